From an optimization exercise on the open Yosys and OpenROAD flow, aimed at small area, a short achievable clock period and few clock cycles per item; shortcuts taken in it are not production practice.
In this exercise RTL edits were held to simulation tests only and were not proved equivalent to the original.
The runs stand in the order in which they began. Some may have run side by side, so a run need not build on the results above it, and the first need not be the original design.
Not every run is shown, and edits may drop behaviour that the tests do not exercise.

<file path="design/flow/design.v">
`timescale 1ns / 1ps
module serial_multiplier (
    input  logic        clk,
    input  logic        rst,
    input  logic        start,
    input  logic [2:0]  funct3,         
    input  logic [31:0] A,
    input  logic [31:0] B,
    output logic [63:0] result_64,      
    output logic [31:0] result,         
    output logic        ready,
    output logic        stall
);
    localparam int D  = 4;              
    localparam int NB = 2 * D;          
    localparam int N  = 16 / D;         
    localparam int CW = (N > 4) ? 3 : (N > 2) ? 2 : 1;
    localparam int SW = 32 + NB;        
    logic          busy;
    logic [CW-1:0] cnt;
    logic [32:0]   a;                   
    logic [31:0]   h;                   
    logic [31:0]   l;                   
    logic          bprev;               
    logic          d16;                 
    logic          hi_sel;              
    wire last = (cnt == CW'(N - 1));
    wire a_sgn = (funct3 != 3'b011);
    wire b_sgn = funct3[2] | ~funct3[1];
    logic [SW-1:0] sum;
    always_comb begin
        logic [SW-1:0] acc;
        logic [2:0]    t;
        logic          one, two, neg;
        logic [34:0]   pp;
        acc = {{NB{h[31]}}, h};
        for (int i = 0; i < D; i++) begin
            t   = {l[2*i+1], l[2*i], (i == 0) ? bprev : l[2*i-1]};
            one = t[1] ^ t[0];
            two = (t[2] & ~t[1] & ~t[0]) | (~t[2] & t[1] & t[0]);
            neg = t[2];
            pp  = ({35{one}} & {{2{a[32]}}, a}) | ({35{two}} & {a[32], a, 1'b0});
            pp  = pp ^ {35{neg}};
            acc = acc + ({{(SW-35){pp[34]}}, pp} << (2 * i)) + (SW'(neg) << (2 * i));
        end
        if (d16 && last)
            acc = acc + ({{(SW-33){a[32]}}, a} << NB);
        sum = acc;
    end
    always_ff @(posedge clk or posedge rst) begin
        if (rst) begin
            busy  <= 1'b0;
            ready <= 1'b0;
        end else begin
            busy  <= busy ? !last : start;
            ready <= busy & last;
        end
    end
    always_ff @(posedge clk) begin
        if (busy) begin
            cnt   <= cnt + 1'b1;
            h     <= sum[SW-1:NB];
            l     <= {sum[NB-1:0], l[31:NB]};
            bprev <= l[NB-1];
        end else begin
            cnt    <= '0;
            h      <= '0;
            l      <= B;
            bprev  <= 1'b0;
            a      <= {a_sgn & A[31], A};
            d16    <= ~b_sgn & B[31];
            hi_sel <= ~funct3[2] & (funct3[1] | funct3[0]);
        end
    end
    assign stall     = busy;
    assign result_64 = {h, l};
    assign result    = hi_sel ? h : l;
endmodule
</file>
<file path="design/flow/config.mk">
export PLATFORM = sky130hd
export DESIGN_NAME = serial_multiplier
export DESIGN_NICKNAME = serial_multiplier
export VERILOG_FILES = /design/flow/design.v
export SDC_FILE = /design/flow/constraint.sdc
export NUM_CORES = 4
export LEC_CHECK = 0
export CAP_MARGIN = 20
export CORE_MARGIN = 2
export CORE_UTILIZATION = 40
export SETUP_SLACK_MARGIN = 0.2
export SLEW_MARGIN = 20
</file>
<file path="design/flow/constraint.sdc">
create_clock -name core_clock -period 5.5 [get_ports {clk}]
set_input_delay 1.1000 -clock core_clock [delete_from_list [all_inputs] [get_ports {clk}]]
set_output_delay 1.1000 -clock core_clock [all_outputs]
set_load 0.01 [all_outputs]
</file>
<file path="design/flow/run.sh">
#!/bin/bash
# synth_recipe.tcl (not shown) runs the flow's synth.tcl, then flattens the netlist and writes it again
# the make line also repeats each setting of config.mk as NAME=value (left out here)
make -C /OpenROAD-flow-scripts/flow DESIGN_CONFIG=/design/flow/config.mk WORK_HOME=/design/flow/orfs CLKGATE_MAP_FILE= SYNTH_SCRIPT=/design/flow/synth_recipe.tcl finish
</file>
==> qor.yml, run 1 <==
routing:
  post_drt_wl_per_cell_um: 20.8
  vias: 17600
  first_iter_violations: 1616
  wl_um: 63800
  route.detailed.drc: 0
  first_pass_iters: 6
  final_antenna_net_count: 0
  post_drt_via_cell_ratio: 5.76
synth:
  yosysMostFrequentCell: "a21oi_1"
  synth-seq-area-share_pct: 15.4
  ys.flop_type: "dfxtp_1"
  ys_seq_elements: 104
  synth_edf_count: 35
  syn_area_per_cell_um2: 7.75
  synth_area_um2: 15800
  netlist_instances: 2040
  async_flop_share_pct: 1.92
  yosys_warnings: 1
  yosysTopAreaCellShare_pct: 13.5
  ys_top_cells_by_count: "a21oi_1 (244), inv_1 (185), clkbuf_1 (174)"
  synth_area_leaders: "fa_1 (14%), ha_1 (8.9%), dfxtp_1 (8.5%), a21oi_1 (7.7%), edfxtp_1 (6.6%)"
  netlist-cell-type-count: 71
  yosysTopAreaCell: "fa_1"
floorplanning:
  core_region_area_um2: 38800
  die-area_um2: 41100
  die_h_um: 203
  start_util_pct: 40.7
  rows: 72
  die_w_um: 203
  io_pins: 168
global_route:
  grt_pass1_vias: 16800
  grt_pass1_wl_um: 95700
  antenna_found_initial: 0
  grt_remaining_overflow: 0
  grt_max_degree: 68
  grt.total_usage_pct: 29.7
sta:
  tightest_slew_ps: 1100
  drv_slew: 0
  hold_viol_final: 0
  timing.final.crit_share_pct: 128
  finClkSkew_ps: 10.2
  fmax_ghz: 0.142
  setup_viol: 27
  period_minus_slack_ps: 7030
  rsz0062_at_grt: "true"
  relSlewSlack_pct: 26.5
  fin_ws_ps: -1530
clock_network:
  cts_buffer_depth: 2
  cts-root-buf: "clkbuf_16"
  htreeDepth: 3
  cts_sinks: 104
  clock_latency_ps: 380
  cts_tree: "yes"
  ctsHoldBuffers: 0
  cts_inserted_buffers: 9
  cts.clk_slew.worst_paths_ps: 80
critical_path:
  slowest_stage: "fa_1"
  ff2ff_setup_slack_ps: -1530
  timing.rr.end: "h[30]$_SDFF_PN0_"
  worstPathArrival_ps: 7300
  crit_path_max_incr_delay_ps: 550
  worstSetupPathType: "reg -> reg"
  path_buf_inv: 5
  crit_fanout: 12
  endpoint: "h[30]$_SDFF_PN0_"
  crit_family: "compound AO/OA/AOI/OAI gates"
  crit_path_start_kind: "register"
  worst_path_most_repeated_cell: "fa_1"
  r2r_start: "l[1]$_DFF_P_"
  cp.required_ps: 5770
  crit_start: "l[1]$_DFF_P_"
  reg2reg_depth: 30
  cp-end-kind: "register"
  cp.depth: 30
status:
  status: "complete, but fails checks"
  failed_checks: "negative setup slack"
hold_path:
  min_path_cells: 1
  min-delay-path-class: "reg -> reg"
  worstHoldStart: "cnt[0]$_SDFF_PN0_"
job:
  drv_cap: 0
place:
  dp_hpwl_um: 49000
  pre_cts_slack_ps: -1560
  place.gp.congestion: 0.966
  io_buffers: 167
layout:
  fillerInstances: 3235
  nNetsFinal: 2825
  drive_gt1_share_pct: 33.6
  area_growth_pct: 52.4
-- placed cells by master, fill, tap and decap left out, types with 20 or more instances in the layout --
cell	synthesis	final
a21o_1	27	27
mux2_2	65	65
maj3_1	61	59
nor2_1	163	148
a221oi_4	0	20
nand2_1	153	149
buf_4	0	442
xor2_1	25	20
a21oi_2	0	32
nor2b_1	60	56
ha_1	112	88
a221oi_2	1	29
o21ai_0	50	34
clkdlybuf4s50_1	0	167
o22ai_1	106	99
buf_6	0	26
buf_12	0	45
dfxtp_1	67	58
inv_1	185	180
fa_1	107	99
edfxtp_1	35	35
a21oi_1	244	209
o31ai_1	51	47
xnor2_1	41	29
-- worst reg2reg max path: cells and delay by family, from the launching register on --
family	cells	cell delay, ps
simple gates	5	650
flops	1	450
buf+inv	5	800
fa+ha+maj	5	2190
xor+xnor	1	70
compound gates	14	2770
-- routing by layer --
layer | share of wire (%) | global-route usage [%] | wire length, µm | vias to the layer above
met5 | 0 | 0 | 0 | -
met4 | 1.7 | 5.37 | 1080 | 0
met3 | 8.5 | 5.54 | 5430 | 60
met2 | 44 | 44.9 | 28100 | 794
met1 | 46 | 44.2 | 29200 | 8543
li1 | - | - | - | 8222
-- metrics by stage --
step	util (%)	std cells	cell area, µm²	hold slack (ps)	TNS (ps)
6_report	62.0	3060	24100	426	-29600
5_1_grt	62.0	3059	24100	460	-33850
4_1_cts	59.0	3030	22900	429	-22130
3_5_place_dp	56.4	2988	21900	418	-27700
3_3_place_gp	56.4	2988	21900	409	-26660
2_1_floorplan	-	2040	16500	399	-11410
-- logic make-up after synthesis --
family	count (synthesis)	synth area share (%)
AOI/OAI and AO/OA	648	26.5
xor gates and xnor gates	66	3.66
adders and majority gates	280	26.3
buffers and inverters	390	9.26
DFF	104	15.4
muxes	70	4.95
and+or+nand+nor	482	13.9
-- registers in the layout, indices dropped and copies added (netlist names) --
register and count:
cnt 2, l 32, hi_sel 1, h 32, bprev 1, busy 1
a 33, d16 1, ready 1
-- worst min-delay path by stage --
stage | endpoint | slack [ps]
after floorplan | cnt[0]$_SDFF_PN0_ | 400
after global placement | cnt[0]$_SDFF_PN0_ | 410
after detailed placement | cnt[0]$_SDFF_PN0_ | 420
after CTS | cnt[0]$_SDFF_PN0_ | 430
after global routing | cnt[0]$_SDFF_PN0_ | 460
final | cnt[0]$_SDFF_PN0_ | 430
-- area by class of cell --
class	instances	area [µm²]	share of cell area, %
multi-input combinational	1546	13600	56.3
timing repair buffer	690	6430	26.7
clock buffer	9	225	0.935
tap	518	648	2.69
clock inverter	7	70.1	0.291
inverter	185	694	2.88
antenna	1	2.50	0.0104
sequential	104	2470	10.3
-- what timing repair did --
action / 4_1_cts / 5_1_grt
buffers inserted: 25 / 22
endpoints found under the setup margin: 29 / 29
gates resized for setup: 92 / 156
gates cloned: 1 / 7
hold endpoints to repair: 0 / 0
pin swaps: 43 / 62
Testbench counts, summed over its fixed seeds: cycles 16,008, items 3,200.
Power of run 1 is not shown: default switching activity piles up to over one toggle a cycle in this logic, so the estimate is an artifact.
==> run 2, diff against run 1 <==
==> design/flow/design.v (replaced) <==
`timescale 1ns / 1ps
module serial_multiplier (
    input  logic        clk,
    input  logic        rst,
    input  logic        start,
    input  logic [2:0]  funct3,         
    input  logic [31:0] A,
    input  logic [31:0] B,
    output logic [63:0] result_64,      
    output logic [31:0] result,         
    output logic        ready,
    output logic        stall
);
    localparam logic [31:0] KUP = 32'ha9a9a9ac;
    logic        busy;
    logic [2:0]  cnt;
    logic        first;                 
    logic        fin;                   
    logic        xg;                    
    logic [32:0] a;                     
    logic [33:0] hs, hc;                
    logic [7:0]  lo_s, lo_c;            
    logic        cin;                   
    logic [31:0] l;                     
    logic [3:0]  one, two, neg;         
    logic        d16;                   
    logic        hi_sel;                
    wire a_sgn = (funct3 != 3'b011);
    wire b_sgn = funct3[2] | ~funct3[1];
    function automatic logic [11:0] booth(input logic [8:0] t);
        logic [3:0] o, w, n;
        for (int i = 0; i < 4; i++) begin
            o[i] = t[2*i+1] ^ t[2*i];
            w[i] = (t[2*i+2] & ~t[2*i+1] & ~t[2*i]) | (~t[2*i+2] & t[2*i+1] & t[2*i]);
            n[i] = t[2*i+2] & ~(t[2*i+1] & t[2*i]);
        end
        booth = {n, w, o};
    endfunction
    function automatic logic [34:0] pprow(input logic o, input logic w, input logic n,
                                          input logic [32:0] m);
        logic [34:0] p;
        p = (({35{o}} & {{2{m[32]}}, m}) | ({35{w}} & {m[32], m, 1'b0})) ^ {35{n}};
        pprow = {~p[34], p[33:0]};
    endfunction
    wire [34:0] u0 = pprow(one[0], two[0], neg[0], a);
    wire [34:0] u1 = pprow(one[1], two[1], neg[1], a);
    wire [34:0] u2 = pprow(one[2], two[2], neg[2], a);
    wire [34:0] u3 = pprow(one[3], two[3], neg[3], a);
    wire [32:0] xr = a & {33{xg}};
    wire [32:0] ux = {~xr[32], xr[31:0]};
    wire [33:0] hs_in = hs & {34{~first}};
    wire [33:0] hc_in = hc & {34{~first}};
    logic [41:0] cs_s, cs_c;
    wire fs0, fc0, fs1, fc1, fs2, fc2, fs3, fc3, fs4, fc4, fs5, fc5, fs6, fc6, fs7, fc7, fs8, fc8, fs9, fc9, fs10, fc10, fs11, fc11, fs12, fc12, fs13, fc13, fs14, fc14, fs15, fc15, fs16, fc16, fs17, fc17, fs18, fc18, fs19, fc19, fs20, fc20, fs21, fc21, fs22, fc22, fs23, fc23, fs24, fc24, fs25, fc25, fs26, fc26, fs27, fc27, fs28, fc28, fs29, fc29, fs30, fc30, fs31, fc31, fs32, fc32, fs33, fc33, fs34, fc34, fs35, fc35, fs36, fc36, fs37, fc37, fs38, fc38, fs39, fc39, fs40, fc40, fs41, fc41, fs42, fc42, fs43, fc43, fs44, fc44, fs45, fc45, fs46, fc46, fs47, fc47, fs48, fc48, fs49, fc49, fs50, fc50, fs51, fc51, fs52, fc52, fs53, fc53, fs54, fc54, fs55, fc55, fs56, fc56, fs57, fc57, fs58, fc58, fs59, fc59, fs60, fc60, fs61, fc61, fs62, fc62, fs63, fc63, fs64, fc64, fs65, fc65, fs66, fc66, fs67, fc67, fs68, fc68, fs69, fc69, fs70, fc70, fs71, fc71, fs72, fc72, fs73, fc73, fs74, fc74, fs75, fc75, fs76, fc76, fs77, fc77, fs78, fc78, fs79, fc79, fs80, fc80, fs81, fc81, fs82, fc82, fs83, fc83, fs84, fc84, fs85, fc85, fs86, fc86, fs87, fc87, fs88, fc88, fs89, fc89, fs90, fc90, fs91, fc91, fs92, fc92, fs93, fc93, fs94, fc94, fs95, fc95, fs96, fc96, fs97, fc97, fs98, fc98, fs99, fc99, fs100, fc100, fs101, fc101, fs102, fc102, fs103, fc103, fs104, fc104, fs105, fc105, fs106, fc106, fs107, fc107, fs108, fc108, fs109, fc109, fs110, fc110, fs111, fc111, fs112, fc112, fs113, fc113, fs114, fc114, fs115, fc115, fs116, fc116, fs117, fc117, fs118, fc118, fs119, fc119, fs120, fc120, fs121, fc121, fs122, fc122, fs123, fc123, fs124, fc124, fs125, fc125, fs126, fc126, fs127, fc127, fs128, fc128, fs129, fc129, fs130, fc130, fs131, fc131, fs132, fc132, fs133, fc133, fs134, fc134, fs135, fc135, fs136, fc136, fs137, fc137, fs138, fc138, fs139, fc139, fs140, fc140, fs141, fc141, fs142, fc142, fs143, fc143, fs144, fc144, fs145, fc145, fs146, fc146, fs147, fc147, fs148, fc148, fs149, fc149, fs150, fc150, fs151, fc151, fs152, fc152, fs153, fc153, fs154, fc154, fs155, fc155, fs156, fc156, fs157, fc157, fs158, fc158, fs159, fc159, fs160, fc160, fs161, fc161, fs162, fc162, fs163, fc163, fs164, fc164, fs165, fc165;
    assign fs0 = hs_in[0] ^ hc_in[0] ^ neg[0];
    assign fc0 = (hs_in[0] & hc_in[0]) | (hs_in[0] & neg[0]) | (hc_in[0] & neg[0]);
    assign fs1 = hs_in[1] ^ hc_in[1] ^ u0[1];
    assign fc1 = (hs_in[1] & hc_in[1]) | (hs_in[1] & u0[1]) | (hc_in[1] & u0[1]);
    assign fs2 = hs_in[2] ^ hc_in[2] ^ neg[1];
    assign fc2 = (hs_in[2] & hc_in[2]) | (hs_in[2] & neg[1]) | (hc_in[2] & neg[1]);
    assign fs3 = u0[2] ^ u1[0] ^ fs2;
    assign fc3 = (u0[2] & u1[0]) | (u0[2] & fs2) | (u1[0] & fs2);
    assign fs4 = hs_in[3] ^ hc_in[3] ^ u0[3];
    assign fc4 = (hs_in[3] & hc_in[3]) | (hs_in[3] & u0[3]) | (hc_in[3] & u0[3]);
    assign fs5 = u1[1] ^ fc2 ^ fs4;
    assign fc5 = (u1[1] & fc2) | (u1[1] & fs4) | (fc2 & fs4);
    assign fs6 = hs_in[4] ^ hc_in[4] ^ neg[2];
    assign fc6 = (hs_in[4] & hc_in[4]) | (hs_in[4] & neg[2]) | (hc_in[4] & neg[2]);
    assign fs7 = u0[4] ^ u1[2] ^ u2[0];
    assign fc7 = (u0[4] & u1[2]) | (u0[4] & u2[0]) | (u1[2] & u2[0]);
    assign fs8 = fs6 ^ fc4 ^ fs7;
    assign fc8 = (fs6 & fc4) | (fs6 & fs7) | (fc4 & fs7);
    assign fs9 = hs_in[5] ^ hc_in[5] ^ u0[5];
    assign fc9 = (hs_in[5] & hc_in[5]) | (hs_in[5] & u0[5]) | (hc_in[5] & u0[5]);
    assign fs10 = u1[3] ^ u2[1] ^ fc6;
    assign fc10 = (u1[3] & u2[1]) | (u1[3] & fc6) | (u2[1] & fc6);
    assign fs11 = fc7 ^ fs9 ^ fs10;
    assign fc11 = (fc7 & fs9) | (fc7 & fs10) | (fs9 & fs10);
    assign fs12 = hs_in[6] ^ hc_in[6] ^ neg[3];
    assign fc12 = (hs_in[6] & hc_in[6]) | (hs_in[6] & neg[3]) | (hc_in[6] & neg[3]);
    assign fs13 = u0[6] ^ u1[4] ^ u2[2];
    assign fc13 = (u0[6] & u1[4]) | (u0[6] & u2[2]) | (u1[4] & u2[2]);
    assign fs14 = u3[0] ^ fs12 ^ fc9;
    assign fc14 = (u3[0] & fs12) | (u3[0] & fc9) | (fs12 & fc9);
    assign fs15 = fc10 ^ fs13 ^ fs14;
    assign fc15 = (fc10 & fs13) | (fc10 & fs14) | (fs13 & fs14);
    assign fs16 = hs_in[7] ^ hc_in[7] ^ u0[7];
    assign fc16 = (hs_in[7] & hc_in[7]) | (hs_in[7] & u0[7]) | (hc_in[7] & u0[7]);
    assign fs17 = u1[5] ^ u2[3] ^ u3[1];
    assign fc17 = (u1[5] & u2[3]) | (u1[5] & u3[1]) | (u2[3] & u3[1]);
    assign fs18 = fc12 ^ fc13 ^ fs16;
    assign fc18 = (fc12 & fc13) | (fc12 & fs16) | (fc13 & fs16);
    assign fs19 = fs17 ^ fc14 ^ fs18;
    assign fc19 = (fs17 & fc14) | (fs17 & fs18) | (fc14 & fs18);
    assign fs20 = hs_in[8] ^ hc_in[8] ^ ux[0];
    assign fc20 = (hs_in[8] & hc_in[8]) | (hs_in[8] & ux[0]) | (hc_in[8] & ux[0]);
    assign fs21 = u0[8] ^ u1[6] ^ u2[4];
    assign fc21 = (u0[8] & u1[6]) | (u0[8] & u2[4]) | (u1[6] & u2[4]);
    assign fs22 = u3[2] ^ fs20 ^ fc16;
    assign fc22 = (u3[2] & fs20) | (u3[2] & fc16) | (fs20 & fc16);
    assign fs23 = fc17 ^ fs21 ^ fs22;
    assign fc23 = (fc17 & fs21) | (fc17 & fs22) | (fs21 & fs22);
    assign fs24 = fc18 ^ fc19 ^ fs23;
    assign fc24 = (fc18 & fc19) | (fc18 & fs23) | (fc19 & fs23);
    assign fs25 = hs_in[9] ^ hc_in[9] ^ ux[1];
    assign fc25 = (hs_in[9] & hc_in[9]) | (hs_in[9] & ux[1]) | (hc_in[9] & ux[1]);
    assign fs26 = u0[9] ^ u1[7] ^ u2[5];
    assign fc26 = (u0[9] & u1[7]) | (u0[9] & u2[5]) | (u1[7] & u2[5]);
    assign fs27 = u3[3] ^ fc20 ^ fs25;
    assign fc27 = (u3[3] & fc20) | (u3[3] & fs25) | (fc20 & fs25);
    assign fs28 = fc21 ^ fs26 ^ fs27;
    assign fc28 = (fc21 & fs26) | (fc21 & fs27) | (fs26 & fs27);
    assign fs29 = fc22 ^ fs28 ^ fc23;
    assign fc29 = (fc22 & fs28) | (fc22 & fc23) | (fs28 & fc23);
    assign fs30 = hs_in[10] ^ hc_in[10] ^ ux[2];
    assign fc30 = (hs_in[10] & hc_in[10]) | (hs_in[10] & ux[2]) | (hc_in[10] & ux[2]);
    assign fs31 = u0[10] ^ u1[8] ^ u2[6];
    assign fc31 = (u0[10] & u1[8]) | (u0[10] & u2[6]) | (u1[8] & u2[6]);
    assign fs32 = u3[4] ^ fc25 ^ fs30;
    assign fc32 = (u3[4] & fc25) | (u3[4] & fs30) | (fc25 & fs30);
    assign fs33 = fc26 ^ fs31 ^ fc27;
    assign fc33 = (fc26 & fs31) | (fc26 & fc27) | (fs31 & fc27);
    assign fs34 = fs32 ^ fc28 ^ fs33;
    assign fc34 = (fs32 & fc28) | (fs32 & fs33) | (fc28 & fs33);
    assign fs35 = hs_in[11] ^ hc_in[11] ^ ux[3];
    assign fc35 = (hs_in[11] & hc_in[11]) | (hs_in[11] & ux[3]) | (hc_in[11] & ux[3]);
    assign fs36 = u0[11] ^ u1[9] ^ u2[7];
    assign fc36 = (u0[11] & u1[9]) | (u0[11] & u2[7]) | (u1[9] & u2[7]);
    assign fs37 = u3[5] ^ fc30 ^ fs35;
    assign fc37 = (u3[5] & fc30) | (u3[5] & fs35) | (fc30 & fs35);
    assign fs38 = fc31 ^ fs36 ^ fc32;
    assign fc38 = (fc31 & fs36) | (fc31 & fc32) | (fs36 & fc32);
    assign fs39 = fs37 ^ fc33 ^ fs38;
    assign fc39 = (fs37 & fc33) | (fs37 & fs38) | (fc33 & fs38);
    assign fs40 = hs_in[12] ^ hc_in[12] ^ ux[4];
    assign fc40 = (hs_in[12] & hc_in[12]) | (hs_in[12] & ux[4]) | (hc_in[12] & ux[4]);
    assign fs41 = u0[12] ^ u1[10] ^ u2[8];
    assign fc41 = (u0[12] & u1[10]) | (u0[12] & u2[8]) | (u1[10] & u2[8]);
    assign fs42 = u3[6] ^ fc35 ^ fs40;
    assign fc42 = (u3[6] & fc35) | (u3[6] & fs40) | (fc35 & fs40);
    assign fs43 = fc36 ^ fs41 ^ fc37;
    assign fc43 = (fc36 & fs41) | (fc36 & fc37) | (fs41 & fc37);
    assign fs44 = fs42 ^ fc38 ^ fs43;
    assign fc44 = (fs42 & fc38) | (fs42 & fs43) | (fc38 & fs43);
    assign fs45 = hs_in[13] ^ hc_in[13] ^ ux[5];
    assign fc45 = (hs_in[13] & hc_in[13]) | (hs_in[13] & ux[5]) | (hc_in[13] & ux[5]);
    assign fs46 = u0[13] ^ u1[11] ^ u2[9];
    assign fc46 = (u0[13] & u1[11]) | (u0[13] & u2[9]) | (u1[11] & u2[9]);
    assign fs47 = u3[7] ^ fc40 ^ fs45;
    assign fc47 = (u3[7] & fc40) | (u3[7] & fs45) | (fc40 & fs45);
    assign fs48 = fc41 ^ fs46 ^ fc42;
    assign fc48 = (fc41 & fs46) | (fc41 & fc42) | (fs46 & fc42);
    assign fs49 = fs47 ^ fc43 ^ fs48;
    assign fc49 = (fs47 & fc43) | (fs47 & fs48) | (fc43 & fs48);
    assign fs50 = hs_in[14] ^ hc_in[14] ^ ux[6];
    assign fc50 = (hs_in[14] & hc_in[14]) | (hs_in[14] & ux[6]) | (hc_in[14] & ux[6]);
    assign fs51 = u0[14] ^ u1[12] ^ u2[10];
    assign fc51 = (u0[14] & u1[12]) | (u0[14] & u2[10]) | (u1[12] & u2[10]);
    assign fs52 = u3[8] ^ fc45 ^ fs50;
    assign fc52 = (u3[8] & fc45) | (u3[8] & fs50) | (fc45 & fs50);
    assign fs53 = fc46 ^ fs51 ^ fc47;
    assign fc53 = (fc46 & fs51) | (fc46 & fc47) | (fs51 & fc47);
    assign fs54 = fs52 ^ fc48 ^ fs53;
    assign fc54 = (fs52 & fc48) | (fs52 & fs53) | (fc48 & fs53);
    assign fs55 = hs_in[15] ^ hc_in[15] ^ ux[7];
    assign fc55 = (hs_in[15] & hc_in[15]) | (hs_in[15] & ux[7]) | (hc_in[15] & ux[7]);
    assign fs56 = u0[15] ^ u1[13] ^ u2[11];
    assign fc56 = (u0[15] & u1[13]) | (u0[15] & u2[11]) | (u1[13] & u2[11]);
    assign fs57 = u3[9] ^ fc50 ^ fs55;
    assign fc57 = (u3[9] & fc50) | (u3[9] & fs55) | (fc50 & fs55);
    assign fs58 = fc51 ^ fs56 ^ fc52;
    assign fc58 = (fc51 & fs56) | (fc51 & fc52) | (fs56 & fc52);
    assign fs59 = fs57 ^ fc53 ^ fs58;
    assign fc59 = (fs57 & fc53) | (fs57 & fs58) | (fc53 & fs58);
    assign fs60 = hs_in[16] ^ hc_in[16] ^ ux[8];
    assign fc60 = (hs_in[16] & hc_in[16]) | (hs_in[16] & ux[8]) | (hc_in[16] & ux[8]);
    assign fs61 = u0[16] ^ u1[14] ^ u2[12];
    assign fc61 = (u0[16] & u1[14]) | (u0[16] & u2[12]) | (u1[14] & u2[12]);
    assign fs62 = u3[10] ^ fc55 ^ fs60;
    assign fc62 = (u3[10] & fc55) | (u3[10] & fs60) | (fc55 & fs60);
    assign fs63 = fc56 ^ fs61 ^ fc57;
    assign fc63 = (fc56 & fs61) | (fc56 & fc57) | (fs61 & fc57);
    assign fs64 = fs62 ^ fc58 ^ fs63;
    assign fc64 = (fs62 & fc58) | (fs62 & fs63) | (fc58 & fs63);
    assign fs65 = hs_in[17] ^ hc_in[17] ^ ux[9];
    assign fc65 = (hs_in[17] & hc_in[17]) | (hs_in[17] & ux[9]) | (hc_in[17] & ux[9]);
    assign fs66 = u0[17] ^ u1[15] ^ u2[13];
    assign fc66 = (u0[17] & u1[15]) | (u0[17] & u2[13]) | (u1[15] & u2[13]);
    assign fs67 = u3[11] ^ fc60 ^ fs65;
    assign fc67 = (u3[11] & fc60) | (u3[11] & fs65) | (fc60 & fs65);
    assign fs68 = fc61 ^ fs66 ^ fc62;
    assign fc68 = (fc61 & fs66) | (fc61 & fc62) | (fs66 & fc62);
    assign fs69 = fs67 ^ fc63 ^ fs68;
    assign fc69 = (fs67 & fc63) | (fs67 & fs68) | (fc63 & fs68);
    assign fs70 = hs_in[18] ^ hc_in[18] ^ ux[10];
    assign fc70 = (hs_in[18] & hc_in[18]) | (hs_in[18] & ux[10]) | (hc_in[18] & ux[10]);
    assign fs71 = u0[18] ^ u1[16] ^ u2[14];
    assign fc71 = (u0[18] & u1[16]) | (u0[18] & u2[14]) | (u1[16] & u2[14]);
    assign fs72 = u3[12] ^ fc65 ^ fs70;
    assign fc72 = (u3[12] & fc65) | (u3[12] & fs70) | (fc65 & fs70);
    assign fs73 = fc66 ^ fs71 ^ fc67;
    assign fc73 = (fc66 & fs71) | (fc66 & fc67) | (fs71 & fc67);
    assign fs74 = fs72 ^ fc68 ^ fs73;
    assign fc74 = (fs72 & fc68) | (fs72 & fs73) | (fc68 & fs73);
    assign fs75 = hs_in[19] ^ hc_in[19] ^ ux[11];
    assign fc75 = (hs_in[19] & hc_in[19]) | (hs_in[19] & ux[11]) | (hc_in[19] & ux[11]);
    assign fs76 = u0[19] ^ u1[17] ^ u2[15];
    assign fc76 = (u0[19] & u1[17]) | (u0[19] & u2[15]) | (u1[17] & u2[15]);
    assign fs77 = u3[13] ^ fc70 ^ fs75;
    assign fc77 = (u3[13] & fc70) | (u3[13] & fs75) | (fc70 & fs75);
    assign fs78 = fc71 ^ fs76 ^ fc72;
    assign fc78 = (fc71 & fs76) | (fc71 & fc72) | (fs76 & fc72);
    assign fs79 = fs77 ^ fc73 ^ fs78;
    assign fc79 = (fs77 & fc73) | (fs77 & fs78) | (fc73 & fs78);
    assign fs80 = hs_in[20] ^ hc_in[20] ^ ux[12];
    assign fc80 = (hs_in[20] & hc_in[20]) | (hs_in[20] & ux[12]) | (hc_in[20] & ux[12]);
    assign fs81 = u0[20] ^ u1[18] ^ u2[16];
    assign fc81 = (u0[20] & u1[18]) | (u0[20] & u2[16]) | (u1[18] & u2[16]);
    assign fs82 = u3[14] ^ fc75 ^ fs80;
    assign fc82 = (u3[14] & fc75) | (u3[14] & fs80) | (fc75 & fs80);
    assign fs83 = fc76 ^ fs81 ^ fc77;
    assign fc83 = (fc76 & fs81) | (fc76 & fc77) | (fs81 & fc77);
    assign fs84 = fs82 ^ fc78 ^ fs83;
    assign fc84 = (fs82 & fc78) | (fs82 & fs83) | (fc78 & fs83);
    assign fs85 = hs_in[21] ^ hc_in[21] ^ ux[13];
    assign fc85 = (hs_in[21] & hc_in[21]) | (hs_in[21] & ux[13]) | (hc_in[21] & ux[13]);
    assign fs86 = u0[21] ^ u1[19] ^ u2[17];
    assign fc86 = (u0[21] & u1[19]) | (u0[21] & u2[17]) | (u1[19] & u2[17]);
    assign fs87 = u3[15] ^ fc80 ^ fs85;
    assign fc87 = (u3[15] & fc80) | (u3[15] & fs85) | (fc80 & fs85);
    assign fs88 = fc81 ^ fs86 ^ fc82;
    assign fc88 = (fc81 & fs86) | (fc81 & fc82) | (fs86 & fc82);
    assign fs89 = fs87 ^ fc83 ^ fs88;
    assign fc89 = (fs87 & fc83) | (fs87 & fs88) | (fc83 & fs88);
    assign fs90 = hs_in[22] ^ hc_in[22] ^ ux[14];
    assign fc90 = (hs_in[22] & hc_in[22]) | (hs_in[22] & ux[14]) | (hc_in[22] & ux[14]);
    assign fs91 = u0[22] ^ u1[20] ^ u2[18];
    assign fc91 = (u0[22] & u1[20]) | (u0[22] & u2[18]) | (u1[20] & u2[18]);
    assign fs92 = u3[16] ^ fc85 ^ fs90;
    assign fc92 = (u3[16] & fc85) | (u3[16] & fs90) | (fc85 & fs90);
    assign fs93 = fc86 ^ fs91 ^ fc87;
    assign fc93 = (fc86 & fs91) | (fc86 & fc87) | (fs91 & fc87);
    assign fs94 = fs92 ^ fc88 ^ fs93;
    assign fc94 = (fs92 & fc88) | (fs92 & fs93) | (fc88 & fs93);
    assign fs95 = hs_in[23] ^ hc_in[23] ^ ux[15];
    assign fc95 = (hs_in[23] & hc_in[23]) | (hs_in[23] & ux[15]) | (hc_in[23] & ux[15]);
    assign fs96 = u0[23] ^ u1[21] ^ u2[19];
    assign fc96 = (u0[23] & u1[21]) | (u0[23] & u2[19]) | (u1[21] & u2[19]);
    assign fs97 = u3[17] ^ fc90 ^ fs95;
    assign fc97 = (u3[17] & fc90) | (u3[17] & fs95) | (fc90 & fs95);
    assign fs98 = fc91 ^ fs96 ^ fc92;
    assign fc98 = (fc91 & fs96) | (fc91 & fc92) | (fs96 & fc92);
    assign fs99 = fs97 ^ fc93 ^ fs98;
    assign fc99 = (fs97 & fc93) | (fs97 & fs98) | (fc93 & fs98);
    assign fs100 = hs_in[24] ^ hc_in[24] ^ ux[16];
    assign fc100 = (hs_in[24] & hc_in[24]) | (hs_in[24] & ux[16]) | (hc_in[24] & ux[16]);
    assign fs101 = u0[24] ^ u1[22] ^ u2[20];
    assign fc101 = (u0[24] & u1[22]) | (u0[24] & u2[20]) | (u1[22] & u2[20]);
    assign fs102 = u3[18] ^ fc95 ^ fs100;
    assign fc102 = (u3[18] & fc95) | (u3[18] & fs100) | (fc95 & fs100);
    assign fs103 = fc96 ^ fs101 ^ fc97;
    assign fc103 = (fc96 & fs101) | (fc96 & fc97) | (fs101 & fc97);
    assign fs104 = fs102 ^ fc98 ^ fs103;
    assign fc104 = (fs102 & fc98) | (fs102 & fs103) | (fc98 & fs103);
    assign fs105 = hs_in[25] ^ hc_in[25] ^ ux[17];
    assign fc105 = (hs_in[25] & hc_in[25]) | (hs_in[25] & ux[17]) | (hc_in[25] & ux[17]);
    assign fs106 = u0[25] ^ u1[23] ^ u2[21];
    assign fc106 = (u0[25] & u1[23]) | (u0[25] & u2[21]) | (u1[23] & u2[21]);
    assign fs107 = u3[19] ^ fc100 ^ fs105;
    assign fc107 = (u3[19] & fc100) | (u3[19] & fs105) | (fc100 & fs105);
    assign fs108 = fc101 ^ fs106 ^ fc102;
    assign fc108 = (fc101 & fs106) | (fc101 & fc102) | (fs106 & fc102);
    assign fs109 = fs107 ^ fc103 ^ fs108;
    assign fc109 = (fs107 & fc103) | (fs107 & fs108) | (fc103 & fs108);
    assign fs110 = hs_in[26] ^ hc_in[26] ^ ux[18];
    assign fc110 = (hs_in[26] & hc_in[26]) | (hs_in[26] & ux[18]) | (hc_in[26] & ux[18]);
    assign fs111 = u0[26] ^ u1[24] ^ u2[22];
    assign fc111 = (u0[26] & u1[24]) | (u0[26] & u2[22]) | (u1[24] & u2[22]);
    assign fs112 = u3[20] ^ fc105 ^ fs110;
    assign fc112 = (u3[20] & fc105) | (u3[20] & fs110) | (fc105 & fs110);
    assign fs113 = fc106 ^ fs111 ^ fc107;
    assign fc113 = (fc106 & fs111) | (fc106 & fc107) | (fs111 & fc107);
    assign fs114 = fs112 ^ fc108 ^ fs113;
    assign fc114 = (fs112 & fc108) | (fs112 & fs113) | (fc108 & fs113);
    assign fs115 = hs_in[27] ^ hc_in[27] ^ ux[19];
    assign fc115 = (hs_in[27] & hc_in[27]) | (hs_in[27] & ux[19]) | (hc_in[27] & ux[19]);
    assign fs116 = u0[27] ^ u1[25] ^ u2[23];
    assign fc116 = (u0[27] & u1[25]) | (u0[27] & u2[23]) | (u1[25] & u2[23]);
    assign fs117 = u3[21] ^ fc110 ^ fs115;
    assign fc117 = (u3[21] & fc110) | (u3[21] & fs115) | (fc110 & fs115);
    assign fs118 = fc111 ^ fs116 ^ fc112;
    assign fc118 = (fc111 & fs116) | (fc111 & fc112) | (fs116 & fc112);
    assign fs119 = fs117 ^ fc113 ^ fs118;
    assign fc119 = (fs117 & fc113) | (fs117 & fs118) | (fc113 & fs118);
    assign fs120 = hs_in[28] ^ hc_in[28] ^ ux[20];
    assign fc120 = (hs_in[28] & hc_in[28]) | (hs_in[28] & ux[20]) | (hc_in[28] & ux[20]);
    assign fs121 = u0[28] ^ u1[26] ^ u2[24];
    assign fc121 = (u0[28] & u1[26]) | (u0[28] & u2[24]) | (u1[26] & u2[24]);
    assign fs122 = u3[22] ^ fc115 ^ fs120;
    assign fc122 = (u3[22] & fc115) | (u3[22] & fs120) | (fc115 & fs120);
    assign fs123 = fc116 ^ fs121 ^ fc117;
    assign fc123 = (fc116 & fs121) | (fc116 & fc117) | (fs121 & fc117);
    assign fs124 = fs122 ^ fc118 ^ fs123;
    assign fc124 = (fs122 & fc118) | (fs122 & fs123) | (fc118 & fs123);
    assign fs125 = hs_in[29] ^ hc_in[29] ^ ux[21];
    assign fc125 = (hs_in[29] & hc_in[29]) | (hs_in[29] & ux[21]) | (hc_in[29] & ux[21]);
    assign fs126 = u0[29] ^ u1[27] ^ u2[25];
    assign fc126 = (u0[29] & u1[27]) | (u0[29] & u2[25]) | (u1[27] & u2[25]);
    assign fs127 = u3[23] ^ fc120 ^ fs125;
    assign fc127 = (u3[23] & fc120) | (u3[23] & fs125) | (fc120 & fs125);
    assign fs128 = fc121 ^ fs126 ^ fc122;
    assign fc128 = (fc121 & fs126) | (fc121 & fc122) | (fs126 & fc122);
    assign fs129 = fs127 ^ fc123 ^ fs128;
    assign fc129 = (fs127 & fc123) | (fs127 & fs128) | (fc123 & fs128);
    assign fs130 = hs_in[30] ^ hc_in[30] ^ ux[22];
    assign fc130 = (hs_in[30] & hc_in[30]) | (hs_in[30] & ux[22]) | (hc_in[30] & ux[22]);
    assign fs131 = u0[30] ^ u1[28] ^ u2[26];
    assign fc131 = (u0[30] & u1[28]) | (u0[30] & u2[26]) | (u1[28] & u2[26]);
    assign fs132 = u3[24] ^ fc125 ^ fs130;
    assign fc132 = (u3[24] & fc125) | (u3[24] & fs130) | (fc125 & fs130);
    assign fs133 = fc126 ^ fs131 ^ fc127;
    assign fc133 = (fc126 & fs131) | (fc126 & fc127) | (fs131 & fc127);
    assign fs134 = fs132 ^ fc128 ^ fs133;
    assign fc134 = (fs132 & fc128) | (fs132 & fs133) | (fc128 & fs133);
    assign fs135 = hs_in[31] ^ hc_in[31] ^ ux[23];
    assign fc135 = (hs_in[31] & hc_in[31]) | (hs_in[31] & ux[23]) | (hc_in[31] & ux[23]);
    assign fs136 = u0[31] ^ u1[29] ^ u2[27];
    assign fc136 = (u0[31] & u1[29]) | (u0[31] & u2[27]) | (u1[29] & u2[27]);
    assign fs137 = u3[25] ^ fc130 ^ fs135;
    assign fc137 = (u3[25] & fc130) | (u3[25] & fs135) | (fc130 & fs135);
    assign fs138 = fc131 ^ fs136 ^ fc132;
    assign fc138 = (fc131 & fs136) | (fc131 & fc132) | (fs136 & fc132);
    assign fs139 = fs137 ^ fc133 ^ fs138;
    assign fc139 = (fs137 & fc133) | (fs137 & fs138) | (fc133 & fs138);
    assign fs140 = hs_in[32] ^ hc_in[32] ^ ux[24];
    assign fc140 = (hs_in[32] & hc_in[32]) | (hs_in[32] & ux[24]) | (hc_in[32] & ux[24]);
    assign fs141 = u0[32] ^ u1[30] ^ u2[28];
    assign fc141 = (u0[32] & u1[30]) | (u0[32] & u2[28]) | (u1[30] & u2[28]);
    assign fs142 = u3[26] ^ fc135 ^ fs140;
    assign fc142 = (u3[26] & fc135) | (u3[26] & fs140) | (fc135 & fs140);
    assign fs143 = fc136 ^ fs141 ^ fc137;
    assign fc143 = (fc136 & fs141) | (fc136 & fc137) | (fs141 & fc137);
    assign fs144 = fs142 ^ fc138 ^ fs143;
    assign fc144 = (fs142 & fc138) | (fs142 & fs143) | (fc138 & fs143);
    assign fs145 = hs_in[33] ^ hc_in[33] ^ ux[25];
    assign fc145 = (hs_in[33] & hc_in[33]) | (hs_in[33] & ux[25]) | (hc_in[33] & ux[25]);
    assign fs146 = u0[33] ^ u1[31] ^ u2[29];
    assign fc146 = (u0[33] & u1[31]) | (u0[33] & u2[29]) | (u1[31] & u2[29]);
    assign fs147 = u3[27] ^ fc140 ^ fs145;
    assign fc147 = (u3[27] & fc140) | (u3[27] & fs145) | (fc140 & fs145);
    assign fs148 = fc141 ^ fs146 ^ fc142;
    assign fc148 = (fc141 & fs146) | (fc141 & fc142) | (fs146 & fc142);
    assign fs149 = fs147 ^ fc143 ^ fs148;
    assign fc149 = (fs147 & fc143) | (fs147 & fs148) | (fc143 & fs148);
    assign fs150 = ux[26] ^ u0[34] ^ u1[32];
    assign fc150 = (ux[26] & u0[34]) | (ux[26] & u1[32]) | (u0[34] & u1[32]);
    assign fs151 = u2[30] ^ u3[28] ^ fc145;
    assign fc151 = (u2[30] & u3[28]) | (u2[30] & fc145) | (u3[28] & fc145);
    assign fs152 = fc146 ^ fs150 ^ fs151;
    assign fc152 = (fc146 & fs150) | (fc146 & fs151) | (fs150 & fs151);
    assign fs153 = fc147 ^ fc148 ^ fs152;
    assign fc153 = (fc147 & fc148) | (fc147 & fs152) | (fc148 & fs152);
    assign fs154 = ux[27] ^ u1[33] ^ u2[31];
    assign fc154 = (ux[27] & u1[33]) | (ux[27] & u2[31]) | (u1[33] & u2[31]);
    assign fs155 = u3[29] ^ fc150 ^ fc151;
    assign fc155 = (u3[29] & fc150) | (u3[29] & fc151) | (fc150 & fc151);
    assign fs156 = fs154 ^ fs155 ^ fc152;
    assign fc156 = (fs154 & fs155) | (fs154 & fc152) | (fs155 & fc152);
    assign fs157 = ux[28] ^ u1[34] ^ u2[32];
    assign fc157 = (ux[28] & u1[34]) | (ux[28] & u2[32]) | (u1[34] & u2[32]);
    assign fs158 = u3[30] ^ fc154 ^ fs157;
    assign fc158 = (u3[30] & fc154) | (u3[30] & fs157) | (fc154 & fs157);
    assign fs159 = fc155 ^ fs158 ^ fc156;
    assign fc159 = (fc155 & fs158) | (fc155 & fc156) | (fs158 & fc156);
    assign fs160 = ux[29] ^ u2[33] ^ u3[31];
    assign fc160 = (ux[29] & u2[33]) | (ux[29] & u3[31]) | (u2[33] & u3[31]);
    assign fs161 = fc157 ^ fs160 ^ fc158;
    assign fc161 = (fc157 & fs160) | (fc157 & fc158) | (fs160 & fc158);
    assign fs162 = ux[30] ^ u2[34] ^ u3[32];
    assign fc162 = (ux[30] & u2[34]) | (ux[30] & u3[32]) | (u2[34] & u3[32]);
    assign fs163 = fc160 ^ fs162 ^ fc161;
    assign fc163 = (fc160 & fs162) | (fc160 & fc161) | (fs162 & fc161);
    assign fs164 = ux[31] ^ u3[33] ^ fc162;
    assign fc164 = (ux[31] & u3[33]) | (ux[31] & fc162) | (u3[33] & fc162);
    assign fs165 = ux[32] ^ u3[34] ^ fc164;
    assign fc165 = (ux[32] & u3[34]) | (ux[32] & fc164) | (u3[34] & fc164);
    assign cs_s[0] = u0[0];
    assign cs_c[0] = fs0;
    assign cs_s[1] = fc0;
    assign cs_c[1] = fs1;
    assign cs_s[2] = fc1;
    assign cs_c[2] = fs3;
    assign cs_s[3] = fc3;
    assign cs_c[3] = fs5;
    assign cs_s[4] = fc5;
    assign cs_c[4] = fs8;
    assign cs_s[5] = fc8;
    assign cs_c[5] = fs11;
    assign cs_s[6] = fc11;
    assign cs_c[6] = fs15;
    assign cs_s[7] = fc15;
    assign cs_c[7] = fs19;
    assign cs_s[8] = fs24;
    assign cs_c[8] = 1'b0;
    assign cs_s[9] = fc24;
    assign cs_c[9] = fs29;
    assign cs_s[10] = fc29;
    assign cs_c[10] = fs34;
    assign cs_s[11] = fc34;
    assign cs_c[11] = fs39;
    assign cs_s[12] = fc39;
    assign cs_c[12] = fs44;
    assign cs_s[13] = fc44;
    assign cs_c[13] = fs49;
    assign cs_s[14] = fc49;
    assign cs_c[14] = fs54;
    assign cs_s[15] = fc54;
    assign cs_c[15] = fs59;
    assign cs_s[16] = fc59;
    assign cs_c[16] = fs64;
    assign cs_s[17] = fc64;
    assign cs_c[17] = fs69;
    assign cs_s[18] = fc69;
    assign cs_c[18] = fs74;
    assign cs_s[19] = fc74;
    assign cs_c[19] = fs79;
    assign cs_s[20] = fc79;
    assign cs_c[20] = fs84;
    assign cs_s[21] = fc84;
    assign cs_c[21] = fs89;
    assign cs_s[22] = fc89;
    assign cs_c[22] = fs94;
    assign cs_s[23] = fc94;
    assign cs_c[23] = fs99;
    assign cs_s[24] = fc99;
    assign cs_c[24] = fs104;
    assign cs_s[25] = fc104;
    assign cs_c[25] = fs109;
    assign cs_s[26] = fc109;
    assign cs_c[26] = fs114;
    assign cs_s[27] = fc114;
    assign cs_c[27] = fs119;
    assign cs_s[28] = fc119;
    assign cs_c[28] = fs124;
    assign cs_s[29] = fc124;
    assign cs_c[29] = fs129;
    assign cs_s[30] = fc129;
    assign cs_c[30] = fs134;
    assign cs_s[31] = fc134;
    assign cs_c[31] = fs139;
    assign cs_s[32] = fc139;
    assign cs_c[32] = fs144;
    assign cs_s[33] = fc144;
    assign cs_c[33] = fs149;
    assign cs_s[34] = fc149;
    assign cs_c[34] = fs153;
    assign cs_s[35] = fc153;
    assign cs_c[35] = fs156;
    assign cs_s[36] = fs159;
    assign cs_c[36] = 1'b0;
    assign cs_s[37] = fc159;
    assign cs_c[37] = fs161;
    assign cs_s[38] = fs163;
    assign cs_c[38] = 1'b0;
    assign cs_s[39] = fc163;
    assign cs_c[39] = fs164;
    assign cs_s[40] = fs165;
    assign cs_c[40] = 1'b0;
    assign cs_s[41] = fc165;
    assign cs_c[41] = 1'b0;
    wire [9:0] lo_w = {1'b0, lo_s, 1'b1} + {1'b0, lo_c, cin};
    wire [8:0] lo_sum = lo_w[9:1];
    wire [31:0] fs = hs[31:0] ^ hc[31:0] ^ KUP;
    wire [31:0] fc = (hs[31:0] & hc[31:0]) | (hs[31:0] & KUP) | (hc[31:0] & KUP);
    wire [32:0] upw = {fs, 1'b1} + {fc[30:0], 1'b0, lo_sum[8]};
    wire [31:0] up = upw[32:1];
    always_ff @(posedge clk or posedge rst) begin
        if (rst) begin
            busy  <= 1'b0;
            ready <= 1'b0;
        end else begin
            busy  <= busy ? !fin : start;
            ready <= busy & fin;
        end
    end
    always_ff @(posedge clk) begin
        first <= ~busy;
        fin   <= busy & (cnt == 3'd3);
        xg    <= busy & (cnt == 3'd2) & d16;
        cnt   <= busy ? cnt + 3'd1 : 3'd0;
        hs    <= cs_s[41:8];
        hc    <= cs_c[41:8];
        lo_s  <= cs_s[7:0];
        lo_c  <= cs_c[7:0];
        cin   <= ~first & lo_sum[8];
        if (fin)
            a <= {1'b0, up};
        else if (!busy)
            a <= {a_sgn & A[31], A};
        if (busy) begin
            l <= {lo_sum[7:0], l[31:8]};
            {neg, two, one} <= booth(l[15:7]);
        end else begin
            l <= B;
            {neg, two, one} <= booth({B[7:0], 1'b0});
            d16    <= ~b_sgn & B[31];
            hi_sel <= ~funct3[2] & (funct3[1] | funct3[0]);
        end
    end
    assign stall     = busy;
    assign result_64 = {a[31:0], l};
    assign result    = hi_sel ? a[31:0] : l;
endmodule
--- a/design/flow/config.mk
+++ b/design/flow/config.mk
@@ -8,5 +8,5 @@
 export CAP_MARGIN = 20
 export CORE_MARGIN = 2
 export CORE_UTILIZATION = 40
-export SETUP_SLACK_MARGIN = 0.2
+export SETUP_SLACK_MARGIN = 2.0
 export SLEW_MARGIN = 20
==> run 2 against run 1 <==
Against the previous run: the run now finishes clean; first-iteration DRC count shrank 44%; sequential cell count increased by 63; global-route usage is 5.3 points lower; synthesized cell count fell by 24%; final cell count is 31% lower.
==> qor.yml, run 2 <==
synth:
  ys.flop_type: "dfxtp_1"
  yosysMostFrequentCell: "inv_1"
  async_flop_share_pct: 1.20  # -0.73 points
  synth_area_um2: 15000  # -4.9%
  synthAdderAreaFrac_pct: 28.2  # +2.0 points
  yosys_warnings: 1  # unchanged
  muxShareOfSynthArea_pct: 5.53  # +0.59 points
  synthXorXnorAreaFrac_pct: 9.32  # +5.7 points
  synth-seq-area-share_pct: 24.6  # +9.1 points
  netlist_instances: 1559  # -24%
  synthSimpleGateAreaFrac_pct: 9.32  # -4.6 points
  synth_area_leaders: "fa_1 (22%), dfxtp_1 (17%), edfxtp_1 (6.8%), ha_1 (6.7%), a22oi_1 (6.5%)"
  ys_seq_elements: 167  # +61%
  syn_area_per_cell_um2: 9.64  # +24%
  synth_top_family_by_area: "adder cells"
  synth_compound_area_share_pct: 13.5  # -13 points
  ys_top_cells_by_count: "inv_1 (193), fa_1 (162), dfxtp_1 (131)"
  yosysTopAreaCellShare_pct: 21.6  # +8.0 points
  yosysTopAreaCell: "fa_1"
  synth_edf_count: 34  # -2.9%
  netlist-cell-type-count: 71  # unchanged
clock_network:
  cts_sinks: 167  # +61%
  cts_inserted_buffers: 17  # +8
  htreeDepth: 4  # +1
  cts_buffer_depth: 2  # unchanged
  ctsHoldBuffers: 0  # unchanged
  cts_tree: "yes"
  cts-root-buf: "clkbuf_16"
  cts.clk_slew.worst_paths_ps: 70  # about the same
  clock_latency_ps: 460  # +80 ps
sta:
  tightest_slew_ps: 992  # -111 ps
  finalSetupTns_ps: 0  # +29600 ps
  relSlewSlack_pct: 33.6  # +7.1 points
  rsz0062_at_grt: "false"
  hold_viol_final: 0  # unchanged
  timing.final.crit_share_pct: 61.1  # -67 points
  fmax_ghz: 0.297  # +110%
  setup_viol: 0  # -100%
  drv_slew: 0  # unchanged
  finClkSkew_ps: 13.9  # +3.70 ps
  period_minus_slack_ps: 3360  # -3670 ps
global_route:
  grt_pass1_wl_um: 71400  # -25%
  antenna_found_initial: 1  # +1
  grt_remaining_overflow: 0  # unchanged
  grt_pass1_vias: 11900  # -29%
  grt.total_usage_pct: 24.4  # -5.3 points
  grt_max_degree: 40  # -41%
floorplanning:
  die-area_um2: 39200  # -4.8%
  rows: 71  # -1.4%
  start_util_pct: 40.3  # -0.43 points
  io_pins: 168  # unchanged
  die_h_um: 198  # -2.4%
  core_region_area_um2: 37300  # -3.9%
  die_w_um: 198  # -2.4%
critical_path:
  worstPathArrival_ps: 3570  # -3730 ps
  worstSetupPathType: "reg -> reg"
  crit_path_start_kind: "register"
  crit_fanout: 4  # -8
  cp.required_ps: 5710  # -60 ps
  cp-end-kind: "register"
routing:
  route.detailed.drc: 0  # unchanged
  final_antenna_net_count: 0  # unchanged
  first_pass_iters: 5  # -1
  post_drt_via_cell_ratio: 5.43  # -5.7%
  post_drt_wl_per_cell_um: 22.0  # +5.3%
  wl_um: 46400  # -27%
  vias: 11500  # -35%
  first_iter_violations: 901  # -44%
layout:
  antenna_cells: 0  # -1
  area_growth_pct: 16.9
  final_common_cell: "inv_1"
  nNetsFinal: 1938  # -31%
  largest_reg_flops: 34  # +3.0%
  regMostFlops: "hs"
  drive_gt1_share_pct: 10.1  # -24 points
  final_cell_mix: "inv_1 (192), clkdlybuf4s50_1 (167), fa_1 (162)"
place:
  io_buffers: 167  # unchanged
  place.gp.congestion: 0.874  # -9.5%
  dp_hpwl_um: 34200  # -30%
hold_path:
  min-delay-path-class: "reg -> reg"
status:
  status: "finished clean"
job:
  drv_cap: 0  # unchanged
run 2: cell families after synthesis:
family | count (synthesis)
AO/OA/AOI/OAI | 291
flip-flops | 167
buffers and inverters | 344
AND/OR/NAND/NOR | 281
adder cells (fa/ha/maj) | 242
multiplexers | 74
XOR/XNOR | 160
run 2: what timing repair did:
item | 4_1_cts | 5_1_grt
resized for setup | 20 | 5
setup endpoints to repair | 18 | 14
pin swaps | 7 | 7
buffers inserted | 5 | 8
run 2: worst paths after layout:
kind,to,slack (ps),cells after the start,startpoint
max in group asynchronous,busy$_DFF_PP0_,4580,2,rst
hold reg to reg,xg$_DFF_P_,430,1,cnt[2]$_SDFF_PN0_
hold / removal,xg$_DFF_P_,430,1,cnt[2]$_SDFF_PN0_
setup / recovery,a[27]$_DFFE_PP_,2140,15,lo_s[0]$_DFF_P_
min in group asynchronous,busy$_DFF_PP0_,790,2,rst
setup reg to reg,a[27]$_DFFE_PP_,2140,15,lo_s[0]$_DFF_P_
run 2: worst max-delay path: stages, from the launching register on:
cell,delay (ps)
dfxtp_1,310
ha_1,280
a21o_1,170
and4_1,210
or2_4,270
a31oi_4,180
inv_2,60
ha_4,170
a311oi_4,240
o21bai_4,150
a211oi_2,210
buf_4,170
o221ai_4,170
a21boi_2,180
xnor2_1,70
mux2_2,250
run 2: per-stage QoR:
stage | utilization, % | instance area [µm²] | std cells | setup slack, ps | hold WS, ps
3_5_place_dp | 44.9 | 16700 | 2068 | 1390 | 413
6_report | 47.1 | 17600 | 2113 | 2140 | 425
3_3_place_gp | 44.9 | 16700 | 2068 | 1520 | 409
2_1_floorplan | - | 15000 | 1559 | 2130 | 395
5_1_grt | 47.1 | 17600 | 2113 | 2010 | 435
4_1_cts | 46.8 | 17500 | 2105 | 2010 | 424
run 2: layout make-up:
| cell class | instances | area (µm²) |
|---|---|---|
| timing repair buffer | 197 | 1920 |
| inverter | 195 | 732 |
| clock inverter | 9 | 76.3 |
| tap | 474 | 593 |
| sequential | 167 | 3720 |
| fill | 3513 | 19700 |
| clock buffer | 23 | 520 |
| multi-input combinational | 1048 | 10000 |
run 2: metal layers:
| layer | global-route usage [%] | part of all wire [%] | wire, µm | up-vias |
|---|---|---|---|---|
| met4 | 8.74 | 2.7 | 1260 | 0 |
| met1 | 32.2 | 43 | 19800 | 5759 |
| met5 | 0 | 0 | 0 | - |
| met2 | 40.1 | 48 | 22300 | 401 |
| li1 | - | - | - | 5258 |
| met3 | 4.31 | 6.5 | 3000 | 53 |
Testbench counts for the RTL of run 2, summed over its fixed seeds: cycles 19,208, items 3,200.
Power of run 2 is left out for the same reason.
==> run 3, diff against run 2 <==
==> design/flow/design.v (replaced) <==
`timescale 1ns / 1ps
module serial_multiplier (
    input  logic        clk,
    input  logic        rst,
    input  logic        start,
    input  logic [2:0]  funct3,         
    input  logic [31:0] A,
    input  logic [31:0] B,
    output logic [63:0] result_64,      
    output logic [31:0] result,         
    output logic        ready,
    output logic        stall
);
    localparam logic [31:0] KUP = 32'h9999999c;
    logic        busy;
    logic [3:0]  cnt;
    logic        first;                 
    logic        fin;                   
    logic        xg;                    
    logic [32:0] a;                     
    logic [33:0] hs, hc;                
    logic [3:0]  lo_s, lo_c;            
    logic        cin;                   
    logic [31:0] l;                     
    logic [1:0]  one, two, neg;         
    logic        d16;                   
    logic        hi_sel;                
    wire a_sgn = (funct3 != 3'b011);
    wire b_sgn = funct3[2] | ~funct3[1];
    function automatic logic [5:0] booth(input logic [4:0] t);
        logic [1:0] o, w, n;
        for (int i = 0; i < 2; i++) begin
            o[i] = t[2*i+1] ^ t[2*i];
            w[i] = (t[2*i+2] & ~t[2*i+1] & ~t[2*i]) | (~t[2*i+2] & t[2*i+1] & t[2*i]);
            n[i] = t[2*i+2] & ~(t[2*i+1] & t[2*i]);
        end
        booth = {n, w, o};
    endfunction
    function automatic logic [34:0] pprow(input logic o, input logic w, input logic n,
                                          input logic [32:0] m);
        logic [34:0] p;
        p = (({35{o}} & {{2{m[32]}}, m}) | ({35{w}} & {m[32], m, 1'b0})) ^ {35{n}};
        pprow = {~p[34], p[33:0]};
    endfunction
    wire [34:0] u0 = pprow(one[0], two[0], neg[0], a);
    wire [34:0] u1 = pprow(one[1], two[1], neg[1], a);
    wire [32:0] xr = a & {33{xg}};
    wire [32:0] ux = {~xr[32], xr[31:0]};
    wire [33:0] hs_in = hs & {34{~first}};
    wire [33:0] hc_in = hc & {34{~first}};
    logic [37:0] cs_s, cs_c;
    wire fs0, fc0, fs1, fc1, fs2, fc2, fs3, fc3, fs4, fc4, fs5, fc5, fs6, fc6, fs7, fc7, fs8, fc8, fs9, fc9, fs10, fc10, fs11, fc11, fs12, fc12, fs13, fc13, fs14, fc14, fs15, fc15, fs16, fc16, fs17, fc17, fs18, fc18, fs19, fc19, fs20, fc20, fs21, fc21, fs22, fc22, fs23, fc23, fs24, fc24, fs25, fc25, fs26, fc26, fs27, fc27, fs28, fc28, fs29, fc29, fs30, fc30, fs31, fc31, fs32, fc32, fs33, fc33, fs34, fc34, fs35, fc35, fs36, fc36, fs37, fc37, fs38, fc38, fs39, fc39, fs40, fc40, fs41, fc41, fs42, fc42, fs43, fc43, fs44, fc44, fs45, fc45, fs46, fc46, fs47, fc47, fs48, fc48, fs49, fc49, fs50, fc50, fs51, fc51, fs52, fc52, fs53, fc53, fs54, fc54, fs55, fc55, fs56, fc56, fs57, fc57, fs58, fc58, fs59, fc59, fs60, fc60, fs61, fc61, fs62, fc62, fs63, fc63, fs64, fc64, fs65, fc65, fs66, fc66, fs67, fc67, fs68, fc68, fs69, fc69, fs70, fc70, fs71, fc71, fs72, fc72, fs73, fc73, fs74, fc74, fs75, fc75, fs76, fc76, fs77, fc77, fs78, fc78, fs79, fc79, fs80, fc80, fs81, fc81, fs82, fc82, fs83, fc83, fs84, fc84, fs85, fc85, fs86, fc86, fs87, fc87, fs88, fc88, fs89, fc89, fs90, fc90, fs91, fc91, fs92, fc92, fs93, fc93, fs94, fc94, fs95, fc95, fs96, fc96, fs97, fc97, fs98, fc98, fs99, fc99;
    assign fs0 = hs_in[0] ^ hc_in[0] ^ neg[0];
    assign fc0 = (hs_in[0] & hc_in[0]) | (hs_in[0] & neg[0]) | (hc_in[0] & neg[0]);
    assign fs1 = hs_in[1] ^ hc_in[1] ^ u0[1];
    assign fc1 = (hs_in[1] & hc_in[1]) | (hs_in[1] & u0[1]) | (hc_in[1] & u0[1]);
    assign fs2 = hs_in[2] ^ hc_in[2] ^ neg[1];
    assign fc2 = (hs_in[2] & hc_in[2]) | (hs_in[2] & neg[1]) | (hc_in[2] & neg[1]);
    assign fs3 = u0[2] ^ u1[0] ^ fs2;
    assign fc3 = (u0[2] & u1[0]) | (u0[2] & fs2) | (u1[0] & fs2);
    assign fs4 = hs_in[3] ^ hc_in[3] ^ u0[3];
    assign fc4 = (hs_in[3] & hc_in[3]) | (hs_in[3] & u0[3]) | (hc_in[3] & u0[3]);
    assign fs5 = u1[1] ^ fc2 ^ fs4;
    assign fc5 = (u1[1] & fc2) | (u1[1] & fs4) | (fc2 & fs4);
    assign fs6 = hs_in[4] ^ hc_in[4] ^ ux[0];
    assign fc6 = (hs_in[4] & hc_in[4]) | (hs_in[4] & ux[0]) | (hc_in[4] & ux[0]);
    assign fs7 = u0[4] ^ u1[2] ^ fs6;
    assign fc7 = (u0[4] & u1[2]) | (u0[4] & fs6) | (u1[2] & fs6);
    assign fs8 = fc4 ^ fs7 ^ fc5;
    assign fc8 = (fc4 & fs7) | (fc4 & fc5) | (fs7 & fc5);
    assign fs9 = hs_in[5] ^ hc_in[5] ^ ux[1];
    assign fc9 = (hs_in[5] & hc_in[5]) | (hs_in[5] & ux[1]) | (hc_in[5] & ux[1]);
    assign fs10 = u0[5] ^ u1[3] ^ fc6;
    assign fc10 = (u0[5] & u1[3]) | (u0[5] & fc6) | (u1[3] & fc6);
    assign fs11 = fs9 ^ fs10 ^ fc7;
    assign fc11 = (fs9 & fs10) | (fs9 & fc7) | (fs10 & fc7);
    assign fs12 = hs_in[6] ^ hc_in[6] ^ ux[2];
    assign fc12 = (hs_in[6] & hc_in[6]) | (hs_in[6] & ux[2]) | (hc_in[6] & ux[2]);
    assign fs13 = u0[6] ^ u1[4] ^ fc9;
    assign fc13 = (u0[6] & u1[4]) | (u0[6] & fc9) | (u1[4] & fc9);
    assign fs14 = fs12 ^ fc10 ^ fs13;
    assign fc14 = (fs12 & fc10) | (fs12 & fs13) | (fc10 & fs13);
    assign fs15 = hs_in[7] ^ hc_in[7] ^ ux[3];
    assign fc15 = (hs_in[7] & hc_in[7]) | (hs_in[7] & ux[3]) | (hc_in[7] & ux[3]);
    assign fs16 = u0[7] ^ u1[5] ^ fc12;
    assign fc16 = (u0[7] & u1[5]) | (u0[7] & fc12) | (u1[5] & fc12);
    assign fs17 = fs15 ^ fc13 ^ fs16;
    assign fc17 = (fs15 & fc13) | (fs15 & fs16) | (fc13 & fs16);
    assign fs18 = hs_in[8] ^ hc_in[8] ^ ux[4];
    assign fc18 = (hs_in[8] & hc_in[8]) | (hs_in[8] & ux[4]) | (hc_in[8] & ux[4]);
    assign fs19 = u0[8] ^ u1[6] ^ fc15;
    assign fc19 = (u0[8] & u1[6]) | (u0[8] & fc15) | (u1[6] & fc15);
    assign fs20 = fs18 ^ fc16 ^ fs19;
    assign fc20 = (fs18 & fc16) | (fs18 & fs19) | (fc16 & fs19);
    assign fs21 = hs_in[9] ^ hc_in[9] ^ ux[5];
    assign fc21 = (hs_in[9] & hc_in[9]) | (hs_in[9] & ux[5]) | (hc_in[9] & ux[5]);
    assign fs22 = u0[9] ^ u1[7] ^ fc18;
    assign fc22 = (u0[9] & u1[7]) | (u0[9] & fc18) | (u1[7] & fc18);
    assign fs23 = fs21 ^ fc19 ^ fs22;
    assign fc23 = (fs21 & fc19) | (fs21 & fs22) | (fc19 & fs22);
    assign fs24 = hs_in[10] ^ hc_in[10] ^ ux[6];
    assign fc24 = (hs_in[10] & hc_in[10]) | (hs_in[10] & ux[6]) | (hc_in[10] & ux[6]);
    assign fs25 = u0[10] ^ u1[8] ^ fc21;
    assign fc25 = (u0[10] & u1[8]) | (u0[10] & fc21) | (u1[8] & fc21);
    assign fs26 = fs24 ^ fc22 ^ fs25;
    assign fc26 = (fs24 & fc22) | (fs24 & fs25) | (fc22 & fs25);
    assign fs27 = hs_in[11] ^ hc_in[11] ^ ux[7];
    assign fc27 = (hs_in[11] & hc_in[11]) | (hs_in[11] & ux[7]) | (hc_in[11] & ux[7]);
    assign fs28 = u0[11] ^ u1[9] ^ fc24;
    assign fc28 = (u0[11] & u1[9]) | (u0[11] & fc24) | (u1[9] & fc24);
    assign fs29 = fs27 ^ fc25 ^ fs28;
    assign fc29 = (fs27 & fc25) | (fs27 & fs28) | (fc25 & fs28);
    assign fs30 = hs_in[12] ^ hc_in[12] ^ ux[8];
    assign fc30 = (hs_in[12] & hc_in[12]) | (hs_in[12] & ux[8]) | (hc_in[12] & ux[8]);
    assign fs31 = u0[12] ^ u1[10] ^ fc27;
    assign fc31 = (u0[12] & u1[10]) | (u0[12] & fc27) | (u1[10] & fc27);
    assign fs32 = fs30 ^ fc28 ^ fs31;
    assign fc32 = (fs30 & fc28) | (fs30 & fs31) | (fc28 & fs31);
    assign fs33 = hs_in[13] ^ hc_in[13] ^ ux[9];
    assign fc33 = (hs_in[13] & hc_in[13]) | (hs_in[13] & ux[9]) | (hc_in[13] & ux[9]);
    assign fs34 = u0[13] ^ u1[11] ^ fc30;
    assign fc34 = (u0[13] & u1[11]) | (u0[13] & fc30) | (u1[11] & fc30);
    assign fs35 = fs33 ^ fc31 ^ fs34;
    assign fc35 = (fs33 & fc31) | (fs33 & fs34) | (fc31 & fs34);
    assign fs36 = hs_in[14] ^ hc_in[14] ^ ux[10];
    assign fc36 = (hs_in[14] & hc_in[14]) | (hs_in[14] & ux[10]) | (hc_in[14] & ux[10]);
    assign fs37 = u0[14] ^ u1[12] ^ fc33;
    assign fc37 = (u0[14] & u1[12]) | (u0[14] & fc33) | (u1[12] & fc33);
    assign fs38 = fs36 ^ fc34 ^ fs37;
    assign fc38 = (fs36 & fc34) | (fs36 & fs37) | (fc34 & fs37);
    assign fs39 = hs_in[15] ^ hc_in[15] ^ ux[11];
    assign fc39 = (hs_in[15] & hc_in[15]) | (hs_in[15] & ux[11]) | (hc_in[15] & ux[11]);
    assign fs40 = u0[15] ^ u1[13] ^ fc36;
    assign fc40 = (u0[15] & u1[13]) | (u0[15] & fc36) | (u1[13] & fc36);
    assign fs41 = fs39 ^ fc37 ^ fs40;
    assign fc41 = (fs39 & fc37) | (fs39 & fs40) | (fc37 & fs40);
    assign fs42 = hs_in[16] ^ hc_in[16] ^ ux[12];
    assign fc42 = (hs_in[16] & hc_in[16]) | (hs_in[16] & ux[12]) | (hc_in[16] & ux[12]);
    assign fs43 = u0[16] ^ u1[14] ^ fc39;
    assign fc43 = (u0[16] & u1[14]) | (u0[16] & fc39) | (u1[14] & fc39);
    assign fs44 = fs42 ^ fc40 ^ fs43;
    assign fc44 = (fs42 & fc40) | (fs42 & fs43) | (fc40 & fs43);
    assign fs45 = hs_in[17] ^ hc_in[17] ^ ux[13];
    assign fc45 = (hs_in[17] & hc_in[17]) | (hs_in[17] & ux[13]) | (hc_in[17] & ux[13]);
    assign fs46 = u0[17] ^ u1[15] ^ fc42;
    assign fc46 = (u0[17] & u1[15]) | (u0[17] & fc42) | (u1[15] & fc42);
    assign fs47 = fs45 ^ fc43 ^ fs46;
    assign fc47 = (fs45 & fc43) | (fs45 & fs46) | (fc43 & fs46);
    assign fs48 = hs_in[18] ^ hc_in[18] ^ ux[14];
    assign fc48 = (hs_in[18] & hc_in[18]) | (hs_in[18] & ux[14]) | (hc_in[18] & ux[14]);
    assign fs49 = u0[18] ^ u1[16] ^ fc45;
    assign fc49 = (u0[18] & u1[16]) | (u0[18] & fc45) | (u1[16] & fc45);
    assign fs50 = fs48 ^ fc46 ^ fs49;
    assign fc50 = (fs48 & fc46) | (fs48 & fs49) | (fc46 & fs49);
    assign fs51 = hs_in[19] ^ hc_in[19] ^ ux[15];
    assign fc51 = (hs_in[19] & hc_in[19]) | (hs_in[19] & ux[15]) | (hc_in[19] & ux[15]);
    assign fs52 = u0[19] ^ u1[17] ^ fc48;
    assign fc52 = (u0[19] & u1[17]) | (u0[19] & fc48) | (u1[17] & fc48);
    assign fs53 = fs51 ^ fc49 ^ fs52;
    assign fc53 = (fs51 & fc49) | (fs51 & fs52) | (fc49 & fs52);
    assign fs54 = hs_in[20] ^ hc_in[20] ^ ux[16];
    assign fc54 = (hs_in[20] & hc_in[20]) | (hs_in[20] & ux[16]) | (hc_in[20] & ux[16]);
    assign fs55 = u0[20] ^ u1[18] ^ fc51;
    assign fc55 = (u0[20] & u1[18]) | (u0[20] & fc51) | (u1[18] & fc51);
    assign fs56 = fs54 ^ fc52 ^ fs55;
    assign fc56 = (fs54 & fc52) | (fs54 & fs55) | (fc52 & fs55);
    assign fs57 = hs_in[21] ^ hc_in[21] ^ ux[17];
    assign fc57 = (hs_in[21] & hc_in[21]) | (hs_in[21] & ux[17]) | (hc_in[21] & ux[17]);
    assign fs58 = u0[21] ^ u1[19] ^ fc54;
    assign fc58 = (u0[21] & u1[19]) | (u0[21] & fc54) | (u1[19] & fc54);
    assign fs59 = fs57 ^ fc55 ^ fs58;
    assign fc59 = (fs57 & fc55) | (fs57 & fs58) | (fc55 & fs58);
    assign fs60 = hs_in[22] ^ hc_in[22] ^ ux[18];
    assign fc60 = (hs_in[22] & hc_in[22]) | (hs_in[22] & ux[18]) | (hc_in[22] & ux[18]);
    assign fs61 = u0[22] ^ u1[20] ^ fc57;
    assign fc61 = (u0[22] & u1[20]) | (u0[22] & fc57) | (u1[20] & fc57);
    assign fs62 = fs60 ^ fc58 ^ fs61;
    assign fc62 = (fs60 & fc58) | (fs60 & fs61) | (fc58 & fs61);
    assign fs63 = hs_in[23] ^ hc_in[23] ^ ux[19];
    assign fc63 = (hs_in[23] & hc_in[23]) | (hs_in[23] & ux[19]) | (hc_in[23] & ux[19]);
    assign fs64 = u0[23] ^ u1[21] ^ fc60;
    assign fc64 = (u0[23] & u1[21]) | (u0[23] & fc60) | (u1[21] & fc60);
    assign fs65 = fs63 ^ fc61 ^ fs64;
    assign fc65 = (fs63 & fc61) | (fs63 & fs64) | (fc61 & fs64);
    assign fs66 = hs_in[24] ^ hc_in[24] ^ ux[20];
    assign fc66 = (hs_in[24] & hc_in[24]) | (hs_in[24] & ux[20]) | (hc_in[24] & ux[20]);
    assign fs67 = u0[24] ^ u1[22] ^ fc63;
    assign fc67 = (u0[24] & u1[22]) | (u0[24] & fc63) | (u1[22] & fc63);
    assign fs68 = fs66 ^ fc64 ^ fs67;
    assign fc68 = (fs66 & fc64) | (fs66 & fs67) | (fc64 & fs67);
    assign fs69 = hs_in[25] ^ hc_in[25] ^ ux[21];
    assign fc69 = (hs_in[25] & hc_in[25]) | (hs_in[25] & ux[21]) | (hc_in[25] & ux[21]);
    assign fs70 = u0[25] ^ u1[23] ^ fc66;
    assign fc70 = (u0[25] & u1[23]) | (u0[25] & fc66) | (u1[23] & fc66);
    assign fs71 = fs69 ^ fc67 ^ fs70;
    assign fc71 = (fs69 & fc67) | (fs69 & fs70) | (fc67 & fs70);
    assign fs72 = hs_in[26] ^ hc_in[26] ^ ux[22];
    assign fc72 = (hs_in[26] & hc_in[26]) | (hs_in[26] & ux[22]) | (hc_in[26] & ux[22]);
    assign fs73 = u0[26] ^ u1[24] ^ fc69;
    assign fc73 = (u0[26] & u1[24]) | (u0[26] & fc69) | (u1[24] & fc69);
    assign fs74 = fs72 ^ fc70 ^ fs73;
    assign fc74 = (fs72 & fc70) | (fs72 & fs73) | (fc70 & fs73);
    assign fs75 = hs_in[27] ^ hc_in[27] ^ ux[23];
    assign fc75 = (hs_in[27] & hc_in[27]) | (hs_in[27] & ux[23]) | (hc_in[27] & ux[23]);
    assign fs76 = u0[27] ^ u1[25] ^ fc72;
    assign fc76 = (u0[27] & u1[25]) | (u0[27] & fc72) | (u1[25] & fc72);
    assign fs77 = fs75 ^ fc73 ^ fs76;
    assign fc77 = (fs75 & fc73) | (fs75 & fs76) | (fc73 & fs76);
    assign fs78 = hs_in[28] ^ hc_in[28] ^ ux[24];
    assign fc78 = (hs_in[28] & hc_in[28]) | (hs_in[28] & ux[24]) | (hc_in[28] & ux[24]);
    assign fs79 = u0[28] ^ u1[26] ^ fc75;
    assign fc79 = (u0[28] & u1[26]) | (u0[28] & fc75) | (u1[26] & fc75);
    assign fs80 = fs78 ^ fc76 ^ fs79;
    assign fc80 = (fs78 & fc76) | (fs78 & fs79) | (fc76 & fs79);
    assign fs81 = hs_in[29] ^ hc_in[29] ^ ux[25];
    assign fc81 = (hs_in[29] & hc_in[29]) | (hs_in[29] & ux[25]) | (hc_in[29] & ux[25]);
    assign fs82 = u0[29] ^ u1[27] ^ fc78;
    assign fc82 = (u0[29] & u1[27]) | (u0[29] & fc78) | (u1[27] & fc78);
    assign fs83 = fs81 ^ fc79 ^ fs82;
    assign fc83 = (fs81 & fc79) | (fs81 & fs82) | (fc79 & fs82);
    assign fs84 = hs_in[30] ^ hc_in[30] ^ ux[26];
    assign fc84 = (hs_in[30] & hc_in[30]) | (hs_in[30] & ux[26]) | (hc_in[30] & ux[26]);
    assign fs85 = u0[30] ^ u1[28] ^ fc81;
    assign fc85 = (u0[30] & u1[28]) | (u0[30] & fc81) | (u1[28] & fc81);
    assign fs86 = fs84 ^ fc82 ^ fs85;
    assign fc86 = (fs84 & fc82) | (fs84 & fs85) | (fc82 & fs85);
    assign fs87 = hs_in[31] ^ hc_in[31] ^ ux[27];
    assign fc87 = (hs_in[31] & hc_in[31]) | (hs_in[31] & ux[27]) | (hc_in[31] & ux[27]);
    assign fs88 = u0[31] ^ u1[29] ^ fc84;
    assign fc88 = (u0[31] & u1[29]) | (u0[31] & fc84) | (u1[29] & fc84);
    assign fs89 = fs87 ^ fc85 ^ fs88;
    assign fc89 = (fs87 & fc85) | (fs87 & fs88) | (fc85 & fs88);
    assign fs90 = hs_in[32] ^ hc_in[32] ^ ux[28];
    assign fc90 = (hs_in[32] & hc_in[32]) | (hs_in[32] & ux[28]) | (hc_in[32] & ux[28]);
    assign fs91 = u0[32] ^ u1[30] ^ fc87;
    assign fc91 = (u0[32] & u1[30]) | (u0[32] & fc87) | (u1[30] & fc87);
    assign fs92 = fs90 ^ fc88 ^ fs91;
    assign fc92 = (fs90 & fc88) | (fs90 & fs91) | (fc88 & fs91);
    assign fs93 = hs_in[33] ^ hc_in[33] ^ ux[29];
    assign fc93 = (hs_in[33] & hc_in[33]) | (hs_in[33] & ux[29]) | (hc_in[33] & ux[29]);
    assign fs94 = u0[33] ^ u1[31] ^ fc90;
    assign fc94 = (u0[33] & u1[31]) | (u0[33] & fc90) | (u1[31] & fc90);
    assign fs95 = fs93 ^ fc91 ^ fs94;
    assign fc95 = (fs93 & fc91) | (fs93 & fs94) | (fc91 & fs94);
    assign fs96 = ux[30] ^ u0[34] ^ u1[32];
    assign fc96 = (ux[30] & u0[34]) | (ux[30] & u1[32]) | (u0[34] & u1[32]);
    assign fs97 = fc93 ^ fc94 ^ fs96;
    assign fc97 = (fc93 & fc94) | (fc93 & fs96) | (fc94 & fs96);
    assign fs98 = ux[31] ^ u1[33] ^ fc96;
    assign fc98 = (ux[31] & u1[33]) | (ux[31] & fc96) | (u1[33] & fc96);
    assign fs99 = ux[32] ^ u1[34] ^ fc98;
    assign fc99 = (ux[32] & u1[34]) | (ux[32] & fc98) | (u1[34] & fc98);
    assign cs_s[0] = u0[0];
    assign cs_c[0] = fs0;
    assign cs_s[1] = fc0;
    assign cs_c[1] = fs1;
    assign cs_s[2] = fc1;
    assign cs_c[2] = fs3;
    assign cs_s[3] = fc3;
    assign cs_c[3] = fs5;
    assign cs_s[4] = fs8;
    assign cs_c[4] = 1'b0;
    assign cs_s[5] = fc8;
    assign cs_c[5] = fs11;
    assign cs_s[6] = fc11;
    assign cs_c[6] = fs14;
    assign cs_s[7] = fc14;
    assign cs_c[7] = fs17;
    assign cs_s[8] = fc17;
    assign cs_c[8] = fs20;
    assign cs_s[9] = fc20;
    assign cs_c[9] = fs23;
    assign cs_s[10] = fc23;
    assign cs_c[10] = fs26;
    assign cs_s[11] = fc26;
    assign cs_c[11] = fs29;
    assign cs_s[12] = fc29;
    assign cs_c[12] = fs32;
    assign cs_s[13] = fc32;
    assign cs_c[13] = fs35;
    assign cs_s[14] = fc35;
    assign cs_c[14] = fs38;
    assign cs_s[15] = fc38;
    assign cs_c[15] = fs41;
    assign cs_s[16] = fc41;
    assign cs_c[16] = fs44;
    assign cs_s[17] = fc44;
    assign cs_c[17] = fs47;
    assign cs_s[18] = fc47;
    assign cs_c[18] = fs50;
    assign cs_s[19] = fc50;
    assign cs_c[19] = fs53;
    assign cs_s[20] = fc53;
    assign cs_c[20] = fs56;
    assign cs_s[21] = fc56;
    assign cs_c[21] = fs59;
    assign cs_s[22] = fc59;
    assign cs_c[22] = fs62;
    assign cs_s[23] = fc62;
    assign cs_c[23] = fs65;
    assign cs_s[24] = fc65;
    assign cs_c[24] = fs68;
    assign cs_s[25] = fc68;
    assign cs_c[25] = fs71;
    assign cs_s[26] = fc71;
    assign cs_c[26] = fs74;
    assign cs_s[27] = fc74;
    assign cs_c[27] = fs77;
    assign cs_s[28] = fc77;
    assign cs_c[28] = fs80;
    assign cs_s[29] = fc80;
    assign cs_c[29] = fs83;
    assign cs_s[30] = fc83;
    assign cs_c[30] = fs86;
    assign cs_s[31] = fc86;
    assign cs_c[31] = fs89;
    assign cs_s[32] = fc89;
    assign cs_c[32] = fs92;
    assign cs_s[33] = fc92;
    assign cs_c[33] = fs95;
    assign cs_s[34] = fc95;
    assign cs_c[34] = fs97;
    assign cs_s[35] = fc97;
    assign cs_c[35] = fs98;
    assign cs_s[36] = fs99;
    assign cs_c[36] = 1'b0;
    assign cs_s[37] = fc99;
    assign cs_c[37] = 1'b0;
    wire [5:0] lo_w = {1'b0, lo_s, 1'b1} + {1'b0, lo_c, cin};
    wire [4:0] lo_sum = lo_w[5:1];
    wire [31:0] fs = hs[31:0] ^ hc[31:0] ^ KUP;
    wire [31:0] fc = (hs[31:0] & hc[31:0]) | (hs[31:0] & KUP) | (hc[31:0] & KUP);
    wire [32:0] upw = {fs, 1'b1} + {fc[30:0], 1'b0, lo_sum[4]};
    wire [31:0] up = upw[32:1];
    always_ff @(posedge clk or posedge rst) begin
        if (rst) begin
            busy  <= 1'b0;
            ready <= 1'b0;
        end else begin
            busy  <= busy ? !fin : start;
            ready <= busy & fin;
        end
    end
    always_ff @(posedge clk) begin
        first <= ~busy;
        fin   <= busy & (cnt == 4'd7);
        xg    <= busy & (cnt == 4'd6) & d16;
        cnt   <= busy ? cnt + 4'd1 : 4'd0;
        hs    <= cs_s[37:4];
        hc    <= cs_c[37:4];
        lo_s  <= cs_s[3:0];
        lo_c  <= cs_c[3:0];
        cin   <= ~first & lo_sum[4];
        if (fin)
            a <= {1'b0, up};
        else if (!busy)
            a <= {a_sgn & A[31], A};
        if (busy) begin
            l <= {lo_sum[3:0], l[31:4]};
            {neg, two, one} <= booth(l[7:3]);
        end else begin
            l <= B;
            {neg, two, one} <= booth({B[3:0], 1'b0});
            d16    <= ~b_sgn & B[31];
            hi_sel <= ~funct3[2] & (funct3[1] | funct3[0]);
        end
    end
    assign stall     = busy;
    assign result_64 = {a[31:0], l};
    assign result    = hi_sel ? a[31:0] : l;
endmodule
--- a/design/flow/config.mk
+++ b/design/flow/config.mk
@@ -8,5 +8,5 @@
 export CAP_MARGIN = 20
 export CORE_MARGIN = 2
 export CORE_UTILIZATION = 40
-export SETUP_SLACK_MARGIN = 2.0
+export SETUP_SLACK_MARGIN = 2.3
 export SLEW_MARGIN = 20
==> run 3 against run 2 <==
Against the previous run: still clean; synthesized area fell by 23%; cell area fell by 19%; count of clock-buffer cells in the layout fell by 5; worst setup slack improved by 260 ps; die area fell by 23%; core utilization rose by 2.7 points; critical endpoint is now result[25].
==> qor.yml, run 3 <==
routing:
  wl_um: 32200  # -31%
  post_drt_via_cell_ratio: 5.11  # -5.9%
  first_iter_violations: 539  # -40%
  post_drt_wl_per_cell_um: 19.1  # -13%
  vias: 8585  # -25%
  final_antenna_net_count: 0  # unchanged
  first_pass_iters: 7  # +2
  route.detailed.drc: 0  # unchanged
clock_network:
  cts_sinks: 156  # -6.6%
  htreeDepth: 4  # unchanged
  cts_inserted_buffers: 17  # unchanged
  cts_buffer_depth: 2  # unchanged
  clock_latency_ps: 430  # -30 ps
  cts.clk_slew.worst_paths_ps: 70  # about the same
  cts_tree: "yes"
  cts-root-buf: "clkbuf_16"
sta:
  drv_slew: 0  # unchanged
  period_minus_slack_ps: 3100  # -263 ps
  relSlewSlack_pct: 40.2  # +6.6 points
  timing.final.crit_share_pct: 56.4  # -4.8 points
  finClkSkew_ps: 11.8  # -2.07 ps
  rsz0062_at_grt: "false"
  setup_viol: 0  # unchanged
  tightest_slew_ps: 897  # -95.2 ps
  hold_viol_final: 0  # unchanged
  finalSetupTns_ps: 0  # unchanged
  fmax_ghz: 0.323  # +8.5%
place:
  dp_hpwl_um: 23300  # -32%
  io_buffers: 167  # unchanged
  placed_area_um2: 13300  # -20%
  place.gp.congestion: 0.822  # -6.0%
floorplanning:
  io_pins: 168  # unchanged
  start_util_pct: 40.4  # +0.14 points
  core_region_area_um2: 28500  # -23%
  die_h_um: 174  # -12%
  die-area_um2: 30200  # -23%
  die_w_um: 174  # -12%
  rows: 62  # -13%
critical_path:
  crit_path_max_incr_delay_ps: 490  # +180 ps
  crit_path_start_kind: "register"
  slowest_stage: "clkdlybuf4s50_1"
  worstSetupPathType: "reg -> out"
  worst_path_most_repeated_cell: "buf_4"
  worstPathArrival_ps: 2000  # -1570 ps
  ff2ff_setup_slack_ps: 2400  # +260 ps
  crit_fanout: 12  # +8
  path_cells: "buf_4, buf_4, mux2_2, clkdlybuf4s50_1"
  cp.required_ps: 4400  # -1310 ps
  cp-end-kind: "output pin"
global_route:
  grt_pass1_wl_um: 50200  # -30%
  grt_remaining_overflow: 0  # unchanged
  grt_max_degree: 43  # +7.5%
  grt_pass1_vias: 9009  # -25%
  grt.total_usage_pct: 21.5  # -2.9 points
  antenna_found_initial: 0  # -1
hold_path:
  min-delay-path-class: "reg -> reg"
layout:
  antenna_cells: 0  # unchanged
  final_common_cell: "inv_1"
  largest_reg_flops: 34  # unchanged
  finish.instance_area_um2: 14200  # -19%
  area_growth_pct: 23.3
  nNetsFinal: 1524  # -21%
  drive_gt1_share_pct: 12.7  # +2.7 points
  fillerInstances: 2710  # -23%
  final_cell_mix: "inv_1 (172), clkdlybuf4s50_1 (167), dfxtp_1 (114)"
  regMostFlops: "hs"
synth:
  ys_seq_elements: 156  # -6.6%
  synth_area_um2: 11500  # -23%
  yosys_warnings: 1  # unchanged
  ys_top_cells_by_count: "inv_1 (172), dfxtp_1 (120), fa_1 (98)"
  netlist_instances: 1159  # -26%
  ys.flop_type: "dfxtp_1"
  synth_area_leaders: "dfxtp_1 (21%), fa_1 (17%), edfxtp_1 (8.8%), ha_1 (7.8%), mux2_2 (7.6%)"
  yosysMostFrequentCell: "inv_1"
  async_flop_share_pct: 1.28  # +0.084 points
  syn_area_per_cell_um2: 9.96  # +3.3%
  netlist-cell-type-count: 59  # -17%
  yosysTopAreaCellShare_pct: 20.8  # -0.76 points
  synth_edf_count: 34  # unchanged
  yosysTopAreaCell: "dfxtp_1"
  synth-seq-area-share_pct: 30.1  # +5.5 points
status:
  status: "finished clean"
job:
  drv_cap: 0  # unchanged
run 3: critical path, delay by kind of cell, from the launching register on:
| family | cells | cell delay, ps |
|---|---|---|
| flip-flops | 1 | 320 |
| multiplexers | 1 | 360 |
| buffers and inverters | 3 | 890 |
run 3: final timing paths:
path                                   endpoint  cells past startpoint               from
worst max-delay path                 result[25]                      4   hi_sel$_DFFE_PN_
worst min-delay path                 xg$_DFF_P_                      1  cnt[3]$_SDFF_PN0_
worst max register to register  a[20]$_DFFE_PP_                     14      hs[7]$_DFF_P_
worst min register to register       xg$_DFF_P_                      1  cnt[3]$_SDFF_PN0_
max in group asynchronous        busy$_DFF_PP0_                      2                rst
min in group asynchronous       ready$_DFF_PP0_                      2                rst
run 3: final cells by class:
class	instances	area (µm²)	area share [%]
sequential	156	3480	24.5
multi-input combinational	747	7170	50.4
clock buffer	18	450	3.16
clock inverter	14	151	1.06
tap	384	480	3.38
timing repair buffer	190	1860	13.0
inverter	172	646	4.54
run 3: per-layer routing:
layer  vias up  global-route usage [%]  wire (µm)
met1      4251                    29.0      14400
met2       270                    35.4      15300
met3        22                    4.69       1980
met4         0                    4.87        430
li1       4042                       -          -
met5         -                       0          0
run 3: what timing repair did:
item | in CTS | in global routing
pin swaps | 3 | 17
gates resized for setup | 6 | 31
buffers inserted | 5 | 8
hold buffers | 0 | 0
setup endpoints to repair | 44 | 16
gates cloned | 0 | 1
run 3: cells by family (layout without fill, tap and decap cells):
family,count (synthesis),after routing,share of synthesized area [%]
adder cells (fa/ha/maj),170,170,24.8
XOR/XNOR,100,100,7.59
AO/OA/AOI/OAI,181,182,10.9
multiplexers,78,78,7.61
buffers and inverters,257,394,9.42
flip-flops,156,156,30.1
AND/OR/NAND/NOR,217,217,9.53
run 3: through the flow:
stage	util [%]	setup slack, ps	cells	hold slack [ps]
6_report	49.9	2400	1681	457
5_1_grt	49.9	2290	1681	469
4_1_cts	49.0	2300	1672	454
3_5_place_dp	46.7	1870	1635	434
3_3_place_gp	46.7	1930	1635	431
2_1_floorplan	-	2470	1159	415
Testbench counts for the RTL of run 3, summed over its fixed seeds: cycles 32,008, items 3,200.
Power of run 3 is left out for the same reason.
==> run 4, diff against run 3 <==
==> design/flow/design.v (replaced) <==
`timescale 1ns / 1ps
module serial_multiplier (
    input  logic        clk,
    input  logic        rst,
    input  logic        start,
    input  logic [2:0]  funct3,         
    input  logic [31:0] A,
    input  logic [31:0] B,
    output logic [63:0] result_64,      
    output logic [31:0] result,         
    output logic        ready,
    output logic        stall
);
    localparam logic [31:0] KUP = 32'ha9a9a9ac;
    logic        busy;
    logic [32:0] a;                     
    logic [3:0]  one, two, neg;         
    logic        d16;                   
    logic        hi_sel;                
    logic [33:0] hs, hc;                
    logic [7:0] lo_s, lo_c;            
    logic [2:0]  cnt;
    logic        first;                 
    logic        xg;                    
    logic        cin;                   
    logic [31:0] l;                     
    wire a_sgn = (funct3 != 3'b011);
    wire b_sgn = funct3[2] | ~funct3[1];
    function automatic logic [11:0] booth(input logic [8:0] t);
        logic [3:0] o, w, n;
        for (int i = 0; i < 4; i++) begin
            o[i] = t[2*i+1] ^ t[2*i];
            w[i] = (t[2*i+2] & ~t[2*i+1] & ~t[2*i]) | (~t[2*i+2] & t[2*i+1] & t[2*i]);
            n[i] = t[2*i+2] & ~(t[2*i+1] & t[2*i]);
        end
        booth = {n, w, o};
    endfunction
    function automatic logic [34:0] pprow(input logic o, input logic w, input logic n,
                                          input logic [32:0] m);
        logic [34:0] p;
        p = (({35{o}} & {{2{m[32]}}, m}) | ({35{w}} & {m[32], m, 1'b0})) ^ {35{n}};
        pprow = {~p[34], p[33:0]};
    endfunction
    wire [34:0] u0 = pprow(one[0], two[0], neg[0], a);
    wire [34:0] u1 = pprow(one[1], two[1], neg[1], a);
    wire [34:0] u2 = pprow(one[2], two[2], neg[2], a);
    wire [34:0] u3 = pprow(one[3], two[3], neg[3], a);
    wire [32:0] xr = a & {33{xg}};
    wire [32:0] ux = {~xr[32], xr[31:0]};
    wire [33:0] hs_in = hs & {34{~first}};
    wire [33:0] hc_in = hc & {34{~first}};
    logic [41:0] cs_s, cs_c;
    wire fs0, fc0, fs1, fc1, fs2, fc2, fs3, fc3, fs4, fc4, fs5, fc5, fs6, fc6, fs7, fc7, fs8, fc8, fs9, fc9, fs10, fc10, fs11, fc11, fs12, fc12, fs13, fc13, fs14, fc14, fs15, fc15, fs16, fc16, fs17, fc17, fs18, fc18, fs19, fc19, fs20, fc20, fs21, fc21, fs22, fc22, fs23, fc23, fs24, fc24, fs25, fc25, fs26, fc26, fs27, fc27, fs28, fc28, fs29, fc29, fs30, fc30, fs31, fc31, fs32, fc32, fs33, fc33, fs34, fc34, fs35, fc35, fs36, fc36, fs37, fc37, fs38, fc38, fs39, fc39, fs40, fc40, fs41, fc41, fs42, fc42, fs43, fc43, fs44, fc44, fs45, fc45, fs46, fc46, fs47, fc47, fs48, fc48, fs49, fc49, fs50, fc50, fs51, fc51, fs52, fc52, fs53, fc53, fs54, fc54, fs55, fc55, fs56, fc56, fs57, fc57, fs58, fc58, fs59, fc59, fs60, fc60, fs61, fc61, fs62, fc62, fs63, fc63, fs64, fc64, fs65, fc65, fs66, fc66, fs67, fc67, fs68, fc68, fs69, fc69, fs70, fc70, fs71, fc71, fs72, fc72, fs73, fc73, fs74, fc74, fs75, fc75, fs76, fc76, fs77, fc77, fs78, fc78, fs79, fc79, fs80, fc80, fs81, fc81, fs82, fc82, fs83, fc83, fs84, fc84, fs85, fc85, fs86, fc86, fs87, fc87, fs88, fc88, fs89, fc89, fs90, fc90, fs91, fc91, fs92, fc92, fs93, fc93, fs94, fc94, fs95, fc95, fs96, fc96, fs97, fc97, fs98, fc98, fs99, fc99, fs100, fc100, fs101, fc101, fs102, fc102, fs103, fc103, fs104, fc104, fs105, fc105, fs106, fc106, fs107, fc107, fs108, fc108, fs109, fc109, fs110, fc110, fs111, fc111, fs112, fc112, fs113, fc113, fs114, fc114, fs115, fc115, fs116, fc116, fs117, fc117, fs118, fc118, fs119, fc119, fs120, fc120, fs121, fc121, fs122, fc122, fs123, fc123, fs124, fc124, fs125, fc125, fs126, fc126, fs127, fc127, fs128, fc128, fs129, fc129, fs130, fc130, fs131, fc131, fs132, fc132, fs133, fc133, fs134, fc134, fs135, fc135, fs136, fc136, fs137, fc137, fs138, fc138, fs139, fc139, fs140, fc140, fs141, fc141, fs142, fc142, fs143, fc143, fs144, fc144, fs145, fc145, fs146, fc146, fs147, fc147, fs148, fc148, fs149, fc149, fs150, fc150, fs151, fc151, fs152, fc152, fs153, fc153, fs154, fc154, fs155, fc155, fs156, fc156, fs157, fc157, fs158, fc158, fs159, fc159, fs160, fc160, fs161, fc161, fs162, fc162;
    wire has0, hac0, has1, hac1, has2, hac2;
    assign fs0 = hs_in[0] ^ hc_in[0] ^ neg[0];
    assign fc0 = (hs_in[0] & hc_in[0]) | (hs_in[0] & neg[0]) | (hc_in[0] & neg[0]);
    assign fs1 = hs_in[1] ^ hc_in[1] ^ u0[1];
    assign fc1 = (hs_in[1] & hc_in[1]) | (hs_in[1] & u0[1]) | (hc_in[1] & u0[1]);
    assign fs2 = hs_in[2] ^ hc_in[2] ^ neg[1];
    assign fc2 = (hs_in[2] & hc_in[2]) | (hs_in[2] & neg[1]) | (hc_in[2] & neg[1]);
    assign fs3 = u0[2] ^ u1[0] ^ fs2;
    assign fc3 = (u0[2] & u1[0]) | (u0[2] & fs2) | (u1[0] & fs2);
    assign fs4 = hs_in[3] ^ hc_in[3] ^ u0[3];
    assign fc4 = (hs_in[3] & hc_in[3]) | (hs_in[3] & u0[3]) | (hc_in[3] & u0[3]);
    assign fs5 = u1[1] ^ fc2 ^ fs4;
    assign fc5 = (u1[1] & fc2) | (u1[1] & fs4) | (fc2 & fs4);
    assign fs6 = hs_in[4] ^ hc_in[4] ^ neg[2];
    assign fc6 = (hs_in[4] & hc_in[4]) | (hs_in[4] & neg[2]) | (hc_in[4] & neg[2]);
    assign fs7 = u0[4] ^ u1[2] ^ u2[0];
    assign fc7 = (u0[4] & u1[2]) | (u0[4] & u2[0]) | (u1[2] & u2[0]);
    assign fs8 = fs6 ^ fc4 ^ fs7;
    assign fc8 = (fs6 & fc4) | (fs6 & fs7) | (fc4 & fs7);
    assign fs9 = hs_in[5] ^ hc_in[5] ^ u0[5];
    assign fc9 = (hs_in[5] & hc_in[5]) | (hs_in[5] & u0[5]) | (hc_in[5] & u0[5]);
    assign fs10 = u1[3] ^ u2[1] ^ fc6;
    assign fc10 = (u1[3] & u2[1]) | (u1[3] & fc6) | (u2[1] & fc6);
    assign fs11 = fc7 ^ fs9 ^ fs10;
    assign fc11 = (fc7 & fs9) | (fc7 & fs10) | (fs9 & fs10);
    assign fs12 = hs_in[6] ^ hc_in[6] ^ neg[3];
    assign fc12 = (hs_in[6] & hc_in[6]) | (hs_in[6] & neg[3]) | (hc_in[6] & neg[3]);
    assign fs13 = u0[6] ^ u1[4] ^ u2[2];
    assign fc13 = (u0[6] & u1[4]) | (u0[6] & u2[2]) | (u1[4] & u2[2]);
    assign fs14 = u3[0] ^ fs12 ^ fc9;
    assign fc14 = (u3[0] & fs12) | (u3[0] & fc9) | (fs12 & fc9);
    assign fs15 = fc10 ^ fs13 ^ fs14;
    assign fc15 = (fc10 & fs13) | (fc10 & fs14) | (fs13 & fs14);
    assign fs16 = hs_in[7] ^ hc_in[7] ^ u0[7];
    assign fc16 = (hs_in[7] & hc_in[7]) | (hs_in[7] & u0[7]) | (hc_in[7] & u0[7]);
    assign fs17 = u1[5] ^ u2[3] ^ u3[1];
    assign fc17 = (u1[5] & u2[3]) | (u1[5] & u3[1]) | (u2[3] & u3[1]);
    assign fs18 = fc12 ^ fc13 ^ fs16;
    assign fc18 = (fc12 & fc13) | (fc12 & fs16) | (fc13 & fs16);
    assign fs19 = fs17 ^ fc14 ^ fs18;
    assign fc19 = (fs17 & fc14) | (fs17 & fs18) | (fc14 & fs18);
    assign fs20 = hs_in[8] ^ hc_in[8] ^ ux[0];
    assign fc20 = (hs_in[8] & hc_in[8]) | (hs_in[8] & ux[0]) | (hc_in[8] & ux[0]);
    assign fs21 = u0[8] ^ u1[6] ^ u2[4];
    assign fc21 = (u0[8] & u1[6]) | (u0[8] & u2[4]) | (u1[6] & u2[4]);
    assign fs22 = u3[2] ^ fs20 ^ fc16;
    assign fc22 = (u3[2] & fs20) | (u3[2] & fc16) | (fs20 & fc16);
    assign fs23 = fc17 ^ fs21 ^ fs22;
    assign fc23 = (fc17 & fs21) | (fc17 & fs22) | (fs21 & fs22);
    assign fs24 = fc18 ^ fc19 ^ fs23;
    assign fc24 = (fc18 & fc19) | (fc18 & fs23) | (fc19 & fs23);
    assign fs25 = hs_in[9] ^ hc_in[9] ^ ux[1];
    assign fc25 = (hs_in[9] & hc_in[9]) | (hs_in[9] & ux[1]) | (hc_in[9] & ux[1]);
    assign fs26 = u0[9] ^ u1[7] ^ u2[5];
    assign fc26 = (u0[9] & u1[7]) | (u0[9] & u2[5]) | (u1[7] & u2[5]);
    assign fs27 = u3[3] ^ fc20 ^ fs25;
    assign fc27 = (u3[3] & fc20) | (u3[3] & fs25) | (fc20 & fs25);
    assign fs28 = fc21 ^ fs26 ^ fs27;
    assign fc28 = (fc21 & fs26) | (fc21 & fs27) | (fs26 & fs27);
    assign fs29 = fc22 ^ fs28 ^ fc23;
    assign fc29 = (fc22 & fs28) | (fc22 & fc23) | (fs28 & fc23);
    assign fs30 = hs_in[10] ^ hc_in[10] ^ ux[2];
    assign fc30 = (hs_in[10] & hc_in[10]) | (hs_in[10] & ux[2]) | (hc_in[10] & ux[2]);
    assign fs31 = u0[10] ^ u1[8] ^ u2[6];
    assign fc31 = (u0[10] & u1[8]) | (u0[10] & u2[6]) | (u1[8] & u2[6]);
    assign fs32 = u3[4] ^ fc25 ^ fs30;
    assign fc32 = (u3[4] & fc25) | (u3[4] & fs30) | (fc25 & fs30);
    assign fs33 = fc26 ^ fs31 ^ fc27;
    assign fc33 = (fc26 & fs31) | (fc26 & fc27) | (fs31 & fc27);
    assign fs34 = fs32 ^ fc28 ^ fs33;
    assign fc34 = (fs32 & fc28) | (fs32 & fs33) | (fc28 & fs33);
    assign fs35 = hs_in[11] ^ hc_in[11] ^ ux[3];
    assign fc35 = (hs_in[11] & hc_in[11]) | (hs_in[11] & ux[3]) | (hc_in[11] & ux[3]);
    assign fs36 = u0[11] ^ u1[9] ^ u2[7];
    assign fc36 = (u0[11] & u1[9]) | (u0[11] & u2[7]) | (u1[9] & u2[7]);
    assign fs37 = u3[5] ^ fc30 ^ fs35;
    assign fc37 = (u3[5] & fc30) | (u3[5] & fs35) | (fc30 & fs35);
    assign fs38 = fc31 ^ fs36 ^ fc32;
    assign fc38 = (fc31 & fs36) | (fc31 & fc32) | (fs36 & fc32);
    assign fs39 = fs37 ^ fc33 ^ fs38;
    assign fc39 = (fs37 & fc33) | (fs37 & fs38) | (fc33 & fs38);
    assign fs40 = hs_in[12] ^ hc_in[12] ^ ux[4];
    assign fc40 = (hs_in[12] & hc_in[12]) | (hs_in[12] & ux[4]) | (hc_in[12] & ux[4]);
    assign fs41 = u0[12] ^ u1[10] ^ u2[8];
    assign fc41 = (u0[12] & u1[10]) | (u0[12] & u2[8]) | (u1[10] & u2[8]);
    assign fs42 = u3[6] ^ fc35 ^ fs40;
    assign fc42 = (u3[6] & fc35) | (u3[6] & fs40) | (fc35 & fs40);
    assign fs43 = fc36 ^ fs41 ^ fc37;
    assign fc43 = (fc36 & fs41) | (fc36 & fc37) | (fs41 & fc37);
    assign fs44 = fs42 ^ fc38 ^ fs43;
    assign fc44 = (fs42 & fc38) | (fs42 & fs43) | (fc38 & fs43);
    assign fs45 = hs_in[13] ^ hc_in[13] ^ ux[5];
    assign fc45 = (hs_in[13] & hc_in[13]) | (hs_in[13] & ux[5]) | (hc_in[13] & ux[5]);
    assign fs46 = u0[13] ^ u1[11] ^ u2[9];
    assign fc46 = (u0[13] & u1[11]) | (u0[13] & u2[9]) | (u1[11] & u2[9]);
    assign fs47 = u3[7] ^ fc40 ^ fs45;
    assign fc47 = (u3[7] & fc40) | (u3[7] & fs45) | (fc40 & fs45);
    assign fs48 = fc41 ^ fs46 ^ fc42;
    assign fc48 = (fc41 & fs46) | (fc41 & fc42) | (fs46 & fc42);
    assign fs49 = fs47 ^ fc43 ^ fs48;
    assign fc49 = (fs47 & fc43) | (fs47 & fs48) | (fc43 & fs48);
    assign fs50 = hs_in[14] ^ hc_in[14] ^ ux[6];
    assign fc50 = (hs_in[14] & hc_in[14]) | (hs_in[14] & ux[6]) | (hc_in[14] & ux[6]);
    assign fs51 = u0[14] ^ u1[12] ^ u2[10];
    assign fc51 = (u0[14] & u1[12]) | (u0[14] & u2[10]) | (u1[12] & u2[10]);
    assign fs52 = u3[8] ^ fc45 ^ fs50;
    assign fc52 = (u3[8] & fc45) | (u3[8] & fs50) | (fc45 & fs50);
    assign fs53 = fc46 ^ fs51 ^ fc47;
    assign fc53 = (fc46 & fs51) | (fc46 & fc47) | (fs51 & fc47);
    assign fs54 = fs52 ^ fc48 ^ fs53;
    assign fc54 = (fs52 & fc48) | (fs52 & fs53) | (fc48 & fs53);
    assign fs55 = hs_in[15] ^ hc_in[15] ^ ux[7];
    assign fc55 = (hs_in[15] & hc_in[15]) | (hs_in[15] & ux[7]) | (hc_in[15] & ux[7]);
    assign fs56 = u0[15] ^ u1[13] ^ u2[11];
    assign fc56 = (u0[15] & u1[13]) | (u0[15] & u2[11]) | (u1[13] & u2[11]);
    assign fs57 = u3[9] ^ fc50 ^ fs55;
    assign fc57 = (u3[9] & fc50) | (u3[9] & fs55) | (fc50 & fs55);
    assign fs58 = fc51 ^ fs56 ^ fc52;
    assign fc58 = (fc51 & fs56) | (fc51 & fc52) | (fs56 & fc52);
    assign fs59 = fs57 ^ fc53 ^ fs58;
    assign fc59 = (fs57 & fc53) | (fs57 & fs58) | (fc53 & fs58);
    assign fs60 = hs_in[16] ^ hc_in[16] ^ ux[8];
    assign fc60 = (hs_in[16] & hc_in[16]) | (hs_in[16] & ux[8]) | (hc_in[16] & ux[8]);
    assign fs61 = u0[16] ^ u1[14] ^ u2[12];
    assign fc61 = (u0[16] & u1[14]) | (u0[16] & u2[12]) | (u1[14] & u2[12]);
    assign fs62 = u3[10] ^ fc55 ^ fs60;
    assign fc62 = (u3[10] & fc55) | (u3[10] & fs60) | (fc55 & fs60);
    assign fs63 = fc56 ^ fs61 ^ fc57;
    assign fc63 = (fc56 & fs61) | (fc56 & fc57) | (fs61 & fc57);
    assign fs64 = fs62 ^ fc58 ^ fs63;
    assign fc64 = (fs62 & fc58) | (fs62 & fs63) | (fc58 & fs63);
    assign fs65 = hs_in[17] ^ hc_in[17] ^ ux[9];
    assign fc65 = (hs_in[17] & hc_in[17]) | (hs_in[17] & ux[9]) | (hc_in[17] & ux[9]);
    assign fs66 = u0[17] ^ u1[15] ^ u2[13];
    assign fc66 = (u0[17] & u1[15]) | (u0[17] & u2[13]) | (u1[15] & u2[13]);
    assign fs67 = u3[11] ^ fc60 ^ fs65;
    assign fc67 = (u3[11] & fc60) | (u3[11] & fs65) | (fc60 & fs65);
    assign fs68 = fc61 ^ fs66 ^ fc62;
    assign fc68 = (fc61 & fs66) | (fc61 & fc62) | (fs66 & fc62);
    assign fs69 = fs67 ^ fc63 ^ fs68;
    assign fc69 = (fs67 & fc63) | (fs67 & fs68) | (fc63 & fs68);
    assign fs70 = hs_in[18] ^ hc_in[18] ^ ux[10];
    assign fc70 = (hs_in[18] & hc_in[18]) | (hs_in[18] & ux[10]) | (hc_in[18] & ux[10]);
    assign fs71 = u0[18] ^ u1[16] ^ u2[14];
    assign fc71 = (u0[18] & u1[16]) | (u0[18] & u2[14]) | (u1[16] & u2[14]);
    assign fs72 = u3[12] ^ fc65 ^ fs70;
    assign fc72 = (u3[12] & fc65) | (u3[12] & fs70) | (fc65 & fs70);
    assign fs73 = fc66 ^ fs71 ^ fc67;
    assign fc73 = (fc66 & fs71) | (fc66 & fc67) | (fs71 & fc67);
    assign fs74 = fs72 ^ fc68 ^ fs73;
    assign fc74 = (fs72 & fc68) | (fs72 & fs73) | (fc68 & fs73);
    assign fs75 = hs_in[19] ^ hc_in[19] ^ ux[11];
    assign fc75 = (hs_in[19] & hc_in[19]) | (hs_in[19] & ux[11]) | (hc_in[19] & ux[11]);
    assign fs76 = u0[19] ^ u1[17] ^ u2[15];
    assign fc76 = (u0[19] & u1[17]) | (u0[19] & u2[15]) | (u1[17] & u2[15]);
    assign fs77 = u3[13] ^ fc70 ^ fs75;
    assign fc77 = (u3[13] & fc70) | (u3[13] & fs75) | (fc70 & fs75);
    assign fs78 = fc71 ^ fs76 ^ fc72;
    assign fc78 = (fc71 & fs76) | (fc71 & fc72) | (fs76 & fc72);
    assign fs79 = fs77 ^ fc73 ^ fs78;
    assign fc79 = (fs77 & fc73) | (fs77 & fs78) | (fc73 & fs78);
    assign fs80 = hs_in[20] ^ hc_in[20] ^ ux[12];
    assign fc80 = (hs_in[20] & hc_in[20]) | (hs_in[20] & ux[12]) | (hc_in[20] & ux[12]);
    assign fs81 = u0[20] ^ u1[18] ^ u2[16];
    assign fc81 = (u0[20] & u1[18]) | (u0[20] & u2[16]) | (u1[18] & u2[16]);
    assign fs82 = u3[14] ^ fc75 ^ fs80;
    assign fc82 = (u3[14] & fc75) | (u3[14] & fs80) | (fc75 & fs80);
    assign fs83 = fc76 ^ fs81 ^ fc77;
    assign fc83 = (fc76 & fs81) | (fc76 & fc77) | (fs81 & fc77);
    assign fs84 = fs82 ^ fc78 ^ fs83;
    assign fc84 = (fs82 & fc78) | (fs82 & fs83) | (fc78 & fs83);
    assign fs85 = hs_in[21] ^ hc_in[21] ^ ux[13];
    assign fc85 = (hs_in[21] & hc_in[21]) | (hs_in[21] & ux[13]) | (hc_in[21] & ux[13]);
    assign fs86 = u0[21] ^ u1[19] ^ u2[17];
    assign fc86 = (u0[21] & u1[19]) | (u0[21] & u2[17]) | (u1[19] & u2[17]);
    assign fs87 = u3[15] ^ fc80 ^ fs85;
    assign fc87 = (u3[15] & fc80) | (u3[15] & fs85) | (fc80 & fs85);
    assign fs88 = fc81 ^ fs86 ^ fc82;
    assign fc88 = (fc81 & fs86) | (fc81 & fc82) | (fs86 & fc82);
    assign fs89 = fs87 ^ fc83 ^ fs88;
    assign fc89 = (fs87 & fc83) | (fs87 & fs88) | (fc83 & fs88);
    assign fs90 = hs_in[22] ^ hc_in[22] ^ ux[14];
    assign fc90 = (hs_in[22] & hc_in[22]) | (hs_in[22] & ux[14]) | (hc_in[22] & ux[14]);
    assign fs91 = u0[22] ^ u1[20] ^ u2[18];
    assign fc91 = (u0[22] & u1[20]) | (u0[22] & u2[18]) | (u1[20] & u2[18]);
    assign fs92 = u3[16] ^ fc85 ^ fs90;
    assign fc92 = (u3[16] & fc85) | (u3[16] & fs90) | (fc85 & fs90);
    assign fs93 = fc86 ^ fs91 ^ fc87;
    assign fc93 = (fc86 & fs91) | (fc86 & fc87) | (fs91 & fc87);
    assign fs94 = fs92 ^ fc88 ^ fs93;
    assign fc94 = (fs92 & fc88) | (fs92 & fs93) | (fc88 & fs93);
    assign fs95 = hs_in[23] ^ hc_in[23] ^ ux[15];
    assign fc95 = (hs_in[23] & hc_in[23]) | (hs_in[23] & ux[15]) | (hc_in[23] & ux[15]);
    assign fs96 = u0[23] ^ u1[21] ^ u2[19];
    assign fc96 = (u0[23] & u1[21]) | (u0[23] & u2[19]) | (u1[21] & u2[19]);
    assign fs97 = u3[17] ^ fc90 ^ fs95;
    assign fc97 = (u3[17] & fc90) | (u3[17] & fs95) | (fc90 & fs95);
    assign fs98 = fc91 ^ fs96 ^ fc92;
    assign fc98 = (fc91 & fs96) | (fc91 & fc92) | (fs96 & fc92);
    assign fs99 = fs97 ^ fc93 ^ fs98;
    assign fc99 = (fs97 & fc93) | (fs97 & fs98) | (fc93 & fs98);
    assign fs100 = hs_in[24] ^ hc_in[24] ^ ux[16];
    assign fc100 = (hs_in[24] & hc_in[24]) | (hs_in[24] & ux[16]) | (hc_in[24] & ux[16]);
    assign fs101 = u0[24] ^ u1[22] ^ u2[20];
    assign fc101 = (u0[24] & u1[22]) | (u0[24] & u2[20]) | (u1[22] & u2[20]);
    assign fs102 = u3[18] ^ fc95 ^ fs100;
    assign fc102 = (u3[18] & fc95) | (u3[18] & fs100) | (fc95 & fs100);
    assign fs103 = fc96 ^ fs101 ^ fc97;
    assign fc103 = (fc96 & fs101) | (fc96 & fc97) | (fs101 & fc97);
    assign fs104 = fs102 ^ fc98 ^ fs103;
    assign fc104 = (fs102 & fc98) | (fs102 & fs103) | (fc98 & fs103);
    assign fs105 = hs_in[25] ^ hc_in[25] ^ ux[17];
    assign fc105 = (hs_in[25] & hc_in[25]) | (hs_in[25] & ux[17]) | (hc_in[25] & ux[17]);
    assign fs106 = u0[25] ^ u1[23] ^ u2[21];
    assign fc106 = (u0[25] & u1[23]) | (u0[25] & u2[21]) | (u1[23] & u2[21]);
    assign fs107 = u3[19] ^ fc100 ^ fs105;
    assign fc107 = (u3[19] & fc100) | (u3[19] & fs105) | (fc100 & fs105);
    assign fs108 = fc101 ^ fs106 ^ fc102;
    assign fc108 = (fc101 & fs106) | (fc101 & fc102) | (fs106 & fc102);
    assign fs109 = fs107 ^ fc103 ^ fs108;
    assign fc109 = (fs107 & fc103) | (fs107 & fs108) | (fc103 & fs108);
    assign fs110 = hs_in[26] ^ hc_in[26] ^ ux[18];
    assign fc110 = (hs_in[26] & hc_in[26]) | (hs_in[26] & ux[18]) | (hc_in[26] & ux[18]);
    assign fs111 = u0[26] ^ u1[24] ^ u2[22];
    assign fc111 = (u0[26] & u1[24]) | (u0[26] & u2[22]) | (u1[24] & u2[22]);
    assign fs112 = u3[20] ^ fc105 ^ fs110;
    assign fc112 = (u3[20] & fc105) | (u3[20] & fs110) | (fc105 & fs110);
    assign fs113 = fc106 ^ fs111 ^ fc107;
    assign fc113 = (fc106 & fs111) | (fc106 & fc107) | (fs111 & fc107);
    assign fs114 = fs112 ^ fc108 ^ fs113;
    assign fc114 = (fs112 & fc108) | (fs112 & fs113) | (fc108 & fs113);
    assign fs115 = hs_in[27] ^ hc_in[27] ^ ux[19];
    assign fc115 = (hs_in[27] & hc_in[27]) | (hs_in[27] & ux[19]) | (hc_in[27] & ux[19]);
    assign fs116 = u0[27] ^ u1[25] ^ u2[23];
    assign fc116 = (u0[27] & u1[25]) | (u0[27] & u2[23]) | (u1[25] & u2[23]);
    assign fs117 = u3[21] ^ fc110 ^ fs115;
    assign fc117 = (u3[21] & fc110) | (u3[21] & fs115) | (fc110 & fs115);
    assign fs118 = fc111 ^ fs116 ^ fc112;
    assign fc118 = (fc111 & fs116) | (fc111 & fc112) | (fs116 & fc112);
    assign fs119 = fs117 ^ fc113 ^ fs118;
    assign fc119 = (fs117 & fc113) | (fs117 & fs118) | (fc113 & fs118);
    assign fs120 = hs_in[28] ^ hc_in[28] ^ ux[20];
    assign fc120 = (hs_in[28] & hc_in[28]) | (hs_in[28] & ux[20]) | (hc_in[28] & ux[20]);
    assign fs121 = u0[28] ^ u1[26] ^ u2[24];
    assign fc121 = (u0[28] & u1[26]) | (u0[28] & u2[24]) | (u1[26] & u2[24]);
    assign fs122 = u3[22] ^ fc115 ^ fs120;
    assign fc122 = (u3[22] & fc115) | (u3[22] & fs120) | (fc115 & fs120);
    assign fs123 = fc116 ^ fs121 ^ fc117;
    assign fc123 = (fc116 & fs121) | (fc116 & fc117) | (fs121 & fc117);
    assign fs124 = fs122 ^ fc118 ^ fs123;
    assign fc124 = (fs122 & fc118) | (fs122 & fs123) | (fc118 & fs123);
    assign fs125 = hs_in[29] ^ hc_in[29] ^ ux[21];
    assign fc125 = (hs_in[29] & hc_in[29]) | (hs_in[29] & ux[21]) | (hc_in[29] & ux[21]);
    assign fs126 = u0[29] ^ u1[27] ^ u2[25];
    assign fc126 = (u0[29] & u1[27]) | (u0[29] & u2[25]) | (u1[27] & u2[25]);
    assign fs127 = u3[23] ^ fc120 ^ fs125;
    assign fc127 = (u3[23] & fc120) | (u3[23] & fs125) | (fc120 & fs125);
    assign fs128 = fc121 ^ fs126 ^ fc122;
    assign fc128 = (fc121 & fs126) | (fc121 & fc122) | (fs126 & fc122);
    assign fs129 = fs127 ^ fc123 ^ fs128;
    assign fc129 = (fs127 & fc123) | (fs127 & fs128) | (fc123 & fs128);
    assign fs130 = hs_in[30] ^ hc_in[30] ^ ux[22];
    assign fc130 = (hs_in[30] & hc_in[30]) | (hs_in[30] & ux[22]) | (hc_in[30] & ux[22]);
    assign fs131 = u0[30] ^ u1[28] ^ u2[26];
    assign fc131 = (u0[30] & u1[28]) | (u0[30] & u2[26]) | (u1[28] & u2[26]);
    assign fs132 = u3[24] ^ fc125 ^ fs130;
    assign fc132 = (u3[24] & fc125) | (u3[24] & fs130) | (fc125 & fs130);
    assign fs133 = fc126 ^ fs131 ^ fc127;
    assign fc133 = (fc126 & fs131) | (fc126 & fc127) | (fs131 & fc127);
    assign fs134 = fs132 ^ fc128 ^ fs133;
    assign fc134 = (fs132 & fc128) | (fs132 & fs133) | (fc128 & fs133);
    assign fs135 = hs_in[31] ^ hc_in[31] ^ ux[23];
    assign fc135 = (hs_in[31] & hc_in[31]) | (hs_in[31] & ux[23]) | (hc_in[31] & ux[23]);
    assign fs136 = u0[31] ^ u1[29] ^ u2[27];
    assign fc136 = (u0[31] & u1[29]) | (u0[31] & u2[27]) | (u1[29] & u2[27]);
    assign fs137 = u3[25] ^ fc130 ^ fs135;
    assign fc137 = (u3[25] & fc130) | (u3[25] & fs135) | (fc130 & fs135);
    assign fs138 = fc131 ^ fs136 ^ fc132;
    assign fc138 = (fc131 & fs136) | (fc131 & fc132) | (fs136 & fc132);
    assign fs139 = fs137 ^ fc133 ^ fs138;
    assign fc139 = (fs137 & fc133) | (fs137 & fs138) | (fc133 & fs138);
    assign fs140 = hs_in[32] ^ hc_in[32] ^ ux[24];
    assign fc140 = (hs_in[32] & hc_in[32]) | (hs_in[32] & ux[24]) | (hc_in[32] & ux[24]);
    assign fs141 = u0[32] ^ u1[30] ^ u2[28];
    assign fc141 = (u0[32] & u1[30]) | (u0[32] & u2[28]) | (u1[30] & u2[28]);
    assign fs142 = u3[26] ^ fc135 ^ fs140;
    assign fc142 = (u3[26] & fc135) | (u3[26] & fs140) | (fc135 & fs140);
    assign fs143 = fc136 ^ fs141 ^ fc137;
    assign fc143 = (fc136 & fs141) | (fc136 & fc137) | (fs141 & fc137);
    assign fs144 = fs142 ^ fc138 ^ fs143;
    assign fc144 = (fs142 & fc138) | (fs142 & fs143) | (fc138 & fs143);
    assign fs145 = hs_in[33] ^ hc_in[33] ^ ux[25];
    assign fc145 = (hs_in[33] & hc_in[33]) | (hs_in[33] & ux[25]) | (hc_in[33] & ux[25]);
    assign fs146 = u0[33] ^ u1[31] ^ u2[29];
    assign fc146 = (u0[33] & u1[31]) | (u0[33] & u2[29]) | (u1[31] & u2[29]);
    assign fs147 = u3[27] ^ fc140 ^ fs145;
    assign fc147 = (u3[27] & fc140) | (u3[27] & fs145) | (fc140 & fs145);
    assign fs148 = fc141 ^ fs146 ^ fc142;
    assign fc148 = (fc141 & fs146) | (fc141 & fc142) | (fs146 & fc142);
    assign fs149 = fs147 ^ fc143 ^ fs148;
    assign fc149 = (fs147 & fc143) | (fs147 & fs148) | (fc143 & fs148);
    assign fs150 = ux[26] ^ u0[34] ^ u1[32];
    assign fc150 = (ux[26] & u0[34]) | (ux[26] & u1[32]) | (u0[34] & u1[32]);
    assign fs151 = u2[30] ^ u3[28] ^ fc145;
    assign fc151 = (u2[30] & u3[28]) | (u2[30] & fc145) | (u3[28] & fc145);
    assign fs152 = fc146 ^ fs150 ^ fs151;
    assign fc152 = (fc146 & fs150) | (fc146 & fs151) | (fs150 & fs151);
    assign fs153 = fc147 ^ fc148 ^ fs152;
    assign fc153 = (fc147 & fc148) | (fc147 & fs152) | (fc148 & fs152);
    assign fs154 = ux[27] ^ u1[33] ^ u2[31];
    assign fc154 = (ux[27] & u1[33]) | (ux[27] & u2[31]) | (u1[33] & u2[31]);
    assign fs155 = u3[29] ^ fc150 ^ fc151;
    assign fc155 = (u3[29] & fc150) | (u3[29] & fc151) | (fc150 & fc151);
    assign fs156 = fs154 ^ fs155 ^ fc152;
    assign fc156 = (fs154 & fs155) | (fs154 & fc152) | (fs155 & fc152);
    assign fs157 = ux[28] ^ u1[34] ^ u2[32];
    assign fc157 = (ux[28] & u1[34]) | (ux[28] & u2[32]) | (u1[34] & u2[32]);
    assign fs158 = u3[30] ^ fc154 ^ fs157;
    assign fc158 = (u3[30] & fc154) | (u3[30] & fs157) | (fc154 & fs157);
    assign has0 = fc155 ^ fs158;
    assign hac0 = fc155 & fs158;
    assign fs159 = ux[29] ^ u2[33] ^ u3[31];
    assign fc159 = (ux[29] & u2[33]) | (ux[29] & u3[31]) | (u2[33] & u3[31]);
    assign fs160 = fc157 ^ fs159 ^ fc158;
    assign fc160 = (fc157 & fs159) | (fc157 & fc158) | (fs159 & fc158);
    assign fs161 = ux[30] ^ u2[34] ^ u3[32];
    assign fc161 = (ux[30] & u2[34]) | (ux[30] & u3[32]) | (u2[34] & u3[32]);
    assign has1 = fc159 ^ fs161;
    assign hac1 = fc159 & fs161;
    assign fs162 = ux[31] ^ u3[33] ^ fc161;
    assign fc162 = (ux[31] & u3[33]) | (ux[31] & fc161) | (u3[33] & fc161);
    assign has2 = ux[32] ^ u3[34];
    assign hac2 = ux[32] & u3[34];
    assign cs_s[0] = u0[0];
    assign cs_c[0] = fs0;
    assign cs_s[1] = fc0;
    assign cs_c[1] = fs1;
    assign cs_s[2] = fc1;
    assign cs_c[2] = fs3;
    assign cs_s[3] = fc3;
    assign cs_c[3] = fs5;
    assign cs_s[4] = fc5;
    assign cs_c[4] = fs8;
    assign cs_s[5] = fc8;
    assign cs_c[5] = fs11;
    assign cs_s[6] = fc11;
    assign cs_c[6] = fs15;
    assign cs_s[7] = fc15;
    assign cs_c[7] = fs19;
    assign cs_s[8] = fs24;
    assign cs_c[8] = 1'b0;
    assign cs_s[9] = fc24;
    assign cs_c[9] = fs29;
    assign cs_s[10] = fc29;
    assign cs_c[10] = fs34;
    assign cs_s[11] = fc34;
    assign cs_c[11] = fs39;
    assign cs_s[12] = fc39;
    assign cs_c[12] = fs44;
    assign cs_s[13] = fc44;
    assign cs_c[13] = fs49;
    assign cs_s[14] = fc49;
    assign cs_c[14] = fs54;
    assign cs_s[15] = fc54;
    assign cs_c[15] = fs59;
    assign cs_s[16] = fc59;
    assign cs_c[16] = fs64;
    assign cs_s[17] = fc64;
    assign cs_c[17] = fs69;
    assign cs_s[18] = fc69;
    assign cs_c[18] = fs74;
    assign cs_s[19] = fc74;
    assign cs_c[19] = fs79;
    assign cs_s[20] = fc79;
    assign cs_c[20] = fs84;
    assign cs_s[21] = fc84;
    assign cs_c[21] = fs89;
    assign cs_s[22] = fc89;
    assign cs_c[22] = fs94;
    assign cs_s[23] = fc94;
    assign cs_c[23] = fs99;
    assign cs_s[24] = fc99;
    assign cs_c[24] = fs104;
    assign cs_s[25] = fc104;
    assign cs_c[25] = fs109;
    assign cs_s[26] = fc109;
    assign cs_c[26] = fs114;
    assign cs_s[27] = fc114;
    assign cs_c[27] = fs119;
    assign cs_s[28] = fc119;
    assign cs_c[28] = fs124;
    assign cs_s[29] = fc124;
    assign cs_c[29] = fs129;
    assign cs_s[30] = fc129;
    assign cs_c[30] = fs134;
    assign cs_s[31] = fc134;
    assign cs_c[31] = fs139;
    assign cs_s[32] = fc139;
    assign cs_c[32] = fs144;
    assign cs_s[33] = fc144;
    assign cs_c[33] = fs149;
    assign cs_s[34] = fc149;
    assign cs_c[34] = fs153;
    assign cs_s[35] = fc153;
    assign cs_c[35] = fs156;
    assign cs_s[36] = fc156;
    assign cs_c[36] = has0;
    assign cs_s[37] = hac0;
    assign cs_c[37] = fs160;
    assign cs_s[38] = fc160;
    assign cs_c[38] = has1;
    assign cs_s[39] = hac1;
    assign cs_c[39] = fs162;
    assign cs_s[40] = fc162;
    assign cs_c[40] = has2;
    assign cs_s[41] = hac2;
    assign cs_c[41] = 1'b0;
    wire [9:0] lo_w = {1'b0, lo_s, 1'b1} + {1'b0, lo_c, cin};
    wire [8:0] lo_sum = lo_w[9:1];
    wire [31:0] fs = hs[31:0] ^ hc[31:0] ^ KUP;
    wire [31:0] fc = (hs[31:0] & hc[31:0]) | (hs[31:0] & KUP) | (hc[31:0] & KUP);
    wire [40:0] pw = {fs, lo_s, 1'b1} + {fc[30:0], 1'b0, lo_c, cin};
    assign result_64 = {pw[40:1], l[31:8]};
    assign result    = hi_sel ? result_64[63:32] : result_64[31:0];
    assign stall     = busy;
    always_ff @(posedge clk or posedge rst) begin
        if (rst) begin
            busy  <= 1'b0;
            ready <= 1'b0;
        end else begin
            busy  <= busy ? (cnt != 3'd3) : start;
            ready <= busy & (cnt == 3'd3);
        end
    end
    always_ff @(posedge clk) begin
        first <= ~busy;
        xg    <= busy & (cnt == 3'd2) & d16;
        cnt   <= busy ? cnt + 3'd1 : 3'd0;
        hs    <= cs_s[41:8];
        hc    <= cs_c[41:8];
        lo_s  <= cs_s[7:0];
        lo_c  <= cs_c[7:0];
        cin   <= ~first & lo_sum[8];
        if (busy) begin
            l <= {lo_sum[7:0], l[31:8]};
            {neg, two, one} <= booth(l[15:7]);
        end else begin
            l <= B;
            {neg, two, one} <= booth({B[7:0], 1'b0});
            a      <= {a_sgn & A[31], A};
            d16    <= ~b_sgn & B[31];
            hi_sel <= ~funct3[2] & (funct3[1] | funct3[0]);
        end
    end
endmodule
--- a/design/flow/config.mk
+++ b/design/flow/config.mk
@@ -8,5 +8,5 @@
 export CAP_MARGIN = 20
 export CORE_MARGIN = 2
 export CORE_UTILIZATION = 40
-export SETUP_SLACK_MARGIN = 2.3
+export SETUP_SLACK_MARGIN = 2.0
 export SLEW_MARGIN = 20
==> run 4 against run 3 <==
Against the previous run: register-to-register slack lost 320 ps; count of clock-buffer cells in the layout decreased by 1; non-clock buffer count rose by 111; core utilization grew 3.5 points; first-iteration DRC count increased by 100%; via count is 38% higher; sequential cell count rose by 6; hold slack lost 45 ps; clock skew rose by 0.94 ps; final cell count up 29%; synthesized area increased by 27%; critical endpoint is now result[22].
==> qor.yml, run 4 <==
floorplanning:
  die_w_um: 196  # +12%
  io_pins: 168  # unchanged
  rows: 70  # +13%
  start_util_pct: 40.4  # -0.070 points
  core_region_area_um2: 36300  # +27%
  die_h_um: 196  # +12%
  die-area_um2: 38200  # +26%
clock_network:
  cts.clk_slew.worst_paths_ps: 70  # about the same
  cts_tree: "yes"
  cts_buffer_depth: 2  # unchanged
  clock_latency_ps: 470  # +40 ps
  cts_inserted_buffers: 17  # unchanged
  cts_sinks: 162  # +3.8%
  htreeDepth: 4  # unchanged
  cts-root-buf: "clkbuf_16"
  ctsHoldBuffers: 0  # unchanged
critical_path:
  path_buf_inv: 5  # +2
  path_cells: "inv_2, ha_4, inv_4, ha_4, and3_4, and4_4, nand2_2, a41oi_4, buf_6, a31oi_4, xnor2_2, buf_4, mux2_4, buf_6"
  crit_family: "simple AND/OR/NAND/NOR gates"
  cp.required_ps: 4400  # about the same
  cp-end-kind: "output pin"
  crit_path_start_kind: "register"
  worstSetupPathType: "reg -> out"
  crit_path_max_incr_delay_ps: 410  # -80 ps
  crit_fanout: 4  # -8
  worstPathArrival_ps: 3350  # +1350 ps
  slowest_stage: "a41oi_4"
synth:
  async_flop_share_pct: 1.23  # -0.047 points
  netlist-cell-type-count: 63  # +6.8%
  yosysMostFrequentCell: "inv_1"
  yosysTopAreaCellShare_pct: 22.1  # +1.3 points
  synth_area_um2: 14700  # +27%
  ys.flop_type: "dfxtp_1"
  ys_seq_elements: 162  # +3.8%
  synth-seq-area-share_pct: 24.6  # -5.5 points
  yosysTopAreaCell: "fa_1"
  syn_area_per_cell_um2: 9.73  # -2.3%
  netlist_instances: 1508  # +30%
  ys_top_cells_by_count: "inv_1 (180), fa_1 (162), a22oi_1 (128)"
  synth_area_leaders: "fa_1 (22%), dfxtp_1 (17%), edfxtp_1 (7.2%), ha_1 (7.0%), a22oi_1 (6.6%)"
  yosys_warnings: 1  # unchanged
  synth_edf_count: 35  # +2.9%
layout:
  drive_gt1_share_pct: 29.5  # +17 points
  regMostFlops: "hs"
  final_cell_mix: "inv_1 (165), fa_1 (161), a22oi_1 (128)"
  largest_reg_flops: 34  # unchanged
  final_common_cell: "inv_1"
  antenna_cells: 0  # unchanged
  nNetsFinal: 2001  # +31%
  area_growth_pct: 32.2
routing:
  first_iter_violations: 1092  # +100%
  vias: 11800  # +38%
  post_drt_wl_per_cell_um: 22.2  # +16%
  wl_um: 48200  # +50%
  post_drt_via_cell_ratio: 5.45  # +6.7%
  first_pass_iters: 5  # -2
  route.detailed.drc: 0  # unchanged
  final_antenna_net_count: 0  # unchanged
sta:
  hold_viol_final: 0  # unchanged
  tightest_slew_ps: 952  # +54.8 ps
  fmax_ghz: 0.225  # -30%
  rsz0062_at_grt: "true"
  setup_viol: 0  # unchanged
  finClkSkew_ps: 12.7  # +0.936 ps
  fin_ws_ps: 1050  # -1350 ps
  timing.final.crit_share_pct: 81.0  # +25 points
  period_minus_slack_ps: 4450  # +1350 ps
  finalSetupTns_ps: 0  # unchanged
  drv_slew: 0  # unchanged
  relSlewSlack_pct: 36.1  # -4.1 points
global_route:
  grt_max_degree: 47  # +9.3%
  antenna_found_initial: 2  # +2
  grt_pass1_wl_um: 72800  # +45%
  grt_remaining_overflow: 0  # unchanged
  grt_pass1_vias: 12300  # +36%
  grt.total_usage_pct: 24.9  # +3.5 points
place:
  place.gp.congestion: 0.871  # +6.0%
  io_buffers: 167  # unchanged
  pre_cts_slack_ps: 891  # -978 ps
  dp_hpwl_um: 35000  # +50%
job:
  drv_cap: 0  # unchanged
hold_path:
  min-delay-path-class: "reg -> reg"
status:
  status: "finished clean"
run 4: cell count changes in the layout (fill, tap and decap cells not counted), sizes merged, moves of 34 or more:
cell / delta
a22oi: +61
fa: +64
xor2: +34
buf: +177
xnor2: +38
clkdlybuf4s50: -69
run 4: metal layers:
layer	vias to the layer above	track usage (%)	part of all wire (%)
met1	5886	33.2	43
li1	5310	-	-
met5	-	0	0.021
met2	501	42.0	47
met3	113	3.44	5.8
met4	2	7.86	3.4
run 4: final cells by class:
type	instances	area [µm²]
Inverter	181	687
Clock buffer	17	425
Multi-Input combinational cell	1024	11200
Clock inverter	15	159
Fill cell	3148	17000
Sequential cell	162	3650
Timing Repair Buffer	301	2730
Tap cell	468	586
run 4: worst paths after layout:
check | start | endpoint | depth (start not counted) | slack (ps)
worst max-delay path | hs[2]$_DFF_P_ | result[22] | 14 | 1050
worst min-delay path | cnt[2]$_SDFF_PN0_ | xg$_DFF_P_ | 1 | 410
worst max register to register | one[2]$_DFF_P_ | hc[24]$_DFF_P_ | 7 | 2080
worst min register to register | cnt[2]$_SDFF_PN0_ | xg$_DFF_P_ | 1 | 410
max in group asynchronous | rst | busy$_DFF_PP0_ | 2 | 4580
min in group asynchronous | rst | ready$_DFF_PP0_ | 2 | 800
run 4: what timing repair did:
action	4_1_cts	5_1_grt
gates resized for setup	477	150
setup endpoints to repair	102	74
buffers inserted	80	38
cloned	0	0
pin swaps	84	79
run 4: per-stage QoR:
stage	area, µm²	cells	util [%]	hold WS, ps
2_1_floorplan	14800	1508	-	395
3_3_place_gp	16500	2018	45.4	404
3_5_place_dp	16500	2018	45.4	412
4_1_cts	18600	2130	51.1	423
5_1_grt	19400	2168	53.4	435
6_report	19400	2168	53.4	412
run 4: kinds of logic (layout without fill, tap and decap cells):
logic type | after synthesis | after routing | share of synthesized area, %
compound gates | 290 | 290 | 14.4
buf+inv | 322 | 514 | 8.93
flops | 162 | 162 | 24.6
mux | 48 | 48 | 3.68
simple gates | 270 | 270 | 9.06
xor+xnor | 172 | 172 | 10.3
fa+ha+maj | 244 | 244 | 29.1
Testbench counts for the RTL of run 4, summed over its fixed seeds: cycles 16,008, items 3,200.
Power of run 4 is left out for the same reason.
## Run 5: large edit since run 4, in outline
design/flow/design.v: 508 -> 792 lines; modules unchanged: 0
  serial_multiplier: edited, 507 -> 791 lines, shown in part
==> module serial_multiplier, changes in run 5, first 42 of 1100 lines <==
@@ -10,14 +10,14 @@
     output logic        ready,
     output logic        stall
 );
-    localparam logic [31:0] KUP = 32'ha9a9a9ac;
+    localparam logic [31:0] KUP = 32'haaa9aaac;
     logic        busy;
     logic [32:0] a;                     
-    logic [3:0]  one, two, neg;         
+    logic [7:0]  one, two, neg;         
     logic        d16;                   
     logic        hi_sel;                
     logic [33:0] hs, hc;                
-    logic [7:0] lo_s, lo_c;            
+    logic [15:0] lo_s, lo_c;            
     logic [2:0]  cnt;
     logic        first;                 
     logic        xg;                    
@@ -25,9 +25,9 @@
     logic [31:0] l;                     
     wire a_sgn = (funct3 != 3'b011);
     wire b_sgn = funct3[2] | ~funct3[1];
-    function automatic logic [11:0] booth(input logic [8:0] t);
-        logic [3:0] o, w, n;
-        for (int i = 0; i < 4; i++) begin
+    function automatic logic [23:0] booth(input logic [16:0] t);
+        logic [7:0] o, w, n;
+        for (int i = 0; i < 8; i++) begin
             o[i] = t[2*i+1] ^ t[2*i];
             w[i] = (t[2*i+2] & ~t[2*i+1] & ~t[2*i]) | (~t[2*i+2] & t[2*i+1] & t[2*i]);
             n[i] = t[2*i+2] & ~(t[2*i+1] & t[2*i]);
@@ -44,13 +44,17 @@
     wire [34:0] u1 = pprow(one[1], two[1], neg[1], a);
     wire [34:0] u2 = pprow(one[2], two[2], neg[2], a);
     wire [34:0] u3 = pprow(one[3], two[3], neg[3], a);
+    wire [34:0] u4 = pprow(one[4], two[4], neg[4], a);
+    wire [34:0] u5 = pprow(one[5], two[5], neg[5], a);
+    wire [34:0] u6 = pprow(one[6], two[6], neg[6], a);
+    wire [34:0] u7 = pprow(one[7], two[7], neg[7], a);
     wire [32:0] xr = a & {33{xg}};
     wire [32:0] ux = {~xr[32], xr[31:0]};
     wire [33:0] hs_in = hs & {34{~first}};
--- a/design/flow/config.mk
+++ b/design/flow/config.mk
@@ -8,5 +8,5 @@
 export CAP_MARGIN = 20
 export CORE_MARGIN = 2
 export CORE_UTILIZATION = 40
-export SETUP_SLACK_MARGIN = 2.0
+export SETUP_SLACK_MARGIN = 1.6
 export SLEW_MARGIN = 20
==> run 5 against run 4 <==
Against the previous run: cell area increased by 44%; register-to-register slack lost 430 ps; final cell count increased by 52%; die area grew 47%.
==> qor.yml, run 5 <==
hold_path:
  min-delay-path-class: "reg -> reg"
global_route:
  antenna_found_initial: 2  # unchanged
  grt_pass1_vias: 19200  # +57%
  grt.total_usage_pct: 28.0  # +3.0 points
  grt_pass1_wl_um: 117000  # +61%
  grt_remaining_overflow: 0  # unchanged
  grt_max_degree: 56  # +19%
sta:
  hold_viol_final: 0  # unchanged
  rsz0062_at_grt: "true"
  period_minus_slack_ps: 4660  # +207 ps
  relSlewSlack_pct: 48.0  # +12 points
  timing.final.crit_share_pct: 84.7  # +3.8 points
  tightest_slew_ps: 781  # -171 ps
  drv_slew: 0  # unchanged
  fmax_ghz: 0.215  # -4.5%
  finalSetupTns_ps: 0  # unchanged
  setup_viol: 0  # unchanged
  finClkSkew_ps: 15.9  # +3.22 ps
place:
  io_buffers: 167  # unchanged
  place.gp.congestion: 0.924  # +6.1%
  placed_area_um2: 23900  # +45%
  dp_hpwl_um: 57400  # +64%
  post-place-cells: 3053  # +51%
floorplanning:
  start_util_pct: 40.4  # +0.072 points
  die_h_um: 237  # +21%
  rows: 85  # +21%
  die-area_um2: 56300  # +47%
  io_pins: 168  # unchanged
  die_w_um: 237  # +21%
  core_region_area_um2: 53800  # +48%
routing:
  post_drt_via_cell_ratio: 5.62  # +3.1%
  post_drt_wl_per_cell_um: 24.3  # +9.6%
  first_iter_violations: 1825  # +67%
  final_antenna_net_count: 0  # unchanged
  first_pass_iters: 6  # +1
  route.detailed.drc: 0  # unchanged
  vias: 18500  # +56%
  wl_um: 80000  # +66%
critical_path:
  worstPathArrival_ps: 3560  # +210 ps
  cp-end-kind: "output pin"
  crit_path_start_kind: "register"
  cp.required_ps: 4400  # about the same
  worstSetupPathType: "reg -> out"
  crit_fanout: 5  # +1
clock_network:
  cts.clk_slew.worst_paths_ps: 80  # about the same
  cts_inserted_buffers: 17  # unchanged
  cts_sinks: 182  # +12%
  clock_latency_ps: 510  # +40 ps
  htreeDepth: 4  # unchanged
  cts_tree: "yes"
  cts-root-buf: "clkbuf_16"
  ctsHoldBuffers: 0  # unchanged
  cts_buffer_depth: 2  # unchanged
layout:
  largest_reg_flops: 34  # unchanged
  nNetsFinal: 3036  # +52%
  drive_gt1_share_pct: 24.9  # -4.6 points
  finalNonFillerCells: 3287  # +52%
  final_common_cell: "inv_1"
  final_cell_mix: "inv_1 (380), fa_1 (285), a22oi_1 (257)"
  area_growth_pct: 28.4
  regMostFlops: "hs"
  finish.instance_area_um2: 27900  # +44%
synth:
  yosysMostFrequentCell: "inv_1"
  yosys_warnings: 1  # unchanged
  yosysTopAreaCellShare_pct: 26.3  # +4.2 points
  ys_seq_elements: 182  # +12%
  yosysTopAreaCell: "fa_1"
  synth-seq-area-share_pct: 18.4  # -6.2 points
  async_flop_share_pct: 1.10  # -0.14 points
  ys_top_cells_by_count: "inv_1 (395), fa_1 (286), a22oi_1 (257)"
  synth_area_leaders: "fa_1 (26%), dfxtp_1 (13%), a22oi_1 (8.9%), xor2_1 (7.1%), inv_1 (6.8%)"
  ys.flop_type: "dfxtp_1"
  synth_area_um2: 21800  # +48%
  synth_edf_count: 35  # unchanged
  netlist_instances: 2347  # +56%
  netlist-cell-type-count: 77  # +22%
  syn_area_per_cell_um2: 9.27  # -4.7%
status:
  status: "finished clean"
job:
  drv_cap: 0  # unchanged
## run 5: cell types whose count changed in the layout (fill, tap and decap cells not counted), moves of 21 or more
cell / change
a21oi_1: +22
a22oi_1: +129
buf_12: +26
buf_4: +90
fa_1: +124
ha_1: +21
inv_1: +215
nand2b_1: -41
nor2_1: +25
nor2b_1: +30
xnor2_1: +74
xor2_1: +74
## run 5: metal layers
metal	global-route usage (%)	share of wire (%)	up-vias
li1	-	-	7990
met1	34.5	39	9335
met2	47.2	49	921
met3	4.58	7.2	226
met4	14.4	5.0	0
met5	0	0	-
## run 5: timing repair
action | 4_1_cts | 5_1_grt
gates cloned | 0 | 1
pin swaps | 98 | 64
setup buffers | 121 | 79
setup endpoints to repair | 110 | 101
resized for setup | 522 | 146
## run 5: final cells by class
| class | count | area (µm²) |
|---|---|---|
| flip-flops and latches | 182 | 4080 |
| clock inverters | 14 | 151 |
| fillers | 4809 | 25900 |
| diodes | 1 | 2.50 |
| well taps | 696 | 871 |
| repair buffers | 427 | 4050 |
| inverters | 398 | 1500 |
| clock buffers | 18 | 429 |
| multi-input cells | 1551 | 16900 |
## run 5: kinds of logic (layout without fill, tap and decap cells)
logic type	Yosys count	in the layout	synth area share [%]
buffers and inverters	614	857	11.0
AO/OA/AOI/OAI	474	474	15.6
adder cells (fa/ha/maj)	391	391	32.3
XOR/XNOR	326	326	13.1
AND/OR/NAND/NOR	309	309	6.90
flip-flops	182	182	18.4
multiplexers	51	51	2.63
other	0	1	0
## run 5: final timing paths
path	from	endpoint	slack, ps	cells after the start
worst max-delay path	hc[12]$_DFF_P_	result[30]	840	14
worst min-delay path	cnt[0]$_SDFF_PN0_	cnt[0]$_SDFF_PN0_	470	1
worst max register to register	one[4]$_DFF_P_	hc[19]$_DFF_P_	1650	9
worst min register to register	cnt[0]$_SDFF_PN0_	cnt[0]$_SDFF_PN0_	470	1
max in group asynchronous	rst	busy$_DFF_PP0_	4640	2
min in group asynchronous	rst	ready$_DFF_PP0_	740	2
## run 5: worst max-delay path, stage by stage, from the launching register on
cell,delay [ps]
dfxtp_2,350
ha_4,240
ha_4,260
buf_4,160
nand2_1,110
o21a_1,250
o21a_1,130
a31oi_1,250
a311oi_2,190
o21ai_2,280
nand4_1,200
buf_4,180
mux2i_1,110
a211o_1,220
buf_2,140
## run 5: per-stage QoR
stage	hold WS (ps)	util [%]	worst slack, ps
floorplan	418	-	1610
global route	506	51.9	754
global placement	431	44.4	877
detailed placement	452	44.4	869
finish	468	51.9	839
CTS	471	49.7	849
Testbench counts for the RTL of run 5, summed over its fixed seeds: cycles 9,608, items 3,200.
Power of run 5 is left out for the same reason.
==> run 6, diff against run 5 <==
==> design/flow/design.v (replaced) <==
`timescale 1ns / 1ps
module serial_multiplier (
    input  logic        clk,
    input  logic        rst,
    input  logic        start,
    input  logic [2:0]  funct3,         
    input  logic [31:0] A,
    input  logic [31:0] B,
    output logic [63:0] result_64,      
    output logic [31:0] result,         
    output logic        ready,
    output logic        stall
);
    logic        busy;
    logic [32:0] a;                     
    logic [7:0]  one, two, neg;         
    logic        d16;                   
    logic        hi_sel;                
    logic [33:0] hs, hc;                
    logic [15:0] lo_s, lo_c;            
    logic [2:0]  cnt;
    logic        first;                 
    logic        xg;                    
    logic        kg;                    
    logic        cin;                   
    logic [31:0] l;                     
    wire a_sgn = (funct3 != 3'b011);
    wire b_sgn = funct3[2] | ~funct3[1];
    function automatic logic [23:0] booth(input logic [16:0] t);
        logic [7:0] o, w, n;
        for (int i = 0; i < 8; i++) begin
            o[i] = t[2*i+1] ^ t[2*i];
            w[i] = (t[2*i+2] & ~t[2*i+1] & ~t[2*i]) | (~t[2*i+2] & t[2*i+1] & t[2*i]);
            n[i] = t[2*i+2] & ~(t[2*i+1] & t[2*i]);
        end
        booth = {n, w, o};
    endfunction
    function automatic logic [34:0] pprow(input logic o, input logic w, input logic n,
                                          input logic [32:0] m);
        logic [34:0] p;
        p = (({35{o}} & {{2{m[32]}}, m}) | ({35{w}} & {m[32], m, 1'b0})) ^ {35{n}};
        pprow = {~p[34], p[33:0]};
    endfunction
    wire [34:0] u0 = pprow(one[0], two[0], neg[0], a);
    wire [34:0] u1 = pprow(one[1], two[1], neg[1], a);
    wire [34:0] u2 = pprow(one[2], two[2], neg[2], a);
    wire [34:0] u3 = pprow(one[3], two[3], neg[3], a);
    wire [34:0] u4 = pprow(one[4], two[4], neg[4], a);
    wire [34:0] u5 = pprow(one[5], two[5], neg[5], a);
    wire [34:0] u6 = pprow(one[6], two[6], neg[6], a);
    wire [34:0] u7 = pprow(one[7], two[7], neg[7], a);
    wire [32:0] xr = a & {33{xg}};
    wire [32:0] ux = {~xr[32], xr[31:0]};
    wire [33:0] hs_in = hs & {34{~first}};
    wire [33:0] hc_in = hc & {34{~first}};
    logic [49:0] cs_s, cs_c;
    wire fs0, fc0, fs1, fc1, fs2, fc2, fs3, fc3, fs4, fc4, fs5, fc5, fs6, fc6, fs7, fc7, fs8, fc8, fs9, fc9, fs10, fc10, fs11, fc11, fs12, fc12, fs13, fc13, fs14, fc14, fs15, fc15, fs16, fc16, fs17, fc17, fs18, fc18, fs19, fc19, fs20, fc20, fs21, fc21, fs22, fc22, fs23, fc23, fs24, fc24, fs25, fc25, fs26, fc26, fs27, fc27, fs28, fc28, fs29, fc29, fs30, fc30, fs31, fc31, fs32, fc32, fs33, fc33, fs34, fc34, fs35, fc35, fs36, fc36, fs37, fc37, fs38, fc38, fs39, fc39, fs40, fc40, fs41, fc41, fs42, fc42, fs43, fc43, fs44, fc44, fs45, fc45, fs46, fc46, fs47, fc47, fs48, fc48, fs49, fc49, fs50, fc50, fs51, fc51, fs52, fc52, fs53, fc53, fs54, fc54, fs55, fc55, fs56, fc56, fs57, fc57, fs58, fc58, fs59, fc59, fs60, fc60, fs61, fc61, fs62, fc62, fs63, fc63, fs64, fc64, fs65, fc65, fs66, fc66, fs67, fc67, fs68, fc68, fs69, fc69, fs70, fc70, fs71, fc71, fs72, fc72, fs73, fc73, fs74, fc74, fs75, fc75, fs76, fc76, fs77, fc77, fs78, fc78, fs79, fc79, fs80, fc80, fs81, fc81, fs82, fc82, fs83, fc83, fs84, fc84, fs85, fc85, fs86, fc86, fs87, fc87, fs88, fc88, fs89, fc89, fs90, fc90, fs91, fc91, fs92, fc92, fs93, fc93, fs94, fc94, fs95, fc95, fs96, fc96, fs97, fc97, fs98, fc98, fs99, fc99, fs100, fc100, fs101, fc101, fs102, fc102, fs103, fc103, fs104, fc104, fs105, fc105, fs106, fc106, fs107, fc107, fs108, fc108, fs109, fc109, fs110, fc110, fs111, fc111, fs112, fc112, fs113, fc113, fs114, fc114, fs115, fc115, fs116, fc116, fs117, fc117, fs118, fc118, fs119, fc119, fs120, fc120, fs121, fc121, fs122, fc122, fs123, fc123, fs124, fc124, fs125, fc125, fs126, fc126, fs127, fc127, fs128, fc128, fs129, fc129, fs130, fc130, fs131, fc131, fs132, fc132, fs133, fc133, fs134, fc134, fs135, fc135, fs136, fc136, fs137, fc137, fs138, fc138, fs139, fc139, fs140, fc140, fs141, fc141, fs142, fc142, fs143, fc143, fs144, fc144, fs145, fc145, fs146, fc146, fs147, fc147, fs148, fc148, fs149, fc149, fs150, fc150, fs151, fc151, fs152, fc152, fs153, fc153, fs154, fc154, fs155, fc155, fs156, fc156, fs157, fc157, fs158, fc158, fs159, fc159, fs160, fc160, fs161, fc161, fs162, fc162, fs163, fc163, fs164, fc164, fs165, fc165, fs166, fc166, fs167, fc167, fs168, fc168, fs169, fc169, fs170, fc170, fs171, fc171, fs172, fc172, fs173, fc173, fs174, fc174, fs175, fc175, fs176, fc176, fs177, fc177, fs178, fc178, fs179, fc179, fs180, fc180, fs181, fc181, fs182, fc182, fs183, fc183, fs184, fc184, fs185, fc185, fs186, fc186, fs187, fc187, fs188, fc188, fs189, fc189, fs190, fc190, fs191, fc191, fs192, fc192, fs193, fc193, fs194, fc194, fs195, fc195, fs196, fc196, fs197, fc197, fs198, fc198, fs199, fc199, fs200, fc200, fs201, fc201, fs202, fc202, fs203, fc203, fs204, fc204, fs205, fc205, fs206, fc206, fs207, fc207, fs208, fc208, fs209, fc209, fs210, fc210, fs211, fc211, fs212, fc212, fs213, fc213, fs214, fc214, fs215, fc215, fs216, fc216, fs217, fc217, fs218, fc218, fs219, fc219, fs220, fc220, fs221, fc221, fs222, fc222, fs223, fc223, fs224, fc224, fs225, fc225, fs226, fc226, fs227, fc227, fs228, fc228, fs229, fc229, fs230, fc230, fs231, fc231, fs232, fc232, fs233, fc233, fs234, fc234, fs235, fc235, fs236, fc236, fs237, fc237, fs238, fc238, fs239, fc239, fs240, fc240, fs241, fc241, fs242, fc242, fs243, fc243, fs244, fc244, fs245, fc245, fs246, fc246, fs247, fc247, fs248, fc248, fs249, fc249, fs250, fc250, fs251, fc251, fs252, fc252, fs253, fc253, fs254, fc254, fs255, fc255, fs256, fc256, fs257, fc257, fs258, fc258, fs259, fc259, fs260, fc260, fs261, fc261, fs262, fc262, fs263, fc263, fs264, fc264, fs265, fc265, fs266, fc266, fs267, fc267, fs268, fc268, fs269, fc269, fs270, fc270, fs271, fc271, fs272, fc272, fs273, fc273, fs274, fc274, fs275, fc275, fs276, fc276, fs277, fc277, fs278, fc278, fs279, fc279, fs280, fc280, fs281, fc281, fs282, fc282, fs283, fc283, fs284, fc284, fs285, fc285, fs286, fc286, fs287, fc287, fs288, fc288, fs289, fc289, fs290, fc290, fs291, fc291, fs292, fc292, fs293, fc293, fs294, fc294, fs295, fc295, fs296, fc296, fs297, fc297, fs298, fc298, fs299, fc299, fs300, fc300, fs301, fc301, fs302, fc302, fs303, fc303, fs304, fc304, fs305, fc305, fs306, fc306, fs307, fc307, fs308, fc308;
    wire has0, hac0, has1, hac1, has2, hac2, has3, hac3, has4, hac4, has5, hac5, has6, hac6, has7, hac7, has8, hac8, has9, hac9, has10, hac10, has11, hac11, has12, hac12;
    serial_multiplier_fa fa0 (.a(hs_in[0]), .b(hc_in[0]), .c(neg[0]), .s(fs0), .co(fc0));
    serial_multiplier_fa fa1 (.a(hs_in[1]), .b(hc_in[1]), .c(u0[1]), .s(fs1), .co(fc1));
    serial_multiplier_fa fa2 (.a(hs_in[2]), .b(hc_in[2]), .c(neg[1]), .s(fs2), .co(fc2));
    serial_multiplier_fa fa3 (.a(u0[2]), .b(u1[0]), .c(fs2), .s(fs3), .co(fc3));
    serial_multiplier_fa fa4 (.a(hs_in[3]), .b(hc_in[3]), .c(u0[3]), .s(fs4), .co(fc4));
    serial_multiplier_fa fa5 (.a(u1[1]), .b(fc2), .c(fs4), .s(fs5), .co(fc5));
    serial_multiplier_fa fa6 (.a(hs_in[4]), .b(hc_in[4]), .c(neg[2]), .s(fs6), .co(fc6));
    serial_multiplier_fa fa7 (.a(u0[4]), .b(u1[2]), .c(u2[0]), .s(fs7), .co(fc7));
    serial_multiplier_fa fa8 (.a(fs6), .b(fc4), .c(fs7), .s(fs8), .co(fc8));
    serial_multiplier_fa fa9 (.a(hs_in[5]), .b(hc_in[5]), .c(u0[5]), .s(fs9), .co(fc9));
    serial_multiplier_fa fa10 (.a(u1[3]), .b(u2[1]), .c(fc6), .s(fs10), .co(fc10));
    serial_multiplier_fa fa11 (.a(fc7), .b(fs9), .c(fs10), .s(fs11), .co(fc11));
    serial_multiplier_fa fa12 (.a(hs_in[6]), .b(hc_in[6]), .c(neg[3]), .s(fs12), .co(fc12));
    serial_multiplier_fa fa13 (.a(u0[6]), .b(u1[4]), .c(u2[2]), .s(fs13), .co(fc13));
    serial_multiplier_fa fa14 (.a(u3[0]), .b(fs12), .c(fc9), .s(fs14), .co(fc14));
    serial_multiplier_fa fa15 (.a(fc10), .b(fs13), .c(fs14), .s(fs15), .co(fc15));
    serial_multiplier_fa fa16 (.a(hs_in[7]), .b(hc_in[7]), .c(u0[7]), .s(fs16), .co(fc16));
    serial_multiplier_fa fa17 (.a(u1[5]), .b(u2[3]), .c(u3[1]), .s(fs17), .co(fc17));
    serial_multiplier_fa fa18 (.a(fc12), .b(fc13), .c(fs16), .s(fs18), .co(fc18));
    serial_multiplier_fa fa19 (.a(fs17), .b(fc14), .c(fs18), .s(fs19), .co(fc19));
    serial_multiplier_fa fa20 (.a(hs_in[8]), .b(hc_in[8]), .c(neg[4]), .s(fs20), .co(fc20));
    serial_multiplier_fa fa21 (.a(u0[8]), .b(u1[6]), .c(u2[4]), .s(fs21), .co(fc21));
    serial_multiplier_fa fa22 (.a(u3[2]), .b(u4[0]), .c(fs20), .s(fs22), .co(fc22));
    serial_multiplier_fa fa23 (.a(fc16), .b(fc17), .c(fs21), .s(fs23), .co(fc23));
    serial_multiplier_fa fa24 (.a(fs22), .b(fc18), .c(fs23), .s(fs24), .co(fc24));
    serial_multiplier_fa fa25 (.a(hs_in[9]), .b(hc_in[9]), .c(u0[9]), .s(fs25), .co(fc25));
    serial_multiplier_fa fa26 (.a(u1[7]), .b(u2[5]), .c(u3[3]), .s(fs26), .co(fc26));
    serial_multiplier_fa fa27 (.a(u4[1]), .b(fc20), .c(fc21), .s(fs27), .co(fc27));
    serial_multiplier_fa fa28 (.a(fs25), .b(fs26), .c(fc22), .s(fs28), .co(fc28));
    serial_multiplier_fa fa29 (.a(fs27), .b(fc23), .c(fs28), .s(fs29), .co(fc29));
    serial_multiplier_fa fa30 (.a(hs_in[10]), .b(hc_in[10]), .c(neg[5]), .s(fs30), .co(fc30));
    serial_multiplier_fa fa31 (.a(u0[10]), .b(u1[8]), .c(u2[6]), .s(fs31), .co(fc31));
    serial_multiplier_fa fa32 (.a(u3[4]), .b(u4[2]), .c(u5[0]), .s(fs32), .co(fc32));
    serial_multiplier_fa fa33 (.a(fs30), .b(fc25), .c(fc26), .s(fs33), .co(fc33));
    serial_multiplier_fa fa34 (.a(fs31), .b(fs32), .c(fc27), .s(fs34), .co(fc34));
    serial_multiplier_fa fa35 (.a(fs33), .b(fc28), .c(fs34), .s(fs35), .co(fc35));
    serial_multiplier_fa fa36 (.a(hs_in[11]), .b(hc_in[11]), .c(u0[11]), .s(fs36), .co(fc36));
    serial_multiplier_fa fa37 (.a(u1[9]), .b(u2[7]), .c(u3[5]), .s(fs37), .co(fc37));
    serial_multiplier_fa fa38 (.a(u4[3]), .b(u5[1]), .c(fc30), .s(fs38), .co(fc38));
    serial_multiplier_fa fa39 (.a(fc31), .b(fc32), .c(fs36), .s(fs39), .co(fc39));
    serial_multiplier_fa fa40 (.a(fs37), .b(fs38), .c(fc33), .s(fs40), .co(fc40));
    serial_multiplier_fa fa41 (.a(fs39), .b(fc34), .c(fs40), .s(fs41), .co(fc41));
    serial_multiplier_fa fa42 (.a(hs_in[12]), .b(hc_in[12]), .c(neg[6]), .s(fs42), .co(fc42));
    serial_multiplier_fa fa43 (.a(u0[12]), .b(u1[10]), .c(u2[8]), .s(fs43), .co(fc43));
    serial_multiplier_fa fa44 (.a(u3[6]), .b(u4[4]), .c(u5[2]), .s(fs44), .co(fc44));
    serial_multiplier_fa fa45 (.a(u6[0]), .b(fs42), .c(fc36), .s(fs45), .co(fc45));
    serial_multiplier_fa fa46 (.a(fc37), .b(fc38), .c(fs43), .s(fs46), .co(fc46));
    serial_multiplier_fa fa47 (.a(fs44), .b(fs45), .c(fc39), .s(fs47), .co(fc47));
    serial_multiplier_fa fa48 (.a(fs46), .b(fc40), .c(fs47), .s(fs48), .co(fc48));
    serial_multiplier_fa fa49 (.a(hs_in[13]), .b(hc_in[13]), .c(u0[13]), .s(fs49), .co(fc49));
    serial_multiplier_fa fa50 (.a(u1[11]), .b(u2[9]), .c(u3[7]), .s(fs50), .co(fc50));
    serial_multiplier_fa fa51 (.a(u4[5]), .b(u5[3]), .c(u6[1]), .s(fs51), .co(fc51));
    serial_multiplier_fa fa52 (.a(fc42), .b(fc43), .c(fc44), .s(fs52), .co(fc52));
    serial_multiplier_fa fa53 (.a(fs49), .b(fs50), .c(fs51), .s(fs53), .co(fc53));
    serial_multiplier_fa fa54 (.a(fc45), .b(fs52), .c(fc46), .s(fs54), .co(fc54));
    serial_multiplier_fa fa55 (.a(fs53), .b(fc47), .c(fs54), .s(fs55), .co(fc55));
    serial_multiplier_fa fa56 (.a(hs_in[14]), .b(hc_in[14]), .c(neg[7]), .s(fs56), .co(fc56));
    serial_multiplier_fa fa57 (.a(u0[14]), .b(u1[12]), .c(u2[10]), .s(fs57), .co(fc57));
    serial_multiplier_fa fa58 (.a(u3[8]), .b(u4[6]), .c(u5[4]), .s(fs58), .co(fc58));
    serial_multiplier_fa fa59 (.a(u6[2]), .b(u7[0]), .c(fs56), .s(fs59), .co(fc59));
    serial_multiplier_fa fa60 (.a(fc49), .b(fc50), .c(fc51), .s(fs60), .co(fc60));
    serial_multiplier_fa fa61 (.a(fs57), .b(fs58), .c(fs59), .s(fs61), .co(fc61));
    serial_multiplier_fa fa62 (.a(fc52), .b(fs60), .c(fc53), .s(fs62), .co(fc62));
    serial_multiplier_fa fa63 (.a(fs61), .b(fc54), .c(fs62), .s(fs63), .co(fc63));
    serial_multiplier_fa fa64 (.a(hs_in[15]), .b(hc_in[15]), .c(u0[15]), .s(fs64), .co(fc64));
    serial_multiplier_fa fa65 (.a(u1[13]), .b(u2[11]), .c(u3[9]), .s(fs65), .co(fc65));
    serial_multiplier_fa fa66 (.a(u4[7]), .b(u5[5]), .c(u6[3]), .s(fs66), .co(fc66));
    serial_multiplier_fa fa67 (.a(u7[1]), .b(fc56), .c(fc57), .s(fs67), .co(fc67));
    serial_multiplier_fa fa68 (.a(fc58), .b(fs64), .c(fs65), .s(fs68), .co(fc68));
    serial_multiplier_fa fa69 (.a(fs66), .b(fc59), .c(fc60), .s(fs69), .co(fc69));
    serial_multiplier_fa fa70 (.a(fs67), .b(fc61), .c(fs68), .s(fs70), .co(fc70));
    serial_multiplier_fa fa71 (.a(fc62), .b(fs69), .c(fs70), .s(fs71), .co(fc71));
    serial_multiplier_fa fa72 (.a(hs_in[16]), .b(hc_in[16]), .c(ux[0]), .s(fs72), .co(fc72));
    serial_multiplier_fa fa73 (.a(u0[16]), .b(u1[14]), .c(u2[12]), .s(fs73), .co(fc73));
    serial_multiplier_fa fa74 (.a(u3[10]), .b(u4[8]), .c(u5[6]), .s(fs74), .co(fc74));
    serial_multiplier_fa fa75 (.a(u6[4]), .b(u7[2]), .c(fs72), .s(fs75), .co(fc75));
    serial_multiplier_fa fa76 (.a(fc64), .b(fc65), .c(fc66), .s(fs76), .co(fc76));
    serial_multiplier_fa fa77 (.a(fs73), .b(fs74), .c(fs75), .s(fs77), .co(fc77));
    serial_multiplier_fa fa78 (.a(fc67), .b(fs76), .c(fc68), .s(fs78), .co(fc78));
    serial_multiplier_fa fa79 (.a(fs77), .b(fc69), .c(fc70), .s(fs79), .co(fc79));
    serial_multiplier_fa fa80 (.a(fs78), .b(fc71), .c(fs79), .s(fs80), .co(fc80));
    serial_multiplier_fa fa81 (.a(hs_in[17]), .b(hc_in[17]), .c(ux[1]), .s(fs81), .co(fc81));
    serial_multiplier_fa fa82 (.a(u0[17]), .b(u1[15]), .c(u2[13]), .s(fs82), .co(fc82));
    serial_multiplier_fa fa83 (.a(u3[11]), .b(u4[9]), .c(u5[7]), .s(fs83), .co(fc83));
    serial_multiplier_fa fa84 (.a(u6[5]), .b(u7[3]), .c(fc72), .s(fs84), .co(fc84));
    serial_multiplier_fa fa85 (.a(fs81), .b(fc73), .c(fc74), .s(fs85), .co(fc85));
    serial_multiplier_fa fa86 (.a(fs82), .b(fs83), .c(fs84), .s(fs86), .co(fc86));
    serial_multiplier_fa fa87 (.a(fc75), .b(fc76), .c(fs85), .s(fs87), .co(fc87));
    serial_multiplier_fa fa88 (.a(fc77), .b(fs86), .c(fc78), .s(fs88), .co(fc88));
    serial_multiplier_fa fa89 (.a(fs87), .b(fc79), .c(fs88), .s(fs89), .co(fc89));
    serial_multiplier_fa fa90 (.a(hs_in[18]), .b(hc_in[18]), .c(ux[2]), .s(fs90), .co(fc90));
    serial_multiplier_fa fa91 (.a(kg), .b(u0[18]), .c(u1[16]), .s(fs91), .co(fc91));
    serial_multiplier_fa fa92 (.a(u2[14]), .b(u3[12]), .c(u4[10]), .s(fs92), .co(fc92));
    serial_multiplier_fa fa93 (.a(u5[8]), .b(u6[6]), .c(u7[4]), .s(fs93), .co(fc93));
    serial_multiplier_fa fa94 (.a(fc81), .b(fs90), .c(fc82), .s(fs94), .co(fc94));
    serial_multiplier_fa fa95 (.a(fc83), .b(fc84), .c(fs91), .s(fs95), .co(fc95));
    serial_multiplier_fa fa96 (.a(fs92), .b(fs93), .c(fc85), .s(fs96), .co(fc96));
    serial_multiplier_fa fa97 (.a(fs94), .b(fc86), .c(fs95), .s(fs97), .co(fc97));
    serial_multiplier_fa fa98 (.a(fc87), .b(fs96), .c(fs97), .s(fs98), .co(fc98));
    assign has0 = fc88 ^ fs98;
    assign hac0 = fc88 & fs98;
    serial_multiplier_fa fa99 (.a(hs_in[19]), .b(hc_in[19]), .c(ux[3]), .s(fs99), .co(fc99));
    serial_multiplier_fa fa100 (.a(kg), .b(u0[19]), .c(u1[17]), .s(fs100), .co(fc100));
    serial_multiplier_fa fa101 (.a(u2[15]), .b(u3[13]), .c(u4[11]), .s(fs101), .co(fc101));
    serial_multiplier_fa fa102 (.a(u5[9]), .b(u6[7]), .c(u7[5]), .s(fs102), .co(fc102));
    serial_multiplier_fa fa103 (.a(fc90), .b(fs99), .c(fc91), .s(fs103), .co(fc103));
    serial_multiplier_fa fa104 (.a(fc92), .b(fc93), .c(fs100), .s(fs104), .co(fc104));
    serial_multiplier_fa fa105 (.a(fs101), .b(fs102), .c(fc94), .s(fs105), .co(fc105));
    serial_multiplier_fa fa106 (.a(fs103), .b(fc95), .c(fs104), .s(fs106), .co(fc106));
    serial_multiplier_fa fa107 (.a(fc96), .b(fs105), .c(fc97), .s(fs107), .co(fc107));
    serial_multiplier_fa fa108 (.a(fs106), .b(fc98), .c(fs107), .s(fs108), .co(fc108));
    serial_multiplier_fa fa109 (.a(hs_in[20]), .b(hc_in[20]), .c(ux[4]), .s(fs109), .co(fc109));
    serial_multiplier_fa fa110 (.a(u0[20]), .b(u1[18]), .c(u2[16]), .s(fs110), .co(fc110));
    serial_multiplier_fa fa111 (.a(u3[14]), .b(u4[12]), .c(u5[10]), .s(fs111), .co(fc111));
    serial_multiplier_fa fa112 (.a(u6[8]), .b(u7[6]), .c(fc99), .s(fs112), .co(fc112));
    serial_multiplier_fa fa113 (.a(fs109), .b(fc100), .c(fc101), .s(fs113), .co(fc113));
    serial_multiplier_fa fa114 (.a(fc102), .b(fs110), .c(fs111), .s(fs114), .co(fc114));
    serial_multiplier_fa fa115 (.a(fs112), .b(fc103), .c(fs113), .s(fs115), .co(fc115));
    serial_multiplier_fa fa116 (.a(fc104), .b(fs114), .c(fc105), .s(fs116), .co(fc116));
    serial_multiplier_fa fa117 (.a(fc106), .b(fs115), .c(fs116), .s(fs117), .co(fc117));
    serial_multiplier_fa fa118 (.a(fc107), .b(fs117), .c(fc108), .s(fs118), .co(fc118));
    serial_multiplier_fa fa119 (.a(hs_in[21]), .b(hc_in[21]), .c(ux[5]), .s(fs119), .co(fc119));
    serial_multiplier_fa fa120 (.a(kg), .b(u0[21]), .c(u1[19]), .s(fs120), .co(fc120));
    serial_multiplier_fa fa121 (.a(u2[17]), .b(u3[15]), .c(u4[13]), .s(fs121), .co(fc121));
    serial_multiplier_fa fa122 (.a(u5[11]), .b(u6[9]), .c(u7[7]), .s(fs122), .co(fc122));
    serial_multiplier_fa fa123 (.a(fc109), .b(fs119), .c(fc110), .s(fs123), .co(fc123));
    serial_multiplier_fa fa124 (.a(fc111), .b(fc112), .c(fs120), .s(fs124), .co(fc124));
    serial_multiplier_fa fa125 (.a(fs121), .b(fs122), .c(fc113), .s(fs125), .co(fc125));
    serial_multiplier_fa fa126 (.a(fs123), .b(fc114), .c(fs124), .s(fs126), .co(fc126));
    serial_multiplier_fa fa127 (.a(fc115), .b(fs125), .c(fs126), .s(fs127), .co(fc127));
    serial_multiplier_fa fa128 (.a(fc116), .b(fs127), .c(fc117), .s(fs128), .co(fc128));
    serial_multiplier_fa fa129 (.a(hs_in[22]), .b(hc_in[22]), .c(ux[6]), .s(fs129), .co(fc129));
    serial_multiplier_fa fa130 (.a(u0[22]), .b(u1[20]), .c(u2[18]), .s(fs130), .co(fc130));
    serial_multiplier_fa fa131 (.a(u3[16]), .b(u4[14]), .c(u5[12]), .s(fs131), .co(fc131));
    serial_multiplier_fa fa132 (.a(u6[10]), .b(u7[8]), .c(fc119), .s(fs132), .co(fc132));
    serial_multiplier_fa fa133 (.a(fs129), .b(fc120), .c(fc121), .s(fs133), .co(fc133));
    serial_multiplier_fa fa134 (.a(fc122), .b(fs130), .c(fs131), .s(fs134), .co(fc134));
    serial_multiplier_fa fa135 (.a(fs132), .b(fc123), .c(fs133), .s(fs135), .co(fc135));
    serial_multiplier_fa fa136 (.a(fc124), .b(fs134), .c(fc125), .s(fs136), .co(fc136));
    serial_multiplier_fa fa137 (.a(fc126), .b(fs135), .c(fs136), .s(fs137), .co(fc137));
    assign has1 = fc127 ^ fs137;
    assign hac1 = fc127 & fs137;
    serial_multiplier_fa fa138 (.a(hs_in[23]), .b(hc_in[23]), .c(ux[7]), .s(fs138), .co(fc138));
    serial_multiplier_fa fa139 (.a(kg), .b(u0[23]), .c(u1[21]), .s(fs139), .co(fc139));
    serial_multiplier_fa fa140 (.a(u2[19]), .b(u3[17]), .c(u4[15]), .s(fs140), .co(fc140));
    serial_multiplier_fa fa141 (.a(u5[13]), .b(u6[11]), .c(u7[9]), .s(fs141), .co(fc141));
    serial_multiplier_fa fa142 (.a(fc129), .b(fs138), .c(fc130), .s(fs142), .co(fc142));
    serial_multiplier_fa fa143 (.a(fc131), .b(fc132), .c(fs139), .s(fs143), .co(fc143));
    serial_multiplier_fa fa144 (.a(fs140), .b(fs141), .c(fc133), .s(fs144), .co(fc144));
    serial_multiplier_fa fa145 (.a(fs142), .b(fc134), .c(fs143), .s(fs145), .co(fc145));
    serial_multiplier_fa fa146 (.a(fc135), .b(fs144), .c(fs145), .s(fs146), .co(fc146));
    serial_multiplier_fa fa147 (.a(fc136), .b(fs146), .c(fc137), .s(fs147), .co(fc147));
    serial_multiplier_fa fa148 (.a(hs_in[24]), .b(hc_in[24]), .c(ux[8]), .s(fs148), .co(fc148));
    serial_multiplier_fa fa149 (.a(u0[24]), .b(u1[22]), .c(u2[20]), .s(fs149), .co(fc149));
    serial_multiplier_fa fa150 (.a(u3[18]), .b(u4[16]), .c(u5[14]), .s(fs150), .co(fc150));
    serial_multiplier_fa fa151 (.a(u6[12]), .b(u7[10]), .c(fc138), .s(fs151), .co(fc151));
    serial_multiplier_fa fa152 (.a(fs148), .b(fc139), .c(fc140), .s(fs152), .co(fc152));
    serial_multiplier_fa fa153 (.a(fc141), .b(fs149), .c(fs150), .s(fs153), .co(fc153));
    serial_multiplier_fa fa154 (.a(fs151), .b(fc142), .c(fs152), .s(fs154), .co(fc154));
    serial_multiplier_fa fa155 (.a(fc143), .b(fs153), .c(fc144), .s(fs155), .co(fc155));
    serial_multiplier_fa fa156 (.a(fc145), .b(fs154), .c(fs155), .s(fs156), .co(fc156));
    assign has2 = fc146 ^ fs156;
    assign hac2 = fc146 & fs156;
    serial_multiplier_fa fa157 (.a(hs_in[25]), .b(hc_in[25]), .c(ux[9]), .s(fs157), .co(fc157));
    serial_multiplier_fa fa158 (.a(kg), .b(u0[25]), .c(u1[23]), .s(fs158), .co(fc158));
    serial_multiplier_fa fa159 (.a(u2[21]), .b(u3[19]), .c(u4[17]), .s(fs159), .co(fc159));
    serial_multiplier_fa fa160 (.a(u5[15]), .b(u6[13]), .c(u7[11]), .s(fs160), .co(fc160));
    serial_multiplier_fa fa161 (.a(fc148), .b(fs157), .c(fc149), .s(fs161), .co(fc161));
    serial_multiplier_fa fa162 (.a(fc150), .b(fc151), .c(fs158), .s(fs162), .co(fc162));
    serial_multiplier_fa fa163 (.a(fs159), .b(fs160), .c(fc152), .s(fs163), .co(fc163));
    serial_multiplier_fa fa164 (.a(fs161), .b(fc153), .c(fs162), .s(fs164), .co(fc164));
    serial_multiplier_fa fa165 (.a(fc154), .b(fs163), .c(fs164), .s(fs165), .co(fc165));
    serial_multiplier_fa fa166 (.a(fc155), .b(fs165), .c(fc156), .s(fs166), .co(fc166));
    serial_multiplier_fa fa167 (.a(hs_in[26]), .b(hc_in[26]), .c(ux[10]), .s(fs167), .co(fc167));
    serial_multiplier_fa fa168 (.a(u0[26]), .b(u1[24]), .c(u2[22]), .s(fs168), .co(fc168));
    serial_multiplier_fa fa169 (.a(u3[20]), .b(u4[18]), .c(u5[16]), .s(fs169), .co(fc169));
    serial_multiplier_fa fa170 (.a(u6[14]), .b(u7[12]), .c(fc157), .s(fs170), .co(fc170));
    serial_multiplier_fa fa171 (.a(fs167), .b(fc158), .c(fc159), .s(fs171), .co(fc171));
    serial_multiplier_fa fa172 (.a(fc160), .b(fs168), .c(fs169), .s(fs172), .co(fc172));
    serial_multiplier_fa fa173 (.a(fs170), .b(fc161), .c(fs171), .s(fs173), .co(fc173));
    serial_multiplier_fa fa174 (.a(fc162), .b(fs172), .c(fc163), .s(fs174), .co(fc174));
    serial_multiplier_fa fa175 (.a(fc164), .b(fs173), .c(fs174), .s(fs175), .co(fc175));
    assign has3 = fc165 ^ fs175;
    assign hac3 = fc165 & fs175;
    serial_multiplier_fa fa176 (.a(hs_in[27]), .b(hc_in[27]), .c(ux[11]), .s(fs176), .co(fc176));
    serial_multiplier_fa fa177 (.a(kg), .b(u0[27]), .c(u1[25]), .s(fs177), .co(fc177));
    serial_multiplier_fa fa178 (.a(u2[23]), .b(u3[21]), .c(u4[19]), .s(fs178), .co(fc178));
    serial_multiplier_fa fa179 (.a(u5[17]), .b(u6[15]), .c(u7[13]), .s(fs179), .co(fc179));
    serial_multiplier_fa fa180 (.a(fc167), .b(fs176), .c(fc168), .s(fs180), .co(fc180));
    serial_multiplier_fa fa181 (.a(fc169), .b(fc170), .c(fs177), .s(fs181), .co(fc181));
    serial_multiplier_fa fa182 (.a(fs178), .b(fs179), .c(fc171), .s(fs182), .co(fc182));
    serial_multiplier_fa fa183 (.a(fs180), .b(fc172), .c(fs181), .s(fs183), .co(fc183));
    serial_multiplier_fa fa184 (.a(fc173), .b(fs182), .c(fs183), .s(fs184), .co(fc184));
    serial_multiplier_fa fa185 (.a(fc174), .b(fs184), .c(fc175), .s(fs185), .co(fc185));
    serial_multiplier_fa fa186 (.a(hs_in[28]), .b(hc_in[28]), .c(ux[12]), .s(fs186), .co(fc186));
    serial_multiplier_fa fa187 (.a(u0[28]), .b(u1[26]), .c(u2[24]), .s(fs187), .co(fc187));
    serial_multiplier_fa fa188 (.a(u3[22]), .b(u4[20]), .c(u5[18]), .s(fs188), .co(fc188));
    serial_multiplier_fa fa189 (.a(u6[16]), .b(u7[14]), .c(fc176), .s(fs189), .co(fc189));
    serial_multiplier_fa fa190 (.a(fs186), .b(fc177), .c(fc178), .s(fs190), .co(fc190));
    serial_multiplier_fa fa191 (.a(fc179), .b(fs187), .c(fs188), .s(fs191), .co(fc191));
    serial_multiplier_fa fa192 (.a(fs189), .b(fc180), .c(fs190), .s(fs192), .co(fc192));
    serial_multiplier_fa fa193 (.a(fc181), .b(fs191), .c(fc182), .s(fs193), .co(fc193));
    serial_multiplier_fa fa194 (.a(fc183), .b(fs192), .c(fs193), .s(fs194), .co(fc194));
    assign has4 = fc184 ^ fs194;
    assign hac4 = fc184 & fs194;
    serial_multiplier_fa fa195 (.a(hs_in[29]), .b(hc_in[29]), .c(ux[13]), .s(fs195), .co(fc195));
    serial_multiplier_fa fa196 (.a(kg), .b(u0[29]), .c(u1[27]), .s(fs196), .co(fc196));
    serial_multiplier_fa fa197 (.a(u2[25]), .b(u3[23]), .c(u4[21]), .s(fs197), .co(fc197));
    serial_multiplier_fa fa198 (.a(u5[19]), .b(u6[17]), .c(u7[15]), .s(fs198), .co(fc198));
    serial_multiplier_fa fa199 (.a(fc186), .b(fs195), .c(fc187), .s(fs199), .co(fc199));
    serial_multiplier_fa fa200 (.a(fc188), .b(fc189), .c(fs196), .s(fs200), .co(fc200));
    serial_multiplier_fa fa201 (.a(fs197), .b(fs198), .c(fc190), .s(fs201), .co(fc201));
    serial_multiplier_fa fa202 (.a(fs199), .b(fc191), .c(fs200), .s(fs202), .co(fc202));
    serial_multiplier_fa fa203 (.a(fc192), .b(fs201), .c(fs202), .s(fs203), .co(fc203));
    serial_multiplier_fa fa204 (.a(fc193), .b(fs203), .c(fc194), .s(fs204), .co(fc204));
    serial_multiplier_fa fa205 (.a(hs_in[30]), .b(hc_in[30]), .c(ux[14]), .s(fs205), .co(fc205));
    serial_multiplier_fa fa206 (.a(u0[30]), .b(u1[28]), .c(u2[26]), .s(fs206), .co(fc206));
    serial_multiplier_fa fa207 (.a(u3[24]), .b(u4[22]), .c(u5[20]), .s(fs207), .co(fc207));
    serial_multiplier_fa fa208 (.a(u6[18]), .b(u7[16]), .c(fc195), .s(fs208), .co(fc208));
    serial_multiplier_fa fa209 (.a(fs205), .b(fc196), .c(fc197), .s(fs209), .co(fc209));
    serial_multiplier_fa fa210 (.a(fc198), .b(fs206), .c(fs207), .s(fs210), .co(fc210));
    serial_multiplier_fa fa211 (.a(fs208), .b(fc199), .c(fs209), .s(fs211), .co(fc211));
    serial_multiplier_fa fa212 (.a(fc200), .b(fs210), .c(fc201), .s(fs212), .co(fc212));
    serial_multiplier_fa fa213 (.a(fc202), .b(fs211), .c(fs212), .s(fs213), .co(fc213));
    assign has5 = fc203 ^ fs213;
    assign hac5 = fc203 & fs213;
    serial_multiplier_fa fa214 (.a(hs_in[31]), .b(hc_in[31]), .c(ux[15]), .s(fs214), .co(fc214));
    serial_multiplier_fa fa215 (.a(kg), .b(u0[31]), .c(u1[29]), .s(fs215), .co(fc215));
    serial_multiplier_fa fa216 (.a(u2[27]), .b(u3[25]), .c(u4[23]), .s(fs216), .co(fc216));
    serial_multiplier_fa fa217 (.a(u5[21]), .b(u6[19]), .c(u7[17]), .s(fs217), .co(fc217));
    serial_multiplier_fa fa218 (.a(fc205), .b(fs214), .c(fc206), .s(fs218), .co(fc218));
    serial_multiplier_fa fa219 (.a(fc207), .b(fc208), .c(fs215), .s(fs219), .co(fc219));
    serial_multiplier_fa fa220 (.a(fs216), .b(fs217), .c(fc209), .s(fs220), .co(fc220));
    serial_multiplier_fa fa221 (.a(fs218), .b(fc210), .c(fs219), .s(fs221), .co(fc221));
    serial_multiplier_fa fa222 (.a(fc211), .b(fs220), .c(fs221), .s(fs222), .co(fc222));
    serial_multiplier_fa fa223 (.a(fc212), .b(fs222), .c(fc213), .s(fs223), .co(fc223));
    serial_multiplier_fa fa224 (.a(hs_in[32]), .b(hc_in[32]), .c(ux[16]), .s(fs224), .co(fc224));
    serial_multiplier_fa fa225 (.a(kg), .b(u0[32]), .c(u1[30]), .s(fs225), .co(fc225));
    serial_multiplier_fa fa226 (.a(u2[28]), .b(u3[26]), .c(u4[24]), .s(fs226), .co(fc226));
    serial_multiplier_fa fa227 (.a(u5[22]), .b(u6[20]), .c(u7[18]), .s(fs227), .co(fc227));
    serial_multiplier_fa fa228 (.a(fc214), .b(fs224), .c(fc215), .s(fs228), .co(fc228));
    serial_multiplier_fa fa229 (.a(fc216), .b(fc217), .c(fs225), .s(fs229), .co(fc229));
    serial_multiplier_fa fa230 (.a(fs226), .b(fs227), .c(fc218), .s(fs230), .co(fc230));
    serial_multiplier_fa fa231 (.a(fs228), .b(fc219), .c(fs229), .s(fs231), .co(fc231));
    serial_multiplier_fa fa232 (.a(fc220), .b(fs230), .c(fc221), .s(fs232), .co(fc232));
    serial_multiplier_fa fa233 (.a(fs231), .b(fc222), .c(fs232), .s(fs233), .co(fc233));
    serial_multiplier_fa fa234 (.a(hs_in[33]), .b(hc_in[33]), .c(ux[17]), .s(fs234), .co(fc234));
    serial_multiplier_fa fa235 (.a(u0[33]), .b(u1[31]), .c(u2[29]), .s(fs235), .co(fc235));
    serial_multiplier_fa fa236 (.a(u3[27]), .b(u4[25]), .c(u5[23]), .s(fs236), .co(fc236));
    serial_multiplier_fa fa237 (.a(u6[21]), .b(u7[19]), .c(fc224), .s(fs237), .co(fc237));
    serial_multiplier_fa fa238 (.a(fs234), .b(fc225), .c(fc226), .s(fs238), .co(fc238));
    serial_multiplier_fa fa239 (.a(fc227), .b(fs235), .c(fs236), .s(fs239), .co(fc239));
    serial_multiplier_fa fa240 (.a(fs237), .b(fc228), .c(fs238), .s(fs240), .co(fc240));
    serial_multiplier_fa fa241 (.a(fc229), .b(fs239), .c(fc230), .s(fs241), .co(fc241));
    serial_multiplier_fa fa242 (.a(fc231), .b(fs240), .c(fs241), .s(fs242), .co(fc242));
    serial_multiplier_fa fa243 (.a(fc232), .b(fs242), .c(fc233), .s(fs243), .co(fc243));
    serial_multiplier_fa fa244 (.a(ux[18]), .b(u0[34]), .c(u1[32]), .s(fs244), .co(fc244));
    serial_multiplier_fa fa245 (.a(u2[30]), .b(u3[28]), .c(u4[26]), .s(fs245), .co(fc245));
    serial_multiplier_fa fa246 (.a(u5[24]), .b(u6[22]), .c(u7[20]), .s(fs246), .co(fc246));
    serial_multiplier_fa fa247 (.a(fc234), .b(fc235), .c(fc236), .s(fs247), .co(fc247));
    serial_multiplier_fa fa248 (.a(fc237), .b(fs244), .c(fs245), .s(fs248), .co(fc248));
    serial_multiplier_fa fa249 (.a(fs246), .b(fc238), .c(fs247), .s(fs249), .co(fc249));
    serial_multiplier_fa fa250 (.a(fc239), .b(fs248), .c(fc240), .s(fs250), .co(fc250));
    serial_multiplier_fa fa251 (.a(fs249), .b(fc241), .c(fs250), .s(fs251), .co(fc251));
    assign has6 = fc242 ^ fs251;
    assign hac6 = fc242 & fs251;
    serial_multiplier_fa fa252 (.a(ux[19]), .b(kg), .c(u1[33]), .s(fs252), .co(fc252));
    serial_multiplier_fa fa253 (.a(u2[31]), .b(u3[29]), .c(u4[27]), .s(fs253), .co(fc253));
    serial_multiplier_fa fa254 (.a(u5[25]), .b(u6[23]), .c(u7[21]), .s(fs254), .co(fc254));
    serial_multiplier_fa fa255 (.a(fc244), .b(fc245), .c(fc246), .s(fs255), .co(fc255));
    serial_multiplier_fa fa256 (.a(fs252), .b(fs253), .c(fs254), .s(fs256), .co(fc256));
    serial_multiplier_fa fa257 (.a(fc247), .b(fs255), .c(fc248), .s(fs257), .co(fc257));
    serial_multiplier_fa fa258 (.a(fs256), .b(fc249), .c(fs257), .s(fs258), .co(fc258));
    serial_multiplier_fa fa259 (.a(fc250), .b(fs258), .c(fc251), .s(fs259), .co(fc259));
    serial_multiplier_fa fa260 (.a(ux[20]), .b(u1[34]), .c(u2[32]), .s(fs260), .co(fc260));
    serial_multiplier_fa fa261 (.a(u3[30]), .b(u4[28]), .c(u5[26]), .s(fs261), .co(fc261));
    serial_multiplier_fa fa262 (.a(u6[24]), .b(u7[22]), .c(fc252), .s(fs262), .co(fc262));
    serial_multiplier_fa fa263 (.a(fc253), .b(fc254), .c(fs260), .s(fs263), .co(fc263));
    serial_multiplier_fa fa264 (.a(fs261), .b(fc255), .c(fs262), .s(fs264), .co(fc264));
    serial_multiplier_fa fa265 (.a(fc256), .b(fs263), .c(fc257), .s(fs265), .co(fc265));
    serial_multiplier_fa fa266 (.a(fs264), .b(fc258), .c(fs265), .s(fs266), .co(fc266));
    serial_multiplier_fa fa267 (.a(ux[21]), .b(kg), .c(u2[33]), .s(fs267), .co(fc267));
    serial_multiplier_fa fa268 (.a(u3[31]), .b(u4[29]), .c(u5[27]), .s(fs268), .co(fc268));
    serial_multiplier_fa fa269 (.a(u6[25]), .b(u7[23]), .c(fc260), .s(fs269), .co(fc269));
    serial_multiplier_fa fa270 (.a(fc261), .b(fs267), .c(fs268), .s(fs270), .co(fc270));
    serial_multiplier_fa fa271 (.a(fc262), .b(fs269), .c(fc263), .s(fs271), .co(fc271));
    serial_multiplier_fa fa272 (.a(fs270), .b(fc264), .c(fs271), .s(fs272), .co(fc272));
    assign has7 = fc265 ^ fs272;
    assign hac7 = fc265 & fs272;
    serial_multiplier_fa fa273 (.a(ux[22]), .b(u2[34]), .c(u3[32]), .s(fs273), .co(fc273));
    serial_multiplier_fa fa274 (.a(u4[30]), .b(u5[28]), .c(u6[26]), .s(fs274), .co(fc274));
    serial_multiplier_fa fa275 (.a(u7[24]), .b(fc267), .c(fc268), .s(fs275), .co(fc275));
    serial_multiplier_fa fa276 (.a(fs273), .b(fs274), .c(fc269), .s(fs276), .co(fc276));
    serial_multiplier_fa fa277 (.a(fs275), .b(fc270), .c(fc271), .s(fs277), .co(fc277));
    serial_multiplier_fa fa278 (.a(fs276), .b(fc272), .c(fs277), .s(fs278), .co(fc278));
    serial_multiplier_fa fa279 (.a(ux[23]), .b(kg), .c(u3[33]), .s(fs279), .co(fc279));
    serial_multiplier_fa fa280 (.a(u4[31]), .b(u5[29]), .c(u6[27]), .s(fs280), .co(fc280));
    serial_multiplier_fa fa281 (.a(u7[25]), .b(fc273), .c(fc274), .s(fs281), .co(fc281));
    serial_multiplier_fa fa282 (.a(fs279), .b(fs280), .c(fc275), .s(fs282), .co(fc282));
    serial_multiplier_fa fa283 (.a(fs281), .b(fc276), .c(fs282), .s(fs283), .co(fc283));
    assign has8 = fc277 ^ fs283;
    assign hac8 = fc277 & fs283;
    serial_multiplier_fa fa284 (.a(ux[24]), .b(u3[34]), .c(u4[32]), .s(fs284), .co(fc284));
    serial_multiplier_fa fa285 (.a(u5[30]), .b(u6[28]), .c(u7[26]), .s(fs285), .co(fc285));
    serial_multiplier_fa fa286 (.a(fc279), .b(fc280), .c(fs284), .s(fs286), .co(fc286));
    serial_multiplier_fa fa287 (.a(fs285), .b(fc281), .c(fs286), .s(fs287), .co(fc287));
    serial_multiplier_fa fa288 (.a(fc282), .b(fs287), .c(fc283), .s(fs288), .co(fc288));
    serial_multiplier_fa fa289 (.a(ux[25]), .b(kg), .c(u4[33]), .s(fs289), .co(fc289));
    serial_multiplier_fa fa290 (.a(u5[31]), .b(u6[29]), .c(u7[27]), .s(fs290), .co(fc290));
    serial_multiplier_fa fa291 (.a(fc284), .b(fc285), .c(fs289), .s(fs291), .co(fc291));
    serial_multiplier_fa fa292 (.a(fs290), .b(fc286), .c(fs291), .s(fs292), .co(fc292));
    assign has9 = fc287 ^ fs292;
    assign hac9 = fc287 & fs292;
    serial_multiplier_fa fa293 (.a(ux[26]), .b(u4[34]), .c(u5[32]), .s(fs293), .co(fc293));
    serial_multiplier_fa fa294 (.a(u6[30]), .b(u7[28]), .c(fc289), .s(fs294), .co(fc294));
    serial_multiplier_fa fa295 (.a(fc290), .b(fs293), .c(fs294), .s(fs295), .co(fc295));
    serial_multiplier_fa fa296 (.a(fc291), .b(fc292), .c(fs295), .s(fs296), .co(fc296));
    serial_multiplier_fa fa297 (.a(ux[27]), .b(kg), .c(u5[33]), .s(fs297), .co(fc297));
    serial_multiplier_fa fa298 (.a(u6[31]), .b(u7[29]), .c(fc293), .s(fs298), .co(fc298));
    serial_multiplier_fa fa299 (.a(fs297), .b(fc294), .c(fs298), .s(fs299), .co(fc299));
    assign has10 = fc295 ^ fs299;
    assign hac10 = fc295 & fs299;
    serial_multiplier_fa fa300 (.a(ux[28]), .b(u5[34]), .c(u6[32]), .s(fs300), .co(fc300));
    serial_multiplier_fa fa301 (.a(u7[30]), .b(fc297), .c(fs300), .s(fs301), .co(fc301));
    serial_multiplier_fa fa302 (.a(fc298), .b(fs301), .c(fc299), .s(fs302), .co(fc302));
    serial_multiplier_fa fa303 (.a(ux[29]), .b(kg), .c(u6[33]), .s(fs303), .co(fc303));
    serial_multiplier_fa fa304 (.a(u7[31]), .b(fc300), .c(fs303), .s(fs304), .co(fc304));
    assign has11 = fc301 ^ fs304;
    assign hac11 = fc301 & fs304;
    serial_multiplier_fa fa305 (.a(ux[30]), .b(u6[34]), .c(u7[32]), .s(fs305), .co(fc305));
    serial_multiplier_fa fa306 (.a(fc303), .b(fs305), .c(fc304), .s(fs306), .co(fc306));
    serial_multiplier_fa fa307 (.a(ux[31]), .b(kg), .c(u7[33]), .s(fs307), .co(fc307));
    assign has12 = fc305 ^ fs307;
    assign hac12 = fc305 & fs307;
    serial_multiplier_fa fa308 (.a(ux[32]), .b(u7[34]), .c(fc307), .s(fs308), .co(fc308));
    assign cs_s[0] = u0[0];
    assign cs_c[0] = fs0;
    assign cs_s[1] = fc0;
    assign cs_c[1] = fs1;
    assign cs_s[2] = fc1;
    assign cs_c[2] = fs3;
    assign cs_s[3] = fc3;
    assign cs_c[3] = fs5;
    assign cs_s[4] = fc5;
    assign cs_c[4] = fs8;
    assign cs_s[5] = fc8;
    assign cs_c[5] = fs11;
    assign cs_s[6] = fc11;
    assign cs_c[6] = fs15;
    assign cs_s[7] = fc15;
    assign cs_c[7] = fs19;
    assign cs_s[8] = fc19;
    assign cs_c[8] = fs24;
    assign cs_s[9] = fc24;
    assign cs_c[9] = fs29;
    assign cs_s[10] = fc29;
    assign cs_c[10] = fs35;
    assign cs_s[11] = fc35;
    assign cs_c[11] = fs41;
    assign cs_s[12] = fc41;
    assign cs_c[12] = fs48;
    assign cs_s[13] = fc48;
    assign cs_c[13] = fs55;
    assign cs_s[14] = fc55;
    assign cs_c[14] = fs63;
    assign cs_s[15] = fc63;
    assign cs_c[15] = fs71;
    assign cs_s[16] = fs80;
    assign cs_c[16] = 1'b0;
    assign cs_s[17] = fc80;
    assign cs_c[17] = fs89;
    assign cs_s[18] = fc89;
    assign cs_c[18] = has0;
    assign cs_s[19] = hac0;
    assign cs_c[19] = fs108;
    assign cs_s[20] = fs118;
    assign cs_c[20] = 1'b0;
    assign cs_s[21] = fc118;
    assign cs_c[21] = fs128;
    assign cs_s[22] = fc128;
    assign cs_c[22] = has1;
    assign cs_s[23] = hac1;
    assign cs_c[23] = fs147;
    assign cs_s[24] = fc147;
    assign cs_c[24] = has2;
    assign cs_s[25] = hac2;
    assign cs_c[25] = fs166;
    assign cs_s[26] = fc166;
    assign cs_c[26] = has3;
    assign cs_s[27] = hac3;
    assign cs_c[27] = fs185;
    assign cs_s[28] = fc185;
    assign cs_c[28] = has4;
    assign cs_s[29] = hac4;
    assign cs_c[29] = fs204;
    assign cs_s[30] = fc204;
    assign cs_c[30] = has5;
    assign cs_s[31] = hac5;
    assign cs_c[31] = fs223;
    assign cs_s[32] = fc223;
    assign cs_c[32] = fs233;
    assign cs_s[33] = fs243;
    assign cs_c[33] = 1'b0;
    assign cs_s[34] = fc243;
    assign cs_c[34] = has6;
    assign cs_s[35] = hac6;
    assign cs_c[35] = fs259;
    assign cs_s[36] = fc259;
    assign cs_c[36] = fs266;
    assign cs_s[37] = fc266;
    assign cs_c[37] = has7;
    assign cs_s[38] = hac7;
    assign cs_c[38] = fs278;
    assign cs_s[39] = fc278;
    assign cs_c[39] = has8;
    assign cs_s[40] = hac8;
    assign cs_c[40] = fs288;
    assign cs_s[41] = fc288;
    assign cs_c[41] = has9;
    assign cs_s[42] = hac9;
    assign cs_c[42] = fs296;
    assign cs_s[43] = fc296;
    assign cs_c[43] = has10;
    assign cs_s[44] = hac10;
    assign cs_c[44] = fs302;
    assign cs_s[45] = fc302;
    assign cs_c[45] = has11;
    assign cs_s[46] = hac11;
    assign cs_c[46] = fs306;
    assign cs_s[47] = fc306;
    assign cs_c[47] = has12;
    assign cs_s[48] = hac12;
    assign cs_c[48] = fs308;
    assign cs_s[49] = fc308;
    assign cs_c[49] = 1'b0;
    wire [17:0] lo_w = {1'b0, lo_s, 1'b1} + {1'b0, lo_c, cin};
    wire [16:0] lo_sum = lo_w[17:1];
    wire [48:0] pw = {hs[31:0], lo_s, 1'b1} + {hc[31:0], lo_c, cin};
    assign result_64 = {pw[48:1], l[31:16]};
    assign result    = hi_sel ? result_64[63:32] : result_64[31:0];
    assign stall     = busy;
    always_ff @(posedge clk or posedge rst) begin
        if (rst) begin
            busy  <= 1'b0;
            ready <= 1'b0;
        end else begin
            busy  <= busy ? (cnt != 3'd1) : start;
            ready <= busy & (cnt == 3'd1);
        end
    end
    always_ff @(posedge clk) begin
        first <= ~busy;
        xg    <= busy & (cnt == 3'd0) & d16;
        kg    <= busy & (cnt == 3'd0);
        cnt   <= busy ? cnt + 3'd1 : 3'd0;
        hs    <= cs_s[49:16];
        hc    <= cs_c[49:16];
        lo_s  <= cs_s[15:0];
        lo_c  <= cs_c[15:0];
        cin   <= ~first & lo_sum[16];
        if (busy) begin
            l <= {lo_sum[15:0], l[31:16]};
            {neg, two, one} <= booth(l[31:15]);
        end else begin
            l <= B;
            {neg, two, one} <= booth({B[15:0], 1'b0});
            a      <= {a_sgn & A[31], A};
            d16    <= ~b_sgn & B[31];
            hi_sel <= ~funct3[2] & (funct3[1] | funct3[0]);
        end
    end
endmodule
module serial_multiplier_fa (
    input  logic a,
    input  logic b,
    input  logic c,
    output logic s,
    output logic co
);
    assign s  = a ^ b ^ c;
    assign co = (a & b) | (a & c) | (b & c);
endmodule
--- a/design/flow/config.mk
+++ b/design/flow/config.mk
@@ -7,6 +7,8 @@
 export LEC_CHECK = 0
 export CAP_MARGIN = 20
 export CORE_MARGIN = 2
-export CORE_UTILIZATION = 40
-export SETUP_SLACK_MARGIN = 1.6
+export CORE_UTILIZATION = 65
+export SETUP_SLACK_MARGIN = 1.2
 export SLEW_MARGIN = 20
+export SYNTH_HIERARCHICAL = 1
+export SYNTH_MINIMUM_KEEP_SIZE = 0
==> run 6 against run 5 <==
Against the previous run: final cell count shrank 25%; via count shrank 7.6%; non-clock buffer count shrank 115; critical endpoint is now result[27].
==> qor.yml, run 6 <==
routing:
  wl_um: 70900  # -11%
  post_drt_via_cell_ratio: 6.93  # +23%
  first_pass_iters: 6  # unchanged
  first_iter_violations: 1923  # +5.4%
  post_drt_wl_per_cell_um: 28.8  # +18%
  final_antenna_net_count: 0  # unchanged
  route.detailed.drc: 0  # unchanged
  vias: 17100  # -7.6%
clock_network:
  cts_tree: "yes"
  cts_sinks: 181  # -0.55%
  clock_latency_ps: 470  # -40 ps
  htreeDepth: 4  # unchanged
  cts-root-buf: "clkbuf_16"
  cts_inserted_buffers: 17  # unchanged
  cts.clk_slew.worst_paths_ps: 80  # about the same
  cts_buffer_depth: 2  # unchanged
  ctsHoldBuffers: 0  # unchanged
floorplanning:
  start_util_pct: 66.2  # +26 points
  io_pins: 168  # unchanged
  core_region_area_um2: 30700  # -43%
  die-area_um2: 32800  # -42%
  rows: 64  # -25%
  die_h_um: 181  # -24%
  die_w_um: 181  # -24%
sta:
  rsz0062_at_grt: "true"
  period_minus_slack_ps: 4440  # -218 ps
  relSlewSlack_pct: 27.3  # -21 points
  setup_viol: 0  # unchanged
  fmax_ghz: 0.225  # +4.9%
  hold_viol_final: 0  # unchanged
  tightest_slew_ps: 1090  # +310 ps
  drv_slew: 0  # unchanged
  finalSetupTns_ps: 0  # unchanged
  timing.final.crit_share_pct: 80.8  # -4.0 points
  finClkSkew_ps: 17.9  # +2.00 ps
layout:
  final_common_cell: "fa_1"
  nNetsFinal: 2509  # -17%
  regMostFlops: "hs"
  final_cell_mix: "fa_1 (309), xnor2_1 (290), a22oi_1 (257)"
  largest_reg_flops: 34  # unchanged
  drive_gt1_share_pct: 19.5  # -5.4 points
  finish.instance_area_um2: 24200  # -13%
  area_growth_pct: 18.9
  utilization_pct: 78.7  # +27 points
  antenna_cells: 0  # -1
critical_path:
  crit_family: "compound AO/OA/AOI/OAI gates"
  worst_path_most_repeated_cell: "buf_4"
  path_cells: "inv_2, fa_2, nor2b_4, o2111ai_2, a211oi_2, buf_4, o311ai_4, and4bb_4, o21ai_4, mux2i_2, buf_4, a31o_2, buf_6"
  cp.depth: 13  # -1
  worstSetupPathType: "reg -> out"
  crit_fanout: 4  # -1
  timing.rr.end: "hc[19]$_DFF_P_"
  worstPathArrival_ps: 3340  # -220 ps
  reg2reg_depth: 9  # unchanged
  crit_start: "cin$_DFF_P_"
  r2r_start: "two[4]$_DFF_P_"
  slowest_stage: "fa_2"
  crit_path_start_kind: "register"
  path_buf_inv: 4  # +1
  crit_path_max_incr_delay_ps: 410  # +60 ps
  endpoint: "result[27]"
  ff2ff_setup_slack_ps: 1220  # -430 ps
  cp.required_ps: 4400  # about the same
  cp-end-kind: "output pin"
global_route:
  grt_max_degree: 55  # -1.8%
  grt_remaining_overflow: 0  # unchanged
  grt.total_usage_pct: 43.0  # +15 points
  antenna_found_initial: 1  # -1
  grt_pass1_vias: 17600  # -8.3%
  grt_pass1_wl_um: 105000  # -11%
synth:
  netlist_instances: 1934  # -18%
  synth_area_um2: 20400  # -6.4%
  async_flop_share_pct: 1.10  # +0.0061 points
  netlist-cell-type-count: 67  # -13%
  yosysMostFrequentCell: "fa_1"
  synth_area_leaders: "fa_1 (30%), dfxtp_1 (14%), xnor2_1 (13%), a22oi_1 (9.5%), edfxtp_1 (5.2%)"
  ys.flop_type: "dfxtp_1"
  synth_edf_count: 35  # unchanged
  syn_area_per_cell_um2: 10.5  # +14%
  yosys_warnings: 7  # +6
  yosysTopAreaCell: "fa_1"
  ys_top_cells_by_count: "fa_1 (310), xnor2_1 (298), a22oi_1 (257)"
  ys_seq_elements: 181  # -0.55%
  yosysTopAreaCellShare_pct: 30.5  # +4.2 points
  synth-seq-area-share_pct: 19.6  # +1.2 points
place:
  io_buffers: 167  # unchanged
  placed_area_um2: 22100  # -7.3%
  dp_hpwl_um: 50800  # -12%
  place.gp.congestion: 1.01  # +9.2%
hold_path:
  min_path_cells: 1  # unchanged
  min-delay-path-class: "reg -> reg"
job:
  drv_cap: 0  # unchanged
status:
  status: "finished clean"
-- run 6: changes by cell type after synthesis, sizes merged, moves of 15 or more --
cell	previous run	this run
xor2	177	20
a21oi	72	41
nor2	88	43
nand2	85	70
ha	103	75
nand2b	19	2
inv	396	28
fa	286	310
nor2b	36	72
xnor2	149	298
-- run 6: area by class of cell --
cell class,instances,area (µm²)
multi-input cells,1514,16300
fillers,2004,6540
flip-flops and latches,181,4020
repair buffers,312,2770
well taps,396,495
clock buffers,18,429
clock inverters,14,118
inverters,28,105
-- run 6: worst register-to-register path, cell delays in order, from the launching register on --
cell and delay, ps:
dfxtp_1 920, buf_4 300, a22oi_1 90, xnor2_1 200, fa_1 390, fa_1 470
fa_1 390, fa_1 470, fa_1 400, fa_1 510
-- run 6: through the flow --
| step | worst slack, ps | cells | hold slack (ps) |
|---|---|---|---|
| after floorplan | 1430 | 1937 | 418 |
| after global placement | 923 | 2345 | 428 |
| after detailed placement | 924 | 2345 | 426 |
| after CTS | 1090 | 2424 | 443 |
| after global routing | 939 | 2463 | 462 |
| final | 1060 | 2463 | 443 |
-- run 6: what timing repair did --
| item | in CTS | in global routing |
|---|---|---|
| hold endpoints to repair | 0 | 0 |
| endpoints found under the setup margin | 70 | 76 |
| pin swaps | 53 | 50 |
| setup buffers | 47 | 39 |
| gates resized for setup | 189 | 118 |
-- run 6: per-module statistics from Yosys (local to each module, per instance) --
module	flip-flops and latches	cells	area [µm²]	times used
serial_multiplier_fa	0	1	20.0	309
serial_multiplier	181	1625	14200	1
-- run 6: worst min path at each step --
stage / start / end / slack (ps)
after floorplan: cnt[0]$_SDFF_PN0_ / cnt[0]$_SDFF_PN0_ / 420
after global placement: d16$_DFFE_PN_ / xg$_DFF_P_ / 430
after detailed placement: d16$_DFFE_PN_ / xg$_DFF_P_ / 430
after CTS: d16$_DFFE_PN_ / xg$_DFF_P_ / 440
after global routing: d16$_DFFE_PN_ / xg$_DFF_P_ / 460
final: d16$_DFFE_PN_ / xg$_DFF_P_ / 440
-- run 6: cells by family (layout without fill, tap and decap cells) --
| kind of cell | Yosys count | after routing | share of synthesized area [%] |
|---|---|---|---|
| compound gates | 446 | 446 | 15.6 |
| fa+ha+maj | 385 | 385 | 35.1 |
| xor+xnor | 318 | 318 | 13.7 |
| simple gates | 309 | 309 | 8.42 |
| buf+inv | 242 | 372 | 4.77 |
| flops | 181 | 181 | 19.6 |
| mux | 52 | 52 | 2.84 |
| other cells | 1 | 4 | 0.0184 |
-- run 6: routing by layer --
metal	GRT usage, %	share of wire [%]
met1	51.9	34
met2	71.7	48
met3	9.11	11
met4	24.7	6.8
met5	0	0
Testbench counts for the RTL of run 6, summed over its fixed seeds: cycles 9,608, items 3,200.
Power of run 6 is left out for the same reason.
==> run 7, diff against run 6 <==
--- a/design/flow/config.mk
+++ b/design/flow/config.mk
@@ -7,7 +7,7 @@
 export LEC_CHECK = 0
 export CAP_MARGIN = 20
 export CORE_MARGIN = 2
-export CORE_UTILIZATION = 65
+export CORE_UTILIZATION = 40
 export SETUP_SLACK_MARGIN = 1.2
 export SLEW_MARGIN = 20
 export SYNTH_HIERARCHICAL = 1
==> run 7 against run 6 <==
Against the previous run: non-clock buffer count grew 1; global-route usage decreased by 15 points; clock skew about the same; sequential cell count unchanged; routed wire length increased by 5.2%; synthesized cell count did not move; critical path depth rose by 1; still clean; sequential share of layout area decreased by 0.27 points; register-to-register slack better by 20 ps; die area increased by 61%; fmax down 0.56%.
==> qor.yml, run 7 <==
layout:
  fillerInstances: 4535  # +130%
  final_cell_mix: "fa_1 (309), xnor2_1 (285), a22oi_1 (257)"
  drive_gt1_share_pct: 20.5  # +0.96 points
  final_common_cell: "fa_1"
  finalNonFillerCells: 2741  # +11%
  largest_reg_flops: 34  # unchanged
  finish.instance_area_um2: 24700  # +1.8%
  area_growth_pct: 21.1
  regMostFlops: "hs"
  nNetsFinal: 2510  # +0.040%
critical_path:
  r2r_start: "one[5]$_DFF_P_"
  cp.required_ps: 4400  # about the same
  worstPathArrival_ps: 3370  # +30 ps
  worstSetupPathType: "reg -> out"
  cp-end-kind: "output pin"
  timing.rr.end: "hs[17]$_DFF_P_"
  crit_fanout: 3  # -1
  crit_path_start_kind: "register"
  reg2reg_depth: 8  # -1
  ff2ff_setup_slack_ps: 1240  # +20 ps
floorplanning:
  die_w_um: 230  # +27%
  io_pins: 168  # unchanged
  die_h_um: 230  # +27%
  start_util_pct: 40.6  # -26 points
  rows: 82  # +28%
  core_region_area_um2: 50200  # +63%
  die-area_um2: 52700  # +61%
place:
  post-place-cells: 2617  # +12%
  place.gp.congestion: 0.893  # -11%
  dp_hpwl_um: 53800  # +5.8%
  pre_cts_slack_ps: 646  # -278 ps
  placed_area_um2: 22500  # +1.4%
  io_buffers: 167  # unchanged
synth:
  ys.flop_type: "dfxtp_1"
  ys_top_cells_by_count: "fa_1 (310), xnor2_1 (298), a22oi_1 (257)"
  syn_area_per_cell_um2: 10.5  # unchanged
  yosysMostFrequentCell: "fa_1"
  synth_edf_count: 35  # unchanged
  yosysTopAreaCell: "fa_1"
  yosys_warnings: 7  # unchanged
  synth-seq-area-share_pct: 19.6  # unchanged
  netlist-cell-type-count: 67  # unchanged
  yosysTopAreaCellShare_pct: 30.5  # unchanged
  netlist_instances: 1934  # unchanged
  ys_seq_elements: 181  # unchanged
  synth_area_leaders: "fa_1 (30%), dfxtp_1 (14%), xnor2_1 (13%), a22oi_1 (9.5%), edfxtp_1 (5.2%)"
  synth_area_um2: 20400  # unchanged
  async_flop_share_pct: 1.10  # unchanged
global_route:
  grt.total_usage_pct: 28.2  # -15 points
  grt_max_degree: 55  # unchanged
  grt_pass1_vias: 17500  # -1.0%
  grt_remaining_overflow: 0  # unchanged
  grt_pass1_wl_um: 110000  # +5.2%
  antenna_found_initial: 3  # +2
sta:
  fmax_ghz: 0.224  # -0.56%
  period_minus_slack_ps: 4470  # +25.1 ps
  fin_ws_ps: 1030  # -25.1 ps
  hold_viol_final: 0  # unchanged
  tightest_slew_ps: 1090  # +2.81 ps
  timing.final.crit_share_pct: 81.2  # +0.46 points
  drv_slew: 0  # unchanged
  relSlewSlack_pct: 27.1  # -0.19 points
  finClkSkew_ps: 17.8  # -0.121 ps
  rsz0062_at_grt: "true"
  setup_viol: 0  # unchanged
  finalSetupTns_ps: 0  # unchanged
hold_path:
  min_path_cells: 1  # unchanged
  min-delay-path-class: "reg -> reg"
  min_to: "cnt[0]$_SDFF_PN0_"
  worstHoldStart: "cnt[0]$_SDFF_PN0_"
routing:
  wl_um: 74600  # +5.2%
  vias: 16200  # -5.0%
  post_drt_wl_per_cell_um: 27.2  # -5.4%
  post_drt_via_cell_ratio: 5.91  # -15%
  route.detailed.drc: 0  # unchanged
  final_antenna_net_count: 0  # unchanged
  first_iter_violations: 1556  # -19%
  first_pass_iters: 6  # unchanged
clock_network:
  cts_sinks: 181  # unchanged
  cts_inserted_buffers: 17  # unchanged
  cts_buffer_depth: 2  # unchanged
  cts-root-buf: "clkbuf_16"
  ctsHoldBuffers: 0  # unchanged
  htreeDepth: 4  # unchanged
  clock_latency_ps: 500  # +30 ps
  cts.clk_slew.worst_paths_ps: 80  # about the same
  cts_tree: "yes"
status:
  status: "finished clean"
job:
  drv_cap: 0  # unchanged
-- run 7: changes by cell type in the layout (fill, tap and decap cells not counted), moves of 4 or more --
cell / delta
buf_2: +9
xor2_1: -4
dfxtp_2: -4
dlymetal6s2s_1: -4
clkdlybuf4s50_1: -8
nor2_1: +4
xnor2_2: +5
dlygate4sd2_1: +4
xnor2_1: -5
-- run 7: kinds of logic (layout without fill, tap and decap cells) --
kind of cell	Yosys count	in the layout	share of synthesized area, %
DFF	181	181	19.6
other	1	5	0.0184
and+or+nand+nor	309	309	8.42
adders and majority gates	385	385	35.1
AOI/OAI and AO/OA	446	446	15.6
xor gates and xnor gates	318	318	13.7
buffers and inverters	242	373	4.77
muxes	52	52	2.84
-- run 7: per-stage QoR --
step,utilization [%],hold WS (ps)
floorplan,-,418
global placement,44.8,434
detailed placement,44.8,444
CTS,48.1,460
global route,49.1,475
finish,49.1,454
-- run 7: how the worst max path moves through the flow --
stage	startpoint	to	slack, ps	cells past startpoint
after floorplan	first$_DFF_P_	hs[4]$_DFF_P_	1430	10
after global placement	lo_s[0]$_DFF_P_	result_64[63]	670	11
after detailed placement	lo_s[0]$_DFF_P_	result_64[63]	650	11
after CTS	lo_c[0]$_DFF_P_	result_64[63]	980	12
after global routing	lo_c[0]$_DFF_P_	result[27]	920	14
final	lo_s[0]$_DFF_P_	result[27]	1030	14
-- run 7: layout make-up --
cell class / count / area [µm²] / area share [%]
antenna: 1 / 2.50 / 0.0101
clock buffer: 19 / 433 / 1.76
clock inverter: 13 / 131 / 0.533
inverter: 28 / 105 / 0.426
multi-input combinational: 1514 / 16400 / 66.6
sequential: 181 / 4030 / 16.3
tap: 672 / 841 / 3.41
timing repair buffer: 313 / 2690 / 10.9
-- run 7: routing by layer --
metal	track usage (%)	wire length, µm	part of all wire, %
met5	0	0	0
met4	12.8	3450	4.6
met3	6.13	5430	7.3
met2	48.9	37500	50
met1	33.3	28200	38
-- run 7: what timing repair did --
item | CTS | global route
buffers inserted | 53 | 38
pin swaps | 59 | 39
gates resized for setup | 278 | 88
setup endpoints to repair | 72 | 64
-- run 7: critical path, stage by stage, from the launching register on --
cell,delay (ps)
dfxtp_2,340
inv_2,40
fa_2,410
nor2b_4,150
o2111ai_4,130
a211oi_2,250
buf_4,190
o311ai_4,150
and4bb_4,390
buf_6,120
o21ai_4,60
mux2i_1,130
buf_4,140
a31o_2,210
buf_2,130
-- run 7: Yosys stat by module, one instance, submodules excluded --
| module | cell area, µm² | times used | cells inside | flops+latches |
|---|---|---|---|---|
| serial_multiplier | 14200 | 1 | 1625 | 181 |
| serial_multiplier_fa | 20.0 | 309 | 1 | 0 |
Power of run 7 is left out for the same reason.
==> run 8, diff against run 7 <==
--- a/design/flow/design.v
+++ b/design/flow/design.v
@@ -23,7 +23,7 @@
     logic        xg;                    
     logic        kg;                    
     logic        cin;                   
-    logic [31:0] l;                     
+    logic [16:0] l;                     
     wire a_sgn = (funct3 != 3'b011);
     wire b_sgn = funct3[2] | ~funct3[1];
     function automatic logic [23:0] booth(input logic [16:0] t);
@@ -494,7 +494,7 @@
     wire [17:0] lo_w = {1'b0, lo_s, 1'b1} + {1'b0, lo_c, cin};
     wire [16:0] lo_sum = lo_w[17:1];
     wire [48:0] pw = {hs[31:0], lo_s, 1'b1} + {hc[31:0], lo_c, cin};
-    assign result_64 = {pw[48:1], l[31:16]};
+    assign result_64 = {pw[48:1], l[16:1]};
     assign result    = hi_sel ? result_64[63:32] : result_64[31:0];
     assign stall     = busy;
     always_ff @(posedge clk or posedge rst) begin
@@ -517,10 +517,10 @@
         lo_c  <= cs_c[15:0];
         cin   <= ~first & lo_sum[16];
         if (busy) begin
-            l <= {lo_sum[15:0], l[31:16]};
-            {neg, two, one} <= booth(l[31:15]);
+            l <= {lo_sum[15:0], l[16:16]};
+            {neg, two, one} <= booth(l[16:0]);
         end else begin
-            l <= B;
+            l <= B[31:15];
             {neg, two, one} <= booth({B[15:0], 1'b0});
             a      <= {a_sgn & A[31], A};
             d16    <= ~b_sgn & B[31];
--- a/design/flow/config.mk
+++ b/design/flow/config.mk
@@ -7,7 +7,7 @@
 export LEC_CHECK = 0
 export CAP_MARGIN = 20
 export CORE_MARGIN = 2
-export CORE_UTILIZATION = 40
+export CORE_UTILIZATION = 50
 export SETUP_SLACK_MARGIN = 1.2
 export SLEW_MARGIN = 20
 export SYNTH_HIERARCHICAL = 1
==> run 8 against run 7 <==
Against the previous run: cell area is 0.75% lower; final cell count down 5.4%; sequential cell count did not move; still clean on timing, DRC and antenna; synthesized area unchanged; fmax grew 1.5%; global-route usage up 7.1 points.
==> qor.yml, run 8 <==
status:
  status: "finished clean"
critical_path:
  crit_path_max_incr_delay_ps: 340  # -70 ps
  path_cells: "ha_1, a211o_1, a211oi_4, buf_4, o21a_1, o41a_1, o21a_4, o211ai_1, xor2_1, mux2_2, dlygate4sd2_1"
  crit_fanout: 3  # unchanged
  worstSetupPathType: "reg -> out"
  worstPathArrival_ps: 3300  # -70 ps
  crit_path_start_kind: "register"
  crit_start: "lo_s[0]$_DFF_P_"
  r2r_start: "neg[1]$_DFF_P_"
  cp.required_ps: 4400  # about the same
  slowest_stage: "dfxtp_2"
  cp-end-kind: "output pin"
clock_network:
  clock_latency_ps: 480  # -20 ps
  cts_tree: "yes"
  cts.clk_slew.worst_paths_ps: 80  # about the same
  cts_sinks: 181  # unchanged
  cts-root-buf: "clkbuf_16"
  cts_inserted_buffers: 17  # unchanged
  cts_buffer_depth: 2  # unchanged
  htreeDepth: 4  # unchanged
  ctsHoldBuffers: 0  # unchanged
sta:
  finClkSkew_ps: 19.9  # +2.04 ps
  finalSetupTns_ps: 0  # unchanged
  timing.final.crit_share_pct: 80.0  # -1.2 points
  fmax_ghz: 0.227  # +1.5%
  period_minus_slack_ps: 4400  # -68.2 ps
  setup_viol: 0  # unchanged
  relSlewSlack_pct: 29.5  # +2.4 points
  rsz0062_at_grt: "true"
  tightest_slew_ps: 1060  # -36.3 ps
  drv_slew: 0  # unchanged
  hold_viol_final: 0  # unchanged
layout:
  drive_gt1_share_pct: 19.5  # -0.92 points
  antenna_cells: 0  # -1
  fillerInstances: 3315  # -27%
  nNetsFinal: 2510  # unchanged
  final_cell_mix: "fa_1 (309), xnor2_1 (288), a22oi_1 (257)"
  area_growth_pct: 20.1
  regMostFlops: "hs"
  final_common_cell: "fa_1"
  largest_reg_flops: 34  # unchanged
routing:
  post_drt_wl_per_cell_um: 28.3  # +3.9%
  final_antenna_net_count: 0  # unchanged
  vias: 16200  # +0.031%
  route.detailed.drc: 0  # unchanged
  first_pass_iters: 6  # unchanged
  post_drt_via_cell_ratio: 6.25  # +5.7%
  wl_um: 73300  # -1.7%
  first_iter_violations: 1456  # -6.4%
floorplanning:
  start_util_pct: 50.9  # +10 points
  rows: 73  # -11%
  io_pins: 168  # unchanged
  die-area_um2: 42400  # -20%
  die_h_um: 206  # -10%
  core_region_area_um2: 40000  # -20%
  die_w_um: 206  # -10%
global_route:
  grt.total_usage_pct: 35.3  # +7.1 points
  grt_max_degree: 55  # unchanged
  grt_pass1_wl_um: 108000  # -2.0%
  grt_pass1_vias: 17000  # -2.5%
  grt_remaining_overflow: 0  # unchanged
  antenna_found_initial: 4  # +1
synth:
  synth_edf_count: 35  # unchanged
  ys_seq_elements: 181  # unchanged
  netlist_instances: 1934  # unchanged
  synth_area_leaders: "fa_1 (30%), dfxtp_1 (14%), xnor2_1 (13%), a22oi_1 (9.5%), edfxtp_1 (5.2%)"
  synth_area_um2: 20400  # unchanged
  netlist-cell-type-count: 67  # unchanged
  syn_area_per_cell_um2: 10.5  # unchanged
  yosysMostFrequentCell: "fa_1"
  synth-seq-area-share_pct: 19.6  # unchanged
  yosys_warnings: 7  # unchanged
  yosysTopAreaCellShare_pct: 30.5  # unchanged
  async_flop_share_pct: 1.10  # unchanged
  ys.flop_type: "dfxtp_1"
  ys_top_cells_by_count: "fa_1 (310), xnor2_1 (298), a22oi_1 (257)"
  yosysTopAreaCell: "fa_1"
job:
  drv_cap: 0  # unchanged
hold_path:
  min-delay-path-class: "reg -> reg"
  worstHoldStart: "cnt[0]$_SDFF_PN0_"
place:
  dp_hpwl_um: 52700  # -1.9%
  io_buffers: 167  # unchanged
  place.gp.congestion: 0.948  # +6.1%
==> run 8: cell types whose count changed in the layout (fill, tap and decap cells not counted), moves of 4 or more <==
cell and change:
a21oi_1 +4, buf_12 +5, buf_2 -4, buf_4 -5
dlygate4sd2_1 -5, dlymetal6s2s_1 +8
==> run 8: per-layer routing <==
layer  part of all wire [%]  vias to the layer above  track usage (%)
met3                    7.4                      201             5.51
li1                       -                     6882                -
met2                     49                      860             58.3
met5                      0                        -                0
met4                    5.1                        0             18.0
met1                     39                     8267             44.9
==> run 8: worst max-delay path, delay by kind of cell (launching register included) <==
family                     cells  cell delay [ps]
AOI/OAI and AO/OA              6             1290
muxes                          1              270
buffers and inverters          2              440
xor gates and xnor gates       1              190
adders and majority gates      1              300
DFF                            1              340
==> run 8: worst paths after layout <==
check | end | depth (start not counted) | slack [ps]
max in group asynchronous | busy$_DFF_PP0_ | 2 | 4580
min in group asynchronous | busy$_DFF_PP0_ | 2 | 800
max | result[26] | 11 | 1100
max reg2reg | hs[4]$_DFF_P_ | 8 | 1240
min reg2reg | cnt[0]$_SDFF_PN0_ | 1 | 460
min | cnt[0]$_SDFF_PN0_ | 1 | 460
==> run 8: final cells by class <==
type / instances / area [µm²] / area share [%]
Sequential cell: 181 / 4030 / 16.5
Multi-Input combinational cell: 1514 / 16300 / 66.6
Tap cell: 525 / 657 / 2.68
Clock buffer: 17 / 425 / 1.74
Timing Repair Buffer: 313 / 2800 / 11.4
Clock inverter: 15 / 165 / 0.675
Inverter: 28 / 105 / 0.429
==> run 8: cells by family (layout without fill, tap and decap cells) <==
group                    after synthesis  after routing  share of synthesized area, %
AO/OA/AOI/OAI                        446            446                          15.6
buffers and inverters                242            373                          4.77
multiplexers                          52             52                          2.84
flip-flops                           181            181                          19.6
AND/OR/NAND/NOR                      309            309                          8.42
other                                  1              4                        0.0184
XOR/XNOR                             318            318                          13.7
adder cells (fa/ha/maj)              385            385                          35.1
==> run 8: stage by stage <==
step                std cells  util, %  hold WS [ps]  setup WS [ps]  instance area, µm²
floorplan                1937        -           418           1430               20400
global placement         2468     55.6           432            745               22300
detailed placement       2468     55.6           454            729               22300
CTS                      2547     59.5           473           1000               23800
global route             2593     61.2           497           1000               24500
finish                   2593     61.2           464           1100               24500
==> run 8: modules after synthesis, one instance, submodules excluded <==
module                times used  area [µm²]  cells
serial_multiplier              1       14200   1625
serial_multiplier_fa         309        20.0      1
==> run 8: what timing repair did <==
item                       in CTS  in global routing
setup endpoints to repair      89                 68
gates cloned                    0                  0
pin swaps                      46                 41
resized for setup             202                118
buffers inserted               47                 46
Testbench counts for the RTL of run 8, summed over its fixed seeds: cycles 9,608, items 3,200.
Power of run 8 is left out for the same reason.
==> run 9, diff against run 8 <==
--- a/design/flow/design.v
+++ b/design/flow/design.v
@@ -493,7 +493,462 @@
     assign cs_c[49] = 1'b0;
     wire [17:0] lo_w = {1'b0, lo_s, 1'b1} + {1'b0, lo_c, cin};
     wire [16:0] lo_sum = lo_w[17:1];
-    wire [48:0] pw = {hs[31:0], lo_s, 1'b1} + {hc[31:0], lo_c, cin};
+    wire [47:0] ax = {hs[31:0], lo_s};
+    wire [47:0] ay = {hc[31:0], lo_c};
+    wire [47:0] pp0 = ax ^ ay;
+    wire [47:0] gg0 = ax & ay;
+    wire g1_1 = gg0[1] | (pp0[1] & (gg0[0] | (pp0[0] & cin)));
+    wire p1_1 = pp0[1] & pp0[0];
+    wire g1_2 = gg0[2] | (pp0[2] & gg0[1]);
+    wire p1_2 = pp0[2] & pp0[1];
+    wire g1_3 = gg0[3] | (pp0[3] & gg0[2]);
+    wire p1_3 = pp0[3] & pp0[2];
+    wire g1_4 = gg0[4] | (pp0[4] & gg0[3]);
+    wire p1_4 = pp0[4] & pp0[3];
+    wire g1_5 = gg0[5] | (pp0[5] & gg0[4]);
+    wire p1_5 = pp0[5] & pp0[4];
+    wire g1_6 = gg0[6] | (pp0[6] & gg0[5]);
+    wire p1_6 = pp0[6] & pp0[5];
+    wire g1_7 = gg0[7] | (pp0[7] & gg0[6]);
+    wire p1_7 = pp0[7] & pp0[6];
+    wire g1_8 = gg0[8] | (pp0[8] & gg0[7]);
+    wire p1_8 = pp0[8] & pp0[7];
+    wire g1_9 = gg0[9] | (pp0[9] & gg0[8]);
+    wire p1_9 = pp0[9] & pp0[8];
+    wire g1_10 = gg0[10] | (pp0[10] & gg0[9]);
+    wire p1_10 = pp0[10] & pp0[9];
+    wire g1_11 = gg0[11] | (pp0[11] & gg0[10]);
+    wire p1_11 = pp0[11] & pp0[10];
+    wire g1_12 = gg0[12] | (pp0[12] & gg0[11]);
+    wire p1_12 = pp0[12] & pp0[11];
+    wire g1_13 = gg0[13] | (pp0[13] & gg0[12]);
+    wire p1_13 = pp0[13] & pp0[12];
+    wire g1_14 = gg0[14] | (pp0[14] & gg0[13]);
+    wire p1_14 = pp0[14] & pp0[13];
+    wire g1_15 = gg0[15] | (pp0[15] & gg0[14]);
+    wire p1_15 = pp0[15] & pp0[14];
+    wire g1_16 = gg0[16] | (pp0[16] & gg0[15]);
+    wire p1_16 = pp0[16] & pp0[15];
+    wire g1_17 = gg0[17] | (pp0[17] & gg0[16]);
+    wire p1_17 = pp0[17] & pp0[16];
+    wire g1_18 = gg0[18] | (pp0[18] & gg0[17]);
+    wire p1_18 = pp0[18] & pp0[17];
+    wire g1_19 = gg0[19] | (pp0[19] & gg0[18]);
+    wire p1_19 = pp0[19] & pp0[18];
+    wire g1_20 = gg0[20] | (pp0[20] & gg0[19]);
+    wire p1_20 = pp0[20] & pp0[19];
+    wire g1_21 = gg0[21] | (pp0[21] & gg0[20]);
+    wire p1_21 = pp0[21] & pp0[20];
+    wire g1_22 = gg0[22] | (pp0[22] & gg0[21]);
+    wire p1_22 = pp0[22] & pp0[21];
+    wire g1_23 = gg0[23] | (pp0[23] & gg0[22]);
+    wire p1_23 = pp0[23] & pp0[22];
+    wire g1_24 = gg0[24] | (pp0[24] & gg0[23]);
+    wire p1_24 = pp0[24] & pp0[23];
+    wire g1_25 = gg0[25] | (pp0[25] & gg0[24]);
+    wire p1_25 = pp0[25] & pp0[24];
+    wire g1_26 = gg0[26] | (pp0[26] & gg0[25]);
+    wire p1_26 = pp0[26] & pp0[25];
+    wire g1_27 = gg0[27] | (pp0[27] & gg0[26]);
+    wire p1_27 = pp0[27] & pp0[26];
+    wire g1_28 = gg0[28] | (pp0[28] & gg0[27]);
+    wire p1_28 = pp0[28] & pp0[27];
+    wire g1_29 = gg0[29] | (pp0[29] & gg0[28]);
+    wire p1_29 = pp0[29] & pp0[28];
+    wire g1_30 = gg0[30] | (pp0[30] & gg0[29]);
+    wire p1_30 = pp0[30] & pp0[29];
+    wire g1_31 = gg0[31] | (pp0[31] & gg0[30]);
+    wire p1_31 = pp0[31] & pp0[30];
+    wire g1_32 = gg0[32] | (pp0[32] & gg0[31]);
+    wire p1_32 = pp0[32] & pp0[31];
+    wire g1_33 = gg0[33] | (pp0[33] & gg0[32]);
+    wire p1_33 = pp0[33] & pp0[32];
+    wire g1_34 = gg0[34] | (pp0[34] & gg0[33]);
+    wire p1_34 = pp0[34] & pp0[33];
+    wire g1_35 = gg0[35] | (pp0[35] & gg0[34]);
+    wire p1_35 = pp0[35] & pp0[34];
+    wire g1_36 = gg0[36] | (pp0[36] & gg0[35]);
+    wire p1_36 = pp0[36] & pp0[35];
+    wire g1_37 = gg0[37] | (pp0[37] & gg0[36]);
+    wire p1_37 = pp0[37] & pp0[36];
+    wire g1_38 = gg0[38] | (pp0[38] & gg0[37]);
+    wire p1_38 = pp0[38] & pp0[37];
+    wire g1_39 = gg0[39] | (pp0[39] & gg0[38]);
+    wire p1_39 = pp0[39] & pp0[38];
+    wire g1_40 = gg0[40] | (pp0[40] & gg0[39]);
+    wire p1_40 = pp0[40] & pp0[39];
+    wire g1_41 = gg0[41] | (pp0[41] & gg0[40]);
+    wire p1_41 = pp0[41] & pp0[40];
+    wire g1_42 = gg0[42] | (pp0[42] & gg0[41]);
+    wire p1_42 = pp0[42] & pp0[41];
+    wire g1_43 = gg0[43] | (pp0[43] & gg0[42]);
+    wire p1_43 = pp0[43] & pp0[42];
+    wire g1_44 = gg0[44] | (pp0[44] & gg0[43]);
+    wire p1_44 = pp0[44] & pp0[43];
+    wire g1_45 = gg0[45] | (pp0[45] & gg0[44]);
+    wire p1_45 = pp0[45] & pp0[44];
+    wire g1_46 = gg0[46] | (pp0[46] & gg0[45]);
+    wire p1_46 = pp0[46] & pp0[45];
+    wire g1_47 = gg0[47] | (pp0[47] & gg0[46]);
+    wire p1_47 = pp0[47] & pp0[46];
+    wire g2_2 = g1_2 | (p1_2 & (gg0[0] | (pp0[0] & cin)));
+    wire p2_2 = p1_2 & pp0[0];
+    wire g2_3 = g1_3 | (p1_3 & g1_1);
+    wire p2_3 = p1_3 & p1_1;
+    wire g2_4 = g1_4 | (p1_4 & g1_2);
+    wire p2_4 = p1_4 & p1_2;
+    wire g2_5 = g1_5 | (p1_5 & g1_3);
+    wire p2_5 = p1_5 & p1_3;
+    wire g2_6 = g1_6 | (p1_6 & g1_4);
+    wire p2_6 = p1_6 & p1_4;
+    wire g2_7 = g1_7 | (p1_7 & g1_5);
+    wire p2_7 = p1_7 & p1_5;
+    wire g2_8 = g1_8 | (p1_8 & g1_6);
+    wire p2_8 = p1_8 & p1_6;
+    wire g2_9 = g1_9 | (p1_9 & g1_7);
+    wire p2_9 = p1_9 & p1_7;
+    wire g2_10 = g1_10 | (p1_10 & g1_8);
+    wire p2_10 = p1_10 & p1_8;
+    wire g2_11 = g1_11 | (p1_11 & g1_9);
+    wire p2_11 = p1_11 & p1_9;
+    wire g2_12 = g1_12 | (p1_12 & g1_10);
+    wire p2_12 = p1_12 & p1_10;
+    wire g2_13 = g1_13 | (p1_13 & g1_11);
+    wire p2_13 = p1_13 & p1_11;
+    wire g2_14 = g1_14 | (p1_14 & g1_12);
+    wire p2_14 = p1_14 & p1_12;
+    wire g2_15 = g1_15 | (p1_15 & g1_13);
+    wire p2_15 = p1_15 & p1_13;
+    wire g2_16 = g1_16 | (p1_16 & g1_14);
+    wire p2_16 = p1_16 & p1_14;
+    wire g2_17 = g1_17 | (p1_17 & g1_15);
+    wire p2_17 = p1_17 & p1_15;
+    wire g2_18 = g1_18 | (p1_18 & g1_16);
+    wire p2_18 = p1_18 & p1_16;
+    wire g2_19 = g1_19 | (p1_19 & g1_17);
+    wire p2_19 = p1_19 & p1_17;
+    wire g2_20 = g1_20 | (p1_20 & g1_18);
+    wire p2_20 = p1_20 & p1_18;
+    wire g2_21 = g1_21 | (p1_21 & g1_19);
+    wire p2_21 = p1_21 & p1_19;
+    wire g2_22 = g1_22 | (p1_22 & g1_20);
+    wire p2_22 = p1_22 & p1_20;
+    wire g2_23 = g1_23 | (p1_23 & g1_21);
+    wire p2_23 = p1_23 & p1_21;
+    wire g2_24 = g1_24 | (p1_24 & g1_22);
+    wire p2_24 = p1_24 & p1_22;
+    wire g2_25 = g1_25 | (p1_25 & g1_23);
+    wire p2_25 = p1_25 & p1_23;
+    wire g2_26 = g1_26 | (p1_26 & g1_24);
+    wire p2_26 = p1_26 & p1_24;
+    wire g2_27 = g1_27 | (p1_27 & g1_25);
+    wire p2_27 = p1_27 & p1_25;
+    wire g2_28 = g1_28 | (p1_28 & g1_26);
+    wire p2_28 = p1_28 & p1_26;
+    wire g2_29 = g1_29 | (p1_29 & g1_27);
+    wire p2_29 = p1_29 & p1_27;
+    wire g2_30 = g1_30 | (p1_30 & g1_28);
+    wire p2_30 = p1_30 & p1_28;
+    wire g2_31 = g1_31 | (p1_31 & g1_29);
+    wire p2_31 = p1_31 & p1_29;
+    wire g2_32 = g1_32 | (p1_32 & g1_30);
+    wire p2_32 = p1_32 & p1_30;
+    wire g2_33 = g1_33 | (p1_33 & g1_31);
+    wire p2_33 = p1_33 & p1_31;
+    wire g2_34 = g1_34 | (p1_34 & g1_32);
+    wire p2_34 = p1_34 & p1_32;
+    wire g2_35 = g1_35 | (p1_35 & g1_33);
+    wire p2_35 = p1_35 & p1_33;
+    wire g2_36 = g1_36 | (p1_36 & g1_34);
+    wire p2_36 = p1_36 & p1_34;
+    wire g2_37 = g1_37 | (p1_37 & g1_35);
+    wire p2_37 = p1_37 & p1_35;
+    wire g2_38 = g1_38 | (p1_38 & g1_36);
+    wire p2_38 = p1_38 & p1_36;
+    wire g2_39 = g1_39 | (p1_39 & g1_37);
+    wire p2_39 = p1_39 & p1_37;
+    wire g2_40 = g1_40 | (p1_40 & g1_38);
+    wire p2_40 = p1_40 & p1_38;
+    wire g2_41 = g1_41 | (p1_41 & g1_39);
+    wire p2_41 = p1_41 & p1_39;
+    wire g2_42 = g1_42 | (p1_42 & g1_40);
+    wire p2_42 = p1_42 & p1_40;
+    wire g2_43 = g1_43 | (p1_43 & g1_41);
+    wire p2_43 = p1_43 & p1_41;
+    wire g2_44 = g1_44 | (p1_44 & g1_42);
+    wire p2_44 = p1_44 & p1_42;
+    wire g2_45 = g1_45 | (p1_45 & g1_43);
+    wire p2_45 = p1_45 & p1_43;
+    wire g2_46 = g1_46 | (p1_46 & g1_44);
+    wire p2_46 = p1_46 & p1_44;
+    wire g2_47 = g1_47 | (p1_47 & g1_45);
+    wire p2_47 = p1_47 & p1_45;
+    wire g3_4 = g2_4 | (p2_4 & (gg0[0] | (pp0[0] & cin)));
+    wire p3_4 = p2_4 & pp0[0];
+    wire g3_5 = g2_5 | (p2_5 & g1_1);
+    wire p3_5 = p2_5 & p1_1;
+    wire g3_6 = g2_6 | (p2_6 & g2_2);
+    wire p3_6 = p2_6 & p2_2;
+    wire g3_7 = g2_7 | (p2_7 & g2_3);
+    wire p3_7 = p2_7 & p2_3;
+    wire g3_8 = g2_8 | (p2_8 & g2_4);
+    wire p3_8 = p2_8 & p2_4;
+    wire g3_9 = g2_9 | (p2_9 & g2_5);
+    wire p3_9 = p2_9 & p2_5;
+    wire g3_10 = g2_10 | (p2_10 & g2_6);
+    wire p3_10 = p2_10 & p2_6;
+    wire g3_11 = g2_11 | (p2_11 & g2_7);
+    wire p3_11 = p2_11 & p2_7;
+    wire g3_12 = g2_12 | (p2_12 & g2_8);
+    wire p3_12 = p2_12 & p2_8;
+    wire g3_13 = g2_13 | (p2_13 & g2_9);
+    wire p3_13 = p2_13 & p2_9;
+    wire g3_14 = g2_14 | (p2_14 & g2_10);
+    wire p3_14 = p2_14 & p2_10;
+    wire g3_15 = g2_15 | (p2_15 & g2_11);
+    wire p3_15 = p2_15 & p2_11;
+    wire g3_16 = g2_16 | (p2_16 & g2_12);
+    wire p3_16 = p2_16 & p2_12;
+    wire g3_17 = g2_17 | (p2_17 & g2_13);
+    wire p3_17 = p2_17 & p2_13;
+    wire g3_18 = g2_18 | (p2_18 & g2_14);
+    wire p3_18 = p2_18 & p2_14;
+    wire g3_19 = g2_19 | (p2_19 & g2_15);
+    wire p3_19 = p2_19 & p2_15;
+    wire g3_20 = g2_20 | (p2_20 & g2_16);
+    wire p3_20 = p2_20 & p2_16;
+    wire g3_21 = g2_21 | (p2_21 & g2_17);
+    wire p3_21 = p2_21 & p2_17;
+    wire g3_22 = g2_22 | (p2_22 & g2_18);
+    wire p3_22 = p2_22 & p2_18;
+    wire g3_23 = g2_23 | (p2_23 & g2_19);
+    wire p3_23 = p2_23 & p2_19;
+    wire g3_24 = g2_24 | (p2_24 & g2_20);
+    wire p3_24 = p2_24 & p2_20;
+    wire g3_25 = g2_25 | (p2_25 & g2_21);
+    wire p3_25 = p2_25 & p2_21;
+    wire g3_26 = g2_26 | (p2_26 & g2_22);
+    wire p3_26 = p2_26 & p2_22;
+    wire g3_27 = g2_27 | (p2_27 & g2_23);
+    wire p3_27 = p2_27 & p2_23;
+    wire g3_28 = g2_28 | (p2_28 & g2_24);
+    wire p3_28 = p2_28 & p2_24;
+    wire g3_29 = g2_29 | (p2_29 & g2_25);
+    wire p3_29 = p2_29 & p2_25;
+    wire g3_30 = g2_30 | (p2_30 & g2_26);
+    wire p3_30 = p2_30 & p2_26;
+    wire g3_31 = g2_31 | (p2_31 & g2_27);
+    wire p3_31 = p2_31 & p2_27;
+    wire g3_32 = g2_32 | (p2_32 & g2_28);
+    wire p3_32 = p2_32 & p2_28;
+    wire g3_33 = g2_33 | (p2_33 & g2_29);
+    wire p3_33 = p2_33 & p2_29;
+    wire g3_34 = g2_34 | (p2_34 & g2_30);
+    wire p3_34 = p2_34 & p2_30;
+    wire g3_35 = g2_35 | (p2_35 & g2_31);
+    wire p3_35 = p2_35 & p2_31;
+    wire g3_36 = g2_36 | (p2_36 & g2_32);
+    wire p3_36 = p2_36 & p2_32;
+    wire g3_37 = g2_37 | (p2_37 & g2_33);
+    wire p3_37 = p2_37 & p2_33;
+    wire g3_38 = g2_38 | (p2_38 & g2_34);
+    wire p3_38 = p2_38 & p2_34;
+    wire g3_39 = g2_39 | (p2_39 & g2_35);
+    wire p3_39 = p2_39 & p2_35;
+    wire g3_40 = g2_40 | (p2_40 & g2_36);
+    wire p3_40 = p2_40 & p2_36;
+    wire g3_41 = g2_41 | (p2_41 & g2_37);
+    wire p3_41 = p2_41 & p2_37;
+    wire g3_42 = g2_42 | (p2_42 & g2_38);
+    wire p3_42 = p2_42 & p2_38;
+    wire g3_43 = g2_43 | (p2_43 & g2_39);
+    wire p3_43 = p2_43 & p2_39;
+    wire g3_44 = g2_44 | (p2_44 & g2_40);
+    wire p3_44 = p2_44 & p2_40;
+    wire g3_45 = g2_45 | (p2_45 & g2_41);
+    wire p3_45 = p2_45 & p2_41;
+    wire g3_46 = g2_46 | (p2_46 & g2_42);
+    wire p3_46 = p2_46 & p2_42;
+    wire g3_47 = g2_47 | (p2_47 & g2_43);
+    wire p3_47 = p2_47 & p2_43;
+    wire g4_8 = g3_8 | (p3_8 & (gg0[0] | (pp0[0] & cin)));
+    wire p4_8 = p3_8 & pp0[0];
+    wire g4_9 = g3_9 | (p3_9 & g1_1);
+    wire p4_9 = p3_9 & p1_1;
+    wire g4_10 = g3_10 | (p3_10 & g2_2);
+    wire p4_10 = p3_10 & p2_2;
+    wire g4_11 = g3_11 | (p3_11 & g2_3);
+    wire p4_11 = p3_11 & p2_3;
+    wire g4_12 = g3_12 | (p3_12 & g3_4);
+    wire p4_12 = p3_12 & p3_4;
+    wire g4_13 = g3_13 | (p3_13 & g3_5);
+    wire p4_13 = p3_13 & p3_5;
+    wire g4_14 = g3_14 | (p3_14 & g3_6);
+    wire p4_14 = p3_14 & p3_6;
+    wire g4_15 = g3_15 | (p3_15 & g3_7);
+    wire p4_15 = p3_15 & p3_7;
+    wire g4_16 = g3_16 | (p3_16 & g3_8);
+    wire p4_16 = p3_16 & p3_8;
+    wire g4_17 = g3_17 | (p3_17 & g3_9);
+    wire p4_17 = p3_17 & p3_9;
+    wire g4_18 = g3_18 | (p3_18 & g3_10);
+    wire p4_18 = p3_18 & p3_10;
+    wire g4_19 = g3_19 | (p3_19 & g3_11);
+    wire p4_19 = p3_19 & p3_11;
+    wire g4_20 = g3_20 | (p3_20 & g3_12);
+    wire p4_20 = p3_20 & p3_12;
+    wire g4_21 = g3_21 | (p3_21 & g3_13);
+    wire p4_21 = p3_21 & p3_13;
+    wire g4_22 = g3_22 | (p3_22 & g3_14);
+    wire p4_22 = p3_22 & p3_14;
+    wire g4_23 = g3_23 | (p3_23 & g3_15);
+    wire p4_23 = p3_23 & p3_15;
+    wire g4_24 = g3_24 | (p3_24 & g3_16);
+    wire p4_24 = p3_24 & p3_16;
+    wire g4_25 = g3_25 | (p3_25 & g3_17);
+    wire p4_25 = p3_25 & p3_17;
+    wire g4_26 = g3_26 | (p3_26 & g3_18);
+    wire p4_26 = p3_26 & p3_18;
+    wire g4_27 = g3_27 | (p3_27 & g3_19);
+    wire p4_27 = p3_27 & p3_19;
+    wire g4_28 = g3_28 | (p3_28 & g3_20);
+    wire p4_28 = p3_28 & p3_20;
+    wire g4_29 = g3_29 | (p3_29 & g3_21);
+    wire p4_29 = p3_29 & p3_21;
+    wire g4_30 = g3_30 | (p3_30 & g3_22);
+    wire p4_30 = p3_30 & p3_22;
+    wire g4_31 = g3_31 | (p3_31 & g3_23);
+    wire p4_31 = p3_31 & p3_23;
+    wire g4_32 = g3_32 | (p3_32 & g3_24);
+    wire p4_32 = p3_32 & p3_24;
+    wire g4_33 = g3_33 | (p3_33 & g3_25);
+    wire p4_33 = p3_33 & p3_25;
+    wire g4_34 = g3_34 | (p3_34 & g3_26);
+    wire p4_34 = p3_34 & p3_26;
+    wire g4_35 = g3_35 | (p3_35 & g3_27);
+    wire p4_35 = p3_35 & p3_27;
+    wire g4_36 = g3_36 | (p3_36 & g3_28);
+    wire p4_36 = p3_36 & p3_28;
+    wire g4_37 = g3_37 | (p3_37 & g3_29);
+    wire p4_37 = p3_37 & p3_29;
+    wire g4_38 = g3_38 | (p3_38 & g3_30);
+    wire p4_38 = p3_38 & p3_30;
+    wire g4_39 = g3_39 | (p3_39 & g3_31);
+    wire p4_39 = p3_39 & p3_31;
+    wire g4_40 = g3_40 | (p3_40 & g3_32);
+    wire p4_40 = p3_40 & p3_32;
+    wire g4_41 = g3_41 | (p3_41 & g3_33);
+    wire p4_41 = p3_41 & p3_33;
+    wire g4_42 = g3_42 | (p3_42 & g3_34);
+    wire p4_42 = p3_42 & p3_34;
+    wire g4_43 = g3_43 | (p3_43 & g3_35);
+    wire p4_43 = p3_43 & p3_35;
+    wire g4_44 = g3_44 | (p3_44 & g3_36);
+    wire p4_44 = p3_44 & p3_36;
+    wire g4_45 = g3_45 | (p3_45 & g3_37);
+    wire p4_45 = p3_45 & p3_37;
+    wire g4_46 = g3_46 | (p3_46 & g3_38);
+    wire p4_46 = p3_46 & p3_38;
+    wire g4_47 = g3_47 | (p3_47 & g3_39);
+    wire p4_47 = p3_47 & p3_39;
+    wire g5_16 = g4_16 | (p4_16 & (gg0[0] | (pp0[0] & cin)));
+    wire p5_16 = p4_16 & pp0[0];
+    wire g5_17 = g4_17 | (p4_17 & g1_1);
+    wire p5_17 = p4_17 & p1_1;
+    wire g5_18 = g4_18 | (p4_18 & g2_2);
+    wire p5_18 = p4_18 & p2_2;
+    wire g5_19 = g4_19 | (p4_19 & g2_3);
+    wire p5_19 = p4_19 & p2_3;
+    wire g5_20 = g4_20 | (p4_20 & g3_4);
+    wire p5_20 = p4_20 & p3_4;
+    wire g5_21 = g4_21 | (p4_21 & g3_5);
+    wire p5_21 = p4_21 & p3_5;
+    wire g5_22 = g4_22 | (p4_22 & g3_6);
+    wire p5_22 = p4_22 & p3_6;
+    wire g5_23 = g4_23 | (p4_23 & g3_7);
+    wire p5_23 = p4_23 & p3_7;
+    wire g5_24 = g4_24 | (p4_24 & g4_8);
+    wire p5_24 = p4_24 & p4_8;
+    wire g5_25 = g4_25 | (p4_25 & g4_9);
+    wire p5_25 = p4_25 & p4_9;
+    wire g5_26 = g4_26 | (p4_26 & g4_10);
+    wire p5_26 = p4_26 & p4_10;
+    wire g5_27 = g4_27 | (p4_27 & g4_11);
+    wire p5_27 = p4_27 & p4_11;
+    wire g5_28 = g4_28 | (p4_28 & g4_12);
+    wire p5_28 = p4_28 & p4_12;
+    wire g5_29 = g4_29 | (p4_29 & g4_13);
+    wire p5_29 = p4_29 & p4_13;
+    wire g5_30 = g4_30 | (p4_30 & g4_14);
+    wire p5_30 = p4_30 & p4_14;
+    wire g5_31 = g4_31 | (p4_31 & g4_15);
+    wire p5_31 = p4_31 & p4_15;
+    wire g5_32 = g4_32 | (p4_32 & g4_16);
+    wire p5_32 = p4_32 & p4_16;
+    wire g5_33 = g4_33 | (p4_33 & g4_17);
+    wire p5_33 = p4_33 & p4_17;
+    wire g5_34 = g4_34 | (p4_34 & g4_18);
+    wire p5_34 = p4_34 & p4_18;
+    wire g5_35 = g4_35 | (p4_35 & g4_19);
+    wire p5_35 = p4_35 & p4_19;
+    wire g5_36 = g4_36 | (p4_36 & g4_20);
+    wire p5_36 = p4_36 & p4_20;
+    wire g5_37 = g4_37 | (p4_37 & g4_21);
+    wire p5_37 = p4_37 & p4_21;
+    wire g5_38 = g4_38 | (p4_38 & g4_22);
+    wire p5_38 = p4_38 & p4_22;
+    wire g5_39 = g4_39 | (p4_39 & g4_23);
+    wire p5_39 = p4_39 & p4_23;
+    wire g5_40 = g4_40 | (p4_40 & g4_24);
+    wire p5_40 = p4_40 & p4_24;
+    wire g5_41 = g4_41 | (p4_41 & g4_25);
+    wire p5_41 = p4_41 & p4_25;
+    wire g5_42 = g4_42 | (p4_42 & g4_26);
+    wire p5_42 = p4_42 & p4_26;
+    wire g5_43 = g4_43 | (p4_43 & g4_27);
+    wire p5_43 = p4_43 & p4_27;
+    wire g5_44 = g4_44 | (p4_44 & g4_28);
+    wire p5_44 = p4_44 & p4_28;
+    wire g5_45 = g4_45 | (p4_45 & g4_29);
+    wire p5_45 = p4_45 & p4_29;
+    wire g5_46 = g4_46 | (p4_46 & g4_30);
+    wire p5_46 = p4_46 & p4_30;
+    wire g5_47 = g4_47 | (p4_47 & g4_31);
+    wire p5_47 = p4_47 & p4_31;
+    wire g6_32 = g5_32 | (p5_32 & (gg0[0] | (pp0[0] & cin)));
+    wire p6_32 = p5_32 & pp0[0];
+    wire g6_33 = g5_33 | (p5_33 & g1_1);
+    wire p6_33 = p5_33 & p1_1;
+    wire g6_34 = g5_34 | (p5_34 & g2_2);
+    wire p6_34 = p5_34 & p2_2;
+    wire g6_35 = g5_35 | (p5_35 & g2_3);
+    wire p6_35 = p5_35 & p2_3;
+    wire g6_36 = g5_36 | (p5_36 & g3_4);
+    wire p6_36 = p5_36 & p3_4;
+    wire g6_37 = g5_37 | (p5_37 & g3_5);
+    wire p6_37 = p5_37 & p3_5;
+    wire g6_38 = g5_38 | (p5_38 & g3_6);
+    wire p6_38 = p5_38 & p3_6;
+    wire g6_39 = g5_39 | (p5_39 & g3_7);
+    wire p6_39 = p5_39 & p3_7;
+    wire g6_40 = g5_40 | (p5_40 & g4_8);
+    wire p6_40 = p5_40 & p4_8;
+    wire g6_41 = g5_41 | (p5_41 & g4_9);
+    wire p6_41 = p5_41 & p4_9;
+    wire g6_42 = g5_42 | (p5_42 & g4_10);
+    wire p6_42 = p5_42 & p4_10;
+    wire g6_43 = g5_43 | (p5_43 & g4_11);
+    wire p6_43 = p5_43 & p4_11;
+    wire g6_44 = g5_44 | (p5_44 & g4_12);
+    wire p6_44 = p5_44 & p4_12;
+    wire g6_45 = g5_45 | (p5_45 & g4_13);
+    wire p6_45 = p5_45 & p4_13;
+    wire g6_46 = g5_46 | (p5_46 & g4_14);
+    wire p6_46 = p5_46 & p4_14;
+    wire g6_47 = g5_47 | (p5_47 & g4_15);
+    wire p6_47 = p5_47 & p4_15;
+    wire [47:0] cy = {g6_47, g6_46, g6_45, g6_44, g6_43, g6_42, g6_41, g6_40, g6_39, g6_38, g6_37, g6_36, g6_35, g6_34, g6_33, g6_32, g5_31, g5_30, g5_29, g5_28, g5_27, g5_26, g5_25, g5_24, g5_23, g5_22, g5_21, g5_20, g5_19, g5_18, g5_17, g5_16, g4_15, g4_14, g4_13, g4_12, g4_11, g4_10, g4_9, g4_8, g3_7, g3_6, g3_5, g3_4, g2_3, g2_2, g1_1, (gg0[0] | (pp0[0] & cin))};
+    wire [48:0] pw = {pp0 ^ {cy[46:0], cin}, 1'b0};
     assign result_64 = {pw[48:1], l[16:1]};
     assign result    = hi_sel ? result_64[63:32] : result_64[31:0];
     assign stall     = busy;
==> run 9 against run 8 <==
Against the previous run: core utilization down 0.40 points; sequential cell count stayed put; fmax shrank 8.5%; final cell count grew 0.46%; hold slack got worse by 6.0 ps; synthesized cell count grew 0.31%; via count fell by 0.14%; non-clock buffer count rose by 7; routed wire length is 2.1% lower; register-to-register slack improved by 60 ps; die area rose by 0.34%; sequential share of layout area shrank 0.17 points; critical path type unchanged; largest cell class unchanged; highest routed layer unchanged.
==> qor.yml, run 9 <==
critical_path:
  crit_family: "compound AO/OA/AOI/OAI gates"
  crit_path_max_incr_delay_ps: 390  # +50 ps
  slowest_stage: "fa_2"
  worstSetupPathType: "reg -> out"
  cp-end-kind: "output pin"
  crit_path_start_kind: "register"
  cp.required_ps: 4400  # about the same
  path_cells: "inv_2, fa_2, inv_2, fa_2, a211oi_4, nor2_4, o31ai_4, a31oi_2, a41o_2, a221oi_4, o41ai_2, xor2_1, buf_4, mux2_4, buf_6"
  worstPathArrival_ps: 3710  # +410 ps
  path_buf_inv: 4  # +2
  crit_fanout: 4  # +1
layout:
  finalNonFillerCells: 2605  # +0.46%
  area_growth_pct: 20.6
  drive_gt1_share_pct: 21.1  # +1.6 points
  largest_reg_flops: 34  # unchanged
  nNetsFinal: 2515  # +0.20%
  regMostFlops: "hs"
  utilization_pct: 60.8  # -0.40 points
  final_common_cell: "fa_1"
  final_cell_mix: "fa_1 (309), xnor2_1 (282), a22oi_1 (256)"
floorplanning:
  core_region_area_um2: 40600  # +1.4%
  io_pins: 168  # unchanged
  die_w_um: 206  # +0.17%
  rows: 74  # +1.4%
  die-area_um2: 42500  # +0.34%
  start_util_pct: 50.4  # -0.52 points
  die_h_um: 206  # +0.17%
global_route:
  grt_pass1_wl_um: 105000  # -2.5%
  grt_remaining_overflow: 0  # unchanged
  antenna_found_initial: 3  # -1
  grt_pass1_vias: 16700  # -2.2%
  grt_max_degree: 55  # unchanged
  grt.total_usage_pct: 34.2  # -1.0 points
routing:
  first_iter_violations: 1406  # -3.4%
  first_pass_iters: 6  # unchanged
  post_drt_wl_per_cell_um: 27.6  # -2.5%
  wl_um: 71800  # -2.1%
  vias: 16200  # -0.14%
  final_antenna_net_count: 0  # unchanged
  post_drt_via_cell_ratio: 6.21  # -0.60%
  route.detailed.drc: 0  # unchanged
clock_network:
  cts_sinks: 181  # unchanged
  cts_buffer_depth: 2  # unchanged
  cts-root-buf: "clkbuf_16"
  ctsHoldBuffers: 0  # unchanged
  htreeDepth: 4  # unchanged
  cts_inserted_buffers: 17  # unchanged
  cts.clk_slew.worst_paths_ps: 80  # about the same
  cts_tree: "yes"
  clock_latency_ps: 470  # about the same
synth:
  yosys_warnings: 7  # unchanged
  yosysTopAreaCell: "fa_1"
  netlist_instances: 1940  # +0.31%
  synth_edf_count: 35  # unchanged
  synth-seq-area-share_pct: 19.5  # -0.067 points
  synth_area_um2: 20400  # +0.34%
  ys.flop_type: "dfxtp_1"
  ys_top_cells_by_count: "fa_1 (311), xnor2_1 (306), a22oi_1 (256)"
  syn_area_per_cell_um2: 10.5  # about the same
  yosysTopAreaCellShare_pct: 30.5  # about the same
  async_flop_share_pct: 1.10  # unchanged
  synth_area_leaders: "fa_1 (30%), dfxtp_1 (14%), xnor2_1 (13%), a22oi_1 (9.4%), edfxtp_1 (5.1%)"
  yosysMostFrequentCell: "fa_1"
  ys_seq_elements: 181  # unchanged
  netlist-cell-type-count: 79  # +18%
sta:
  drv_slew: 0  # unchanged
  finalSetupTns_ps: 0  # unchanged
  timing.final.crit_share_pct: 87.5  # +7.5 points
  relSlewSlack_pct: 29.2  # -0.29 points
  hold_viol_final: 0  # unchanged
  fmax_ghz: 0.208  # -8.5%
  period_minus_slack_ps: 4810  # +410 ps
  rsz0062_at_grt: "true"
  hold_ws_ps: 458  # -6.03 ps
  setup_viol: 0  # unchanged
  tightest_slew_ps: 1060  # +4.41 ps
  finClkSkew_ps: 19.8  # -0.112 ps
place:
  post-place-cells: 2477  # +0.36%
  dp_hpwl_um: 51700  # -1.9%
  place.gp.congestion: 0.923  # -2.6%
  io_buffers: 167  # unchanged
status:
  status: "finished clean"
job:
  drv_cap: 0  # unchanged
hold_path:
  min-delay-path-class: "reg -> reg"
run 9: what timing repair did:
item	4_1_cts	5_1_grt
buffers inserted	36	59
pin swaps	44	55
endpoints found under the setup margin	84	82
resized for setup	249	154
hold endpoints to repair	0	0
gates cloned	0	0
run 9: path summary, 6_finish.rpt:
check / end / slack [ps] / startpoint / cells past startpoint
max: result[30] / 690 / cin$_DFF_P_ / 15
min: cnt[0]$_SDFF_PN0_ / 460 / cnt[0]$_SDFF_PN0_ / 1
max reg2reg: hs[17]$_DFF_P_ / 1300 / two[6]$_DFF_P_ / 8
min reg2reg: cnt[0]$_SDFF_PN0_ / 460 / cnt[0]$_SDFF_PN0_ / 1
max in group asynchronous: busy$_DFF_PP0_ / 4600 / rst / 2
min in group asynchronous: busy$_DFF_PP0_ / 780 / rst / 2
run 9: area by class of cell:
class	count	area (µm²)
clock buffers	20	457
clock inverters	12	115
multi-input cells	1502	16300
repair buffers	320	2910
well taps	532	666
diodes	1	2.50
flip-flops and latches	181	4020
fillers	3449	15900
inverters	37	139
run 9: cells by family after synthesis:
| family | count (synthesis) | synth area share, % |
|---|---|---|
| adder cells (fa/ha/maj) | 386 | 35.1 |
| other | 1 | 0.0183 |
| multiplexers | 54 | 2.99 |
| buffers and inverters | 260 | 5.36 |
| flip-flops | 181 | 19.5 |
| AO/OA/AOI/OAI | 439 | 15.5 |
| XOR/XNOR | 325 | 13.9 |
| AND/OR/NAND/NOR | 294 | 7.64 |
run 9: through the flow:
stage	instance area, µm²	setup WS [ps]
final	24600	690
after global routing	24600	573
after CTS	23700	602
after detailed placement	22300	585
after global placement	22300	657
after floorplan	20400	1430
run 9: metal layers:
layer / up-vias / global-route usage, % / routed length (µm)
met5: - / 0 / 0
met4: 0 / 16.3 / 3630
met3: 186 / 5.06 / 5650
met2: 876 / 56.8 / 34900
met1: 8282 / 44.1 / 27600
li1: 6844 / - / -
run 9: per-module statistics from Yosys, one instance, submodules excluded:
module                flip-flops and latches  times used  cell area [µm²]  cells inside
serial_multiplier                        181           1            14300          1631
serial_multiplier_fa                       0         309             20.0             1
Testbench counts for the RTL of run 9, summed over its fixed seeds: cycles 9,608, items 3,200.
Power of run 9 is left out for the same reason.
==> run 10, diff against run 9 <==
==> design/flow/design.v (replaced) <==
`timescale 1ns / 1ps
module serial_multiplier (
    input  logic        clk,
    input  logic        rst,
    input  logic        start,
    input  logic [2:0]  funct3,         
    input  logic [31:0] A,
    input  logic [31:0] B,
    output logic [63:0] result_64,      
    output logic [31:0] result,         
    output logic        ready,
    output logic        stall
);
    logic        busy;
    logic [32:0] a;                     
    logic [7:0]  one, two, neg;         
    logic        d16;                   
    logic        hi_sel;                
    logic [33:0] hs, hc;                
    logic [15:0] lo_s, lo_c;            
    logic [0:0]  cnt;
    logic        first;                 
    logic        xg;                    
    logic        kg;                    
    logic        cin;                   
    logic [16:0] l;                     
    wire a_sgn = (funct3 != 3'b011);
    wire b_sgn = funct3[2] | ~funct3[1];
    function automatic logic [23:0] booth(input logic [16:0] t);
        logic [7:0] o, w, n;
        for (int i = 0; i < 8; i++) begin
            o[i] = t[2*i+1] ^ t[2*i];
            w[i] = (t[2*i+2] & ~t[2*i+1] & ~t[2*i]) | (~t[2*i+2] & t[2*i+1] & t[2*i]);
            n[i] = t[2*i+2] & ~(t[2*i+1] & t[2*i]);
        end
        booth = {n, w, o};
    endfunction
    function automatic logic [33:0] pprow(input logic o, input logic w, input logic n,
                                          input logic [32:0] m);
        logic [33:0] p;
        p = (({34{o}} & {m[32], m}) | ({34{w}} & {m, 1'b0})) ^ {34{n}};
        pprow = {~p[33], p[32:0]};
    endfunction
    wire [33:0] u0 = pprow(one[0], two[0], neg[0], a);
    wire [33:0] u1 = pprow(one[1], two[1], neg[1], a);
    wire [33:0] u2 = pprow(one[2], two[2], neg[2], a);
    wire [33:0] u3 = pprow(one[3], two[3], neg[3], a);
    wire [33:0] u4 = pprow(one[4], two[4], neg[4], a);
    wire [33:0] u5 = pprow(one[5], two[5], neg[5], a);
    wire [33:0] u6 = pprow(one[6], two[6], neg[6], a);
    wire [33:0] u7 = pprow(one[7], two[7], neg[7], a);
    wire [32:0] xr = a & {33{xg}};
    wire [32:0] ux = {~xr[32], xr[31:0]};
    wire [33:0] hs_in = hs & {34{~first}};
    wire [33:0] hc_in = hc & {34{~first}};
    logic [49:0] cs_s, cs_c;
    wire fs0, fc0, fs1, fc1, fs2, fc2, fs3, fc3, fs4, fc4, fs5, fc5, fs6, fc6, fs7, fc7, fs8, fc8, fs9, fc9, fs10, fc10, fs11, fc11, fs12, fc12, fs13, fc13, fs14, fc14, fs15, fc15, fs16, fc16, fs17, fc17, fs18, fc18, fs19, fc19, fs20, fc20, fs21, fc21, fs22, fc22, fs23, fc23, fs24, fc24, fs25, fc25, fs26, fc26, fs27, fc27, fs28, fc28, fs29, fc29, fs30, fc30, fs31, fc31, fs32, fc32, fs33, fc33, fs34, fc34, fs35, fc35, fs36, fc36, fs37, fc37, fs38, fc38, fs39, fc39, fs40, fc40, fs41, fc41, fs42, fc42, fs43, fc43, fs44, fc44, fs45, fc45, fs46, fc46, fs47, fc47, fs48, fc48, fs49, fc49, fs50, fc50, fs51, fc51, fs52, fc52, fs53, fc53, fs54, fc54, fs55, fc55, fs56, fc56, fs57, fc57, fs58, fc58, fs59, fc59, fs60, fc60, fs61, fc61, fs62, fc62, fs63, fc63, fs64, fc64, fs65, fc65, fs66, fc66, fs67, fc67, fs68, fc68, fs69, fc69, fs70, fc70, fs71, fc71, fs72, fc72, fs73, fc73, fs74, fc74, fs75, fc75, fs76, fc76, fs77, fc77, fs78, fc78, fs79, fc79, fs80, fc80, fs81, fc81, fs82, fc82, fs83, fc83, fs84, fc84, fs85, fc85, fs86, fc86, fs87, fc87, fs88, fc88, fs89, fc89, fs90, fc90, fs91, fc91, fs92, fc92, fs93, fc93, fs94, fc94, fs95, fc95, fs96, fc96, fs97, fc97, fs98, fc98, fs99, fc99, fs100, fc100, fs101, fc101, fs102, fc102, fs103, fc103, fs104, fc104, fs105, fc105, fs106, fc106, fs107, fc107, fs108, fc108, fs109, fc109, fs110, fc110, fs111, fc111, fs112, fc112, fs113, fc113, fs114, fc114, fs115, fc115, fs116, fc116, fs117, fc117, fs118, fc118, fs119, fc119, fs120, fc120, fs121, fc121, fs122, fc122, fs123, fc123, fs124, fc124, fs125, fc125, fs126, fc126, fs127, fc127, fs128, fc128, fs129, fc129, fs130, fc130, fs131, fc131, fs132, fc132, fs133, fc133, fs134, fc134, fs135, fc135, fs136, fc136, fs137, fc137, fs138, fc138, fs139, fc139, fs140, fc140, fs141, fc141, fs142, fc142, fs143, fc143, fs144, fc144, fs145, fc145, fs146, fc146, fs147, fc147, fs148, fc148, fs149, fc149, fs150, fc150, fs151, fc151, fs152, fc152, fs153, fc153, fs154, fc154, fs155, fc155, fs156, fc156, fs157, fc157, fs158, fc158, fs159, fc159, fs160, fc160, fs161, fc161, fs162, fc162, fs163, fc163, fs164, fc164, fs165, fc165, fs166, fc166, fs167, fc167, fs168, fc168, fs169, fc169, fs170, fc170, fs171, fc171, fs172, fc172, fs173, fc173, fs174, fc174, fs175, fc175, fs176, fc176, fs177, fc177, fs178, fc178, fs179, fc179, fs180, fc180, fs181, fc181, fs182, fc182, fs183, fc183, fs184, fc184, fs185, fc185, fs186, fc186, fs187, fc187, fs188, fc188, fs189, fc189, fs190, fc190, fs191, fc191, fs192, fc192, fs193, fc193, fs194, fc194, fs195, fc195, fs196, fc196, fs197, fc197, fs198, fc198, fs199, fc199, fs200, fc200, fs201, fc201, fs202, fc202, fs203, fc203, fs204, fc204, fs205, fc205, fs206, fc206, fs207, fc207, fs208, fc208, fs209, fc209, fs210, fc210, fs211, fc211, fs212, fc212, fs213, fc213, fs214, fc214, fs215, fc215, fs216, fc216, fs217, fc217, fs218, fc218, fs219, fc219, fs220, fc220, fs221, fc221, fs222, fc222, fs223, fc223, fs224, fc224, fs225, fc225, fs226, fc226, fs227, fc227, fs228, fc228, fs229, fc229, fs230, fc230, fs231, fc231, fs232, fc232, fs233, fc233, fs234, fc234, fs235, fc235, fs236, fc236, fs237, fc237, fs238, fc238, fs239, fc239, fs240, fc240, fs241, fc241, fs242, fc242, fs243, fc243, fs244, fc244, fs245, fc245, fs246, fc246, fs247, fc247, fs248, fc248, fs249, fc249, fs250, fc250, fs251, fc251, fs252, fc252, fs253, fc253, fs254, fc254, fs255, fc255, fs256, fc256, fs257, fc257, fs258, fc258, fs259, fc259, fs260, fc260, fs261, fc261, fs262, fc262, fs263, fc263, fs264, fc264, fs265, fc265, fs266, fc266, fs267, fc267, fs268, fc268, fs269, fc269, fs270, fc270, fs271, fc271, fs272, fc272, fs273, fc273, fs274, fc274, fs275, fc275, fs276, fc276, fs277, fc277, fs278, fc278, fs279, fc279, fs280, fc280, fs281, fc281, fs282, fc282, fs283, fc283, fs284, fc284, fs285, fc285, fs286, fc286, fs287, fc287, fs288, fc288, fs289, fc289, fs290, fc290, fs291, fc291, fs292, fc292, fs293, fc293, fs294, fc294, fs295, fc295, fs296, fc296, fs297, fc297, fs298, fc298, fs299, fc299, fs300, fc300;
    wire has0, hac0, has1, hac1, has2, hac2, has3, hac3, has4, hac4, has5, hac5, has6, hac6, has7, hac7, has8, hac8, has9, hac9, has10, hac10, has11, hac11, has12, hac12, has13, hac13, has14, hac14;
    serial_multiplier_fa fa0 (.a(hs_in[0]), .b(hc_in[0]), .c(neg[0]), .s(fs0), .co(fc0));
    serial_multiplier_fa fa1 (.a(hs_in[1]), .b(hc_in[1]), .c(u0[1]), .s(fs1), .co(fc1));
    serial_multiplier_fa fa2 (.a(hs_in[2]), .b(hc_in[2]), .c(neg[1]), .s(fs2), .co(fc2));
    serial_multiplier_fa fa3 (.a(u0[2]), .b(u1[0]), .c(fs2), .s(fs3), .co(fc3));
    serial_multiplier_fa fa4 (.a(hs_in[3]), .b(hc_in[3]), .c(u0[3]), .s(fs4), .co(fc4));
    serial_multiplier_fa fa5 (.a(u1[1]), .b(fc2), .c(fs4), .s(fs5), .co(fc5));
    serial_multiplier_fa fa6 (.a(hs_in[4]), .b(hc_in[4]), .c(neg[2]), .s(fs6), .co(fc6));
    serial_multiplier_fa fa7 (.a(u0[4]), .b(u1[2]), .c(u2[0]), .s(fs7), .co(fc7));
    serial_multiplier_fa fa8 (.a(fs6), .b(fc4), .c(fs7), .s(fs8), .co(fc8));
    serial_multiplier_fa fa9 (.a(hs_in[5]), .b(hc_in[5]), .c(u0[5]), .s(fs9), .co(fc9));
    serial_multiplier_fa fa10 (.a(u1[3]), .b(u2[1]), .c(fc6), .s(fs10), .co(fc10));
    serial_multiplier_fa fa11 (.a(fc7), .b(fs9), .c(fs10), .s(fs11), .co(fc11));
    serial_multiplier_fa fa12 (.a(hs_in[6]), .b(hc_in[6]), .c(neg[3]), .s(fs12), .co(fc12));
    serial_multiplier_fa fa13 (.a(u0[6]), .b(u1[4]), .c(u2[2]), .s(fs13), .co(fc13));
    serial_multiplier_fa fa14 (.a(u3[0]), .b(fs12), .c(fc9), .s(fs14), .co(fc14));
    serial_multiplier_fa fa15 (.a(fc10), .b(fs13), .c(fs14), .s(fs15), .co(fc15));
    serial_multiplier_fa fa16 (.a(hs_in[7]), .b(hc_in[7]), .c(u0[7]), .s(fs16), .co(fc16));
    serial_multiplier_fa fa17 (.a(u1[5]), .b(u2[3]), .c(u3[1]), .s(fs17), .co(fc17));
    serial_multiplier_fa fa18 (.a(fc12), .b(fc13), .c(fs16), .s(fs18), .co(fc18));
    serial_multiplier_fa fa19 (.a(fs17), .b(fc14), .c(fs18), .s(fs19), .co(fc19));
    serial_multiplier_fa fa20 (.a(hs_in[8]), .b(hc_in[8]), .c(neg[4]), .s(fs20), .co(fc20));
    serial_multiplier_fa fa21 (.a(u0[8]), .b(u1[6]), .c(u2[4]), .s(fs21), .co(fc21));
    serial_multiplier_fa fa22 (.a(u3[2]), .b(u4[0]), .c(fs20), .s(fs22), .co(fc22));
    serial_multiplier_fa fa23 (.a(fc16), .b(fc17), .c(fs21), .s(fs23), .co(fc23));
    serial_multiplier_fa fa24 (.a(fs22), .b(fc18), .c(fs23), .s(fs24), .co(fc24));
    serial_multiplier_fa fa25 (.a(hs_in[9]), .b(hc_in[9]), .c(u0[9]), .s(fs25), .co(fc25));
    serial_multiplier_fa fa26 (.a(u1[7]), .b(u2[5]), .c(u3[3]), .s(fs26), .co(fc26));
    serial_multiplier_fa fa27 (.a(u4[1]), .b(fc20), .c(fc21), .s(fs27), .co(fc27));
    serial_multiplier_fa fa28 (.a(fs25), .b(fs26), .c(fc22), .s(fs28), .co(fc28));
    serial_multiplier_fa fa29 (.a(fs27), .b(fc23), .c(fs28), .s(fs29), .co(fc29));
    serial_multiplier_fa fa30 (.a(hs_in[10]), .b(hc_in[10]), .c(neg[5]), .s(fs30), .co(fc30));
    serial_multiplier_fa fa31 (.a(u0[10]), .b(u1[8]), .c(u2[6]), .s(fs31), .co(fc31));
    serial_multiplier_fa fa32 (.a(u3[4]), .b(u4[2]), .c(u5[0]), .s(fs32), .co(fc32));
    serial_multiplier_fa fa33 (.a(fs30), .b(fc25), .c(fc26), .s(fs33), .co(fc33));
    serial_multiplier_fa fa34 (.a(fs31), .b(fs32), .c(fc27), .s(fs34), .co(fc34));
    serial_multiplier_fa fa35 (.a(fs33), .b(fc28), .c(fs34), .s(fs35), .co(fc35));
    serial_multiplier_fa fa36 (.a(hs_in[11]), .b(hc_in[11]), .c(u0[11]), .s(fs36), .co(fc36));
    serial_multiplier_fa fa37 (.a(u1[9]), .b(u2[7]), .c(u3[5]), .s(fs37), .co(fc37));
    serial_multiplier_fa fa38 (.a(u4[3]), .b(u5[1]), .c(fc30), .s(fs38), .co(fc38));
    serial_multiplier_fa fa39 (.a(fc31), .b(fc32), .c(fs36), .s(fs39), .co(fc39));
    serial_multiplier_fa fa40 (.a(fs37), .b(fs38), .c(fc33), .s(fs40), .co(fc40));
    serial_multiplier_fa fa41 (.a(fs39), .b(fc34), .c(fs40), .s(fs41), .co(fc41));
    serial_multiplier_fa fa42 (.a(hs_in[12]), .b(hc_in[12]), .c(neg[6]), .s(fs42), .co(fc42));
    serial_multiplier_fa fa43 (.a(u0[12]), .b(u1[10]), .c(u2[8]), .s(fs43), .co(fc43));
    serial_multiplier_fa fa44 (.a(u3[6]), .b(u4[4]), .c(u5[2]), .s(fs44), .co(fc44));
    serial_multiplier_fa fa45 (.a(u6[0]), .b(fs42), .c(fc36), .s(fs45), .co(fc45));
    serial_multiplier_fa fa46 (.a(fc37), .b(fc38), .c(fs43), .s(fs46), .co(fc46));
    serial_multiplier_fa fa47 (.a(fs44), .b(fs45), .c(fc39), .s(fs47), .co(fc47));
    serial_multiplier_fa fa48 (.a(fs46), .b(fc40), .c(fs47), .s(fs48), .co(fc48));
    serial_multiplier_fa fa49 (.a(hs_in[13]), .b(hc_in[13]), .c(u0[13]), .s(fs49), .co(fc49));
    serial_multiplier_fa fa50 (.a(u1[11]), .b(u2[9]), .c(u3[7]), .s(fs50), .co(fc50));
    serial_multiplier_fa fa51 (.a(u4[5]), .b(u5[3]), .c(u6[1]), .s(fs51), .co(fc51));
    serial_multiplier_fa fa52 (.a(fc42), .b(fc43), .c(fc44), .s(fs52), .co(fc52));
    serial_multiplier_fa fa53 (.a(fs49), .b(fs50), .c(fs51), .s(fs53), .co(fc53));
    serial_multiplier_fa fa54 (.a(fc45), .b(fs52), .c(fc46), .s(fs54), .co(fc54));
    serial_multiplier_fa fa55 (.a(fs53), .b(fc47), .c(fs54), .s(fs55), .co(fc55));
    serial_multiplier_fa fa56 (.a(hs_in[14]), .b(hc_in[14]), .c(neg[7]), .s(fs56), .co(fc56));
    serial_multiplier_fa fa57 (.a(u0[14]), .b(u1[12]), .c(u2[10]), .s(fs57), .co(fc57));
    serial_multiplier_fa fa58 (.a(u3[8]), .b(u4[6]), .c(u5[4]), .s(fs58), .co(fc58));
    serial_multiplier_fa fa59 (.a(u6[2]), .b(u7[0]), .c(fs56), .s(fs59), .co(fc59));
    serial_multiplier_fa fa60 (.a(fc49), .b(fc50), .c(fc51), .s(fs60), .co(fc60));
    serial_multiplier_fa fa61 (.a(fs57), .b(fs58), .c(fs59), .s(fs61), .co(fc61));
    serial_multiplier_fa fa62 (.a(fc52), .b(fs60), .c(fc53), .s(fs62), .co(fc62));
    serial_multiplier_fa fa63 (.a(fs61), .b(fc54), .c(fs62), .s(fs63), .co(fc63));
    serial_multiplier_fa fa64 (.a(hs_in[15]), .b(hc_in[15]), .c(u0[15]), .s(fs64), .co(fc64));
    serial_multiplier_fa fa65 (.a(u1[13]), .b(u2[11]), .c(u3[9]), .s(fs65), .co(fc65));
    serial_multiplier_fa fa66 (.a(u4[7]), .b(u5[5]), .c(u6[3]), .s(fs66), .co(fc66));
    serial_multiplier_fa fa67 (.a(u7[1]), .b(fc56), .c(fc57), .s(fs67), .co(fc67));
    serial_multiplier_fa fa68 (.a(fc58), .b(fs64), .c(fs65), .s(fs68), .co(fc68));
    serial_multiplier_fa fa69 (.a(fs66), .b(fc59), .c(fc60), .s(fs69), .co(fc69));
    serial_multiplier_fa fa70 (.a(fs67), .b(fc61), .c(fs68), .s(fs70), .co(fc70));
    serial_multiplier_fa fa71 (.a(fc62), .b(fs69), .c(fs70), .s(fs71), .co(fc71));
    serial_multiplier_fa fa72 (.a(hs_in[16]), .b(hc_in[16]), .c(ux[0]), .s(fs72), .co(fc72));
    serial_multiplier_fa fa73 (.a(u0[16]), .b(u1[14]), .c(u2[12]), .s(fs73), .co(fc73));
    serial_multiplier_fa fa74 (.a(u3[10]), .b(u4[8]), .c(u5[6]), .s(fs74), .co(fc74));
    serial_multiplier_fa fa75 (.a(u6[4]), .b(u7[2]), .c(fs72), .s(fs75), .co(fc75));
    serial_multiplier_fa fa76 (.a(fc64), .b(fc65), .c(fc66), .s(fs76), .co(fc76));
    serial_multiplier_fa fa77 (.a(fs73), .b(fs74), .c(fs75), .s(fs77), .co(fc77));
    serial_multiplier_fa fa78 (.a(fc67), .b(fs76), .c(fc68), .s(fs78), .co(fc78));
    serial_multiplier_fa fa79 (.a(fs77), .b(fc69), .c(fc70), .s(fs79), .co(fc79));
    serial_multiplier_fa fa80 (.a(fs78), .b(fc71), .c(fs79), .s(fs80), .co(fc80));
    serial_multiplier_fa fa81 (.a(hs_in[17]), .b(hc_in[17]), .c(ux[1]), .s(fs81), .co(fc81));
    serial_multiplier_fa fa82 (.a(kg), .b(u0[17]), .c(u1[15]), .s(fs82), .co(fc82));
    serial_multiplier_fa fa83 (.a(u2[13]), .b(u3[11]), .c(u4[9]), .s(fs83), .co(fc83));
    serial_multiplier_fa fa84 (.a(u5[7]), .b(u6[5]), .c(u7[3]), .s(fs84), .co(fc84));
    serial_multiplier_fa fa85 (.a(fc72), .b(fs81), .c(fc73), .s(fs85), .co(fc85));
    serial_multiplier_fa fa86 (.a(fc74), .b(fs82), .c(fs83), .s(fs86), .co(fc86));
    serial_multiplier_fa fa87 (.a(fs84), .b(fc75), .c(fc76), .s(fs87), .co(fc87));
    serial_multiplier_fa fa88 (.a(fs85), .b(fc77), .c(fs86), .s(fs88), .co(fc88));
    serial_multiplier_fa fa89 (.a(fc78), .b(fs87), .c(fs88), .s(fs89), .co(fc89));
    assign has0 = fc79 ^ fs89;
    assign hac0 = fc79 & fs89;
    serial_multiplier_fa fa90 (.a(hs_in[18]), .b(hc_in[18]), .c(ux[2]), .s(fs90), .co(fc90));
    serial_multiplier_fa fa91 (.a(kg), .b(u0[18]), .c(u1[16]), .s(fs91), .co(fc91));
    serial_multiplier_fa fa92 (.a(u2[14]), .b(u3[12]), .c(u4[10]), .s(fs92), .co(fc92));
    serial_multiplier_fa fa93 (.a(u5[8]), .b(u6[6]), .c(u7[4]), .s(fs93), .co(fc93));
    serial_multiplier_fa fa94 (.a(fc81), .b(fs90), .c(fc82), .s(fs94), .co(fc94));
    serial_multiplier_fa fa95 (.a(fc83), .b(fc84), .c(fs91), .s(fs95), .co(fc95));
    serial_multiplier_fa fa96 (.a(fs92), .b(fs93), .c(fc85), .s(fs96), .co(fc96));
    serial_multiplier_fa fa97 (.a(fs94), .b(fc86), .c(fs95), .s(fs97), .co(fc97));
    serial_multiplier_fa fa98 (.a(fc87), .b(fs96), .c(fc88), .s(fs98), .co(fc98));
    serial_multiplier_fa fa99 (.a(fs97), .b(fc89), .c(fs98), .s(fs99), .co(fc99));
    serial_multiplier_fa fa100 (.a(hs_in[19]), .b(hc_in[19]), .c(ux[3]), .s(fs100), .co(fc100));
    serial_multiplier_fa fa101 (.a(u0[19]), .b(u1[17]), .c(u2[15]), .s(fs101), .co(fc101));
    serial_multiplier_fa fa102 (.a(u3[13]), .b(u4[11]), .c(u5[9]), .s(fs102), .co(fc102));
    serial_multiplier_fa fa103 (.a(u6[7]), .b(u7[5]), .c(fc90), .s(fs103), .co(fc103));
    serial_multiplier_fa fa104 (.a(fs100), .b(fc91), .c(fc92), .s(fs104), .co(fc104));
    serial_multiplier_fa fa105 (.a(fc93), .b(fs101), .c(fs102), .s(fs105), .co(fc105));
    serial_multiplier_fa fa106 (.a(fs103), .b(fc94), .c(fs104), .s(fs106), .co(fc106));
    serial_multiplier_fa fa107 (.a(fc95), .b(fs105), .c(fc96), .s(fs107), .co(fc107));
    serial_multiplier_fa fa108 (.a(fc97), .b(fs106), .c(fs107), .s(fs108), .co(fc108));
    serial_multiplier_fa fa109 (.a(fc98), .b(fs108), .c(fc99), .s(fs109), .co(fc109));
    serial_multiplier_fa fa110 (.a(hs_in[20]), .b(hc_in[20]), .c(ux[4]), .s(fs110), .co(fc110));
    serial_multiplier_fa fa111 (.a(kg), .b(u0[20]), .c(u1[18]), .s(fs111), .co(fc111));
    serial_multiplier_fa fa112 (.a(u2[16]), .b(u3[14]), .c(u4[12]), .s(fs112), .co(fc112));
    serial_multiplier_fa fa113 (.a(u5[10]), .b(u6[8]), .c(u7[6]), .s(fs113), .co(fc113));
    serial_multiplier_fa fa114 (.a(fc100), .b(fs110), .c(fc101), .s(fs114), .co(fc114));
    serial_multiplier_fa fa115 (.a(fc102), .b(fc103), .c(fs111), .s(fs115), .co(fc115));
    serial_multiplier_fa fa116 (.a(fs112), .b(fs113), .c(fc104), .s(fs116), .co(fc116));
    serial_multiplier_fa fa117 (.a(fs114), .b(fc105), .c(fs115), .s(fs117), .co(fc117));
    serial_multiplier_fa fa118 (.a(fc106), .b(fs116), .c(fs117), .s(fs118), .co(fc118));
    serial_multiplier_fa fa119 (.a(fc107), .b(fs118), .c(fc108), .s(fs119), .co(fc119));
    serial_multiplier_fa fa120 (.a(hs_in[21]), .b(hc_in[21]), .c(ux[5]), .s(fs120), .co(fc120));
    serial_multiplier_fa fa121 (.a(u0[21]), .b(u1[19]), .c(u2[17]), .s(fs121), .co(fc121));
    serial_multiplier_fa fa122 (.a(u3[15]), .b(u4[13]), .c(u5[11]), .s(fs122), .co(fc122));
    serial_multiplier_fa fa123 (.a(u6[9]), .b(u7[7]), .c(fc110), .s(fs123), .co(fc123));
    serial_multiplier_fa fa124 (.a(fs120), .b(fc111), .c(fc112), .s(fs124), .co(fc124));
    serial_multiplier_fa fa125 (.a(fc113), .b(fs121), .c(fs122), .s(fs125), .co(fc125));
    serial_multiplier_fa fa126 (.a(fs123), .b(fc114), .c(fs124), .s(fs126), .co(fc126));
    serial_multiplier_fa fa127 (.a(fc115), .b(fs125), .c(fc116), .s(fs127), .co(fc127));
    serial_multiplier_fa fa128 (.a(fc117), .b(fs126), .c(fs127), .s(fs128), .co(fc128));
    assign has1 = fc118 ^ fs128;
    assign hac1 = fc118 & fs128;
    serial_multiplier_fa fa129 (.a(hs_in[22]), .b(hc_in[22]), .c(ux[6]), .s(fs129), .co(fc129));
    serial_multiplier_fa fa130 (.a(kg), .b(u0[22]), .c(u1[20]), .s(fs130), .co(fc130));
    serial_multiplier_fa fa131 (.a(u2[18]), .b(u3[16]), .c(u4[14]), .s(fs131), .co(fc131));
    serial_multiplier_fa fa132 (.a(u5[12]), .b(u6[10]), .c(u7[8]), .s(fs132), .co(fc132));
    serial_multiplier_fa fa133 (.a(fc120), .b(fs129), .c(fc121), .s(fs133), .co(fc133));
    serial_multiplier_fa fa134 (.a(fc122), .b(fc123), .c(fs130), .s(fs134), .co(fc134));
    serial_multiplier_fa fa135 (.a(fs131), .b(fs132), .c(fc124), .s(fs135), .co(fc135));
    serial_multiplier_fa fa136 (.a(fs133), .b(fc125), .c(fs134), .s(fs136), .co(fc136));
    serial_multiplier_fa fa137 (.a(fc126), .b(fs135), .c(fs136), .s(fs137), .co(fc137));
    serial_multiplier_fa fa138 (.a(fc127), .b(fs137), .c(fc128), .s(fs138), .co(fc138));
    serial_multiplier_fa fa139 (.a(hs_in[23]), .b(hc_in[23]), .c(ux[7]), .s(fs139), .co(fc139));
    serial_multiplier_fa fa140 (.a(u0[23]), .b(u1[21]), .c(u2[19]), .s(fs140), .co(fc140));
    serial_multiplier_fa fa141 (.a(u3[17]), .b(u4[15]), .c(u5[13]), .s(fs141), .co(fc141));
    serial_multiplier_fa fa142 (.a(u6[11]), .b(u7[9]), .c(fc129), .s(fs142), .co(fc142));
    serial_multiplier_fa fa143 (.a(fs139), .b(fc130), .c(fc131), .s(fs143), .co(fc143));
    serial_multiplier_fa fa144 (.a(fc132), .b(fs140), .c(fs141), .s(fs144), .co(fc144));
    serial_multiplier_fa fa145 (.a(fs142), .b(fc133), .c(fs143), .s(fs145), .co(fc145));
    serial_multiplier_fa fa146 (.a(fc134), .b(fs144), .c(fc135), .s(fs146), .co(fc146));
    serial_multiplier_fa fa147 (.a(fc136), .b(fs145), .c(fs146), .s(fs147), .co(fc147));
    assign has2 = fc137 ^ fs147;
    assign hac2 = fc137 & fs147;
    serial_multiplier_fa fa148 (.a(hs_in[24]), .b(hc_in[24]), .c(ux[8]), .s(fs148), .co(fc148));
    serial_multiplier_fa fa149 (.a(kg), .b(u0[24]), .c(u1[22]), .s(fs149), .co(fc149));
    serial_multiplier_fa fa150 (.a(u2[20]), .b(u3[18]), .c(u4[16]), .s(fs150), .co(fc150));
    serial_multiplier_fa fa151 (.a(u5[14]), .b(u6[12]), .c(u7[10]), .s(fs151), .co(fc151));
    serial_multiplier_fa fa152 (.a(fc139), .b(fs148), .c(fc140), .s(fs152), .co(fc152));
    serial_multiplier_fa fa153 (.a(fc141), .b(fc142), .c(fs149), .s(fs153), .co(fc153));
    serial_multiplier_fa fa154 (.a(fs150), .b(fs151), .c(fc143), .s(fs154), .co(fc154));
    serial_multiplier_fa fa155 (.a(fs152), .b(fc144), .c(fs153), .s(fs155), .co(fc155));
    serial_multiplier_fa fa156 (.a(fc145), .b(fs154), .c(fs155), .s(fs156), .co(fc156));
    serial_multiplier_fa fa157 (.a(fc146), .b(fs156), .c(fc147), .s(fs157), .co(fc157));
    serial_multiplier_fa fa158 (.a(hs_in[25]), .b(hc_in[25]), .c(ux[9]), .s(fs158), .co(fc158));
    serial_multiplier_fa fa159 (.a(u0[25]), .b(u1[23]), .c(u2[21]), .s(fs159), .co(fc159));
    serial_multiplier_fa fa160 (.a(u3[19]), .b(u4[17]), .c(u5[15]), .s(fs160), .co(fc160));
    serial_multiplier_fa fa161 (.a(u6[13]), .b(u7[11]), .c(fc148), .s(fs161), .co(fc161));
    serial_multiplier_fa fa162 (.a(fs158), .b(fc149), .c(fc150), .s(fs162), .co(fc162));
    serial_multiplier_fa fa163 (.a(fc151), .b(fs159), .c(fs160), .s(fs163), .co(fc163));
    serial_multiplier_fa fa164 (.a(fs161), .b(fc152), .c(fs162), .s(fs164), .co(fc164));
    serial_multiplier_fa fa165 (.a(fc153), .b(fs163), .c(fc154), .s(fs165), .co(fc165));
    serial_multiplier_fa fa166 (.a(fc155), .b(fs164), .c(fs165), .s(fs166), .co(fc166));
    assign has3 = fc156 ^ fs166;
    assign hac3 = fc156 & fs166;
    serial_multiplier_fa fa167 (.a(hs_in[26]), .b(hc_in[26]), .c(ux[10]), .s(fs167), .co(fc167));
    serial_multiplier_fa fa168 (.a(kg), .b(u0[26]), .c(u1[24]), .s(fs168), .co(fc168));
    serial_multiplier_fa fa169 (.a(u2[22]), .b(u3[20]), .c(u4[18]), .s(fs169), .co(fc169));
    serial_multiplier_fa fa170 (.a(u5[16]), .b(u6[14]), .c(u7[12]), .s(fs170), .co(fc170));
    serial_multiplier_fa fa171 (.a(fc158), .b(fs167), .c(fc159), .s(fs171), .co(fc171));
    serial_multiplier_fa fa172 (.a(fc160), .b(fc161), .c(fs168), .s(fs172), .co(fc172));
    serial_multiplier_fa fa173 (.a(fs169), .b(fs170), .c(fc162), .s(fs173), .co(fc173));
    serial_multiplier_fa fa174 (.a(fs171), .b(fc163), .c(fs172), .s(fs174), .co(fc174));
    serial_multiplier_fa fa175 (.a(fc164), .b(fs173), .c(fs174), .s(fs175), .co(fc175));
    serial_multiplier_fa fa176 (.a(fc165), .b(fs175), .c(fc166), .s(fs176), .co(fc176));
    serial_multiplier_fa fa177 (.a(hs_in[27]), .b(hc_in[27]), .c(ux[11]), .s(fs177), .co(fc177));
    serial_multiplier_fa fa178 (.a(u0[27]), .b(u1[25]), .c(u2[23]), .s(fs178), .co(fc178));
    serial_multiplier_fa fa179 (.a(u3[21]), .b(u4[19]), .c(u5[17]), .s(fs179), .co(fc179));
    serial_multiplier_fa fa180 (.a(u6[15]), .b(u7[13]), .c(fc167), .s(fs180), .co(fc180));
    serial_multiplier_fa fa181 (.a(fs177), .b(fc168), .c(fc169), .s(fs181), .co(fc181));
    serial_multiplier_fa fa182 (.a(fc170), .b(fs178), .c(fs179), .s(fs182), .co(fc182));
    serial_multiplier_fa fa183 (.a(fs180), .b(fc171), .c(fs181), .s(fs183), .co(fc183));
    serial_multiplier_fa fa184 (.a(fc172), .b(fs182), .c(fc173), .s(fs184), .co(fc184));
    serial_multiplier_fa fa185 (.a(fc174), .b(fs183), .c(fs184), .s(fs185), .co(fc185));
    assign has4 = fc175 ^ fs185;
    assign hac4 = fc175 & fs185;
    serial_multiplier_fa fa186 (.a(hs_in[28]), .b(hc_in[28]), .c(ux[12]), .s(fs186), .co(fc186));
    serial_multiplier_fa fa187 (.a(kg), .b(u0[28]), .c(u1[26]), .s(fs187), .co(fc187));
    serial_multiplier_fa fa188 (.a(u2[24]), .b(u3[22]), .c(u4[20]), .s(fs188), .co(fc188));
    serial_multiplier_fa fa189 (.a(u5[18]), .b(u6[16]), .c(u7[14]), .s(fs189), .co(fc189));
    serial_multiplier_fa fa190 (.a(fc177), .b(fs186), .c(fc178), .s(fs190), .co(fc190));
    serial_multiplier_fa fa191 (.a(fc179), .b(fc180), .c(fs187), .s(fs191), .co(fc191));
    serial_multiplier_fa fa192 (.a(fs188), .b(fs189), .c(fc181), .s(fs192), .co(fc192));
    serial_multiplier_fa fa193 (.a(fs190), .b(fc182), .c(fs191), .s(fs193), .co(fc193));
    serial_multiplier_fa fa194 (.a(fc183), .b(fs192), .c(fs193), .s(fs194), .co(fc194));
    serial_multiplier_fa fa195 (.a(fc184), .b(fs194), .c(fc185), .s(fs195), .co(fc195));
    serial_multiplier_fa fa196 (.a(hs_in[29]), .b(hc_in[29]), .c(ux[13]), .s(fs196), .co(fc196));
    serial_multiplier_fa fa197 (.a(u0[29]), .b(u1[27]), .c(u2[25]), .s(fs197), .co(fc197));
    serial_multiplier_fa fa198 (.a(u3[23]), .b(u4[21]), .c(u5[19]), .s(fs198), .co(fc198));
    serial_multiplier_fa fa199 (.a(u6[17]), .b(u7[15]), .c(fc186), .s(fs199), .co(fc199));
    serial_multiplier_fa fa200 (.a(fs196), .b(fc187), .c(fc188), .s(fs200), .co(fc200));
    serial_multiplier_fa fa201 (.a(fc189), .b(fs197), .c(fs198), .s(fs201), .co(fc201));
    serial_multiplier_fa fa202 (.a(fs199), .b(fc190), .c(fs200), .s(fs202), .co(fc202));
    serial_multiplier_fa fa203 (.a(fc191), .b(fs201), .c(fc192), .s(fs203), .co(fc203));
    serial_multiplier_fa fa204 (.a(fc193), .b(fs202), .c(fs203), .s(fs204), .co(fc204));
    assign has5 = fc194 ^ fs204;
    assign hac5 = fc194 & fs204;
    serial_multiplier_fa fa205 (.a(hs_in[30]), .b(hc_in[30]), .c(ux[14]), .s(fs205), .co(fc205));
    serial_multiplier_fa fa206 (.a(kg), .b(u0[30]), .c(u1[28]), .s(fs206), .co(fc206));
    serial_multiplier_fa fa207 (.a(u2[26]), .b(u3[24]), .c(u4[22]), .s(fs207), .co(fc207));
    serial_multiplier_fa fa208 (.a(u5[20]), .b(u6[18]), .c(u7[16]), .s(fs208), .co(fc208));
    serial_multiplier_fa fa209 (.a(fc196), .b(fs205), .c(fc197), .s(fs209), .co(fc209));
    serial_multiplier_fa fa210 (.a(fc198), .b(fc199), .c(fs206), .s(fs210), .co(fc210));
    serial_multiplier_fa fa211 (.a(fs207), .b(fs208), .c(fc200), .s(fs211), .co(fc211));
    serial_multiplier_fa fa212 (.a(fs209), .b(fc201), .c(fs210), .s(fs212), .co(fc212));
    serial_multiplier_fa fa213 (.a(fc202), .b(fs211), .c(fs212), .s(fs213), .co(fc213));
    serial_multiplier_fa fa214 (.a(fc203), .b(fs213), .c(fc204), .s(fs214), .co(fc214));
    serial_multiplier_fa fa215 (.a(hs_in[31]), .b(hc_in[31]), .c(ux[15]), .s(fs215), .co(fc215));
    serial_multiplier_fa fa216 (.a(u0[31]), .b(u1[29]), .c(u2[27]), .s(fs216), .co(fc216));
    serial_multiplier_fa fa217 (.a(u3[25]), .b(u4[23]), .c(u5[21]), .s(fs217), .co(fc217));
    serial_multiplier_fa fa218 (.a(u6[19]), .b(u7[17]), .c(fc205), .s(fs218), .co(fc218));
    serial_multiplier_fa fa219 (.a(fs215), .b(fc206), .c(fc207), .s(fs219), .co(fc219));
    serial_multiplier_fa fa220 (.a(fc208), .b(fs216), .c(fs217), .s(fs220), .co(fc220));
    serial_multiplier_fa fa221 (.a(fs218), .b(fc209), .c(fs219), .s(fs221), .co(fc221));
    serial_multiplier_fa fa222 (.a(fc210), .b(fs220), .c(fc211), .s(fs222), .co(fc222));
    serial_multiplier_fa fa223 (.a(fc212), .b(fs221), .c(fs222), .s(fs223), .co(fc223));
    assign has6 = fc213 ^ fs223;
    assign hac6 = fc213 & fs223;
    serial_multiplier_fa fa224 (.a(hs_in[32]), .b(hc_in[32]), .c(ux[16]), .s(fs224), .co(fc224));
    serial_multiplier_fa fa225 (.a(u0[32]), .b(u1[30]), .c(u2[28]), .s(fs225), .co(fc225));
    serial_multiplier_fa fa226 (.a(u3[26]), .b(u4[24]), .c(u5[22]), .s(fs226), .co(fc226));
    serial_multiplier_fa fa227 (.a(u6[20]), .b(u7[18]), .c(fc215), .s(fs227), .co(fc227));
    serial_multiplier_fa fa228 (.a(fs224), .b(fc216), .c(fc217), .s(fs228), .co(fc228));
    serial_multiplier_fa fa229 (.a(fc218), .b(fs225), .c(fs226), .s(fs229), .co(fc229));
    serial_multiplier_fa fa230 (.a(fs227), .b(fc219), .c(fs228), .s(fs230), .co(fc230));
    serial_multiplier_fa fa231 (.a(fc220), .b(fs229), .c(fc221), .s(fs231), .co(fc231));
    serial_multiplier_fa fa232 (.a(fs230), .b(fc222), .c(fs231), .s(fs232), .co(fc232));
    serial_multiplier_fa fa233 (.a(fc223), .b(fs232), .c(hac6), .s(fs233), .co(fc233));
    serial_multiplier_fa fa234 (.a(hs_in[33]), .b(hc_in[33]), .c(ux[17]), .s(fs234), .co(fc234));
    serial_multiplier_fa fa235 (.a(u0[33]), .b(u1[31]), .c(u2[29]), .s(fs235), .co(fc235));
    serial_multiplier_fa fa236 (.a(u3[27]), .b(u4[25]), .c(u5[23]), .s(fs236), .co(fc236));
    serial_multiplier_fa fa237 (.a(u6[21]), .b(u7[19]), .c(fc224), .s(fs237), .co(fc237));
    serial_multiplier_fa fa238 (.a(fs234), .b(fc225), .c(fc226), .s(fs238), .co(fc238));
    serial_multiplier_fa fa239 (.a(fc227), .b(fs235), .c(fs236), .s(fs239), .co(fc239));
    serial_multiplier_fa fa240 (.a(fs237), .b(fc228), .c(fs238), .s(fs240), .co(fc240));
    serial_multiplier_fa fa241 (.a(fc229), .b(fs239), .c(fc230), .s(fs241), .co(fc241));
    serial_multiplier_fa fa242 (.a(fs240), .b(fc231), .c(fs241), .s(fs242), .co(fc242));
    assign has7 = fc232 ^ fs242;
    assign hac7 = fc232 & fs242;
    serial_multiplier_fa fa243 (.a(ux[18]), .b(kg), .c(u1[32]), .s(fs243), .co(fc243));
    serial_multiplier_fa fa244 (.a(u2[30]), .b(u3[28]), .c(u4[26]), .s(fs244), .co(fc244));
    serial_multiplier_fa fa245 (.a(u5[24]), .b(u6[22]), .c(u7[20]), .s(fs245), .co(fc245));
    serial_multiplier_fa fa246 (.a(fc234), .b(fc235), .c(fc236), .s(fs246), .co(fc246));
    serial_multiplier_fa fa247 (.a(fc237), .b(fs243), .c(fs244), .s(fs247), .co(fc247));
    serial_multiplier_fa fa248 (.a(fs245), .b(fc238), .c(fs246), .s(fs248), .co(fc248));
    serial_multiplier_fa fa249 (.a(fc239), .b(fs247), .c(fc240), .s(fs249), .co(fc249));
    serial_multiplier_fa fa250 (.a(fs248), .b(fc241), .c(fs249), .s(fs250), .co(fc250));
    assign has8 = fc242 ^ fs250;
    assign hac8 = fc242 & fs250;
    serial_multiplier_fa fa251 (.a(ux[19]), .b(u1[33]), .c(u2[31]), .s(fs251), .co(fc251));
    serial_multiplier_fa fa252 (.a(u3[29]), .b(u4[27]), .c(u5[25]), .s(fs252), .co(fc252));
    serial_multiplier_fa fa253 (.a(u6[23]), .b(u7[21]), .c(fc243), .s(fs253), .co(fc253));
    serial_multiplier_fa fa254 (.a(fc244), .b(fc245), .c(fs251), .s(fs254), .co(fc254));
    serial_multiplier_fa fa255 (.a(fs252), .b(fc246), .c(fs253), .s(fs255), .co(fc255));
    serial_multiplier_fa fa256 (.a(fc247), .b(fs254), .c(fc248), .s(fs256), .co(fc256));
    serial_multiplier_fa fa257 (.a(fs255), .b(fc249), .c(fs256), .s(fs257), .co(fc257));
    assign has9 = fc250 ^ fs257;
    assign hac9 = fc250 & fs257;
    serial_multiplier_fa fa258 (.a(ux[20]), .b(kg), .c(u2[32]), .s(fs258), .co(fc258));
    serial_multiplier_fa fa259 (.a(u3[30]), .b(u4[28]), .c(u5[26]), .s(fs259), .co(fc259));
    serial_multiplier_fa fa260 (.a(u6[24]), .b(u7[22]), .c(fc251), .s(fs260), .co(fc260));
    serial_multiplier_fa fa261 (.a(fc252), .b(fs258), .c(fs259), .s(fs261), .co(fc261));
    serial_multiplier_fa fa262 (.a(fc253), .b(fs260), .c(fc254), .s(fs262), .co(fc262));
    serial_multiplier_fa fa263 (.a(fs261), .b(fc255), .c(fs262), .s(fs263), .co(fc263));
    serial_multiplier_fa fa264 (.a(fc256), .b(fs263), .c(fc257), .s(fs264), .co(fc264));
    serial_multiplier_fa fa265 (.a(ux[21]), .b(u2[33]), .c(u3[31]), .s(fs265), .co(fc265));
    serial_multiplier_fa fa266 (.a(u4[29]), .b(u5[27]), .c(u6[25]), .s(fs266), .co(fc266));
    serial_multiplier_fa fa267 (.a(u7[23]), .b(fc258), .c(fc259), .s(fs267), .co(fc267));
    serial_multiplier_fa fa268 (.a(fs265), .b(fs266), .c(fc260), .s(fs268), .co(fc268));
    serial_multiplier_fa fa269 (.a(fs267), .b(fc261), .c(fc262), .s(fs269), .co(fc269));
    serial_multiplier_fa fa270 (.a(fs268), .b(fc263), .c(fs269), .s(fs270), .co(fc270));
    serial_multiplier_fa fa271 (.a(ux[22]), .b(kg), .c(u3[32]), .s(fs271), .co(fc271));
    serial_multiplier_fa fa272 (.a(u4[30]), .b(u5[28]), .c(u6[26]), .s(fs272), .co(fc272));
    serial_multiplier_fa fa273 (.a(u7[24]), .b(fc265), .c(fc266), .s(fs273), .co(fc273));
    serial_multiplier_fa fa274 (.a(fs271), .b(fs272), .c(fc267), .s(fs274), .co(fc274));
    serial_multiplier_fa fa275 (.a(fs273), .b(fc268), .c(fs274), .s(fs275), .co(fc275));
    assign has10 = fc269 ^ fs275;
    assign hac10 = fc269 & fs275;
    serial_multiplier_fa fa276 (.a(ux[23]), .b(u3[33]), .c(u4[31]), .s(fs276), .co(fc276));
    serial_multiplier_fa fa277 (.a(u5[29]), .b(u6[27]), .c(u7[25]), .s(fs277), .co(fc277));
    serial_multiplier_fa fa278 (.a(fc271), .b(fc272), .c(fs276), .s(fs278), .co(fc278));
    serial_multiplier_fa fa279 (.a(fs277), .b(fc273), .c(fs278), .s(fs279), .co(fc279));
    serial_multiplier_fa fa280 (.a(fc274), .b(fs279), .c(fc275), .s(fs280), .co(fc280));
    serial_multiplier_fa fa281 (.a(ux[24]), .b(kg), .c(u4[32]), .s(fs281), .co(fc281));
    serial_multiplier_fa fa282 (.a(u5[30]), .b(u6[28]), .c(u7[26]), .s(fs282), .co(fc282));
    serial_multiplier_fa fa283 (.a(fc276), .b(fc277), .c(fs281), .s(fs283), .co(fc283));
    serial_multiplier_fa fa284 (.a(fs282), .b(fc278), .c(fs283), .s(fs284), .co(fc284));
    assign has11 = fc279 ^ fs284;
    assign hac11 = fc279 & fs284;
    serial_multiplier_fa fa285 (.a(ux[25]), .b(u4[33]), .c(u5[31]), .s(fs285), .co(fc285));
    serial_multiplier_fa fa286 (.a(u6[29]), .b(u7[27]), .c(fc281), .s(fs286), .co(fc286));
    serial_multiplier_fa fa287 (.a(fc282), .b(fs285), .c(fs286), .s(fs287), .co(fc287));
    serial_multiplier_fa fa288 (.a(fc283), .b(fc284), .c(fs287), .s(fs288), .co(fc288));
    serial_multiplier_fa fa289 (.a(ux[26]), .b(kg), .c(u5[32]), .s(fs289), .co(fc289));
    serial_multiplier_fa fa290 (.a(u6[30]), .b(u7[28]), .c(fc285), .s(fs290), .co(fc290));
    serial_multiplier_fa fa291 (.a(fs289), .b(fc286), .c(fs290), .s(fs291), .co(fc291));
    assign has12 = fc287 ^ fs291;
    assign hac12 = fc287 & fs291;
    serial_multiplier_fa fa292 (.a(ux[27]), .b(u5[33]), .c(u6[31]), .s(fs292), .co(fc292));
    serial_multiplier_fa fa293 (.a(u7[29]), .b(fc289), .c(fs292), .s(fs293), .co(fc293));
    serial_multiplier_fa fa294 (.a(fc290), .b(fs293), .c(fc291), .s(fs294), .co(fc294));
    serial_multiplier_fa fa295 (.a(ux[28]), .b(kg), .c(u6[32]), .s(fs295), .co(fc295));
    serial_multiplier_fa fa296 (.a(u7[30]), .b(fc292), .c(fs295), .s(fs296), .co(fc296));
    assign has13 = fc293 ^ fs296;
    assign hac13 = fc293 & fs296;
    serial_multiplier_fa fa297 (.a(ux[29]), .b(u6[33]), .c(u7[31]), .s(fs297), .co(fc297));
    serial_multiplier_fa fa298 (.a(fc295), .b(fs297), .c(fc296), .s(fs298), .co(fc298));
    serial_multiplier_fa fa299 (.a(ux[30]), .b(kg), .c(u7[32]), .s(fs299), .co(fc299));
    assign has14 = fc297 ^ fs299;
    assign hac14 = fc297 & fs299;
    serial_multiplier_fa fa300 (.a(ux[31]), .b(u7[33]), .c(fc299), .s(fs300), .co(fc300));
    assign cs_s[0] = u0[0];
    assign cs_c[0] = fs0;
    assign cs_s[1] = fc0;
    assign cs_c[1] = fs1;
    assign cs_s[2] = fc1;
    assign cs_c[2] = fs3;
    assign cs_s[3] = fc3;
    assign cs_c[3] = fs5;
    assign cs_s[4] = fc5;
    assign cs_c[4] = fs8;
    assign cs_s[5] = fc8;
    assign cs_c[5] = fs11;
    assign cs_s[6] = fc11;
    assign cs_c[6] = fs15;
    assign cs_s[7] = fc15;
    assign cs_c[7] = fs19;
    assign cs_s[8] = fc19;
    assign cs_c[8] = fs24;
    assign cs_s[9] = fc24;
    assign cs_c[9] = fs29;
    assign cs_s[10] = fc29;
    assign cs_c[10] = fs35;
    assign cs_s[11] = fc35;
    assign cs_c[11] = fs41;
    assign cs_s[12] = fc41;
    assign cs_c[12] = fs48;
    assign cs_s[13] = fc48;
    assign cs_c[13] = fs55;
    assign cs_s[14] = fc55;
    assign cs_c[14] = fs63;
    assign cs_s[15] = fc63;
    assign cs_c[15] = fs71;
    assign cs_s[16] = fs80;
    assign cs_c[16] = 1'b0;
    assign cs_s[17] = fc80;
    assign cs_c[17] = has0;
    assign cs_s[18] = hac0;
    assign cs_c[18] = fs99;
    assign cs_s[19] = fs109;
    assign cs_c[19] = 1'b0;
    assign cs_s[20] = fc109;
    assign cs_c[20] = fs119;
    assign cs_s[21] = fc119;
    assign cs_c[21] = has1;
    assign cs_s[22] = hac1;
    assign cs_c[22] = fs138;
    assign cs_s[23] = fc138;
    assign cs_c[23] = has2;
    assign cs_s[24] = hac2;
    assign cs_c[24] = fs157;
    assign cs_s[25] = fc157;
    assign cs_c[25] = has3;
    assign cs_s[26] = hac3;
    assign cs_c[26] = fs176;
    assign cs_s[27] = fc176;
    assign cs_c[27] = has4;
    assign cs_s[28] = hac4;
    assign cs_c[28] = fs195;
    assign cs_s[29] = fc195;
    assign cs_c[29] = has5;
    assign cs_s[30] = hac5;
    assign cs_c[30] = fs214;
    assign cs_s[31] = fc214;
    assign cs_c[31] = has6;
    assign cs_s[32] = fs233;
    assign cs_c[32] = 1'b0;
    assign cs_s[33] = fc233;
    assign cs_c[33] = has7;
    assign cs_s[34] = hac7;
    assign cs_c[34] = has8;
    assign cs_s[35] = hac8;
    assign cs_c[35] = has9;
    assign cs_s[36] = hac9;
    assign cs_c[36] = fs264;
    assign cs_s[37] = fc264;
    assign cs_c[37] = fs270;
    assign cs_s[38] = fc270;
    assign cs_c[38] = has10;
    assign cs_s[39] = hac10;
    assign cs_c[39] = fs280;
    assign cs_s[40] = fc280;
    assign cs_c[40] = has11;
    assign cs_s[41] = hac11;
    assign cs_c[41] = fs288;
    assign cs_s[42] = fc288;
    assign cs_c[42] = has12;
    assign cs_s[43] = hac12;
    assign cs_c[43] = fs294;
    assign cs_s[44] = fc294;
    assign cs_c[44] = has13;
    assign cs_s[45] = hac13;
    assign cs_c[45] = fs298;
    assign cs_s[46] = fc298;
    assign cs_c[46] = has14;
    assign cs_s[47] = hac14;
    assign cs_c[47] = fs300;
    assign cs_s[48] = ux[32];
    assign cs_c[48] = fc300;
    assign cs_s[49] = 1'b0;
    assign cs_c[49] = 1'b0;
    wire [17:0] lo_w = {1'b0, lo_s, 1'b1} + {1'b0, lo_c, cin};
    wire [16:0] lo_sum = lo_w[17:1];
    wire [48:0] pw = {hs[31:0], lo_s, 1'b1} + {hc[31:0], lo_c, cin};
    assign result_64 = {pw[48:1], l[16:1]};
    assign result    = hi_sel ? result_64[63:32] : result_64[31:0];
    assign stall     = busy;
    always_ff @(posedge clk or posedge rst) begin
        if (rst) begin
            busy  <= 1'b0;
            ready <= 1'b0;
        end else begin
            busy  <= busy ? (cnt != 1'd1) : start;
            ready <= busy & (cnt == 1'd1);
        end
    end
    always_ff @(posedge clk) begin
        first <= ~busy;
        xg    <= busy & (cnt == 1'd0) & d16;
        kg    <= busy & (cnt == 1'd0);
        cnt   <= busy ? cnt + 1'd1 : 1'd0;
        hs    <= cs_s[49:16];
        hc    <= cs_c[49:16];
        lo_s  <= cs_s[15:0];
        lo_c  <= cs_c[15:0];
        cin   <= ~first & lo_sum[16];
        if (busy) begin
            l <= {lo_sum[15:0], l[16:16]};
            {neg, two, one} <= booth(l[16:0]);
        end else begin
            l <= B[31:15];
            {neg, two, one} <= booth({B[15:0], 1'b0});
            a      <= {a_sgn & A[31], A};
            d16    <= ~b_sgn & B[31];
            hi_sel <= ~funct3[2] & (funct3[1] | funct3[0]);
        end
    end
endmodule
module serial_multiplier_fa (
    input  logic a,
    input  logic b,
    input  logic c,
    output logic s,
    output logic co
);
    assign s  = a ^ b ^ c;
    assign co = (a & b) | (a & c) | (b & c);
endmodule
==> run 10 against run 9 <==
Against the previous run: sequential share of layout area about the same; worst setup slack better by 340 ps; via count down 2.1%; die area decreased by 2.3%; critical path depth shrank 3; non-clock buffer count up 19; synthesized area shrank 2.3%; largest cell class unchanged; critical endpoint is now result[29]; final cell count is 1.6% lower.
==> qor.yml, run 10 <==
global_route:
  grt_max_degree: 64  # +16%
  grt_pass1_wl_um: 105000  # -0.74%
  grt_remaining_overflow: 0  # unchanged
  grt.total_usage_pct: 34.5  # +0.28 points
  grt_pass1_vias: 16500  # -1.0%
  antenna_found_initial: 1  # -2
sta:
  hold_viol_final: 0  # unchanged
  finalSetupTns_ps: 0  # unchanged
  fmax_ghz: 0.224  # +7.7%
  period_minus_slack_ps: 4470  # -344 ps
  rsz0062_at_grt: "true"
  timing.final.crit_share_pct: 81.2  # -6.2 points
  tightest_slew_ps: 882  # -180 ps
  finClkSkew_ps: 20.3  # +0.594 ps
  setup_viol: 0  # unchanged
  drv_slew: 0  # unchanged
  relSlewSlack_pct: 41.2  # +12 points
status:
  status: "finished clean"
layout:
  multi_input_area_um2: 16100  # -1.5%
  nNetsFinal: 2471  # -1.7%
  area_growth_pct: 22.2
  final_cell_mix: "fa_1 (301), xnor2_1 (276), a22oi_1 (256)"
  fillerInstances: 3300  # -4.3%
  final_common_cell: "fa_1"
  drive_gt1_share_pct: 22.0  # +0.85 points
  seq_area_um2: 3970  # -1.3%
place:
  io_buffers: 167  # unchanged
  place.gp.congestion: 0.920  # -0.40%
  dp_hpwl_um: 52600  # +1.8%
critical_path:
  cp-end-kind: "output pin"
  crit_fanout: 7  # +3
  crit_path_start_kind: "register"
  worstSetupPathType: "reg -> out"
  worstPathArrival_ps: 3370  # -340 ps
  cp.required_ps: 4400  # about the same
synth:
  synthXorXnorAreaFrac_pct: 14.1  # +0.15 points
  ys.flop_type: "dfxtp_1"
  synthAdderAreaFrac_pct: 34.9  # -0.13 points
  synth_area_um2: 20000  # -2.3%
  synth-seq-area-share_pct: 19.7  # +0.17 points
  yosys_warnings: 7  # unchanged
  synth_area_leaders: "fa_1 (30%), dfxtp_1 (14%), xnor2_1 (13%), a22oi_1 (9.6%), edfxtp_1 (5.3%)"
  synthSimpleGateAreaFrac_pct: 7.47  # -0.17 points
  ys_top_cells_by_count: "fa_1 (302), xnor2_1 (296), a22oi_1 (256)"
  netlist-cell-type-count: 68  # -14%
  yosysTopAreaCellShare_pct: 30.3  # -0.17 points
  yosysMostFrequentCell: "fa_1"
  netlist_instances: 1882  # -3.0%
  yosysTopAreaCell: "fa_1"
  synth_compound_area_share_pct: 16.0  # +0.45 points
  ys_seq_elements: 178  # -1.7%
  synth_top_family_by_area: "adder cells"
  syn_area_per_cell_um2: 10.6  # +0.67%
  async_flop_share_pct: 1.12  # +0.019 points
  synth_edf_count: 35  # unchanged
  muxShareOfSynthArea_pct: 3.04  # +0.047 points
routing:
  first_iter_violations: 1361  # -3.2%
  vias: 15800  # -2.1%
  post_drt_via_cell_ratio: 6.18  # -0.57%
  wl_um: 71200  # -0.83%
  first_pass_iters: 5  # -1
  post_drt_wl_per_cell_um: 27.8  # +0.76%
  final_antenna_net_count: 0  # unchanged
  route.detailed.drc: 0  # unchanged
floorplanning:
  die-area_um2: 41500  # -2.3%
  io_pins: 168  # unchanged
  die_h_um: 204  # -1.2%
  start_util_pct: 50.5  # +0.072 points
  die_w_um: 204  # -1.2%
  rows: 73  # -1.4%
  core_region_area_um2: 39500  # -2.5%
clock_network:
  cts_tree: "yes"
  clock_latency_ps: 470  # about the same
  cts_buffer_depth: 2  # unchanged
  cts_inserted_buffers: 17  # unchanged
  htreeDepth: 4  # unchanged
  cts-root-buf: "clkbuf_16"
  cts_sinks: 178  # -1.7%
  ctsHoldBuffers: 0  # unchanged
  cts.clk_slew.worst_paths_ps: 70  # about the same
hold_path:
  min-delay-path-class: "reg -> reg"
job:
  drv_cap: 0  # unchanged
==> run 10: final timing paths <==
path	from	end	slack, ps	cells after the start
worst max-delay path	lo_s[15]$_DFF_P_	result[29]	1030	12
worst min-delay path	cnt$_SDFF_PN0_	cnt$_SDFF_PN0_	440	1
max in group asynchronous	rst	busy$_DFF_PP0_	4590	2
min in group asynchronous	rst	busy$_DFF_PP0_	790	2
worst min register to register	cnt$_SDFF_PN0_	cnt$_SDFF_PN0_	440	1
worst max register to register	two[1]$_DFF_P_	hs[16]$_DFF_P_	1300	9
==> run 10: worst max-delay path: stages, from the launching register on <==
cell and delay, ps:
dfxtp_1 330, ha_4 320, o21ai_1 100, or3_1 410, a21o_1 190, o211ai_2 100
a41oi_2 190, a221oi_2 390, a31oi_1 150, xnor2_1 170, buf_4 150, mux2_4 250
buf_2 140
==> run 10: timing repair <==
action / in CTS / in global routing
setup buffers: 36 / 61
resized for setup: 186 / 115
endpoints found under the setup margin: 95 / 61
pin swaps: 52 / 46
==> run 10: cells by family after synthesis <==
kind of cell	count (synthesis)
xor gates and xnor gates	319
AOI/OAI and AO/OA	438
adders and majority gates	376
other	1
DFF	178
and+or+nand+nor	280
buffers and inverters	236
muxes	54
==> run 10: Yosys stat by module (local to each module, per instance) <==
module                cells inside  flops+latches  times used  area (µm²)
serial_multiplier             1581            178           1       13900
serial_multiplier_fa             1              0         301        20.0
==> run 10: stage by stage <==
step | setup WS, ps | hold slack [ps] | util (%) | cell area (µm²) | instances
6_report | 1030 | 436 | 61.7 | 24400 | 2564
5_1_grt | 943 | 471 | 61.7 | 24400 | 2563
4_1_cts | 979 | 430 | 59.6 | 23600 | 2501
3_5_place_dp | 913 | 418 | 55.6 | 22000 | 2434
3_3_place_gp | 974 | 408 | 55.6 | 22000 | 2434
2_1_floorplan | 1390 | 393 | - | 20000 | 1886
==> run 10: final cells by class <==
| class | instances | area share, % |
|---|---|---|
| Multi-Input combinational cell | 1472 | 66.0 |
| Inverter | 17 | 0.262 |
| Clock buffer | 20 | 1.91 |
| Timing Repair Buffer | 339 | 12.3 |
| Clock inverter | 11 | 0.580 |
| Antenna cell | 2 | 0.0205 |
| Tap cell | 525 | 2.69 |
| Sequential cell | 178 | 16.3 |
==> run 10: routing by layer <==
metal / share of wire (%) / vias to the layer above / GRT usage [%]
met5: 0 / - / 0
met4: 4.3 / 0 / 14.4
met3: 6.9 / 159 / 5.35
met2: 50 / 781 / 59.6
met1: 38 / 8153 / 43.1
li1: - / 6749 / -
Testbench counts for the RTL of run 10, summed over its fixed seeds: cycles 9,608, items 3,200.
Power of run 10 is left out for the same reason.
==> run 11, diff against run 10 <==
==> design/flow/flow/run.sh (new file) <==
#!/bin/bash
# Own layout flow: the standard flow, with two placement/sizing knobs changed.
# - the port buffers are buf_1 cells (the standard flow's buffer_ports picks a
#   delay buffer, clkdlybuf4s50_1, for every port);
# - the resizer may change a cell to one with another footprint (the platform
#   sets MATCH_CELL_FOOTPRINT=1), so a flip-flop can be upsized.
# Synthesis is the standard synthesis, unchanged.
set -euo pipefail
bash standard.sh synth > flow_synth.log 2>&1
sed -e 's|^make -C |make MATCH_CELL_FOOTPRINT=0 "BUFFER_PORTS_ARGS=-buffer_cell sky130_fd_sc_hd__buf_1" -C |' standard.sh > layout.sh
grep -q 'MATCH_CELL_FOOTPRINT=0' layout.sh
bash layout.sh finish > flow_layout.log 2>&1
==> design/flow/standard.sh (new file) <==
#!/bin/bash
# synth_recipe.tcl (not shown) runs the flow's synth.tcl, then flattens the netlist and writes it again
# the make line also repeats each setting of config.mk as NAME=value (left out here)
make -C /OpenROAD-flow-scripts/flow DESIGN_CONFIG=/design/flow/config.mk WORK_HOME=/design/flow/orfs CLKGATE_MAP_FILE= SYNTH_SCRIPT=/design/flow/synth_recipe.tcl "${@:-finish}"
removed: design/flow/run.sh
==> run 11 against run 10 <==
Against the previous run: core utilization is 4.8 points lower; count of clock-buffer cells in the layout fell by 1; fmax grew 1.8%; hold slack got worse by 8.6 ps; cell area is 7.7% lower; sequential cell count unchanged; global-route usage shrank 1.1 points; via count decreased by 2.2%; critical path type unchanged; highest routed layer is now met5.
==> qor.yml, run 11 <==
floorplanning:
  die_h_um: 204  # unchanged
  io_pins: 168  # unchanged
  rows: 73  # unchanged
  die-area_um2: 41500  # unchanged
  die_w_um: 204  # unchanged
  start_util_pct: 50.5  # unchanged
  core_region_area_um2: 39500  # unchanged
place:
  io_buffers: 167  # unchanged
  dp_hpwl_um: 50900  # -3.3%
  place.gp.congestion: 0.932  # +1.3%
sta:
  setup_viol: 0  # unchanged
  finalSetupTns_ps: 0  # unchanged
  period_minus_slack_ps: 4390  # -76.9 ps
  hold_viol_final: 0  # unchanged
  rsz0062_at_grt: "true"
  finClkSkew_ps: 13.2  # -7.10 ps
  tightest_slew_ps: 1020  # +135 ps
  timing.final.crit_share_pct: 79.8  # -1.4 points
  fmax_ghz: 0.228  # +1.8%
  relSlewSlack_pct: 32.1  # -9.1 points
  drv_slew: 0  # unchanged
global_route:
  grt_remaining_overflow: 0  # unchanged
  grt.total_usage_pct: 33.4  # -1.1 points
  antenna_found_initial: 2  # +1
  grt_pass1_wl_um: 101000  # -3.2%
  grt_max_degree: 54  # -16%
  grt_pass1_vias: 16000  # -2.9%
routing:
  post_drt_wl_per_cell_um: 27.3  # -1.7%
  route.detailed.drc: 0  # unchanged
  wl_um: 68700  # -3.5%
  first_pass_iters: 6  # +1
  first_iter_violations: 1445  # +6.2%
  final_antenna_net_count: 0  # unchanged
  post_drt_via_cell_ratio: 6.15  # -0.38%
  vias: 15500  # -2.2%
critical_path:
  reg2reg_depth: 7  # -2
  worstSetupPathType: "reg -> out"
  crit_fanout: 3  # -4
  timing.rr.end: "hs[3]$_DFF_P_"
  cp.required_ps: 4400  # about the same
  ff2ff_setup_slack_ps: 1280  # -20 ps
  cp-end-kind: "output pin"
  r2r_start: "neg[6]$_DFF_P_"
  crit_path_start_kind: "register"
  worstPathArrival_ps: 3290  # -80 ps
clock_network:
  cts_buffer_depth: 2  # unchanged
  clock_latency_ps: 480  # about the same
  cts-root-buf: "clkbuf_16"
  htreeDepth: 4  # unchanged
  ctsHoldBuffers: 0  # unchanged
  cts_tree: "yes"
  cts_sinks: 178  # unchanged
  cts_inserted_buffers: 17  # unchanged
  cts.clk_slew.worst_paths_ps: 80  # about the same
synth:
  synthAdderAreaFrac_pct: 34.9  # unchanged
  synth_top_family_by_area: "adder cells"
  synth_area_um2: 20000  # unchanged
  synthSimpleGateAreaFrac_pct: 7.47  # unchanged
  yosysTopAreaCell: "fa_1"
  yosys_warnings: 7  # unchanged
  ys_seq_elements: 178  # unchanged
  yosysMostFrequentCell: "fa_1"
  yosysTopAreaCellShare_pct: 30.3  # unchanged
  muxShareOfSynthArea_pct: 3.04  # unchanged
  netlist-cell-type-count: 68  # unchanged
  synthXorXnorAreaFrac_pct: 14.1  # unchanged
  synth-seq-area-share_pct: 19.7  # unchanged
  netlist_instances: 1882  # unchanged
  synth_compound_area_share_pct: 16.0  # unchanged
  ys.flop_type: "dfxtp_1"
  synth_edf_count: 35  # unchanged
  async_flop_share_pct: 1.12  # unchanged
  syn_area_per_cell_um2: 10.6  # unchanged
  synth_area_leaders: "fa_1 (30%), dfxtp_1 (14%), xnor2_1 (13%), a22oi_1 (9.6%), edfxtp_1 (5.3%)"
  ys_top_cells_by_count: "fa_1 (302), xnor2_1 (296), a22oi_1 (256)"
layout:
  fillerInstances: 3413  # +3.4%
  final_cell_mix: "fa_1 (301), xnor2_1 (293), a22oi_1 (256)"
  area_growth_pct: 12.8
  nNetsFinal: 2424  # -1.9%
  drive_gt1_share_pct: 17.1  # -4.9 points
  final_common_cell: "fa_1"
hold_path:
  worstHoldStart: "cnt$_SDFF_PN0_"
  min-delay-path-class: "reg -> reg"
  min_to: "cnt$_SDFF_PN0_"
  min_path_cells: 1  # unchanged
job:
  drv_cap: 0  # unchanged
status:
  status: "finished clean"
==> run 11: changes by cell type in the layout (fill, tap and decap cells not counted), sizes merged <==
cell,before,now
clkdlybuf4s50,118,0
buf,181,290
dlygate4sd2,16,0
dlymetal6s2s,14,0
clkbuf,30,21
inv,22,26
bufinv,2,0
diode,2,1
==> run 11: worst max path at each step <==
| stage | start | endpoint | slack (ps) | cells after the start |
|---|---|---|---|---|
| CTS | lo_c[0]$_DFF_P_ | result[25] | 1130 | 12 |
| floorplan | first$_DFF_P_ | hs[3]$_DFF_P_ | 1390 | 10 |
| detailed placement | two[3]$_DFF_P_ | hc[14]$_DFF_P_ | 920 | 9 |
| global placement | one[3]$_DFF_P_ | hc[14]$_DFF_P_ | 800 | 9 |
| global route | lo_s[4]$_DFF_P_ | result[29] | 1020 | 12 |
| finish | lo_s[0]$_DFF_P_ | result[25] | 1110 | 12 |
==> run 11: per-stage QoR <==
step | hold slack (ps) | worst slack, ps | cell area, µm² | cells | utilization, %
6_report | 427 | 1110 | 22500 | 2517 | 56.9
5_1_grt | 443 | 1020 | 22500 | 2516 | 56.9
4_1_cts | 425 | 1130 | 21900 | 2473 | 55.3
3_5_place_dp | 415 | 918 | 20900 | 2422 | 52.7
3_3_place_gp | 409 | 803 | 20900 | 2422 | 52.7
2_1_floorplan | 393 | 1390 | 20000 | 1886 | -
==> run 11: Yosys stat by module (local to each module, per instance) <==
module,flip-flops and latches,cells inside,copies in the design,cell area (µm²)
serial_multiplier,178,1581,1,13900
serial_multiplier_fa,0,1,301,20.0
==> run 11: critical path, cell delays in order, from the launching register on <==
cell	delay [ps]
dfxtp_2	340
fa_2	410
a211oi_2	240
o211ai_1	130
buf_4	180
a21oi_4	160
o211ai_2	150
a41oi_2	330
a221oi_4	120
a31oi_1	220
xnor2_1	130
mux2_4	280
buf_6	120
==> run 11: cells by family (layout without fill, tap and decap cells) <==
kind of cell | Yosys count | in the layout
xor gates and xnor gates | 319 | 319
and+or+nand+nor | 280 | 280
buffers and inverters | 236 | 341
muxes | 54 | 54
adders and majority gates | 376 | 376
AOI/OAI and AO/OA | 438 | 438
DFF | 178 | 178
other | 1 | 6
==> run 11: cell type report <==
type / count / area (µm²) / share of cell area (%)
sequential: 178 / 3970 / 17.6
tap: 525 / 657 / 2.92
inverter: 17 / 63.8 / 0.283
multi-input combinational: 1472 / 15600 / 69.3
clock buffer: 19 / 453 / 2.01
timing repair buffer: 292 / 1650 / 7.32
antenna: 1 / 2.50 / 0.0111
clock inverter: 13 / 115 / 0.511
==> run 11: what timing repair did <==
item,4_1_cts,5_1_grt
gates resized for setup,63,72
pin swaps,20,34
buffers inserted,19,43
endpoints found under the setup margin,68,44
==> run 11: layer usage <==
metal / vias up / track usage [%] / wire (µm)
met4: 2 / 18.7 / 4050
met3: 211 / 5.91 / 5280
met2: 804 / 54.4 / 32700
li1: 6659 / - / -
met1: 7816 / 42.2 / 26700
met5: - / 0 / 10
Power of run 11 is left out for the same reason.
==> run 12, diff against run 11 <==
--- a/design/flow/config.mk
+++ b/design/flow/config.mk
@@ -8,6 +8,8 @@
 export CAP_MARGIN = 20
 export CORE_MARGIN = 2
 export CORE_UTILIZATION = 50
+export CTS_CLUSTER_DIAMETER = 150
+export CTS_CLUSTER_SIZE = 50
 export SETUP_SLACK_MARGIN = 1.2
 export SLEW_MARGIN = 20
 export SYNTH_HIERARCHICAL = 1
==> run 12 against run 11 <==
Against the previous run: routed wire length unchanged; fmax unchanged; synthesized area did not move; critical path depth did not move; non-clock buffer count stayed put; die area unchanged; worst setup slack stayed put; global-route usage unchanged; critical endpoint unchanged; highest routed layer unchanged.
==> qor.yml, run 12 <==
status:
  status: "finished clean"
routing:
  post_drt_via_cell_ratio: 6.15  # unchanged
  route.detailed.drc: 0  # unchanged
  post_drt_wl_per_cell_um: 27.3  # unchanged
  first_pass_iters: 6  # unchanged
  wl_um: 68700  # unchanged
  vias: 15500  # unchanged
  first_iter_violations: 1445  # unchanged
  final_antenna_net_count: 0  # unchanged
place:
  post-place-cells: 2422  # unchanged
  dp_hpwl_um: 50900  # unchanged
  place.gp.congestion: 0.932  # unchanged
  io_buffers: 167  # unchanged
sta:
  hold_viol_final: 0  # unchanged
  finalSetupTns_ps: 0  # unchanged
  fmax_ghz: 0.228  # unchanged
  tightest_slew_ps: 1020  # unchanged
  rsz0062_at_grt: "true"
  period_minus_slack_ps: 4390  # unchanged
  setup_viol: 0  # unchanged
  drv_slew: 0  # unchanged
  finClkSkew_ps: 13.2  # unchanged
  relSlewSlack_pct: 32.1  # unchanged
  timing.final.crit_share_pct: 79.8  # unchanged
layout:
  area_growth_pct: 12.8  # unchanged
  finalNonFillerCells: 2517  # unchanged
  drive_gt1_share_pct: 17.1  # unchanged
  fillerInstances: 3413  # unchanged
  final_common_cell: "fa_1"
  nNetsFinal: 2424  # unchanged
  final_cell_mix: "fa_1 (301), xnor2_1 (293), a22oi_1 (256)"
clock_network:
  cts.clk_slew.worst_paths_ps: 80  # about the same
  cts_tree: "yes"
  cts_inserted_buffers: 17  # unchanged
  cts_sinks: 178  # unchanged
  cts-root-buf: "clkbuf_16"
  htreeDepth: 4  # unchanged
  cts_buffer_depth: 2  # unchanged
  clock_latency_ps: 480  # about the same
  ctsHoldBuffers: 0  # unchanged
hold_path:
  worstHoldStart: "cnt$_SDFF_PN0_"
  min-delay-path-class: "reg -> reg"
  min_path_cells: 1  # unchanged
  min_to: "cnt$_SDFF_PN0_"
synth:
  synth_area_leaders: "fa_1 (30%), dfxtp_1 (14%), xnor2_1 (13%), a22oi_1 (9.6%), edfxtp_1 (5.3%)"
  yosys_warnings: 7  # unchanged
  netlist-cell-type-count: 68  # unchanged
  netlist_instances: 1882  # unchanged
  synth_edf_count: 35  # unchanged
  yosysTopAreaCell: "fa_1"
  async_flop_share_pct: 1.12  # unchanged
  yosysTopAreaCellShare_pct: 30.3  # unchanged
  syn_area_per_cell_um2: 10.6  # unchanged
  ys_seq_elements: 178  # unchanged
  yosysMostFrequentCell: "fa_1"
  ys_top_cells_by_count: "fa_1 (302), xnor2_1 (296), a22oi_1 (256)"
  ys.flop_type: "dfxtp_1"
  synth_area_um2: 20000  # unchanged
  synth-seq-area-share_pct: 19.7  # unchanged
floorplanning:
  die-area_um2: 41500  # unchanged
  core_region_area_um2: 39500  # unchanged
  die_w_um: 204  # unchanged
  die_h_um: 204  # unchanged
  io_pins: 168  # unchanged
  start_util_pct: 50.5  # unchanged
  rows: 73  # unchanged
critical_path:
  cp-end-kind: "output pin"
  cp.required_ps: 4400  # about the same
  crit_fanout: 3  # unchanged
  ff2ff_setup_slack_ps: 1280  # about the same
  worstPathArrival_ps: 3290  # about the same
  reg2reg_depth: 7  # unchanged
  worstSetupPathType: "reg -> out"
  timing.rr.end: "hs[3]$_DFF_P_"
  crit_path_start_kind: "register"
  r2r_start: "neg[6]$_DFF_P_"
global_route:
  grt_pass1_wl_um: 101000  # unchanged
  grt.total_usage_pct: 33.4  # unchanged
  grt_pass1_vias: 16000  # unchanged
  antenna_found_initial: 2  # unchanged
  grt_max_degree: 54  # unchanged
  grt_remaining_overflow: 0  # unchanged
job:
  drv_cap: 0  # unchanged
[run 12: cell counts in the layout (fill, tap and decap cells not counted)]
No cell type changed its count.
[run 12: cell type report]
cell class	count	area, µm²	share of cell area (%)
Multi-Input combinational cell	1472	15600	69.3
Sequential cell	178	3970	17.6
Clock inverter	13	115	0.511
Tap cell	525	657	2.92
Timing Repair Buffer	292	1650	7.32
Clock buffer	19	453	2.01
Inverter	17	63.8	0.283
Antenna cell	1	2.50	0.0111
[run 12: how the worst max path moves through the flow]
stage                     from             end  slack [ps]
3_5_place_dp    two[3]$_DFF_P_  hc[14]$_DFF_P_         920
6_report       lo_s[0]$_DFF_P_      result[25]        1110
4_1_cts        lo_c[0]$_DFF_P_      result[25]        1130
3_3_place_gp    one[3]$_DFF_P_  hc[14]$_DFF_P_         800
2_1_floorplan    first$_DFF_P_   hs[3]$_DFF_P_        1390
5_1_grt        lo_s[4]$_DFF_P_      result[29]        1020
[run 12: repair_timing]
| item | CTS | global route |
|---|---|---|
| pin swaps | 20 | 34 |
| setup endpoints to repair | 68 | 44 |
| gates resized for setup | 63 | 72 |
| buffers inserted | 19 | 43 |
[run 12: cell families after synthesis]
| logic type | synth area share, % |
|---|---|
| muxes | 3.04 |
| buffers and inverters | 4.85 |
| DFF | 19.7 |
| and+or+nand+nor | 7.47 |
| other | 0.0188 |
| xor gates and xnor gates | 14.1 |
| AOI/OAI and AO/OA | 16.0 |
| adders and majority gates | 34.9 |
[run 12: metal layers]
metal	wire (µm)	global-route usage, %
met5	10	0
met4	4050	18.7
met3	5280	5.91
met2	32700	54.4
met1	26700	42.2
[run 12: metrics by stage]
step | hold slack (ps) | setup WS [ps] | area [µm²] | utilization, %
after global routing | 443 | 1020 | 22500 | 56.9
final | 427 | 1110 | 22500 | 56.9
after detailed placement | 415 | 918 | 20900 | 52.7
after floorplan | 393 | 1390 | 20000 | -
after CTS | 425 | 1130 | 21900 | 55.3
after global placement | 409 | 803 | 20900 | 52.7
[run 12: worst max-delay path: stages (launching register included)]
cell,delay [ps]
dfxtp_2,340
fa_2,410
a211oi_2,240
o211ai_1,130
buf_4,180
a21oi_4,160
o211ai_2,150
a41oi_2,330
a221oi_4,120
a31oi_1,220
xnor2_1,130
mux2_4,280
buf_6,120
[run 12: per-module statistics from Yosys (local to each module, per instance)]
module,times used,flip-flops and latches
serial_multiplier_fa,301,0
serial_multiplier,1,178
Power of run 12 is left out for the same reason.
==> run 13, diff against run 12 <==
--- a/design/flow/config.mk
+++ b/design/flow/config.mk
@@ -8,8 +8,8 @@
 export CAP_MARGIN = 20
 export CORE_MARGIN = 2
 export CORE_UTILIZATION = 50
-export CTS_CLUSTER_DIAMETER = 150
-export CTS_CLUSTER_SIZE = 50
+export CTS_CLUSTER_DIAMETER = 100
+export CTS_CLUSTER_SIZE = 30
 export SETUP_SLACK_MARGIN = 1.2
 export SLEW_MARGIN = 20
 export SYNTH_HIERARCHICAL = 1
==> run 13 against run 12 <==
Against the previous run: still clean on timing, DRC and antenna; routed wire length is the same; clock skew unchanged; via count stayed put; synthesized cell count stayed put; count of clock-buffer cells in the layout stayed put; final cell count unchanged; non-clock buffer count unchanged; die area did not move; sequential share of layout area is the same; cell area unchanged.
==> qor.yml, run 13 <==
status:
  status: "finished clean"
critical_path:
  cp.required_ps: 4400  # about the same
  crit_path_start_kind: "register"
  reg2reg_depth: 7  # unchanged
  worstPathArrival_ps: 3290  # about the same
  cp-end-kind: "output pin"
  worstSetupPathType: "reg -> out"
  crit_fanout: 3  # unchanged
clock_network:
  cts.clk_slew.worst_paths_ps: 80  # about the same
  cts_tree: "yes"
  cts_buffer_depth: 2  # unchanged
  clock_latency_ps: 480  # about the same
  cts_sinks: 178  # unchanged
  htreeDepth: 4  # unchanged
  cts_inserted_buffers: 17  # unchanged
  cts-root-buf: "clkbuf_16"
place:
  place.gp.congestion: 0.932  # unchanged
  dp_hpwl_um: 50900  # unchanged
  io_buffers: 167  # unchanged
routing:
  first_iter_violations: 1445  # unchanged
  final_antenna_net_count: 0  # unchanged
  post_drt_via_cell_ratio: 6.15  # unchanged
  route.detailed.drc: 0  # unchanged
  vias: 15500  # unchanged
  first_pass_iters: 6  # unchanged
  post_drt_wl_per_cell_um: 27.3  # unchanged
  wl_um: 68700  # unchanged
sta:
  drv_slew: 0  # unchanged
  hold_viol_final: 0  # unchanged
  setup_viol: 0  # unchanged
  relSlewSlack_pct: 32.1  # unchanged
  period_minus_slack_ps: 4390  # unchanged
  rsz0062_at_grt: "true"
  finalSetupTns_ps: 0  # unchanged
  timing.final.crit_share_pct: 79.8  # unchanged
  tightest_slew_ps: 1020  # unchanged
  finClkSkew_ps: 13.2  # unchanged
  fmax_ghz: 0.228  # unchanged
floorplanning:
  start_util_pct: 50.5  # unchanged
  io_pins: 168  # unchanged
  rows: 73  # unchanged
  die-area_um2: 41500  # unchanged
  core_region_area_um2: 39500  # unchanged
  die_h_um: 204  # unchanged
  die_w_um: 204  # unchanged
global_route:
  antenna_found_initial: 2  # unchanged
  grt_pass1_wl_um: 101000  # unchanged
  grt_max_degree: 54  # unchanged
  grt_pass1_vias: 16000  # unchanged
  grt_remaining_overflow: 0  # unchanged
  grt.total_usage_pct: 33.4  # unchanged
synth:
  synth_area_leaders: "fa_1 (30%), dfxtp_1 (14%), xnor2_1 (13%), a22oi_1 (9.6%), edfxtp_1 (5.3%)"
  netlist-cell-type-count: 68  # unchanged
  yosysTopAreaCellShare_pct: 30.3  # unchanged
  ys_seq_elements: 178  # unchanged
  synth-seq-area-share_pct: 19.7  # unchanged
  netlist_instances: 1882  # unchanged
  syn_area_per_cell_um2: 10.6  # unchanged
  ys.flop_type: "dfxtp_1"
  yosys_warnings: 7  # unchanged
  ys_top_cells_by_count: "fa_1 (302), xnor2_1 (296), a22oi_1 (256)"
  synth_edf_count: 35  # unchanged
  yosysMostFrequentCell: "fa_1"
  synth_area_um2: 20000  # unchanged
  async_flop_share_pct: 1.12  # unchanged
  yosysTopAreaCell: "fa_1"
layout:
  final_common_cell: "fa_1"
  drive_gt1_share_pct: 17.1  # unchanged
  utilization_pct: 56.9  # unchanged
  final_cell_mix: "fa_1 (301), xnor2_1 (293), a22oi_1 (256)"
  nNetsFinal: 2424  # unchanged
  area_growth_pct: 12.8  # unchanged
hold_path:
  min-delay-path-class: "reg -> reg"
  min_path_cells: 1  # unchanged
job:
  drv_cap: 0  # unchanged
==> run 13: cell families (layout without fill, tap and decap cells) <==
group / after synthesis / in the layout / share of synthesized area (%)
other cells: 1 / 6 / 0.0188
buf+inv: 236 / 341 / 4.85
flops: 178 / 178 / 19.7
simple gates: 280 / 280 / 7.47
mux: 54 / 54 / 3.04
compound gates: 438 / 438 / 16.0
xor+xnor: 319 / 319 / 14.1
fa+ha+maj: 376 / 376 / 34.9
==> run 13: what timing repair did <==
item	4_1_cts	5_1_grt
hold buffers	0	0
gates cloned	0	0
buffers inserted	19	43
pin swaps	20	34
setup endpoints to repair	68	44
gates resized for setup	63	72
==> run 13: metal layers <==
metal	share of wire (%)	wire length, µm	GRT usage [%]	vias up
met5	0.015	10	0	-
met4	5.9	4050	18.7	2
met3	7.7	5280	5.91	211
met2	48	32700	54.4	804
met1	39	26700	42.2	7816
li1	-	-	-	6659
==> run 13: critical path, stage by stage, from the launching register on <==
cell,delay [ps]
dfxtp_2,340
fa_2,410
a211oi_2,240
o211ai_1,130
buf_4,180
a21oi_4,160
o211ai_2,150
a41oi_2,330
a221oi_4,120
a31oi_1,220
xnor2_1,130
mux2_4,280
buf_6,120
==> run 13: per-module statistics from Yosys, one instance, submodules excluded <==
module,times used,area [µm²],cells,flops+latches
serial_multiplier,1,13900,1581,178
serial_multiplier_fa,301,20.0,1,0
==> run 13: worst paths after layout <==
check                                startpoint               to  slack (ps)
worst max-delay path            lo_s[0]$_DFF_P_       result[25]        1110
worst min-delay path             cnt$_SDFF_PN0_   cnt$_SDFF_PN0_         430
worst max register to register   neg[6]$_DFF_P_    hs[3]$_DFF_P_        1280
worst min register to register   cnt$_SDFF_PN0_   cnt$_SDFF_PN0_         430
max in group asynchronous                   rst   busy$_DFF_PP0_        4940
min in group asynchronous                   rst  ready$_DFF_PP0_         440
==> run 13: metrics by stage <==
step,setup slack (ps),instance area [µm²],instances,hold WS [ps]
6_report,1110,22500,2517,427
5_1_grt,1020,22500,2516,443
4_1_cts,1130,21900,2473,425
3_5_place_dp,918,20900,2422,415
3_3_place_gp,803,20900,2422,409
2_1_floorplan,1390,20000,1886,393
==> run 13: area by class of cell <==
type | instances | area [µm²]
fillers | 3413 | 17000
multi-input cells | 1472 | 15600
flip-flops and latches | 178 | 3970
repair buffers | 292 | 1650
well taps | 525 | 657
clock buffers | 19 | 453
clock inverters | 13 | 115
inverters | 17 | 63.8
diodes | 1 | 2.50
Power of run 13 is left out for the same reason.
==> run 14, diff against run 13 <==
--- a/design/flow/design.v
+++ b/design/flow/design.v
@@ -487,9 +487,8 @@
     assign cs_c[48] = fc300;
     assign cs_s[49] = 1'b0;
     assign cs_c[49] = 1'b0;
-    wire [17:0] lo_w = {1'b0, lo_s, 1'b1} + {1'b0, lo_c, cin};
-    wire [16:0] lo_sum = lo_w[17:1];
     wire [48:0] pw = {hs[31:0], lo_s, 1'b1} + {hc[31:0], lo_c, cin};
+    wire [16:0] lo_sum = {pw[17] ^ hs[0] ^ hc[0], pw[16:1]};
     assign result_64 = {pw[48:1], l[16:1]};
     assign result    = hi_sel ? result_64[63:32] : result_64[31:0];
     assign stall     = busy;
--- a/design/flow/config.mk
+++ b/design/flow/config.mk
@@ -8,8 +8,6 @@
 export CAP_MARGIN = 20
 export CORE_MARGIN = 2
 export CORE_UTILIZATION = 50
-export CTS_CLUSTER_DIAMETER = 100
-export CTS_CLUSTER_SIZE = 30
 export SETUP_SLACK_MARGIN = 1.2
 export SLEW_MARGIN = 20
 export SYNTH_HIERARCHICAL = 1
==> run 14 against run 13 <==
Against the previous run: critical path type unchanged; critical path depth is 2 lower; core utilization up 0.23 points; synthesized cell count up 3.1%; worst setup slack better by 110 ps; die area is 1.6% higher; non-clock buffer count rose by 3; via count rose by 4.4%; routed wire length grew 1.6%; register-to-register slack barely moved.
==> qor.yml, run 14 <==
status:
  status: "finished clean"
sta:
  setup_viol: 0  # unchanged
  hold_viol_final: 0  # unchanged
  finClkSkew_ps: 16.8  # +3.60 ps
  timing.final.crit_share_pct: 77.7  # -2.1 points
  fin_ws_ps: 1220  # +113 ps
  period_minus_slack_ps: 4280  # -113 ps
  drv_slew: 0  # unchanged
  finalSetupTns_ps: 0  # unchanged
  tightest_slew_ps: 946  # -70.2 ps
  rsz0062_at_grt: "true"
  relSlewSlack_pct: 36.8  # +4.7 points
  fmax_ghz: 0.234  # +2.6%
routing:
  wl_um: 69800  # +1.6%
  post_drt_via_cell_ratio: 6.27  # +1.9%
  vias: 16200  # +4.4%
  final_antenna_net_count: 0  # unchanged
  first_iter_violations: 1548  # +7.1%
  route.detailed.drc: 0  # unchanged
  post_drt_wl_per_cell_um: 27.0  # -0.95%
  first_pass_iters: 6  # unchanged
critical_path:
  worstSetupPathType: "reg -> out"
  worstPathArrival_ps: 3180  # -110 ps
  slowest_stage: "a211o_4"
  cp-end-kind: "output pin"
  r2r_start: "two[2]$_DFF_P_"
  timing.rr.end: "hc[6]$_DFF_P_"
  cp.required_ps: 4400  # about the same
  crit_path_start_kind: "register"
  crit_path_max_incr_delay_ps: 390  # -20 ps
  crit_fanout: 6  # +3
  ff2ff_setup_slack_ps: 1270  # about the same
  path_cells: "ha_1, a211oi_2, o21a_2, a211oi_4, o21ai_4, o31ai_4, a211o_4, a2111oi_1, nor3b_1, buf_1"
  reg2reg_depth: 9  # +2
place:
  place.gp.congestion: 0.955  # +2.5%
  io_buffers: 167  # unchanged
  pre_cts_slack_ps: 1000  # +82.3 ps
  dp_hpwl_um: 53700  # +5.5%
synth:
  netlist-cell-type-count: 82  # +21%
  yosys_warnings: 7  # unchanged
  yosysTopAreaCellShare_pct: 29.8  # -0.50 points
  ys_seq_elements: 178  # unchanged
  synth_area_um2: 20300  # +1.7%
  netlist_instances: 1940  # +3.1%
  ys_top_cells_by_count: "fa_1 (302), xnor2_1 (288), a22oi_1 (256)"
  yosysMostFrequentCell: "fa_1"
  async_flop_share_pct: 1.12  # unchanged
  synth-seq-area-share_pct: 19.3  # -0.32 points
  ys.flop_type: "dfxtp_1"
  synth_area_leaders: "fa_1 (30%), dfxtp_1 (14%), xnor2_1 (12%), a22oi_1 (9.5%), edfxtp_1 (5.2%)"
  yosysTopAreaCell: "fa_1"
  syn_area_per_cell_um2: 10.5  # -1.4%
  synth_edf_count: 35  # unchanged
layout:
  final_common_cell: "fa_1"
  drive_gt1_share_pct: 16.0  # -1.1 points
  seq_area_um2: 3960  # -0.22%
  multi_input_area_um2: 15900  # +1.8%
  final_cell_mix: "fa_1 (301), xnor2_1 (285), a22oi_1 (256)"
  area_growth_pct: 12.4
  fillerInstances: 3527  # +3.3%
  nNetsFinal: 2488  # +2.6%
clock_network:
  cts_inserted_buffers: 17  # unchanged
  cts_tree: "yes"
  htreeDepth: 4  # unchanged
  ctsHoldBuffers: 0  # unchanged
  clock_latency_ps: 480  # about the same
  cts_sinks: 178  # unchanged
  cts_buffer_depth: 2  # unchanged
  cts-root-buf: "clkbuf_16"
  cts.clk_slew.worst_paths_ps: 80  # about the same
global_route:
  grt_pass1_wl_um: 104000  # +2.4%
  grt_max_degree: 56  # +3.7%
  grt_use_met1_pct: 42.4  # +0.18 points
  met2_usage_pct: 54.4  # about the same
  grt_use_met3_pct: 5.57  # -0.34 points
  grt.total_usage_pct: 33.6  # +0.21 points
  busiest_layer: "met2"
  grt_pass1_vias: 16500  # +3.1%
  grt_remaining_overflow: 0  # unchanged
  antenna_found_initial: 3  # +1
floorplanning:
  die_h_um: 205  # +0.81%
  die-area_um2: 42200  # +1.6%
  io_pins: 168  # unchanged
  start_util_pct: 50.8  # +0.37 points
  core_region_area_um2: 39900  # +0.92%
  die_w_um: 205  # +0.81%
  rows: 73  # unchanged
hold_path:
  min-delay-path-class: "in -> async"
job:
  drv_cap: 0  # unchanged
-- run 14: cell count changes in the layout (fill, tap and decap cells not counted), moves of 6 or more --
cell     before  now
xnor2_1     293  285
a21o_1       28   20
nor2_1       46   58
a21oi_1      34   49
mux2_2       49   43
xor2_1       16   22
nand2_1      57   69
-- run 14: kinds of logic after synthesis --
kind of cell / synth area share, %
adder cells (fa/ha/maj): 34.4
AO/OA/AOI/OAI: 17.1
other: 0.0185
flip-flops: 19.3
multiplexers: 2.39
buffers and inverters: 4.91
AND/OR/NAND/NOR: 8.36
XOR/XNOR: 13.5
-- run 14: repair_timing --
action | CTS | global route
pin swaps | 17 | 32
buffers inserted | 13 | 46
resized for setup | 47 | 72
setup endpoints to repair | 51 | 42
-- run 14: area by class of cell --
| type | instances | area share (%) |
|---|---|---|
| multi-input cells | 1529 | 69.7 |
| flip-flops and latches | 178 | 17.4 |
| clock buffers | 17 | 1.86 |
| well taps | 525 | 2.88 |
| inverters | 21 | 0.346 |
| repair buffers | 295 | 7.32 |
| clock inverters | 15 | 0.554 |
| diodes | 1 | 0.0110 |
-- run 14: how the worst max path moves through the flow --
stage / slack, ps / start / end
finish: 1220 / lo_s[0]$_DFF_P_ / result[28]
global route: 1090 / lo_s[0]$_DFF_P_ / result[21]
CTS: 1170 / lo_c[0]$_DFF_P_ / result[21]
detailed placement: 1000 / one[1]$_DFF_P_ / hs[16]$_DFF_P_
global placement: 1110 / one[1]$_DFF_P_ / hs[16]$_DFF_P_
floorplan: 1390 / first$_DFF_P_ / hs[3]$_DFF_P_
-- run 14: stage by stage --
stage	cells	instance area, µm²	hold slack [ps]	utilization (%)
after CTS	2534	22100	418	55.4
final	2581	22800	425	57.2
after floorplan	1944	20300	393	-
after global placement	2489	21200	408	53.2
after global routing	2580	22800	437	57.1
after detailed placement	2489	21200	421	53.2
-- run 14: routing by layer --
| layer | up-vias | wire, µm |
|---|---|---|
| li1 | 6920 | - |
| met4 | 4 | 4500 |
| met1 | 8188 | 27100 |
| met2 | 852 | 33000 |
| met5 | - | 23 |
| met3 | 217 | 5090 |
-- run 14: Yosys stat by module (local to each module, per instance) --
module,copies in the design,flops+latches,area (µm²),cells inside
serial_multiplier,1,178,14300,1639
serial_multiplier_fa,301,0,20.0,1
-- run 14: worst max-delay path: cells and delay by family, from the launching register on --
| kind | cells | cell delay (ps) |
|---|---|---|
| AND/OR/NAND/NOR | 1 | 120 |
| buffers and inverters | 1 | 150 |
| adder cells (fa/ha/maj) | 1 | 320 |
| flip-flops | 1 | 340 |
| AO/OA/AOI/OAI | 7 | 1760 |
Testbench counts for the RTL of run 14, summed over its fixed seeds: cycles 9,608, items 3,200.
Power of run 14 is left out for the same reason.
==> run 15, diff against run 14 <==
--- a/design/flow/design.v
+++ b/design/flow/design.v
@@ -14,6 +14,7 @@
     logic        busy;
     logic [32:0] a;                     
     logic [7:0]  one, two, neg;         
+    logic [7:0]  one_h, two_h, neg_h;   
     logic        d16;                   
     logic        hi_sel;                
     logic [33:0] hs, hc;                
@@ -41,14 +42,30 @@
         p = (({34{o}} & {m[32], m}) | ({34{w}} & {m, 1'b0})) ^ {34{n}};
         pprow = {~p[33], p[32:0]};
     endfunction
-    wire [33:0] u0 = pprow(one[0], two[0], neg[0], a);
-    wire [33:0] u1 = pprow(one[1], two[1], neg[1], a);
-    wire [33:0] u2 = pprow(one[2], two[2], neg[2], a);
-    wire [33:0] u3 = pprow(one[3], two[3], neg[3], a);
-    wire [33:0] u4 = pprow(one[4], two[4], neg[4], a);
-    wire [33:0] u5 = pprow(one[5], two[5], neg[5], a);
-    wire [33:0] u6 = pprow(one[6], two[6], neg[6], a);
-    wire [33:0] u7 = pprow(one[7], two[7], neg[7], a);
+    wire [33:0] uh0 = pprow(one_h[0], two_h[0], neg_h[0], a);
+    wire [33:0] ul0 = pprow(one[0], two[0], neg[0], a);
+    wire [33:0] u0 = {uh0[33:17], ul0[16:0]};
+    wire [33:0] uh1 = pprow(one_h[1], two_h[1], neg_h[1], a);
+    wire [33:0] ul1 = pprow(one[1], two[1], neg[1], a);
+    wire [33:0] u1 = {uh1[33:17], ul1[16:0]};
+    wire [33:0] uh2 = pprow(one_h[2], two_h[2], neg_h[2], a);
+    wire [33:0] ul2 = pprow(one[2], two[2], neg[2], a);
+    wire [33:0] u2 = {uh2[33:17], ul2[16:0]};
+    wire [33:0] uh3 = pprow(one_h[3], two_h[3], neg_h[3], a);
+    wire [33:0] ul3 = pprow(one[3], two[3], neg[3], a);
+    wire [33:0] u3 = {uh3[33:17], ul3[16:0]};
+    wire [33:0] uh4 = pprow(one_h[4], two_h[4], neg_h[4], a);
+    wire [33:0] ul4 = pprow(one[4], two[4], neg[4], a);
+    wire [33:0] u4 = {uh4[33:17], ul4[16:0]};
+    wire [33:0] uh5 = pprow(one_h[5], two_h[5], neg_h[5], a);
+    wire [33:0] ul5 = pprow(one[5], two[5], neg[5], a);
+    wire [33:0] u5 = {uh5[33:17], ul5[16:0]};
+    wire [33:0] uh6 = pprow(one_h[6], two_h[6], neg_h[6], a);
+    wire [33:0] ul6 = pprow(one[6], two[6], neg[6], a);
+    wire [33:0] u6 = {uh6[33:17], ul6[16:0]};
+    wire [33:0] uh7 = pprow(one_h[7], two_h[7], neg_h[7], a);
+    wire [33:0] ul7 = pprow(one[7], two[7], neg[7], a);
+    wire [33:0] u7 = {uh7[33:17], ul7[16:0]};
     wire [32:0] xr = a & {33{xg}};
     wire [32:0] ux = {~xr[32], xr[31:0]};
     wire [33:0] hs_in = hs & {34{~first}};
@@ -514,9 +531,12 @@
         if (busy) begin
             l <= {lo_sum[15:0], l[16:16]};
             {neg, two, one} <= booth(l[16:0]);
+            {neg_h, two_h, one_h} <= booth(l[16:0]);
         end else begin
             l <= B[31:15];
             {neg, two, one} <= booth({B[15:0], 1'b0});
+            if (start)
+                {neg_h, two_h, one_h} <= booth({B[15:0], 1'b0});
             a      <= {a_sgn & A[31], A};
             d16    <= ~b_sgn & B[31];
             hi_sel <= ~funct3[2] & (funct3[1] | funct3[0]);
==> run 15 against run 14 <==
Against the previous run: fmax down 7.4%; non-clock buffer count up 11; still clean on timing, DRC and antenna; clock skew up 7.9 ps; worst setup slack worse by 340 ps; final cell count up 1.4%; routed wire length up 0.80%; count of clock-buffer cells in the layout up 12; via count down 1.0%; die area up 2.4%; synthesized cell count up 0.26%; first-iteration DRC count up 0.26%; synthesized area up 2.4%.
==> qor.yml, run 15 <==
sta:
  finalSetupTns_ps: 0  # unchanged
  setup_viol: 0  # unchanged
  finClkSkew_ps: 24.7  # +7.87 ps
  rsz0062_at_grt: "true"
  relSlewSlack_pct: 26.7  # -10 points
  hold_ws_ps: 358  # -67.1 ps
  drv_slew: 0  # unchanged
  hold_viol_final: 0  # unchanged
  fmax_ghz: 0.217  # -7.4%
  tightest_slew_ps: 1090  # +142 ps
  timing.final.crit_share_pct: 84.0  # +6.2 points
  period_minus_slack_ps: 4620  # +342 ps
clock_network:
  cts_tree: "yes"
  clock_latency_ps: 580  # +100 ps
  cts_buffer_depth: 3  # +1
  cts_inserted_buffers: 26  # +9
  cts_sinks: 202  # +13%
  cts-root-buf: "clkbuf_16"
  cts.clk_slew.worst_paths_ps: 60  # -20 ps
  htreeDepth: 1  # -3
layout:
  nNetsFinal: 2510  # +0.88%
  multi_input_area_um2: 15800  # -0.37%
  utilization_pct: 58.5  # +1.4 points
  final_common_cell: "fa_1"
  fillerInstances: 3477  # -1.4%
  area_growth_pct: 15.3
  drive_gt1_share_pct: 17.5  # +1.5 points
  final_cell_mix: "fa_1 (301), xnor2_1 (282), a22oi_1 (256)"
  seq_area_um2: 4660  # +18%
synth:
  ys.flop_type: "dfxtp_1"
  yosysTopAreaCellShare_pct: 29.1  # -0.71 points
  ys_seq_elements: 202  # +13%
  async_flop_share_pct: 0.990  # -0.13 points
  synth-seq-area-share_pct: 22.3  # +3.0 points
  yosysMostFrequentCell: "fa_1"
  synth_edf_count: 59  # +69%
  synth_area_um2: 20800  # +2.4%
  netlist_instances: 1945  # +0.26%
  syn_area_per_cell_um2: 10.7  # +2.2%
  ys_top_cells_by_count: "fa_1 (302), xnor2_1 (290), a22oi_1 (256)"
  netlist-cell-type-count: 70  # -15%
  yosys_warnings: 7  # unchanged
  yosysTopAreaCell: "fa_1"
  synth_area_leaders: "fa_1 (29%), dfxtp_1 (14%), xnor2_1 (12%), a22oi_1 (9.2%), edfxtp_1 (8.5%)"
place:
  io_buffers: 167  # unchanged
  place.gp.congestion: 0.933  # -2.3%
  dp_hpwl_um: 54200  # +0.92%
global_route:
  grt.total_usage_pct: 31.9  # -1.7 points
  grt_max_degree: 42  # -25%
  grt_pass1_vias: 16200  # -1.9%
  antenna_found_initial: 5  # +2
  grt_pass1_wl_um: 104000  # +0.22%
  grt_remaining_overflow: 0  # unchanged
floorplanning:
  rows: 74  # +1.4%
  core_region_area_um2: 40900  # +2.5%
  die-area_um2: 43200  # +2.4%
  io_pins: 168  # unchanged
  die_w_um: 208  # +1.2%
  die_h_um: 208  # +1.2%
  start_util_pct: 50.8  # about the same
critical_path:
  path_cells: "inv_2, fa_2, and2b_1, o211ai_2, buf_6, a211oi_4, buf_6, o21ai_4, o41ai_4, o221ai_2, buf_4, xnor2_4, mux2_4, buf_6"
  crit_path_start_kind: "register"
  worstPathArrival_ps: 3520  # +340 ps
  crit_fanout: 4  # -2
  cp-end-kind: "output pin"
  worst_path_most_repeated_cell: "buf_6"
  slowest_stage: "fa_2"
  cp.required_ps: 4400  # about the same
  crit_family: "compound AO/OA/AOI/OAI gates"
  crit_path_max_incr_delay_ps: 380  # about the same
  timing.rr.end: "hs[3]$_DFF_P_"
  ff2ff_setup_slack_ps: 1300  # +30 ps
  worstSetupPathType: "reg -> out"
  r2r_start: "two[3]$_DFF_P_"
  reg2reg_depth: 8  # -1
  path_buf_inv: 5  # +4
status:
  status: "finished clean"
routing:
  route.detailed.drc: 0  # unchanged
  vias: 16000  # -1.0%
  first_iter_violations: 1552  # +0.26%
  wl_um: 70300  # +0.80%
  final_antenna_net_count: 0  # unchanged
  first_pass_iters: 6  # unchanged
  post_drt_via_cell_ratio: 6.12  # -2.4%
  post_drt_wl_per_cell_um: 26.9  # -0.59%
hold_path:
  min-delay-path-class: "in -> async"
job:
  drv_cap: 0  # unchanged
-- run 15: cell count changes after synthesis, sizes merged, moves of 6 or more --
cell | before | now
mux2 | 43 | 49
nor3 | 12 | 20
edfxtp | 35 | 59
nand4 | 13 | 19
o31ai | 8 | 2
a21o | 23 | 30
a31oi | 15 | 8
a211oi | 16 | 7
o21ai | 30 | 37
o21bai | 10 | 4
-- run 15: what timing repair did --
| item | 4_1_cts | 5_1_grt |
|---|---|---|
| buffers inserted | 26 | 52 |
| setup endpoints to repair | 49 | 50 |
| gates resized for setup | 96 | 79 |
| hold buffers | 0 | 0 |
| pin swaps | 29 | 26 |
-- run 15: logic make-up (layout without fill, tap and decap cells) --
group,after synthesis,count (layout),share of synthesized area (%)
AOI/OAI and AO/OA,451,451,15.6
buffers and inverters,238,373,4.65
muxes,49,49,2.65
and+or+nand+nor,310,310,7.73
other,1,6,0.0180
xor gates and xnor gates,318,318,13.5
DFF,202,202,22.3
adders and majority gates,376,376,33.5
-- run 15: worst max-delay path by stage --
stage	startpoint	endpoint	slack (ps)	cells after the start
finish	cin$_DFF_P_	result[27]	880	14
global placement	lo_s[0]$_DFF_P_	result[31]	1210	12
detailed placement	lo_s[0]$_DFF_P_	result[31]	1130	12
CTS	cin$_DFF_P_	result[29]	920	12
floorplan	neg_h[0]$_DFFE_PP_	hs[16]$_DFF_P_	1360	10
global route	lo_c[0]$_DFF_P_	result[29]	800	12
-- run 15: per-module statistics from Yosys (local to each module, per instance) --
| module | flops+latches | copies in the design |
|---|---|---|
| serial_multiplier | 202 | 1 |
| serial_multiplier_fa | 0 | 301 |
-- run 15: stage by stage --
step	instances	cell area [µm²]	setup slack, ps
after floorplan	1949	20800	1360
after global placement	2490	21700	1210
after detailed placement	2490	21700	1130
after CTS	2564	23200	920
after global routing	2616	24000	797
final	2617	24000	882
-- run 15: per-layer routing --
metal | wire, µm | vias to the layer above | track usage [%] | part of all wire, %
met2 | 34100 | 779 | 52.3 | 48
li1 | - | 6931 | - | -
met5 | 46 | - | 0 | 0.065
met4 | 3270 | 8 | 12.7 | 4.6
met3 | 5530 | 169 | 6.04 | 7.9
met1 | 27400 | 8128 | 42.0 | 39
-- run 15: area by class of cell --
| class | instances | share of cell area, % |
|---|---|---|
| multi-input combinational | 1509 | 66.1 |
| sequential | 202 | 19.5 |
| timing repair buffer | 306 | 7.54 |
| tap | 532 | 2.78 |
| clock inverter | 19 | 0.903 |
| clock buffer | 29 | 2.94 |
| inverter | 19 | 0.298 |
| antenna | 1 | 0.0104 |
Testbench counts for the RTL of run 15, summed over its fixed seeds: cycles 9,608, items 3,200.
Power of run 15 is left out for the same reason.

-- re-timing with driven ports --
Ports are ideal in the flow. The routed layouts listed here were re-timed in OpenROAD.
Step 1 assumes that a clkbuf_16 drives the clock port and a buf_2 every other input.
Step 2 moves the port delays by t, midway between the first and last clock arrival at a register: inputs arrive t later, outputs are due t later. That takes back most of the time a late clock gives input paths.
a / b / c = ideal ports / drivers / drivers and shift; a / b = the first two.
run | t, ns | slack for setup (ns) | hold slack, ns | worst register clock-pin slew, ns | worst data-port slew with drivers (ns)
run 1 | 0.422 | -1.532 / -1.532 / -1.532 | 0.426 / 0.426 / 0.426 | 0.08 / 0.08 | 0.05
run 2 | 0.502 | 2.138 / 2.138 / 2.138 | 0.425 / 0.425 / 0.425 | 0.07 / 0.07 | 0.06
run 3 | 0.475 | 2.401 / 2.349 / 2.403 | 0.457 / 0.457 / 0.457 | 0.07 / 0.07 | 0.05
run 4 | 0.520 | 1.046 / 0.987 / 1.507 | 0.412 / 0.412 / 0.412 | 0.08 / 0.08 | 0.06
run 5 | 0.564 | 0.839 / 0.775 / 1.338 | 0.468 / 0.468 / 0.468 | 0.09 / 0.09 | 0.07
run 6 | 0.517 | 1.057 / 1.002 / 1.222 | 0.443 / 0.443 / 0.443 | 0.09 / 0.09 | 0.05
run 7 | 0.545 | 1.032 / 0.975 / 1.243 | 0.454 / 0.454 / 0.454 | 0.08 / 0.08 | 0.06
run 8 | 0.524 | 1.100 / 1.044 / 1.241 | 0.464 / 0.464 / 0.464 | 0.09 / 0.09 | 0.06
run 9 | 0.523 | 0.690 / 0.632 / 1.155 | 0.458 / 0.458 / 0.458 | 0.08 / 0.08 | 0.07
run 10 | 0.524 | 1.034 / 0.972 / 1.301 | 0.436 / 0.436 / 0.436 | 0.08 / 0.08 | 0.05
run 11 | 0.526 | 1.111 / 1.055 / 1.277 | 0.427 / 0.415 / 0.427 | 0.08 / 0.08 | 0.05
run 12 | 0.526 | 1.111 / 1.055 / 1.277 | 0.427 / 0.415 / 0.427 | 0.08 / 0.08 | 0.05
run 13 | 0.526 | 1.111 / 1.055 / 1.277 | 0.427 / 0.415 / 0.427 | 0.08 / 0.08 | 0.05
run 14 | 0.530 | 1.224 / 1.168 / 1.265 | 0.425 / 0.399 / 0.443 | 0.08 / 0.08 | 0.05
run 15 | 0.621 | 0.882 / 0.823 / 1.301 | 0.358 / 0.336 / 0.443 | 0.06 / 0.06 | 0.06
